This design comes from an exercise in tuning for small area on the open sky130 flow, not from production work.
At most, simulation tests tie the RTL to the original design; equivalence was not proved.
The runs stand in the order in which they began. Some may have run side by side, so a run need not build on the results above it, and the first need not be the original design.
Some runs may be left out. An edit can pass the tests and still lose a function that they never use.
Function not checked in runs 4 to 6: the RTL went through the layout flow alone.
The flow treats the clock pin as an ideal source, which a real chip does not have.

File: design/flow/config.mk
export PLATFORM = sky130hd
export DESIGN_NAME = neural_pipeline_top
export DESIGN_NICKNAME = neural_pipeline_top
export VERILOG_FILES = /design/flow/design.v
export SDC_FILE = /design/flow/constraint.sdc
export NUM_CORES = 4
export LEC_CHECK = 0
export CAP_MARGIN = 20
export CORE_MARGIN = 2
export CORE_UTILIZATION = 40
export SLEW_MARGIN = 20
File: design/flow/constraint.sdc
create_clock -name core_clock -period 25.0 [get_ports {clk}]
set_input_delay 5.0000 -clock core_clock [delete_from_list [all_inputs] [get_ports {clk}]]
set_output_delay 5.0000 -clock core_clock [all_outputs]
set_load 0.01 [all_outputs]
File: design/flow/design.v
`timescale 1ns / 1ps
module iir_filter (
    input wire clk,
    input wire rst,
    input wire signed [15:0] x_in,
    output reg signed [15:0] y_out
);
    localparam signed [39:0] B0 =  3947;
    localparam signed [39:0] B1 = -7894;
    localparam signed [39:0] B2 =  3947;
    localparam signed [39:0] A2 = -7891; 
    localparam signed [39:0] A3 =  3801;
    reg signed [39:0] z1;
    reg signed [39:0] z2;
    wire signed [39:0] x_ext;
    wire signed [39:0] b0_x, b1_x, b2_x;
    wire signed [39:0] a2_y, a3_y;
    wire signed [39:0] y_acc;
    assign x_ext = {{24{x_in[15]}}, x_in};
    assign b0_x = x_ext * B0;
    assign b1_x = x_ext * B1;
    assign b2_x = x_ext * B2;
    assign y_acc = b0_x + z1;
    reg signed [15:0] y_comb;
    wire signed [39:0] y_scaled = y_acc >>> 12; 
    always @(*) begin
        if (y_scaled > 32767)      
            y_comb = 32767;
        else if (y_scaled < -32768) 
            y_comb = -32768;
        else                        
            y_comb = y_scaled[15:0];
    end
    wire signed [39:0] y_comb_ext = {{24{y_comb[15]}}, y_comb};
    assign a2_y = y_comb_ext * A2;
    assign a3_y = y_comb_ext * A3;
    always @(posedge clk) begin
        if (rst) begin
            y_out <= 0;
            z1 <= 0;
            z2 <= 0;
        end else begin
            y_out <= y_comb;
            z1 <= b1_x - a2_y + z2;
            z2 <= b2_x - a3_y;
        end
    end
endmodule
`timescale 1ns / 1ps
module threshold_estimator (
    input wire clk,
    input wire rst,
    input wire signed [15:0] data_in,
    output reg signed [15:0] threshold
);
    reg signed [15:0] abs_data;
    always @(*) begin
        if (data_in == -16'd32768) abs_data = 16'd32767;
        else abs_data = (data_in < 0) ? -data_in : data_in;
    end
    localparam K = 14; 
    reg signed [31:0] accumulator;
    always @(posedge clk) begin
        if (rst) begin
            accumulator <= 0;
            threshold <= 0;
        end else begin
            accumulator <= accumulator - (accumulator >>> K) + abs_data;
            threshold <= -(((accumulator >>> K) * 45) >>> 3);
        end
    end
endmodule
`timescale 1ns / 1ps
module spike_detect (
    input wire clk,
    input wire rst,
    input wire signed [15:0] data_in,
    input wire signed [15:0] threshold,
    output reg spike_out
);
    localparam integer LOCKOUT = 20;
    localparam signed [15:0] SATURATION_NEG = -16'd30000;
    reg [4:0] timer;
    always @(posedge clk) begin
        if (rst) begin
            spike_out <= 0;
            timer <= 0;
        end else begin
            spike_out <= 0;
            if (timer > 0) begin
                timer <= timer - 1;
            end else begin
                if ((data_in < threshold) && (data_in > SATURATION_NEG)) begin
                    spike_out <= 1;
                    timer <= LOCKOUT;
                end
            end
        end
    end
endmodule
`timescale 1ns / 1ps
module velocity_decoder (
    input wire clk,
    input wire rst,
    input wire bin_strobe,  
    input wire signed [15:0] bin_count,  
    output reg signed [15:0] velocity  
);
    localparam signed [15:0] M1 = 16'd3891;  
    localparam signed [15:0] M2 = 16'd819;  
    localparam signed [15:0] MAX_VEL = 16'd20480; 
    localparam signed [15:0] MIN_VEL = -16'd20480;
    reg signed [31:0] term1;  
    reg signed [31:0] term2;  
    reg signed [31:0] sum;  
    always @(posedge clk) begin
        if (rst) begin
            velocity <= 0;
        end else if (bin_strobe) begin
            term1 = velocity * M1; 
            term2 = (bin_count * M2) <<< 12;
            sum = term1 + term2;
            if ((sum >>> 12) > MAX_VEL) 
                velocity <= MAX_VEL;
            else if ((sum >>> 12) < MIN_VEL)
                velocity <= MIN_VEL;
            else
                velocity <= sum >>> 12;
        end
    end
endmodule
`timescale 1ns / 1ps
module neural_pipeline_top (
    input wire clk,
    input wire rst,
    input wire signed [15:0] raw_in,
    output wire signed [15:0] vel_out
);
    wire signed [15:0] filt_out;
    wire spike_pulse_raw;  
    reg spike_pulse_safe;  
    wire signed [15:0] auto_threshold;
    reg [17:0] warmup_cnt; 
    always @(posedge clk) begin
        if (rst) begin
            warmup_cnt <= 0;
            spike_pulse_safe <= 0;
        end else begin
            if (warmup_cnt < 150000) 
                warmup_cnt <= warmup_cnt + 1;
            if (warmup_cnt == 150000) 
                spike_pulse_safe <= spike_pulse_raw;
            else 
                spike_pulse_safe <= 0;
        end
    end
    reg [10:0] bin_timer;
    reg bin_strobe;
    reg signed [15:0] bin_accumulator;
    reg signed [15:0] current_bin_count;
    iir_filter u_filter (
        .clk(clk),
        .rst(rst),
        .x_in(raw_in),
        .y_out(filt_out)
    );
    threshold_estimator u_thresh_gen (
        .clk(clk),
        .rst(rst),
        .data_in(filt_out),
        .threshold(auto_threshold)
    );
    spike_detect u_detect (
        .clk(clk),
        .rst(rst),
        .data_in(filt_out),
        .threshold(auto_threshold), 
        .spike_out(spike_pulse_raw) 
    );
    always @(posedge clk) begin
        if (rst) begin
            bin_timer <= 0;
            bin_accumulator <= 0;
            current_bin_count <= 0;
            bin_strobe <= 0;
        end else begin
            bin_strobe <= 0;
            if (spike_pulse_safe)
                bin_accumulator <= bin_accumulator + 1;
            if (bin_timer == 1499) begin
                bin_timer <= 0;
                current_bin_count <= bin_accumulator;
                bin_accumulator <= 0;
                bin_strobe <= 1;
            end else begin
                bin_timer <= bin_timer + 1;
                bin_strobe <= 0;
            end
        end
    end
    velocity_decoder u_decoder (
        .clk(clk),
        .rst(rst),
        .bin_strobe(bin_strobe),
        .bin_count(current_bin_count),
        .velocity(vel_out)
    );
endmodule
File: design/flow/run.sh
#!/bin/bash
# synth_recipe.tcl (not shown) runs the flow's synth.tcl, then flattens the netlist and writes it again
# the make line also repeats each setting of config.mk as NAME=value (left out here)
make -C /OpenROAD-flow-scripts/flow DESIGN_CONFIG=/design/flow/config.mk WORK_HOME=/design/flow/orfs CLKGATE_MAP_FILE= SYNTH_SCRIPT=/design/flow/synth_recipe.tcl finish
==> summary.md, run 1 <==
| Metric | Value |
|---|---|
| Status | `finished clean` |
| Placed Cells | `5834` |
| Crit. Startpoint | `raw_in[1]` |
| Worst r2r dst | `u_filter.z1[29]$_SDFF_PP0_` |
| Final Max Slew Viols | `0` |
| FF-to-FF Start | `u_filter.z1[13]$_SDFF_PP0_` |
| Diodes inserted | `0` |
| Clock Latency Late Sink | `0.62 ns` |
| Worst Min Path Start | `bin_timer[0]$_SDFF_PP0_` |
| Clk pin slew, worst setup/hold paths | `roughly 0.060 ns` |
| Syn. warnings | `5` |
| Largest net degree at the start of global routing | `between 60 and 70` |
| Register bit count reported by yosys | `219` |
| Final Cycle Share | `91.72%` |
| Post-synth top area cell | `fa_1` |
| CP max FO | `24` |
| Worst EP required | `25.50 ns` |
| Initial Util | `40.33%` |
| RSZ-0062 raised after global routing | `no` |
| Non-Filler Instances | `5885` |
| H-tree Lvls | `1` |
| Iter 0 DRT Violations | `1697` |
| Crit-path slowest cell | `a2111oi_0` |
| Post-CTS setup buffer count | `0` |
| Post-Route Setup TNS | `0 ns` |
| Setup violators final | `0` |
| Ratio of cells with drive above 1 in the final layout | `2.158%` |
| Hold Path Class | `flop to flop` |
| Vias per cell | `roughly 5.1` |
| FFs w/ async S/R, synth | `0%` |
| Global-route wire length before repair | `between 150 and 200 mm` |
| Ranking of synthesized cells by area | `fa_1 26%, ha_1 22%, dfxtp_1 11%, inv_1 9.3%, xnor2_1 4.2%` |
| Post-synthesis cell area | `around 40000 µm²` |
| # port buffers | `33` |
| Core Rows | `116` |
| Final clock skew | `0.01784 ns` |
| CP endpoint kind | `flop` |
| Die width | `321.8 µm` |
| Hold_buf cts | `0` |
| I/O pin total | `34` |
| R2R setup slack | `11.78 ns` |
| Core ar. | `100100 µm²` |
| FF/Latch Area | `~4400 µm²` |
| Per-cell routed wire length | `about 17 µm` |
| Initial antenna violation count | `2` |
| FILL cells | `between 9000 and 10000` |
| Most used DFF post-synth | `dfxtp_1` |
| Worst-case clock buffer depth | `3` |
| Worst slew pin tran | `1.053 ns` |
| Top cell type's share of synthesized area | `25.97%` |
| WP data arrival | `23.43 ns` |
| Crit path launch type | `primary input` |
| CTS resizes | `0` |
| Die Y | `321.8 µm` |
| Drt drc | `0` |
| Kind of critical path | `primary input to flop` |
| Vias in the first global route | `between 30000 and 40000` |
| Drt total wl | `100.3 mm` |
| Tmin final | `22.93 ns` |
| NumNets Final | `5822` |
| Via count | `between 20000 and 30000` |
| Unique masters post-synth | `89` |
| Clock sink count | `219` |
| Clock Tree Root | `clkbuf_16` |
| Slew HR | `29.81%` |
| Die area | `between 100000 and 150000 µm²` |
| Seq/Total Area, Yosys | `10.86%` |
| R2R cell count | `43` |
| Avg Inst Size Synth | `slightly below 9 µm²` |
| Max incr delay on CP | `0.82 ns` |
| CTS Buf Count | `30` |
| Global-route congestion overflow total | `0` |
| Post-Syn Instances | `4550` |
| First-pass DRT Iterations | `6` |
| GRT Overall Usage | `20.02%` |
| Peak Freq | `about 0.044 GHz` |
| Routability congestion estimate | `0.9262` |
| Post-synth EDFFs | `0` |
| TritonCTS clock tree | `done` |
| Dpl hpwl | `85.92 mm` |
| Most used cell, CP | `ha_1` |
| Worst Setup EP | `u_filter.z1[29]$_SDFF_PP0_` |
| Hold path cells | `1` |
| Final count of hold timing violations | `0` |
| Layout area overhead | `6.785%` |
| Max-Cap Viols | `0` |
| Antenna-violating nets left | `0` |
| Area taken by multi-input logic gates | `32000 µm²` |
[kinds of logic after synthesis]
logic type / share of synthesized area, %
adder cells (fa/ha/maj): 48.03
buffers and inverters: 9.951
AND/OR/NAND/NOR: 11.29
AO/OA/AOI/OAI: 11.36
XOR/XNOR: 7.429
flip-flops: 10.86
multiplexers: 1.087
[worst min-delay path by stage]
| stage | end | slack, ns |
|---|---|---|
| floorplan | bin_timer[0]$_SDFF_PP0_ | 0.43 |
| global placement | bin_timer[0]$_SDFF_PP0_ | 0.45 |
| detailed placement | bin_timer[0]$_SDFF_PP0_ | 0.45 |
| CTS | bin_timer[0]$_SDFF_PP0_ | 0.46 |
| global route | bin_timer[8]$_SDFF_PP0_ | 0.50 |
| finish | bin_timer[0]$_SDFF_PP0_ | 0.46 |
[worst max-delay path: cells and delay by family]
kind	cells	cell delay, ns
AND/OR/NAND/NOR	10	1.29
AO/OA/AOI/OAI	22	6.73
multiplexers	1	0.40
buffers and inverters	8	1.84
XOR/XNOR	4	1.31
adder cells (fa/ha/maj)	16	6.78
[synth_stat cells, types with 7 or more instances]
library cell,number
nor4_1,8
nor3b_1,8
a21o_1,101
ha_1,712
nand2_1,181
dfxtp_1,219
o211ai_1,19
xnor2_1,194
o21ai_0,122
or2_2,8
nand2b_1,44
or4_1,13
nor4b_1,8
and4_1,7
o21bai_1,14
o311ai_0,10
buf_1,7
nor2b_1,44
a211o_1,13
nand3_1,69
nor3_1,62
a31oi_1,25
fa_1,524
a21oi_1,198
o211a_1,8
inv_1,1004
mux2_2,7
o2111ai_1,8
or3_1,24
a211oi_1,23
mux2i_1,36
a2111oi_0,12
xor2_1,146
o31ai_1,11
nor2_1,351
clkbuf_1,49
and2_1,32
and3_1,37
a21boi_0,8
o21a_1,39
nand4_1,32
[through the flow]
| stage | instance area [µm²] | utilization [%] | hold WS [ns] | setup slack [ns] |
|---|---|---|---|---|
| finish | 43130 | 43.06 | 0.4581 | 2.069 |
| global route | 43130 | 43.06 | 0.5042 | 0.9295 |
| CTS | 43130 | 43.06 | 0.4649 | 2.384 |
| detailed placement | 42230 | 42.17 | 0.4512 | 1.812 |
| global placement | 42230 | 42.17 | 0.4464 | 1.977 |
| floorplan | 40390 | - | 0.4298 | 5.295 |
[area by class of cell]
class                      count  area share, %
tap                         1298          3.766
sequential                   219          10.17
multi-input combinational   3263          74.21
clock buffer                  44          1.955
inverter                    1006          8.756
timing repair buffer          48          1.018
clock inverter                 7         0.1335
[sequential cells by signal, indices dropped and copies added, names as in the netlist]
register	cells
u_filter.z1	40
u_detect.timer	5
warmup_cnt	18
u_filter.y_out	16
u_detect.spike_out	1
current_bin_count	16
spike_pulse_safe	1
bin_timer	11
u_decoder.velocity	16
u_filter.z2	30
u_thresh_gen.threshold	16
bin_strobe	1
bin_accumulator	16
u_thresh_gen.accumulator	32
[per-layer routing]
layer	share of wire [%]	up-vias	GRT usage (%)	wire length, µm
li1	-	14810	-	-
met1	48	14440	28.15	48440
met2	46	497	33.34	46130
met3	3.5	119	1.767	3549
met4	2.2	2	4.434	2206
met5	0.010	-	0	10
[placed cells by master (no fill, tap or decap), types with 10 or more instances in the layout]
| cell | count |
|---|---|
| inv_1 | 1004 |
| ha_1 | 712 |
| fa_1 | 524 |
| nor2_1 | 351 |
| dfxtp_1 | 219 |
| a21oi_1 | 198 |
| xnor2_1 | 194 |
| nand2_1 | 181 |
| xor2_1 | 145 |
| o21ai_0 | 122 |
| a21o_1 | 101 |
| nand3_1 | 69 |
| nor3_1 | 62 |
| nor2b_1 | 44 |
| nand2b_1 | 44 |
| o21a_1 | 39 |
| and3_1 | 37 |
| mux2i_1 | 36 |
| nand4_1 | 32 |
| and2_1 | 32 |
| clkdlybuf4s50_1 | 31 |
| clkbuf_16 | 30 |
| a31oi_1 | 25 |
| or3_1 | 24 |
| a211oi_1 | 23 |
| o211ai_1 | 19 |
| buf_4 | 15 |
| o21bai_1 | 14 |
| a211o_1 | 13 |
| or4_1 | 13 |
| a2111oi_0 | 12 |
| o31ai_1 | 11 |
| o311ai_0 | 10 |
| clkbuf_1 | 10 |
Power of run 1 is left out: the tool's default activity adds up to more than one toggle a clock period on the data nets, which glitch-free logic cannot reach.
==> inputs of run 2 (changes only) <==
==> design/flow/design.v (replaced) <==
`timescale 1ns / 1ps
module fa (input wire a, input wire b, input wire c, output wire s, output wire co);
    assign s = a ^ b ^ c;
    assign co = (a & b) | (a & c) | (b & c);
endmodule
module ha (input wire a, input wire b, output wire s, output wire co);
    assign s = a ^ b;
    assign co = a & b;
endmodule
module iir_filter (
    input wire clk,
    input wire rst,
    input wire signed [15:0] x_in,
    output reg signed [15:0] y_out,
    output reg signed [15:0] y2
);
    reg signed [15:0] x1, x2;
    wire n1;
    wire n2;
    wire n3;
    wire n4;
    wire n5;
    wire n6;
    wire n7;
    wire n8;
    wire n9;
    wire n10;
    wire n11;
    wire n12;
    wire n13;
    wire n14;
    wire n15;
    wire n16;
    wire n17;
    wire n18;
    wire n19;
    wire n20;
    wire n21;
    wire n22;
    wire n23;
    wire n24;
    wire n25;
    wire n26;
    wire n27;
    wire n28;
    wire n29;
    wire n30;
    wire n31;
    wire n32;
    wire n33;
    wire n34;
    wire n35;
    wire n36;
    wire n37;
    wire n38;
    wire n39;
    wire n40;
    wire n41;
    wire n42;
    wire n43;
    wire n44;
    wire n45;
    wire n46;
    wire n47;
    wire n48;
    wire n49;
    wire n50;
    wire n51;
    wire n52;
    wire n53;
    wire n54;
    wire n55;
    wire n56;
    wire n57;
    wire n58;
    wire n59;
    wire n60;
    wire n61;
    wire n62;
    wire n63;
    wire n64;
    wire n65;
    wire n66;
    wire n67;
    wire n68;
    wire n69;
    wire n70;
    wire n71;
    wire n72;
    wire n73;
    wire n74;
    wire n75;
    wire n76;
    wire n77;
    wire n78;
    wire n79;
    wire n80;
    wire n81;
    wire n82;
    wire n83;
    wire n84;
    wire n85;
    wire n86;
    wire n87;
    wire n88;
    wire n89;
    wire n90;
    wire n91;
    wire n92;
    wire n93;
    wire n94;
    wire n95;
    wire n96;
    wire n97;
    wire n98;
    wire n99;
    wire n100;
    wire n101;
    wire n102;
    wire n103;
    wire n104;
    wire n105;
    wire n106;
    wire n107;
    wire n108;
    wire n109;
    wire n110;
    wire n111;
    wire n112;
    wire n113;
    wire n114;
    wire n115;
    wire n116;
    wire n117;
    wire n118;
    wire n119;
    wire n120;
    wire n121;
    wire n122;
    wire n123;
    wire n124;
    wire n125;
    wire n126;
    wire n127;
    wire n128;
    wire n129;
    wire n130;
    wire n131;
    wire n132;
    wire n133;
    wire n134;
    wire n135;
    wire n136;
    wire n137;
    wire n138;
    wire n139;
    wire n140;
    wire n141;
    wire n142;
    wire n143;
    wire n144;
    wire n145;
    wire n146;
    wire n147;
    wire n148;
    wire n149;
    wire n150;
    wire n151;
    wire n152;
    wire n153;
    wire n154;
    wire n155;
    wire n156;
    wire n157;
    wire n158;
    wire n159;
    wire n160;
    wire n161;
    wire n162;
    wire n163;
    wire n164;
    wire n165;
    wire n166;
    wire n167;
    wire n168;
    wire n169;
    wire n170;
    wire n171;
    wire n172;
    wire n173;
    wire n174;
    wire n175;
    wire n176;
    wire n177;
    wire n178;
    wire n179;
    wire n180;
    wire n181;
    wire n182;
    wire n183;
    wire n184;
    wire n185;
    wire n186;
    wire n187;
    wire n188;
    wire n189;
    wire n190;
    wire n191;
    wire n192;
    wire n193;
    wire n194;
    wire n195;
    wire n196;
    wire n197;
    wire n198;
    wire n199;
    wire n200;
    wire n201;
    wire n202;
    wire n203;
    wire n204;
    wire n205;
    wire n206;
    wire n207;
    wire n208;
    wire n209;
    wire n210;
    wire n211;
    wire n212;
    wire n213;
    wire n214;
    wire n215;
    wire n216;
    wire n217;
    wire n218;
    wire n219;
    wire n220;
    wire n221;
    wire n222;
    wire n223;
    wire n224;
    wire n225;
    wire n226;
    wire n227;
    wire n228;
    wire n229;
    wire n230;
    wire n231;
    wire n232;
    wire n233;
    wire n234;
    wire n235;
    wire n236;
    wire n237;
    wire n238;
    wire n239;
    wire n240;
    wire n241;
    wire n242;
    wire n243;
    wire n244;
    wire n245;
    wire n246;
    wire n247;
    wire n248;
    wire n249;
    wire n250;
    wire n251;
    wire n252;
    wire n253;
    wire n254;
    wire n255;
    wire n256;
    wire n257;
    wire n258;
    wire n259;
    wire n260;
    wire n261;
    wire n262;
    wire n263;
    wire n264;
    wire n265;
    wire n266;
    wire n267;
    wire n268;
    wire n269;
    wire n270;
    wire n271;
    wire n272;
    wire n273;
    wire n274;
    wire n275;
    wire n276;
    wire n277;
    wire n278;
    wire n279;
    wire n280;
    wire n281;
    wire n282;
    wire n283;
    wire n284;
    wire n285;
    wire n286;
    wire n287;
    wire n288;
    wire n289;
    wire n290;
    wire n291;
    wire n292;
    wire n293;
    wire n294;
    wire n295;
    wire n296;
    wire n297;
    wire n298;
    wire n299;
    wire n300;
    wire n301;
    wire n302;
    wire n303;
    wire n304;
    wire n305;
    wire n306;
    wire n307;
    wire n308;
    wire n309;
    wire n310;
    wire n311;
    wire n312;
    wire n313;
    wire n314;
    wire n315;
    wire n316;
    wire n317;
    wire n318;
    wire n319;
    wire n320;
    wire n321;
    wire n322;
    wire n323;
    wire n324;
    wire n325;
    wire n326;
    wire n327;
    wire n328;
    wire n329;
    wire n330;
    wire n331;
    wire n332;
    wire n333;
    wire n334;
    wire n335;
    wire n336;
    wire n337;
    wire n338;
    wire n339;
    wire n340;
    wire n341;
    wire n342;
    wire n343;
    wire n344;
    wire n345;
    wire n346;
    wire n347;
    wire n348;
    wire n349;
    wire n350;
    wire n351;
    wire n352;
    wire n353;
    wire n354;
    wire n355;
    wire n356;
    wire n357;
    wire n358;
    wire n359;
    wire n360;
    wire n361;
    wire n362;
    wire n363;
    wire n364;
    wire n365;
    wire n366;
    wire n367;
    wire n368;
    wire n369;
    wire n370;
    wire n371;
    wire n372;
    wire n373;
    wire n374;
    wire n375;
    wire n376;
    wire n377;
    wire n378;
    wire n379;
    wire n380;
    wire n381;
    wire n382;
    wire n383;
    wire n384;
    wire n385;
    wire n386;
    wire n387;
    wire n388;
    wire n389;
    wire n390;
    wire n391;
    wire n392;
    wire n393;
    wire n394;
    wire n395;
    wire n396;
    wire n397;
    wire n398;
    wire n399;
    wire n400;
    wire n401;
    wire n402;
    wire n403;
    wire n404;
    wire n405;
    wire n406;
    wire n407;
    wire n408;
    wire n409;
    wire n410;
    wire n411;
    wire n412;
    wire n413;
    wire n414;
    wire n415;
    wire n416;
    wire n417;
    wire n418;
    wire n419;
    wire n420;
    wire n421;
    wire n422;
    wire n423;
    wire n424;
    wire n425;
    wire n426;
    wire n427;
    wire n428;
    wire n429;
    wire n430;
    ha n1_ha (.a(x2[0]), .b(x_in[0]), .s(n1), .co(n2));
    fa n3_fa (.a(~x1[0]), .b(x2[1]), .c(y_out[0]), .s(n3), .co(n4));
    fa n5_fa (.a(n3), .b(x_in[1]), .c(n2), .s(n5), .co(n6));
    ha n7_ha (.a(~y2[0]), .b(n5), .s(n7), .co(n8));
    fa n9_fa (.a(x2[2]), .b(y_out[1]), .c(n4), .s(n9), .co(n10));
    fa n11_fa (.a(x1[1]), .b(y2[1]), .c(~n9), .s(n11), .co(n12));
    fa n13_fa (.a(x_in[2]), .b(n6), .c(n8), .s(n13), .co(n14));
    assign n15 = ~(~n11 ^ n13);
    assign n16 = ~n11 | n13;
    fa n17_fa (.a(x2[3]), .b(y_out[2]), .c(n10), .s(n17), .co(n18));
    fa n19_fa (.a(x1[2]), .b(y2[2]), .c(n12), .s(n19), .co(n20));
    fa n21_fa (.a(n17), .b(~n19), .c(x_in[3]), .s(n21), .co(n22));
    fa n23_fa (.a(n21), .b(n14), .c(n16), .s(n23), .co(n24));
    fa n25_fa (.a(~x1[3]), .b(x2[4]), .c(y_out[3]), .s(n25), .co(n26));
    fa n27_fa (.a(~y2[3]), .b(n25), .c(n18), .s(n27), .co(n28));
    fa n29_fa (.a(n27), .b(x_in[4]), .c(n22), .s(n29), .co(n30));
    fa n31_fa (.a(~n20), .b(n29), .c(n24), .s(n31), .co(n32));
    fa n33_fa (.a(x2[5]), .b(y_out[4]), .c(n26), .s(n33), .co(n34));
    fa n35_fa (.a(x1[4]), .b(y2[4]), .c(~n33), .s(n35), .co(n36));
    fa n37_fa (.a(n28), .b(x_in[5]), .c(n30), .s(n37), .co(n38));
    fa n39_fa (.a(~n35), .b(n37), .c(n32), .s(n39), .co(n40));
    fa n41_fa (.a(x2[6]), .b(y_out[5]), .c(n34), .s(n41), .co(n42));
    fa n43_fa (.a(x1[5]), .b(y2[5]), .c(n36), .s(n43), .co(n44));
    fa n45_fa (.a(n41), .b(~n43), .c(x_in[6]), .s(n45), .co(n46));
    fa n47_fa (.a(n45), .b(n38), .c(n40), .s(n47), .co(n48));
    fa n49_fa (.a(~x1[6]), .b(x2[7]), .c(y_out[6]), .s(n49), .co(n50));
    fa n51_fa (.a(~y2[6]), .b(n49), .c(n42), .s(n51), .co(n52));
    fa n53_fa (.a(n51), .b(x_in[7]), .c(n46), .s(n53), .co(n54));
    fa n55_fa (.a(~n44), .b(n53), .c(n48), .s(n55), .co(n56));
    fa n57_fa (.a(x2[8]), .b(y_out[7]), .c(n50), .s(n57), .co(n58));
    fa n59_fa (.a(x1[7]), .b(y2[7]), .c(~n57), .s(n59), .co(n60));
    fa n61_fa (.a(n52), .b(x_in[8]), .c(n54), .s(n61), .co(n62));
    fa n63_fa (.a(~n59), .b(n61), .c(n56), .s(n63), .co(n64));
    fa n65_fa (.a(x2[9]), .b(y_out[8]), .c(n58), .s(n65), .co(n66));
    fa n67_fa (.a(x1[8]), .b(y2[8]), .c(n60), .s(n67), .co(n68));
    fa n69_fa (.a(n65), .b(~n67), .c(x_in[9]), .s(n69), .co(n70));
    fa n71_fa (.a(n69), .b(n62), .c(n64), .s(n71), .co(n72));
    fa n73_fa (.a(~x1[9]), .b(x2[10]), .c(y_out[9]), .s(n73), .co(n74));
    fa n75_fa (.a(~y2[9]), .b(n73), .c(n66), .s(n75), .co(n76));
    fa n77_fa (.a(n75), .b(x_in[10]), .c(n70), .s(n77), .co(n78));
    fa n79_fa (.a(~n68), .b(n77), .c(n72), .s(n79), .co(n80));
    fa n81_fa (.a(x2[11]), .b(y_out[10]), .c(n74), .s(n81), .co(n82));
    fa n83_fa (.a(x1[10]), .b(y2[10]), .c(~n81), .s(n83), .co(n84));
    fa n85_fa (.a(n76), .b(x_in[11]), .c(n78), .s(n85), .co(n86));
    fa n87_fa (.a(~n83), .b(n85), .c(n80), .s(n87), .co(n88));
    fa n89_fa (.a(x2[12]), .b(y_out[11]), .c(n82), .s(n89), .co(n90));
    fa n91_fa (.a(x1[11]), .b(y2[11]), .c(n84), .s(n91), .co(n92));
    fa n93_fa (.a(n89), .b(~n91), .c(x_in[12]), .s(n93), .co(n94));
    fa n95_fa (.a(n93), .b(n86), .c(n88), .s(n95), .co(n96));
    fa n97_fa (.a(~x1[12]), .b(x2[13]), .c(y_out[12]), .s(n97), .co(n98));
    fa n99_fa (.a(~y2[12]), .b(n97), .c(n90), .s(n99), .co(n100));
    fa n101_fa (.a(n99), .b(x_in[13]), .c(n94), .s(n101), .co(n102));
    fa n103_fa (.a(~n92), .b(n101), .c(n96), .s(n103), .co(n104));
    fa n105_fa (.a(x2[14]), .b(y_out[13]), .c(n98), .s(n105), .co(n106));
    fa n107_fa (.a(x1[13]), .b(y2[13]), .c(~n105), .s(n107), .co(n108));
    fa n109_fa (.a(n100), .b(x_in[14]), .c(n102), .s(n109), .co(n110));
    fa n111_fa (.a(~n107), .b(n109), .c(n104), .s(n111), .co(n112));
    fa n113_fa (.a(x1[14]), .b(x2[15]), .c(y2[14]), .s(n113), .co(n114));
    fa n115_fa (.a(y_out[14]), .b(~n113), .c(n106), .s(n115), .co(n116));
    fa n117_fa (.a(n108), .b(~n115), .c(x_in[15]), .s(n117), .co(n118));
    fa n119_fa (.a(~n117), .b(n110), .c(n112), .s(n119), .co(n120));
    fa n121_fa (.a(x1[15]), .b(~y_out[15]), .c(y2[15]), .s(n121), .co(n122));
    fa n123_fa (.a(~n114), .b(n121), .c(n116), .s(n123), .co(n124));
    fa n125_fa (.a(n123), .b(~n118), .c(n120), .s(n125), .co(n126));
    fa n127_fa (.a(n122), .b(n124), .c(n126), .s(n127), .co(n128));
    ha n129_ha (.a(y_out[0]), .b(y2[0]), .s(n129), .co(n130));
    fa n131_fa (.a(y_out[1]), .b(y2[1]), .c(n130), .s(n131), .co(n132));
    fa n133_fa (.a(y_out[2]), .b(y2[2]), .c(n132), .s(n133), .co(n134));
    fa n135_fa (.a(y_out[3]), .b(y2[3]), .c(n134), .s(n135), .co(n136));
    fa n137_fa (.a(y_out[4]), .b(y2[4]), .c(n136), .s(n137), .co(n138));
    fa n139_fa (.a(y_out[5]), .b(y2[5]), .c(n138), .s(n139), .co(n140));
    fa n141_fa (.a(y_out[6]), .b(y2[6]), .c(n140), .s(n141), .co(n142));
    fa n143_fa (.a(y_out[7]), .b(y2[7]), .c(n142), .s(n143), .co(n144));
    fa n145_fa (.a(y_out[8]), .b(y2[8]), .c(n144), .s(n145), .co(n146));
    fa n147_fa (.a(y_out[9]), .b(y2[9]), .c(n146), .s(n147), .co(n148));
    fa n149_fa (.a(y_out[10]), .b(y2[10]), .c(n148), .s(n149), .co(n150));
    fa n151_fa (.a(y_out[11]), .b(y2[11]), .c(n150), .s(n151), .co(n152));
    fa n153_fa (.a(y_out[12]), .b(y2[12]), .c(n152), .s(n153), .co(n154));
    fa n155_fa (.a(y_out[13]), .b(y2[13]), .c(n154), .s(n155), .co(n156));
    fa n157_fa (.a(y_out[14]), .b(y2[14]), .c(n156), .s(n157), .co(n158));
    fa n159_fa (.a(y_out[15]), .b(y2[15]), .c(~n158), .s(n159), .co(n160));
    assign n161 = ~(n129 ^ ~n1);
    assign n162 = n129 | ~n1;
    fa n163_fa (.a(n131), .b(n162), .c(~n7), .s(n163), .co(n164));
    fa n165_fa (.a(n129), .b(~n133), .c(n1), .s(n165), .co(n166));
    fa n167_fa (.a(n165), .b(~n164), .c(n15), .s(n167), .co(n168));
    fa n169_fa (.a(n131), .b(n166), .c(n7), .s(n169), .co(n170));
    fa n171_fa (.a(n169), .b(n168), .c(n23), .s(n171), .co(n172));
    assign n173 = ~(n135 ^ ~n171);
    assign n174 = n135 | ~n171;
    fa n175_fa (.a(n133), .b(~n137), .c(n1), .s(n175), .co(n176));
    fa n177_fa (.a(n175), .b(n170), .c(n15), .s(n177), .co(n178));
    fa n179_fa (.a(n177), .b(n31), .c(n172), .s(n179), .co(n180));
    assign n181 = ~(n174 ^ ~n179);
    assign n182 = n174 | ~n179;
    fa n183_fa (.a(n135), .b(n176), .c(n7), .s(n183), .co(n184));
    fa n185_fa (.a(n183), .b(n178), .c(n23), .s(n185), .co(n186));
    fa n187_fa (.a(n185), .b(n39), .c(n180), .s(n187), .co(n188));
    fa n189_fa (.a(n139), .b(n182), .c(~n187), .s(n189), .co(n190));
    fa n191_fa (.a(n137), .b(n184), .c(n15), .s(n191), .co(n192));
    fa n193_fa (.a(n191), .b(n31), .c(n186), .s(n193), .co(n194));
    fa n195_fa (.a(n193), .b(n47), .c(n188), .s(n195), .co(n196));
    fa n197_fa (.a(n141), .b(n190), .c(~n195), .s(n197), .co(n198));
    fa n199_fa (.a(n139), .b(~n143), .c(n1), .s(n199), .co(n200));
    fa n201_fa (.a(n199), .b(n192), .c(n23), .s(n201), .co(n202));
    fa n203_fa (.a(n201), .b(n39), .c(n194), .s(n203), .co(n204));
    fa n205_fa (.a(n203), .b(n55), .c(n196), .s(n205), .co(n206));
    assign n207 = ~(n198 ^ ~n205);
    assign n208 = n198 | ~n205;
    fa n209_fa (.a(n141), .b(n200), .c(n7), .s(n209), .co(n210));
    fa n211_fa (.a(n209), .b(n31), .c(n202), .s(n211), .co(n212));
    fa n213_fa (.a(n211), .b(n47), .c(n204), .s(n213), .co(n214));
    fa n215_fa (.a(n213), .b(n63), .c(n206), .s(n215), .co(n216));
    fa n217_fa (.a(n145), .b(n208), .c(~n215), .s(n217), .co(n218));
    fa n219_fa (.a(n143), .b(n210), .c(n15), .s(n219), .co(n220));
    fa n221_fa (.a(n219), .b(n39), .c(n212), .s(n221), .co(n222));
    fa n223_fa (.a(n221), .b(n55), .c(n214), .s(n223), .co(n224));
    fa n225_fa (.a(n223), .b(n71), .c(n216), .s(n225), .co(n226));
    fa n227_fa (.a(n147), .b(n218), .c(~n225), .s(n227), .co(n228));
    fa n229_fa (.a(n145), .b(n220), .c(n23), .s(n229), .co(n230));
    fa n231_fa (.a(n229), .b(n47), .c(n222), .s(n231), .co(n232));
    fa n233_fa (.a(n231), .b(n63), .c(n224), .s(n233), .co(n234));
    fa n235_fa (.a(n233), .b(n79), .c(n226), .s(n235), .co(n236));
    fa n237_fa (.a(n149), .b(n228), .c(~n235), .s(n237), .co(n238));
    fa n239_fa (.a(n147), .b(n31), .c(n230), .s(n239), .co(n240));
    fa n241_fa (.a(n239), .b(n55), .c(n232), .s(n241), .co(n242));
    fa n243_fa (.a(n241), .b(n71), .c(n234), .s(n243), .co(n244));
    fa n245_fa (.a(n243), .b(n87), .c(n236), .s(n245), .co(n246));
    fa n247_fa (.a(n151), .b(n238), .c(~n245), .s(n247), .co(n248));
    fa n249_fa (.a(y2[0]), .b(n153), .c(n1), .s(n249), .co(n250));
    fa n251_fa (.a(n149), .b(n39), .c(n240), .s(n251), .co(n252));
    fa n253_fa (.a(n251), .b(n63), .c(n242), .s(n253), .co(n254));
    fa n255_fa (.a(n253), .b(n79), .c(n244), .s(n255), .co(n256));
    fa n257_fa (.a(n255), .b(n95), .c(n246), .s(n257), .co(n258));
    fa n259_fa (.a(n249), .b(n248), .c(~n257), .s(n259), .co(n260));
    fa n261_fa (.a(y2[1]), .b(n155), .c(n250), .s(n261), .co(n262));
    fa n263_fa (.a(~n151), .b(n7), .c(n261), .s(n263), .co(n264));
    fa n265_fa (.a(~n263), .b(n47), .c(n252), .s(n265), .co(n266));
    fa n267_fa (.a(n265), .b(n71), .c(n254), .s(n267), .co(n268));
    fa n269_fa (.a(n267), .b(n87), .c(n256), .s(n269), .co(n270));
    fa n271_fa (.a(n269), .b(n103), .c(n258), .s(n271), .co(n272));
    ha n273_ha (.a(n260), .b(~n271), .s(n273), .co(n274));
    fa n275_fa (.a(y2[2]), .b(n157), .c(n262), .s(n275), .co(n276));
    fa n277_fa (.a(n264), .b(n275), .c(n15), .s(n277), .co(n278));
    fa n279_fa (.a(n153), .b(n55), .c(n266), .s(n279), .co(n280));
    fa n281_fa (.a(n279), .b(n79), .c(n268), .s(n281), .co(n282));
    fa n283_fa (.a(n281), .b(n95), .c(n270), .s(n283), .co(n284));
    fa n285_fa (.a(n283), .b(n111), .c(n272), .s(n285), .co(n286));
    fa n287_fa (.a(n277), .b(n274), .c(~n285), .s(n287), .co(n288));
    fa n289_fa (.a(~y2[3]), .b(n155), .c(n159), .s(n289), .co(n290));
    fa n291_fa (.a(n276), .b(n278), .c(n23), .s(n291), .co(n292));
    fa n293_fa (.a(n289), .b(n63), .c(n280), .s(n293), .co(n294));
    fa n295_fa (.a(n293), .b(n87), .c(n282), .s(n295), .co(n296));
    fa n297_fa (.a(n295), .b(n103), .c(n284), .s(n297), .co(n298));
    fa n299_fa (.a(n297), .b(n119), .c(n286), .s(n299), .co(n300));
    fa n301_fa (.a(n291), .b(n288), .c(~n299), .s(n301), .co(n302));
    fa n303_fa (.a(n157), .b(n160), .c(n290), .s(n303), .co(n304));
    fa n305_fa (.a(y2[4]), .b(n31), .c(n292), .s(n305), .co(n306));
    fa n307_fa (.a(n303), .b(n71), .c(n294), .s(n307), .co(n308));
    fa n309_fa (.a(n307), .b(n95), .c(n296), .s(n309), .co(n310));
    fa n311_fa (.a(n309), .b(n111), .c(n298), .s(n311), .co(n312));
    fa n313_fa (.a(n311), .b(n125), .c(n300), .s(n313), .co(n314));
    fa n315_fa (.a(n305), .b(n302), .c(~n313), .s(n315), .co(n316));
    fa n317_fa (.a(y2[5]), .b(n159), .c(~n304), .s(n317), .co(n318));
    fa n319_fa (.a(n317), .b(n39), .c(n306), .s(n319), .co(n320));
    fa n321_fa (.a(~n319), .b(n79), .c(n308), .s(n321), .co(n322));
    fa n323_fa (.a(n321), .b(n103), .c(n310), .s(n323), .co(n324));
    fa n325_fa (.a(n323), .b(n119), .c(n312), .s(n325), .co(n326));
    fa n327_fa (.a(n325), .b(n127), .c(n314), .s(n327), .co(n328));
    fa n329_fa (.a(n316), .b(~n327), .c(n315), .s(n329), .co(n330));
    fa n331_fa (.a(y2[6]), .b(n160), .c(n318), .s(n331), .co(n332));
    fa n333_fa (.a(n331), .b(n47), .c(n320), .s(n333), .co(n334));
    fa n335_fa (.a(~n333), .b(n87), .c(n322), .s(n335), .co(n336));
    fa n337_fa (.a(n335), .b(n111), .c(n324), .s(n337), .co(n338));
    fa n339_fa (.a(n337), .b(n125), .c(n326), .s(n339), .co(n340));
    fa n341_fa (.a(n128), .b(n330), .c(n329), .s(n341), .co(n342));
    fa n343_fa (.a(n339), .b(n328), .c(~n341), .s(n343), .co(n344));
    fa n345_fa (.a(y2[7]), .b(n332), .c(n55), .s(n345), .co(n346));
    fa n347_fa (.a(n334), .b(n345), .c(~n95), .s(n347), .co(n348));
    fa n349_fa (.a(n336), .b(n119), .c(n338), .s(n349), .co(n350));
    fa n351_fa (.a(n349), .b(n128), .c(n127), .s(n351), .co(n352));
    fa n353_fa (.a(~n347), .b(n340), .c(n351), .s(n353), .co(n354));
    fa n355_fa (.a(n353), .b(~n342), .c(n344), .s(n355), .co(n356));
    fa n357_fa (.a(y2[8]), .b(n63), .c(n346), .s(n357), .co(n358));
    fa n359_fa (.a(n357), .b(~n103), .c(n348), .s(n359), .co(n360));
    fa n361_fa (.a(n125), .b(n350), .c(n352), .s(n361), .co(n362));
    fa n363_fa (.a(n359), .b(n128), .c(~n354), .s(n363), .co(n364));
    fa n365_fa (.a(n361), .b(~n363), .c(n356), .s(n365), .co(n366));
    fa n367_fa (.a(y2[9]), .b(n71), .c(n358), .s(n367), .co(n368));
    fa n369_fa (.a(n367), .b(~n111), .c(n360), .s(n369), .co(n370));
    fa n371_fa (.a(n128), .b(n127), .c(n362), .s(n371), .co(n372));
    fa n373_fa (.a(n369), .b(n364), .c(~n371), .s(n373), .co(n374));
    fa n375_fa (.a(~n373), .b(n366), .c(n365), .s(n375), .co(n376));
    fa n377_fa (.a(y2[10]), .b(n79), .c(n368), .s(n377), .co(n378));
    fa n379_fa (.a(n377), .b(n370), .c(n128), .s(n379), .co(n380));
    fa n381_fa (.a(n119), .b(~n379), .c(n372), .s(n381), .co(n382));
    fa n383_fa (.a(~n374), .b(n381), .c(n376), .s(n383), .co(n384));
    fa n385_fa (.a(y2[11]), .b(n87), .c(n378), .s(n385), .co(n386));
    fa n387_fa (.a(~n385), .b(n125), .c(n128), .s(n387), .co(n388));
    fa n389_fa (.a(~n380), .b(n387), .c(n382), .s(n389), .co(n390));
    fa n391_fa (.a(n389), .b(n384), .c(n383), .s(n391), .co(n392));
    fa n393_fa (.a(y2[12]), .b(n95), .c(n386), .s(n393), .co(n394));
    fa n395_fa (.a(~n393), .b(n127), .c(n388), .s(n395), .co(n396));
    fa n397_fa (.a(n395), .b(n390), .c(n392), .s(n397), .co(n398));
    fa n399_fa (.a(y2[13]), .b(n103), .c(n394), .s(n399), .co(n400));
    fa n401_fa (.a(n399), .b(n128), .c(~n396), .s(n401), .co(n402));
    fa n403_fa (.a(~n401), .b(n398), .c(n397), .s(n403), .co(n404));
    fa n405_fa (.a(y2[14]), .b(n111), .c(n400), .s(n405), .co(n406));
    fa n407_fa (.a(n405), .b(~n128), .c(n402), .s(n407), .co(n408));
    fa n409_fa (.a(~n407), .b(n404), .c(n403), .s(n409), .co(n410));
    fa n411_fa (.a(~y2[15]), .b(n119), .c(n406), .s(n411), .co(n412));
    fa n413_fa (.a(n411), .b(n408), .c(~n410), .s(n413), .co(n414));
    fa n415_fa (.a(n125), .b(n412), .c(n414), .s(n415), .co(n416));
    fa n417_fa (.a(n127), .b(n416), .c(n415), .s(n417), .co(n418));
    fa n419_fa (.a(~n128), .b(n418), .c(n417), .s(n419), .co(n420));
    assign n421 = ~n315;
    assign n422 = ~n329;
    assign n423 = ~n343;
    assign n424 = ~n355;
    assign n425 = ~n375;
    assign n426 = ~n391;
    assign n427 = ~n409;
    assign n428 = ~n415;
    assign n429 = ~n417;
    assign n430 = ~n419;
    wire [30:12] ya;
    assign ya[12] = n259;
    assign ya[13] = n273;
    assign ya[14] = n287;
    assign ya[15] = n301;
    assign ya[16] = n421;
    assign ya[17] = n422;
    assign ya[18] = n423;
    assign ya[19] = n424;
    assign ya[20] = n365;
    assign ya[21] = n425;
    assign ya[22] = n383;
    assign ya[23] = n426;
    assign ya[24] = n397;
    assign ya[25] = n403;
    assign ya[26] = n427;
    assign ya[27] = n413;
    assign ya[28] = n428;
    assign ya[29] = n429;
    assign ya[30] = n430;
    wire ovf = (ya[30] != ya[27]) | (ya[29] != ya[27]) | (ya[28] != ya[27]);
    wire [15:0] y_comb = ovf ? {ya[30], {15{~ya[30]}}} : ya[27:12];
    always @(posedge clk) begin
        if (rst) begin
            y_out <= 0;
            y2 <= 0;
            x1 <= 0;
            x2 <= 0;
        end else begin
            y_out <= y_comb;
            y2 <= y_out;
            x1 <= x_in;
            x2 <= x1;
        end
    end
endmodule
`timescale 1ns / 1ps
module threshold_estimator (
    input wire clk,
    input wire rst,
    input wire signed [15:0] data_in,
    output wire signed [15:0] threshold
);
    reg [28:0] acc;
    wire s = data_in[15];
    wire [14:0] ax = data_in[14:0] ^ {15{s}};
    wire cin = s & (|data_in[14:0]);
    wire t1;
    wire t2;
    wire t3;
    wire t4;
    wire t5;
    wire t6;
    wire t7;
    wire t8;
    wire t9;
    wire t10;
    wire t11;
    wire t12;
    wire t13;
    wire t14;
    wire t15;
    wire t16;
    wire t17;
    wire t18;
    wire t19;
    wire t20;
    wire t21;
    wire t22;
    wire t23;
    wire t24;
    wire t25;
    wire t26;
    wire t27;
    wire t28;
    wire t29;
    wire t30;
    wire t31;
    wire t32;
    wire t33;
    wire t34;
    wire t35;
    wire t36;
    wire t37;
    wire t38;
    wire t39;
    wire t40;
    wire t41;
    wire t42;
    wire t43;
    wire t44;
    wire t45;
    wire t46;
    wire t47;
    wire t48;
    wire t49;
    wire t50;
    wire t51;
    wire t52;
    wire t53;
    wire t54;
    wire t55;
    wire t56;
    wire t57;
    wire t58;
    wire t59;
    wire t60;
    wire t61;
    wire t62;
    wire t63;
    wire t64;
    wire t65;
    wire t66;
    wire t67;
    wire t68;
    wire t69;
    wire t70;
    wire t71;
    wire t72;
    wire t73;
    wire t74;
    wire t75;
    wire t76;
    wire t77;
    wire t78;
    wire t79;
    wire t80;
    wire t81;
    wire t82;
    wire t83;
    wire t84;
    wire t85;
    wire t86;
    wire t87;
    wire t88;
    wire t89;
    wire t90;
    wire t91;
    wire t92;
    wire t93;
    wire t94;
    wire t95;
    wire t96;
    wire t97;
    wire t98;
    wire t99;
    wire t100;
    wire t101;
    wire t102;
    wire t103;
    wire t104;
    wire t105;
    wire t106;
    wire t107;
    wire t108;
    wire t109;
    wire t110;
    wire t111;
    wire t112;
    wire t113;
    wire t114;
    wire t115;
    wire t116;
    wire t117;
    wire t118;
    wire t119;
    wire t120;
    wire t121;
    wire t122;
    wire t123;
    wire t124;
    wire t125;
    wire t126;
    wire t127;
    wire t128;
    wire t129;
    wire t130;
    wire t131;
    wire t132;
    wire t133;
    wire t134;
    wire t135;
    wire t136;
    wire t137;
    wire t138;
    wire t139;
    wire t140;
    wire t141;
    wire t142;
    wire t143;
    wire t144;
    wire t145;
    wire t146;
    wire t147;
    wire t148;
    wire t149;
    wire t150;
    wire t151;
    wire t152;
    wire t153;
    wire t154;
    wire t155;
    wire t156;
    wire t157;
    wire t158;
    wire t159;
    wire t160;
    wire t161;
    wire t162;
    wire t163;
    wire t164;
    wire t165;
    wire t166;
    wire t167;
    wire t168;
    wire t169;
    wire t170;
    wire t171;
    wire t172;
    wire t173;
    wire t174;
    wire t175;
    wire t176;
    wire t177;
    wire t178;
    wire t179;
    wire t180;
    wire t181;
    wire t182;
    wire t183;
    wire t184;
    wire t185;
    wire t186;
    wire t187;
    wire t188;
    wire t189;
    wire t190;
    fa t1_fa (.a(acc[0]), .b(ax[0]), .c(cin), .s(t1), .co(t2));
    assign t3 = ~(~acc[14] ^ t1);
    assign t4 = ~acc[14] | t1;
    fa t5_fa (.a(acc[1]), .b(ax[1]), .c(t2), .s(t5), .co(t6));
    fa t7_fa (.a(~acc[15]), .b(t4), .c(t5), .s(t7), .co(t8));
    fa t9_fa (.a(acc[2]), .b(~acc[16]), .c(ax[2]), .s(t9), .co(t10));
    fa t11_fa (.a(t9), .b(t6), .c(t8), .s(t11), .co(t12));
    fa t13_fa (.a(acc[3]), .b(ax[3]), .c(t10), .s(t13), .co(t14));
    fa t15_fa (.a(~acc[17]), .b(t13), .c(t12), .s(t15), .co(t16));
    fa t17_fa (.a(acc[4]), .b(ax[4]), .c(t14), .s(t17), .co(t18));
    fa t19_fa (.a(~acc[18]), .b(t17), .c(t16), .s(t19), .co(t20));
    fa t21_fa (.a(acc[5]), .b(~acc[19]), .c(ax[5]), .s(t21), .co(t22));
    fa t23_fa (.a(t21), .b(t18), .c(t20), .s(t23), .co(t24));
    fa t25_fa (.a(acc[6]), .b(ax[6]), .c(t22), .s(t25), .co(t26));
    fa t27_fa (.a(~acc[20]), .b(t25), .c(t24), .s(t27), .co(t28));
    fa t29_fa (.a(acc[7]), .b(ax[7]), .c(t26), .s(t29), .co(t30));
    fa t31_fa (.a(~acc[21]), .b(t29), .c(t28), .s(t31), .co(t32));
    fa t33_fa (.a(acc[8]), .b(~acc[22]), .c(ax[8]), .s(t33), .co(t34));
    fa t35_fa (.a(t33), .b(t30), .c(t32), .s(t35), .co(t36));
    fa t37_fa (.a(acc[9]), .b(ax[9]), .c(t34), .s(t37), .co(t38));
    fa t39_fa (.a(~acc[23]), .b(t37), .c(t36), .s(t39), .co(t40));
    fa t41_fa (.a(acc[10]), .b(ax[10]), .c(t38), .s(t41), .co(t42));
    fa t43_fa (.a(~acc[24]), .b(t41), .c(t40), .s(t43), .co(t44));
    fa t45_fa (.a(acc[11]), .b(~acc[25]), .c(ax[11]), .s(t45), .co(t46));
    fa t47_fa (.a(t45), .b(t42), .c(t44), .s(t47), .co(t48));
    fa t49_fa (.a(acc[12]), .b(ax[12]), .c(t46), .s(t49), .co(t50));
    fa t51_fa (.a(~acc[26]), .b(t49), .c(t48), .s(t51), .co(t52));
    fa t53_fa (.a(acc[13]), .b(ax[13]), .c(t50), .s(t53), .co(t54));
    fa t55_fa (.a(~acc[27]), .b(t53), .c(t52), .s(t55), .co(t56));
    fa t57_fa (.a(acc[14]), .b(~acc[28]), .c(ax[14]), .s(t57), .co(t58));
    fa t59_fa (.a(t57), .b(t54), .c(t56), .s(t59), .co(t60));
    fa t61_fa (.a(acc[15]), .b(t58), .c(t60), .s(t61), .co(t62));
    fa t63_fa (.a(acc[16]), .b(t62), .c(t61), .s(t63), .co(t64));
    fa t65_fa (.a(acc[17]), .b(t64), .c(t63), .s(t65), .co(t66));
    fa t67_fa (.a(acc[18]), .b(t66), .c(t65), .s(t67), .co(t68));
    fa t69_fa (.a(acc[19]), .b(t68), .c(t67), .s(t69), .co(t70));
    fa t71_fa (.a(acc[20]), .b(t70), .c(t69), .s(t71), .co(t72));
    fa t73_fa (.a(acc[21]), .b(t72), .c(t71), .s(t73), .co(t74));
    fa t75_fa (.a(acc[22]), .b(t74), .c(t73), .s(t75), .co(t76));
    fa t77_fa (.a(acc[23]), .b(t76), .c(t75), .s(t77), .co(t78));
    fa t79_fa (.a(acc[24]), .b(t78), .c(t77), .s(t79), .co(t80));
    fa t81_fa (.a(acc[25]), .b(t80), .c(t79), .s(t81), .co(t82));
    fa t83_fa (.a(acc[26]), .b(t82), .c(t81), .s(t83), .co(t84));
    fa t85_fa (.a(acc[27]), .b(t84), .c(t83), .s(t85), .co(t86));
    fa t87_fa (.a(acc[28]), .b(t86), .c(t85), .s(t87), .co(t88));
    assign t89 = ~t61;
    assign t90 = ~t63;
    assign t91 = ~t65;
    assign t92 = ~t67;
    assign t93 = ~t69;
    assign t94 = ~t71;
    assign t95 = ~t73;
    assign t96 = ~t75;
    assign t97 = ~t77;
    assign t98 = ~t79;
    assign t99 = ~t81;
    assign t100 = ~t83;
    assign t101 = ~t85;
    assign t102 = ~t87;
    ha t103_ha (.a(acc[16]), .b(acc[14]), .s(t103), .co(t104));
    fa t105_fa (.a(acc[17]), .b(acc[15]), .c(t104), .s(t105), .co(t106));
    fa t107_fa (.a(acc[18]), .b(acc[16]), .c(t106), .s(t107), .co(t108));
    fa t109_fa (.a(acc[19]), .b(acc[17]), .c(t108), .s(t109), .co(t110));
    fa t111_fa (.a(acc[20]), .b(acc[18]), .c(t110), .s(t111), .co(t112));
    fa t113_fa (.a(acc[21]), .b(acc[19]), .c(t112), .s(t113), .co(t114));
    fa t115_fa (.a(acc[22]), .b(acc[20]), .c(t114), .s(t115), .co(t116));
    fa t117_fa (.a(acc[23]), .b(acc[21]), .c(t116), .s(t117), .co(t118));
    fa t119_fa (.a(acc[24]), .b(acc[22]), .c(t118), .s(t119), .co(t120));
    fa t121_fa (.a(acc[25]), .b(acc[23]), .c(t120), .s(t121), .co(t122));
    fa t123_fa (.a(acc[26]), .b(acc[24]), .c(t122), .s(t123), .co(t124));
    fa t125_fa (.a(acc[27]), .b(acc[25]), .c(t124), .s(t125), .co(t126));
    fa t127_fa (.a(acc[28]), .b(acc[26]), .c(t126), .s(t127), .co(t128));
    ha t129_ha (.a(acc[27]), .b(t128), .s(t129), .co(t130));
    ha t131_ha (.a(acc[28]), .b(t130), .s(t131), .co(t132));
    ha t133_ha (.a(~acc[14]), .b(~t105), .s(t133), .co(t134));
    fa t135_fa (.a(acc[15]), .b(~t134), .c(t107), .s(t135), .co(t136));
    fa t137_fa (.a(t103), .b(t109), .c(t136), .s(t137), .co(t138));
    ha t139_ha (.a(~t135), .b(~t137), .s(t139), .co(t140));
    fa t141_fa (.a(t105), .b(t111), .c(t138), .s(t141), .co(t142));
    ha t143_ha (.a(t140), .b(~t141), .s(t143), .co(t144));
    fa t145_fa (.a(t107), .b(t113), .c(t142), .s(t145), .co(t146));
    ha t147_ha (.a(t144), .b(~t145), .s(t147), .co(t148));
    fa t149_fa (.a(t109), .b(t115), .c(t146), .s(t149), .co(t150));
    ha t151_ha (.a(t148), .b(~t149), .s(t151), .co(t152));
    fa t153_fa (.a(t111), .b(t117), .c(t150), .s(t153), .co(t154));
    ha t155_ha (.a(t152), .b(~t153), .s(t155), .co(t156));
    fa t157_fa (.a(t113), .b(t119), .c(t154), .s(t157), .co(t158));
    ha t159_ha (.a(t156), .b(~t157), .s(t159), .co(t160));
    fa t161_fa (.a(t115), .b(t121), .c(t158), .s(t161), .co(t162));
    ha t163_ha (.a(t160), .b(~t161), .s(t163), .co(t164));
    fa t165_fa (.a(t117), .b(t123), .c(t162), .s(t165), .co(t166));
    ha t167_ha (.a(t164), .b(~t165), .s(t167), .co(t168));
    fa t169_fa (.a(t119), .b(t125), .c(t166), .s(t169), .co(t170));
    ha t171_ha (.a(t168), .b(~t169), .s(t171), .co(t172));
    fa t173_fa (.a(t121), .b(t127), .c(t170), .s(t173), .co(t174));
    ha t175_ha (.a(t172), .b(~t173), .s(t175), .co(t176));
    fa t177_fa (.a(t123), .b(t129), .c(t174), .s(t177), .co(t178));
    ha t179_ha (.a(t176), .b(~t177), .s(t179), .co(t180));
    fa t181_fa (.a(t125), .b(t131), .c(t178), .s(t181), .co(t182));
    ha t183_ha (.a(t180), .b(~t181), .s(t183), .co(t184));
    fa t185_fa (.a(t127), .b(t132), .c(t182), .s(t185), .co(t186));
    ha t187_ha (.a(t184), .b(~t185), .s(t187), .co(t188));
    fa t189_fa (.a(t129), .b(t186), .c(~t188), .s(t189), .co(t190));
    wire [28:0] acc_nx;
    assign acc_nx[0] = t3;
    assign acc_nx[1] = t7;
    assign acc_nx[2] = t11;
    assign acc_nx[3] = t15;
    assign acc_nx[4] = t19;
    assign acc_nx[5] = t23;
    assign acc_nx[6] = t27;
    assign acc_nx[7] = t31;
    assign acc_nx[8] = t35;
    assign acc_nx[9] = t39;
    assign acc_nx[10] = t43;
    assign acc_nx[11] = t47;
    assign acc_nx[12] = t51;
    assign acc_nx[13] = t55;
    assign acc_nx[14] = t59;
    assign acc_nx[15] = t89;
    assign acc_nx[16] = t90;
    assign acc_nx[17] = t91;
    assign acc_nx[18] = t92;
    assign acc_nx[19] = t93;
    assign acc_nx[20] = t94;
    assign acc_nx[21] = t95;
    assign acc_nx[22] = t96;
    assign acc_nx[23] = t97;
    assign acc_nx[24] = t98;
    assign acc_nx[25] = t99;
    assign acc_nx[26] = t100;
    assign acc_nx[27] = t101;
    assign acc_nx[28] = t102;
    wire [15:0] thr;
    assign thr[0] = t133;
    assign thr[1] = t135;
    assign thr[2] = t139;
    assign thr[3] = t143;
    assign thr[4] = t147;
    assign thr[5] = t151;
    assign thr[6] = t155;
    assign thr[7] = t159;
    assign thr[8] = t163;
    assign thr[9] = t167;
    assign thr[10] = t171;
    assign thr[11] = t175;
    assign thr[12] = t179;
    assign thr[13] = t183;
    assign thr[14] = t187;
    assign thr[15] = t189;
    assign threshold = thr;
    always @(posedge clk) begin
        if (rst)
            acc <= 0;
        else
            acc <= acc_nx;
    end
endmodule
`timescale 1ns / 1ps
module spike_detect (
    input wire clk,
    input wire rst,
    input wire signed [15:0] data_in,
    input wire signed [15:0] threshold,
    output wire spike_out
);
    reg [4:0] timer;
    wire [15:0] ya = {~data_in[15], data_in[14:0]};
    wire [15:0] tb = {~threshold[15], threshold[14:0]};
    wire [16:0] lc;
    assign lc[0] = 1'b0;
    genvar i;
    generate for (i = 0; i < 16; i = i + 1) begin : g_lt
        assign lc[i+1] = (tb[i] & ~ya[i]) | (tb[i] & lc[i]) | (~ya[i] & lc[i]);
    end endgenerate
    wire below = lc[16];
    wire above = (data_in > -16'sd30000);
    wire idle = (timer == 5'd0);
    assign spike_out = (timer == 5'd20);
    always @(posedge clk) begin
        if (rst)
            timer <= 0;
        else if (!idle)
            timer <= timer - 5'd1;
        else if (below && above)
            timer <= 5'd20;
    end
endmodule
`timescale 1ns / 1ps
module velocity_decoder (
    input wire clk,
    input wire rst,
    input wire upd,        
    input wire mult,       
    input wire kbit,       
    input wire add,        
    output reg [14:0] velocity
);
    reg [16:0] S;
    wire [16:0] bop = mult ? (kbit ? {2'b00, velocity} : 17'd0) : (add ? 17'd819 : 17'd0);
    wire v1;
    wire v2;
    wire v3;
    wire v4;
    wire v5;
    wire v6;
    wire v7;
    wire v8;
    wire v9;
    wire v10;
    wire v11;
    wire v12;
    wire v13;
    wire v14;
    wire v15;
    wire v16;
    wire v17;
    wire v18;
    wire v19;
    wire v20;
    wire v21;
    wire v22;
    wire v23;
    wire v24;
    wire v25;
    wire v26;
    wire v27;
    wire v28;
    wire v29;
    wire v30;
    wire v31;
    wire v32;
    wire v33;
    wire v34;
    ha v1_ha (.a(S[0]), .b(bop[0]), .s(v1), .co(v2));
    fa v3_fa (.a(S[1]), .b(bop[1]), .c(v2), .s(v3), .co(v4));
    fa v5_fa (.a(S[2]), .b(bop[2]), .c(v4), .s(v5), .co(v6));
    fa v7_fa (.a(S[3]), .b(bop[3]), .c(v6), .s(v7), .co(v8));
    fa v9_fa (.a(S[4]), .b(bop[4]), .c(v8), .s(v9), .co(v10));
    fa v11_fa (.a(S[5]), .b(bop[5]), .c(v10), .s(v11), .co(v12));
    fa v13_fa (.a(S[6]), .b(bop[6]), .c(v12), .s(v13), .co(v14));
    fa v15_fa (.a(S[7]), .b(bop[7]), .c(v14), .s(v15), .co(v16));
    fa v17_fa (.a(S[8]), .b(bop[8]), .c(v16), .s(v17), .co(v18));
    fa v19_fa (.a(S[9]), .b(bop[9]), .c(v18), .s(v19), .co(v20));
    fa v21_fa (.a(S[10]), .b(bop[10]), .c(v20), .s(v21), .co(v22));
    fa v23_fa (.a(S[11]), .b(bop[11]), .c(v22), .s(v23), .co(v24));
    fa v25_fa (.a(S[12]), .b(bop[12]), .c(v24), .s(v25), .co(v26));
    fa v27_fa (.a(S[13]), .b(bop[13]), .c(v26), .s(v27), .co(v28));
    fa v29_fa (.a(S[14]), .b(bop[14]), .c(v28), .s(v29), .co(v30));
    fa v31_fa (.a(S[15]), .b(bop[15]), .c(v30), .s(v31), .co(v32));
    fa v33_fa (.a(S[16]), .b(bop[16]), .c(v32), .s(v33), .co(v34));
    wire [16:0] ssum;
    assign ssum[0] = v1;
    assign ssum[1] = v3;
    assign ssum[2] = v5;
    assign ssum[3] = v7;
    assign ssum[4] = v9;
    assign ssum[5] = v11;
    assign ssum[6] = v13;
    assign ssum[7] = v15;
    assign ssum[8] = v17;
    assign ssum[9] = v19;
    assign ssum[10] = v21;
    assign ssum[11] = v23;
    assign ssum[12] = v25;
    assign ssum[13] = v27;
    assign ssum[14] = v29;
    assign ssum[15] = v31;
    assign ssum[16] = v33;
    wire over = (S > 17'd20480);
    always @(posedge clk) begin
        if (rst || upd)
            S <= 0;
        else if (mult)
            S <= {1'b0, ssum[16:1]};
        else
            S <= ssum;
        if (rst)
            velocity <= 0;
        else if (upd)
            velocity <= over ? 15'd20480 : S[14:0];
    end
endmodule
`timescale 1ns / 1ps
module neural_pipeline_top (
    input wire clk,
    input wire rst,
    input wire signed [15:0] raw_in,
    output wire signed [15:0] vel_out
);
    wire signed [15:0] filt_out;    
    wire signed [15:0] filt_d;      
    wire signed [15:0] auto_threshold;
    wire spike;                     
    iir_filter u_filter (
        .clk(clk), .rst(rst), .x_in(raw_in), .y_out(filt_out), .y2(filt_d)
    );
    threshold_estimator u_thresh_gen (
        .clk(clk), .rst(rst), .data_in(filt_d), .threshold(auto_threshold)
    );
    spike_detect u_detect (
        .clk(clk), .rst(rst), .data_in(filt_out), .threshold(auto_threshold),
        .spike_out(spike)
    );
    reg [10:0] u;
    wire [11:0] uc;
    assign uc[0] = 1'b1;
    genvar i;
    generate for (i = 0; i < 11; i = i + 1) begin : g_inc
        assign uc[i+1] = uc[i] & u[i];
    end endgenerate
    wire [10:0] u_inc = u ^ uc[10:0];
    wire u_last = (u == 11'd1499);
    wire u_zero = (u == 11'd0);         
    wire u_one = (u == 11'd1);          
    reg [6:0] w;
    wire done = (w == 7'd22);
    wire [6:0] w_nx = {w[5:0], ~(w[6] ^ w[5])};
    always @(posedge clk) begin
        if (rst) begin
            u <= 11'd1;
            w <= 7'd0;
        end else begin
            u <= u_last ? 11'd0 : u_inc;
            if (u_zero && !done)
                w <= w_nx;
        end
    end
    wire sp = done & spike;
    wire pwin = (u[10:4] == 7'd0);                
    wire mult = pwin & (u[3] | u[2]);             
    wire kbit = ~u[1] | (u[3] & u[2]);            
    reg pending;
    wire add = ~pwin & ~u_last & (sp | pending);  
    always @(posedge clk) begin
        if (rst)
            pending <= 1'b0;
        else
            pending <= pwin & (pending | sp);
    end
    wire [14:0] vel;
    velocity_decoder u_decoder (
        .clk(clk), .rst(rst), .upd(u_one), .mult(mult), .kbit(kbit), .add(add),
        .velocity(vel)
    );
    assign vel_out = {1'b0, vel};
endmodule
--- a/design/flow/config.mk
+++ b/design/flow/config.mk
@@ -10,2 +10,3 @@
 export CORE_UTILIZATION = 40
 export SLEW_MARGIN = 20
+export SYNTH_HIERARCHICAL = 1
==> run 2 against run 1 <==
  * Still clean on timing, DRC and antenna
  * Wire length shrank 75%
  * Final cell count decreased by 76%
  * Global-route usage down 3.2 points
  * Fmax rose by 4.7%
  * Design area fell by 68%
  * Via count shrank 77%
  * Non-clock buffer count fell by 13
  * Sequential share of layout area rose by 12 points
  * Setup slack better by 1.0 ns
  * Critical path depth shrank 16
  * Critical endpoint is now u_filter.y_out[7]$_SDFF_PP0_
  * Largest cell class unchanged
==> summary.md, run 2 <==
| Metric | Value |
|---|---|
| Status | `finished clean` |
| Worst r2r dst | `u_filter.y_out[7]$_SDFF_PP0_` |
| Setup violators final | `0 (unchanged)` |
| Worst Min Path Start | `u_filter.x1[9]$_SDFF_PP0_` |
| Final clock skew | `0.009945 ns (-0.007895 ns)` |
| Crit-path slowest cell | `fa_1` |
| Syn. warnings | `11 (+6)` |
| Initial antenna violation count | `0 (-2)` |
| Worst EP required | `25.33 ns (-0.17 ns)` |
| Iter 0 DRT Violations | `340 (-80%)` |
| Vias in the first global route | `7782 (-75%)` |
| RSZ-0062 raised after global routing | `no` |
| Antenna-violating nets left | `0 (unchanged)` |
| Layout area overhead | `8.470%` |
| Commonest cells post-synth | `287 x fa_1, 149 x dfxtp_1, 144 x inv_1` |
| Final Cycle Share | `87.63% (-4.1 points)` |
| Top-count cell post-synth | `fa_1` |
| Drt drc | `0 (unchanged)` |
| Clock Latency Late Sink | `0.43 ns (-0.19 ns)` |
| FFs w/ async S/R, synth | `0% (unchanged)` |
| Routability congestion estimate | `0.8665 (-6.4%)` |
| GRT Overall Usage | `16.80% (-3.2 points)` |
| FF-to-FF Start | `u_filter.y_out[0]$_SDFF_PP0_` |
| Post-Syn Instances | `1000 (-78%)` |
| Diodes inserted | `0 (unchanged)` |
| Seq/Total Area, Yosys | `23.75% (+13 points)` |
| Largest register FFs | `29 (-28%)` |
| Hold path cells | `2 (+1)` |
| Vias per cell | `4.890 (-3.6%)` |
| Core Rows | `64 (-45%)` |
| CTS resizes | `0 (unchanged)` |
| R2R cell count | `46 (+7.0%)` |
| Commonest cells after routing, fill and taps aside | `287 x fa_1, 149 x dfxtp_1, 144 x inv_1` |
| Post-synth EDFFs | `0 (unchanged)` |
| Share of synthesized cell area in full adder, half adder and majority cells | `49.77% (+1.7 points)` |
| Post-Synth Simple-Gate Area | `10.36% (-0.93 points)` |
| Global-route congestion overflow total | `0 (unchanged)` |
| Final Max Slew Viols | `0 (unchanged)` |
| Synth Area in Compound Gates | `5.839% (-5.5 points)` |
| Avg Inst Size Synth | `12.56 µm² (+41%)` |
| Slew HR | `35.22% (+5.4 points)` |
| Post-Route Setup TNS | `0 ns (unchanged)` |
| Drt total wl | `25.06 mm (-75%)` |
| CTS Buf Count | `17 (-43%)` |
| Ratio of cells with drive above 1 in the final layout | `8.219% (+6.1 points)` |
| Clk pin slew, worst setup/hold paths | `0.06 ns (about the same)` |
| Dpl hpwl | `20.60 mm (-76%)` |
| Max-Cap Viols | `0 (unchanged)` |
| Top cell type's share of synthesized area | `45.76% (+20 points)` |
| H-tree Lvls | `4 (+3)` |
| CP max FO | `18 (-25%)` |
| Post-synth top area cell | `fa_1` |
| Hold EP | `u_filter.x2[9]$_SDFF_PP0_` |
| Final count of hold timing violations | `0 (unchanged)` |
| Worst slew pin tran | `0.9681 ns (-0.08477 ns)` |
| Crit path launch type | `primary input` |
| Largest family of logic cells by synthesized area | `adder cells` |
| Global-route wire length before repair | `42.54 mm (-74%)` |
| Die area | `32830 µm² (-68%)` |
| Register bit count reported by yosys | `149 (-32%)` |
| Unique masters post-synth | `74 (-17%)` |
| Largest net degree at the start of global routing | `83 (+22%)` |
| Largest registers | `u_thresh_gen.acc (29), u_decoder.S (17)` |
| Hold Path Class | `flop to flop` |
| Clock Tree Root | `clkbuf_16` |
| R2R setup slack | `5.61 ns (-6.17 ns)` |
| Tmin final | `21.91 ns (-1.023 ns)` |
| Via count | `6934 (-77%)` |
| Core ar. | `30750 µm² (-69%)` |
| Most used cell, CP | `fa_1` |
| NumNets Final | `1352 (-77%)` |
| Most used DFF post-synth | `dfxtp_1` |
| Hold_buf cts | `0 (unchanged)` |
| WP data arrival | `22.24 ns (-1.19 ns)` |
| Post-CTS setup buffer count | `0 (unchanged)` |
| Peak Freq | `0.04565 GHz (+4.7%)` |
| Post-synthesis cell area | `12560 µm² (-69%)` |
| Worst-case clock buffer depth | `2 (-1)` |
| Die width | `181.2 µm (-44%)` |
| Max incr delay on CP | `1.09 ns (+0.27 ns)` |
| Per-cell routed wire length | `17.67 µm (+3.6%)` |
| TritonCTS clock tree | `done` |
| Initial Util | `40.84% (+0.51 points)` |
| FILL cells | `2871 (-71%)` |
| Ranking of synthesized cells by area | `fa_1 46%, dfxtp_1 24%, inv_1 4.3%, ha_1 3.7%, nor2b_1 3.0%` |
| Kind of critical path | `primary input to flop` |
| Die Y | `181.2 µm (-44%)` |
| CP endpoint kind | `flop` |
| Largest register by flop count | `u_thresh_gen.acc` |
| Synth Area in XOR/XNOR | `1.325% (-6.1 points)` |
| Commonest non-fill, non-tap cell in the layout | `fa_1` |
| First-pass DRT Iterations | `4 (-2)` |
| Clock sink count | `149 (-32%)` |
| I/O pin total | `34 (unchanged)` |
| # port buffers | `32 (-3.0%)` |
| Mux share of post-synthesis cell area | `1.754% (+0.67 points)` |
[run 2: cell types whose count changed after synthesis, moves of 95 or more]
cell,before,now
inv_1,1004,144
a21o_1,101,6
nand2_1,181,12
fa_1,524,287
nor2_1,351,39
ha_1,712,37
xor2_1,146,16
a21oi_1,198,17
o21ai_0,122,2
xnor2_1,194,3
[run 2: worst max path at each step]
stage / depth (start not counted) / endpoint / from / slack, ns
global route: 45 / u_filter.y_out[6]$_SDFF_PP0_ / raw_in[0] / 2.44
CTS: 45 / u_filter.y_out[7]$_SDFF_PP0_ / raw_in[0] / 3.03
floorplan: 46 / u_filter.y_out[0]$_SDFF_PP0_ / raw_in[0] / 4.50
finish: 45 / u_filter.y_out[7]$_SDFF_PP0_ / raw_in[0] / 3.09
global placement: 45 / u_filter.y_out[7]$_SDFF_PP0_ / raw_in[0] / 2.89
detailed placement: 45 / u_filter.y_out[6]$_SDFF_PP0_ / raw_in[0] / 2.59
[run 2: per-stage QoR]
stage | hold slack (ns) | std cells | setup WS (ns) | util [%] | cell area (µm²)
CTS | 0.4820 | 1418 | 3.032 | 44.30 | 13620
finish | 0.4783 | 1418 | 3.092 | 44.30 | 13620
global placement | 0.4635 | 1387 | 2.888 | 42.46 | 13060
detailed placement | 0.4682 | 1387 | 2.591 | 42.46 | 13060
global route | 0.5032 | 1418 | 2.444 | 44.30 | 13620
floorplan | 0.4473 | 1001 | 4.499 | - | 12560
[run 2: layout make-up]
cell class	count	area, µm²	share of cell area (%)
multi-input cells	660	8685	63.76
flip-flops and latches	149	2983	21.90
clock buffers	19	442.9	3.252
clock inverters	12	120.1	0.8819
inverters	147	554.3	4.069
repair buffers	35	340.3	2.499
well taps	396	495.5	3.638
[run 2: cell families after synthesis]
family / Yosys count
adders and majority gates: 328
AOI/OAI and AO/OA: 84
buffers and inverters: 192
xor gates and xnor gates: 19
muxes: 22
other: 2
and+or+nand+nor: 204
DFF: 149
[run 2: routing by layer]
layer	track usage, %	part of all wire, %
met1	22.89	45
met2	27.88	50
met3	2.903	3.2
met4	4.455	2.0
met5	0	0
[run 2: critical path, delay by kind of cell]
family                     cells  cell delay [ns]
buffers and inverters          7             0.78
adders and majority gates     36            15.85
AOI/OAI and AO/OA              2             0.59
[run 2: per-module statistics from Yosys, one instance, submodules excluded]
module	flip-flops and latches	area, µm²
velocity_decoder	32	1468
ha	0	12.51
iir_filter	64	2341
fa	0	20.02
spike_detect	5	636.9
neural_pipeline_top	19	889.6
threshold_estimator	29	1201
Power of run 2 is left out for the same reason.
==> inputs of run 3 (changes only) <==
==> design/flow/design.v (replaced) <==
`timescale 1ns / 1ps
module fa (input wire a, input wire b, input wire c, output wire s, output wire co);
    assign s = a ^ b ^ c;
    assign co = (a & b) | (a & c) | (b & c);
endmodule
module ha (input wire a, input wire b, output wire s, output wire co);
    assign s = a ^ b;
    assign co = a & b;
endmodule
`timescale 1ns / 1ps
`timescale 1ns / 1ps
`timescale 1ns / 1ps
`timescale 1ns / 1ps
module neural_pipeline_top (
    input wire clk,
    input wire rst,
    input wire signed [15:0] raw_in,
    output wire signed [15:0] vel_out
);
    genvar i;
    reg [15:0] x1, x2, y1, y2;
    wire f1;
    wire f2;
    wire f3;
    wire f4;
    wire f5;
    wire f6;
    wire f7;
    wire f8;
    wire f9;
    wire f10;
    wire f11;
    wire f12;
    wire f13;
    wire f14;
    wire f15;
    wire f16;
    wire f17;
    wire f18;
    wire f19;
    wire f20;
    wire f21;
    wire f22;
    wire f23;
    wire f24;
    wire f25;
    wire f26;
    wire f27;
    wire f28;
    wire f29;
    wire f30;
    wire f31;
    wire f32;
    wire f33;
    wire f34;
    wire f35;
    wire f36;
    wire f37;
    wire f38;
    wire f39;
    wire f40;
    wire f41;
    wire f42;
    wire f43;
    wire f44;
    wire f45;
    wire f46;
    wire f47;
    wire f48;
    wire f49;
    wire f50;
    wire f51;
    wire f52;
    wire f53;
    wire f54;
    wire f55;
    wire f56;
    wire f57;
    wire f58;
    wire f59;
    wire f60;
    wire f61;
    wire f62;
    wire f63;
    wire f64;
    wire f65;
    wire f66;
    wire f67;
    wire f68;
    wire f69;
    wire f70;
    wire f71;
    wire f72;
    wire f73;
    wire f74;
    wire f75;
    wire f76;
    wire f77;
    wire f78;
    wire f79;
    wire f80;
    wire f81;
    wire f82;
    wire f83;
    wire f84;
    wire f85;
    wire f86;
    wire f87;
    wire f88;
    wire f89;
    wire f90;
    wire f91;
    wire f92;
    wire f93;
    wire f94;
    wire f95;
    wire f96;
    wire f97;
    wire f98;
    wire f99;
    wire f100;
    wire f101;
    wire f102;
    wire f103;
    wire f104;
    wire f105;
    wire f106;
    wire f107;
    wire f108;
    wire f109;
    wire f110;
    wire f111;
    wire f112;
    wire f113;
    wire f114;
    wire f115;
    wire f116;
    wire f117;
    wire f118;
    wire f119;
    wire f120;
    wire f121;
    wire f122;
    wire f123;
    wire f124;
    wire f125;
    wire f126;
    wire f127;
    wire f128;
    wire f129;
    wire f130;
    wire f131;
    wire f132;
    wire f133;
    wire f134;
    wire f135;
    wire f136;
    wire f137;
    wire f138;
    wire f139;
    wire f140;
    wire f141;
    wire f142;
    wire f143;
    wire f144;
    wire f145;
    wire f146;
    wire f147;
    wire f148;
    wire f149;
    wire f150;
    wire f151;
    wire f152;
    wire f153;
    wire f154;
    wire f155;
    wire f156;
    wire f157;
    wire f158;
    wire f159;
    wire f160;
    wire f161;
    wire f162;
    wire f163;
    wire f164;
    wire f165;
    wire f166;
    wire f167;
    wire f168;
    wire f169;
    wire f170;
    wire f171;
    wire f172;
    wire f173;
    wire f174;
    wire f175;
    wire f176;
    wire f177;
    wire f178;
    wire f179;
    wire f180;
    wire f181;
    wire f182;
    wire f183;
    wire f184;
    wire f185;
    wire f186;
    wire f187;
    wire f188;
    wire f189;
    wire f190;
    wire f191;
    wire f192;
    wire f193;
    wire f194;
    wire f195;
    wire f196;
    wire f197;
    wire f198;
    wire f199;
    wire f200;
    wire f201;
    wire f202;
    wire f203;
    wire f204;
    wire f205;
    wire f206;
    wire f207;
    wire f208;
    wire f209;
    wire f210;
    wire f211;
    wire f212;
    wire f213;
    wire f214;
    wire f215;
    wire f216;
    wire f217;
    wire f218;
    wire f219;
    wire f220;
    wire f221;
    wire f222;
    wire f223;
    wire f224;
    wire f225;
    wire f226;
    wire f227;
    wire f228;
    wire f229;
    wire f230;
    wire f231;
    wire f232;
    wire f233;
    wire f234;
    wire f235;
    wire f236;
    wire f237;
    wire f238;
    wire f239;
    wire f240;
    wire f241;
    wire f242;
    wire f243;
    wire f244;
    wire f245;
    wire f246;
    wire f247;
    wire f248;
    wire f249;
    wire f250;
    wire f251;
    wire f252;
    wire f253;
    wire f254;
    wire f255;
    wire f256;
    wire f257;
    wire f258;
    wire f259;
    wire f260;
    wire f261;
    wire f262;
    wire f263;
    wire f264;
    wire f265;
    wire f266;
    wire f267;
    wire f268;
    wire f269;
    wire f270;
    wire f271;
    wire f272;
    wire f273;
    wire f274;
    wire f275;
    wire f276;
    wire f277;
    wire f278;
    wire f279;
    wire f280;
    wire f281;
    wire f282;
    wire f283;
    wire f284;
    wire f285;
    wire f286;
    wire f287;
    wire f288;
    wire f289;
    wire f290;
    wire f291;
    wire f292;
    wire f293;
    wire f294;
    wire f295;
    wire f296;
    wire f297;
    wire f298;
    wire f299;
    wire f300;
    wire f301;
    wire f302;
    wire f303;
    wire f304;
    wire f305;
    wire f306;
    wire f307;
    wire f308;
    wire f309;
    wire f310;
    wire f311;
    wire f312;
    wire f313;
    wire f314;
    wire f315;
    wire f316;
    wire f317;
    wire f318;
    wire f319;
    wire f320;
    wire f321;
    wire f322;
    wire f323;
    wire f324;
    wire f325;
    wire f326;
    wire f327;
    wire f328;
    wire f329;
    wire f330;
    wire f331;
    wire f332;
    wire f333;
    wire f334;
    wire f335;
    wire f336;
    wire f337;
    wire f338;
    wire f339;
    wire f340;
    wire f341;
    wire f342;
    wire f343;
    wire f344;
    wire f345;
    wire f346;
    wire f347;
    wire f348;
    wire f349;
    wire f350;
    wire f351;
    wire f352;
    wire f353;
    wire f354;
    wire f355;
    wire f356;
    wire f357;
    wire f358;
    wire f359;
    wire f360;
    wire f361;
    wire f362;
    wire f363;
    wire f364;
    wire f365;
    wire f366;
    wire f367;
    wire f368;
    wire f369;
    wire f370;
    wire f371;
    wire f372;
    wire f373;
    wire f374;
    wire f375;
    wire f376;
    wire f377;
    wire f378;
    wire f379;
    wire f380;
    wire f381;
    wire f382;
    wire f383;
    wire f384;
    wire f385;
    wire f386;
    wire f387;
    wire f388;
    wire f389;
    wire f390;
    wire f391;
    wire f392;
    wire f393;
    wire f394;
    wire f395;
    wire f396;
    wire f397;
    wire f398;
    wire f399;
    wire f400;
    wire f401;
    wire f402;
    wire f403;
    wire f404;
    wire f405;
    wire f406;
    wire f407;
    wire f408;
    wire f409;
    wire f410;
    wire f411;
    wire f412;
    wire f413;
    wire f414;
    wire f415;
    wire f416;
    wire f417;
    wire f418;
    wire f419;
    wire f420;
    wire f421;
    wire f422;
    wire f423;
    wire f424;
    wire f425;
    wire f426;
    wire f427;
    wire f428;
    wire f429;
    wire f430;
    ha f1_ha (.a(x2[0]), .b(raw_in[0]), .s(f1), .co(f2));
    fa f3_fa (.a(~x1[0]), .b(x2[1]), .c(y1[0]), .s(f3), .co(f4));
    fa f5_fa (.a(f3), .b(raw_in[1]), .c(f2), .s(f5), .co(f6));
    ha f7_ha (.a(~y2[0]), .b(f5), .s(f7), .co(f8));
    fa f9_fa (.a(x2[2]), .b(y1[1]), .c(f4), .s(f9), .co(f10));
    fa f11_fa (.a(x1[1]), .b(y2[1]), .c(~f9), .s(f11), .co(f12));
    fa f13_fa (.a(raw_in[2]), .b(f6), .c(f8), .s(f13), .co(f14));
    assign f15 = ~(~f11 ^ f13);
    assign f16 = ~f11 | f13;
    fa f17_fa (.a(x2[3]), .b(y1[2]), .c(f10), .s(f17), .co(f18));
    fa f19_fa (.a(x1[2]), .b(y2[2]), .c(f12), .s(f19), .co(f20));
    fa f21_fa (.a(f17), .b(~f19), .c(raw_in[3]), .s(f21), .co(f22));
    fa f23_fa (.a(f21), .b(f14), .c(f16), .s(f23), .co(f24));
    fa f25_fa (.a(~x1[3]), .b(x2[4]), .c(y1[3]), .s(f25), .co(f26));
    fa f27_fa (.a(~y2[3]), .b(f25), .c(f18), .s(f27), .co(f28));
    fa f29_fa (.a(f27), .b(raw_in[4]), .c(f22), .s(f29), .co(f30));
    fa f31_fa (.a(~f20), .b(f29), .c(f24), .s(f31), .co(f32));
    fa f33_fa (.a(x2[5]), .b(y1[4]), .c(f26), .s(f33), .co(f34));
    fa f35_fa (.a(x1[4]), .b(y2[4]), .c(~f33), .s(f35), .co(f36));
    fa f37_fa (.a(f28), .b(raw_in[5]), .c(f30), .s(f37), .co(f38));
    fa f39_fa (.a(~f35), .b(f37), .c(f32), .s(f39), .co(f40));
    fa f41_fa (.a(x2[6]), .b(y1[5]), .c(f34), .s(f41), .co(f42));
    fa f43_fa (.a(x1[5]), .b(y2[5]), .c(f36), .s(f43), .co(f44));
    fa f45_fa (.a(f41), .b(~f43), .c(raw_in[6]), .s(f45), .co(f46));
    fa f47_fa (.a(f45), .b(f38), .c(f40), .s(f47), .co(f48));
    fa f49_fa (.a(~x1[6]), .b(x2[7]), .c(y1[6]), .s(f49), .co(f50));
    fa f51_fa (.a(~y2[6]), .b(f49), .c(f42), .s(f51), .co(f52));
    fa f53_fa (.a(f51), .b(raw_in[7]), .c(f46), .s(f53), .co(f54));
    fa f55_fa (.a(~f44), .b(f53), .c(f48), .s(f55), .co(f56));
    fa f57_fa (.a(x2[8]), .b(y1[7]), .c(f50), .s(f57), .co(f58));
    fa f59_fa (.a(x1[7]), .b(y2[7]), .c(~f57), .s(f59), .co(f60));
    fa f61_fa (.a(f52), .b(raw_in[8]), .c(f54), .s(f61), .co(f62));
    fa f63_fa (.a(~f59), .b(f61), .c(f56), .s(f63), .co(f64));
    fa f65_fa (.a(x2[9]), .b(y1[8]), .c(f58), .s(f65), .co(f66));
    fa f67_fa (.a(x1[8]), .b(y2[8]), .c(f60), .s(f67), .co(f68));
    fa f69_fa (.a(f65), .b(~f67), .c(raw_in[9]), .s(f69), .co(f70));
    fa f71_fa (.a(f69), .b(f62), .c(f64), .s(f71), .co(f72));
    fa f73_fa (.a(~x1[9]), .b(x2[10]), .c(y1[9]), .s(f73), .co(f74));
    fa f75_fa (.a(~y2[9]), .b(f73), .c(f66), .s(f75), .co(f76));
    fa f77_fa (.a(f75), .b(raw_in[10]), .c(f70), .s(f77), .co(f78));
    fa f79_fa (.a(~f68), .b(f77), .c(f72), .s(f79), .co(f80));
    fa f81_fa (.a(x2[11]), .b(y1[10]), .c(f74), .s(f81), .co(f82));
    fa f83_fa (.a(x1[10]), .b(y2[10]), .c(~f81), .s(f83), .co(f84));
    fa f85_fa (.a(f76), .b(raw_in[11]), .c(f78), .s(f85), .co(f86));
    fa f87_fa (.a(~f83), .b(f85), .c(f80), .s(f87), .co(f88));
    fa f89_fa (.a(x2[12]), .b(y1[11]), .c(f82), .s(f89), .co(f90));
    fa f91_fa (.a(x1[11]), .b(y2[11]), .c(f84), .s(f91), .co(f92));
    fa f93_fa (.a(f89), .b(~f91), .c(raw_in[12]), .s(f93), .co(f94));
    fa f95_fa (.a(f93), .b(f86), .c(f88), .s(f95), .co(f96));
    fa f97_fa (.a(~x1[12]), .b(x2[13]), .c(y1[12]), .s(f97), .co(f98));
    fa f99_fa (.a(~y2[12]), .b(f97), .c(f90), .s(f99), .co(f100));
    fa f101_fa (.a(f99), .b(raw_in[13]), .c(f94), .s(f101), .co(f102));
    fa f103_fa (.a(~f92), .b(f101), .c(f96), .s(f103), .co(f104));
    fa f105_fa (.a(x2[14]), .b(y1[13]), .c(f98), .s(f105), .co(f106));
    fa f107_fa (.a(x1[13]), .b(y2[13]), .c(~f105), .s(f107), .co(f108));
    fa f109_fa (.a(f100), .b(raw_in[14]), .c(f102), .s(f109), .co(f110));
    fa f111_fa (.a(~f107), .b(f109), .c(f104), .s(f111), .co(f112));
    fa f113_fa (.a(x1[14]), .b(x2[15]), .c(y2[14]), .s(f113), .co(f114));
    fa f115_fa (.a(y1[14]), .b(~f113), .c(f106), .s(f115), .co(f116));
    fa f117_fa (.a(f108), .b(~f115), .c(raw_in[15]), .s(f117), .co(f118));
    fa f119_fa (.a(~f117), .b(f110), .c(f112), .s(f119), .co(f120));
    fa f121_fa (.a(x1[15]), .b(~y1[15]), .c(y2[15]), .s(f121), .co(f122));
    fa f123_fa (.a(~f114), .b(f121), .c(f116), .s(f123), .co(f124));
    fa f125_fa (.a(f123), .b(~f118), .c(f120), .s(f125), .co(f126));
    fa f127_fa (.a(f122), .b(f124), .c(f126), .s(f127), .co(f128));
    ha f129_ha (.a(y1[0]), .b(y2[0]), .s(f129), .co(f130));
    fa f131_fa (.a(y1[1]), .b(y2[1]), .c(f130), .s(f131), .co(f132));
    fa f133_fa (.a(y1[2]), .b(y2[2]), .c(f132), .s(f133), .co(f134));
    fa f135_fa (.a(y1[3]), .b(y2[3]), .c(f134), .s(f135), .co(f136));
    fa f137_fa (.a(y1[4]), .b(y2[4]), .c(f136), .s(f137), .co(f138));
    fa f139_fa (.a(y1[5]), .b(y2[5]), .c(f138), .s(f139), .co(f140));
    fa f141_fa (.a(y1[6]), .b(y2[6]), .c(f140), .s(f141), .co(f142));
    fa f143_fa (.a(y1[7]), .b(y2[7]), .c(f142), .s(f143), .co(f144));
    fa f145_fa (.a(y1[8]), .b(y2[8]), .c(f144), .s(f145), .co(f146));
    fa f147_fa (.a(y1[9]), .b(y2[9]), .c(f146), .s(f147), .co(f148));
    fa f149_fa (.a(y1[10]), .b(y2[10]), .c(f148), .s(f149), .co(f150));
    fa f151_fa (.a(y1[11]), .b(y2[11]), .c(f150), .s(f151), .co(f152));
    fa f153_fa (.a(y1[12]), .b(y2[12]), .c(f152), .s(f153), .co(f154));
    fa f155_fa (.a(y1[13]), .b(y2[13]), .c(f154), .s(f155), .co(f156));
    fa f157_fa (.a(y1[14]), .b(y2[14]), .c(f156), .s(f157), .co(f158));
    fa f159_fa (.a(y1[15]), .b(y2[15]), .c(~f158), .s(f159), .co(f160));
    assign f161 = ~(f129 ^ ~f1);
    assign f162 = f129 | ~f1;
    fa f163_fa (.a(f131), .b(f162), .c(~f7), .s(f163), .co(f164));
    fa f165_fa (.a(f129), .b(~f133), .c(f1), .s(f165), .co(f166));
    fa f167_fa (.a(f165), .b(~f164), .c(f15), .s(f167), .co(f168));
    fa f169_fa (.a(f131), .b(f166), .c(f7), .s(f169), .co(f170));
    fa f171_fa (.a(f169), .b(f168), .c(f23), .s(f171), .co(f172));
    assign f173 = ~(f135 ^ ~f171);
    assign f174 = f135 | ~f171;
    fa f175_fa (.a(f133), .b(~f137), .c(f1), .s(f175), .co(f176));
    fa f177_fa (.a(f175), .b(f170), .c(f15), .s(f177), .co(f178));
    fa f179_fa (.a(f177), .b(f31), .c(f172), .s(f179), .co(f180));
    assign f181 = ~(f174 ^ ~f179);
    assign f182 = f174 | ~f179;
    fa f183_fa (.a(f135), .b(f176), .c(f7), .s(f183), .co(f184));
    fa f185_fa (.a(f183), .b(f178), .c(f23), .s(f185), .co(f186));
    fa f187_fa (.a(f185), .b(f39), .c(f180), .s(f187), .co(f188));
    fa f189_fa (.a(f139), .b(f182), .c(~f187), .s(f189), .co(f190));
    fa f191_fa (.a(f137), .b(f184), .c(f15), .s(f191), .co(f192));
    fa f193_fa (.a(f191), .b(f31), .c(f186), .s(f193), .co(f194));
    fa f195_fa (.a(f193), .b(f47), .c(f188), .s(f195), .co(f196));
    fa f197_fa (.a(f141), .b(f190), .c(~f195), .s(f197), .co(f198));
    fa f199_fa (.a(f139), .b(~f143), .c(f1), .s(f199), .co(f200));
    fa f201_fa (.a(f199), .b(f192), .c(f23), .s(f201), .co(f202));
    fa f203_fa (.a(f201), .b(f39), .c(f194), .s(f203), .co(f204));
    fa f205_fa (.a(f203), .b(f55), .c(f196), .s(f205), .co(f206));
    assign f207 = ~(f198 ^ ~f205);
    assign f208 = f198 | ~f205;
    fa f209_fa (.a(f141), .b(f200), .c(f7), .s(f209), .co(f210));
    fa f211_fa (.a(f209), .b(f31), .c(f202), .s(f211), .co(f212));
    fa f213_fa (.a(f211), .b(f47), .c(f204), .s(f213), .co(f214));
    fa f215_fa (.a(f213), .b(f63), .c(f206), .s(f215), .co(f216));
    fa f217_fa (.a(f145), .b(f208), .c(~f215), .s(f217), .co(f218));
    fa f219_fa (.a(f143), .b(f210), .c(f15), .s(f219), .co(f220));
    fa f221_fa (.a(f219), .b(f39), .c(f212), .s(f221), .co(f222));
    fa f223_fa (.a(f221), .b(f55), .c(f214), .s(f223), .co(f224));
    fa f225_fa (.a(f223), .b(f71), .c(f216), .s(f225), .co(f226));
    fa f227_fa (.a(f147), .b(f218), .c(~f225), .s(f227), .co(f228));
    fa f229_fa (.a(f145), .b(f220), .c(f23), .s(f229), .co(f230));
    fa f231_fa (.a(f229), .b(f47), .c(f222), .s(f231), .co(f232));
    fa f233_fa (.a(f231), .b(f63), .c(f224), .s(f233), .co(f234));
    fa f235_fa (.a(f233), .b(f79), .c(f226), .s(f235), .co(f236));
    fa f237_fa (.a(f149), .b(f228), .c(~f235), .s(f237), .co(f238));
    fa f239_fa (.a(f147), .b(f31), .c(f230), .s(f239), .co(f240));
    fa f241_fa (.a(f239), .b(f55), .c(f232), .s(f241), .co(f242));
    fa f243_fa (.a(f241), .b(f71), .c(f234), .s(f243), .co(f244));
    fa f245_fa (.a(f243), .b(f87), .c(f236), .s(f245), .co(f246));
    fa f247_fa (.a(f151), .b(f238), .c(~f245), .s(f247), .co(f248));
    fa f249_fa (.a(y2[0]), .b(f153), .c(f1), .s(f249), .co(f250));
    fa f251_fa (.a(f149), .b(f39), .c(f240), .s(f251), .co(f252));
    fa f253_fa (.a(f251), .b(f63), .c(f242), .s(f253), .co(f254));
    fa f255_fa (.a(f253), .b(f79), .c(f244), .s(f255), .co(f256));
    fa f257_fa (.a(f255), .b(f95), .c(f246), .s(f257), .co(f258));
    fa f259_fa (.a(f249), .b(f248), .c(~f257), .s(f259), .co(f260));
    fa f261_fa (.a(y2[1]), .b(f155), .c(f250), .s(f261), .co(f262));
    fa f263_fa (.a(~f151), .b(f7), .c(f261), .s(f263), .co(f264));
    fa f265_fa (.a(~f263), .b(f47), .c(f252), .s(f265), .co(f266));
    fa f267_fa (.a(f265), .b(f71), .c(f254), .s(f267), .co(f268));
    fa f269_fa (.a(f267), .b(f87), .c(f256), .s(f269), .co(f270));
    fa f271_fa (.a(f269), .b(f103), .c(f258), .s(f271), .co(f272));
    ha f273_ha (.a(f260), .b(~f271), .s(f273), .co(f274));
    fa f275_fa (.a(y2[2]), .b(f157), .c(f262), .s(f275), .co(f276));
    fa f277_fa (.a(f264), .b(f275), .c(f15), .s(f277), .co(f278));
    fa f279_fa (.a(f153), .b(f55), .c(f266), .s(f279), .co(f280));
    fa f281_fa (.a(f279), .b(f79), .c(f268), .s(f281), .co(f282));
    fa f283_fa (.a(f281), .b(f95), .c(f270), .s(f283), .co(f284));
    fa f285_fa (.a(f283), .b(f111), .c(f272), .s(f285), .co(f286));
    fa f287_fa (.a(f277), .b(f274), .c(~f285), .s(f287), .co(f288));
    fa f289_fa (.a(~y2[3]), .b(f155), .c(f159), .s(f289), .co(f290));
    fa f291_fa (.a(f276), .b(f278), .c(f23), .s(f291), .co(f292));
    fa f293_fa (.a(f289), .b(f63), .c(f280), .s(f293), .co(f294));
    fa f295_fa (.a(f293), .b(f87), .c(f282), .s(f295), .co(f296));
    fa f297_fa (.a(f295), .b(f103), .c(f284), .s(f297), .co(f298));
    fa f299_fa (.a(f297), .b(f119), .c(f286), .s(f299), .co(f300));
    fa f301_fa (.a(f291), .b(f288), .c(~f299), .s(f301), .co(f302));
    fa f303_fa (.a(f157), .b(f160), .c(f290), .s(f303), .co(f304));
    fa f305_fa (.a(y2[4]), .b(f31), .c(f292), .s(f305), .co(f306));
    fa f307_fa (.a(f303), .b(f71), .c(f294), .s(f307), .co(f308));
    fa f309_fa (.a(f307), .b(f95), .c(f296), .s(f309), .co(f310));
    fa f311_fa (.a(f309), .b(f111), .c(f298), .s(f311), .co(f312));
    fa f313_fa (.a(f311), .b(f125), .c(f300), .s(f313), .co(f314));
    fa f315_fa (.a(f305), .b(f302), .c(~f313), .s(f315), .co(f316));
    fa f317_fa (.a(y2[5]), .b(f159), .c(~f304), .s(f317), .co(f318));
    fa f319_fa (.a(f317), .b(f39), .c(f306), .s(f319), .co(f320));
    fa f321_fa (.a(~f319), .b(f79), .c(f308), .s(f321), .co(f322));
    fa f323_fa (.a(f321), .b(f103), .c(f310), .s(f323), .co(f324));
    fa f325_fa (.a(f323), .b(f119), .c(f312), .s(f325), .co(f326));
    fa f327_fa (.a(f325), .b(f127), .c(f314), .s(f327), .co(f328));
    fa f329_fa (.a(f316), .b(~f327), .c(f315), .s(f329), .co(f330));
    fa f331_fa (.a(y2[6]), .b(f160), .c(f318), .s(f331), .co(f332));
    fa f333_fa (.a(f331), .b(f47), .c(f320), .s(f333), .co(f334));
    fa f335_fa (.a(~f333), .b(f87), .c(f322), .s(f335), .co(f336));
    fa f337_fa (.a(f335), .b(f111), .c(f324), .s(f337), .co(f338));
    fa f339_fa (.a(f337), .b(f125), .c(f326), .s(f339), .co(f340));
    fa f341_fa (.a(f128), .b(f330), .c(f329), .s(f341), .co(f342));
    fa f343_fa (.a(f339), .b(f328), .c(~f341), .s(f343), .co(f344));
    fa f345_fa (.a(y2[7]), .b(f332), .c(f55), .s(f345), .co(f346));
    fa f347_fa (.a(f334), .b(f345), .c(~f95), .s(f347), .co(f348));
    fa f349_fa (.a(f336), .b(f119), .c(f338), .s(f349), .co(f350));
    fa f351_fa (.a(f349), .b(f128), .c(f127), .s(f351), .co(f352));
    fa f353_fa (.a(~f347), .b(f340), .c(f351), .s(f353), .co(f354));
    fa f355_fa (.a(f353), .b(~f342), .c(f344), .s(f355), .co(f356));
    fa f357_fa (.a(y2[8]), .b(f63), .c(f346), .s(f357), .co(f358));
    fa f359_fa (.a(f357), .b(~f103), .c(f348), .s(f359), .co(f360));
    fa f361_fa (.a(f125), .b(f350), .c(f352), .s(f361), .co(f362));
    fa f363_fa (.a(f359), .b(f128), .c(~f354), .s(f363), .co(f364));
    fa f365_fa (.a(f361), .b(~f363), .c(f356), .s(f365), .co(f366));
    fa f367_fa (.a(y2[9]), .b(f71), .c(f358), .s(f367), .co(f368));
    fa f369_fa (.a(f367), .b(~f111), .c(f360), .s(f369), .co(f370));
    fa f371_fa (.a(f128), .b(f127), .c(f362), .s(f371), .co(f372));
    fa f373_fa (.a(f369), .b(f364), .c(~f371), .s(f373), .co(f374));
    fa f375_fa (.a(~f373), .b(f366), .c(f365), .s(f375), .co(f376));
    fa f377_fa (.a(y2[10]), .b(f79), .c(f368), .s(f377), .co(f378));
    fa f379_fa (.a(f377), .b(f370), .c(f128), .s(f379), .co(f380));
    fa f381_fa (.a(f119), .b(~f379), .c(f372), .s(f381), .co(f382));
    fa f383_fa (.a(~f374), .b(f381), .c(f376), .s(f383), .co(f384));
    fa f385_fa (.a(y2[11]), .b(f87), .c(f378), .s(f385), .co(f386));
    fa f387_fa (.a(~f385), .b(f125), .c(f128), .s(f387), .co(f388));
    fa f389_fa (.a(~f380), .b(f387), .c(f382), .s(f389), .co(f390));
    fa f391_fa (.a(f389), .b(f384), .c(f383), .s(f391), .co(f392));
    fa f393_fa (.a(y2[12]), .b(f95), .c(f386), .s(f393), .co(f394));
    fa f395_fa (.a(~f393), .b(f127), .c(f388), .s(f395), .co(f396));
    fa f397_fa (.a(f395), .b(f390), .c(f392), .s(f397), .co(f398));
    fa f399_fa (.a(y2[13]), .b(f103), .c(f394), .s(f399), .co(f400));
    fa f401_fa (.a(f399), .b(f128), .c(~f396), .s(f401), .co(f402));
    fa f403_fa (.a(~f401), .b(f398), .c(f397), .s(f403), .co(f404));
    fa f405_fa (.a(y2[14]), .b(f111), .c(f400), .s(f405), .co(f406));
    fa f407_fa (.a(f405), .b(~f128), .c(f402), .s(f407), .co(f408));
    fa f409_fa (.a(~f407), .b(f404), .c(f403), .s(f409), .co(f410));
    fa f411_fa (.a(~y2[15]), .b(f119), .c(f406), .s(f411), .co(f412));
    fa f413_fa (.a(f411), .b(f408), .c(~f410), .s(f413), .co(f414));
    fa f415_fa (.a(f125), .b(f412), .c(f414), .s(f415), .co(f416));
    fa f417_fa (.a(f127), .b(f416), .c(f415), .s(f417), .co(f418));
    fa f419_fa (.a(~f128), .b(f418), .c(f417), .s(f419), .co(f420));
    assign f421 = ~f315;
    assign f422 = ~f329;
    assign f423 = ~f343;
    assign f424 = ~f355;
    assign f425 = ~f375;
    assign f426 = ~f391;
    assign f427 = ~f409;
    assign f428 = ~f415;
    assign f429 = ~f417;
    assign f430 = ~f419;
    wire [30:12] ya;
    assign ya[12] = f259;
    assign ya[13] = f273;
    assign ya[14] = f287;
    assign ya[15] = f301;
    assign ya[16] = f421;
    assign ya[17] = f422;
    assign ya[18] = f423;
    assign ya[19] = f424;
    assign ya[20] = f365;
    assign ya[21] = f425;
    assign ya[22] = f383;
    assign ya[23] = f426;
    assign ya[24] = f397;
    assign ya[25] = f403;
    assign ya[26] = f427;
    assign ya[27] = f413;
    assign ya[28] = f428;
    assign ya[29] = f429;
    assign ya[30] = f430;
    wire ovf = (ya[30] != ya[27]) | (ya[29] != ya[27]) | (ya[28] != ya[27]);
    wire [15:0] y_comb = ovf ? {ya[30], {15{~ya[30]}}} : ya[27:12];
    always @(posedge clk) begin
        if (rst) begin
            x1 <= 0;
            x2 <= 0;
            y1 <= 0;
            y2 <= 0;
        end else begin
            x1 <= raw_in;
            x2 <= x1;
            y1 <= y_comb;
            y2 <= y1;
        end
    end
    reg [28:0] acc;
    wire [14:0] ax = y2[14:0] ^ {15{y2[15]}};
    wire cin = y2[15] & (|y2[14:0]);
    wire t1;
    wire t2;
    wire t3;
    wire t4;
    wire t5;
    wire t6;
    wire t7;
    wire t8;
    wire t9;
    wire t10;
    wire t11;
    wire t12;
    wire t13;
    wire t14;
    wire t15;
    wire t16;
    wire t17;
    wire t18;
    wire t19;
    wire t20;
    wire t21;
    wire t22;
    wire t23;
    wire t24;
    wire t25;
    wire t26;
    wire t27;
    wire t28;
    wire t29;
    wire t30;
    wire t31;
    wire t32;
    wire t33;
    wire t34;
    wire t35;
    wire t36;
    wire t37;
    wire t38;
    wire t39;
    wire t40;
    wire t41;
    wire t42;
    wire t43;
    wire t44;
    wire t45;
    wire t46;
    wire t47;
    wire t48;
    wire t49;
    wire t50;
    wire t51;
    wire t52;
    wire t53;
    wire t54;
    wire t55;
    wire t56;
    wire t57;
    wire t58;
    wire t59;
    wire t60;
    wire t61;
    wire t62;
    wire t63;
    wire t64;
    wire t65;
    wire t66;
    wire t67;
    wire t68;
    wire t69;
    wire t70;
    wire t71;
    wire t72;
    wire t73;
    wire t74;
    wire t75;
    wire t76;
    wire t77;
    wire t78;
    wire t79;
    wire t80;
    wire t81;
    wire t82;
    wire t83;
    wire t84;
    wire t85;
    wire t86;
    wire t87;
    wire t88;
    wire t89;
    wire t90;
    wire t91;
    wire t92;
    wire t93;
    wire t94;
    wire t95;
    wire t96;
    wire t97;
    wire t98;
    wire t99;
    wire t100;
    wire t101;
    wire t102;
    wire t103;
    wire t104;
    wire t105;
    wire t106;
    wire t107;
    wire t108;
    wire t109;
    wire t110;
    wire t111;
    wire t112;
    wire t113;
    wire t114;
    wire t115;
    wire t116;
    wire t117;
    wire t118;
    wire t119;
    wire t120;
    wire t121;
    wire t122;
    wire t123;
    wire t124;
    wire t125;
    wire t126;
    wire t127;
    wire t128;
    wire t129;
    wire t130;
    wire t131;
    wire t132;
    wire t133;
    wire t134;
    wire t135;
    wire t136;
    wire t137;
    wire t138;
    wire t139;
    wire t140;
    wire t141;
    wire t142;
    wire t143;
    wire t144;
    wire t145;
    wire t146;
    wire t147;
    wire t148;
    wire t149;
    wire t150;
    wire t151;
    wire t152;
    wire t153;
    wire t154;
    wire t155;
    wire t156;
    wire t157;
    wire t158;
    wire t159;
    wire t160;
    wire t161;
    wire t162;
    wire t163;
    wire t164;
    wire t165;
    wire t166;
    wire t167;
    wire t168;
    wire t169;
    wire t170;
    wire t171;
    wire t172;
    wire t173;
    wire t174;
    wire t175;
    wire t176;
    wire t177;
    wire t178;
    wire t179;
    wire t180;
    wire t181;
    wire t182;
    wire t183;
    wire t184;
    wire t185;
    wire t186;
    wire t187;
    wire t188;
    wire t189;
    wire t190;
    fa t1_fa (.a(acc[0]), .b(ax[0]), .c(cin), .s(t1), .co(t2));
    assign t3 = ~(~acc[14] ^ t1);
    assign t4 = ~acc[14] | t1;
    fa t5_fa (.a(acc[1]), .b(ax[1]), .c(t2), .s(t5), .co(t6));
    fa t7_fa (.a(~acc[15]), .b(t4), .c(t5), .s(t7), .co(t8));
    fa t9_fa (.a(acc[2]), .b(~acc[16]), .c(ax[2]), .s(t9), .co(t10));
    fa t11_fa (.a(t9), .b(t6), .c(t8), .s(t11), .co(t12));
    fa t13_fa (.a(acc[3]), .b(ax[3]), .c(t10), .s(t13), .co(t14));
    fa t15_fa (.a(~acc[17]), .b(t13), .c(t12), .s(t15), .co(t16));
    fa t17_fa (.a(acc[4]), .b(ax[4]), .c(t14), .s(t17), .co(t18));
    fa t19_fa (.a(~acc[18]), .b(t17), .c(t16), .s(t19), .co(t20));
    fa t21_fa (.a(acc[5]), .b(~acc[19]), .c(ax[5]), .s(t21), .co(t22));
    fa t23_fa (.a(t21), .b(t18), .c(t20), .s(t23), .co(t24));
    fa t25_fa (.a(acc[6]), .b(ax[6]), .c(t22), .s(t25), .co(t26));
    fa t27_fa (.a(~acc[20]), .b(t25), .c(t24), .s(t27), .co(t28));
    fa t29_fa (.a(acc[7]), .b(ax[7]), .c(t26), .s(t29), .co(t30));
    fa t31_fa (.a(~acc[21]), .b(t29), .c(t28), .s(t31), .co(t32));
    fa t33_fa (.a(acc[8]), .b(~acc[22]), .c(ax[8]), .s(t33), .co(t34));
    fa t35_fa (.a(t33), .b(t30), .c(t32), .s(t35), .co(t36));
    fa t37_fa (.a(acc[9]), .b(ax[9]), .c(t34), .s(t37), .co(t38));
    fa t39_fa (.a(~acc[23]), .b(t37), .c(t36), .s(t39), .co(t40));
    fa t41_fa (.a(acc[10]), .b(ax[10]), .c(t38), .s(t41), .co(t42));
    fa t43_fa (.a(~acc[24]), .b(t41), .c(t40), .s(t43), .co(t44));
    fa t45_fa (.a(acc[11]), .b(~acc[25]), .c(ax[11]), .s(t45), .co(t46));
    fa t47_fa (.a(t45), .b(t42), .c(t44), .s(t47), .co(t48));
    fa t49_fa (.a(acc[12]), .b(ax[12]), .c(t46), .s(t49), .co(t50));
    fa t51_fa (.a(~acc[26]), .b(t49), .c(t48), .s(t51), .co(t52));
    fa t53_fa (.a(acc[13]), .b(ax[13]), .c(t50), .s(t53), .co(t54));
    fa t55_fa (.a(~acc[27]), .b(t53), .c(t52), .s(t55), .co(t56));
    fa t57_fa (.a(acc[14]), .b(~acc[28]), .c(ax[14]), .s(t57), .co(t58));
    fa t59_fa (.a(t57), .b(t54), .c(t56), .s(t59), .co(t60));
    fa t61_fa (.a(acc[15]), .b(t58), .c(t60), .s(t61), .co(t62));
    fa t63_fa (.a(acc[16]), .b(t62), .c(t61), .s(t63), .co(t64));
    fa t65_fa (.a(acc[17]), .b(t64), .c(t63), .s(t65), .co(t66));
    fa t67_fa (.a(acc[18]), .b(t66), .c(t65), .s(t67), .co(t68));
    fa t69_fa (.a(acc[19]), .b(t68), .c(t67), .s(t69), .co(t70));
    fa t71_fa (.a(acc[20]), .b(t70), .c(t69), .s(t71), .co(t72));
    fa t73_fa (.a(acc[21]), .b(t72), .c(t71), .s(t73), .co(t74));
    fa t75_fa (.a(acc[22]), .b(t74), .c(t73), .s(t75), .co(t76));
    fa t77_fa (.a(acc[23]), .b(t76), .c(t75), .s(t77), .co(t78));
    fa t79_fa (.a(acc[24]), .b(t78), .c(t77), .s(t79), .co(t80));
    fa t81_fa (.a(acc[25]), .b(t80), .c(t79), .s(t81), .co(t82));
    fa t83_fa (.a(acc[26]), .b(t82), .c(t81), .s(t83), .co(t84));
    fa t85_fa (.a(acc[27]), .b(t84), .c(t83), .s(t85), .co(t86));
    fa t87_fa (.a(acc[28]), .b(t86), .c(t85), .s(t87), .co(t88));
    assign t89 = ~t61;
    assign t90 = ~t63;
    assign t91 = ~t65;
    assign t92 = ~t67;
    assign t93 = ~t69;
    assign t94 = ~t71;
    assign t95 = ~t73;
    assign t96 = ~t75;
    assign t97 = ~t77;
    assign t98 = ~t79;
    assign t99 = ~t81;
    assign t100 = ~t83;
    assign t101 = ~t85;
    assign t102 = ~t87;
    ha t103_ha (.a(acc[16]), .b(acc[14]), .s(t103), .co(t104));
    fa t105_fa (.a(acc[17]), .b(acc[15]), .c(t104), .s(t105), .co(t106));
    fa t107_fa (.a(acc[18]), .b(acc[16]), .c(t106), .s(t107), .co(t108));
    fa t109_fa (.a(acc[19]), .b(acc[17]), .c(t108), .s(t109), .co(t110));
    fa t111_fa (.a(acc[20]), .b(acc[18]), .c(t110), .s(t111), .co(t112));
    fa t113_fa (.a(acc[21]), .b(acc[19]), .c(t112), .s(t113), .co(t114));
    fa t115_fa (.a(acc[22]), .b(acc[20]), .c(t114), .s(t115), .co(t116));
    fa t117_fa (.a(acc[23]), .b(acc[21]), .c(t116), .s(t117), .co(t118));
    fa t119_fa (.a(acc[24]), .b(acc[22]), .c(t118), .s(t119), .co(t120));
    fa t121_fa (.a(acc[25]), .b(acc[23]), .c(t120), .s(t121), .co(t122));
    fa t123_fa (.a(acc[26]), .b(acc[24]), .c(t122), .s(t123), .co(t124));
    fa t125_fa (.a(acc[27]), .b(acc[25]), .c(t124), .s(t125), .co(t126));
    fa t127_fa (.a(acc[28]), .b(acc[26]), .c(t126), .s(t127), .co(t128));
    ha t129_ha (.a(acc[27]), .b(t128), .s(t129), .co(t130));
    ha t131_ha (.a(acc[28]), .b(t130), .s(t131), .co(t132));
    ha t133_ha (.a(~acc[14]), .b(~t105), .s(t133), .co(t134));
    fa t135_fa (.a(acc[15]), .b(~t134), .c(t107), .s(t135), .co(t136));
    fa t137_fa (.a(t103), .b(t109), .c(t136), .s(t137), .co(t138));
    ha t139_ha (.a(~t135), .b(~t137), .s(t139), .co(t140));
    fa t141_fa (.a(t105), .b(t111), .c(t138), .s(t141), .co(t142));
    ha t143_ha (.a(t140), .b(~t141), .s(t143), .co(t144));
    fa t145_fa (.a(t107), .b(t113), .c(t142), .s(t145), .co(t146));
    ha t147_ha (.a(t144), .b(~t145), .s(t147), .co(t148));
    fa t149_fa (.a(t109), .b(t115), .c(t146), .s(t149), .co(t150));
    ha t151_ha (.a(t148), .b(~t149), .s(t151), .co(t152));
    fa t153_fa (.a(t111), .b(t117), .c(t150), .s(t153), .co(t154));
    ha t155_ha (.a(t152), .b(~t153), .s(t155), .co(t156));
    fa t157_fa (.a(t113), .b(t119), .c(t154), .s(t157), .co(t158));
    ha t159_ha (.a(t156), .b(~t157), .s(t159), .co(t160));
    fa t161_fa (.a(t115), .b(t121), .c(t158), .s(t161), .co(t162));
    ha t163_ha (.a(t160), .b(~t161), .s(t163), .co(t164));
    fa t165_fa (.a(t117), .b(t123), .c(t162), .s(t165), .co(t166));
    ha t167_ha (.a(t164), .b(~t165), .s(t167), .co(t168));
    fa t169_fa (.a(t119), .b(t125), .c(t166), .s(t169), .co(t170));
    ha t171_ha (.a(t168), .b(~t169), .s(t171), .co(t172));
    fa t173_fa (.a(t121), .b(t127), .c(t170), .s(t173), .co(t174));
    ha t175_ha (.a(t172), .b(~t173), .s(t175), .co(t176));
    fa t177_fa (.a(t123), .b(t129), .c(t174), .s(t177), .co(t178));
    ha t179_ha (.a(t176), .b(~t177), .s(t179), .co(t180));
    fa t181_fa (.a(t125), .b(t131), .c(t178), .s(t181), .co(t182));
    ha t183_ha (.a(t180), .b(~t181), .s(t183), .co(t184));
    fa t185_fa (.a(t127), .b(t132), .c(t182), .s(t185), .co(t186));
    ha t187_ha (.a(t184), .b(~t185), .s(t187), .co(t188));
    fa t189_fa (.a(t129), .b(t186), .c(~t188), .s(t189), .co(t190));
    wire [28:0] acc_nx;
    assign acc_nx[0] = t3;
    assign acc_nx[1] = t7;
    assign acc_nx[2] = t11;
    assign acc_nx[3] = t15;
    assign acc_nx[4] = t19;
    assign acc_nx[5] = t23;
    assign acc_nx[6] = t27;
    assign acc_nx[7] = t31;
    assign acc_nx[8] = t35;
    assign acc_nx[9] = t39;
    assign acc_nx[10] = t43;
    assign acc_nx[11] = t47;
    assign acc_nx[12] = t51;
    assign acc_nx[13] = t55;
    assign acc_nx[14] = t59;
    assign acc_nx[15] = t89;
    assign acc_nx[16] = t90;
    assign acc_nx[17] = t91;
    assign acc_nx[18] = t92;
    assign acc_nx[19] = t93;
    assign acc_nx[20] = t94;
    assign acc_nx[21] = t95;
    assign acc_nx[22] = t96;
    assign acc_nx[23] = t97;
    assign acc_nx[24] = t98;
    assign acc_nx[25] = t99;
    assign acc_nx[26] = t100;
    assign acc_nx[27] = t101;
    assign acc_nx[28] = t102;
    wire [15:0] thr;
    assign thr[0] = t133;
    assign thr[1] = t135;
    assign thr[2] = t139;
    assign thr[3] = t143;
    assign thr[4] = t147;
    assign thr[5] = t151;
    assign thr[6] = t155;
    assign thr[7] = t159;
    assign thr[8] = t163;
    assign thr[9] = t167;
    assign thr[10] = t171;
    assign thr[11] = t175;
    assign thr[12] = t179;
    assign thr[13] = t183;
    assign thr[14] = t187;
    assign thr[15] = t189;
    always @(posedge clk) begin
        if (rst)
            acc <= 0;
        else
            acc <= acc_nx;
    end
    wire m1;
    wire m2;
    wire m3;
    wire m4;
    wire m5;
    wire m6;
    wire m7;
    wire m8;
    wire m9;
    wire m10;
    wire m11;
    wire m12;
    wire m13;
    wire m14;
    wire m15;
    wire m16;
    wire m17;
    wire m18;
    wire m19;
    wire m20;
    wire m21;
    wire m22;
    wire m23;
    wire m24;
    wire m25;
    wire m26;
    wire m27;
    wire m28;
    wire m29;
    wire m30;
    wire m31;
    wire m32;
    wire m33;
    assign m1 = y1[0];
    assign m2 = y1[1] | m1;
    assign m3 = y1[2] | m2;
    assign m4 = y1[3] | m3;
    assign m5 = y1[4] & m4;
    assign m6 = y1[5] | m5;
    assign m7 = y1[6] & m6;
    assign m8 = y1[7] & m7;
    assign m9 = y1[8] | m8;
    assign m10 = y1[9] & m9;
    assign m11 = y1[10] | m10;
    assign m12 = y1[11] & m11;
    assign m13 = y1[12] | m12;
    assign m14 = y1[13] | m13;
    assign m15 = y1[14] | m14;
    assign m16 = ~y1[15] | m15;
    assign m17 = S[0];
    assign m18 = S[1] | m17;
    assign m19 = S[2] | m18;
    assign m20 = S[3] | m19;
    assign m21 = S[4] | m20;
    assign m22 = S[5] | m21;
    assign m23 = S[6] | m22;
    assign m24 = S[7] | m23;
    assign m25 = S[8] | m24;
    assign m26 = S[9] | m25;
    assign m27 = S[10] | m26;
    assign m28 = S[11] | m27;
    assign m29 = S[12] & m28;
    assign m30 = S[13] | m29;
    assign m31 = S[14] & m30;
    assign m32 = S[15] | m31;
    assign m33 = S[16] | m32;
    wire above = m16;
    wire over = m33;
    wire [15:0] ya_ = {~y1[15], y1[14:0]};
    wire [15:0] tb_ = {~thr[15], thr[14:0]};
    wire [16:0] lc;
    assign lc[0] = 1'b0;
    generate for (i = 0; i < 16; i = i + 1) begin : g_lt
        assign lc[i+1] = (tb_[i] & ~ya_[i]) | (tb_[i] & lc[i]) | (~ya_[i] & lc[i]);
    end endgenerate
    wire below = lc[16];
    reg [4:0] timer;
    wire idle = (timer == 5'd0);
    wire spike = (timer == 5'd20);
    wire [5:0] tbw;                    
    assign tbw[0] = 1'b1;
    generate for (i = 0; i < 5; i = i + 1) begin : g_dec
        assign tbw[i+1] = tbw[i] & ~timer[i];
    end endgenerate
    always @(posedge clk) begin
        if (rst)
            timer <= 0;
        else if (!idle)
            timer <= timer ^ tbw[4:0];
        else if (below && above)
            timer <= 5'd20;
    end
    reg [10:0] u;
    wire [11:0] uc;
    assign uc[0] = 1'b1;
    generate for (i = 0; i < 11; i = i + 1) begin : g_inc
        assign uc[i+1] = uc[i] & u[i];
    end endgenerate
    wire u_last = (u == 11'd1499);
    wire u_zero = (u == 11'd0);         
    wire upd = (u == 11'd1);            
    reg [6:0] w;
    wire done = (w == 7'd22);
    wire [6:0] w_nx = {w[5:0], ~(w[6] ^ w[5])};
    always @(posedge clk) begin
        if (rst) begin
            u <= 11'd1;
            w <= 7'd0;
        end else begin
            u <= u_last ? 11'd0 : (u ^ uc[10:0]);
            if (u_zero && !done)
                w <= w_nx;
        end
    end
    wire sp = done & spike;
    wire pwin = (u[10:4] == 7'd0);                
    wire mult = pwin & (u[3] | u[2]);             
    wire kbit = ~u[1] | (u[3] & u[2]);            
    reg pending;
    wire add = ~pwin & ~u_last & (sp | pending);  
    always @(posedge clk) begin
        if (rst)
            pending <= 1'b0;
        else
            pending <= pwin & (pending | sp);
    end
    reg [16:0] S;
    reg [14:0] v;
    wire [16:0] bop = mult ? (kbit ? {2'b00, v} : 17'd0) : (add ? 17'd819 : 17'd0);
    wire s1;
    wire s2;
    wire s3;
    wire s4;
    wire s5;
    wire s6;
    wire s7;
    wire s8;
    wire s9;
    wire s10;
    wire s11;
    wire s12;
    wire s13;
    wire s14;
    wire s15;
    wire s16;
    wire s17;
    wire s18;
    wire s19;
    wire s20;
    wire s21;
    wire s22;
    wire s23;
    wire s24;
    wire s25;
    wire s26;
    wire s27;
    wire s28;
    wire s29;
    wire s30;
    wire s31;
    wire s32;
    wire s33;
    wire s34;
    ha s1_ha (.a(S[0]), .b(bop[0]), .s(s1), .co(s2));
    fa s3_fa (.a(S[1]), .b(bop[1]), .c(s2), .s(s3), .co(s4));
    fa s5_fa (.a(S[2]), .b(bop[2]), .c(s4), .s(s5), .co(s6));
    fa s7_fa (.a(S[3]), .b(bop[3]), .c(s6), .s(s7), .co(s8));
    fa s9_fa (.a(S[4]), .b(bop[4]), .c(s8), .s(s9), .co(s10));
    fa s11_fa (.a(S[5]), .b(bop[5]), .c(s10), .s(s11), .co(s12));
    fa s13_fa (.a(S[6]), .b(bop[6]), .c(s12), .s(s13), .co(s14));
    fa s15_fa (.a(S[7]), .b(bop[7]), .c(s14), .s(s15), .co(s16));
    fa s17_fa (.a(S[8]), .b(bop[8]), .c(s16), .s(s17), .co(s18));
    fa s19_fa (.a(S[9]), .b(bop[9]), .c(s18), .s(s19), .co(s20));
    fa s21_fa (.a(S[10]), .b(bop[10]), .c(s20), .s(s21), .co(s22));
    fa s23_fa (.a(S[11]), .b(bop[11]), .c(s22), .s(s23), .co(s24));
    fa s25_fa (.a(S[12]), .b(bop[12]), .c(s24), .s(s25), .co(s26));
    fa s27_fa (.a(S[13]), .b(bop[13]), .c(s26), .s(s27), .co(s28));
    fa s29_fa (.a(S[14]), .b(bop[14]), .c(s28), .s(s29), .co(s30));
    fa s31_fa (.a(S[15]), .b(bop[15]), .c(s30), .s(s31), .co(s32));
    fa s33_fa (.a(S[16]), .b(bop[16]), .c(s32), .s(s33), .co(s34));
    wire [16:0] ssum;
    assign ssum[0] = s1;
    assign ssum[1] = s3;
    assign ssum[2] = s5;
    assign ssum[3] = s7;
    assign ssum[4] = s9;
    assign ssum[5] = s11;
    assign ssum[6] = s13;
    assign ssum[7] = s15;
    assign ssum[8] = s17;
    assign ssum[9] = s19;
    assign ssum[10] = s21;
    assign ssum[11] = s23;
    assign ssum[12] = s25;
    assign ssum[13] = s27;
    assign ssum[14] = s29;
    assign ssum[15] = s31;
    assign ssum[16] = s33;
    always @(posedge clk) begin
        if (rst || upd)
            S <= 0;
        else if (mult)
            S <= {1'b0, ssum[16:1]};
        else
            S <= ssum;
        if (rst)
            v <= 0;
        else if (upd)
            v <= over ? 15'd20480 : S[14:0];
    end
    assign vel_out = {1'b0, v};
endmodule
==> run 3 against run 2 <==
  * Hold slack worse by 0.011 ns
  * Critical path depth rose by 1
  * Count of clock-buffer cells in the layout is 1 higher
  * First-iteration DRC count rose by 4.4%
  * Wire length fell by 6.8%
  * Sequential share of layout area is 0.80 points higher
  * Still clean on timing, DRC and antenna
  * Die area down 6.1%
  * Clock skew shrank 0.0014 ns
  * Synthesized cell count down 4.5%
  * Area after synthesis shrank 6.2%
  * Non-clock buffer count increased by 1
  * Fmax barely moved
==> summary.md, run 3 <==
| Metric | Value |
|---|---|
| Worst slew pin tran | `1.027 ns (+0.05889 ns)` |
| NumNets Final | `1330 (-1.6%)` |
| TritonCTS clock tree | `done` |
| Global-route congestion overflow total | `0 (unchanged)` |
| Per-cell routed wire length | `16.87 µm (-4.5%)` |
| Post-Syn Instances | `955 (-4.5%)` |
| Global-route wire length before repair | `40.67 mm (-4.4%)` |
| Slew HR | `31.39% (-3.8 points)` |
| Post-synth EDFFs | `0 (unchanged)` |
| First-pass DRT Iterations | `4 (unchanged)` |
| CP endpoint kind | `flop` |
| Largest register by flop count | `acc` |
| Ranking of synthesized cells by area | `fa_1 49%, dfxtp_1 25%, inv_1 4.3%, ha_1 4.0%, nor2b_1 3.0%` |
| Most used DFF post-synth | `dfxtp_1` |
| Die area | `30820 µm² (-6.1%)` |
| Tmin final | `21.89 ns (-0.01594 ns)` |
| Clock Tree Root | `clkbuf_16` |
| Core ar. | `28860 µm² (-6.2%)` |
| RSZ-0062 raised after global routing | `no` |
| Crit path launch type | `primary input` |
| Syn. warnings | `7 (-4)` |
| Hold_buf cts | `0 (unchanged)` |
| Largest register FFs | `29 (unchanged)` |
| Placed Cells | `1352 (-2.5%)` |
| Initial Util | `40.80% (about the same)` |
| Post-Route Setup TNS | `0 ns (unchanged)` |
| FFs w/ async S/R, synth | `0% (unchanged)` |
| CP max FO | `16 (-2)` |
| Unique masters post-synth | `52 (-30%)` |
| Commonest cells post-synth | `287 x fa_1, 149 x dfxtp_1, 134 x inv_1` |
| Via count | `6664 (-3.9%)` |
| Iter 0 DRT Violations | `355 (+4.4%)` |
| Post-CTS setup buffer count | `0 (unchanged)` |
| Commonest cells after routing, fill and taps aside | `287 x fa_1, 149 x dfxtp_1, 134 x inv_1` |
| Top cell type's share of synthesized area | `48.80% (+3.0 points)` |
| Drt total wl | `23.35 mm (-6.8%)` |
| Die Y | `175.6 µm (-3.1%)` |
| Kind of critical path | `primary input to flop` |
| Peak Freq | `0.04568 GHz (about the same)` |
| Clk pin slew, worst setup/hold paths | `0.06 ns (about the same)` |
| Antenna-violating nets left | `0 (unchanged)` |
| R2R setup slack | `5.67 ns (+0.06 ns)` |
| Vias in the first global route | `7610 (-2.2%)` |
| Register bit count reported by yosys | `149 (unchanged)` |
| Commonest non-fill, non-tap cell in the layout | `fa_1` |
| Drt drc | `0 (unchanged)` |
| # port buffers | `32 (unchanged)` |
| Top-count cell post-synth | `fa_1` |
| CTS Buf Count | `17 (unchanged)` |
| Ratio of cells with drive above 1 in the final layout | `4.700% (-3.5 points)` |
| Final clock skew | `0.008594 ns (-0.001351 ns)` |
| Initial antenna violation count | `0 (unchanged)` |
| Final Max Slew Viols | `0 (unchanged)` |
| Clock sink count | `149 (unchanged)` |
| Max-Cap Viols | `0 (unchanged)` |
| Post-synth top area cell | `fa_1` |
| Final count of hold timing violations | `0 (unchanged)` |
| Non-Filler Instances | `1384 (-2.4%)` |
| Crit-path slowest cell | `fa_1` |
| Setup violators final | `0 (unchanged)` |
| Clock Latency Late Sink | `0.43 ns (about the same)` |
| Dpl hpwl | `19.21 mm (-6.7%)` |
| WP data arrival | `22.25 ns (about the same)` |
| Largest net degree at the start of global routing | `103 (+24%)` |
| Hold Path Class | `flop to flop` |
| CTS resizes | `0 (unchanged)` |
| Post-synthesis cell area | `11770 µm² (-6.2%)` |
| Layout area overhead | `11.59%` |
| I/O pin total | `34 (unchanged)` |
| Final Cycle Share | `87.57% (about the same)` |
| H-tree Lvls | `4 (unchanged)` |
| Routability congestion estimate | `0.8736 (+0.82%)` |
| Core Rows | `62 (-3.1%)` |
| Largest registers | `acc (29), S (17)` |
| Vias per cell | `4.815 (-1.5%)` |
| Worst-case clock buffer depth | `2 (unchanged)` |
| Status | `finished clean` |
| Avg Inst Size Synth | `12.33 µm² (-1.8%)` |
| Seq/Total Area, Yosys | `25.33% (+1.6 points)` |
| Max incr delay on CP | `0.75 ns (-0.34 ns)` |
| Most used cell, CP | `fa_1` |
| Diodes inserted | `0 (unchanged)` |
| Worst EP required | `25.35 ns (+0.02 ns)` |
| GRT Overall Usage | `17.16% (+0.36 points)` |
| Die width | `175.6 µm (-3.1%)` |
[run 3: changes by cell type in the layout (fill, tap and decap cells not counted), moves of 3 or more]
cell,previous run,this run
nor3b_1,5,2
nor2b_1,61,55
nor3b_2,9,0
nand2_1,12,46
clkinvlp_4,1,4
a311oi_2,10,0
inv_1,144,134
nor2_2,12,0
a311oi_1,4,0
nor2_1,38,41
a21oi_1,17,36
mux2i_1,22,7
o31ai_1,3,0
[run 3: layout make-up]
class,instances,area [µm²]
fill,2651,15720
tap,384,480.5
clock inverter,12,166.4
inverter,134,503.0
multi-input combinational,649,8198
clock buffer,20,456.7
sequential,149,2983
timing repair buffer,36,351.6
[run 3: final timing paths]
kind / cells after the start / startpoint / endpoint
worst min register to register: 2 / x1[12]$_SDFF_PP0_ / x2[12]$_SDFF_PP0_
worst max-delay path: 46 / raw_in[0] / y1[7]$_SDFF_PP0_
worst max register to register: 47 / y1[0]$_SDFF_PP0_ / y1[7]$_SDFF_PP0_
worst min-delay path: 2 / x1[12]$_SDFF_PP0_ / x2[12]$_SDFF_PP0_
[run 3: stage by stage]
stage	area [µm²]	worst slack (ns)	utilization, %	hold WS (ns)
floorplan	11780	4.035	-	0.4412
global placement	12510	2.880	43.35	0.4545
detailed placement	12510	2.614	43.36	0.4583
CTS	13140	3.037	45.52	0.4767
global route	13140	2.340	45.53	0.4870
finish	13140	3.108	45.53	0.4668
[run 3: cell families after synthesis]
| family | share of synthesized area [%] |
|---|---|
| flip-flops | 25.33 |
| buffers and inverters | 5.175 |
| XOR/XNOR | 1.339 |
| AND/OR/NAND/NOR | 9.448 |
| other | 0.03185 |
| multiplexers | 0.5951 |
| adder cells (fa/ha/maj) | 53.26 |
| AO/OA/AOI/OAI | 4.814 |
[run 3: metal layers]
layer  vias to the layer above  track usage (%)  part of all wire (%)
met2                       105            27.71                    49
met4                         0            4.752                   1.4
li1                       3029                -                     -
met1                      3507            24.07                    46
met3                        23            2.922                   3.8
met5                         -                0                     0
[run 3: Yosys stat by module, one instance, submodules excluded]
module               flops+latches  times used
fa                               0         287
neural_pipeline_top            149           1
ha                               0          22
[run 3: worst max-delay path, delay by kind of cell]
| kind | cells | cell delay (ns) |
|---|---|---|
| buf+inv | 6 | 0.74 |
| simple gates | 2 | 1.09 |
| compound gates | 2 | 0.53 |
| fa+ha+maj | 36 | 14.89 |
Power of run 3 is left out for the same reason.
==> inputs of run 4 (changes only) <==
--- a/design/flow/design.v
+++ b/design/flow/design.v
@@ -8,4 +8,7 @@
     assign co = a & b;
 endmodule
+module mj (input wire a, input wire b, input wire c, output wire y);
+    assign y = (a & b) | (a & c) | (b & c);
+endmodule
 `timescale 1ns / 1ps
 `timescale 1ns / 1ps
@@ -450,10 +453,91 @@
     wire f429;
     wire f430;
+    wire f431;
+    wire f432;
+    wire f433;
+    wire f434;
+    wire f435;
+    wire f436;
+    wire f437;
+    wire f438;
+    wire f439;
+    wire f103_n = ~f103;
+    wire f111_n = ~f111;
+    wire f113_n = ~f113;
+    wire f114_n = ~f114;
+    wire f128_n = ~f128;
+    wire f133_n = ~f133;
+    wire f137_n = ~f137;
+    wire f143_n = ~f143;
+    wire f151_n = ~f151;
+    wire f158_n = ~f158;
+    wire f164_n = ~f164;
+    wire f187_n = ~f187;
+    wire f19_n = ~f19;
+    wire f195_n = ~f195;
+    wire f20_n = ~f20;
+    wire f215_n = ~f215;
+    wire f225_n = ~f225;
+    wire f235_n = ~f235;
+    wire f245_n = ~f245;
+    wire f257_n = ~f257;
+    wire f263_n = ~f263;
+    wire f271_n = ~f271;
+    wire f285_n = ~f285;
+    wire f299_n = ~f299;
+    wire f304_n = ~f304;
+    wire f313_n = ~f313;
+    wire f319_n = ~f319;
+    wire f327_n = ~f327;
+    wire f33_n = ~f33;
+    wire f333_n = ~f333;
+    wire f341_n = ~f341;
+    wire f342_n = ~f342;
+    wire f347_n = ~f347;
+    wire f35_n = ~f35;
+    wire f359_n = ~f359;
+    wire f369_n = ~f369;
+    wire f379_n = ~f379;
+    wire f380_n = ~f380;
+    wire f385_n = ~f385;
+    wire f393_n = ~f393;
+    wire f396_n = ~f396;
+    wire f401_n = ~f401;
+    wire f407_n = ~f407;
+    wire f410_n = ~f410;
+    wire f43_n = ~f43;
+    wire f44_n = ~f44;
+    wire f57_n = ~f57;
+    wire f59_n = ~f59;
+    wire f67_n = ~f67;
+    wire f68_n = ~f68;
+    wire f7_n = ~f7;
+    wire f81_n = ~f81;
+    wire f83_n = ~f83;
+    wire f9_n = ~f9;
+    wire f91_n = ~f91;
+    wire f92_n = ~f92;
+    wire f95_n = ~f95;
+    wire raw_in_15_n = ~raw_in[15];
+    wire x1_0_n = ~x1[0];
+    wire x1_12_n = ~x1[12];
+    wire x1_13_n = ~x1[13];
+    wire x1_3_n = ~x1[3];
+    wire x1_6_n = ~x1[6];
+    wire x1_9_n = ~x1[9];
+    wire y1_15_n = ~y1[15];
+    wire y2_0_n = ~y2[0];
+    wire y2_12_n = ~y2[12];
+    wire y2_13_n = ~y2[13];
+    wire y2_15_n = ~y2[15];
+    wire y2_3_n = ~y2[3];
+    wire y2_6_n = ~y2[6];
+    wire y2_9_n = ~y2[9];
     ha f1_ha (.a(x2[0]), .b(raw_in[0]), .s(f1), .co(f2));
-    fa f3_fa (.a(~x1[0]), .b(x2[1]), .c(y1[0]), .s(f3), .co(f4));
+    fa f3_fa (.a(x1_0_n), .b(x2[1]), .c(y1[0]), .s(f3), .co(f4));
     fa f5_fa (.a(f3), .b(raw_in[1]), .c(f2), .s(f5), .co(f6));
-    ha f7_ha (.a(~y2[0]), .b(f5), .s(f7), .co(f8));
+    ha f7_ha (.a(y2_0_n), .b(f5), .s(f7), .co(f8));
     fa f9_fa (.a(x2[2]), .b(y1[1]), .c(f4), .s(f9), .co(f10));
-    fa f11_fa (.a(x1[1]), .b(y2[1]), .c(~f9), .s(f11), .co(f12));
+    fa f11_fa (.a(x1[1]), .b(y2[1]), .c(f9_n), .s(f11), .co(f12));
     fa f13_fa (.a(raw_in[2]), .b(f6), .c(f8), .s(f13), .co(f14));
     assign f15 = ~(~f11 ^ f13);
@@ -461,57 +545,57 @@
     fa f17_fa (.a(x2[3]), .b(y1[2]), .c(f10), .s(f17), .co(f18));
     fa f19_fa (.a(x1[2]), .b(y2[2]), .c(f12), .s(f19), .co(f20));
-    fa f21_fa (.a(f17), .b(~f19), .c(raw_in[3]), .s(f21), .co(f22));
+    fa f21_fa (.a(f17), .b(f19_n), .c(raw_in[3]), .s(f21), .co(f22));
     fa f23_fa (.a(f21), .b(f14), .c(f16), .s(f23), .co(f24));
-    fa f25_fa (.a(~x1[3]), .b(x2[4]), .c(y1[3]), .s(f25), .co(f26));
-    fa f27_fa (.a(~y2[3]), .b(f25), .c(f18), .s(f27), .co(f28));
+    fa f25_fa (.a(x1_3_n), .b(x2[4]), .c(y1[3]), .s(f25), .co(f26));
+    fa f27_fa (.a(y2_3_n), .b(f25), .c(f18), .s(f27), .co(f28));
     fa f29_fa (.a(f27), .b(raw_in[4]), .c(f22), .s(f29), .co(f30));
-    fa f31_fa (.a(~f20), .b(f29), .c(f24), .s(f31), .co(f32));
+    fa f31_fa (.a(f20_n), .b(f29), .c(f24), .s(f31), .co(f32));
     fa f33_fa (.a(x2[5]), .b(y1[4]), .c(f26), .s(f33), .co(f34));
-    fa f35_fa (.a(x1[4]), .b(y2[4]), .c(~f33), .s(f35), .co(f36));
+    fa f35_fa (.a(x1[4]), .b(y2[4]), .c(f33_n), .s(f35), .co(f36));
     fa f37_fa (.a(f28), .b(raw_in[5]), .c(f30), .s(f37), .co(f38));
-    fa f39_fa (.a(~f35), .b(f37), .c(f32), .s(f39), .co(f40));
+    fa f39_fa (.a(f35_n), .b(f37), .c(f32), .s(f39), .co(f40));
     fa f41_fa (.a(x2[6]), .b(y1[5]), .c(f34), .s(f41), .co(f42));
     fa f43_fa (.a(x1[5]), .b(y2[5]), .c(f36), .s(f43), .co(f44));
-    fa f45_fa (.a(f41), .b(~f43), .c(raw_in[6]), .s(f45), .co(f46));
+    fa f45_fa (.a(f41), .b(f43_n), .c(raw_in[6]), .s(f45), .co(f46));
     fa f47_fa (.a(f45), .b(f38), .c(f40), .s(f47), .co(f48));
-    fa f49_fa (.a(~x1[6]), .b(x2[7]), .c(y1[6]), .s(f49), .co(f50));
-    fa f51_fa (.a(~y2[6]), .b(f49), .c(f42), .s(f51), .co(f52));
+    fa f49_fa (.a(x1_6_n), .b(x2[7]), .c(y1[6]), .s(f49), .co(f50));
+    fa f51_fa (.a(y2_6_n), .b(f49), .c(f42), .s(f51), .co(f52));
     fa f53_fa (.a(f51), .b(raw_in[7]), .c(f46), .s(f53), .co(f54));
-    fa f55_fa (.a(~f44), .b(f53), .c(f48), .s(f55), .co(f56));
+    fa f55_fa (.a(f44_n), .b(f53), .c(f48), .s(f55), .co(f56));
     fa f57_fa (.a(x2[8]), .b(y1[7]), .c(f50), .s(f57), .co(f58));
-    fa f59_fa (.a(x1[7]), .b(y2[7]), .c(~f57), .s(f59), .co(f60));
+    fa f59_fa (.a(x1[7]), .b(y2[7]), .c(f57_n), .s(f59), .co(f60));
     fa f61_fa (.a(f52), .b(raw_in[8]), .c(f54), .s(f61), .co(f62));
-    fa f63_fa (.a(~f59), .b(f61), .c(f56), .s(f63), .co(f64));
+    fa f63_fa (.a(f59_n), .b(f61), .c(f56), .s(f63), .co(f64));
     fa f65_fa (.a(x2[9]), .b(y1[8]), .c(f58), .s(f65), .co(f66));
     fa f67_fa (.a(x1[8]), .b(y2[8]), .c(f60), .s(f67), .co(f68));
-    fa f69_fa (.a(f65), .b(~f67), .c(raw_in[9]), .s(f69), .co(f70));
+    fa f69_fa (.a(f65), .b(f67_n), .c(raw_in[9]), .s(f69), .co(f70));
     fa f71_fa (.a(f69), .b(f62), .c(f64), .s(f71), .co(f72));
-    fa f73_fa (.a(~x1[9]), .b(x2[10]), .c(y1[9]), .s(f73), .co(f74));
-    fa f75_fa (.a(~y2[9]), .b(f73), .c(f66), .s(f75), .co(f76));
+    fa f73_fa (.a(x1_9_n), .b(x2[10]), .c(y1[9]), .s(f73), .co(f74));
+    fa f75_fa (.a(y2_9_n), .b(f73), .c(f66), .s(f75), .co(f76));
     fa f77_fa (.a(f75), .b(raw_in[10]), .c(f70), .s(f77), .co(f78));
-    fa f79_fa (.a(~f68), .b(f77), .c(f72), .s(f79), .co(f80));
+    fa f79_fa (.a(f68_n), .b(f77), .c(f72), .s(f79), .co(f80));
     fa f81_fa (.a(x2[11]), .b(y1[10]), .c(f74), .s(f81), .co(f82));
-    fa f83_fa (.a(x1[10]), .b(y2[10]), .c(~f81), .s(f83), .co(f84));
+    fa f83_fa (.a(x1[10]), .b(y2[10]), .c(f81_n), .s(f83), .co(f84));
     fa f85_fa (.a(f76), .b(raw_in[11]), .c(f78), .s(f85), .co(f86));
-    fa f87_fa (.a(~f83), .b(f85), .c(f80), .s(f87), .co(f88));
+    fa f87_fa (.a(f83_n), .b(f85), .c(f80), .s(f87), .co(f88));
     fa f89_fa (.a(x2[12]), .b(y1[11]), .c(f82), .s(f89), .co(f90));
     fa f91_fa (.a(x1[11]), .b(y2[11]), .c(f84), .s(f91), .co(f92));
-    fa f93_fa (.a(f89), .b(~f91), .c(raw_in[12]), .s(f93), .co(f94));
+    fa f93_fa (.a(f89), .b(f91_n), .c(raw_in[12]), .s(f93), .co(f94));
     fa f95_fa (.a(f93), .b(f86), .c(f88), .s(f95), .co(f96));
-    fa f97_fa (.a(~x1[12]), .b(x2[13]), .c(y1[12]), .s(f97), .co(f98));
-    fa f99_fa (.a(~y2[12]), .b(f97), .c(f90), .s(f99), .co(f100));
+    fa f97_fa (.a(x1_12_n), .b(x2[13]), .c(y1[12]), .s(f97), .co(f98));
+    fa f99_fa (.a(y2_12_n), .b(f97), .c(f90), .s(f99), .co(f100));
     fa f101_fa (.a(f99), .b(raw_in[13]), .c(f94), .s(f101), .co(f102));
-    fa f103_fa (.a(~f92), .b(f101), .c(f96), .s(f103), .co(f104));
+    fa f103_fa (.a(f92_n), .b(f101), .c(f96), .s(f103), .co(f104));
     fa f105_fa (.a(x2[14]), .b(y1[13]), .c(f98), .s(f105), .co(f106));
-    fa f107_fa (.a(x1[13]), .b(y2[13]), .c(~f105), .s(f107), .co(f108));
+    fa f107_fa (.a(x1_13_n), .b(y2_13_n), .c(f105), .s(f107), .co(f108));
     fa f109_fa (.a(f100), .b(raw_in[14]), .c(f102), .s(f109), .co(f110));
-    fa f111_fa (.a(~f107), .b(f109), .c(f104), .s(f111), .co(f112));
+    fa f111_fa (.a(f107), .b(f109), .c(f104), .s(f111), .co(f112));
     fa f113_fa (.a(x1[14]), .b(x2[15]), .c(y2[14]), .s(f113), .co(f114));
-    fa f115_fa (.a(y1[14]), .b(~f113), .c(f106), .s(f115), .co(f116));
-    fa f117_fa (.a(f108), .b(~f115), .c(raw_in[15]), .s(f117), .co(f118));
-    fa f119_fa (.a(~f117), .b(f110), .c(f112), .s(f119), .co(f120));
-    fa f121_fa (.a(x1[15]), .b(~y1[15]), .c(y2[15]), .s(f121), .co(f122));
-    fa f123_fa (.a(~f114), .b(f121), .c(f116), .s(f123), .co(f124));
-    fa f125_fa (.a(f123), .b(~f118), .c(f120), .s(f125), .co(f126));
+    fa f115_fa (.a(y1[14]), .b(f113_n), .c(f106), .s(f115), .co(f116));
+    fa f117_fa (.a(f108), .b(f115), .c(raw_in_15_n), .s(f117), .co(f118));
+    fa f119_fa (.a(f117), .b(f110), .c(f112), .s(f119), .co(f120));
+    fa f121_fa (.a(x1[15]), .b(y1_15_n), .c(y2[15]), .s(f121), .co(f122));
+    fa f123_fa (.a(f114_n), .b(f121), .c(f116), .s(f123), .co(f124));
+    fa f125_fa (.a(f123), .b(f118), .c(f120), .s(f125), .co(f126));
     fa f127_fa (.a(f122), .b(f124), .c(f126), .s(f127), .co(f128));
     ha f129_ha (.a(y1[0]), .b(y2[0]), .s(f129), .co(f130));
@@ -530,15 +614,15 @@
     fa f155_fa (.a(y1[13]), .b(y2[13]), .c(f154), .s(f155), .co(f156));
     fa f157_fa (.a(y1[14]), .b(y2[14]), .c(f156), .s(f157), .co(f158));
-    fa f159_fa (.a(y1[15]), .b(y2[15]), .c(~f158), .s(f159), .co(f160));
+    fa f159_fa (.a(y1[15]), .b(y2[15]), .c(f158_n), .s(f159), .co(f160));
     assign f161 = ~(f129 ^ ~f1);
     assign f162 = f129 | ~f1;
-    fa f163_fa (.a(f131), .b(f162), .c(~f7), .s(f163), .co(f164));
-    fa f165_fa (.a(f129), .b(~f133), .c(f1), .s(f165), .co(f166));
-    fa f167_fa (.a(f165), .b(~f164), .c(f15), .s(f167), .co(f168));
+    mj f164_mj (.a(f131), .b(f162), .c(f7_n), .y(f164));
+    fa f165_fa (.a(f129), .b(f133_n), .c(f1), .s(f165), .co(f166));
+    mj f168_mj (.a(f165), .b(f164_n), .c(f15), .y(f168));
     fa f169_fa (.a(f131), .b(f166), .c(f7), .s(f169), .co(f170));
     fa f171_fa (.a(f169), .b(f168), .c(f23), .s(f171), .co(f172));
     assign f173 = ~(f135 ^ ~f171);
     assign f174 = f135 | ~f171;
-    fa f175_fa (.a(f133), .b(~f137), .c(f1), .s(f175), .co(f176));
+    fa f175_fa (.a(f133), .b(f137_n), .c(f1), .s(f175), .co(f176));
     fa f177_fa (.a(f175), .b(f170), .c(f15), .s(f177), .co(f178));
     fa f179_fa (.a(f177), .b(f31), .c(f172), .s(f179), .co(f180));
@@ -548,10 +632,10 @@
     fa f185_fa (.a(f183), .b(f178), .c(f23), .s(f185), .co(f186));
     fa f187_fa (.a(f185), .b(f39), .c(f180), .s(f187), .co(f188));
-    fa f189_fa (.a(f139), .b(f182), .c(~f187), .s(f189), .co(f190));
+    mj f190_mj (.a(f139), .b(f182), .c(f187_n), .y(f190));
     fa f191_fa (.a(f137), .b(f184), .c(f15), .s(f191), .co(f192));
     fa f193_fa (.a(f191), .b(f31), .c(f186), .s(f193), .co(f194));
     fa f195_fa (.a(f193), .b(f47), .c(f188), .s(f195), .co(f196));
-    fa f197_fa (.a(f141), .b(f190), .c(~f195), .s(f197), .co(f198));
-    fa f199_fa (.a(f139), .b(~f143), .c(f1), .s(f199), .co(f200));
+    mj f198_mj (.a(f141), .b(f190), .c(f195_n), .y(f198));
+    fa f199_fa (.a(f139), .b(f143_n), .c(f1), .s(f199), .co(f200));
     fa f201_fa (.a(f199), .b(f192), .c(f23), .s(f201), .co(f202));
     fa f203_fa (.a(f201), .b(f39), .c(f194), .s(f203), .co(f204));
@@ -563,20 +647,20 @@
     fa f213_fa (.a(f211), .b(f47), .c(f204), .s(f213), .co(f214));
     fa f215_fa (.a(f213), .b(f63), .c(f206), .s(f215), .co(f216));
-    fa f217_fa (.a(f145), .b(f208), .c(~f215), .s(f217), .co(f218));
+    mj f218_mj (.a(f145), .b(f208), .c(f215_n), .y(f218));
     fa f219_fa (.a(f143), .b(f210), .c(f15), .s(f219), .co(f220));
     fa f221_fa (.a(f219), .b(f39), .c(f212), .s(f221), .co(f222));
     fa f223_fa (.a(f221), .b(f55), .c(f214), .s(f223), .co(f224));
     fa f225_fa (.a(f223), .b(f71), .c(f216), .s(f225), .co(f226));
-    fa f227_fa (.a(f147), .b(f218), .c(~f225), .s(f227), .co(f228));
+    mj f228_mj (.a(f147), .b(f218), .c(f225_n), .y(f228));
     fa f229_fa (.a(f145), .b(f220), .c(f23), .s(f229), .co(f230));
     fa f231_fa (.a(f229), .b(f47), .c(f222), .s(f231), .co(f232));
     fa f233_fa (.a(f231), .b(f63), .c(f224), .s(f233), .co(f234));
     fa f235_fa (.a(f233), .b(f79), .c(f226), .s(f235), .co(f236));
-    fa f237_fa (.a(f149), .b(f228), .c(~f235), .s(f237), .co(f238));
+    mj f238_mj (.a(f149), .b(f228), .c(f235_n), .y(f238));
     fa f239_fa (.a(f147), .b(f31), .c(f230), .s(f239), .co(f240));
     fa f241_fa (.a(f239), .b(f55), .c(f232), .s(f241), .co(f242));
     fa f243_fa (.a(f241), .b(f71), .c(f234), .s(f243), .co(f244));
     fa f245_fa (.a(f243), .b(f87), .c(f236), .s(f245), .co(f246));
-    fa f247_fa (.a(f151), .b(f238), .c(~f245), .s(f247), .co(f248));
+    mj f248_mj (.a(f151), .b(f238), .c(f245_n), .y(f248));
     fa f249_fa (.a(y2[0]), .b(f153), .c(f1), .s(f249), .co(f250));
     fa f251_fa (.a(f149), .b(f39), .c(f240), .s(f251), .co(f252));
@@ -584,12 +668,12 @@
     fa f255_fa (.a(f253), .b(f79), .c(f244), .s(f255), .co(f256));
     fa f257_fa (.a(f255), .b(f95), .c(f246), .s(f257), .co(f258));
-    fa f259_fa (.a(f249), .b(f248), .c(~f257), .s(f259), .co(f260));
+    fa f259_fa (.a(f249), .b(f248), .c(f257_n), .s(f259), .co(f260));
     fa f261_fa (.a(y2[1]), .b(f155), .c(f250), .s(f261), .co(f262));
-    fa f263_fa (.a(~f151), .b(f7), .c(f261), .s(f263), .co(f264));
-    fa f265_fa (.a(~f263), .b(f47), .c(f252), .s(f265), .co(f266));
+    fa f263_fa (.a(f151_n), .b(f7), .c(f261), .s(f263), .co(f264));
+    fa f265_fa (.a(f263_n), .b(f47), .c(f252), .s(f265), .co(f266));
     fa f267_fa (.a(f265), .b(f71), .c(f254), .s(f267), .co(f268));
     fa f269_fa (.a(f267), .b(f87), .c(f256), .s(f269), .co(f270));
     fa f271_fa (.a(f269), .b(f103), .c(f258), .s(f271), .co(f272));
-    ha f273_ha (.a(f260), .b(~f271), .s(f273), .co(f274));
+    ha f273_ha (.a(f260), .b(f271_n), .s(f273), .co(f274));
     fa f275_fa (.a(y2[2]), .b(f157), .c(f262), .s(f275), .co(f276));
     fa f277_fa (.a(f264), .b(f275), .c(f15), .s(f277), .co(f278));
@@ -598,6 +682,6 @@
     fa f283_fa (.a(f281), .b(f95), .c(f270), .s(f283), .co(f284));
     fa f285_fa (.a(f283), .b(f111), .c(f272), .s(f285), .co(f286));
-    fa f287_fa (.a(f277), .b(f274), .c(~f285), .s(f287), .co(f288));
-    fa f289_fa (.a(~y2[3]), .b(f155), .c(f159), .s(f289), .co(f290));
+    fa f287_fa (.a(f277), .b(f274), .c(f285_n), .s(f287), .co(f288));
+    fa f289_fa (.a(y2_3_n), .b(f155), .c(f159), .s(f289), .co(f290));
     fa f291_fa (.a(f276), .b(f278), .c(f23), .s(f291), .co(f292));
     fa f293_fa (.a(f289), .b(f63), .c(f280), .s(f293), .co(f294));
@@ -605,5 +689,5 @@
     fa f297_fa (.a(f295), .b(f103), .c(f284), .s(f297), .co(f298));
     fa f299_fa (.a(f297), .b(f119), .c(f286), .s(f299), .co(f300));
-    fa f301_fa (.a(f291), .b(f288), .c(~f299), .s(f301), .co(f302));
+    fa f301_fa (.a(f291), .b(f288), .c(f299_n), .s(f301), .co(f302));
     fa f303_fa (.a(f157), .b(f160), .c(f290), .s(f303), .co(f304));
     fa f305_fa (.a(y2[4]), .b(f31), .c(f292), .s(f305), .co(f306));
@@ -612,87 +696,96 @@
     fa f311_fa (.a(f309), .b(f111), .c(f298), .s(f311), .co(f312));
     fa f313_fa (.a(f311), .b(f125), .c(f300), .s(f313), .co(f314));
-    fa f315_fa (.a(f305), .b(f302), .c(~f313), .s(f315), .co(f316));
-    fa f317_fa (.a(y2[5]), .b(f159), .c(~f304), .s(f317), .co(f318));
+    fa f315_fa (.a(f305), .b(f302), .c(f313_n), .s(f315), .co(f316));
+    fa f317_fa (.a(y2[5]), .b(f159), .c(f304_n), .s(f317), .co(f318));
     fa f319_fa (.a(f317), .b(f39), .c(f306), .s(f319), .co(f320));
-    fa f321_fa (.a(~f319), .b(f79), .c(f308), .s(f321), .co(f322));
+    fa f321_fa (.a(f319_n), .b(f79), .c(f308), .s(f321), .co(f322));
     fa f323_fa (.a(f321), .b(f103), .c(f310), .s(f323), .co(f324));
     fa f325_fa (.a(f323), .b(f119), .c(f312), .s(f325), .co(f326));
     fa f327_fa (.a(f325), .b(f127), .c(f314), .s(f327), .co(f328));
-    fa f329_fa (.a(f316), .b(~f327), .c(f315), .s(f329), .co(f330));
+    fa f329_fa (.a(f316), .b(f327_n), .c(f315), .s(f329), .co(f330));
     fa f331_fa (.a(y2[6]), .b(f160), .c(f318), .s(f331), .co(f332));
     fa f333_fa (.a(f331), .b(f47), .c(f320), .s(f333), .co(f334));
-    fa f335_fa (.a(~f333), .b(f87), .c(f322), .s(f335), .co(f336));
+    fa f335_fa (.a(f333_n), .b(f87), .c(f322), .s(f335), .co(f336));
     fa f337_fa (.a(f335), .b(f111), .c(f324), .s(f337), .co(f338));
     fa f339_fa (.a(f337), .b(f125), .c(f326), .s(f339), .co(f340));
     fa f341_fa (.a(f128), .b(f330), .c(f329), .s(f341), .co(f342));
-    fa f343_fa (.a(f339), .b(f328), .c(~f341), .s(f343), .co(f344));
+    fa f343_fa (.a(f339), .b(f328), .c(f341_n), .s(f343), .co(f344));
     fa f345_fa (.a(y2[7]), .b(f332), .c(f55), .s(f345), .co(f346));
-    fa f347_fa (.a(f334), .b(f345), .c(~f95), .s(f347), .co(f348));
+    fa f347_fa (.a(f334), .b(f345), .c(f95_n), .s(f347), .co(f348));
     fa f349_fa (.a(f336), .b(f119), .c(f338), .s(f349), .co(f350));
     fa f351_fa (.a(f349), .b(f128), .c(f127), .s(f351), .co(f352));
-    fa f353_fa (.a(~f347), .b(f340), .c(f351), .s(f353), .co(f354));
-    fa f355_fa (.a(f353), .b(~f342), .c(f344), .s(f355), .co(f356));
+    fa f353_fa (.a(f347_n), .b(f340), .c(f351), .s(f353), .co(f354));
+    fa f355_fa (.a(f353), .b(f342_n), .c(f344), .s(f355), .co(f356));
     fa f357_fa (.a(y2[8]), .b(f63), .c(f346), .s(f357), .co(f358));
-    fa f359_fa (.a(f357), .b(~f103), .c(f348), .s(f359), .co(f360));
+    fa f359_fa (.a(f357), .b(f103_n), .c(f348), .s(f359), .co(f360));
     fa f361_fa (.a(f125), .b(f350), .c(f352), .s(f361), .co(f362));
-    fa f363_fa (.a(f359), .b(f128), .c(~f354), .s(f363), .co(f364));
-    fa f365_fa (.a(f361), .b(~f363), .c(f356), .s(f365), .co(f366));
+    fa f363_fa (.a(f359_n), .b(f128_n), .c(f354), .s(f363), .co(f364));
+    fa f365_fa (.a(f361), .b(f363), .c(f356), .s(f365), .co(f366));
     fa f367_fa (.a(y2[9]), .b(f71), .c(f358), .s(f367), .co(f368));
-    fa f369_fa (.a(f367), .b(~f111), .c(f360), .s(f369), .co(f370));
+    fa f369_fa (.a(f367), .b(f111_n), .c(f360), .s(f369), .co(f370));
     fa f371_fa (.a(f128), .b(f127), .c(f362), .s(f371), .co(f372));
-    fa f373_fa (.a(f369), .b(f364), .c(~f371), .s(f373), .co(f374));
-    fa f375_fa (.a(~f373), .b(f366), .c(f365), .s(f375), .co(f376));
+    fa f373_fa (.a(f369_n), .b(f364), .c(f371), .s(f373), .co(f374));
+    fa f375_fa (.a(f373), .b(f366), .c(f365), .s(f375), .co(f376));
     fa f377_fa (.a(y2[10]), .b(f79), .c(f368), .s(f377), .co(f378));
     fa f379_fa (.a(f377), .b(f370), .c(f128), .s(f379), .co(f380));
-    fa f381_fa (.a(f119), .b(~f379), .c(f372), .s(f381), .co(f382));
-    fa f383_fa (.a(~f374), .b(f381), .c(f376), .s(f383), .co(f384));
+    fa f381_fa (.a(f119), .b(f379_n), .c(f372), .s(f381), .co(f382));
+    fa f383_fa (.a(f374), .b(f381), .c(f376), .s(f383), .co(f384));
     fa f385_fa (.a(y2[11]), .b(f87), .c(f378), .s(f385), .co(f386));
-    fa f387_fa (.a(~f385), .b(f125), .c(f128), .s(f387), .co(f388));
-    fa f389_fa (.a(~f380), .b(f387), .c(f382), .s(f389), .co(f390));
+    fa f387_fa (.a(f385_n), .b(f125), .c(f128), .s(f387), .co(f388));
+    fa f389_fa (.a(f380_n), .b(f387), .c(f382), .s(f389), .co(f390));
     fa f391_fa (.a(f389), .b(f384), .c(f383), .s(f391), .co(f392));
     fa f393_fa (.a(y2[12]), .b(f95), .c(f386), .s(f393), .co(f394));
-    fa f395_fa (.a(~f393), .b(f127), .c(f388), .s(f395), .co(f396));
+    fa f395_fa (.a(f393_n), .b(f127), .c(f388), .s(f395), .co(f396));
     fa f397_fa (.a(f395), .b(f390), .c(f392), .s(f397), .co(f398));
     fa f399_fa (.a(y2[13]), .b(f103), .c(f394), .s(f399), .co(f400));
-    fa f401_fa (.a(f399), .b(f128), .c(~f396), .s(f401), .co(f402));
-    fa f403_fa (.a(~f401), .b(f398), .c(f397), .s(f403), .co(f404));
+    fa f401_fa (.a(f399), .b(f128), .c(f396_n), .s(f401), .co(f402));
+    fa f403_fa (.a(f401_n), .b(f398), .c(f397), .s(f403), .co(f404));
     fa f405_fa (.a(y2[14]), .b(f111), .c(f400), .s(f405), .co(f406));
-    fa f407_fa (.a(f405), .b(~f128), .c(f402), .s(f407), .co(f408));
-    fa f409_fa (.a(~f407), .b(f404), .c(f403), .s(f409), .co(f410));
-    fa f411_fa (.a(~y2[15]), .b(f119), .c(f406), .s(f411), .co(f412));
-    fa f413_fa (.a(f411), .b(f408), .c(~f410), .s(f413), .co(f414));
+    fa f407_fa (.a(f405), .b(f128_n), .c(f402), .s(f407), .co(f408));
+    fa f409_fa (.a(f407_n), .b(f404), .c(f403), .s(f409), .co(f410));
+    fa f411_fa (.a(y2_15_n), .b(f119), .c(f406), .s(f411), .co(f412));
+    fa f413_fa (.a(f411), .b(f408), .c(f410_n), .s(f413), .co(f414));
     fa f415_fa (.a(f125), .b(f412), .c(f414), .s(f415), .co(f416));
     fa f417_fa (.a(f127), .b(f416), .c(f415), .s(f417), .co(f418));
-    fa f419_fa (.a(~f128), .b(f418), .c(f417), .s(f419), .co(f420));
-    assign f421 = ~f315;
-    assign f422 = ~f329;
-    assign f423 = ~f343;
-    assign f424 = ~f355;
-    assign f425 = ~f375;
-    assign f426 = ~f391;
-    assign f427 = ~f409;
-    assign f428 = ~f415;
-    assign f429 = ~f417;
-    assign f430 = ~f419;
+    assign f419 = ~f128 ^ f418 ^ f417;
+    assign f421 = f259;
+    assign f422 = f273;
+    assign f423 = f287;
+    assign f424 = f301;
+    assign f425 = ~f315;
+    assign f426 = ~f329;
+    assign f427 = ~f343;
+    assign f428 = ~f355;
+    assign f429 = f365;
+    assign f430 = ~f375;
+    assign f431 = f383;
+    assign f432 = ~f391;
+    assign f433 = f397;
+    assign f434 = f403;
+    assign f435 = ~f409;
+    assign f436 = f413;
+    assign f437 = ~f415;
+    assign f438 = ~f417;
+    assign f439 = ~f419;
     wire [30:12] ya;
-    assign ya[12] = f259;
-    assign ya[13] = f273;
-    assign ya[14] = f287;
-    assign ya[15] = f301;
-    assign ya[16] = f421;
-    assign ya[17] = f422;
-    assign ya[18] = f423;
-    assign ya[19] = f424;
-    assign ya[20] = f365;
-    assign ya[21] = f425;
-    assign ya[22] = f383;
-    assign ya[23] = f426;
-    assign ya[24] = f397;
-    assign ya[25] = f403;
-    assign ya[26] = f427;
-    assign ya[27] = f413;
-    assign ya[28] = f428;
-    assign ya[29] = f429;
-    assign ya[30] = f430;
+    assign ya[12] = f421;
+    assign ya[13] = f422;
+    assign ya[14] = f423;
+    assign ya[15] = f424;
+    assign ya[16] = f425;
+    assign ya[17] = f426;
+    assign ya[18] = f427;
+    assign ya[19] = f428;
+    assign ya[20] = f429;
+    assign ya[21] = f430;
+    assign ya[22] = f431;
+    assign ya[23] = f432;
+    assign ya[24] = f433;
+    assign ya[25] = f434;
+    assign ya[26] = f435;
+    assign ya[27] = f436;
+    assign ya[28] = f437;
+    assign ya[29] = f438;
+    assign ya[30] = f439;
     wire ovf = (ya[30] != ya[27]) | (ya[29] != ya[27]) | (ya[28] != ya[27]);
     wire [15:0] y_comb = ovf ? {ya[30], {15{~ya[30]}}} : ya[27:12];
@@ -903,34 +996,96 @@
     wire t189;
     wire t190;
+    wire t191;
+    wire t192;
+    wire t193;
+    wire t194;
+    wire t195;
+    wire t196;
+    wire t197;
+    wire t198;
+    wire t199;
+    wire t200;
+    wire t201;
+    wire t202;
+    wire t203;
+    wire t204;
+    wire t205;
+    wire t206;
+    wire t207;
+    wire t208;
+    wire t209;
+    wire t210;
+    wire t211;
+    wire t212;
+    wire t213;
+    wire t214;
+    wire t215;
+    wire t216;
+    wire t217;
+    wire t218;
+    wire t219;
+    wire t220;
+    wire t221;
+    wire acc_14_n = ~acc[14];
+    wire acc_15_n = ~acc[15];
+    wire acc_16_n = ~acc[16];
+    wire acc_17_n = ~acc[17];
+    wire acc_18_n = ~acc[18];
+    wire acc_19_n = ~acc[19];
+    wire acc_20_n = ~acc[20];
+    wire acc_21_n = ~acc[21];
+    wire acc_22_n = ~acc[22];
+    wire acc_23_n = ~acc[23];
+    wire acc_24_n = ~acc[24];
+    wire acc_25_n = ~acc[25];
+    wire acc_26_n = ~acc[26];
+    wire acc_27_n = ~acc[27];
+    wire acc_28_n = ~acc[28];
+    wire t120_n = ~t120;
+    wire t149_n = ~t149;
+    wire t150_n = ~t150;
+    wire t152_n = ~t152;
+    wire t156_n = ~t156;
+    wire t160_n = ~t160;
+    wire t164_n = ~t164;
+    wire t168_n = ~t168;
+    wire t172_n = ~t172;
+    wire t176_n = ~t176;
+    wire t180_n = ~t180;
+    wire t184_n = ~t184;
+    wire t188_n = ~t188;
+    wire t192_n = ~t192;
+    wire t196_n = ~t196;
+    wire t200_n = ~t200;
     fa t1_fa (.a(acc[0]), .b(ax[0]), .c(cin), .s(t1), .co(t2));
     assign t3 = ~(~acc[14] ^ t1);
     assign t4 = ~acc[14] | t1;
     fa t5_fa (.a(acc[1]), .b(ax[1]), .c(t2), .s(t5), .co(t6));
-    fa t7_fa (.a(~acc[15]), .b(t4), .c(t5), .s(t7), .co(t8));
-    fa t9_fa (.a(acc[2]), .b(~acc[16]), .c(ax[2]), .s(t9), .co(t10));
+    fa t7_fa (.a(acc_15_n), .b(t4), .c(t5), .s(t7), .co(t8));
+    fa t9_fa (.a(acc[2]), .b(acc_16_n), .c(ax[2]), .s(t9), .co(t10));
     fa t11_fa (.a(t9), .b(t6), .c(t8), .s(t11), .co(t12));
     fa t13_fa (.a(acc[3]), .b(ax[3]), .c(t10), .s(t13), .co(t14));
-    fa t15_fa (.a(~acc[17]), .b(t13), .c(t12), .s(t15), .co(t16));
+    fa t15_fa (.a(acc_17_n), .b(t13), .c(t12), .s(t15), .co(t16));
     fa t17_fa (.a(acc[4]), .b(ax[4]), .c(t14), .s(t17), .co(t18));
-    fa t19_fa (.a(~acc[18]), .b(t17), .c(t16), .s(t19), .co(t20));
-    fa t21_fa (.a(acc[5]), .b(~acc[19]), .c(ax[5]), .s(t21), .co(t22));
+    fa t19_fa (.a(acc_18_n), .b(t17), .c(t16), .s(t19), .co(t20));
+    fa t21_fa (.a(acc[5]), .b(acc_19_n), .c(ax[5]), .s(t21), .co(t22));
     fa t23_fa (.a(t21), .b(t18), .c(t20), .s(t23), .co(t24));
     fa t25_fa (.a(acc[6]), .b(ax[6]), .c(t22), .s(t25), .co(t26));
-    fa t27_fa (.a(~acc[20]), .b(t25), .c(t24), .s(t27), .co(t28));
+    fa t27_fa (.a(acc_20_n), .b(t25), .c(t24), .s(t27), .co(t28));
     fa t29_fa (.a(acc[7]), .b(ax[7]), .c(t26), .s(t29), .co(t30));
-    fa t31_fa (.a(~acc[21]), .b(t29), .c(t28), .s(t31), .co(t32));
-    fa t33_fa (.a(acc[8]), .b(~acc[22]), .c(ax[8]), .s(t33), .co(t34));
+    fa t31_fa (.a(acc_21_n), .b(t29), .c(t28), .s(t31), .co(t32));
+    fa t33_fa (.a(acc[8]), .b(acc_22_n), .c(ax[8]), .s(t33), .co(t34));
     fa t35_fa (.a(t33), .b(t30), .c(t32), .s(t35), .co(t36));
     fa t37_fa (.a(acc[9]), .b(ax[9]), .c(t34), .s(t37), .co(t38));
-    fa t39_fa (.a(~acc[23]), .b(t37), .c(t36), .s(t39), .co(t40));
+    fa t39_fa (.a(acc_23_n), .b(t37), .c(t36), .s(t39), .co(t40));
     fa t41_fa (.a(acc[10]), .b(ax[10]), .c(t38), .s(t41), .co(t42));
-    fa t43_fa (.a(~acc[24]), .b(t41), .c(t40), .s(t43), .co(t44));
-    fa t45_fa (.a(acc[11]), .b(~acc[25]), .c(ax[11]), .s(t45), .co(t46));
+    fa t43_fa (.a(acc_24_n), .b(t41), .c(t40), .s(t43), .co(t44));
+    fa t45_fa (.a(acc[11]), .b(acc_25_n), .c(ax[11]), .s(t45), .co(t46));
     fa t47_fa (.a(t45), .b(t42), .c(t44), .s(t47), .co(t48));
     fa t49_fa (.a(acc[12]), .b(ax[12]), .c(t46), .s(t49), .co(t50));
-    fa t51_fa (.a(~acc[26]), .b(t49), .c(t48), .s(t51), .co(t52));
+    fa t51_fa (.a(acc_26_n), .b(t49), .c(t48), .s(t51), .co(t52));
     fa t53_fa (.a(acc[13]), .b(ax[13]), .c(t50), .s(t53), .co(t54));
-    fa t55_fa (.a(~acc[27]), .b(t53), .c(t52), .s(t55), .co(t56));
-    fa t57_fa (.a(acc[14]), .b(~acc[28]), .c(ax[14]), .s(t57), .co(t58));
+    fa t55_fa (.a(acc_27_n), .b(t53), .c(t52), .s(t55), .co(t56));
+    fa t57_fa (.a(acc[14]), .b(acc_28_n), .c(ax[14]), .s(t57), .co(t58));
     fa t59_fa (.a(t57), .b(t54), .c(t56), .s(t59), .co(t60));
     fa t61_fa (.a(acc[15]), .b(t58), .c(t60), .s(t61), .co(t62));
@@ -947,110 +1102,141 @@
     fa t83_fa (.a(acc[26]), .b(t82), .c(t81), .s(t83), .co(t84));
     fa t85_fa (.a(acc[27]), .b(t84), .c(t83), .s(t85), .co(t86));
-    fa t87_fa (.a(acc[28]), .b(t86), .c(t85), .s(t87), .co(t88));
-    assign t89 = ~t61;
-    assign t90 = ~t63;
-    assign t91 = ~t65;
-    assign t92 = ~t67;
-    assign t93 = ~t69;
-    assign t94 = ~t71;
-    assign t95 = ~t73;
-    assign t96 = ~t75;
-    assign t97 = ~t77;
-    assign t98 = ~t79;
-    assign t99 = ~t81;
-    assign t100 = ~t83;
-    assign t101 = ~t85;
-    assign t102 = ~t87;
-    ha t103_ha (.a(acc[16]), .b(acc[14]), .s(t103), .co(t104));
-    fa t105_fa (.a(acc[17]), .b(acc[15]), .c(t104), .s(t105), .co(t106));
-    fa t107_fa (.a(acc[18]), .b(acc[16]), .c(t106), .s(t107), .co(t108));
-    fa t109_fa (.a(acc[19]), .b(acc[17]), .c(t108), .s(t109), .co(t110));
-    fa t111_fa (.a(acc[20]), .b(acc[18]), .c(t110), .s(t111), .co(t112));
-    fa t113_fa (.a(acc[21]), .b(acc[19]), .c(t112), .s(t113), .co(t114));
-    fa t115_fa (.a(acc[22]), .b(acc[20]), .c(t114), .s(t115), .co(t116));
-    fa t117_fa (.a(acc[23]), .b(acc[21]), .c(t116), .s(t117), .co(t118));
-    fa t119_fa (.a(acc[24]), .b(acc[22]), .c(t118), .s(t119), .co(t120));
-    fa t121_fa (.a(acc[25]), .b(acc[23]), .c(t120), .s(t121), .co(t122));
-    fa t123_fa (.a(acc[26]), .b(acc[24]), .c(t122), .s(t123), .co(t124));
-    fa t125_fa (.a(acc[27]), .b(acc[25]), .c(t124), .s(t125), .co(t126));
-    fa t127_fa (.a(acc[28]), .b(acc[26]), .c(t126), .s(t127), .co(t128));
-    ha t129_ha (.a(acc[27]), .b(t128), .s(t129), .co(t130));
-    ha t131_ha (.a(acc[28]), .b(t130), .s(t131), .co(t132));
-    ha t133_ha (.a(~acc[14]), .b(~t105), .s(t133), .co(t134));
-    fa t135_fa (.a(acc[15]), .b(~t134), .c(t107), .s(t135), .co(t136));
-    fa t137_fa (.a(t103), .b(t109), .c(t136), .s(t137), .co(t138));
-    ha t139_ha (.a(~t135), .b(~t137), .s(t139), .co(t140));
-    fa t141_fa (.a(t105), .b(t111), .c(t138), .s(t141), .co(t142));
-    ha t143_ha (.a(t140), .b(~t141), .s(t143), .co(t144));
-    fa t145_fa (.a(t107), .b(t113), .c(t142), .s(t145), .co(t146));
-    ha t147_ha (.a(t144), .b(~t145), .s(t147), .co(t148));
-    fa t149_fa (.a(t109), .b(t115), .c(t146), .s(t149), .co(t150));
-    ha t151_ha (.a(t148), .b(~t149), .s(t151), .co(t152));
-    fa t153_fa (.a(t111), .b(t117), .c(t150), .s(t153), .co(t154));
-    ha t155_ha (.a(t152), .b(~t153), .s(t155), .co(t156));
-    fa t157_fa (.a(t113), .b(t119), .c(t154), .s(t157), .co(t158));
-    ha t159_ha (.a(t156), .b(~t157), .s(t159), .co(t160));
-    fa t161_fa (.a(t115), .b(t121), .c(t158), .s(t161), .co(t162));
-    ha t163_ha (.a(t160), .b(~t161), .s(t163), .co(t164));
-    fa t165_fa (.a(t117), .b(t123), .c(t162), .s(t165), .co(t166));
-    ha t167_ha (.a(t164), .b(~t165), .s(t167), .co(t168));
-    fa t169_fa (.a(t119), .b(t125), .c(t166), .s(t169), .co(t170));
-    ha t171_ha (.a(t168), .b(~t169), .s(t171), .co(t172));
-    fa t173_fa (.a(t121), .b(t127), .c(t170), .s(t173), .co(t174));
-    ha t175_ha (.a(t172), .b(~t173), .s(t175), .co(t176));
-    fa t177_fa (.a(t123), .b(t129), .c(t174), .s(t177), .co(t178));
-    ha t179_ha (.a(t176), .b(~t177), .s(t179), .co(t180));
-    fa t181_fa (.a(t125), .b(t131), .c(t178), .s(t181), .co(t182));
-    ha t183_ha (.a(t180), .b(~t181), .s(t183), .co(t184));
-    fa t185_fa (.a(t127), .b(t132), .c(t182), .s(t185), .co(t186));
-    ha t187_ha (.a(t184), .b(~t185), .s(t187), .co(t188));
-    fa t189_fa (.a(t129), .b(t186), .c(~t188), .s(t189), .co(t190));
+    assign t87 = acc[28] ^ t86 ^ t85;
+    assign t89 = t3;
+    assign t90 = t7;
+    assign t91 = t11;
+    assign t92 = t15;
+    assign t93 = t19;
+    assign t94 = t23;
+    assign t95 = t27;
+    assign t96 = t31;
+    assign t97 = t35;
+    assign t98 = t39;
+    assign t99 = t43;
+    assign t100 = t47;
+    assign t101 = t51;
+    assign t102 = t55;
+    assign t103 = t59;
+    assign t104 = ~t61;
+    assign t105 = ~t63;
+    assign t106 = ~t65;
+    assign t107 = ~t67;
+    assign t108 = ~t69;
+    assign t109 = ~t71;
+    assign t110 = ~t73;
+    assign t111 = ~t75;
+    assign t112 = ~t77;
+    assign t113 = ~t79;
+    assign t114 = ~t81;
+    assign t115 = ~t83;
+    assign t116 = ~t85;
+    assign t117 = ~t87;
+    ha t118_ha (.a(acc[16]), .b(acc[14]), .s(t118), .co(t119));
+    fa t120_fa (.a(acc[17]), .b(acc[15]), .c(t119), .s(t120), .co(t121));
+    fa t122_fa (.a(acc[18]), .b(acc[16]), .c(t121), .s(t122), .co(t123));
+    fa t124_fa (.a(acc[19]), .b(acc[17]), .c(t123), .s(t124), .co(t125));
+    fa t126_fa (.a(acc[20]), .b(acc[18]), .c(t125), .s(t126), .co(t127));
+    fa t128_fa (.a(acc[21]), .b(acc[19]), .c(t127), .s(t128), .co(t129));
+    fa t130_fa (.a(acc[22]), .b(acc[20]), .c(t129), .s(t130), .co(t131));
+    fa t132_fa (.a(acc[23]), .b(acc[21]), .c(t131), .s(t132), .co(t133));
+    fa t134_fa (.a(acc[24]), .b(acc[22]), .c(t133), .s(t134), .co(t135));
+    fa t136_fa (.a(acc[25]), .b(acc[23]), .c(t135), .s(t136), .co(t137));
+    fa t138_fa (.a(acc[26]), .b(acc[24]), .c(t137), .s(t138), .co(t139));
+    fa t140_fa (.a(acc[27]), .b(acc[25]), .c(t139), .s(t140), .co(t141));
+    fa t142_fa (.a(acc[28]), .b(acc[26]), .c(t141), .s(t142), .co(t143));
+    ha t144_ha (.a(acc[27]), .b(t143), .s(t144), .co(t145));
+    ha t146_ha (.a(acc[28]), .b(t145), .s(t146), .co(t147));
+    ha t148_ha (.a(acc_14_n), .b(t120_n), .s(t148), .co(t149));
+    fa t150_fa (.a(acc[15]), .b(t149_n), .c(t122), .s(t150), .co(t151));
+    fa t152_fa (.a(t118), .b(t124), .c(t151), .s(t152), .co(t153));
+    ha t154_ha (.a(t150_n), .b(t152_n), .s(t154), .co(t155));
+    fa t156_fa (.a(t120), .b(t126), .c(t153), .s(t156), .co(t157));
+    ha t158_ha (.a(t155), .b(t156_n), .s(t158), .co(t159));
+    fa t160_fa (.a(t122), .b(t128), .c(t157), .s(t160), .co(t161));
+    ha t162_ha (.a(t159), .b(t160_n), .s(t162), .co(t163));
+    fa t164_fa (.a(t124), .b(t130), .c(t161), .s(t164), .co(t165));
+    ha t166_ha (.a(t163), .b(t164_n), .s(t166), .co(t167));
+    fa t168_fa (.a(t126), .b(t132), .c(t165), .s(t168), .co(t169));
+    ha t170_ha (.a(t167), .b(t168_n), .s(t170), .co(t171));
+    fa t172_fa (.a(t128), .b(t134), .c(t169), .s(t172), .co(t173));
+    ha t174_ha (.a(t171), .b(t172_n), .s(t174), .co(t175));
+    fa t176_fa (.a(t130), .b(t136), .c(t173), .s(t176), .co(t177));
+    ha t178_ha (.a(t175), .b(t176_n), .s(t178), .co(t179));
+    fa t180_fa (.a(t132), .b(t138), .c(t177), .s(t180), .co(t181));
+    ha t182_ha (.a(t179), .b(t180_n), .s(t182), .co(t183));
+    fa t184_fa (.a(t134), .b(t140), .c(t181), .s(t184), .co(t185));
+    ha t186_ha (.a(t183), .b(t184_n), .s(t186), .co(t187));
+    fa t188_fa (.a(t136), .b(t142), .c(t185), .s(t188), .co(t189));
+    ha t190_ha (.a(t187), .b(t188_n), .s(t190), .co(t191));
+    fa t192_fa (.a(t138), .b(t144), .c(t189), .s(t192), .co(t193));
+    ha t194_ha (.a(t191), .b(t192_n), .s(t194), .co(t195));
+    fa t196_fa (.a(t140), .b(t146), .c(t193), .s(t196), .co(t197));
+    ha t198_ha (.a(t195), .b(t196_n), .s(t198), .co(t199));
+    fa t200_fa (.a(t142), .b(t147), .c(t197), .s(t200), .co(t201));
+    ha t202_ha (.a(t199), .b(t200_n), .s(t202), .co(t203));
+    assign t204 = t144 ^ t201 ^ ~t203;
+    assign t206 = t148;
+    assign t207 = t150;
+    assign t208 = t154;
+    assign t209 = t158;
+    assign t210 = t162;
+    assign t211 = t166;
+    assign t212 = t170;
+    assign t213 = t174;
+    assign t214 = t178;
+    assign t215 = t182;
+    assign t216 = t186;
+    assign t217 = t190;
+    assign t218 = t194;
+    assign t219 = t198;
+    assign t220 = t202;
+    assign t221 = t204;
     wire [28:0] acc_nx;
-    assign acc_nx[0] = t3;
-    assign acc_nx[1] = t7;
-    assign acc_nx[2] = t11;
-    assign acc_nx[3] = t15;
-    assign acc_nx[4] = t19;
-    assign acc_nx[5] = t23;
-    assign acc_nx[6] = t27;
-    assign acc_nx[7] = t31;
-    assign acc_nx[8] = t35;
-    assign acc_nx[9] = t39;
-    assign acc_nx[10] = t43;
-    assign acc_nx[11] = t47;
-    assign acc_nx[12] = t51;
-    assign acc_nx[13] = t55;
-    assign acc_nx[14] = t59;
-    assign acc_nx[15] = t89;
-    assign acc_nx[16] = t90;
-    assign acc_nx[17] = t91;
-    assign acc_nx[18] = t92;
-    assign acc_nx[19] = t93;
-    assign acc_nx[20] = t94;
-    assign acc_nx[21] = t95;
-    assign acc_nx[22] = t96;
-    assign acc_nx[23] = t97;
-    assign acc_nx[24] = t98;
-    assign acc_nx[25] = t99;
-    assign acc_nx[26] = t100;
-    assign acc_nx[27] = t101;
-    assign acc_nx[28] = t102;
+    assign acc_nx[0] = t89;
+    assign acc_nx[1] = t90;
+    assign acc_nx[2] = t91;
+    assign acc_nx[3] = t92;
+    assign acc_nx[4] = t93;
+    assign acc_nx[5] = t94;
+    assign acc_nx[6] = t95;
+    assign acc_nx[7] = t96;
+    assign acc_nx[8] = t97;
+    assign acc_nx[9] = t98;
+    assign acc_nx[10] = t99;
+    assign acc_nx[11] = t100;
+    assign acc_nx[12] = t101;
+    assign acc_nx[13] = t102;
+    assign acc_nx[14] = t103;
+    assign acc_nx[15] = t104;
+    assign acc_nx[16] = t105;
+    assign acc_nx[17] = t106;
+    assign acc_nx[18] = t107;
+    assign acc_nx[19] = t108;
+    assign acc_nx[20] = t109;
+    assign acc_nx[21] = t110;
+    assign acc_nx[22] = t111;
+    assign acc_nx[23] = t112;
+    assign acc_nx[24] = t113;
+    assign acc_nx[25] = t114;
+    assign acc_nx[26] = t115;
+    assign acc_nx[27] = t116;
+    assign acc_nx[28] = t117;
     wire [15:0] thr;
-    assign thr[0] = t133;
-    assign thr[1] = t135;
-    assign thr[2] = t139;
-    assign thr[3] = t143;
-    assign thr[4] = t147;
-    assign thr[5] = t151;
-    assign thr[6] = t155;
-    assign thr[7] = t159;
-    assign thr[8] = t163;
-    assign thr[9] = t167;
-    assign thr[10] = t171;
-    assign thr[11] = t175;
-    assign thr[12] = t179;
-    assign thr[13] = t183;
-    assign thr[14] = t187;
-    assign thr[15] = t189;
+    assign thr[0] = t206;
+    assign thr[1] = t207;
+    assign thr[2] = t208;
+    assign thr[3] = t209;
+    assign thr[4] = t210;
+    assign thr[5] = t211;
+    assign thr[6] = t212;
+    assign thr[7] = t213;
+    assign thr[8] = t214;
+    assign thr[9] = t215;
+    assign thr[10] = t216;
+    assign thr[11] = t217;
+    assign thr[12] = t218;
+    assign thr[13] = t219;
+    assign thr[14] = t220;
+    assign thr[15] = t221;
     always @(posedge clk) begin
         if (rst)
@@ -1222,4 +1408,21 @@
     wire s33;
     wire s34;
+    wire s35;
+    wire s36;
+    wire s37;
+    wire s38;
+    wire s39;
+    wire s40;
+    wire s41;
+    wire s42;
+    wire s43;
+    wire s44;
+    wire s45;
+    wire s46;
+    wire s47;
+    wire s48;
+    wire s49;
+    wire s50;
+    wire s51;
     ha s1_ha (.a(S[0]), .b(bop[0]), .s(s1), .co(s2));
     fa s3_fa (.a(S[1]), .b(bop[1]), .c(s2), .s(s3), .co(s4));
@@ -1238,23 +1441,40 @@
     fa s29_fa (.a(S[14]), .b(bop[14]), .c(s28), .s(s29), .co(s30));
     fa s31_fa (.a(S[15]), .b(bop[15]), .c(s30), .s(s31), .co(s32));
-    fa s33_fa (.a(S[16]), .b(bop[16]), .c(s32), .s(s33), .co(s34));
+    assign s33 = S[16] ^ bop[16] ^ s32;
+    assign s35 = s1;
+    assign s36 = s3;
+    assign s37 = s5;
+    assign s38 = s7;
+    assign s39 = s9;
+    assign s40 = s11;
+    assign s41 = s13;
+    assign s42 = s15;
+    assign s43 = s17;
+    assign s44 = s19;
+    assign s45 = s21;
+    assign s46 = s23;
+    assign s47 = s25;
+    assign s48 = s27;
+    assign s49 = s29;
+    assign s50 = s31;
+    assign s51 = s33;
     wire [16:0] ssum;
-    assign ssum[0] = s1;
-    assign ssum[1] = s3;
-    assign ssum[2] = s5;
-    assign ssum[3] = s7;
-    assign ssum[4] = s9;
-    assign ssum[5] = s11;
-    assign ssum[6] = s13;
-    assign ssum[7] = s15;
-    assign ssum[8] = s17;
-    assign ssum[9] = s19;
-    assign ssum[10] = s21;
-    assign ssum[11] = s23;
-    assign ssum[12] = s25;
-    assign ssum[13] = s27;
-    assign ssum[14] = s29;
-    assign ssum[15] = s31;
-    assign ssum[16] = s33;
+    assign ssum[0] = s35;
+    assign ssum[1] = s36;
+    assign ssum[2] = s37;
+    assign ssum[3] = s38;
+    assign ssum[4] = s39;
+    assign ssum[5] = s40;
+    assign ssum[6] = s41;
+    assign ssum[7] = s42;
+    assign ssum[8] = s43;
+    assign ssum[9] = s44;
+    assign ssum[10] = s45;
+    assign ssum[11] = s46;
+    assign ssum[12] = s47;
+    assign ssum[13] = s48;
+    assign ssum[14] = s49;
+    assign ssum[15] = s50;
+    assign ssum[16] = s51;
     always @(posedge clk) begin
         if (rst || upd)
--- a/design/flow/config.mk
+++ b/design/flow/config.mk
@@ -9,4 +9,5 @@
 export CORE_MARGIN = 2
 export CORE_UTILIZATION = 40
+export CTS_BUF_LIST = sky130_fd_sc_hd__clkbuf_2 sky130_fd_sc_hd__clkbuf_4 sky130_fd_sc_hd__clkbuf_8
 export SLEW_MARGIN = 20
 export SYNTH_HIERARCHICAL = 1
==> run 4 against run 3 <==
  * Wire length is 1.0% lower
  * Clock skew up 0.013 ns
  * Final cell count about the same
  * Non-clock buffer count unchanged
  * Area after synthesis fell by 0.82%
==> summary.md, run 4 <==
| Metric | Value |
|---|---|
| Avg Inst Size Synth | `12.19 µm² (-1.1%)` |
| Crit-path slowest cell | `fa_1` |
| Worst Min Path Start | `x1[6]$_SDFF_PP0_` |
| Hold Path Class | `flop to flop` |
| Commonest cells after routing, fill and taps aside | `275 x fa_1, 149 x dfxtp_1, 126 x inv_1` |
| Top-count cell post-synth | `fa_1` |
| Seq/Total Area, Yosys | `25.54% (+0.21 points)` |
| Worst EP required | `25.40 ns (+0.05 ns)` |
| Global-route congestion overflow total | `0 (unchanged)` |
| Synth Area in XOR/XNOR | `1.875% (+0.54 points)` |
| Vias in the first global route | `7453 (-2.1%)` |
| Post-Route Setup TNS | `0 ns (unchanged)` |
| Largest net degree at the start of global routing | `72 (-30%)` |
| Post-synth EDFFs | `0 (unchanged)` |
| Die Y | `174.9 µm (-0.40%)` |
| Bufs and invs on worst path | `6 (unchanged)` |
| Iter 0 DRT Violations | `323 (-9.0%)` |
| Syn. warnings | `7 (unchanged)` |
| Share of synthesized cell area in full adder, half adder and majority cells | `52.33% (-0.93 points)` |
| Per-cell routed wire length | `16.68 µm (-1.1%)` |
| Die width | `174.9 µm (-0.40%)` |
| Final Max Slew Viols | `0 (unchanged)` |
| CP max FO | `15 (-1)` |
| Tmin final | `21.04 ns (-0.8499 ns)` |
| Drt drc | `0 (unchanged)` |
| Drt total wl | `23.10 mm (-1.0%)` |
| Via count | `6590 (-1.1%)` |
| Clock Latency Late Sink | `0.48 ns (+0.05 ns)` |
| CP delay by family, top | `adder cells` |
| CTS Buf Count | `17 (unchanged)` |
| TritonCTS clock tree | `done` |
| Ratio of cells with drive above 1 in the final layout | `5.395% (+0.69 points)` |
| Clock sink count | `149 (unchanged)` |
| Final clock skew | `0.02188 ns (+0.01329 ns)` |
| Post-CTS setup buffer count | `0 (unchanged)` |
| Met2 wire len | `11.78 mm (+3.4%)` |
| Largest register by flop count | `acc` |
| Initial Util | `40.68% (-0.12 points)` |
| Peak Freq | `0.04752 GHz (+4.0%)` |
| Setup violators final | `0 (unchanged)` |
| CP endpoint kind | `flop` |
| Largest register FFs | `29 (unchanged)` |
| Commonest non-fill, non-tap cell in the layout | `fa_1` |
| R2R cell count | `47 (unchanged)` |
| Most used cell, CP | `fa_1` |
| Clk pin slew, worst setup/hold paths | `0.11 ns (+0.05 ns)` |
| H-tree Lvls | `4 (unchanged)` |
| Post-Synth Simple-Gate Area | `9.707% (+0.26 points)` |
| WP data arrival | `21.44 ns (-0.81 ns)` |
| Post-synth top area cell | `fa_1` |
| Final Cycle Share | `84.17% (-3.4 points)` |
| Max incr delay on CP | `0.61 ns (-0.14 ns)` |
| GRT Overall Usage | `17.05% (-0.11 points)` |
| Die area | `30580 µm² (-0.80%)` |
| I/O pin total | `34 (unchanged)` |
| Status | `finished clean` |
| Hold path cells | `2 (unchanged)` |
| FF-to-FF Start | `y1[0]$_SDFF_PP0_` |
| Post-Syn Instances | `958 (+0.31%)` |
| Met1 wire length | `10.45 mm (-2.7%)` |
| Largest registers | `acc (29), S (17)` |
| Worst-case clock buffer depth | `2 (unchanged)` |
| Max-Cap Viols | `0 (unchanged)` |
| Register bit count reported by yosys | `149 (unchanged)` |
| Commonest cells post-synth | `275 x fa_1, 149 x dfxtp_1, 126 x inv_1` |
| Initial antenna violation count | `0 (unchanged)` |
| Unique masters post-synth | `56 (+7.7%)` |
| Ranking of synthesized cells by area | `fa_1 47%, dfxtp_1 26%, ha_1 4.1%, inv_1 4.1%, nor2b_1 2.8%` |
| Post-synthesis cell area | `11680 µm² (-0.82%)` |
| Core ar. | `28700 µm² (-0.54%)` |
| RSZ-0062 raised after global routing | `no` |
| Hold_buf cts | `0 (unchanged)` |
| R2R setup slack | `6.36 ns (+0.69 ns)` |
| Hold EP | `x2[6]$_SDFF_PP0_` |
| Routability congestion estimate | `0.8961 (+2.6%)` |
| First-pass DRT Iterations | `6 (+2)` |
| Highest metal used | `met4` |
| Vias per cell | `4.758 (-1.2%)` |
| Top cell type's share of synthesized area | `47.14% (-1.7 points)` |
| Antenna-violating nets left | `0 (unchanged)` |
| Most used DFF post-synth | `dfxtp_1` |
| Largest family of logic cells by synthesized area | `adder cells` |
| Layout area overhead | `9.847%` |
| Final core occ | `44.69% (-0.84 points)` |
| Clock Tree Root | `clkbuf_8` |
| Worst slew pin tran | `1.083 ns (+0.05605 ns)` |
| Mux share of post-synthesis cell area | `0.6000% (+0.0049 points)` |
| Diodes inserted | `0 (unchanged)` |
| Global-route wire length before repair | `39.74 mm (-2.3%)` |
| Crit path launch type | `primary input` |
| Synth Area in Compound Gates | `4.897% (+0.083 points)` |
| Kind of critical path | `primary input to flop` |
| CTS resizes | `0 (unchanged)` |
| Core Rows | `62 (unchanged)` |
| Final count of hold timing violations | `0 (unchanged)` |
| NumNets Final | `1319 (-0.83%)` |
| Slew HR | `27.31% (-4.1 points)` |
| Worst r2r dst | `y1[5]$_SDFF_PP0_` |
| FFs w/ async S/R, synth | `0% (unchanged)` |
| Dpl hpwl | `18.86 mm (-1.8%)` |
| # port buffers | `32 (unchanged)` |
| Met3 wire len | `704 µm (-20%)` |
-- run 4: changes by cell type after synthesis, moves of 3 or more --
cell / delta
nor2b_1: -3
nand2_1: -8
buf_1: -3
fa_1: -12
a21oi_1: -6
nor2_1: +26
inv_1: -8
maj3_2: +8
xnor2_1: +6
-- run 4: stage by stage --
stage	setup WS (ns)	instance area, µm²	hold slack [ns]	instances
6_report	3.958	12830	0.4645	1385
5_1_grt	3.219	12830	0.4984	1385
2_1_floorplan	4.763	11680	0.4412	959
3_5_place_dp	3.407	12400	0.4639	1353
3_3_place_gp	3.628	12400	0.4585	1353
4_1_cts	3.903	12830	0.4777	1385
-- run 4: per-module statistics from Yosys, one instance, submodules excluded --
| module | times used | flip-flops and latches |
|---|---|---|
| neural_pipeline_top | 1 | 149 |
| fa | 275 | 0 |
| ha | 22 | 0 |
| mj | 8 | 0 |
-- run 4: area by class of cell --
| type | count | area [µm²] |
|---|---|---|
| Fill cell | 2678 | 15880 |
| Multi-Input combinational cell | 658 | 8115 |
| Sequential cell | 149 | 2983 |
| Tap cell | 384 | 480.5 |
| Inverter | 126 | 473.0 |
| Timing Repair Buffer | 36 | 347.8 |
| Clock buffer | 17 | 234.0 |
| Clock inverter | 15 | 193.9 |
-- run 4: cells by family after synthesis --
group                    count (synthesis)
adder cells (fa/ha/maj)                325
AND/OR/NAND/NOR                        217
flip-flops                             149
AO/OA/AOI/OAI                           82
other                                    1
XOR/XNOR                                25
multiplexers                             7
buffers and inverters                  152
-- run 4: worst max path at each step --
stage               from           endpoint  slack (ns)  depth (start not counted)
6_report       raw_in[0]   y1[5]$_SDFF_PP0_        3.96                         46
5_1_grt        raw_in[0]   y1[5]$_SDFF_PP0_        3.22                         46
4_1_cts        raw_in[0]   y1[5]$_SDFF_PP0_        3.90                         46
3_5_place_dp   raw_in[0]   y1[5]$_SDFF_PP0_        3.41                         46
3_3_place_gp   raw_in[0]   y1[0]$_SDFF_PP0_        3.63                         46
2_1_floorplan  raw_in[0]  y1[11]$_SDFF_PP0_        4.76                         46
-- run 4: metal layers --
metal | GRT usage [%] | up-vias
li1 | - | 3049
met1 | 23.30 | 3436
met2 | 28.28 | 93
met3 | 3.177 | 12
met4 | 4.132 | 0
met5 | 0 | -
-- run 4: worst register-to-register path: cells and delay by family (launching register included) --
kind / cells / cell delay, ns
fa+ha+maj: 38 / 16.50
buf+inv: 4 / 0.23
compound gates: 3 / 1.22
flops: 1 / 0.40
simple gates: 2 / 0.21
Power of run 4 is left out for the same reason.
==> inputs of run 5 (changes only) <==
--- a/design/flow/config.mk
+++ b/design/flow/config.mk
@@ -9,5 +9,6 @@
 export CORE_MARGIN = 2
 export CORE_UTILIZATION = 40
-export CTS_BUF_LIST = sky130_fd_sc_hd__clkbuf_2 sky130_fd_sc_hd__clkbuf_4 sky130_fd_sc_hd__clkbuf_8
+export CTS_BUF_LIST = sky130_fd_sc_hd__clkbuf_16
+export CTS_CLUSTER_SIZE = 30
 export SLEW_MARGIN = 20
 export SYNTH_HIERARCHICAL = 1
==> run 5 against run 4 <==
  * Design area grew 1.5%
  * Final cell count is the same
  * Non-clock buffer count is the same
  * Critical path type unchanged
  * Critical endpoint unchanged
  * Highest routed layer unchanged
==> summary.md, run 5 <==
| Metric | Value |
|---|---|
| Status | `finished clean` |
| CTS resizes | `0 (unchanged)` |
| Most used cell, CP | `fa_1` |
| Tmin final | `21.10 ns (+0.06110 ns)` |
| Largest register FFs | `29 (unchanged)` |
| NumNets Final | `1319 (unchanged)` |
| Global-route congestion overflow total | `0 (unchanged)` |
| Die width | `174.9 µm (unchanged)` |
| Register bit count reported by yosys | `149 (unchanged)` |
| Via count | `6584 (-0.091%)` |
| Final count of hold timing violations | `0 (unchanged)` |
| Per-cell routed wire length | `16.68 µm (about the same)` |
| Commonest cells after routing, fill and taps aside | `275 x fa_1, 149 x dfxtp_1, 126 x inv_1` |
| Seq/Total Area, Yosys | `25.54% (unchanged)` |
| # port buffers | `32 (unchanged)` |
| H-tree Lvls | `4 (unchanged)` |
| Crit. Startpoint | `raw_in[0]` |
| Max incr delay on CP | `0.62 ns (about the same)` |
| Core Rows | `62 (unchanged)` |
| Crit-path slowest cell | `fa_1` |
| Peak Freq | `0.04739 GHz (-0.29%)` |
| Max-Cap Viols | `0 (unchanged)` |
| Syn. warnings | `7 (unchanged)` |
| Unique masters post-synth | `56 (unchanged)` |
| CP endpoint kind | `flop` |
| Commonest non-fill, non-tap cell in the layout | `fa_1` |
| Final core occ | `45.36% (+0.67 points)` |
| Drt total wl | `23.10 mm (about the same)` |
| CP max FO | `15 (unchanged)` |
| Clk pin slew, worst setup/hold paths | `0.07 ns (-0.04 ns)` |
| Initial Util | `40.68% (unchanged)` |
| DP Area | `12400 µm² (unchanged)` |
| Commonest cells post-synth | `275 x fa_1, 149 x dfxtp_1, 126 x inv_1` |
| WP data arrival | `21.47 ns (+0.03 ns)` |
| Hold Path Class | `flop to flop` |
| Diodes inserted | `0 (unchanged)` |
| FFs w/ async S/R, synth | `0% (unchanged)` |
| Hold_buf cts | `0 (unchanged)` |
| Clock sink count | `149 (unchanged)` |
| Final Max Slew Viols | `0 (unchanged)` |
| R2R setup slack | `6.37 ns (about the same)` |
| TritonCTS clock tree | `done` |
| Crit path launch type | `primary input` |
| Largest registers | `acc (29), S (17)` |
| Core ar. | `28700 µm² (unchanged)` |
| Most used DFF post-synth | `dfxtp_1` |
| Post-synth EDFFs | `0 (unchanged)` |
| Initial antenna violation count | `0 (unchanged)` |
| First-pass DRT Iterations | `4 (-2)` |
| Final clock skew | `0.01338 ns (-0.008504 ns)` |
| Vias in the first global route | `7461 (+0.11%)` |
| Routability congestion estimate | `0.8961 (unchanged)` |
| GRT Overall Usage | `17.03% (-0.021 points)` |
| Post-Route Setup TNS | `0 ns (unchanged)` |
| Top cell type's share of synthesized area | `47.14% (unchanged)` |
| Ranking of synthesized cells by area | `fa_1 47%, dfxtp_1 26%, ha_1 4.1%, inv_1 4.1%, nor2b_1 2.8%` |
| Final Cell Area | `13020 µm² (+1.5%)` |
| Antenna-violating nets left | `0 (unchanged)` |
| Worst-case clock buffer depth | `2 (unchanged)` |
| Post-CTS setup buffer count | `0 (unchanged)` |
| Vias per cell | `4.754 (about the same)` |
| Die Y | `174.9 µm (unchanged)` |
| Ratio of cells with drive above 1 in the final layout | `5.395% (unchanged)` |
| Largest net degree at the start of global routing | `72 (unchanged)` |
| Drt drc | `0 (unchanged)` |
| Final Cycle Share | `84.41% (+0.24 points)` |
| DP Worst Slack | `3.407 ns (unchanged)` |
| Dpl hpwl | `18.86 mm (unchanged)` |
| Worst Min Path Start | `x1[6]$_SDFF_PP0_` |
| Clock Latency Late Sink | `0.45 ns (-0.03 ns)` |
| Worst EP required | `25.36 ns (-0.04 ns)` |
| Avg Inst Size Synth | `12.19 µm² (unchanged)` |
| Top-count cell post-synth | `fa_1` |
| CTS Buf Count | `17 (unchanged)` |
| Clock Tree Root | `clkbuf_16` |
| PnR worst setup slack | `3.897 ns (-0.06110 ns)` |
| Worst slew pin tran | `1.072 ns (-0.01063 ns)` |
| Setup violators final | `0 (unchanged)` |
| Largest register by flop count | `acc` |
| I/O pin total | `34 (unchanged)` |
| Post-synth top area cell | `fa_1` |
| Iter 0 DRT Violations | `340 (+5.3%)` |
| Post-synthesis cell area | `11680 µm² (unchanged)` |
| FF-to-FF Start | `y2[0]$_SDFF_PP0_` |
| Die area | `30580 µm² (unchanged)` |
| Slew HR | `28.03% (+0.71 points)` |
| Global-route wire length before repair | `39.76 mm (about the same)` |
| RSZ-0062 raised after global routing | `no` |
| Kind of critical path | `primary input to flop` |
| Post-Syn Instances | `958 (unchanged)` |
| Layout area overhead | `11.49%` |
## run 5: path summary, 6_finish.rpt
| check | endpoint | cells after the start |
|---|---|---|
| max | y1[5]$_SDFF_PP0_ | 46 |
| min | x2[6]$_SDFF_PP0_ | 2 |
| max reg2reg | y1[5]$_SDFF_PP0_ | 47 |
| min reg2reg | x2[6]$_SDFF_PP0_ | 2 |
## run 5: Yosys stat by module, one instance, submodules excluded
module               flops+latches  area (µm²)
ha                               0       12.51
fa                               0       20.02
mj                               0       11.26
neural_pipeline_top            149        5807
## run 5: through the flow
| step | cells | hold WS [ns] |
|---|---|---|
| global placement | 1353 | 0.4585 |
| global route | 1385 | 0.4980 |
| finish | 1385 | 0.4695 |
| CTS | 1385 | 0.4779 |
| floorplan | 959 | 0.4412 |
| detailed placement | 1353 | 0.4639 |
## run 5: layout make-up
| class | instances | area (µm²) |
|---|---|---|
| clock buffers | 17 | 425.4 |
| clock inverters | 15 | 193.9 |
| fillers | 2661 | 15680 |
| inverters | 126 | 473.0 |
| multi-input cells | 658 | 8115 |
| flip-flops and latches | 149 | 2983 |
| well taps | 384 | 480.5 |
| repair buffers | 36 | 347.8 |
## run 5: cell families (layout without fill, tap and decap cells)
family | count (synthesis) | count (layout) | synth area share, %
buffers and inverters | 152 | 194 | 5.014
AND/OR/NAND/NOR | 217 | 217 | 9.708
multiplexers | 7 | 7 | 0.6000
other | 1 | 2 | 0.03211
flip-flops | 149 | 149 | 25.54
AO/OA/AOI/OAI | 82 | 82 | 4.897
adder cells (fa/ha/maj) | 325 | 325 | 52.33
XOR/XNOR | 25 | 25 | 1.875
## run 5: worst max-delay path: cells and delay by family
family,cells,cell delay [ns]
adder cells (fa/ha/maj),35,14.30
AND/OR/NAND/NOR,2,0.21
AO/OA/AOI/OAI,3,1.23
buffers and inverters,6,0.69
## run 5: routing by layer
| layer | track usage, % | part of all wire (%) |
|---|---|---|
| met2 | 28.29 | 51 |
| met1 | 23.25 | 45 |
| met3 | 3.242 | 3.4 |
| met5 | 0 | 0 |
| met4 | 3.958 | 1.1 |
Power of run 5 is left out for the same reason.
==> inputs of run 6 (changes only) <==
--- a/design/flow/config.mk
+++ b/design/flow/config.mk
@@ -9,6 +9,6 @@
 export CORE_MARGIN = 2
 export CORE_UTILIZATION = 40
-export CTS_BUF_LIST = sky130_fd_sc_hd__clkbuf_16
-export CTS_CLUSTER_SIZE = 30
+export CTS_BUF_LIST = sky130_fd_sc_hd__clkbuf_8
+export CTS_CLUSTER_SIZE = 20
 export SLEW_MARGIN = 20
 export SYNTH_HIERARCHICAL = 1
==> run 6 against run 5 <==
  * Still clean on timing, DRC and antenna
  * Area after synthesis did not move
  * Sequential share of layout area rose by 0.34 points
  * Clock skew rose by 0.0085 ns
  * Hold slack got worse by 0.0050 ns
  * First-iteration DRC count fell by 5.0%
  * Final cell count did not move
  * Highest routed layer unchanged
==> summary.md, run 6 <==
| Metric | Value |
|---|---|
| H-tree Lvls | `4 (unchanged)` |
| Hold path cells | `2 (unchanged)` |
| FFs w/ async S/R, synth | `0% (unchanged)` |
| Post-synth top area cell | `fa_1` |
| Largest register FFs | `29 (unchanged)` |
| Post-CTS setup buffer count | `0 (unchanged)` |
| Ratio of cells with drive above 1 in the final layout | `5.395% (unchanged)` |
| # port buffers | `32 (unchanged)` |
| TritonCTS clock tree | `done` |
| Slew HR | `27.31% (-0.71 points)` |
| Post-synth EDFFs | `0 (unchanged)` |
| Final Cycle Share | `84.17% (-0.24 points)` |
| Per-cell routed wire length | `16.68 µm (about the same)` |
| Worst-case clock buffer depth | `2 (unchanged)` |
| Unique masters post-synth | `56 (unchanged)` |
| Register bit count reported by yosys | `149 (unchanged)` |
| Worst Min Path Start | `x1[6]$_SDFF_PP0_` |
| Ranking of synthesized cells by area | `fa_1 47%, dfxtp_1 26%, ha_1 4.1%, inv_1 4.1%, nor2b_1 2.8%` |
| Worst slew pin tran | `1.083 ns (+0.01063 ns)` |
| NumNets Final | `1319 (unchanged)` |
| Drt total wl | `23.10 mm (about the same)` |
| Global-route congestion overflow total | `0 (unchanged)` |
| Clock Tree Root | `clkbuf_8` |
| Final clock skew | `0.02188 ns (+0.008504 ns)` |
| Commonest cells post-synth | `275 x fa_1, 149 x dfxtp_1, 126 x inv_1` |
| Hold_buf cts | `0 (unchanged)` |
| Hold Path Class | `flop to flop` |
| Post-synthesis cell area | `11680 µm² (unchanged)` |
| Crit-path slowest cell | `fa_1` |
| Avg Inst Size Synth | `12.19 µm² (unchanged)` |
| Most used DFF post-synth | `dfxtp_1` |
| Layout area overhead | `9.847%` |
| Top cell type's share of synthesized area | `47.14% (unchanged)` |
| Via count | `6590 (+0.091%)` |
| GRT Overall Usage | `17.05% (+0.021 points)` |
| Post-Syn Instances | `958 (unchanged)` |
| Routability congestion estimate | `0.8961 (unchanged)` |
| Tmin final | `21.04 ns (-0.06110 ns)` |
| Setup violators final | `0 (unchanged)` |
| RSZ-0062 raised after global routing | `no` |
| Initial Util | `40.68% (unchanged)` |
| DP Worst Slack | `3.407 ns (unchanged)` |
| Most used cell, CP | `fa_1` |
| Hold EP | `x2[6]$_SDFF_PP0_` |
| Core ar. | `28700 µm² (unchanged)` |
| Commonest cells after routing, fill and taps aside | `275 x fa_1, 149 x dfxtp_1, 126 x inv_1` |
| Clk pin slew, worst setup/hold paths | `0.11 ns (+0.04 ns)` |
| FF-to-FF Start | `y1[0]$_SDFF_PP0_` |
| Largest register by flop count | `acc` |
| Top-count cell post-synth | `fa_1` |
| Initial antenna violation count | `0 (unchanged)` |
| Antenna-violating nets left | `0 (unchanged)` |
| CTS Buf Count | `17 (unchanged)` |
| CP endpoint kind | `flop` |
| Drt drc | `0 (unchanged)` |
| Core Rows | `62 (unchanged)` |
| Final Max Slew Viols | `0 (unchanged)` |
| PnR worst setup slack | `3.958 ns (+0.06110 ns)` |
| R2R cell count | `47 (unchanged)` |
| Vias in the first global route | `7453 (-0.11%)` |
| Clock Latency Late Sink | `0.48 ns (+0.03 ns)` |
| R2R setup slack | `6.36 ns (about the same)` |
| Max incr delay on CP | `0.61 ns (about the same)` |
| Die Y | `174.9 µm (unchanged)` |
| Iter 0 DRT Violations | `323 (-5.0%)` |
| CTS resizes | `0 (unchanged)` |
| Worst r2r dst | `y1[5]$_SDFF_PP0_` |
| Max-Cap Viols | `0 (unchanged)` |
| Peak Freq | `0.04752 GHz (+0.29%)` |
| Final count of hold timing violations | `0 (unchanged)` |
| CP max FO | `15 (unchanged)` |
| WP data arrival | `21.44 ns (-0.03 ns)` |
| Post-Route Setup TNS | `0 ns (unchanged)` |
| Worst EP required | `25.40 ns (+0.04 ns)` |
| Dpl hpwl | `18.86 mm (unchanged)` |
| Crit path launch type | `primary input` |
| Vias per cell | `4.758 (about the same)` |
| Syn. warnings | `7 (unchanged)` |
| Commonest non-fill, non-tap cell in the layout | `fa_1` |
| Largest net degree at the start of global routing | `72 (unchanged)` |
| I/O pin total | `34 (unchanged)` |
| Die area | `30580 µm² (unchanged)` |
| Diodes inserted | `0 (unchanged)` |
| Seq/Total Area, Yosys | `25.54% (unchanged)` |
| First-pass DRT Iterations | `6 (+2)` |
| Kind of critical path | `primary input to flop` |
| Clock sink count | `149 (unchanged)` |
| Global-route wire length before repair | `39.74 mm (about the same)` |
| Largest registers | `acc (29), S (17)` |
| Status | `finished clean` |
| Die width | `174.9 µm (unchanged)` |
[run 6: changes by cell type in the layout (fill, tap and decap cells not counted)]
cell	before	now
clkbuf_16	17	0
clkbuf_8	0	17
[run 6: how the worst max path moves through the flow]
stage               slack, ns      start           endpoint
floorplan                4.76  raw_in[0]  y1[11]$_SDFF_PP0_
global placement         3.63  raw_in[0]   y1[0]$_SDFF_PP0_
detailed placement       3.41  raw_in[0]   y1[5]$_SDFF_PP0_
CTS                      3.90  raw_in[0]   y1[5]$_SDFF_PP0_
global route             3.22  raw_in[0]   y1[5]$_SDFF_PP0_
finish                   3.96  raw_in[0]   y1[5]$_SDFF_PP0_
[run 6: modules after synthesis (local to each module, per instance)]
module,copies in the design,cell area (µm²)
ha,22,12.51
mj,8,11.26
neural_pipeline_top,1,5807
fa,275,20.02
[run 6: layer usage]
| metal | track usage, % | share of wire [%] | vias up |
|---|---|---|---|
| met2 | 28.28 | 51 | 93 |
| met5 | 0 | 0 | - |
| li1 | - | - | 3049 |
| met1 | 23.30 | 45 | 3436 |
| met3 | 3.177 | 3.0 | 12 |
| met4 | 4.132 | 0.74 | 0 |
[run 6: cell families (layout without fill, tap and decap cells)]
group	after synthesis	count (layout)	share of synthesized area (%)
flip-flops	149	149	25.54
AO/OA/AOI/OAI	82	82	4.897
buffers and inverters	152	194	5.014
XOR/XNOR	25	25	1.875
adder cells (fa/ha/maj)	325	325	52.33
multiplexers	7	7	0.6000
other	1	2	0.03211
AND/OR/NAND/NOR	217	217	9.708
[run 6: critical path, delay by kind of cell]
| kind | cells | cell delay (ns) |
|---|---|---|
| AND/OR/NAND/NOR | 2 | 0.21 |
| buffers and inverters | 6 | 0.70 |
| adder cells (fa/ha/maj) | 35 | 14.29 |
| AO/OA/AOI/OAI | 3 | 1.21 |
[run 6: final cells by class]
type | instances | area [µm²]
clock buffers | 17 | 234.0
repair buffers | 36 | 347.8
clock inverters | 15 | 193.9
fillers | 2678 | 15880
multi-input cells | 658 | 8115
inverters | 126 | 473.0
well taps | 384 | 480.5
flip-flops and latches | 149 | 2983
[run 6: per-stage QoR]
stage | area (µm²) | hold WS, ns | std cells | util [%]
CTS | 12830 | 0.4777 | 1385 | 44.69
floorplan | 11680 | 0.4412 | 959 | -
global placement | 12400 | 0.4585 | 1353 | 43.19
finish | 12830 | 0.4645 | 1385 | 44.69
global route | 12830 | 0.4984 | 1385 | 44.69
detailed placement | 12400 | 0.4639 | 1353 | 43.20
Power of run 6 is left out for the same reason.
==> inputs of run 7 (changes only) <==
--- a/design/flow/design.v
+++ b/design/flow/design.v
@@ -1027,5 +1027,11 @@
     wire t220;
     wire t221;
-    wire acc_14_n = ~acc[14];
+    wire t222;
+    wire t223;
+    wire t224;
+    wire t225;
+    wire t226;
+    wire t227;
+    wire t228;
     wire acc_15_n = ~acc[15];
     wire acc_16_n = ~acc[16];
@@ -1042,20 +1048,4 @@
     wire acc_27_n = ~acc[27];
     wire acc_28_n = ~acc[28];
-    wire t120_n = ~t120;
-    wire t149_n = ~t149;
-    wire t150_n = ~t150;
-    wire t152_n = ~t152;
-    wire t156_n = ~t156;
-    wire t160_n = ~t160;
-    wire t164_n = ~t164;
-    wire t168_n = ~t168;
-    wire t172_n = ~t172;
-    wire t176_n = ~t176;
-    wire t180_n = ~t180;
-    wire t184_n = ~t184;
-    wire t188_n = ~t188;
-    wire t192_n = ~t192;
-    wire t196_n = ~t196;
-    wire t200_n = ~t200;
     fa t1_fa (.a(acc[0]), .b(ax[0]), .c(cin), .s(t1), .co(t2));
     assign t3 = ~(~acc[14] ^ t1);
@@ -1147,49 +1137,53 @@
     ha t144_ha (.a(acc[27]), .b(t143), .s(t144), .co(t145));
     ha t146_ha (.a(acc[28]), .b(t145), .s(t146), .co(t147));
-    ha t148_ha (.a(acc_14_n), .b(t120_n), .s(t148), .co(t149));
-    fa t150_fa (.a(acc[15]), .b(t149_n), .c(t122), .s(t150), .co(t151));
+    ha t148_ha (.a(acc[14]), .b(t120), .s(t148), .co(t149));
+    fa t150_fa (.a(acc[15]), .b(t149), .c(t122), .s(t150), .co(t151));
     fa t152_fa (.a(t118), .b(t124), .c(t151), .s(t152), .co(t153));
-    ha t154_ha (.a(t150_n), .b(t152_n), .s(t154), .co(t155));
-    fa t156_fa (.a(t120), .b(t126), .c(t153), .s(t156), .co(t157));
-    ha t158_ha (.a(t155), .b(t156_n), .s(t158), .co(t159));
-    fa t160_fa (.a(t122), .b(t128), .c(t157), .s(t160), .co(t161));
-    ha t162_ha (.a(t159), .b(t160_n), .s(t162), .co(t163));
-    fa t164_fa (.a(t124), .b(t130), .c(t161), .s(t164), .co(t165));
-    ha t166_ha (.a(t163), .b(t164_n), .s(t166), .co(t167));
-    fa t168_fa (.a(t126), .b(t132), .c(t165), .s(t168), .co(t169));
-    ha t170_ha (.a(t167), .b(t168_n), .s(t170), .co(t171));
-    fa t172_fa (.a(t128), .b(t134), .c(t169), .s(t172), .co(t173));
-    ha t174_ha (.a(t171), .b(t172_n), .s(t174), .co(t175));
-    fa t176_fa (.a(t130), .b(t136), .c(t173), .s(t176), .co(t177));
-    ha t178_ha (.a(t175), .b(t176_n), .s(t178), .co(t179));
-    fa t180_fa (.a(t132), .b(t138), .c(t177), .s(t180), .co(t181));
-    ha t182_ha (.a(t179), .b(t180_n), .s(t182), .co(t183));
-    fa t184_fa (.a(t134), .b(t140), .c(t181), .s(t184), .co(t185));
-    ha t186_ha (.a(t183), .b(t184_n), .s(t186), .co(t187));
-    fa t188_fa (.a(t136), .b(t142), .c(t185), .s(t188), .co(t189));
-    ha t190_ha (.a(t187), .b(t188_n), .s(t190), .co(t191));
-    fa t192_fa (.a(t138), .b(t144), .c(t189), .s(t192), .co(t193));
-    ha t194_ha (.a(t191), .b(t192_n), .s(t194), .co(t195));
-    fa t196_fa (.a(t140), .b(t146), .c(t193), .s(t196), .co(t197));
-    ha t198_ha (.a(t195), .b(t196_n), .s(t198), .co(t199));
-    fa t200_fa (.a(t142), .b(t147), .c(t197), .s(t200), .co(t201));
-    ha t202_ha (.a(t199), .b(t200_n), .s(t202), .co(t203));
-    assign t204 = t144 ^ t201 ^ ~t203;
-    assign t206 = t148;
-    assign t207 = t150;
-    assign t208 = t154;
-    assign t209 = t158;
-    assign t210 = t162;
-    assign t211 = t166;
-    assign t212 = t170;
-    assign t213 = t174;
-    assign t214 = t178;
-    assign t215 = t182;
-    assign t216 = t186;
-    assign t217 = t190;
-    assign t218 = t194;
-    assign t219 = t198;
-    assign t220 = t202;
-    assign t221 = t204;
+    fa t154_fa (.a(t120), .b(t126), .c(t153), .s(t154), .co(t155));
+    fa t156_fa (.a(t122), .b(t128), .c(t155), .s(t156), .co(t157));
+    fa t158_fa (.a(t124), .b(t130), .c(t157), .s(t158), .co(t159));
+    fa t160_fa (.a(t126), .b(t132), .c(t159), .s(t160), .co(t161));
+    fa t162_fa (.a(t128), .b(t134), .c(t161), .s(t162), .co(t163));
+    fa t164_fa (.a(t130), .b(t136), .c(t163), .s(t164), .co(t165));
+    fa t166_fa (.a(t132), .b(t138), .c(t165), .s(t166), .co(t167));
+    fa t168_fa (.a(t134), .b(t140), .c(t167), .s(t168), .co(t169));
+    fa t170_fa (.a(t136), .b(t142), .c(t169), .s(t170), .co(t171));
+    fa t172_fa (.a(t138), .b(t144), .c(t171), .s(t172), .co(t173));
+    fa t174_fa (.a(t140), .b(t146), .c(t173), .s(t174), .co(t175));
+    fa t176_fa (.a(t142), .b(t147), .c(t175), .s(t176), .co(t177));
+    assign t178 = t144 ^ t177;
+    assign t180 = t148;
+    assign t181 = t150;
+    assign t182 = t152;
+    assign t183 = t154;
+    assign t184 = t156;
+    assign t185 = t158;
+    assign t186 = t160;
+    assign t187 = t162;
+    assign t188 = t164;
+    assign t189 = t166;
+    assign t190 = t168;
+    assign t191 = t170;
+    assign t192 = t172;
+    assign t193 = t174;
+    assign t194 = t176;
+    assign t195 = t178;
+    assign t197 = y1[0] & m[0];
+    mj t199_mj (.a(y1[1]), .b(m[1]), .c(t197), .y(t199));
+    mj t201_mj (.a(y1[2]), .b(m[2]), .c(t199), .y(t201));
+    mj t203_mj (.a(y1[3]), .b(m[3]), .c(t201), .y(t203));
+    mj t205_mj (.a(y1[4]), .b(m[4]), .c(t203), .y(t205));
+    mj t207_mj (.a(y1[5]), .b(m[5]), .c(t205), .y(t207));
+    mj t209_mj (.a(y1[6]), .b(m[6]), .c(t207), .y(t209));
+    mj t211_mj (.a(y1[7]), .b(m[7]), .c(t209), .y(t211));
+    mj t213_mj (.a(y1[8]), .b(m[8]), .c(t211), .y(t213));
+    mj t215_mj (.a(y1[9]), .b(m[9]), .c(t213), .y(t215));
+    mj t217_mj (.a(y1[10]), .b(m[10]), .c(t215), .y(t217));
+    mj t219_mj (.a(y1[11]), .b(m[11]), .c(t217), .y(t219));
+    mj t221_mj (.a(y1[12]), .b(m[12]), .c(t219), .y(t221));
+    mj t223_mj (.a(y1[13]), .b(m[13]), .c(t221), .y(t223));
+    mj t225_mj (.a(y1[14]), .b(m[14]), .c(t223), .y(t225));
+    mj t227_mj (.a(y1[15]), .b(m[15]), .c(t225), .y(t227));
+    assign t228 = t227;
     wire [28:0] acc_nx;
     assign acc_nx[0] = t89;
@@ -1222,21 +1216,22 @@
     assign acc_nx[27] = t116;
     assign acc_nx[28] = t117;
-    wire [15:0] thr;
-    assign thr[0] = t206;
-    assign thr[1] = t207;
-    assign thr[2] = t208;
-    assign thr[3] = t209;
-    assign thr[4] = t210;
-    assign thr[5] = t211;
-    assign thr[6] = t212;
-    assign thr[7] = t213;
-    assign thr[8] = t214;
-    assign thr[9] = t215;
-    assign thr[10] = t216;
-    assign thr[11] = t217;
-    assign thr[12] = t218;
-    assign thr[13] = t219;
-    assign thr[14] = t220;
-    assign thr[15] = t221;
+    wire [15:0] m;
+    assign m[0] = t180;
+    assign m[1] = t181;
+    assign m[2] = t182;
+    assign m[3] = t183;
+    assign m[4] = t184;
+    assign m[5] = t185;
+    assign m[6] = t186;
+    assign m[7] = t187;
+    assign m[8] = t188;
+    assign m[9] = t189;
+    assign m[10] = t190;
+    assign m[11] = t191;
+    assign m[12] = t192;
+    assign m[13] = t193;
+    assign m[14] = t194;
+    assign m[15] = t195;
+    wire c16 = t228;
     always @(posedge clk) begin
         if (rst)
@@ -1313,12 +1308,6 @@
     wire above = m16;
     wire over = m33;
-    wire [15:0] ya_ = {~y1[15], y1[14:0]};
-    wire [15:0] tb_ = {~thr[15], thr[14:0]};
-    wire [16:0] lc;
-    assign lc[0] = 1'b0;
-    generate for (i = 0; i < 16; i = i + 1) begin : g_lt
-        assign lc[i+1] = (tb_[i] & ~ya_[i]) | (tb_[i] & lc[i]) | (~ya_[i] & lc[i]);
-    end endgenerate
-    wire below = lc[16];
+    wire mz = ~|m[14:0];
+    wire below = m[15] ? (~mz & ~(y1[15] ^ c16)) : (y1[15] & ~c16);
     reg [4:0] timer;
     wire idle = (timer == 5'd0);
==> design/flow/flow/run.sh (new file) <==
#!/bin/bash
# Standard ORFS layout (standard.sh, standard synthesis included) with
# two changes: port buffers use the smallest buffer cell, and clock tree
# synthesis uses clkbuf_8 without dummy loads.
set -euo pipefail
export BUFFER_PORTS_ARGS="-buffer_cell sky130_fd_sc_hd__buf_1"
export CTS_ARGS="-sink_clustering_enable -repair_clock_nets -dont_use_dummy_load -buf_list sky130_fd_sc_hd__clkbuf_8"
bash standard.sh > standard.log 2>&1
==> design/flow/standard.sh (new file) <==
#!/bin/bash
# synth_recipe.tcl (not shown) runs the flow's synth.tcl, then flattens the netlist and writes it again
# the make line also repeats each setting of config.mk as NAME=value (left out here)
make -C /OpenROAD-flow-scripts/flow DESIGN_CONFIG=/design/flow/config.mk WORK_HOME=/design/flow/orfs CLKGATE_MAP_FILE= SYNTH_SCRIPT=/design/flow/synth_recipe.tcl "${@:-finish}"
--- a/design/flow/config.mk
+++ b/design/flow/config.mk
@@ -9,6 +9,4 @@
 export CORE_MARGIN = 2
 export CORE_UTILIZATION = 40
-export CTS_BUF_LIST = sky130_fd_sc_hd__clkbuf_8
-export CTS_CLUSTER_SIZE = 20
 export SLEW_MARGIN = 20
 export SYNTH_HIERARCHICAL = 1
removed: design/flow/run.sh
==> run 7 against run 6 <==
  * Die area down 0.90%
  * Via count down 3.0%
  * Wire length up 2.0%
  * Final cell count down 4.4%
  * First-iteration DRC count up 3.1%
  * Design area down 4.2%
  * Hold slack better by 0.0016 ns
  * Setup slack worse by 0.012 ns
  * Non-clock buffer count unchanged
  * Count of clock-buffer cells in the layout unchanged
  * Critical path type unchanged
==> summary.md, run 7 <==
| Metric | Value |
|---|---|
| Status | `finished clean` |
| Clock Latency Late Sink | `0.47 ns (about the same)` |
| Peak Freq | `0.04750 GHz (about the same)` |
| Crit path launch type | `primary input` |
| H-tree Lvls | `4 (unchanged)` |
| Global-route wire length before repair | `39.99 mm (+0.62%)` |
| Final clock skew | `0.04158 ns (+0.01970 ns)` |
| Hold_buf cts | `0 (unchanged)` |
| Final count of hold timing violations | `0 (unchanged)` |
| Most used DFF post-synth | `dfxtp_1` |
| Largest register by flop count | `acc` |
| Clock Tree Root | `clkbuf_8` |
| Syn. warnings | `7 (unchanged)` |
| Per-cell routed wire length | `17.80 µm (+6.7%)` |
| Seq/Total Area, Yosys | `25.78% (+0.24 points)` |
| Avg Inst Size Synth | `12.67 µm² (+4.0%)` |
| Via count | `6391 (-3.0%)` |
| Largest register FFs | `29 (unchanged)` |
| Post-CTS setup buffer count | `0 (unchanged)` |
| Unique masters post-synth | `57 (+1.8%)` |
| Drt drc | `0 (unchanged)` |
| Core Rows | `62 (unchanged)` |
| Post-Route Setup TNS | `0 ns (unchanged)` |
| Clk pin slew, worst setup/hold paths | `0.06 ns (-0.05 ns)` |
| I/O pin total | `34 (unchanged)` |
| Vias in the first global route | `7300 (-2.1%)` |
| R2R cell count | `46 (-2.1%)` |
| Vias per cell | `4.827 (+1.4%)` |
| Routability congestion estimate | `0.8694 (-3.0%)` |
| First-pass DRT Iterations | `4 (-2)` |
| Initial Util | `40.42% (-0.27 points)` |
| Slew HR | `26.74% (-0.57 points)` |
| CTS Buf Count | `17 (unchanged)` |
| Die Y | `174.1 µm (-0.45%)` |
| TritonCTS clock tree | `done` |
| Hold path cells | `2 (unchanged)` |
| CTS resizes | `0 (unchanged)` |
| Commonest cells post-synth | `275 x fa_1, 149 x dfxtp_1, 100 x inv_1` |
| Post-synth top area cell | `fa_1` |
| Worst-case clock buffer depth | `2 (unchanged)` |
| Crit-path slowest cell | `fa_1` |
| Kind of critical path | `primary input to flop` |
| Ranking of synthesized cells by area | `fa_1 48%, dfxtp_1 26%, inv_1 3.2%, nor2b_1 3.0%, ha_1 2.8%` |
| Final Max Slew Viols | `0 (unchanged)` |
| Core ar. | `28630 µm² (-0.27%)` |
| Largest net degree at the start of global routing | `81 (+13%)` |
| Max-Cap Viols | `0 (unchanged)` |
| Tmin final | `21.05 ns (+0.01248 ns)` |
| R2R setup slack | `6.06 ns (-0.30 ns)` |
| Commonest cells after routing, fill and taps aside | `275 x fa_1, 149 x dfxtp_1, 100 x inv_1` |
| CP endpoint kind | `flop` |
| Diodes inserted | `0 (unchanged)` |
| Commonest non-fill, non-tap cell in the layout | `fa_1` |
| RSZ-0062 raised after global routing | `no` |
| NumNets Final | `1261 (-4.4%)` |
| Iter 0 DRT Violations | `333 (+3.1%)` |
| Post-synthesis cell area | `11570 µm² (-0.92%)` |
| Worst EP required | `25.28 ns (-0.12 ns)` |
| Final Cycle Share | `84.22% (about the same)` |
| Clock sink count | `149 (unchanged)` |
| Drt total wl | `23.57 mm (+2.0%)` |
| Global-route congestion overflow total | `0 (unchanged)` |
| Hold Path Class | `flop to flop` |
| Register bit count reported by yosys | `149 (unchanged)` |
| Most used cell, CP | `fa_1` |
| GRT Overall Usage | `17.34% (+0.29 points)` |
| Die area | `30300 µm² (-0.90%)` |
| Dpl hpwl | `19.12 mm (+1.4%)` |
| Top-count cell post-synth | `fa_1` |
| Initial antenna violation count | `0 (unchanged)` |
| # port buffers | `32 (unchanged)` |
| Die width | `174.1 µm (-0.45%)` |
| Setup violators final | `0 (unchanged)` |
| Post-synth EDFFs | `0 (unchanged)` |
| Largest registers | `acc (29), S (17)` |
| Worst slew pin tran | `1.092 ns (+0.008495 ns)` |
| Post-Syn Instances | `913 (-4.7%)` |
| Top cell type's share of synthesized area | `47.58% (+0.44 points)` |
| Layout area overhead | `6.218%` |
| CP max FO | `15 (unchanged)` |
| Ratio of cells with drive above 1 in the final layout | `7.660% (+2.3 points)` |
| WP data arrival | `21.33 ns (-0.11 ns)` |
| Antenna-violating nets left | `0 (unchanged)` |
| FFs w/ async S/R, synth | `0% (unchanged)` |
| Max incr delay on CP | `0.61 ns (about the same)` |
-- run 7: logic make-up after synthesis --
family	after synthesis	share of synthesized area, %
flip-flops	149	25.78
XOR/XNOR	24	1.817
AND/OR/NAND/NOR	204	9.733
other	1	0.03241
AO/OA/AOI/OAI	76	4.748
buffers and inverters	127	4.564
adder cells (fa/ha/maj)	325	52.72
multiplexers	7	0.6056
-- run 7: path summary, 6_finish.rpt --
check                                        from                end
worst min-delay path            x1[12]$_SDFF_PP0_  x2[12]$_SDFF_PP0_
worst max register to register   y1[0]$_SDFF_PP0_   y1[7]$_SDFF_PP0_
worst max-delay path                    raw_in[0]   y1[7]$_SDFF_PP0_
worst min register to register  x1[12]$_SDFF_PP0_  x2[12]$_SDFF_PP0_
-- run 7: critical path, delay by kind of cell --
| kind | cells | cell delay, ns |
|---|---|---|
| AOI/OAI and AO/OA | 2 | 0.58 |
| buffers and inverters | 6 | 0.35 |
| xor gates and xnor gates | 1 | 0.56 |
| and+or+nand+nor | 1 | 0.50 |
| adders and majority gates | 35 | 14.33 |
-- run 7: modules after synthesis, one instance, submodules excluded --
module | area, µm² | copies in the design | cells | flops+latches
mj | 11.26 | 23 | 1 | 0
fa | 20.02 | 275 | 1 | 0
neural_pipeline_top | 5693 | 1 | 606 | 149
ha | 12.51 | 9 | 1 | 0
-- run 7: per-layer routing --
| layer | track usage (%) | vias to the layer above | wire length (µm) |
|---|---|---|---|
| met4 | 5.567 | 0 | 501 |
| met2 | 27.95 | 87 | 11430 |
| met5 | 0 | - | 0 |
| li1 | - | 2917 | - |
| met1 | 24.03 | 3359 | 10860 |
| met3 | 2.953 | 28 | 777 |
-- run 7: final cells by class --
type	count	area, µm²
multi-input combinational	638	8063
timing repair buffer	36	153.9
tap	384	480.5
clock buffer	17	234.0
fill	2707	16340
sequential	149	2983
inverter	100	375.4
-- run 7: stage by stage --
stage / hold WS, ns / cell area, µm² / setup slack [ns] / utilization, % / cells
after floorplan: 0.4412 / 11570 / 4.629 / - / 914
after global placement: 0.4544 / 12060 / 3.851 / 42.11 / 1307
after detailed placement: 0.4633 / 12060 / 3.508 / 42.11 / 1307
after CTS: 0.4686 / 12290 / 3.964 / 42.93 / 1324
after global routing: 0.4903 / 12290 / 3.192 / 42.93 / 1324
final: 0.4661 / 12290 / 3.945 / 42.93 / 1324
Power of run 7 is left out for the same reason.
==> inputs of run 8 (changes only) <==
==> design/flow/run.sh (new file) <==
#!/bin/bash
# synth_recipe.tcl (not shown) runs the flow's synth.tcl, then flattens the netlist and writes it again
# the make line also repeats each setting of config.mk as NAME=value (left out here)
make -C /OpenROAD-flow-scripts/flow DESIGN_CONFIG=/design/flow/config.mk WORK_HOME=/design/flow/orfs CLKGATE_MAP_FILE= SYNTH_SCRIPT=/design/flow/synth_recipe.tcl finish
--- a/design/flow/config.mk
+++ b/design/flow/config.mk
@@ -9,4 +9,5 @@
 export CORE_MARGIN = 2
 export CORE_UTILIZATION = 40
+export CTS_BUF_LIST = sky130_fd_sc_hd__clkbuf_8
 export SLEW_MARGIN = 20
 export SYNTH_HIERARCHICAL = 1
removed: design/flow/flow/run.sh
removed: design/flow/standard.sh
==> run 8 against run 7 <==
  * Still clean on timing, DRC and antenna
  * Area after synthesis unchanged
  * Sequential cell count unchanged
  * Design area increased by 2.9%
  * Critical path type unchanged
  * Largest cell class unchanged
  * Highest routed layer unchanged
==> summary.md, run 8 <==
| Metric | Value |
|---|---|
| Status | `finished clean` |
| Hold_buf cts | `0 (unchanged)` |
| Die area | `30300 µm² (unchanged)` |
| Top-count cell post-synth | `fa_1` |
| Diodes inserted | `0 (unchanged)` |
| Placed Cells | `1307 (unchanged)` |
| Largest registers | `acc (29), S (17)` |
| Post-Syn Instances | `913 (unchanged)` |
| Final Cell Area | `12640 µm² (+2.9%)` |
| Worst EP required | `25.29 ns (about the same)` |
| Post-synth EDFFs | `0 (unchanged)` |
| Max-Cap Viols | `0 (unchanged)` |
| CP endpoint kind | `flop` |
| Vias in the first global route | `7453 (+2.1%)` |
| Drt drc | `0 (unchanged)` |
| Clock Tree Root | `clkbuf_8` |
| Core Rows | `62 (unchanged)` |
| Post-Synth Simple-Gate Area | `9.733% (unchanged)` |
| PnR worst setup slack | `3.738 ns (-0.2075 ns)` |
| Largest register by flop count | `acc` |
| Register bit count reported by yosys | `149 (unchanged)` |
| Synth Area in Compound Gates | `4.747% (unchanged)` |
| Post-Route Setup TNS | `0 ns (unchanged)` |
| Die width | `174.1 µm (unchanged)` |
| Dpl hpwl | `19.12 mm (about the same)` |
| Iter 0 DRT Violations | `334 (+0.30%)` |
| Largest net degree at the start of global routing | `85 (+4.9%)` |
| Commonest cells after routing, fill and taps aside | `275 x fa_1, 149 x dfxtp_1, 100 x inv_1` |
| Max incr delay on CP | `0.76 ns (+0.15 ns)` |
| Tmin final | `21.26 ns (+0.2075 ns)` |
| TritonCTS clock tree | `done` |
| Per-cell routed wire length | `17.78 µm (-0.10%)` |
| Worst slew pin tran | `1.053 ns (-0.03869 ns)` |
| Final count of hold timing violations | `0 (unchanged)` |
| Drt total wl | `23.79 mm (+0.95%)` |
| NumNets Final | `1261 (unchanged)` |
| I/O pin total | `34 (unchanged)` |
| Clock Latency Late Sink | `0.46 ns (about the same)` |
| Mux share of post-synthesis cell area | `0.6056% (unchanged)` |
| Ranking of synthesized cells by area | `fa_1 48%, dfxtp_1 26%, inv_1 3.2%, nor2b_1 3.0%, ha_1 2.8%` |
| Ratio of cells with drive above 1 in the final layout | `9.015% (+1.4 points)` |
| Seq/Total Area, Yosys | `25.78% (unchanged)` |
| Slew HR | `29.34% (+2.6 points)` |
| CP max FO | `15 (unchanged)` |
| FILL cells | `2621 (-3.2%)` |
| Via count | `6480 (+1.4%)` |
| Setup violators final | `0 (unchanged)` |
| Top cell type's share of synthesized area | `47.58% (unchanged)` |
| Vias per cell | `4.843 (+0.33%)` |
| CTS Buf Count | `17 (unchanged)` |
| Commonest cells post-synth | `275 x fa_1, 149 x dfxtp_1, 100 x inv_1` |
| Non-Filler Instances | `1338 (+1.1%)` |
| Final Max Slew Viols | `0 (unchanged)` |
| # port buffers | `32 (unchanged)` |
| H-tree Lvls | `4 (unchanged)` |
| Hold Path Class | `flop to flop` |
| Kind of critical path | `primary input to flop` |
| GRT Overall Usage | `17.39% (+0.047 points)` |
| Global-route wire length before repair | `40.25 mm (+0.67%)` |
| Initial Util | `40.42% (unchanged)` |
| Avg Inst Size Synth | `12.67 µm² (unchanged)` |
| Share of synthesized cell area in full adder, half adder and majority cells | `52.72% (unchanged)` |
| CTS resizes | `0 (unchanged)` |
| Global-route congestion overflow total | `0 (unchanged)` |
| First-pass DRT Iterations | `5 (+1)` |
| FFs w/ async S/R, synth | `0% (unchanged)` |
| Clk pin slew, worst setup/hold paths | `0.10 ns (+0.04 ns)` |
| Final clock skew | `0.01603 ns (-0.02555 ns)` |
| Routability congestion estimate | `0.8812 (+1.4%)` |
| Post-CTS setup buffer count | `0 (unchanged)` |
| RSZ-0062 raised after global routing | `no` |
| Core ar. | `28630 µm² (unchanged)` |
| Syn. warnings | `7 (unchanged)` |
| Initial antenna violation count | `0 (unchanged)` |
| Synth Area in XOR/XNOR | `1.817% (unchanged)` |
| DP Worst Slack | `3.274 ns (-0.2344 ns)` |
| Post-synth top area cell | `fa_1` |
| DP Area | `12250 µm² (+1.6%)` |
| Largest register FFs | `29 (unchanged)` |
| Layout area overhead | `9.246%` |
| Commonest non-fill, non-tap cell in the layout | `fa_1` |
| Crit path launch type | `primary input` |
| Largest family of logic cells by synthesized area | `adder cells` |
| Most used cell, CP | `fa_1` |
| Peak Freq | `0.04703 GHz (-0.98%)` |
| Unique masters post-synth | `57 (unchanged)` |
| Clock sink count | `149 (unchanged)` |
| Most used DFF post-synth | `dfxtp_1` |
| Crit-path slowest cell | `fa_1` |
| Post-synthesis cell area | `11570 µm² (unchanged)` |
| WP data arrival | `21.56 ns (+0.23 ns)` |
| Final Cycle Share | `85.05% (+0.83 points)` |
| Die Y | `174.1 µm (unchanged)` |
| Antenna-violating nets left | `0 (unchanged)` |
| Worst-case clock buffer depth | `2 (unchanged)` |
==> run 8: cell counts after synthesis <==
Identical to the previous run, type by type.
==> run 8: per-layer routing <==
layer / wire (µm) / global-route usage (%) / vias to the layer above
li1: - / - / 2929
met1: 10830 / 23.54 / 3414
met3: 743 / 3.171 / 29
met2: 11720 / 28.54 / 108
met4: 496 / 5.497 / 0
met5: 0 / 0 / -
==> run 8: modules after synthesis, one instance, submodules excluded <==
module | cell area [µm²] | flops+latches
fa | 20.02 | 0
ha | 12.51 | 0
mj | 11.26 | 0
neural_pipeline_top | 5693 | 149
==> run 8: cells by family (layout without fill, tap and decap cells) <==
kind of cell               Yosys count  count (layout)
buffers and inverters              127             167
and+or+nand+nor                    204             204
muxes                                7               7
AOI/OAI and AO/OA                   76              76
other                                1               2
adders and majority gates          325             325
DFF                                149             149
xor gates and xnor gates            24              24
==> run 8: path summary, 6_finish.rpt <==
kind	startpoint	endpoint	slack (ns)	depth (start not counted)
hold reg to reg	x1[12]$_SDFF_PP0_	x2[12]$_SDFF_PP0_	0.45	2
hold / removal	x1[12]$_SDFF_PP0_	x2[12]$_SDFF_PP0_	0.45	2
setup reg to reg	y1[0]$_SDFF_PP0_	y1[7]$_SDFF_PP0_	6.10	46
setup / recovery	raw_in[0]	y1[7]$_SDFF_PP0_	3.74	45
==> run 8: worst max-delay path, delay by kind of cell <==
family / cells / cell delay, ns
buffers and inverters: 6 / 0.70
AOI/OAI and AO/OA: 2 / 0.55
and+or+nand+nor: 1 / 0.48
adders and majority gates: 35 / 14.25
xor gates and xnor gates: 1 / 0.57
==> run 8: cell type report <==
class,instances,area [µm²],share of cell area [%]
clock inverter,11,115.1,0.9107
tap,384,480.5,3.801
inverter,100,375.4,2.970
clock buffer,20,275.3,2.178
multi-input combinational,638,8063,63.79
sequential,149,2983,23.60
timing repair buffer,36,347.8,2.752
==> run 8: through the flow <==
step / util [%] / hold slack [ns]
4_1_cts: 44.16 / 0.4711
6_report: 44.16 / 0.4497
5_1_grt: 44.16 / 0.5045
3_5_place_dp: 42.79 / 0.4574
3_3_place_gp: 42.79 / 0.4509
2_1_floorplan: - / 0.4412
Power of run 8 is left out for the same reason.
==> inputs of run 9 (changes only) <==
==> design/flow/flow/run.sh (new file) <==
#!/bin/bash
# Standard ORFS layout (standard.sh, standard synthesis included) with
# two changes: port buffers use the smallest buffer cell, and clock tree
# synthesis uses clkbuf_8 without dummy loads.
set -euo pipefail
export BUFFER_PORTS_ARGS="-buffer_cell sky130_fd_sc_hd__buf_1"
export CTS_ARGS="-sink_clustering_enable -repair_clock_nets -dont_use_dummy_load -buf_list sky130_fd_sc_hd__clkbuf_8"
bash standard.sh > standard.log 2>&1
==> design/flow/standard.sh (new file) <==
#!/bin/bash
# synth_recipe.tcl (not shown) runs the flow's synth.tcl, then flattens the netlist and writes it again
# the make line also repeats each setting of config.mk as NAME=value (left out here)
make -C /OpenROAD-flow-scripts/flow DESIGN_CONFIG=/design/flow/config.mk WORK_HOME=/design/flow/orfs CLKGATE_MAP_FILE= SYNTH_SCRIPT=/design/flow/synth_recipe.tcl "${@:-finish}"
--- a/design/flow/config.mk
+++ b/design/flow/config.mk
@@ -8,6 +8,6 @@
 export CAP_MARGIN = 20
 export CORE_MARGIN = 2
-export CORE_UTILIZATION = 40
-export CTS_BUF_LIST = sky130_fd_sc_hd__clkbuf_8
+export CORE_UTILIZATION = 70
+export PLACE_DENSITY = 0.8
 export SLEW_MARGIN = 20
 export SYNTH_HIERARCHICAL = 1
removed: design/flow/run.sh
==> run 9 against run 8 <==
  * Via count grew 2.4%
  * Count of clock-buffer cells in the layout shrank 3
  * Register-to-register slack gained 0.06 ns
==> summary.md, run 9 <==
| Metric | Value |
|---|---|
| Kind of critical path | `primary input to flop` |
| Core ar. | `16350 µm² (-43%)` |
| I/O pin total | `34 (unchanged)` |
| Tmin final | `21.02 ns (-0.2389 ns)` |
| CTS resizes | `0 (unchanged)` |
| Post-synth top area cell | `fa_1` |
| Final count of hold timing violations | `0 (unchanged)` |
| TritonCTS clock tree | `done` |
| Iter 0 DRT Violations | `375 (+12%)` |
| Ranking of synthesized cells by area | `fa_1 48%, dfxtp_1 26%, inv_1 3.2%, nor2b_1 3.0%, ha_1 2.8%` |
| Post-Route Setup TNS | `0 ns (unchanged)` |
| Max-Cap Viols | `0 (unchanged)` |
| Status | `finished clean` |
| FF-to-FF Start | `y1[0]$_SDFF_PP0_` |
| Post-Syn Instances | `913 (unchanged)` |
| Diodes inserted | `0 (unchanged)` |
| Dpl hpwl | `19.13 mm (about the same)` |
| Global-route wire length before repair | `39.43 mm (-2.1%)` |
| Clock sink count | `149 (unchanged)` |
| Peak Freq | `0.04757 GHz (+1.1%)` |
| Top cell type's share of synthesized area | `47.58% (unchanged)` |
| WP data arrival | `21.30 ns (-0.26 ns)` |
| FF/Latch Area | `2983 µm² (unchanged)` |
| Layout area overhead | `4.434%` |
| Commonest cells after routing, fill and taps aside | `275 x fa_1, 149 x dfxtp_1, 100 x inv_1` |
| Vias in the first global route | `7782 (+4.4%)` |
| NumNets Final | `1260 (-0.079%)` |
| Largest net degree at the start of global routing | `78 (-8.2%)` |
| Hold Path Class | `flop to flop` |
| Avg Inst Size Synth | `12.67 µm² (unchanged)` |
| Max incr delay on CP | `0.76 ns (about the same)` |
| Die Y | `132.6 µm (-24%)` |
| Final Max Slew Viols | `0 (unchanged)` |
| Most used cell, CP | `fa_1` |
| Crit path launch type | `primary input` |
| Unique masters post-synth | `57 (unchanged)` |
| Seq/Total Area, Yosys | `25.78% (unchanged)` |
| Global-route congestion overflow total | `0 (unchanged)` |
| Commonest cells post-synth | `275 x fa_1, 149 x dfxtp_1, 100 x inv_1` |
| CTS Buf Count | `17 (unchanged)` |
| Post-synthesis cell area | `11570 µm² (unchanged)` |
| Setup violators final | `0 (unchanged)` |
| Syn. warnings | `7 (unchanged)` |
| Largest register FFs | `29 (unchanged)` |
| Via count | `6635 (+2.4%)` |
| Core Rows | `47 (-24%)` |
| Worst Min Path Start | `v[14]$_SDFFE_PP0P_` |
| Ratio of cells with drive above 1 in the final layout | `7.774% (-1.2 points)` |
| Largest register by flop count | `acc` |
| Hold_buf cts | `0 (unchanged)` |
| First-pass DRT Iterations | `4 (-1)` |
| Top-count cell post-synth | `fa_1` |
| Initial antenna violation count | `0 (unchanged)` |
| Most used DFF post-synth | `dfxtp_1` |
| Crit. Startpoint | `raw_in[0]` |
| Clk pin slew, worst setup/hold paths | `0.08 ns (-0.02 ns)` |
| Final Cycle Share | `84.09% (-0.96 points)` |
| Antenna-violating nets left | `0 (unchanged)` |
| Vias per cell | `5.725 (+18%)` |
| FILL cells | `1137 (-57%)` |
| CP max FO | `15 (unchanged)` |
| Drt total wl | `23.16 mm (-2.6%)` |
| GRT Overall Usage | `29.81% (+12 points)` |
| Area taken by multi-input logic gates | `8069 µm² (about the same)` |
| Worst slew pin tran | `0.8632 ns (-0.1896 ns)` |
| Per-cell routed wire length | `19.98 µm (+12%)` |
| Drt drc | `0 (unchanged)` |
| # port buffers | `32 (unchanged)` |
| FFs w/ async S/R, synth | `0% (unchanged)` |
| Clock Latency Late Sink | `0.46 ns (about the same)` |
| Worst EP required | `25.27 ns (-0.02 ns)` |
| Register bit count reported by yosys | `149 (unchanged)` |
| Routability congestion estimate | `0.9249 (+5.0%)` |
| Worst-case clock buffer depth | `2 (unchanged)` |
| Die width | `132.6 µm (-24%)` |
| Largest registers | `acc (29), S (17)` |
| RSZ-0062 raised after global routing | `no` |
| CP endpoint kind | `flop` |
| Crit-path slowest cell | `fa_1` |
| H-tree Lvls | `4 (unchanged)` |
| Commonest non-fill, non-tap cell in the layout | `fa_1` |
| Final clock skew | `0.03218 ns (+0.01615 ns)` |
| Initial Util | `70.77% (+30 points)` |
| Clock Tree Root | `clkbuf_8` |
| Slew HR | `42.01% (+13 points)` |
| Die area | `17570 µm² (-42%)` |
| Post-synth EDFFs | `0 (unchanged)` |
| R2R setup slack | `6.16 ns (+0.06 ns)` |
| Post-CTS setup buffer count | `0 (unchanged)` |
[run 9: final timing paths]
path	endpoint	cells after the start
max	y1[6]$_SDFF_PP0_	46
min	v[14]$_SDFFE_PP0P_	2
max reg2reg	y1[6]$_SDFF_PP0_	47
min reg2reg	v[14]$_SDFFE_PP0P_	2
[run 9: worst max-delay path, delay by kind of cell]
family / cells / cell delay, ns
compound gates: 2 / 0.47
buf+inv: 6 / 0.38
simple gates: 3 / 0.96
fa+ha+maj: 35 / 14.44
[run 9: final cells by class]
| cell class | instances | share of cell area [%] |
|---|---|---|
| inverter | 100 | 3.107 |
| tap | 220 | 2.278 |
| clock buffer | 17 | 1.936 |
| sequential | 149 | 24.69 |
| timing repair buffer | 35 | 1.212 |
| multi-input combinational | 638 | 66.78 |
[run 9: routing by layer]
layer	wire [µm]	part of all wire [%]	vias up	GRT usage, %
li1	-	-	2925	-
met3	916	4.0	67	5.134
met2	12290	53	161	51.84
met1	9057	39	3482	37.35
met5	0	0	-	0
met4	898	3.9	0	12.49
[run 9: logic make-up (layout without fill, tap and decap cells)]
| family | count (synthesis) | in the layout | synth area share [%] |
|---|---|---|---|
| buffers and inverters | 127 | 152 | 4.564 |
| xor gates and xnor gates | 24 | 24 | 1.817 |
| muxes | 7 | 7 | 0.6056 |
| other | 1 | 2 | 0.03241 |
| adders and majority gates | 325 | 325 | 52.72 |
| AOI/OAI and AO/OA | 76 | 76 | 4.748 |
| and+or+nand+nor | 204 | 204 | 9.733 |
| DFF | 149 | 149 | 25.78 |
[run 9: modules after synthesis, one instance, submodules excluded]
module               cells  cell area [µm²]  flops+latches
neural_pipeline_top    606             5693            149
mj                       1            11.26              0
ha                       1            12.51              0
fa                       1            20.02              0
[run 9: per-stage QoR]
step                      hold WS [ns]  instances  area, µm²  util, %  setup slack, ns
final                           0.4730       1159      12080    73.91            3.977
after global routing            0.4978       1159      12080    73.91            3.366
after CTS                       0.4761       1159      12080    73.89            3.996
after detailed placement        0.4601       1142      11850    72.46            3.583
after global placement          0.4491       1142      11840    72.44            3.944
after floorplan                 0.4412        914      11570        -            4.629
Power of run 9 is left out for the same reason.
==> inputs of run 10 (changes only) <==
==> design/flow/flow/run.sh (replaced) <==
#!/bin/bash
# The standard layout (standard.sh, with the standard synthesis unchanged)
# plus three changes:
#  1. after the standard synthesis, the combinational logic other than the
#     adder, majority and tie cells is re-mapped by ABC with an area script
#     (flow/reabc.abc); flip-flops and their names are left as they are;
#  2. port buffers use the smallest buffer cell (buf_1);
#  3. clock tree synthesis uses clkbuf_8 and no dummy loads.
# Each tool's output goes to a log file of its own in this folder.
set -euo pipefail
export BUFFER_PORTS_ARGS="-buffer_cell sky130_fd_sc_hd__buf_1"
export CTS_ARGS="-sink_clustering_enable -repair_clock_nets -dont_use_dummy_load -buf_list sky130_fd_sc_hd__clkbuf_8"

R=orfs/results/${FLOW_PLATFORM}/neural_pipeline_top/base
LIB=${FLOW_HOME}/platforms/${FLOW_PLATFORM}/lib/sky130_fd_sc_hd__tt_025C_1v80.lib
YOSYS=${FLOW_HOME}/../tools/install/yosys/bin/yosys
[ -x "$YOSYS" ] || YOSYS=yosys

bash standard.sh synth > standard_synth.log 2>&1
cp $R/1_2_yosys.v 1_2_yosys_standard.v

DU=""
for c in probe_p_8 probec_p_8 lpflow_bleeder_1 lpflow_clkbufkapwr_1 lpflow_clkbufkapwr_16 \
  lpflow_clkbufkapwr_2 lpflow_clkbufkapwr_4 lpflow_clkbufkapwr_8 lpflow_clkinvkapwr_1 \
  lpflow_clkinvkapwr_16 lpflow_clkinvkapwr_2 lpflow_clkinvkapwr_4 lpflow_clkinvkapwr_8 \
  lpflow_decapkapwr_12 lpflow_decapkapwr_3 lpflow_decapkapwr_4 lpflow_decapkapwr_6 \
  lpflow_decapkapwr_8 lpflow_inputiso0n_1 lpflow_inputiso0p_1 lpflow_inputiso1n_1 \
  lpflow_inputiso1p_1 lpflow_inputisolatch_1 lpflow_isobufsrc_1 lpflow_isobufsrc_16 \
  lpflow_isobufsrc_2 lpflow_isobufsrc_4 lpflow_isobufsrc_8 lpflow_isobufsrckapwr_16 \
  lpflow_lsbuf_lh_hl_isowell_tap_1 lpflow_lsbuf_lh_hl_isowell_tap_2 \
  lpflow_lsbuf_lh_hl_isowell_tap_4 lpflow_lsbuf_lh_isowell_4 lpflow_lsbuf_lh_isowell_tap_1 \
  lpflow_lsbuf_lh_isowell_tap_2 lpflow_lsbuf_lh_isowell_tap_4; do
  DU="$DU -dont_use sky130_fd_sc_hd__$c"
done

cat > reabc.ys <<EOT
read_liberty -ignore_miss_func $LIB
setattr -mod -set keep_hierarchy 1 sky130_fd_sc_hd__fa_1 sky130_fd_sc_hd__ha_1 sky130_fd_sc_hd__maj3_1 sky130_fd_sc_hd__maj3_2 sky130_fd_sc_hd__maj3_4 sky130_fd_sc_hd__conb_1 sky130_fd_sc_hd__dfxtp_1
read_verilog 1_2_yosys_standard.v
hierarchy -top ${FLOW_TOP}
flatten
opt -purge
abc -liberty $LIB $DU -script flow/reabc.abc
opt_clean -purge
chtype -set sky130_fd_sc_hd__maj3_1 t:sky130_fd_sc_hd__maj3_2
splitnets
opt_clean -purge
tee -o reabc_stat.txt stat -liberty $LIB
select ${FLOW_TOP}
write_verilog -noattr -nohex -nodec -selected $R/1_2_yosys.v
EOT
$YOSYS -s reabc.ys > reabc.log 2>&1

bash standard.sh > standard.log 2>&1
==> design/flow/flow/reabc.abc (new file) <==
strash
dch -f
amap
strash
dch -f
amap
topo
==> run 10 against run 9 <==
  * Wire length fell by 4.5%
  * Synthesized cell count rose by 0.11%
  * Critical endpoint is now y1[4]$_SDFF_PP0_
  * Sequential share of layout area rose by 0.54 points
  * Still clean on timing, DRC and antenna
  * Highest routed layer unchanged
  * Final cell count rose by 2.1%
==> summary.md, run 10 <==
| Metric | Value |
|---|---|
| Status | `finished clean` |
| Post-Route Setup TNS | `0 ns (unchanged)` |
| Tmin final | `20.72 ns (-0.2999 ns)` |
| NumNets Final | `1288 (+2.2%)` |
| Post-synthesis cell area | `11170 µm² (-3.4%)` |
| I/O pin total | `34 (unchanged)` |
| RSZ-0062 raised after global routing | `no` |
| Setup violators final | `0 (unchanged)` |
| Initial antenna violation count | `0 (unchanged)` |
| Core Rows | `46 (-2.1%)` |
| Routability congestion estimate | `0.9273 (+0.26%)` |
| Post-Syn Instances | `914 (+0.11%)` |
| Clock Tree Root | `clkbuf_8` |
| FF-to-FF Start | `y1[0]$_SDFF_PP0_` |
| Avg Inst Size Synth | `12.22 µm² (-3.6%)` |
| Dpl hpwl | `18.26 mm (-4.5%)` |
| TritonCTS clock tree | `done` |
| Most used cell, CP | `fa_1` |
| Vias in the first global route | `7508 (-3.5%)` |
| FILL cells | `1047 (-7.9%)` |
| Vias per cell | `5.683 (-0.73%)` |
| Commonest non-fill, non-tap cell in the layout | `fa_1` |
| Drt drc | `0 (unchanged)` |
| Ratio of cells with drive above 1 in the final layout | `2.172% (-5.6 points)` |
| Largest net degree at the start of global routing | `90 (+15%)` |
| Max-Cap Viols | `0 (unchanged)` |
| Layout area overhead | `5.858%` |
| Final Max Slew Viols | `0 (unchanged)` |
| Diodes inserted | `0 (unchanged)` |
| R2R setup slack | `6.49 ns (+0.33 ns)` |
| Commonest cells after routing, fill and taps aside | `275 x fa_1, 150 x clkinv_1, 149 x dfxtp_1` |
| Die area | `16980 µm² (-3.3%)` |
| CP max FO | `15 (unchanged)` |
| Largest registers | `acc (29), S (17)` |
| Die Y | `130.3 µm (-1.7%)` |
| Syn. warnings | `7 (unchanged)` |
| Worst Setup EP | `y1[4]$_SDFF_PP0_` |
| GRT Overall Usage | `29.91% (+0.092 points)` |
| Core ar. | `15710 µm² (-3.9%)` |
| Per-cell routed wire length | `18.71 µm (-6.4%)` |
| Drt total wl | `22.13 mm (-4.5%)` |
| Final Cycle Share | `82.89% (-1.2 points)` |
| Worst r2r dst | `y1[4]$_SDFF_PP0_` |
| Max incr delay on CP | `0.56 ns (-0.20 ns)` |
| Largest register by flop count | `acc` |
| CP endpoint kind | `flop` |
| Kind of critical path | `primary input to flop` |
| CTS resizes | `0 (unchanged)` |
| Final clock skew | `0.03248 ns (+0.0002958 ns)` |
| Clock sink count | `149 (unchanged)` |
| First-pass DRT Iterations | `8 (+4)` |
| Clk pin slew, worst setup/hold paths | `0.06 ns (-0.02 ns)` |
| Iter 0 DRT Violations | `393 (+4.8%)` |
| Crit. Startpoint | `raw_in[0]` |
| Slew HR | `30.57% (-11 points)` |
| Hold_buf cts | `0 (unchanged)` |
| Worst slew pin tran | `1.039 ns (+0.1758 ns)` |
| WP data arrival | `21.06 ns (-0.24 ns)` |
| Worst EP required | `25.34 ns (+0.07 ns)` |
| Crit path launch type | `primary input` |
| CTS Buf Count | `17 (unchanged)` |
| Final count of hold timing violations | `0 (unchanged)` |
| Via count | `6723 (+1.3%)` |
| Global-route wire length before repair | `37.31 mm (-5.4%)` |
| H-tree Lvls | `4 (unchanged)` |
| Largest register FFs | `29 (unchanged)` |
| Global-route congestion overflow total | `0 (unchanged)` |
| Clock Latency Late Sink | `0.46 ns (about the same)` |
| Die width | `130.3 µm (-1.7%)` |
| Worst-case clock buffer depth | `2 (unchanged)` |
| Initial Util | `71.09% (+0.32 points)` |
| Hold Path Class | `flop to flop` |
| Antenna-violating nets left | `0 (unchanged)` |
| Peak Freq | `0.04825 GHz (+1.4%)` |
| # port buffers | `32 (unchanged)` |
| R2R cell count | `47 (unchanged)` |
| Post-CTS setup buffer count | `0 (unchanged)` |
| Crit-path slowest cell | `fa_1` |
==> run 10: worst min-delay path by stage <==
stage                     slack [ns]          endpoint  depth (start not counted)             start
after floorplan                 0.43  x2[0]$_SDFF_PP0_                          2  x1[0]$_SDFF_PP0_
after global placement          0.44  x2[9]$_SDFF_PP0_                          2  x1[9]$_SDFF_PP0_
after detailed placement        0.45  x2[6]$_SDFF_PP0_                          2  x1[6]$_SDFF_PP0_
after CTS                       0.46  x2[9]$_SDFF_PP0_                          2  x1[9]$_SDFF_PP0_
after global routing            0.48  x2[6]$_SDFF_PP0_                          2  x1[6]$_SDFF_PP0_
final                           0.46  x2[9]$_SDFF_PP0_                          2  x1[9]$_SDFF_PP0_
==> run 10: worst max-delay path: cells and delay by family <==
family	cells	cell delay (ns)
and+or+nand+nor	3	0.57
AOI/OAI and AO/OA	2	0.36
buffers and inverters	6	0.63
adders and majority gates	35	14.48
==> run 10: area by class of cell <==
class / count / area [µm²] / share of cell area (%)
Clock buffer: 17 / 234.0 / 1.979
Sequential cell: 149 / 2983 / 25.22
Inverter: 150 / 563.0 / 4.761
Tap cell: 216 / 270.3 / 2.285
Timing Repair Buffer: 35 / 146.4 / 1.238
Multi-Input combinational cell: 616 / 7629 / 64.51
==> run 10: through the flow <==
step	utilization, %	instances	setup slack [ns]	hold slack [ns]	instance area (µm²)
after global routing	75.26	1183	3.809	0.4779	11830
after CTS	75.21	1182	4.310	0.4592	11820
after global placement	73.72	1165	4.324	0.4426	11580
after detailed placement	73.72	1165	3.902	0.4533	11580
final	75.26	1183	4.277	0.4557	11830
after floorplan	-	915	4.891	0.4262	11170
==> run 10: per-layer routing <==
layer	global-route usage, %	up-vias	wire (µm)
li1	-	2994	-
met1	36.88	3450	8423
met2	51.37	204	11620
met3	4.961	75	980
met4	15.56	0	1104
met5	0	-	0
Power of run 10 is left out for the same reason.
==> inputs of run 11 (changes only) <==
--- a/design/flow/design.v
+++ b/design/flow/design.v
@@ -1272,5 +1272,4 @@
     wire m31;
     wire m32;
-    wire m33;
     assign m1 = y1[0];
     assign m2 = y1[1] | m1;
@@ -1305,7 +1304,6 @@
     assign m31 = S[14] & m30;
     assign m32 = S[15] | m31;
-    assign m33 = S[16] | m32;
     wire above = m16;
-    wire over = m33;
+    wire over = m32;
     wire mz = ~|m[14:0];
     wire below = m[15] ? (~mz & ~(y1[15] ^ c16)) : (y1[15] & ~c16);
@@ -1353,5 +1351,7 @@
     wire kbit = ~u[1] | (u[3] & u[2]);            
     reg pending;
-    wire add = ~pwin & ~u_last & (sp | pending);  
+    reg [15:0] S;
+    reg [14:0] v;
+    wire add = ~pwin & ~u_last & ~S[15] & (sp | pending);
     always @(posedge clk) begin
         if (rst)
@@ -1360,7 +1360,5 @@
             pending <= pwin & (pending | sp);
     end
-    reg [16:0] S;
-    reg [14:0] v;
-    wire [16:0] bop = mult ? (kbit ? {2'b00, v} : 17'd0) : (add ? 17'd819 : 17'd0);
+    wire [15:0] bop = mult ? (kbit ? {1'b0, v} : 16'd0) : (add ? 16'd819 : 16'd0);
     wire s1;
     wire s2;
@@ -1411,7 +1409,4 @@
     wire s47;
     wire s48;
-    wire s49;
-    wire s50;
-    wire s51;
     ha s1_ha (.a(S[0]), .b(bop[0]), .s(s1), .co(s2));
     fa s3_fa (.a(S[1]), .b(bop[1]), .c(s2), .s(s3), .co(s4));
@@ -1429,46 +1424,43 @@
     fa s27_fa (.a(S[13]), .b(bop[13]), .c(s26), .s(s27), .co(s28));
     fa s29_fa (.a(S[14]), .b(bop[14]), .c(s28), .s(s29), .co(s30));
-    fa s31_fa (.a(S[15]), .b(bop[15]), .c(s30), .s(s31), .co(s32));
-    assign s33 = S[16] ^ bop[16] ^ s32;
-    assign s35 = s1;
-    assign s36 = s3;
-    assign s37 = s5;
-    assign s38 = s7;
-    assign s39 = s9;
-    assign s40 = s11;
-    assign s41 = s13;
-    assign s42 = s15;
-    assign s43 = s17;
-    assign s44 = s19;
-    assign s45 = s21;
-    assign s46 = s23;
-    assign s47 = s25;
-    assign s48 = s27;
-    assign s49 = s29;
-    assign s50 = s31;
-    assign s51 = s33;
-    wire [16:0] ssum;
-    assign ssum[0] = s35;
-    assign ssum[1] = s36;
-    assign ssum[2] = s37;
-    assign ssum[3] = s38;
-    assign ssum[4] = s39;
-    assign ssum[5] = s40;
-    assign ssum[6] = s41;
-    assign ssum[7] = s42;
-    assign ssum[8] = s43;
-    assign ssum[9] = s44;
-    assign ssum[10] = s45;
-    assign ssum[11] = s46;
-    assign ssum[12] = s47;
-    assign ssum[13] = s48;
-    assign ssum[14] = s49;
-    assign ssum[15] = s50;
-    assign ssum[16] = s51;
+    assign s31 = S[15] ^ bop[15] ^ s30;
+    assign s33 = s1;
+    assign s34 = s3;
+    assign s35 = s5;
+    assign s36 = s7;
+    assign s37 = s9;
+    assign s38 = s11;
+    assign s39 = s13;
+    assign s40 = s15;
+    assign s41 = s17;
+    assign s42 = s19;
+    assign s43 = s21;
+    assign s44 = s23;
+    assign s45 = s25;
+    assign s46 = s27;
+    assign s47 = s29;
+    assign s48 = s31;
+    wire [15:0] ssum;
+    assign ssum[0] = s33;
+    assign ssum[1] = s34;
+    assign ssum[2] = s35;
+    assign ssum[3] = s36;
+    assign ssum[4] = s37;
+    assign ssum[5] = s38;
+    assign ssum[6] = s39;
+    assign ssum[7] = s40;
+    assign ssum[8] = s41;
+    assign ssum[9] = s42;
+    assign ssum[10] = s43;
+    assign ssum[11] = s44;
+    assign ssum[12] = s45;
+    assign ssum[13] = s46;
+    assign ssum[14] = s47;
+    assign ssum[15] = s48;
     always @(posedge clk) begin
         if (rst || upd)
             S <= 0;
         else if (mult)
-            S <= {1'b0, ssum[16:1]};
+            S <= {1'b0, ssum[15:1]};
         else
             S <= ssum;
==> run 11 against run 10 <==
  * Die area down 0.19%
  * Global-route usage rose by 0.78 points
  * First-iteration DRC count is 14% lower
  * Hold slack worse by 0.0057 ns
  * Still clean
  * Sequential cell count down 1
  * Fmax rose by 0.21%
  * Wire length increased by 1.2%
  * Synthesized cell count is the same
  * Largest cell class unchanged
  * Area after synthesis down 0.20%
==> summary.md, run 11 <==
| Metric | Value |
|---|---|
| Drt total wl | `22.41 mm (+1.2%)` |
| Global-route wire length before repair | `37.83 mm (+1.4%)` |
| DP Worst Slack | `3.972 ns (+0.07002 ns)` |
| Layout area overhead | `5.836% (about the same)` |
| CTS Buf Count | `17 (unchanged)` |
| Commonest non-fill, non-tap cell in the layout | `fa_1` |
| Crit-path slowest cell | `fa_1` |
| Largest net degree at the start of global routing | `58 (-36%)` |
| Clk pin slew, worst setup/hold paths | `0.07 ns (about the same)` |
| Avg Inst Size Synth | `12.20 µm² (-0.20%)` |
| Diodes inserted | `0 (unchanged)` |
| Peak Freq | `0.04835 GHz (+0.21%)` |
| Worst-case clock buffer depth | `2 (unchanged)` |
| GRT met1 Usage | `38.55% (+1.7 points)` |
| Slew HR | `33.75% (+3.2 points)` |
| RSZ-0062 raised after global routing | `no` |
| CP delay by family, top | `adder cells` |
| Ratio of cells with drive above 1 in the final layout | `2.174% (+0.0022 points)` |
| Dpl hpwl | `18.48 mm (+1.2%)` |
| Vias in the first global route | `7405 (-1.4%)` |
| Die Y | `130.2 µm (about the same)` |
| Post-CTS setup buffer count | `0 (unchanged)` |
| Via count | `6657 (-0.98%)` |
| Tmin final | `20.68 ns (-0.04284 ns)` |
| CP max FO | `15 (unchanged)` |
| Largest register by flop count | `acc` |
| # port buffers | `32 (unchanged)` |
| Crit path launch type | `primary input` |
| TritonCTS clock tree | `done` |
| Initial Util | `70.95% (-0.14 points)` |
| R2R cell count | `47 (unchanged)` |
| Per-cell routed wire length | `18.96 µm (+1.3%)` |
| Hold Path Class | `flop to flop` |
| Clock Tree Root | `clkbuf_8` |
| Vias per cell | `5.632 (-0.90%)` |
| PnR worst setup slack | `4.319 ns (+0.04284 ns)` |
| CTS resizes | `0 (unchanged)` |
| Final clock skew | `0.04509 ns (+0.01261 ns)` |
| Hold path cells | `2 (unchanged)` |
| Bufs and invs on worst path | `6 (unchanged)` |
| Post-Syn Instances | `914 (unchanged)` |
| Core Rows | `46 (unchanged)` |
| First-pass DRT Iterations | `5 (-3)` |
| Final count of hold timing violations | `0 (unchanged)` |
| Largest register FFs | `29 (unchanged)` |
| Hold EP | `x2[12]$_SDFF_PP0_` |
| Syn. warnings | `7 (unchanged)` |
| Post-Route Setup TNS | `0 ns (unchanged)` |
| Setup violators final | `0 (unchanged)` |
| Final Max Slew Viols | `0 (unchanged)` |
| Max-Cap Viols | `0 (unchanged)` |
| R2R setup slack | `6.46 ns (-0.03 ns)` |
| Die area | `16950 µm² (-0.19%)` |
| Drt drc | `0 (unchanged)` |
| Worst Min Path Start | `x1[12]$_SDFF_PP0_` |
| Die width | `130.2 µm (about the same)` |
| Max incr delay on CP | `0.58 ns (+0.02 ns)` |
| Commonest cells after routing, fill and taps aside | `274 x fa_1, 152 x clkinv_1, 148 x dfxtp_1` |
| GRT Overall Usage | `30.69% (+0.78 points)` |
| I/O pin total | `34 (unchanged)` |
| Most used cell, CP | `fa_1` |
| Kind of critical path | `primary input to flop` |
| Final Cell Area | `11800 µm² (-0.22%)` |
| Core ar. | `15710 µm² (unchanged)` |
| Final Cycle Share | `82.72% (-0.17 points)` |
| Worst r2r dst | `y1[13]$_SDFF_PP0_` |
| Initial antenna violation count | `0 (unchanged)` |
| Routability congestion estimate | `0.9138 (-1.5%)` |
| Clock Latency Late Sink | `0.47 ns (about the same)` |
| WP data arrival | `21.02 ns (-0.04 ns)` |
| Hold_buf cts | `0 (unchanged)` |
| Iter 0 DRT Violations | `339 (-14%)` |
| Clock sink count | `148 (-0.67%)` |
| H-tree Lvls | `4 (unchanged)` |
| CP endpoint kind | `flop` |
| Status | `finished clean` |
| Global-route congestion overflow total | `0 (unchanged)` |
| NumNets Final | `1286 (-0.16%)` |
| Antenna-violating nets left | `0 (unchanged)` |
| Grt met2 use | `53.99% (+2.6 points)` |
| FILL cells | `1070 (+2.2%)` |
| Top Usage Layer GRT | `met2` |
| DP Area | `11560 µm² (-0.16%)` |
| Met3 Track Usage GR | `5.330% (+0.37 points)` |
| FF-to-FF Start | `y1[0]$_SDFF_PP0_` |
| Post-synthesis cell area | `11150 µm² (-0.20%)` |
| Worst EP required | `25.34 ns (about the same)` |
| Worst slew pin tran | `0.9914 ns (-0.04763 ns)` |
run 11: layout make-up:
class	count	area [µm²]	area share, %
Clock buffer	17	234.0	1.983
Multi-Input combinational cell	614	7615	64.54
Tap cell	216	270.3	2.291
Timing Repair Buffer	35	146.4	1.241
Inverter	152	570.5	4.836
Sequential cell	148	2963	25.11
run 11: worst max path at each step:
stage          startpoint           endpoint  slack (ns)  cells past startpoint
5_1_grt         raw_in[0]  y1[13]$_SDFF_PP0_        3.85                     46
6_report        raw_in[0]  y1[13]$_SDFF_PP0_        4.32                     46
2_1_floorplan   raw_in[0]   y1[0]$_SDFF_PP0_        4.89                     45
3_5_place_dp    raw_in[0]  y1[13]$_SDFF_PP0_        3.97                     46
3_3_place_gp    raw_in[0]   y1[0]$_SDFF_PP0_        4.37                     46
4_1_cts         raw_in[0]  y1[13]$_SDFF_PP0_        4.34                     46
run 11: worst reg2reg max path: cells and delay by family (launching register included):
kind / cells / cell delay [ns]
buffers and inverters: 4 / 0.33
and+or+nand+nor: 3 / 0.60
adders and majority gates: 38 / 16.69
DFF: 1 / 0.38
AOI/OAI and AO/OA: 2 / 0.42
run 11: layer usage:
metal	wire, µm	up-vias
li1	-	2998
met1	8577	3443
met2	12050	175
met3	1103	41
met4	677	0
met5	0	-
run 11: per-stage QoR:
stage / instances / hold WS, ns / utilization, %
finish: 1182 / 0.4500 / 75.09
global route: 1182 / 0.4750 / 75.09
CTS: 1182 / 0.4552 / 75.09
detailed placement: 1165 / 0.4447 / 73.60
global placement: 1165 / 0.4391 / 73.60
floorplan: 914 / 0.4262 / -
Power of run 11 is left out for the same reason.
==> inputs of run 12 (changes only) <==
--- a/design/flow/design.v
+++ b/design/flow/design.v
@@ -456,14 +456,11 @@
     wire f432;
     wire f433;
-    wire f434;
-    wire f435;
-    wire f436;
-    wire f437;
-    wire f438;
-    wire f439;
     wire f103_n = ~f103;
     wire f111_n = ~f111;
     wire f113_n = ~f113;
     wire f114_n = ~f114;
+    wire f119_n = ~f119;
+    wire f125_n = ~f125;
+    wire f127_n = ~f127;
     wire f128_n = ~f128;
     wire f133_n = ~f133;
@@ -493,17 +490,14 @@
     wire f333_n = ~f333;
     wire f341_n = ~f341;
-    wire f342_n = ~f342;
-    wire f347_n = ~f347;
     wire f35_n = ~f35;
+    wire f353_n = ~f353;
+    wire f354_n = ~f354;
     wire f359_n = ~f359;
     wire f369_n = ~f369;
-    wire f379_n = ~f379;
-    wire f380_n = ~f380;
+    wire f377_n = ~f377;
     wire f385_n = ~f385;
-    wire f393_n = ~f393;
-    wire f396_n = ~f396;
-    wire f401_n = ~f401;
-    wire f407_n = ~f407;
-    wire f410_n = ~f410;
+    wire f391_n = ~f391;
+    wire f397_n = ~f397;
+    wire f400_n = ~f400;
     wire f43_n = ~f43;
     wire f44_n = ~f44;
@@ -709,83 +703,80 @@
     fa f337_fa (.a(f335), .b(f111), .c(f324), .s(f337), .co(f338));
     fa f339_fa (.a(f337), .b(f125), .c(f326), .s(f339), .co(f340));
-    fa f341_fa (.a(f128), .b(f330), .c(f329), .s(f341), .co(f342));
-    fa f343_fa (.a(f339), .b(f328), .c(f341_n), .s(f343), .co(f344));
+    fa f341_fa (.a(f128), .b(f339), .c(f328), .s(f341), .co(f342));
+    fa f343_fa (.a(f341_n), .b(f330), .c(f329), .s(f343), .co(f344));
     fa f345_fa (.a(y2[7]), .b(f332), .c(f55), .s(f345), .co(f346));
     fa f347_fa (.a(f334), .b(f345), .c(f95_n), .s(f347), .co(f348));
     fa f349_fa (.a(f336), .b(f119), .c(f338), .s(f349), .co(f350));
-    fa f351_fa (.a(f349), .b(f128), .c(f127), .s(f351), .co(f352));
-    fa f353_fa (.a(f347_n), .b(f340), .c(f351), .s(f353), .co(f354));
-    fa f355_fa (.a(f353), .b(f342_n), .c(f344), .s(f355), .co(f356));
+    fa f351_fa (.a(f349), .b(f127), .c(f340), .s(f351), .co(f352));
+    fa f353_fa (.a(f347), .b(f344), .c(f343), .s(f353), .co(f354));
+    fa f355_fa (.a(f351), .b(f342), .c(f353_n), .s(f355), .co(f356));
     fa f357_fa (.a(y2[8]), .b(f63), .c(f346), .s(f357), .co(f358));
     fa f359_fa (.a(f357), .b(f103_n), .c(f348), .s(f359), .co(f360));
-    fa f361_fa (.a(f125), .b(f350), .c(f352), .s(f361), .co(f362));
-    fa f363_fa (.a(f359_n), .b(f128_n), .c(f354), .s(f363), .co(f364));
-    fa f365_fa (.a(f361), .b(f363), .c(f356), .s(f365), .co(f366));
+    fa f361_fa (.a(f125), .b(f350), .c(f128), .s(f361), .co(f362));
+    fa f363_fa (.a(f359_n), .b(f352), .c(f361), .s(f363), .co(f364));
+    fa f365_fa (.a(f363), .b(f354_n), .c(f356), .s(f365), .co(f366));
     fa f367_fa (.a(y2[9]), .b(f71), .c(f358), .s(f367), .co(f368));
     fa f369_fa (.a(f367), .b(f111_n), .c(f360), .s(f369), .co(f370));
-    fa f371_fa (.a(f128), .b(f127), .c(f362), .s(f371), .co(f372));
-    fa f373_fa (.a(f369_n), .b(f364), .c(f371), .s(f373), .co(f374));
-    fa f375_fa (.a(f373), .b(f366), .c(f365), .s(f375), .co(f376));
-    fa f377_fa (.a(y2[10]), .b(f79), .c(f368), .s(f377), .co(f378));
-    fa f379_fa (.a(f377), .b(f370), .c(f128), .s(f379), .co(f380));
-    fa f381_fa (.a(f119), .b(f379_n), .c(f372), .s(f381), .co(f382));
-    fa f383_fa (.a(f374), .b(f381), .c(f376), .s(f383), .co(f384));
-    fa f385_fa (.a(y2[11]), .b(f87), .c(f378), .s(f385), .co(f386));
-    fa f387_fa (.a(f385_n), .b(f125), .c(f128), .s(f387), .co(f388));
-    fa f389_fa (.a(f380_n), .b(f387), .c(f382), .s(f389), .co(f390));
-    fa f391_fa (.a(f389), .b(f384), .c(f383), .s(f391), .co(f392));
-    fa f393_fa (.a(y2[12]), .b(f95), .c(f386), .s(f393), .co(f394));
-    fa f395_fa (.a(f393_n), .b(f127), .c(f388), .s(f395), .co(f396));
-    fa f397_fa (.a(f395), .b(f390), .c(f392), .s(f397), .co(f398));
-    fa f399_fa (.a(y2[13]), .b(f103), .c(f394), .s(f399), .co(f400));
-    fa f401_fa (.a(f399), .b(f128), .c(f396_n), .s(f401), .co(f402));
-    fa f403_fa (.a(f401_n), .b(f398), .c(f397), .s(f403), .co(f404));
-    fa f405_fa (.a(y2[14]), .b(f111), .c(f400), .s(f405), .co(f406));
-    fa f407_fa (.a(f405), .b(f128_n), .c(f402), .s(f407), .co(f408));
-    fa f409_fa (.a(f407_n), .b(f404), .c(f403), .s(f409), .co(f410));
-    fa f411_fa (.a(y2_15_n), .b(f119), .c(f406), .s(f411), .co(f412));
-    fa f413_fa (.a(f411), .b(f408), .c(f410_n), .s(f413), .co(f414));
-    fa f415_fa (.a(f125), .b(f412), .c(f414), .s(f415), .co(f416));
-    fa f417_fa (.a(f127), .b(f416), .c(f415), .s(f417), .co(f418));
-    assign f419 = ~f128 ^ f418 ^ f417;
-    assign f421 = f259;
-    assign f422 = f273;
-    assign f423 = f287;
-    assign f424 = f301;
-    assign f425 = ~f315;
-    assign f426 = ~f329;
-    assign f427 = ~f343;
-    assign f428 = ~f355;
-    assign f429 = f365;
-    assign f430 = ~f375;
-    assign f431 = f383;
-    assign f432 = ~f391;
-    assign f433 = f397;
-    assign f434 = f403;
-    assign f435 = ~f409;
-    assign f436 = f413;
-    assign f437 = ~f415;
-    assign f438 = ~f417;
-    assign f439 = ~f419;
+    fa f371_fa (.a(f127), .b(f362), .c(f364), .s(f371), .co(f372));
+    fa f373_fa (.a(f369_n), .b(f371), .c(f366), .s(f373), .co(f374));
+    fa f375_fa (.a(y2[10]), .b(f79), .c(f368), .s(f375), .co(f376));
+    fa f377_fa (.a(f375), .b(f119_n), .c(f370), .s(f377), .co(f378));
+    fa f379_fa (.a(f377_n), .b(f128), .c(f372), .s(f379), .co(f380));
+    fa f381_fa (.a(f379), .b(f374), .c(f373), .s(f381), .co(f382));
+    fa f383_fa (.a(y2[11]), .b(f87), .c(f376), .s(f383), .co(f384));
+    fa f385_fa (.a(f383), .b(f125_n), .c(f378), .s(f385), .co(f386));
+    fa f387_fa (.a(f385_n), .b(f380), .c(f382), .s(f387), .co(f388));
+    fa f389_fa (.a(y2[12]), .b(f95), .c(f384), .s(f389), .co(f390));
+    fa f391_fa (.a(f389), .b(f127_n), .c(f386), .s(f391), .co(f392));
+    fa f393_fa (.a(f391_n), .b(f388), .c(f387), .s(f393), .co(f394));
+    fa f395_fa (.a(y2[13]), .b(f103), .c(f390), .s(f395), .co(f396));
+    fa f397_fa (.a(f395), .b(f128_n), .c(f392), .s(f397), .co(f398));
+    fa f399_fa (.a(f397_n), .b(f394), .c(f393), .s(f399), .co(f400));
+    fa f401_fa (.a(y2[14]), .b(f111), .c(f396), .s(f401), .co(f402));
+    fa f403_fa (.a(f401), .b(f398), .c(f400_n), .s(f403), .co(f404));
+    fa f405_fa (.a(y2_15_n), .b(f119), .c(f402), .s(f405), .co(f406));
+    fa f407_fa (.a(f405), .b(f404), .c(f403), .s(f407), .co(f408));
+    fa f409_fa (.a(f125), .b(f406), .c(f408), .s(f409), .co(f410));
+    fa f411_fa (.a(f127), .b(f410), .c(f409), .s(f411), .co(f412));
+    assign f413 = f128 ^ f412 ^ f411;
+    assign f415 = f259;
+    assign f416 = f273;
+    assign f417 = f287;
+    assign f418 = f301;
+    assign f419 = ~f315;
+    assign f420 = ~f329;
+    assign f421 = ~f343;
+    assign f422 = ~f355;
+    assign f423 = ~f365;
+    assign f424 = f373;
+    assign f425 = ~f381;
+    assign f426 = f387;
+    assign f427 = f393;
+    assign f428 = ~f399;
+    assign f429 = ~f403;
+    assign f430 = f407;
+    assign f431 = ~f409;
+    assign f432 = ~f411;
+    assign f433 = f413;
     wire [30:12] ya;
-    assign ya[12] = f421;
-    assign ya[13] = f422;
-    assign ya[14] = f423;
-    assign ya[15] = f424;
-    assign ya[16] = f425;
-    assign ya[17] = f426;
-    assign ya[18] = f427;
-    assign ya[19] = f428;
-    assign ya[20] = f429;
-    assign ya[21] = f430;
-    assign ya[22] = f431;
-    assign ya[23] = f432;
-    assign ya[24] = f433;
-    assign ya[25] = f434;
-    assign ya[26] = f435;
-    assign ya[27] = f436;
-    assign ya[28] = f437;
-    assign ya[29] = f438;
-    assign ya[30] = f439;
+    assign ya[12] = f415;
+    assign ya[13] = f416;
+    assign ya[14] = f417;
+    assign ya[15] = f418;
+    assign ya[16] = f419;
+    assign ya[17] = f420;
+    assign ya[18] = f421;
+    assign ya[19] = f422;
+    assign ya[20] = f423;
+    assign ya[21] = f424;
+    assign ya[22] = f425;
+    assign ya[23] = f426;
+    assign ya[24] = f427;
+    assign ya[25] = f428;
+    assign ya[26] = f429;
+    assign ya[27] = f430;
+    assign ya[28] = f431;
+    assign ya[29] = f432;
+    assign ya[30] = f433;
     wire ovf = (ya[30] != ya[27]) | (ya[29] != ya[27]) | (ya[28] != ya[27]);
     wire [15:0] y_comb = ovf ? {ya[30], {15{~ya[30]}}} : ya[27:12];
==> run 12 against run 11 <==
  * Global-route usage down 0.69 points
  * Area after synthesis down 0.56%
  * Utilization down 0.17 points
  * Count of clock-buffer cells in the layout unchanged
  * Fmax is 2.2% lower
  * Final cell count shrank 0.25%
  * Design area down 0.59%
  * Largest cell class unchanged
  * Wire length is 0.49% lower
  * Still clean
  * Non-clock buffer count down 1
  * Setup slack got worse by 0.46 ns
==> summary.md, run 12 <==
| Metric | Value |
|---|---|
| Post-Route Setup TNS | `0 ns (unchanged)` |
| Worst Min Path Start | `x1[9]$_SDFF_PP0_` |
| TritonCTS clock tree | `done` |
| CP max FO | `15 (unchanged)` |
| WP data arrival | `21.51 ns (+0.49 ns)` |
| First-pass DRT Iterations | `5 (unchanged)` |
| Commonest non-fill, non-tap cell in the layout | `fa_1` |
| CP delay by family, top | `adder cells` |
| Post-synthesis cell area | `11090 µm² (-0.56%)` |
| Layout area overhead | `5.801% (about the same)` |
| Final Cycle Share | `84.57% (+1.8 points)` |
| R2R cell count | `47 (unchanged)` |
| Routability congestion estimate | `0.8885 (-2.8%)` |
| Syn. warnings | `7 (unchanged)` |
| Ratio of cells with drive above 1 in the final layout | `2.077% (-0.097 points)` |
| Die area | `16860 µm² (-0.54%)` |
| Drt drc | `0 (unchanged)` |
| Global-route wire length before repair | `37.13 mm (-1.8%)` |
| Tmin final | `21.14 ns (+0.4616 ns)` |
| Top Usage Layer GRT | `met2` |
| Per-cell routed wire length | `18.91 µm (-0.24%)` |
| Max-Cap Viols | `0 (unchanged)` |
| Initial Util | `70.81% (-0.14 points)` |
| CTS resizes | `0 (unchanged)` |
| Slew HR | `29.16% (-4.6 points)` |
| Largest register FFs | `29 (unchanged)` |
| Core ar. | `15660 µm² (-0.37%)` |
| Grt met2 use | `51.25% (-2.7 points)` |
| Vias in the first global route | `7409 (+0.054%)` |
| Worst slew pin tran | `1.059 ns (+0.06734 ns)` |
| GRT met1 Usage | `38.00% (-0.55 points)` |
| Clock Latency Late Sink | `0.46 ns (about the same)` |
| Drt total wl | `22.30 mm (-0.49%)` |
| Post-Syn Instances | `912 (-0.22%)` |
| NumNets Final | `1280 (-0.47%)` |
| Die width | `129.8 µm (-0.27%)` |
| Core Rows | `46 (unchanged)` |
| Bufs and invs on worst path | `7 (+1)` |
| Dpl hpwl | `18.46 mm (-0.16%)` |
| Final Max Slew Viols | `0 (unchanged)` |
| Largest net degree at the start of global routing | `92 (+59%)` |
| FF-to-FF Start | `y1[0]$_SDFF_PP0_` |
| Final count of hold timing violations | `0 (unchanged)` |
| Worst-case clock buffer depth | `2 (unchanged)` |
| Setup violators final | `0 (unchanged)` |
| Initial antenna violation count | `0 (unchanged)` |
| Met3 Track Usage GR | `6.150% (+0.82 points)` |
| I/O pin total | `34 (unchanged)` |
| Status | `finished clean` |
| Final clock skew | `0.02575 ns (-0.01934 ns)` |
| Antenna-violating nets left | `0 (unchanged)` |
| Crit. Startpoint | `raw_in[0]` |
| # port buffers | `32 (unchanged)` |
| Critical path depth in cells | `46 (unchanged)` |
| RSZ-0062 raised after global routing | `no` |
| Clock Tree Root | `clkbuf_8` |
| Diodes inserted | `0 (unchanged)` |
| Crit path launch type | `primary input` |
| Hold path cells | `2 (unchanged)` |
| Worst EP required | `25.37 ns (+0.03 ns)` |
| Post-CTS setup buffer count | `0 (unchanged)` |
| Clk pin slew, worst setup/hold paths | `0.07 ns (about the same)` |
| Peak Freq | `0.04730 GHz (-2.2%)` |
| Via count | `6641 (-0.24%)` |
| Global-route congestion overflow total | `0 (unchanged)` |
| Iter 0 DRT Violations | `301 (-11%)` |
| Kind of critical path | `primary input to flop` |
| Max incr delay on CP | `0.56 ns (-0.02 ns)` |
| GRT Overall Usage | `30.00% (-0.69 points)` |
| Hold_buf cts | `0 (unchanged)` |
| CP endpoint kind | `flop` |
| Die Y | `129.8 µm (-0.27%)` |
| Clock sink count | `148 (unchanged)` |
| Commonest cells after routing, fill and taps aside | `271 x fa_1, 150 x clkinv_1, 148 x dfxtp_1` |
| H-tree Lvls | `4 (unchanged)` |
| Vias per cell | `5.633 (about the same)` |
| CTS Buf Count | `17 (unchanged)` |
| Crit-path slowest cell | `fa_1` |
| Most used cell, CP | `fa_1` |
| Avg Inst Size Synth | `12.16 µm² (-0.34%)` |
| Hold Path Class | `flop to flop` |
| Largest register by flop count | `acc` |
[run 12: cell count changes in the layout (fill, tap and decap cells not counted), sizes merged, moves of 2 or more]
cell | previous run | this run
nand2 | 10 | 14
clkinv | 152 | 150
nor3 | 8 | 12
fa | 274 | 271
a21oi | 14 | 11
or3 | 0 | 3
o21ai | 33 | 38
nor4 | 10 | 7
a41oi | 2 | 0
nor2 | 77 | 72
[run 12: path summary, 6_finish.rpt]
path / endpoint / slack, ns
worst max-delay path: y1[8]$_SDFF_PP0_ / 3.86
worst min-delay path: x2[9]$_SDFF_PP0_ / 0.45
worst max register to register: y1[8]$_SDFF_PP0_ / 5.99
worst min register to register: x2[9]$_SDFF_PP0_ / 0.45
[run 12: area by class of cell]
class                      instances  area [µm²]
clock buffer                      17       234.0
fill                            1063        3926
multi-input combinational        614        7560
sequential                       148        2963
timing repair buffer              34       138.9
inverter                         150       563.0
tap                              216       270.3
[run 12: worst register-to-register path: cells and delay by family, from the launching register on]
kind	cells	cell delay, ns
compound gates	2	0.31
buf+inv	5	0.41
simple gates	2	0.78
fa+ha+maj	38	17.07
flops	1	0.41
[run 12: metal layers]
metal | share of wire [%] | vias to the layer above
met5 | 0 | -
met4 | 3.8 | 0
met3 | 4.9 | 62
met2 | 51 | 176
met1 | 40 | 3416
li1 | - | 2987
[run 12: per-stage QoR]
step | hold slack [ns] | std cells | cell area, µm² | util [%] | worst slack [ns]
after global placement | 0.4312 | 1162 | 11490 | 73.43 | 3.862
final | 0.4534 | 1179 | 11730 | 74.92 | 3.858
after floorplan | 0.4228 | 912 | 11090 | - | 4.428
after detailed placement | 0.4505 | 1162 | 11490 | 73.43 | 3.428
after global routing | 0.4771 | 1179 | 11730 | 74.92 | 3.336
after CTS | 0.4520 | 1179 | 11730 | 74.92 | 3.857
Power of run 12 is left out for the same reason.
==> inputs of run 13 (changes only) <==
--- a/design/flow/flow/run.sh
+++ b/design/flow/flow/run.sh
@@ -6,5 +6,7 @@
 #     (flow/reabc.abc); flip-flops and their names are left as they are;
 #  2. port buffers use the smallest buffer cell (buf_1);
-#  3. clock tree synthesis uses clkbuf_8 and no dummy loads.
+#  3. clock tree synthesis uses clkbuf_8 and no dummy loads; afterwards
+#     clock buffers are downsized to clkbuf_4 where the clock-pin slew
+#     allows it (flow/cts_trim.tcl).
 # Each tool's output goes to a log file of its own in this folder.
 set -euo pipefail
@@ -52,3 +54,9 @@
 $YOSYS -s reabc.ys > reabc.log 2>&1
 
+bash standard.sh cts > standard_to_cts.log 2>&1
+OPENROAD=${FLOW_HOME}/../tools/install/OpenROAD/bin/openroad
+[ -x "$OPENROAD" ] || OPENROAD=openroad
+export R LIB
+$OPENROAD -no_init -exit flow/cts_trim.tcl > cts_trim.log 2>&1
+
 bash standard.sh > standard.log 2>&1
==> design/flow/flow/cts_trim.tcl (new file) <==
read_liberty $::env(LIB)
read_db $::env(R)/4_cts.odb
read_sdc $::env(R)/4_cts.sdc
source $::env(FLOW_HOME)/platforms/$::env(FLOW_PLATFORM)/setRC.tcl
set_propagated_clock [all_clocks]
estimate_parasitics -placement
proc maxslew {} {
  set ms 0
  foreach p [get_pins -of_objects [get_cells -filter "ref_name =~ *df*"] -filter "name == CLK"] {
    set s [get_property $p slew_max]
    if {$s > $ms} { set ms $s }
  }
  return $ms
}
puts "max clock-pin slew before: [maxslew]"
set small [[ord::get_db] findMaster sky130_fd_sc_hd__clkbuf_4]
foreach inst [[ord::get_db_block] getInsts] {
  set m [$inst getMaster]
  if {[$m getName] != "sky130_fd_sc_hd__clkbuf_8"} continue
  $inst swapMaster $small
  estimate_parasitics -placement
  set s [maxslew]
  if {$s > 0.110} {
    $inst swapMaster $m
    estimate_parasitics -placement
    puts "kept [$inst getName] ($s)"
  } else {
    puts "downsized [$inst getName] ($s)"
  }
}
puts "max clock-pin slew after: [maxslew]"
write_db $::env(R)/4_cts.odb
==> run 13 against run 12 <==
  * First-iteration DRC count grew 2.0%
  * Synthesized cell count is the same
  * Count of clock-buffer cells in the layout is the same
  * Register-to-register slack lost 0.03 ns
  * Die area is the same
  * Final cell count is essentially flat
  * Fmax grew 0.38%
  * Utilization shrank 0.50 points
  * Still clean on timing, DRC and antenna
  * Area after synthesis is the same
  * Wire length shrank 0.36%
  * Non-clock buffer count is the same
==> summary.md, run 13 <==
| Metric | Value |
|---|---|
| Status | `finished clean` |
| Met3 wire len | `1.063 mm (-3.5%)` |
| Post-synthesis cell area | `11090 µm² (unchanged)` |
| Dpl hpwl | `18.46 mm (unchanged)` |
| Post-Syn Instances | `912 (unchanged)` |
| R2R setup slack | `5.96 ns (-0.03 ns)` |
| # port buffers | `32 (unchanged)` |
| Largest net degree at the start of global routing | `92 (unchanged)` |
| WP data arrival | `21.55 ns (+0.04 ns)` |
| Hold Path Class | `flop to flop` |
| Worst EP required | `25.49 ns (+0.12 ns)` |
| Met1 wire length | `8.873 mm (+0.10%)` |
| Worst-case clock buffer depth | `2 (unchanged)` |
| Final Cycle Share | `84.25% (-0.32 points)` |
| Clock Tree Root | `clkbuf_8` |
| Die Y | `129.8 µm (unchanged)` |
| Avg Inst Size Synth | `12.16 µm² (unchanged)` |
| FF-to-FF Start | `y1[0]$_SDFF_PP0_` |
| Via count | `6646 (+0.075%)` |
| Core ar. | `15660 µm² (unchanged)` |
| I/O pin total | `34 (unchanged)` |
| Core Rows | `46 (unchanged)` |
| Global-route congestion overflow total | `0 (unchanged)` |
| Antenna-violating nets left | `0 (unchanged)` |
| NumNets Final | `1280 (unchanged)` |
| Vias per cell | `5.632 (about the same)` |
| Crit-path slowest cell | `fa_1` |
| Max-Cap Viols | `0 (unchanged)` |
| Per-cell routed wire length | `18.83 µm (-0.44%)` |
| Crit. Startpoint | `raw_in[0]` |
| Worst r2r dst | `y1[8]$_SDFF_PP0_` |
| Hold_buf cts | `0 (unchanged)` |
| Most used cell, CP | `fa_1` |
| FILL cells | `1077 (+1.3%)` |
| DP Area | `11490 µm² (unchanged)` |
| CTS resizes | `0 (unchanged)` |
| First-pass DRT Iterations | `5 (unchanged)` |
| Worst Setup EP | `y1[8]$_SDFF_PP0_` |
| R2R cell count | `47 (unchanged)` |
| GRT Overall Usage | `29.98% (about the same)` |
| Setup violators final | `0 (unchanged)` |
| Drt total wl | `22.22 mm (-0.36%)` |
| CP max FO | `15 (unchanged)` |
| Die area | `16860 µm² (unchanged)` |
| Final Max Slew Viols | `0 (unchanged)` |
| Initial antenna violation count | `1 (+1)` |
| Peak Freq | `0.04748 GHz (+0.38%)` |
| Die width | `129.8 µm (unchanged)` |
| Tmin final | `21.06 ns (-0.08010 ns)` |
| Initial Util | `70.81% (unchanged)` |
| RSZ-0062 raised after global routing | `no` |
| Final Cell Area | `11650 µm² (-0.67%)` |
| Final core occ | `74.42% (-0.50 points)` |
| Syn. warnings | `7 (unchanged)` |
| TritonCTS clock tree | `done` |
| Layout area overhead | `5.090%` |
| Ratio of cells with drive above 1 in the final layout | `2.077% (unchanged)` |
| Largest register FFs | `29 (unchanged)` |
| Final clock skew | `0.03316 ns (+0.007410 ns)` |
| Clock sink count | `148 (unchanged)` |
| CP endpoint kind | `flop` |
| CTS Buf Count | `17 (unchanged)` |
| Slew HR | `28.77% (-0.39 points)` |
| Post-CTS setup buffer count | `0 (unchanged)` |
| Routability congestion estimate | `0.8885 (unchanged)` |
| Commonest non-fill, non-tap cell in the layout | `fa_1` |
| Final count of hold timing violations | `0 (unchanged)` |
| Iter 0 DRT Violations | `307 (+2.0%)` |
| Crit path launch type | `primary input` |
| Vias in the first global route | `7415 (+0.081%)` |
| Global-route wire length before repair | `37.10 mm (about the same)` |
| Highest metal used | `met4` |
| Commonest cells after routing, fill and taps aside | `271 x fa_1, 150 x clkinv_1, 148 x dfxtp_1` |
| Clock Latency Late Sink | `0.57 ns (+0.11 ns)` |
| Clk pin slew, worst setup/hold paths | `0.10 ns (+0.03 ns)` |
| Drt drc | `0 (unchanged)` |
| Kind of critical path | `primary input to flop` |
| Met2 wire len | `11.45 mm (-0.26%)` |
| Post-Route Setup TNS | `0 ns (unchanged)` |
| Largest register by flop count | `acc` |
| Worst slew pin tran | `1.065 ns (+0.005871 ns)` |
| Min Hold Slack | `0.4557 ns (+0.002345 ns)` |
| H-tree Lvls | `4 (unchanged)` |
| Max incr delay on CP | `0.56 ns (about the same)` |
==> run 13: worst min path at each step <==
stage                           startpoint               end  slack (ns)  cells past startpoint
after detailed placement  x1[3]$_SDFF_PP0_  x2[3]$_SDFF_PP0_        0.45                      2
after CTS                 x1[3]$_SDFF_PP0_  x2[3]$_SDFF_PP0_        0.45                      2
after floorplan           x1[0]$_SDFF_PP0_  x2[0]$_SDFF_PP0_        0.42                      2
after global routing      x1[6]$_SDFF_PP0_  x2[6]$_SDFF_PP0_        0.48                      2
final                     x1[6]$_SDFF_PP0_  x2[6]$_SDFF_PP0_        0.46                      2
after global placement    x1[3]$_SDFF_PP0_  x2[3]$_SDFF_PP0_        0.43                      2
==> run 13: cell type report <==
cell class	instances	area, µm²	area share, %
Clock buffer	17	152.6	1.310
Multi-Input combinational cell	614	7560	64.89
Timing Repair Buffer	34	138.9	1.192
Inverter	150	563.0	4.833
Sequential cell	148	2963	25.43
Antenna cell	1	2.502	0.02148
Tap cell	216	270.3	2.320
==> run 13: worst max-delay path: cells and delay by family <==
| family | cells | cell delay, ns |
|---|---|---|
| buffers and inverters | 7 | 0.66 |
| adder cells (fa/ha/maj) | 35 | 14.81 |
| AND/OR/NAND/NOR | 2 | 0.78 |
| AO/OA/AOI/OAI | 2 | 0.31 |
==> run 13: per-stage QoR <==
| step | setup slack [ns] | std cells |
|---|---|---|
| final | 3.938 | 1180 |
| after global routing | 3.470 | 1180 |
| after CTS | 3.857 | 1179 |
| after detailed placement | 3.428 | 1162 |
| after global placement | 3.862 | 1162 |
| after floorplan | 4.428 | 912 |
==> run 13: routing by layer <==
layer	vias up	GRT usage (%)
li1	2993	-
met1	3418	37.91
met2	174	51.25
met3	61	6.150
met4	0	12.21
met5	-	0
Power of run 13 is left out for the same reason.
==> inputs of run 14 (changes only) <==
==> design/flow/flow/reabc.abc (replaced) <==
strash
&get -n
&deepsyn -T 30
&put
dch -f
amap
strash
dch -f
amap
topo
==> run 14 against run 13 <==
  * Die area fell by 0.76%
  * Critical path depth fell by 1
  * Final cell count fell by 1.4%
  * Clock skew fell by 0.0018 ns
  * Largest cell class unchanged
  * Critical endpoint unchanged
  * Sequential share of layout area rose by 0.18 points
  * Design area fell by 0.69%
  * Non-clock buffer count did not move
==> summary.md, run 14 <==
| Metric | Value |
|---|---|
| Status | `finished clean` |
| Post-Syn Instances | `899 (-1.4%)` |
| Kind of critical path | `primary input to flop` |
| Largest net degree at the start of global routing | `86 (-6.5%)` |
| H-tree Lvls | `4 (unchanged)` |
| Final count of hold timing violations | `0 (unchanged)` |
| Peak Freq | `0.04785 GHz (+0.78%)` |
| Hold Path Class | `flop to flop` |
| GRT Overall Usage | `29.82% (-0.15 points)` |
| CTS resizes | `0 (unchanged)` |
| Dpl hpwl | `17.84 mm (-3.3%)` |
| Commonest cells after routing, fill and taps aside | `271 x fa_1, 163 x clkinv_1, 148 x dfxtp_1` |
| Iter 0 DRT Violations | `422 (+37%)` |
| Avg Inst Size Synth | `12.24 µm² (+0.66%)` |
| Most used cell, CP | `fa_1` |
| R2R cell count | `46 (-2.1%)` |
| Global-route congestion overflow total | `0 (unchanged)` |
| WP data arrival | `21.33 ns (-0.22 ns)` |
| Tmin final | `20.90 ns (-0.1639 ns)` |
| Die width | `129.4 µm (-0.38%)` |
| Largest register FFs | `29 (unchanged)` |
| Final clock skew | `0.03138 ns (-0.001785 ns)` |
| Hold_buf cts | `0 (unchanged)` |
| CP endpoint kind | `flop` |
| Per-cell routed wire length | `18.42 µm (-2.1%)` |
| Clock Tree Root | `clkbuf_8` |
| Post-synthesis cell area | `11000 µm² (-0.78%)` |
| Worst EP required | `25.43 ns (-0.06 ns)` |
| Die Y | `129.4 µm (-0.38%)` |
| Drt total wl | `21.43 mm (-3.6%)` |
| Clock sink count | `148 (unchanged)` |
| Post-Route Setup TNS | `0 ns (unchanged)` |
| Crit path launch type | `primary input` |
| Setup violators final | `0 (unchanged)` |
| Die area | `16730 µm² (-0.76%)` |
| Max-Cap Viols | `0 (unchanged)` |
| Global-route wire length before repair | `36.82 mm (-0.76%)` |
| I/O pin total | `34 (unchanged)` |
| Final Cycle Share | `83.59% (-0.66 points)` |
| CTS Buf Count | `17 (unchanged)` |
| First-pass DRT Iterations | `5 (unchanged)` |
| TritonCTS clock tree | `done` |
| Vias per cell | `5.488 (-2.6%)` |
| RSZ-0062 raised after global routing | `no` |
| Max incr delay on CP | `0.55 ns (about the same)` |
| Via count | `6383 (-4.0%)` |
| Post-CTS setup buffer count | `0 (unchanged)` |
| DP Worst Slack | `3.463 ns (+0.03516 ns)` |
| Initial antenna violation count | `1 (unchanged)` |
| Worst-case clock buffer depth | `2 (unchanged)` |
| Final Max Slew Viols | `0 (unchanged)` |
| Drt drc | `0 (unchanged)` |
| Slew HR | `37.87% (+9.1 points)` |
| Core ar. | `15260 µm² (-2.5%)` |
| Ratio of cells with drive above 1 in the final layout | `2.105% (+0.028 points)` |
| Layout area overhead | `5.187% (about the same)` |
| Clock Latency Late Sink | `0.58 ns (about the same)` |
| Largest register by flop count | `acc` |
| Initial Util | `72.09% (+1.3 points)` |
| NumNets Final | `1267 (-1.0%)` |
| Final core occ | `75.83% (+1.4 points)` |
| Clk pin slew, worst setup/hold paths | `0.10 ns (about the same)` |
| PnR worst setup slack | `4.102 ns (+0.1639 ns)` |
| Syn. warnings | `7 (unchanged)` |
| Routability congestion estimate | `0.8892 (about the same)` |
| # port buffers | `32 (unchanged)` |
| Vias in the first global route | `7370 (-0.61%)` |
| Worst slew pin tran | `0.9319 ns (-0.1326 ns)` |
| CP max FO | `15 (unchanged)` |
| Min Hold Slack | `0.4464 ns (-0.009350 ns)` |
| Antenna-violating nets left | `0 (unchanged)` |
| Crit-path slowest cell | `fa_1` |
| Hold path cells | `2 (unchanged)` |
| Commonest non-fill, non-tap cell in the layout | `fa_1` |
| Core Rows | `45 (-2.2%)` |
## run 14: worst paths after layout
| path | startpoint | to | slack [ns] |
|---|---|---|---|
| min | x1[6]$_SDFF_PP0_ | x2[6]$_SDFF_PP0_ | 0.45 |
| min reg2reg | x1[6]$_SDFF_PP0_ | x2[6]$_SDFF_PP0_ | 0.45 |
| max reg2reg | y1[0]$_SDFF_PP0_ | y1[8]$_SDFF_PP0_ | 6.11 |
| max | raw_in[0] | y1[8]$_SDFF_PP0_ | 4.10 |
## run 14: metal layers
metal | global-route usage, % | vias to the layer above | routed length [µm]
met5 | 0 | - | 0
met4 | 11.57 | 0 | 769
met3 | 5.863 | 60 | 835
met2 | 51.98 | 125 | 11370
met1 | 37.22 | 3271 | 8448
li1 | - | 2927 | -
## run 14: cell type report
| class | count | area, µm² |
|---|---|---|
| sequential | 148 | 2963 |
| clock buffer | 17 | 165.2 |
| antenna | 2 | 5.005 |
| timing repair buffer | 34 | 136.4 |
| tap | 211 | 264.0 |
| inverter | 163 | 611.8 |
| multi-input combinational | 588 | 7425 |
| fill | 1009 | 3689 |
## run 14: per-stage QoR
stage | cell area, µm² | instances
floorplan | 11000 | 899
global placement | 11400 | 1144
detailed placement | 11400 | 1144
CTS | 11630 | 1161
global route | 11570 | 1163
finish | 11570 | 1163
## run 14: worst max-delay path, delay by kind of cell
family	cells	cell delay, ns
AOI/OAI and AO/OA	2	0.39
adders and majority gates	35	14.70
buffers and inverters	7	0.67
and+or+nand+nor	1	0.55
Power of run 14 is left out for the same reason.
==> inputs of run 15 (changes only) <==
--- a/design/flow/flow/run.sh
+++ b/design/flow/flow/run.sh
@@ -3,5 +3,5 @@
 # plus three changes:
 #  1. after the standard synthesis, the combinational logic other than the
-#     adder, majority and tie cells is re-mapped by ABC with an area script
+#     full-adder and tie cells is re-mapped by ABC with an area script
 #     (flow/reabc.abc); flip-flops and their names are left as they are;
 #  2. port buffers use the smallest buffer cell (buf_1);
@@ -38,5 +38,5 @@
 cat > reabc.ys <<EOT
 read_liberty -ignore_miss_func $LIB
-setattr -mod -set keep_hierarchy 1 sky130_fd_sc_hd__fa_1 sky130_fd_sc_hd__ha_1 sky130_fd_sc_hd__maj3_1 sky130_fd_sc_hd__maj3_2 sky130_fd_sc_hd__maj3_4 sky130_fd_sc_hd__conb_1 sky130_fd_sc_hd__dfxtp_1
+setattr -mod -set keep_hierarchy 1 sky130_fd_sc_hd__fa_1 sky130_fd_sc_hd__conb_1 sky130_fd_sc_hd__dfxtp_1
 read_verilog 1_2_yosys_standard.v
 hierarchy -top ${FLOW_TOP}
@@ -45,5 +45,5 @@
 abc -liberty $LIB $DU -script flow/reabc.abc
 opt_clean -purge
-chtype -set sky130_fd_sc_hd__maj3_1 t:sky130_fd_sc_hd__maj3_2
+
 splitnets
 opt_clean -purge
==> design/flow/flow/reabc.abc (replaced) <==
strash
dch -f
amap
strash
dch -f
amap
topo
==> run 15 against run 14 <==
  * Synthesized cell count rose by 3.8%
  * Clock skew is 0.0094 ns higher
  * Via count increased by 7.3%
  * Utilization decreased by 0.45 points
  * Critical path type unchanged
  * Highest routed layer unchanged
==> summary.md, run 15 <==
| Metric | Value |
|---|---|
| Avg Inst Size Synth | `11.68 µm² (-4.5%)` |
| Drt drc | `0 (unchanged)` |
| Crit-path slowest cell | `o21ai_0` |
| Die area | `16580 µm² (-0.90%)` |
| First-pass DRT Iterations | `5 (unchanged)` |
| Worst-case clock buffer depth | `2 (unchanged)` |
| Worst Setup EP | `y1[9]$_SDFF_PP0_` |
| Slew HR | `33.74% (-4.1 points)` |
| Worst r2r dst | `y1[9]$_SDFF_PP0_` |
| Global-route congestion overflow total | `0 (unchanged)` |
| Post-CTS setup buffer count | `0 (unchanged)` |
| Setup violators final | `0 (unchanged)` |
| Global-route wire length before repair | `37.68 mm (+2.3%)` |
| Syn. warnings | `7 (unchanged)` |
| TritonCTS clock tree | `done` |
| Die width | `128.8 µm (-0.45%)` |
| Initial antenna violation count | `1 (unchanged)` |
| Status | `finished clean` |
| Placed Cells | `1156 (+1.0%)` |
| Core ar. | `15200 µm² (-0.37%)` |
| Routability congestion estimate | `0.8786 (-1.2%)` |
| Vias in the first global route | `7688 (+4.3%)` |
| Worst EP required | `25.47 ns (+0.04 ns)` |
| Tmin final | `21.05 ns (+0.1556 ns)` |
| Final Max Slew Viols | `0 (unchanged)` |
| Iter 0 DRT Violations | `324 (-23%)` |
| Kind of critical path | `primary input to flop` |
| Drt total wl | `22.16 mm (+3.4%)` |
| Post-Route Setup TNS | `0 ns (unchanged)` |
| Initial Util | `71.68% (-0.41 points)` |
| Most used cell, CP | `fa_1` |
| Commonest non-fill, non-tap cell in the layout | `fa_1` |
| FF/Latch Area | `2963 µm² (unchanged)` |
| Final clock skew | `0.04073 ns (+0.009359 ns)` |
| GRT Overall Usage | `30.31% (+0.49 points)` |
| R2R setup slack | `6.10 ns (about the same)` |
| CP max FO | `15 (unchanged)` |
| Dpl hpwl | `17.88 mm (+0.23%)` |
| # port buffers | `32 (unchanged)` |
| DP Worst Slack | `3.423 ns (-0.04016 ns)` |
| Bufs and invs on worst path | `8 (+1)` |
| NumNets Final | `1276 (+0.71%)` |
| Area taken by multi-input logic gates | `7317 µm² (-1.4%)` |
| CTS Buf Count | `17 (unchanged)` |
| Core Rows | `45 (unchanged)` |
| Hold path cells | `1 (-1)` |
| FF-to-FF Start | `y1[0]$_SDFF_PP0_` |
| Peak Freq | `0.04750 GHz (-0.74%)` |
| CP delay by family, top | `adder cells` |
| Via count | `6850 (+7.3%)` |
| Vias per cell | `5.835 (+6.3%)` |
| Commonest cells after routing, fill and taps aside | `271 x fa_1, 166 x clkinv_1, 148 x dfxtp_1` |
| Clock sink count | `148 (unchanged)` |
| Final Cycle Share | `84.22% (+0.62 points)` |
| Critical path depth in cells | `46 (+2.2%)` |
| Largest register by flop count | `acc` |
| Non-Filler Instances | `1174 (+0.95%)` |
| Antenna-violating nets left | `0 (unchanged)` |
| Post-Syn Instances | `933 (+3.8%)` |
| PnR worst setup slack | `3.946 ns (-0.1556 ns)` |
| Die Y | `128.8 µm (-0.45%)` |
| Post-synthesis cell area | `10900 µm² (-0.93%)` |
| Clock Latency Late Sink | `0.57 ns (about the same)` |
| RSZ-0062 raised after global routing | `no` |
| Crit. Startpoint | `raw_in[0]` |
| Max-Cap Viols | `0 (unchanged)` |
| Hold_buf cts | `0 (unchanged)` |
| Per-cell routed wire length | `18.88 µm (+2.5%)` |
| Ratio of cells with drive above 1 in the final layout | `2.234% (+0.13 points)` |
| Final count of hold timing violations | `0 (unchanged)` |
| H-tree Lvls | `4 (unchanged)` |
| WP data arrival | `21.53 ns (+0.20 ns)` |
| CP endpoint kind | `flop` |
| Hold Path Class | `flop to flop` |
| R2R cell count | `48 (+4.3%)` |
| Largest register FFs | `29 (unchanged)` |
| Max incr delay on CP | `0.77 ns (+0.22 ns)` |
| I/O pin total | `34 (unchanged)` |
| Clk pin slew, worst setup/hold paths | `0.09 ns (about the same)` |
| Worst slew pin tran | `0.9835 ns (+0.05152 ns)` |
| FILL cells | `1015 (+0.59%)` |
| Clock Tree Root | `clkbuf_8` |
| Largest net degree at the start of global routing | `64 (-26%)` |
| CTS resizes | `0 (unchanged)` |
| Layout area overhead | `5.156% (about the same)` |
| Crit path launch type | `primary input` |
## run 15: layer usage
layer / GRT usage [%] / wire length (µm)
met5: 0 / 0
met4: 12.79 / 834
met3: 5.530 / 862
met2: 54.03 / 11860
met1: 36.55 / 8603
## run 15: final cells by class
| type | instances | share of cell area, % |
|---|---|---|
| Antenna cell | 1 | 0.02184 |
| Sequential cell | 148 | 25.86 |
| Tap cell | 188 | 2.053 |
| Inverter | 166 | 5.438 |
| Timing Repair Buffer | 35 | 1.278 |
| Clock buffer | 17 | 1.496 |
| Multi-Input combinational cell | 619 | 63.86 |
## run 15: how the worst min path moves through the flow
stage | from | endpoint | slack [ns]
CTS | u[0]$_SDFF_PP1_ | u[0]$_SDFF_PP1_ | 0.42
floorplan | u[0]$_SDFF_PP1_ | u[0]$_SDFF_PP1_ | 0.39
detailed placement | u[0]$_SDFF_PP1_ | u[0]$_SDFF_PP1_ | 0.41
global placement | u[0]$_SDFF_PP1_ | u[0]$_SDFF_PP1_ | 0.40
finish | u[0]$_SDFF_PP1_ | u[0]$_SDFF_PP1_ | 0.43
global route | u[0]$_SDFF_PP1_ | u[0]$_SDFF_PP1_ | 0.45
## run 15: through the flow
step,hold WS [ns],area (µm²),utilization [%]
floorplan,0.3885,10900,-
global placement,0.3980,11280,74.19
detailed placement,0.4060,11280,74.19
CTS,0.4239,11510,75.73
global route,0.4478,11460,75.37
finish,0.4269,11460,75.37
Power of run 15 is left out for the same reason.
==> inputs of run 16 (changes only) <==
--- a/design/flow/design.v
+++ b/design/flow/design.v
@@ -22,4 +22,6 @@
 );
     genvar i;
+    reg [14:0] S;       
+    reg [14:0] v;       
     reg [15:0] x1, x2, y1, y2;
     wire f1;
@@ -1262,5 +1264,4 @@
     wire m30;
     wire m31;
-    wire m32;
     assign m1 = y1[0];
     assign m2 = y1[1] | m1;
@@ -1294,7 +1295,6 @@
     assign m30 = S[13] | m29;
     assign m31 = S[14] & m30;
-    assign m32 = S[15] | m31;
     wire above = m16;
-    wire over = m32;
+    wire over = m31;
     wire mz = ~|m[14:0];
     wire below = m[15] ? (~mz & ~(y1[15] ^ c16)) : (y1[15] & ~c16);
@@ -1342,7 +1342,5 @@
     wire kbit = ~u[1] | (u[3] & u[2]);            
     reg pending;
-    reg [15:0] S;
-    reg [14:0] v;
-    wire add = ~pwin & ~u_last & ~S[15] & (sp | pending);
+    wire add = ~pwin & ~u_last & ~over & (sp | pending);
     always @(posedge clk) begin
         if (rst)
@@ -1351,5 +1349,5 @@
             pending <= pwin & (pending | sp);
     end
-    wire [15:0] bop = mult ? (kbit ? {1'b0, v} : 16'd0) : (add ? 16'd819 : 16'd0);
+    wire [14:0] bop = mult ? (kbit ? v : 15'd0) : (add ? 15'd819 : 15'd0);
     wire s1;
     wire s2;
@@ -1398,6 +1396,4 @@
     wire s45;
     wire s46;
-    wire s47;
-    wire s48;
     ha s1_ha (.a(S[0]), .b(bop[0]), .s(s1), .co(s2));
     fa s3_fa (.a(S[1]), .b(bop[1]), .c(s2), .s(s3), .co(s4));
@@ -1415,45 +1411,44 @@
     fa s27_fa (.a(S[13]), .b(bop[13]), .c(s26), .s(s27), .co(s28));
     fa s29_fa (.a(S[14]), .b(bop[14]), .c(s28), .s(s29), .co(s30));
-    assign s31 = S[15] ^ bop[15] ^ s30;
-    assign s33 = s1;
-    assign s34 = s3;
-    assign s35 = s5;
-    assign s36 = s7;
-    assign s37 = s9;
-    assign s38 = s11;
-    assign s39 = s13;
-    assign s40 = s15;
-    assign s41 = s17;
-    assign s42 = s19;
-    assign s43 = s21;
-    assign s44 = s23;
-    assign s45 = s25;
-    assign s46 = s27;
-    assign s47 = s29;
-    assign s48 = s31;
+    assign s31 = s1;
+    assign s32 = s3;
+    assign s33 = s5;
+    assign s34 = s7;
+    assign s35 = s9;
+    assign s36 = s11;
+    assign s37 = s13;
+    assign s38 = s15;
+    assign s39 = s17;
+    assign s40 = s19;
+    assign s41 = s21;
+    assign s42 = s23;
+    assign s43 = s25;
+    assign s44 = s27;
+    assign s45 = s29;
+    assign s46 = s30;
     wire [15:0] ssum;
-    assign ssum[0] = s33;
-    assign ssum[1] = s34;
-    assign ssum[2] = s35;
-    assign ssum[3] = s36;
-    assign ssum[4] = s37;
-    assign ssum[5] = s38;
-    assign ssum[6] = s39;
-    assign ssum[7] = s40;
-    assign ssum[8] = s41;
-    assign ssum[9] = s42;
-    assign ssum[10] = s43;
-    assign ssum[11] = s44;
-    assign ssum[12] = s45;
-    assign ssum[13] = s46;
-    assign ssum[14] = s47;
-    assign ssum[15] = s48;
+    assign ssum[0] = s31;
+    assign ssum[1] = s32;
+    assign ssum[2] = s33;
+    assign ssum[3] = s34;
+    assign ssum[4] = s35;
+    assign ssum[5] = s36;
+    assign ssum[6] = s37;
+    assign ssum[7] = s38;
+    assign ssum[8] = s39;
+    assign ssum[9] = s40;
+    assign ssum[10] = s41;
+    assign ssum[11] = s42;
+    assign ssum[12] = s43;
+    assign ssum[13] = s44;
+    assign ssum[14] = s45;
+    assign ssum[15] = s46;
     always @(posedge clk) begin
         if (rst || upd)
             S <= 0;
         else if (mult)
-            S <= {1'b0, ssum[15:1]};
+            S <= ssum[15:1];
         else
-            S <= ssum;
+            S <= ssum[14:0];
         if (rst)
             v <= 0;
==> design/flow/flow/reabc.abc (replaced) <==
strash
dch -f
amap
strash
dch -f
amap
strash
dch -f
amap
topo
==> run 16 against run 15 <==
  * Global-route usage is 0.59 points higher
  * Sequential share of layout area is 0.15 points lower
  * Count of clock-buffer cells in the layout stayed put
  * Wire length is 0.37% higher
  * Register-to-register slack better by 0.03 ns
  * Sequential cell count is 1 lower
  * Utilization is 0.074 points lower
  * Die area is 0.26% lower
  * Critical endpoint is now y1[5]$_SDFF_PP0_
  * Largest cell class unchanged
==> summary.md, run 16 <==
| Metric | Value |
|---|---|
| Post-synthesis cell area | `10870 µm² (-0.28%)` |
| DP Worst Slack | `3.352 ns (-0.07123 ns)` |
| Commonest non-fill, non-tap cell in the layout | `fa_1` |
| CP max FO | `15 (unchanged)` |
| Worst EP required | `25.49 ns (+0.02 ns)` |
| Routability congestion estimate | `0.9245 (+5.2%)` |
| Hold_buf cts | `0 (unchanged)` |
| Antenna-violating nets left | `0 (unchanged)` |
| Die width | `128.6 µm (-0.13%)` |
| Crit-path slowest cell | `o21ai_0` |
| GRT Overall Usage | `30.90% (+0.59 points)` |
| Clock Tree Root | `clkbuf_8` |
| Bufs and invs on worst path | `8 (unchanged)` |
| Post-CTS setup buffer count | `0 (unchanged)` |
| Iter 0 DRT Violations | `460 (+42%)` |
| Avg Inst Size Synth | `11.54 µm² (-1.2%)` |
| WP data arrival | `21.59 ns (+0.06 ns)` |
| Crit path launch type | `primary input` |
| Post-Route Setup TNS | `0 ns (unchanged)` |
| Final Max Slew Viols | `0 (unchanged)` |
| Clock Latency Late Sink | `0.58 ns (about the same)` |
| Largest net degree at the start of global routing | `91 (+42%)` |
| Initial Util | `71.48% (-0.20 points)` |
| Max incr delay on CP | `0.82 ns (+0.05 ns)` |
| Min Hold Slack | `0.4242 ns (-0.002633 ns)` |
| Die Y | `128.6 µm (-0.13%)` |
| Drt drc | `0 (unchanged)` |
| Post-Syn Instances | `942 (+0.96%)` |
| Clock sink count | `147 (-0.68%)` |
| Die area | `16540 µm² (-0.26%)` |
| Final Cycle Share | `84.43% (+0.21 points)` |
| I/O pin total | `34 (unchanged)` |
| Per-cell routed wire length | `18.74 µm (-0.73%)` |
| Hold Path Class | `flop to flop` |
| Final count of hold timing violations | `0 (unchanged)` |
| CTS resizes | `0 (unchanged)` |
| Largest register FFs | `29 (unchanged)` |
| Drt total wl | `22.25 mm (+0.37%)` |
| Vias per cell | `5.802 (-0.56%)` |
| CP delay by family, top | `adder cells` |
| Core Rows | `45 (unchanged)` |
| Worst-case clock buffer depth | `2 (unchanged)` |
| Global-route congestion overflow total | `0 (unchanged)` |
| Vias in the first global route | `7549 (-1.8%)` |
| Clk pin slew, worst setup/hold paths | `0.08 ns (about the same)` |
| Largest register by flop count | `acc` |
| Commonest cells after routing, fill and taps aside | `271 x fa_1, 153 x clkinv_1, 147 x dfxtp_1` |
| Worst slew pin tran | `1.056 ns (+0.07248 ns)` |
| TritonCTS clock tree | `done` |
| NumNets Final | `1288 (+0.94%)` |
| First-pass DRT Iterations | `8 (+3)` |
| Global-route wire length before repair | `38.09 mm (+1.1%)` |
| Final clock skew | `0.03023 ns (-0.01051 ns)` |
| Core ar. | `15200 µm² (unchanged)` |
| CP endpoint kind | `flop` |
| Kind of critical path | `primary input to flop` |
| Initial antenna violation count | `1 (unchanged)` |
| H-tree Lvls | `4 (unchanged)` |
| Slew HR | `28.86% (-4.9 points)` |
| PnR worst setup slack | `3.893 ns (-0.05358 ns)` |
| Ratio of cells with drive above 1 in the final layout | `2.407% (+0.17 points)` |
| Status | `finished clean` |
| Dpl hpwl | `18.16 mm (+1.5%)` |
| Final core occ | `75.30% (about the same)` |
| RSZ-0062 raised after global routing | `no` |
| Peak Freq | `0.04738 GHz (-0.25%)` |
| Syn. warnings | `7 (unchanged)` |
| Most used cell, CP | `fa_1` |
| Layout area overhead | `5.342%` |
| Max-Cap Viols | `0 (unchanged)` |
| Tmin final | `21.11 ns (+0.05358 ns)` |
| CTS Buf Count | `17 (unchanged)` |
| Via count | `6887 (+0.54%)` |
| Setup violators final | `0 (unchanged)` |
| # port buffers | `32 (unchanged)` |
## run 16: path summary, 6_finish.rpt
| kind | end | slack (ns) | start | depth (start not counted) |
|---|---|---|---|---|
| setup / recovery | y1[5]$_SDFF_PP0_ | 3.89 | raw_in[0] | 46 |
| hold / removal | u[0]$_SDFF_PP1_ | 0.42 | u[0]$_SDFF_PP1_ | 1 |
| setup reg to reg | y1[5]$_SDFF_PP0_ | 6.13 | y2[0]$_SDFF_PP0_ | 48 |
| hold reg to reg | u[0]$_SDFF_PP1_ | 0.42 | u[0]$_SDFF_PP1_ | 1 |
## run 16: layout make-up
| class | instances | area (µm²) |
|---|---|---|
| diodes | 2 | 5.005 |
| clock buffers | 17 | 171.4 |
| fillers | 970 | 3755 |
| inverters | 153 | 574.3 |
| multi-input cells | 642 | 7350 |
| flip-flops and latches | 147 | 2943 |
| well taps | 188 | 235.2 |
| repair buffers | 38 | 168.9 |
## run 16: worst reg2reg max path: cells and delay by family, from the launching register on
family | cells | cell delay, ns
AOI/OAI and AO/OA | 2 | 0.33
adders and majority gates | 37 | 16.63
buffers and inverters | 6 | 0.59
DFF | 1 | 0.41
and+or+nand+nor | 3 | 0.84
## run 16: through the flow
stage               cell area (µm²)  cells
detailed placement            11270   1168
floorplan                     10870    942
finish                        11450   1187
CTS                           11500   1185
global placement              11270   1168
global route                  11450   1187
## run 16: metal layers
metal | global-route usage [%] | wire, µm | up-vias
met1 | 39.73 | 8518 | 3488
met3 | 5.239 | 1014 | 59
met5 | 0 | 0 | -
li1 | - | - | 3112
met4 | 12.21 | 840 | 0
met2 | 53.35 | 11870 | 228
Power of run 16 is left out for the same reason.
==> inputs of run 17 (changes only) <==
--- a/design/flow/design.v
+++ b/design/flow/design.v
@@ -1324,20 +1324,19 @@
     wire u_zero = (u == 11'd0);         
     wire upd = (u == 11'd1);            
-    reg [6:0] w;
-    wire done = (w == 7'd22);
-    wire [6:0] w_nx = {w[5:0], ~(w[6] ^ w[5])};
+    reg done;
+    wire wend = S[6] & S[5] & S[1] & S[0];         
     always @(posedge clk) begin
         if (rst) begin
             u <= 11'd1;
-            w <= 7'd0;
+            done <= 1'b0;
         end else begin
             u <= u_last ? 11'd0 : (u ^ uc[10:0]);
-            if (u_zero && !done)
-                w <= w_nx;
+            if (u_zero && wend)
+                done <= 1'b1;
         end
     end
     wire sp = done & spike;
     wire pwin = (u[10:4] == 7'd0);                
-    wire mult = pwin & (u[3] | u[2]);             
+    wire mult = done & pwin & (u[3] | u[2]);      
     wire kbit = ~u[1] | (u[3] & u[2]);            
     reg pending;
@@ -1349,5 +1348,7 @@
             pending <= pwin & (pending | sp);
     end
-    wire [14:0] bop = mult ? (kbit ? v : 15'd0) : (add ? 15'd819 : 15'd0);
+    wire inc = ~done & u_zero;                    
+    wire [14:0] bop = mult ? (kbit ? v : 15'd0) : ((add ? 15'd819 : 15'd0) | {14'd0, inc});
+    wire clear = done ? upd : (u_zero & wend);
     wire s1;
     wire s2;
@@ -1445,5 +1446,5 @@
     assign ssum[15] = s46;
     always @(posedge clk) begin
-        if (rst || upd)
+        if (rst || clear)
             S <= 0;
         else if (mult)
@@ -1453,5 +1454,5 @@
         if (rst)
             v <= 0;
-        else if (upd)
+        else if (upd && done)
             v <= over ? 15'd20480 : S[14:0];
     end
==> run 17 against run 16 <==
  * Fmax decreased by 2.2%
  * Still clean on timing, DRC and antenna
  * Sequential share of layout area decreased by 0.55 points
  * Utilization decreased by 0.65 points
  * Sequential cell count decreased by 6
  * Clock skew increased by 0.012 ns
  * Via count decreased by 0.96%
  * Register-to-register slack got worse by 0.56 ns
==> summary.md, run 17 <==
| Metric | Value |
|---|---|
| Vias in the first global route | `7588 (+0.52%)` |
| Hold_buf cts | `0 (unchanged)` |
| Setup violators final | `0 (unchanged)` |
| Avg Inst Size Synth | `11.55 µm² (about the same)` |
| Syn. warnings | `7 (unchanged)` |
| I/O pin total | `34 (unchanged)` |
| Commonest non-fill, non-tap cell in the layout | `fa_1` |
| # port buffers | `32 (unchanged)` |
| Largest register by flop count | `acc` |
| Core Rows | `45 (unchanged)` |
| Dpl hpwl | `18.16 mm (about the same)` |
| CP endpoint kind | `flop` |
| Clk pin slew, worst setup/hold paths | `0.08 ns (about the same)` |
| Final clock skew | `0.04242 ns (+0.01219 ns)` |
| Drt total wl | `22.52 mm (+1.2%)` |
| Largest register FFs | `29 (unchanged)` |
| First-pass DRT Iterations | `5 (-3)` |
| Commonest cells after routing, fill and taps aside | `271 x fa_1, 141 x dfxtp_1, 137 x clkinv_1` |
| Routability congestion estimate | `0.9034 (-2.3%)` |
| Layout area overhead | `5.183%` |
| Post-synthesis cell area | `10670 µm² (-1.8%)` |
| Most used cell, CP | `fa_1` |
| Crit path launch type | `primary input` |
| WP data arrival | `22.07 ns (+0.48 ns)` |
| Per-cell routed wire length | `19.31 µm (+3.0%)` |
| Core ar. | `15030 µm² (-1.1%)` |
| Max-Cap Viols | `0 (unchanged)` |
| Peak Freq | `0.04632 GHz (-2.2%)` |
| Hold Path Class | `flop to flop` |
| Iter 0 DRT Violations | `350 (-24%)` |
| Final Cycle Share | `86.36% (+1.9 points)` |
| Largest net degree at the start of global routing | `47 (-48%)` |
| TritonCTS clock tree | `done` |
| Status | `finished clean` |
| Global-route wire length before repair | `38.47 mm (+1.0%)` |
| GRT Overall Usage | `31.51% (+0.61 points)` |
| Vias per cell | `5.850 (+0.83%)` |
| Worst-case clock buffer depth | `2 (unchanged)` |
| Via count | `6821 (-0.96%)` |
| H-tree Lvls | `4 (unchanged)` |
| Initial Util | `70.97% (-0.51 points)` |
| RSZ-0062 raised after global routing | `no` |
| Initial antenna violation count | `1 (unchanged)` |
| Antenna-violating nets left | `0 (unchanged)` |
| Post-Route Setup TNS | `0 ns (unchanged)` |
| NumNets Final | `1268 (-1.6%)` |
| Die width | `127.5 µm (-0.89%)` |
| Kind of critical path | `primary input to flop` |
| Clock Tree Root | `clkbuf_8` |
| Post-Syn Instances | `924 (-1.9%)` |
| Ratio of cells with drive above 1 in the final layout | `2.354% (-0.053 points)` |
| Worst EP required | `25.48 ns (about the same)` |
| Clock sink count | `141 (-4.1%)` |
| Post-CTS setup buffer count | `0 (unchanged)` |
| FILL cells | `1034 (+6.6%)` |
| Drt drc | `0 (unchanged)` |
| CTS resizes | `0 (unchanged)` |
| Slew HR | `38.34% (+9.5 points)` |
| CP max FO | `8 (-7)` |
| CTS Buf Count | `17 (unchanged)` |
| Clock Latency Late Sink | `0.59 ns (about the same)` |
| Max incr delay on CP | `0.71 ns (-0.11 ns)` |
| Global-route congestion overflow total | `0 (unchanged)` |
| Final Max Slew Viols | `0 (unchanged)` |
| Die area | `16240 µm² (-1.8%)` |
| Worst slew pin tran | `0.9152 ns (-0.1407 ns)` |
| Crit-path slowest cell | `o21ai_0` |
| Die Y | `127.5 µm (-0.89%)` |
| Tmin final | `21.59 ns (+0.4825 ns)` |
| Final count of hold timing violations | `0 (unchanged)` |
[run 17: layout make-up]
| cell class | count | area (µm²) | area share (%) |
|---|---|---|---|
| repair buffers | 36 | 153.9 | 1.371 |
| diodes | 1 | 2.502 | 0.02230 |
| multi-input cells | 646 | 7335 | 65.36 |
| flip-flops and latches | 141 | 2823 | 25.15 |
| well taps | 188 | 235.2 | 2.096 |
| clock buffers | 17 | 158.9 | 1.416 |
| inverters | 137 | 514.2 | 4.582 |
[run 17: per-stage QoR]
step / hold slack (ns) / cells / setup slack (ns) / util [%] / instance area (µm²)
2_1_floorplan: 0.3750 / 924 / 4.203 / - / 10670
3_3_place_gp: 0.3847 / 1148 / 3.309 / 73.56 / 11060
3_5_place_dp: 0.3950 / 1148 / 2.907 / 73.56 / 11060
4_1_cts: 0.4155 / 1165 / 3.381 / 75.11 / 11290
5_1_grt: 0.4452 / 1166 / 2.718 / 74.65 / 11220
6_report: 0.4146 / 1166 / 3.410 / 74.65 / 11220
[run 17: routing by layer]
| metal | share of wire, % | global-route usage [%] |
|---|---|---|
| met1 | 39 | 40.17 |
| met3 | 5.1 | 5.737 |
| met2 | 53 | 54.07 |
| met4 | 3.4 | 12.80 |
| met5 | 0 | 0 |
[run 17: critical path, delay by kind of cell]
family / cells / cell delay [ns]
buf+inv: 9 / 1.06
simple gates: 4 / 1.20
fa+ha+maj: 31 / 13.75
compound gates: 3 / 1.06
[run 17: worst paths after layout]
kind | from | end | slack [ns] | depth (start not counted)
min reg2reg | u[0]$_SDFF_PP1_ | u[0]$_SDFF_PP1_ | 0.41 | 1
max reg2reg | y2[0]$_SDFF_PP0_ | y1[10]$_SDFF_PP0_ | 5.57 | 49
max | raw_in[0] | y1[10]$_SDFF_PP0_ | 3.41 | 47
min | u[0]$_SDFF_PP1_ | u[0]$_SDFF_PP1_ | 0.41 | 1
Power of run 17 is left out for the same reason.
==> inputs of run 18 (changes only) <==
--- a/design/flow/design.v
+++ b/design/flow/design.v
@@ -24,5 +24,6 @@
     reg [14:0] S;       
     reg [14:0] v;       
-    reg [15:0] x1, x2, y1, y2;
+    reg [15:0] x1n, x2, y1, y2n;
+    wire [15:0] y2 = ~y2n;
     wire f1;
     wire f2;
@@ -460,284 +461,269 @@
     wire f103_n = ~f103;
     wire f111_n = ~f111;
-    wire f113_n = ~f113;
-    wire f114_n = ~f114;
-    wire f119_n = ~f119;
-    wire f125_n = ~f125;
-    wire f127_n = ~f127;
-    wire f128_n = ~f128;
-    wire f133_n = ~f133;
-    wire f137_n = ~f137;
+    wire f121_n = ~f121;
+    wire f122_n = ~f122;
+    wire f141_n = ~f141;
     wire f143_n = ~f143;
-    wire f151_n = ~f151;
-    wire f158_n = ~f158;
-    wire f164_n = ~f164;
+    wire f153_n = ~f153;
+    wire f165_n = ~f165;
     wire f187_n = ~f187;
-    wire f19_n = ~f19;
-    wire f195_n = ~f195;
-    wire f20_n = ~f20;
+    wire f188_n = ~f188;
     wire f215_n = ~f215;
     wire f225_n = ~f225;
+    wire f23_n = ~f23;
     wire f235_n = ~f235;
     wire f245_n = ~f245;
     wire f257_n = ~f257;
+    wire f261_n = ~f261;
     wire f263_n = ~f263;
     wire f271_n = ~f271;
     wire f285_n = ~f285;
     wire f299_n = ~f299;
-    wire f304_n = ~f304;
+    wire f306_n = ~f306;
     wire f313_n = ~f313;
-    wire f319_n = ~f319;
     wire f327_n = ~f327;
-    wire f33_n = ~f33;
-    wire f333_n = ~f333;
     wire f341_n = ~f341;
-    wire f35_n = ~f35;
     wire f353_n = ~f353;
-    wire f354_n = ~f354;
-    wire f359_n = ~f359;
-    wire f369_n = ~f369;
-    wire f377_n = ~f377;
-    wire f385_n = ~f385;
-    wire f391_n = ~f391;
-    wire f397_n = ~f397;
-    wire f400_n = ~f400;
-    wire f43_n = ~f43;
-    wire f44_n = ~f44;
-    wire f57_n = ~f57;
-    wire f59_n = ~f59;
-    wire f67_n = ~f67;
-    wire f68_n = ~f68;
+    wire f356_n = ~f356;
+    wire f39_n = ~f39;
+    wire f402_n = ~f402;
+    wire f405_n = ~f405;
+    wire f408_n = ~f408;
+    wire f47_n = ~f47;
+    wire f55_n = ~f55;
+    wire f63_n = ~f63;
     wire f7_n = ~f7;
-    wire f81_n = ~f81;
-    wire f83_n = ~f83;
-    wire f9_n = ~f9;
-    wire f91_n = ~f91;
-    wire f92_n = ~f92;
+    wire f71_n = ~f71;
+    wire f79_n = ~f79;
+    wire f87_n = ~f87;
     wire f95_n = ~f95;
     wire raw_in_15_n = ~raw_in[15];
-    wire x1_0_n = ~x1[0];
-    wire x1_12_n = ~x1[12];
-    wire x1_13_n = ~x1[13];
-    wire x1_3_n = ~x1[3];
-    wire x1_6_n = ~x1[6];
-    wire x1_9_n = ~x1[9];
+    wire x2_15_n = ~x2[15];
     wire y1_15_n = ~y1[15];
-    wire y2_0_n = ~y2[0];
-    wire y2_12_n = ~y2[12];
-    wire y2_13_n = ~y2[13];
-    wire y2_15_n = ~y2[15];
-    wire y2_3_n = ~y2[3];
-    wire y2_6_n = ~y2[6];
-    wire y2_9_n = ~y2[9];
+    wire y2n_0_n = ~y2n[0];
+    wire y2n_10_n = ~y2n[10];
+    wire y2n_11_n = ~y2n[11];
+    wire y2n_12_n = ~y2n[12];
+    wire y2n_13_n = ~y2n[13];
+    wire y2n_14_n = ~y2n[14];
+    wire y2n_1_n = ~y2n[1];
+    wire y2n_2_n = ~y2n[2];
+    wire y2n_3_n = ~y2n[3];
+    wire y2n_4_n = ~y2n[4];
+    wire y2n_5_n = ~y2n[5];
+    wire y2n_6_n = ~y2n[6];
+    wire y2n_7_n = ~y2n[7];
+    wire y2n_8_n = ~y2n[8];
+    wire y2n_9_n = ~y2n[9];
     ha f1_ha (.a(x2[0]), .b(raw_in[0]), .s(f1), .co(f2));
-    fa f3_fa (.a(x1_0_n), .b(x2[1]), .c(y1[0]), .s(f3), .co(f4));
-    fa f5_fa (.a(f3), .b(raw_in[1]), .c(f2), .s(f5), .co(f6));
-    ha f7_ha (.a(y2_0_n), .b(f5), .s(f7), .co(f8));
-    fa f9_fa (.a(x2[2]), .b(y1[1]), .c(f4), .s(f9), .co(f10));
-    fa f11_fa (.a(x1[1]), .b(y2[1]), .c(f9_n), .s(f11), .co(f12));
-    fa f13_fa (.a(raw_in[2]), .b(f6), .c(f8), .s(f13), .co(f14));
-    assign f15 = ~(~f11 ^ f13);
-    assign f16 = ~f11 | f13;
-    fa f17_fa (.a(x2[3]), .b(y1[2]), .c(f10), .s(f17), .co(f18));
-    fa f19_fa (.a(x1[2]), .b(y2[2]), .c(f12), .s(f19), .co(f20));
-    fa f21_fa (.a(f17), .b(f19_n), .c(raw_in[3]), .s(f21), .co(f22));
+    fa f3_fa (.a(x1n[0]), .b(x2[1]), .c(y1[0]), .s(f3), .co(f4));
+    fa f5_fa (.a(y2n[0]), .b(f3), .c(raw_in[1]), .s(f5), .co(f6));
+    ha f7_ha (.a(f2), .b(f5), .s(f7), .co(f8));
+    fa f9_fa (.a(x1n[1]), .b(x2[2]), .c(y1[1]), .s(f9), .co(f10));
+    fa f11_fa (.a(y2n[1]), .b(f4), .c(f9), .s(f11), .co(f12));
+    fa f13_fa (.a(f11), .b(raw_in[2]), .c(f6), .s(f13), .co(f14));
+    assign f15 = ~(f8 ^ f13);
+    assign f16 = f8 | f13;
+    fa f17_fa (.a(x1n[2]), .b(x2[3]), .c(y1[2]), .s(f17), .co(f18));
+    fa f19_fa (.a(y2n[2]), .b(f10), .c(f17), .s(f19), .co(f20));
+    fa f21_fa (.a(f12), .b(f19), .c(raw_in[3]), .s(f21), .co(f22));
     fa f23_fa (.a(f21), .b(f14), .c(f16), .s(f23), .co(f24));
-    fa f25_fa (.a(x1_3_n), .b(x2[4]), .c(y1[3]), .s(f25), .co(f26));
-    fa f27_fa (.a(y2_3_n), .b(f25), .c(f18), .s(f27), .co(f28));
-    fa f29_fa (.a(f27), .b(raw_in[4]), .c(f22), .s(f29), .co(f30));
-    fa f31_fa (.a(f20_n), .b(f29), .c(f24), .s(f31), .co(f32));
-    fa f33_fa (.a(x2[5]), .b(y1[4]), .c(f26), .s(f33), .co(f34));
-    fa f35_fa (.a(x1[4]), .b(y2[4]), .c(f33_n), .s(f35), .co(f36));
-    fa f37_fa (.a(f28), .b(raw_in[5]), .c(f30), .s(f37), .co(f38));
-    fa f39_fa (.a(f35_n), .b(f37), .c(f32), .s(f39), .co(f40));
-    fa f41_fa (.a(x2[6]), .b(y1[5]), .c(f34), .s(f41), .co(f42));
-    fa f43_fa (.a(x1[5]), .b(y2[5]), .c(f36), .s(f43), .co(f44));
-    fa f45_fa (.a(f41), .b(f43_n), .c(raw_in[6]), .s(f45), .co(f46));
-    fa f47_fa (.a(f45), .b(f38), .c(f40), .s(f47), .co(f48));
-    fa f49_fa (.a(x1_6_n), .b(x2[7]), .c(y1[6]), .s(f49), .co(f50));
-    fa f51_fa (.a(y2_6_n), .b(f49), .c(f42), .s(f51), .co(f52));
-    fa f53_fa (.a(f51), .b(raw_in[7]), .c(f46), .s(f53), .co(f54));
-    fa f55_fa (.a(f44_n), .b(f53), .c(f48), .s(f55), .co(f56));
-    fa f57_fa (.a(x2[8]), .b(y1[7]), .c(f50), .s(f57), .co(f58));
-    fa f59_fa (.a(x1[7]), .b(y2[7]), .c(f57_n), .s(f59), .co(f60));
-    fa f61_fa (.a(f52), .b(raw_in[8]), .c(f54), .s(f61), .co(f62));
-    fa f63_fa (.a(f59_n), .b(f61), .c(f56), .s(f63), .co(f64));
-    fa f65_fa (.a(x2[9]), .b(y1[8]), .c(f58), .s(f65), .co(f66));
-    fa f67_fa (.a(x1[8]), .b(y2[8]), .c(f60), .s(f67), .co(f68));
-    fa f69_fa (.a(f65), .b(f67_n), .c(raw_in[9]), .s(f69), .co(f70));
-    fa f71_fa (.a(f69), .b(f62), .c(f64), .s(f71), .co(f72));
-    fa f73_fa (.a(x1_9_n), .b(x2[10]), .c(y1[9]), .s(f73), .co(f74));
-    fa f75_fa (.a(y2_9_n), .b(f73), .c(f66), .s(f75), .co(f76));
-    fa f77_fa (.a(f75), .b(raw_in[10]), .c(f70), .s(f77), .co(f78));
-    fa f79_fa (.a(f68_n), .b(f77), .c(f72), .s(f79), .co(f80));
-    fa f81_fa (.a(x2[11]), .b(y1[10]), .c(f74), .s(f81), .co(f82));
-    fa f83_fa (.a(x1[10]), .b(y2[10]), .c(f81_n), .s(f83), .co(f84));
-    fa f85_fa (.a(f76), .b(raw_in[11]), .c(f78), .s(f85), .co(f86));
-    fa f87_fa (.a(f83_n), .b(f85), .c(f80), .s(f87), .co(f88));
-    fa f89_fa (.a(x2[12]), .b(y1[11]), .c(f82), .s(f89), .co(f90));
-    fa f91_fa (.a(x1[11]), .b(y2[11]), .c(f84), .s(f91), .co(f92));
-    fa f93_fa (.a(f89), .b(f91_n), .c(raw_in[12]), .s(f93), .co(f94));
-    fa f95_fa (.a(f93), .b(f86), .c(f88), .s(f95), .co(f96));
-    fa f97_fa (.a(x1_12_n), .b(x2[13]), .c(y1[12]), .s(f97), .co(f98));
-    fa f99_fa (.a(y2_12_n), .b(f97), .c(f90), .s(f99), .co(f100));
-    fa f101_fa (.a(f99), .b(raw_in[13]), .c(f94), .s(f101), .co(f102));
-    fa f103_fa (.a(f92_n), .b(f101), .c(f96), .s(f103), .co(f104));
-    fa f105_fa (.a(x2[14]), .b(y1[13]), .c(f98), .s(f105), .co(f106));
-    fa f107_fa (.a(x1_13_n), .b(y2_13_n), .c(f105), .s(f107), .co(f108));
-    fa f109_fa (.a(f100), .b(raw_in[14]), .c(f102), .s(f109), .co(f110));
-    fa f111_fa (.a(f107), .b(f109), .c(f104), .s(f111), .co(f112));
-    fa f113_fa (.a(x1[14]), .b(x2[15]), .c(y2[14]), .s(f113), .co(f114));
-    fa f115_fa (.a(y1[14]), .b(f113_n), .c(f106), .s(f115), .co(f116));
-    fa f117_fa (.a(f108), .b(f115), .c(raw_in_15_n), .s(f117), .co(f118));
-    fa f119_fa (.a(f117), .b(f110), .c(f112), .s(f119), .co(f120));
-    fa f121_fa (.a(x1[15]), .b(y1_15_n), .c(y2[15]), .s(f121), .co(f122));
-    fa f123_fa (.a(f114_n), .b(f121), .c(f116), .s(f123), .co(f124));
+    fa f25_fa (.a(x1n[3]), .b(x2[4]), .c(y1[3]), .s(f25), .co(f26));
+    fa f27_fa (.a(y2n[3]), .b(f18), .c(f25), .s(f27), .co(f28));
+    fa f29_fa (.a(f20), .b(f27), .c(raw_in[4]), .s(f29), .co(f30));
+    fa f31_fa (.a(f22), .b(f29), .c(f24), .s(f31), .co(f32));
+    fa f33_fa (.a(x1n[4]), .b(x2[5]), .c(y1[4]), .s(f33), .co(f34));
+    fa f35_fa (.a(y2n[4]), .b(f26), .c(f33), .s(f35), .co(f36));
+    fa f37_fa (.a(f28), .b(f35), .c(raw_in[5]), .s(f37), .co(f38));
+    fa f39_fa (.a(f30), .b(f37), .c(f32), .s(f39), .co(f40));
+    fa f41_fa (.a(x1n[5]), .b(x2[6]), .c(y1[5]), .s(f41), .co(f42));
+    fa f43_fa (.a(y2n[5]), .b(f34), .c(f41), .s(f43), .co(f44));
+    fa f45_fa (.a(f36), .b(f43), .c(raw_in[6]), .s(f45), .co(f46));
+    fa f47_fa (.a(f38), .b(f45), .c(f40), .s(f47), .co(f48));
+    fa f49_fa (.a(x1n[6]), .b(x2[7]), .c(y1[6]), .s(f49), .co(f50));
+    fa f51_fa (.a(y2n[6]), .b(f42), .c(f49), .s(f51), .co(f52));
+    fa f53_fa (.a(f44), .b(f51), .c(raw_in[7]), .s(f53), .co(f54));
+    fa f55_fa (.a(f46), .b(f53), .c(f48), .s(f55), .co(f56));
+    fa f57_fa (.a(x1n[7]), .b(x2[8]), .c(y1[7]), .s(f57), .co(f58));
+    fa f59_fa (.a(y2n[7]), .b(f50), .c(f57), .s(f59), .co(f60));
+    fa f61_fa (.a(f52), .b(f59), .c(raw_in[8]), .s(f61), .co(f62));
+    fa f63_fa (.a(f54), .b(f61), .c(f56), .s(f63), .co(f64));
+    fa f65_fa (.a(x1n[8]), .b(x2[9]), .c(y1[8]), .s(f65), .co(f66));
+    fa f67_fa (.a(y2n[8]), .b(f58), .c(f65), .s(f67), .co(f68));
+    fa f69_fa (.a(f60), .b(f67), .c(raw_in[9]), .s(f69), .co(f70));
+    fa f71_fa (.a(f62), .b(f69), .c(f64), .s(f71), .co(f72));
+    fa f73_fa (.a(x1n[9]), .b(x2[10]), .c(y1[9]), .s(f73), .co(f74));
+    fa f75_fa (.a(y2n[9]), .b(f66), .c(f73), .s(f75), .co(f76));
+    fa f77_fa (.a(f68), .b(f75), .c(raw_in[10]), .s(f77), .co(f78));
+    fa f79_fa (.a(f70), .b(f77), .c(f72), .s(f79), .co(f80));
+    fa f81_fa (.a(x1n[10]), .b(x2[11]), .c(y1[10]), .s(f81), .co(f82));
+    fa f83_fa (.a(y2n[10]), .b(f74), .c(f81), .s(f83), .co(f84));
+    fa f85_fa (.a(f76), .b(f83), .c(raw_in[11]), .s(f85), .co(f86));
+    fa f87_fa (.a(f78), .b(f85), .c(f80), .s(f87), .co(f88));
+    fa f89_fa (.a(x1n[11]), .b(x2[12]), .c(y1[11]), .s(f89), .co(f90));
+    fa f91_fa (.a(y2n[11]), .b(f82), .c(f89), .s(f91), .co(f92));
+    fa f93_fa (.a(f84), .b(f91), .c(raw_in[12]), .s(f93), .co(f94));
+    fa f95_fa (.a(f86), .b(f93), .c(f88), .s(f95), .co(f96));
+    fa f97_fa (.a(x1n[12]), .b(x2[13]), .c(y1[12]), .s(f97), .co(f98));
+    fa f99_fa (.a(y2n[12]), .b(f90), .c(f97), .s(f99), .co(f100));
+    fa f101_fa (.a(f92), .b(f99), .c(raw_in[13]), .s(f101), .co(f102));
+    fa f103_fa (.a(f94), .b(f101), .c(f96), .s(f103), .co(f104));
+    fa f105_fa (.a(x1n[13]), .b(x2[14]), .c(y1[13]), .s(f105), .co(f106));
+    fa f107_fa (.a(y2n[13]), .b(f98), .c(f105), .s(f107), .co(f108));
+    fa f109_fa (.a(f100), .b(f107), .c(raw_in[14]), .s(f109), .co(f110));
+    fa f111_fa (.a(f102), .b(f109), .c(f104), .s(f111), .co(f112));
+    fa f113_fa (.a(x1n[14]), .b(y1[14]), .c(y2n[14]), .s(f113), .co(f114));
+    fa f115_fa (.a(f106), .b(f113), .c(f108), .s(f115), .co(f116));
+    fa f117_fa (.a(x2_15_n), .b(f115), .c(raw_in_15_n), .s(f117), .co(f118));
+    fa f119_fa (.a(f110), .b(f117), .c(f112), .s(f119), .co(f120));
+    fa f121_fa (.a(x1n[15]), .b(y1[15]), .c(y2n[15]), .s(f121), .co(f122));
+    fa f123_fa (.a(f114), .b(f121_n), .c(f116), .s(f123), .co(f124));
     fa f125_fa (.a(f123), .b(f118), .c(f120), .s(f125), .co(f126));
-    fa f127_fa (.a(f122), .b(f124), .c(f126), .s(f127), .co(f128));
-    ha f129_ha (.a(y1[0]), .b(y2[0]), .s(f129), .co(f130));
-    fa f131_fa (.a(y1[1]), .b(y2[1]), .c(f130), .s(f131), .co(f132));
-    fa f133_fa (.a(y1[2]), .b(y2[2]), .c(f132), .s(f133), .co(f134));
-    fa f135_fa (.a(y1[3]), .b(y2[3]), .c(f134), .s(f135), .co(f136));
-    fa f137_fa (.a(y1[4]), .b(y2[4]), .c(f136), .s(f137), .co(f138));
-    fa f139_fa (.a(y1[5]), .b(y2[5]), .c(f138), .s(f139), .co(f140));
-    fa f141_fa (.a(y1[6]), .b(y2[6]), .c(f140), .s(f141), .co(f142));
-    fa f143_fa (.a(y1[7]), .b(y2[7]), .c(f142), .s(f143), .co(f144));
-    fa f145_fa (.a(y1[8]), .b(y2[8]), .c(f144), .s(f145), .co(f146));
-    fa f147_fa (.a(y1[9]), .b(y2[9]), .c(f146), .s(f147), .co(f148));
-    fa f149_fa (.a(y1[10]), .b(y2[10]), .c(f148), .s(f149), .co(f150));
-    fa f151_fa (.a(y1[11]), .b(y2[11]), .c(f150), .s(f151), .co(f152));
-    fa f153_fa (.a(y1[12]), .b(y2[12]), .c(f152), .s(f153), .co(f154));
-    fa f155_fa (.a(y1[13]), .b(y2[13]), .c(f154), .s(f155), .co(f156));
-    fa f157_fa (.a(y1[14]), .b(y2[14]), .c(f156), .s(f157), .co(f158));
-    fa f159_fa (.a(y1[15]), .b(y2[15]), .c(f158_n), .s(f159), .co(f160));
+    fa f127_fa (.a(f122_n), .b(f124), .c(f126), .s(f127), .co(f128));
+    ha f129_ha (.a(y1[0]), .b(y2n_0_n), .s(f129), .co(f130));
+    fa f131_fa (.a(y1[1]), .b(y2n_1_n), .c(f130), .s(f131), .co(f132));
+    fa f133_fa (.a(y1[2]), .b(y2n_2_n), .c(f132), .s(f133), .co(f134));
+    fa f135_fa (.a(y1[3]), .b(y2n_3_n), .c(f134), .s(f135), .co(f136));
+    fa f137_fa (.a(y1[4]), .b(y2n_4_n), .c(f136), .s(f137), .co(f138));
+    fa f139_fa (.a(y1[5]), .b(y2n_5_n), .c(f138), .s(f139), .co(f140));
+    fa f141_fa (.a(y1[6]), .b(y2n_6_n), .c(f140), .s(f141), .co(f142));
+    fa f143_fa (.a(y1[7]), .b(y2n_7_n), .c(f142), .s(f143), .co(f144));
+    fa f145_fa (.a(y1[8]), .b(y2n_8_n), .c(f144), .s(f145), .co(f146));
+    fa f147_fa (.a(y1[9]), .b(y2n_9_n), .c(f146), .s(f147), .co(f148));
+    fa f149_fa (.a(y1[10]), .b(y2n_10_n), .c(f148), .s(f149), .co(f150));
+    fa f151_fa (.a(y1[11]), .b(y2n_11_n), .c(f150), .s(f151), .co(f152));
+    fa f153_fa (.a(y1[12]), .b(y2n_12_n), .c(f152), .s(f153), .co(f154));
+    fa f155_fa (.a(y1[13]), .b(y2n_13_n), .c(f154), .s(f155), .co(f156));
+    fa f157_fa (.a(y1[14]), .b(y2n_14_n), .c(f156), .s(f157), .co(f158));
+    fa f159_fa (.a(y1_15_n), .b(y2n[15]), .c(f158), .s(f159), .co(f160));
     assign f161 = ~(f129 ^ ~f1);
     assign f162 = f129 | ~f1;
     mj f164_mj (.a(f131), .b(f162), .c(f7_n), .y(f164));
-    fa f165_fa (.a(f129), .b(f133_n), .c(f1), .s(f165), .co(f166));
-    mj f168_mj (.a(f165), .b(f164_n), .c(f15), .y(f168));
-    fa f169_fa (.a(f131), .b(f166), .c(f7), .s(f169), .co(f170));
-    fa f171_fa (.a(f169), .b(f168), .c(f23), .s(f171), .co(f172));
-    assign f173 = ~(f135 ^ ~f171);
-    assign f174 = f135 | ~f171;
-    fa f175_fa (.a(f133), .b(f137_n), .c(f1), .s(f175), .co(f176));
-    fa f177_fa (.a(f175), .b(f170), .c(f15), .s(f177), .co(f178));
-    fa f179_fa (.a(f177), .b(f31), .c(f172), .s(f179), .co(f180));
-    assign f181 = ~(f174 ^ ~f179);
-    assign f182 = f174 | ~f179;
-    fa f183_fa (.a(f135), .b(f176), .c(f7), .s(f183), .co(f184));
-    fa f185_fa (.a(f183), .b(f178), .c(f23), .s(f185), .co(f186));
-    fa f187_fa (.a(f185), .b(f39), .c(f180), .s(f187), .co(f188));
-    mj f190_mj (.a(f139), .b(f182), .c(f187_n), .y(f190));
-    fa f191_fa (.a(f137), .b(f184), .c(f15), .s(f191), .co(f192));
-    fa f193_fa (.a(f191), .b(f31), .c(f186), .s(f193), .co(f194));
-    fa f195_fa (.a(f193), .b(f47), .c(f188), .s(f195), .co(f196));
-    mj f198_mj (.a(f141), .b(f190), .c(f195_n), .y(f198));
+    fa f165_fa (.a(f129), .b(f1), .c(f15), .s(f165), .co(f166));
+    mj f168_mj (.a(f133), .b(f164), .c(f165_n), .y(f168));
+    fa f169_fa (.a(f131), .b(f7), .c(f166), .s(f169), .co(f170));
+    fa f171_fa (.a(f135), .b(f23_n), .c(f168), .s(f171), .co(f172));
+    assign f173 = ~(~f169 ^ f171);
+    assign f174 = ~f169 | f171;
+    fa f175_fa (.a(f133), .b(f1), .c(f15), .s(f175), .co(f176));
+    fa f177_fa (.a(f175), .b(f170), .c(f31), .s(f177), .co(f178));
+    fa f179_fa (.a(f137), .b(f172), .c(f174), .s(f179), .co(f180));
+    assign f181 = ~(~f177 ^ f179);
+    assign f182 = ~f177 | f179;
+    fa f183_fa (.a(f135), .b(f7), .c(f176), .s(f183), .co(f184));
+    fa f185_fa (.a(f23), .b(f183), .c(f39), .s(f185), .co(f186));
+    fa f187_fa (.a(f139), .b(f180), .c(f182), .s(f187), .co(f188));
+    mj f190_mj (.a(f178), .b(f185), .c(f187_n), .y(f190));
+    fa f191_fa (.a(f137), .b(f15), .c(f184), .s(f191), .co(f192));
+    fa f193_fa (.a(f31), .b(f191), .c(f47), .s(f193), .co(f194));
+    fa f195_fa (.a(f141_n), .b(f186), .c(f193), .s(f195), .co(f196));
+    mj f198_mj (.a(f195), .b(f188_n), .c(f190), .y(f198));
     fa f199_fa (.a(f139), .b(f143_n), .c(f1), .s(f199), .co(f200));
-    fa f201_fa (.a(f199), .b(f192), .c(f23), .s(f201), .co(f202));
-    fa f203_fa (.a(f201), .b(f39), .c(f194), .s(f203), .co(f204));
-    fa f205_fa (.a(f203), .b(f55), .c(f196), .s(f205), .co(f206));
-    assign f207 = ~(f198 ^ ~f205);
-    assign f208 = f198 | ~f205;
+    fa f201_fa (.a(f199), .b(f23), .c(f192), .s(f201), .co(f202));
+    fa f203_fa (.a(f39), .b(f201), .c(f55), .s(f203), .co(f204));
+    fa f205_fa (.a(f194), .b(f196), .c(f203), .s(f205), .co(f206));
+    assign f207 = ~(~f205 ^ ~f198);
+    assign f208 = ~f205 | ~f198;
     fa f209_fa (.a(f141), .b(f200), .c(f7), .s(f209), .co(f210));
     fa f211_fa (.a(f209), .b(f31), .c(f202), .s(f211), .co(f212));
-    fa f213_fa (.a(f211), .b(f47), .c(f204), .s(f213), .co(f214));
-    fa f215_fa (.a(f213), .b(f63), .c(f206), .s(f215), .co(f216));
-    mj f218_mj (.a(f145), .b(f208), .c(f215_n), .y(f218));
-    fa f219_fa (.a(f143), .b(f210), .c(f15), .s(f219), .co(f220));
+    fa f213_fa (.a(f47), .b(f211), .c(f63), .s(f213), .co(f214));
+    fa f215_fa (.a(f204), .b(f206), .c(f213), .s(f215), .co(f216));
+    mj f218_mj (.a(f145), .b(f215_n), .c(f208), .y(f218));
+    fa f219_fa (.a(f143), .b(f15), .c(f210), .s(f219), .co(f220));
     fa f221_fa (.a(f219), .b(f39), .c(f212), .s(f221), .co(f222));
-    fa f223_fa (.a(f221), .b(f55), .c(f214), .s(f223), .co(f224));
-    fa f225_fa (.a(f223), .b(f71), .c(f216), .s(f225), .co(f226));
-    mj f228_mj (.a(f147), .b(f218), .c(f225_n), .y(f228));
+    fa f223_fa (.a(f55), .b(f221), .c(f71), .s(f223), .co(f224));
+    fa f225_fa (.a(f214), .b(f216), .c(f223), .s(f225), .co(f226));
+    mj f228_mj (.a(f147), .b(f225_n), .c(f218), .y(f228));
     fa f229_fa (.a(f145), .b(f220), .c(f23), .s(f229), .co(f230));
     fa f231_fa (.a(f229), .b(f47), .c(f222), .s(f231), .co(f232));
-    fa f233_fa (.a(f231), .b(f63), .c(f224), .s(f233), .co(f234));
-    fa f235_fa (.a(f233), .b(f79), .c(f226), .s(f235), .co(f236));
-    mj f238_mj (.a(f149), .b(f228), .c(f235_n), .y(f238));
+    fa f233_fa (.a(f63), .b(f231), .c(f79), .s(f233), .co(f234));
+    fa f235_fa (.a(f224), .b(f226), .c(f233), .s(f235), .co(f236));
+    mj f238_mj (.a(f149), .b(f235_n), .c(f228), .y(f238));
     fa f239_fa (.a(f147), .b(f31), .c(f230), .s(f239), .co(f240));
     fa f241_fa (.a(f239), .b(f55), .c(f232), .s(f241), .co(f242));
-    fa f243_fa (.a(f241), .b(f71), .c(f234), .s(f243), .co(f244));
-    fa f245_fa (.a(f243), .b(f87), .c(f236), .s(f245), .co(f246));
-    mj f248_mj (.a(f151), .b(f238), .c(f245_n), .y(f248));
-    fa f249_fa (.a(y2[0]), .b(f153), .c(f1), .s(f249), .co(f250));
-    fa f251_fa (.a(f149), .b(f39), .c(f240), .s(f251), .co(f252));
+    fa f243_fa (.a(f71), .b(f241), .c(f87), .s(f243), .co(f244));
+    fa f245_fa (.a(f234), .b(f236), .c(f243), .s(f245), .co(f246));
+    mj f248_mj (.a(f151), .b(f245_n), .c(f238), .y(f248));
+    fa f249_fa (.a(y2n[0]), .b(f149), .c(f153_n), .s(f249), .co(f250));
+    fa f251_fa (.a(f249), .b(f39), .c(f240), .s(f251), .co(f252));
     fa f253_fa (.a(f251), .b(f63), .c(f242), .s(f253), .co(f254));
-    fa f255_fa (.a(f253), .b(f79), .c(f244), .s(f255), .co(f256));
-    fa f257_fa (.a(f255), .b(f95), .c(f246), .s(f257), .co(f258));
-    fa f259_fa (.a(f249), .b(f248), .c(f257_n), .s(f259), .co(f260));
-    fa f261_fa (.a(y2[1]), .b(f155), .c(f250), .s(f261), .co(f262));
-    fa f263_fa (.a(f151_n), .b(f7), .c(f261), .s(f263), .co(f264));
+    fa f255_fa (.a(f79), .b(f253), .c(f95), .s(f255), .co(f256));
+    fa f257_fa (.a(f244), .b(f246), .c(f255), .s(f257), .co(f258));
+    fa f259_fa (.a(f1), .b(f257_n), .c(f248), .s(f259), .co(f260));
+    fa f261_fa (.a(y2n[1]), .b(f151), .c(f250), .s(f261), .co(f262));
+    fa f263_fa (.a(f155), .b(f261_n), .c(f7), .s(f263), .co(f264));
     fa f265_fa (.a(f263_n), .b(f47), .c(f252), .s(f265), .co(f266));
     fa f267_fa (.a(f265), .b(f71), .c(f254), .s(f267), .co(f268));
-    fa f269_fa (.a(f267), .b(f87), .c(f256), .s(f269), .co(f270));
-    fa f271_fa (.a(f269), .b(f103), .c(f258), .s(f271), .co(f272));
-    ha f273_ha (.a(f260), .b(f271_n), .s(f273), .co(f274));
-    fa f275_fa (.a(y2[2]), .b(f157), .c(f262), .s(f275), .co(f276));
-    fa f277_fa (.a(f264), .b(f275), .c(f15), .s(f277), .co(f278));
-    fa f279_fa (.a(f153), .b(f55), .c(f266), .s(f279), .co(f280));
+    fa f269_fa (.a(f87), .b(f267), .c(f103), .s(f269), .co(f270));
+    fa f271_fa (.a(f256), .b(f258), .c(f269), .s(f271), .co(f272));
+    ha f273_ha (.a(f271_n), .b(f260), .s(f273), .co(f274));
+    fa f275_fa (.a(y2n[2]), .b(f153), .c(f262), .s(f275), .co(f276));
+    fa f277_fa (.a(f157), .b(f15), .c(f264), .s(f277), .co(f278));
+    fa f279_fa (.a(f275), .b(f55), .c(f266), .s(f279), .co(f280));
     fa f281_fa (.a(f279), .b(f79), .c(f268), .s(f281), .co(f282));
-    fa f283_fa (.a(f281), .b(f95), .c(f270), .s(f283), .co(f284));
-    fa f285_fa (.a(f283), .b(f111), .c(f272), .s(f285), .co(f286));
-    fa f287_fa (.a(f277), .b(f274), .c(f285_n), .s(f287), .co(f288));
-    fa f289_fa (.a(y2_3_n), .b(f155), .c(f159), .s(f289), .co(f290));
-    fa f291_fa (.a(f276), .b(f278), .c(f23), .s(f291), .co(f292));
+    fa f283_fa (.a(f95), .b(f281), .c(f111), .s(f283), .co(f284));
+    fa f285_fa (.a(f270), .b(f272), .c(f283), .s(f285), .co(f286));
+    fa f287_fa (.a(f277), .b(f285_n), .c(f274), .s(f287), .co(f288));
+    fa f289_fa (.a(y2n[3]), .b(f155), .c(f276), .s(f289), .co(f290));
+    fa f291_fa (.a(f159), .b(f278), .c(f23), .s(f291), .co(f292));
     fa f293_fa (.a(f289), .b(f63), .c(f280), .s(f293), .co(f294));
     fa f295_fa (.a(f293), .b(f87), .c(f282), .s(f295), .co(f296));
-    fa f297_fa (.a(f295), .b(f103), .c(f284), .s(f297), .co(f298));
-    fa f299_fa (.a(f297), .b(f119), .c(f286), .s(f299), .co(f300));
-    fa f301_fa (.a(f291), .b(f288), .c(f299_n), .s(f301), .co(f302));
-    fa f303_fa (.a(f157), .b(f160), .c(f290), .s(f303), .co(f304));
-    fa f305_fa (.a(y2[4]), .b(f31), .c(f292), .s(f305), .co(f306));
+    fa f297_fa (.a(f103), .b(f295), .c(f119), .s(f297), .co(f298));
+    fa f299_fa (.a(f284), .b(f286), .c(f297), .s(f299), .co(f300));
+    fa f301_fa (.a(f291), .b(f299_n), .c(f288), .s(f301), .co(f302));
+    fa f303_fa (.a(y2n[4]), .b(f157), .c(f290), .s(f303), .co(f304));
+    fa f305_fa (.a(f160), .b(f31), .c(f292), .s(f305), .co(f306));
     fa f307_fa (.a(f303), .b(f71), .c(f294), .s(f307), .co(f308));
     fa f309_fa (.a(f307), .b(f95), .c(f296), .s(f309), .co(f310));
-    fa f311_fa (.a(f309), .b(f111), .c(f298), .s(f311), .co(f312));
-    fa f313_fa (.a(f311), .b(f125), .c(f300), .s(f313), .co(f314));
-    fa f315_fa (.a(f305), .b(f302), .c(f313_n), .s(f315), .co(f316));
-    fa f317_fa (.a(y2[5]), .b(f159), .c(f304_n), .s(f317), .co(f318));
-    fa f319_fa (.a(f317), .b(f39), .c(f306), .s(f319), .co(f320));
-    fa f321_fa (.a(f319_n), .b(f79), .c(f308), .s(f321), .co(f322));
+    fa f311_fa (.a(f111), .b(f309), .c(f125), .s(f311), .co(f312));
+    fa f313_fa (.a(f298), .b(f300), .c(f311), .s(f313), .co(f314));
+    fa f315_fa (.a(f305), .b(f313_n), .c(f302), .s(f315), .co(f316));
+    fa f317_fa (.a(y2n[5]), .b(f159), .c(f304), .s(f317), .co(f318));
+    fa f319_fa (.a(f317), .b(f39_n), .c(f306_n), .s(f319), .co(f320));
+    fa f321_fa (.a(f319), .b(f79), .c(f308), .s(f321), .co(f322));
     fa f323_fa (.a(f321), .b(f103), .c(f310), .s(f323), .co(f324));
-    fa f325_fa (.a(f323), .b(f119), .c(f312), .s(f325), .co(f326));
-    fa f327_fa (.a(f325), .b(f127), .c(f314), .s(f327), .co(f328));
-    fa f329_fa (.a(f316), .b(f327_n), .c(f315), .s(f329), .co(f330));
-    fa f331_fa (.a(y2[6]), .b(f160), .c(f318), .s(f331), .co(f332));
-    fa f333_fa (.a(f331), .b(f47), .c(f320), .s(f333), .co(f334));
-    fa f335_fa (.a(f333_n), .b(f87), .c(f322), .s(f335), .co(f336));
+    fa f325_fa (.a(f119), .b(f323), .c(f127), .s(f325), .co(f326));
+    fa f327_fa (.a(f312), .b(f314), .c(f325), .s(f327), .co(f328));
+    fa f329_fa (.a(f327_n), .b(f316), .c(f315), .s(f329), .co(f330));
+    fa f331_fa (.a(y2n[6]), .b(f160), .c(f318), .s(f331), .co(f332));
+    fa f333_fa (.a(f331), .b(f47_n), .c(f320), .s(f333), .co(f334));
+    fa f335_fa (.a(f333), .b(f87), .c(f322), .s(f335), .co(f336));
     fa f337_fa (.a(f335), .b(f111), .c(f324), .s(f337), .co(f338));
-    fa f339_fa (.a(f337), .b(f125), .c(f326), .s(f339), .co(f340));
-    fa f341_fa (.a(f128), .b(f339), .c(f328), .s(f341), .co(f342));
+    fa f339_fa (.a(f125), .b(f128), .c(f337), .s(f339), .co(f340));
+    fa f341_fa (.a(f326), .b(f339), .c(f328), .s(f341), .co(f342));
     fa f343_fa (.a(f341_n), .b(f330), .c(f329), .s(f343), .co(f344));
-    fa f345_fa (.a(y2[7]), .b(f332), .c(f55), .s(f345), .co(f346));
-    fa f347_fa (.a(f334), .b(f345), .c(f95_n), .s(f347), .co(f348));
-    fa f349_fa (.a(f336), .b(f119), .c(f338), .s(f349), .co(f350));
-    fa f351_fa (.a(f349), .b(f127), .c(f340), .s(f351), .co(f352));
-    fa f353_fa (.a(f347), .b(f344), .c(f343), .s(f353), .co(f354));
-    fa f355_fa (.a(f351), .b(f342), .c(f353_n), .s(f355), .co(f356));
-    fa f357_fa (.a(y2[8]), .b(f63), .c(f346), .s(f357), .co(f358));
-    fa f359_fa (.a(f357), .b(f103_n), .c(f348), .s(f359), .co(f360));
-    fa f361_fa (.a(f125), .b(f350), .c(f128), .s(f361), .co(f362));
-    fa f363_fa (.a(f359_n), .b(f352), .c(f361), .s(f363), .co(f364));
-    fa f365_fa (.a(f363), .b(f354_n), .c(f356), .s(f365), .co(f366));
-    fa f367_fa (.a(y2[9]), .b(f71), .c(f358), .s(f367), .co(f368));
-    fa f369_fa (.a(f367), .b(f111_n), .c(f360), .s(f369), .co(f370));
-    fa f371_fa (.a(f127), .b(f362), .c(f364), .s(f371), .co(f372));
-    fa f373_fa (.a(f369_n), .b(f371), .c(f366), .s(f373), .co(f374));
-    fa f375_fa (.a(y2[10]), .b(f79), .c(f368), .s(f375), .co(f376));
-    fa f377_fa (.a(f375), .b(f119_n), .c(f370), .s(f377), .co(f378));
-    fa f379_fa (.a(f377_n), .b(f128), .c(f372), .s(f379), .co(f380));
+    fa f345_fa (.a(y2n[7]), .b(f332), .c(f55_n), .s(f345), .co(f346));
+    fa f347_fa (.a(f345), .b(f95), .c(f336), .s(f347), .co(f348));
+    fa f349_fa (.a(f347), .b(f119), .c(f338), .s(f349), .co(f350));
+    fa f351_fa (.a(f127), .b(f340), .c(f349), .s(f351), .co(f352));
+    fa f353_fa (.a(f334), .b(f351), .c(f342), .s(f353), .co(f354));
+    fa f355_fa (.a(f353_n), .b(f344), .c(f343), .s(f355), .co(f356));
+    fa f357_fa (.a(y2n[8]), .b(f63_n), .c(f346), .s(f357), .co(f358));
+    fa f359_fa (.a(f357), .b(f103), .c(f348), .s(f359), .co(f360));
+    fa f361_fa (.a(f359), .b(f125), .c(f128), .s(f361), .co(f362));
+    fa f363_fa (.a(f350), .b(f361), .c(f352), .s(f363), .co(f364));
+    fa f365_fa (.a(f363), .b(f354), .c(f356_n), .s(f365), .co(f366));
+    fa f367_fa (.a(y2n[9]), .b(f71_n), .c(f358), .s(f367), .co(f368));
+    fa f369_fa (.a(f367), .b(f111), .c(f360), .s(f369), .co(f370));
+    fa f371_fa (.a(f369), .b(f127), .c(f362), .s(f371), .co(f372));
+    fa f373_fa (.a(f371), .b(f364), .c(f366), .s(f373), .co(f374));
+    fa f375_fa (.a(y2n[10]), .b(f79_n), .c(f368), .s(f375), .co(f376));
+    fa f377_fa (.a(f375), .b(f119), .c(f370), .s(f377), .co(f378));
+    fa f379_fa (.a(f377), .b(f128), .c(f372), .s(f379), .co(f380));
     fa f381_fa (.a(f379), .b(f374), .c(f373), .s(f381), .co(f382));
-    fa f383_fa (.a(y2[11]), .b(f87), .c(f376), .s(f383), .co(f384));
-    fa f385_fa (.a(f383), .b(f125_n), .c(f378), .s(f385), .co(f386));
-    fa f387_fa (.a(f385_n), .b(f380), .c(f382), .s(f387), .co(f388));
-    fa f389_fa (.a(y2[12]), .b(f95), .c(f384), .s(f389), .co(f390));
-    fa f391_fa (.a(f389), .b(f127_n), .c(f386), .s(f391), .co(f392));
-    fa f393_fa (.a(f391_n), .b(f388), .c(f387), .s(f393), .co(f394));
-    fa f395_fa (.a(y2[13]), .b(f103), .c(f390), .s(f395), .co(f396));
-    fa f397_fa (.a(f395), .b(f128_n), .c(f392), .s(f397), .co(f398));
-    fa f399_fa (.a(f397_n), .b(f394), .c(f393), .s(f399), .co(f400));
-    fa f401_fa (.a(y2[14]), .b(f111), .c(f396), .s(f401), .co(f402));
-    fa f403_fa (.a(f401), .b(f398), .c(f400_n), .s(f403), .co(f404));
-    fa f405_fa (.a(y2_15_n), .b(f119), .c(f402), .s(f405), .co(f406));
-    fa f407_fa (.a(f405), .b(f404), .c(f403), .s(f407), .co(f408));
-    fa f409_fa (.a(f125), .b(f406), .c(f408), .s(f409), .co(f410));
+    fa f383_fa (.a(y2n[11]), .b(f87_n), .c(f376), .s(f383), .co(f384));
+    fa f385_fa (.a(f383), .b(f125), .c(f378), .s(f385), .co(f386));
+    fa f387_fa (.a(f385), .b(f380), .c(f382), .s(f387), .co(f388));
+    fa f389_fa (.a(y2n[12]), .b(f95_n), .c(f384), .s(f389), .co(f390));
+    fa f391_fa (.a(f389), .b(f127), .c(f386), .s(f391), .co(f392));
+    fa f393_fa (.a(f391), .b(f388), .c(f387), .s(f393), .co(f394));
+    fa f395_fa (.a(y2n[13]), .b(f103_n), .c(f390), .s(f395), .co(f396));
+    fa f397_fa (.a(f395), .b(f128), .c(f392), .s(f397), .co(f398));
+    fa f399_fa (.a(f397), .b(f394), .c(f393), .s(f399), .co(f400));
+    fa f401_fa (.a(y2n[14]), .b(f111_n), .c(f396), .s(f401), .co(f402));
+    fa f403_fa (.a(f401), .b(f398), .c(f400), .s(f403), .co(f404));
+    fa f405_fa (.a(y2n[15]), .b(f119), .c(f402_n), .s(f405), .co(f406));
+    fa f407_fa (.a(f405_n), .b(f404), .c(f403), .s(f407), .co(f408));
+    fa f409_fa (.a(f125), .b(f406), .c(f408_n), .s(f409), .co(f410));
     fa f411_fa (.a(f127), .b(f410), .c(f409), .s(f411), .co(f412));
     assign f413 = f128 ^ f412 ^ f411;
@@ -749,5 +735,5 @@
     assign f420 = ~f329;
     assign f421 = ~f343;
-    assign f422 = ~f355;
+    assign f422 = f355;
     assign f423 = ~f365;
     assign f424 = f373;
@@ -756,6 +742,6 @@
     assign f427 = f393;
     assign f428 = ~f399;
-    assign f429 = ~f403;
-    assign f430 = f407;
+    assign f429 = f403;
+    assign f430 = ~f407;
     assign f431 = ~f409;
     assign f432 = ~f411;
@@ -785,13 +771,13 @@
     always @(posedge clk) begin
         if (rst) begin
-            x1 <= 0;
+            x1n <= 16'hffff;
             x2 <= 0;
             y1 <= 0;
-            y2 <= 0;
+            y2n <= 16'hffff;
         end else begin
-            x1 <= raw_in;
-            x2 <= x1;
+            x1n <= ~raw_in;
+            x2 <= ~x1n;
             y1 <= y_comb;
-            y2 <= y1;
+            y2n <= ~y1;
         end
     end
==> run 18 against run 17 <==
  * Design area shrank 1.5%
  * Fmax grew 6.1%
  * Count of clock-buffer cells in the layout is the same
  * Critical path type unchanged
  * Still clean
  * Sequential cell count is the same
==> summary.md, run 18 <==
| Metric | Value |
|---|---|
| Worst-case clock buffer depth | `2 (unchanged)` |
| Crit-path slowest cell | `fa_1` |
| Status | `finished clean` |
| Largest register by flop count | `acc` |
| Routability congestion estimate | `0.9996 (+11%)` |
| TritonCTS clock tree | `done` |
| Die width | `126.5 µm (-0.77%)` |
| Avg Inst Size Synth | `11.84 µm² (+2.5%)` |
| Clock Latency Late Sink | `0.57 ns (-0.02 ns)` |
| Max incr delay on CP | `0.71 ns (about the same)` |
| Worst EP required | `25.46 ns (-0.02 ns)` |
| CP delay by family, top | `adder cells` |
| Most used cell, CP | `fa_1` |
| Post-Syn Instances | `887 (-4.0%)` |
| # port buffers | `32 (unchanged)` |
| Largest net degree at the start of global routing | `57 (+21%)` |
| Core ar. | `14590 µm² (-3.0%)` |
| Post-synthesis cell area | `10500 µm² (-1.6%)` |
| Syn. warnings | `7 (unchanged)` |
| Vias per cell | `6.052 (+3.4%)` |
| CP endpoint kind | `flop` |
| Crit path launch type | `primary input` |
| Initial Util | `71.97% (+1.0 points)` |
| Vias in the first global route | `7671 (+1.1%)` |
| Via count | `6808 (-0.19%)` |
| Initial antenna violation count | `0 (-1)` |
| Antenna-violating nets left | `0 (unchanged)` |
| Final clock skew | `0.03356 ns (-0.008866 ns)` |
| Clk pin slew, worst setup/hold paths | `0.10 ns (+0.02 ns)` |
| Drt total wl | `22.66 mm (+0.61%)` |
| Drt drc | `0 (unchanged)` |
| Die Y | `126.5 µm (-0.77%)` |
| Setup violators final | `0 (unchanged)` |
| Post-CTS setup buffer count | `0 (unchanged)` |
| NumNets Final | `1232 (-2.8%)` |
| Peak Freq | `0.04912 GHz (+6.1%)` |
| CTS resizes | `0 (unchanged)` |
| Global-route wire length before repair | `38.70 mm (+0.59%)` |
| RSZ-0062 raised after global routing | `no` |
| Diodes inserted | `0 (-1)` |
| Tmin final | `20.36 ns (-1.232 ns)` |
| Global-route congestion overflow total | `0 (unchanged)` |
| Layout area overhead | `5.303%` |
| Hold Path Class | `flop to flop` |
| GRT Overall Usage | `32.07% (+0.56 points)` |
| I/O pin total | `34 (unchanged)` |
| Kind of critical path | `primary input to flop` |
| Final Max Slew Viols | `0 (unchanged)` |
| Largest register FFs | `29 (unchanged)` |
| Dpl hpwl | `18.68 mm (+2.9%)` |
| Commonest cells after routing, fill and taps aside | `271 x fa_1, 141 x dfxtp_1, 129 x clkinv_1` |
| First-pass DRT Iterations | `6 (+1)` |
| Core Rows | `44 (-2.2%)` |
| WP data arrival | `20.82 ns (-1.25 ns)` |
| Final Cycle Share | `81.43% (-4.9 points)` |
| Commonest non-fill, non-tap cell in the layout | `fa_1` |
| CTS Buf Count | `17 (unchanged)` |
| Max-Cap Viols | `0 (unchanged)` |
| CP max FO | `15 (+7)` |
| Post-Route Setup TNS | `0 ns (unchanged)` |
| H-tree Lvls | `4 (unchanged)` |
| Clock sink count | `141 (unchanged)` |
| Bufs and invs on worst path | `5 (-4)` |
| Slew HR | `31.77% (-6.6 points)` |
| Final count of hold timing violations | `0 (unchanged)` |
| Worst slew pin tran | `1.017 ns (+0.1015 ns)` |
| Per-cell routed wire length | `20.14 µm (+4.3%)` |
| Final core occ | `75.79% (+1.1 points)` |
| Iter 0 DRT Violations | `637 (+82%)` |
| Die area | `16000 µm² (-1.5%)` |
| Ratio of cells with drive above 1 in the final layout | `2.550% (+0.20 points)` |
| Hold_buf cts | `0 (unchanged)` |
| Clock Tree Root | `clkbuf_8` |
run 18: stage by stage:
step | hold WS (ns) | setup slack, ns | cell area [µm²] | std cells
2_1_floorplan | 0.3834 | 5.072 | 10500 | 887
3_3_place_gp | 0.3952 | 4.550 | 10890 | 1108
3_5_place_dp | 0.4165 | 4.080 | 10890 | 1108
4_1_cts | 0.4348 | 4.558 | 11120 | 1125
5_1_grt | 0.4358 | 3.982 | 11060 | 1125
6_report | 0.4188 | 4.642 | 11060 | 1125
run 18: worst paths after layout:
| check | start | slack, ns | endpoint | cells after the start |
|---|---|---|---|---|
| setup / recovery | raw_in[1] | 4.64 | y1[2]$_SDFF_PP0_ | 43 |
| hold / removal | x1n[0]$_SDFF_PP1_ | 0.42 | x2[0]$_SDFF_PP0_ | 1 |
| setup reg to reg | y2n[1]$_SDFF_PP1_ | 6.66 | y1[2]$_SDFF_PP0_ | 48 |
| hold reg to reg | x1n[0]$_SDFF_PP1_ | 0.42 | x2[0]$_SDFF_PP0_ | 1 |
run 18: metal layers:
layer  up-vias  share of wire, %  GRT usage, %
li1       2958                 -             -
met1      3535                40         44.23
met2       265                51         52.50
met3        50               6.6         7.676
met4         0               2.1         8.662
met5         -                 0             0
run 18: area by class of cell:
cell class | instances | area (µm²)
inverter | 129 | 484.2
multi-input combinational | 617 | 7196
sequential | 141 | 2823
fill | 964 | 3532
clock buffer | 17 | 165.2
timing repair buffer | 37 | 158.9
tap | 184 | 230.2
Power of run 18 is left out for the same reason.
==> inputs of run 19 (changes only) <==
--- a/design/flow/design.v
+++ b/design/flow/design.v
@@ -1301,21 +1301,24 @@
             timer <= 5'd20;
     end
-    reg [10:0] u;
-    wire [11:0] uc;
-    assign uc[0] = 1'b1;
-    generate for (i = 0; i < 11; i = i + 1) begin : g_inc
-        assign uc[i+1] = uc[i] & u[i];
-    end endgenerate
-    wire u_last = (u == 11'd1499);
-    wire u_zero = (u == 11'd0);         
-    wire upd = (u == 11'd1);            
+    reg [3:0] lo;
+    reg [6:0] b;
+    wire b0 = (b == 7'd0);
+    wire b93 = (b == 7'd39);
+    wire lo15 = &lo;
+    wire upd = b93 & lo15;                        
+    wire u_zero = b93 & (lo == 4'd14);            
+    wire u_last = b93 & (lo == 4'd13);            
+    wire [3:0] lo_inc = lo + 4'd1;
     reg done;
     wire wend = S[6] & S[5] & S[1] & S[0];         
     always @(posedge clk) begin
         if (rst) begin
-            u <= 11'd1;
+            lo <= 4'd15;
+            b <= 7'd39;
             done <= 1'b0;
         end else begin
-            u <= u_last ? 11'd0 : (u ^ uc[10:0]);
+            lo <= (lo15 & b93) ? 4'd4 : lo_inc;
+            if (lo15)
+                b <= b93 ? 7'd0 : {b[5:0], ~(b[6] ^ b[5])};
             if (u_zero && wend)
                 done <= 1'b1;
@@ -1323,7 +1326,7 @@
     end
     wire sp = done & spike;
-    wire pwin = (u[10:4] == 7'd0);                
-    wire mult = done & pwin & (u[3] | u[2]);      
-    wire kbit = ~u[1] | (u[3] & u[2]);            
+    wire pwin = b0 | (b93 & (lo[3:1] == 3'b111));  
+    wire mult = done & b0;                        
+    wire kbit = ~lo[1] | (lo[3] & lo[2]);         
     reg pending;
     wire add = ~pwin & ~u_last & ~over & (sp | pending);
==> run 19 against run 18 <==
  * Still clean on timing, DRC and antenna
  * Global-route usage shrank 0.66 points
  * Sequential share of layout area up 0.064 points
  * Wire length fell by 2.0%
  * Hold slack better by 0.023 ns
  * Die area decreased by 0.17%
  * Largest cell class unchanged
==> summary.md, run 19 <==
| Metric | Value |
|---|---|
| Max-Cap Viols | `0 (unchanged)` |
| Final count of hold timing violations | `0 (unchanged)` |
| Hold_buf cts | `0 (unchanged)` |
| Antenna-violating nets left | `0 (unchanged)` |
| Dpl hpwl | `18.16 mm (-2.8%)` |
| Hold Path Class | `flop to flop` |
| Worst-case clock buffer depth | `2 (unchanged)` |
| FILL cells | `925 (-4.0%)` |
| Core ar. | `14590 µm² (unchanged)` |
| FF-to-FF Start | `y2n[1]$_SDFF_PP1_` |
| Clk pin slew, worst setup/hold paths | `0.08 ns (-0.02 ns)` |
| Kind of critical path | `primary input to flop` |
| Tmin final | `20.26 ns (-0.1024 ns)` |
| CP endpoint kind | `flop` |
| TritonCTS clock tree | `done` |
| Post-synthesis cell area | `10480 µm² (-0.18%)` |
| Worst EP required | `25.47 ns (about the same)` |
| Non-Filler Instances | `1119 (-0.53%)` |
| Clock Tree Root | `clkbuf_8` |
| Commonest non-fill, non-tap cell in the layout | `fa_1` |
| Ratio of cells with drive above 1 in the final layout | `2.460% (-0.091 points)` |
| Syn. warnings | `7 (unchanged)` |
| R2R setup slack | `6.70 ns (+0.04 ns)` |
| Per-cell routed wire length | `19.85 µm (-1.4%)` |
| Global-route wire length before repair | `37.77 mm (-2.4%)` |
| Post-CTS setup buffer count | `0 (unchanged)` |
| Status | `finished clean` |
| Final Cycle Share | `81.02% (-0.41 points)` |
| CTS Buf Count | `17 (unchanged)` |
| I/O pin total | `34 (unchanged)` |
| Die width | `126.4 µm (about the same)` |
| First-pass DRT Iterations | `5 (-1)` |
| Avg Inst Size Synth | `11.90 µm² (+0.50%)` |
| Clock sink count | `141 (unchanged)` |
| Worst Setup EP | `y1[13]$_SDFF_PP0_` |
| Clock Latency Late Sink | `0.57 ns (about the same)` |
| Post-Syn Instances | `881 (-0.68%)` |
| Worst slew pin tran | `0.6991 ns (-0.3176 ns)` |
| Layout area overhead | `5.228% (about the same)` |
| R2R cell count | `48 (unchanged)` |
| Drt drc | `0 (unchanged)` |
| Via count | `6652 (-2.3%)` |
| Most used cell, CP | `fa_1` |
| Die Y | `126.4 µm (about the same)` |
| Worst r2r dst | `y1[13]$_SDFF_PP0_` |
| Drt total wl | `22.21 mm (-2.0%)` |
| Vias per cell | `5.945 (-1.8%)` |
| Post-Route Setup TNS | `0 ns (unchanged)` |
| GRT Overall Usage | `31.41% (-0.66 points)` |
| Largest net degree at the start of global routing | `57 (unchanged)` |
| Iter 0 DRT Violations | `479 (-25%)` |
| Final Max Slew Viols | `0 (unchanged)` |
| Initial Util | `71.84% (-0.13 points)` |
| CTS resizes | `0 (unchanged)` |
| RSZ-0062 raised after global routing | `no` |
| Diodes inserted | `0 (unchanged)` |
| Slew HR | `53.08% (+21 points)` |
| WP data arrival | `20.73 ns (-0.09 ns)` |
| NumNets Final | `1226 (-0.49%)` |
| Placed Cells | `1102 (-0.54%)` |
| # port buffers | `32 (unchanged)` |
| Die area | `15970 µm² (-0.17%)` |
| H-tree Lvls | `4 (unchanged)` |
| Peak Freq | `0.04937 GHz (+0.51%)` |
| Max incr delay on CP | `0.70 ns (about the same)` |
| Largest register FFs | `29 (unchanged)` |
| Commonest cells after routing, fill and taps aside | `271 x fa_1, 145 x clkinv_1, 141 x dfxtp_1` |
| Final clock skew | `0.02953 ns (-0.004023 ns)` |
| Crit-path slowest cell | `fa_1` |
| Crit. Startpoint | `raw_in[1]` |
| Crit path launch type | `primary input` |
| Core Rows | `44 (unchanged)` |
| Routability congestion estimate | `0.8872 (-11%)` |
| Setup violators final | `0 (unchanged)` |
| Initial antenna violation count | `0 (unchanged)` |
| Global-route congestion overflow total | `0 (unchanged)` |
| CP max FO | `15 (unchanged)` |
| Largest register by flop count | `acc` |
| Vias in the first global route | `7667 (-0.052%)` |
-- run 19: changes by cell type in the layout (fill, tap and decap cells not counted), moves of 5 or more --
cell and delta:
nor3_1 -7, nor2_1 -26, clkinv_1 +16, o21ai_0 -5
nand2_1 +9, a22oi_1 +5, o221ai_1 +5
-- run 19: worst min-delay path by stage --
stage                            from                to  slack, ns  cells after the start
floorplan            lo[0]$_SDFF_PP1_  lo[0]$_SDFF_PP1_       0.38                      1
global placement     lo[0]$_SDFF_PP1_  lo[0]$_SDFF_PP1_       0.39                      1
detailed placement   lo[0]$_SDFF_PP1_  lo[0]$_SDFF_PP1_       0.41                      1
CTS                 x1n[0]$_SDFF_PP1_  x2[0]$_SDFF_PP0_       0.44                      1
global route         lo[0]$_SDFF_PP1_  lo[0]$_SDFF_PP1_       0.46                      1
finish              x1n[2]$_SDFF_PP1_  x2[2]$_SDFF_PP0_       0.44                      1
-- run 19: through the flow --
step                      hold WS (ns)  area (µm²)  utilization (%)  setup slack, ns
final                           0.4422       11030            75.60            4.744
after global routing            0.4607       11030            75.60            4.035
after global placement          0.3948       10870            74.51            4.527
after detailed placement        0.4125       10870            74.51            4.118
after CTS                       0.4368       11100            76.11            4.598
after floorplan                 0.3834       10480                -            5.070
-- run 19: metal layers --
layer	vias to the layer above	share of wire (%)	GRT usage, %
met2	231	51	53.73
met5	-	0	0
met4	0	3.6	12.22
met1	3430	39	39.63
li1	2923	-	-
met3	68	5.8	7.001
-- run 19: critical path, delay by kind of cell --
family                   cells  cell delay, ns
AO/OA/AOI/OAI                3            0.66
adder cells (fa/ha/maj)     32           14.18
buffers and inverters        5            0.41
AND/OR/NAND/NOR              3            0.49
-- run 19: area by class of cell --
cell class              count  area, µm²  share of cell area (%)
clock buffers              17      158.9                   1.441
inverters                 145      544.3                   4.935
multi-input cells         595       7114                   64.50
flip-flops and latches    141       2823                   25.59
well taps                 184      230.2                   2.087
repair buffers             37      158.9                   1.441
Power of run 19 is left out for the same reason.

-- re-timing with driven ports --
No port has a modelled driver above. Below, the same layouts with a new extraction and two added sets of constraints.
Step 1, drivers: a clkbuf_16 drives clk and a buf_2 each remaining input, both assumed.
Step 2 times the ports against the registers' clock, not the clock port: input delays grow and output delays shrink by t, the midpoint of the rising clock arrivals with the driver on.
Three values: no drivers, after step 1, after step 2; two values: the first two.
run | t, ns | setup WS [ns] | worst setup path after step 2 | latest minus earliest clock arrival (ns)
run 1 | 0.681 | 2.069 / 2.102 / 1.421 | input to register | 0.018 / 0.018
run 2 | 0.472 | 3.092 / 3.112 / 2.640 | input to register | 0.012 / 0.012
run 3 | 0.474 | 3.108 / 3.132 / 2.657 | input to register | 0.009 / 0.009
run 4 | 0.514 | 3.958 / 3.977 / 3.463 | input to register | 0.022 / 0.022
run 5 | 0.488 | 3.897 / 3.922 / 3.434 | input to register | 0.014 / 0.014
run 6 | 0.514 | 3.958 / 3.977 / 3.463 | input to register | 0.022 / 0.022
run 7 | 0.495 | 3.945 / 3.972 / 3.476 | input to register | 0.043 / 0.043
run 8 | 0.499 | 3.738 / 3.762 / 3.263 | input to register | 0.017 / 0.017
run 9 | 0.477 | 3.977 / 3.993 / 3.516 | input to register | 0.032 / 0.032
run 10 | 0.482 | 4.277 / 4.295 / 3.814 | input to register | 0.046 / 0.045
run 11 | 0.489 | 4.319 / 4.338 / 3.849 | input to register | 0.046 / 0.046
run 12 | 0.487 | 3.858 / 3.878 / 3.391 | input to register | 0.029 / 0.029
run 13 | 0.590 | 3.938 / 3.955 / 3.365 | input to register | 0.033 / 0.034
run 14 | 0.608 | 4.102 / 4.128 / 3.520 | input to register | 0.032 / 0.032
run 15 | 0.585 | 3.946 / 3.960 / 3.375 | input to register | 0.040 / 0.040
run 16 | 0.605 | 3.893 / 3.908 / 3.302 | input to register | 0.031 / 0.031
run 17 | 0.609 | 3.410 / 3.426 / 2.816 | input to register | 0.042 / 0.043
run 18 | 0.591 | 4.642 / 4.657 / 4.066 | input to register | 0.035 / 0.035
run 19 | 0.585 | 4.744 / 4.756 / 4.171 | input to register | 0.030 / 0.030
After both steps every run listed still meets setup and hold. The setup slack of run 1, which loses most, moves by +0.033 ns with the drivers and by -0.648 ns with both steps.
